Context: an optimization exercise on an open-source flow, tuned for small area, a short achievable clock period and few clock cycles. The choices shown serve that exercise and are no tape-out recipe. RTL that was checked went through simulation tests only; none was proved equivalent to the original. Order is by start time. A run may have started before the one above it ended, and the first run may already hold edits. The series may have gaps, and a smaller design here may also do less where the tests do not look. For runs 10 and 12, only the layout was checked, not whether the RTL still works. Power is estimated from default activity; no workload was simulated.

$ cat design.v
package mp_types;
  typedef enum logic [1:0] {
    PREC_INT8  = 2'b00,
    PREC_FP16  = 2'b01,
    PREC_FP32  = 2'b10
  } prec_e;
  localparam int W_INT8 = 8;
  localparam int W_FP16 = 16;  
  localparam int W_FP32 = 32;  
  localparam int W_ACC_INT8 = 32;  
endpackage
module int8_mac (
  input  logic         clk,
  input  logic         rstn,
  input  logic         valid,
  input  logic  [7:0]  a,
  input  logic  [7:0]  b,
  input  logic  [31:0] acc_in,
  output logic  [31:0] acc_out
);
  logic signed [15:0] prod;
  assign prod = $signed(a) * $signed(b);
  assign acc_out = acc_in + {{16{prod[15]}}, prod};
endmodule
module fp16_mul(
  input  logic        clk,
  input  logic        rstn,
  input  logic        valid,
  input  logic [15:0] a,
  input  logic [15:0] b,
  output logic [15:0] y,
  output logic        ready
);
  logic        sa, sb, s;
  logic [4:0]  ea, eb;
  logic [9:0]  fa, fb;
  logic        a_nan, b_nan, a_inf, b_inf, a_zero, b_zero;
  logic [21:0] p;
  logic [10:0] mant;
  logic        g, st, inc;
  logic [11:0] mant_r;
  logic signed [7:0] e;
  assign ready = valid;
  always_comb begin
    sa = a[15]; ea = a[14:10]; fa = a[9:0];
    sb = b[15]; eb = b[14:10]; fb = b[9:0];
    s  = sa ^ sb;
    a_nan  = (ea == 5'h1f) && (fa != 10'h0);
    b_nan  = (eb == 5'h1f) && (fb != 10'h0);
    a_inf  = (ea == 5'h1f) && (fa == 10'h0);
    b_inf  = (eb == 5'h1f) && (fb == 10'h0);
    a_zero = (ea == 5'h00);
    b_zero = (eb == 5'h00);
    p = {1'b1, fa} * {1'b1, fb};
    e = $signed({3'b000, ea}) + $signed({3'b000, eb}) - 8'sd15;
    if (p[21]) begin
      mant = p[21:11]; g = p[10]; st = |p[9:0]; e = e + 8'sd1;
    end else begin
      mant = p[20:10]; g = p[9];  st = |p[8:0];
    end
    inc    = g & (st | mant[0]);
    mant_r = {1'b0, mant} + {11'b0, inc};
    if (a_nan || b_nan || (a_inf && b_zero) || (a_zero && b_inf))
      y = 16'h7e00;
    else if (a_inf || b_inf)
      y = {s, 5'h1f, 10'h0};
    else if (a_zero || b_zero)
      y = {s, 15'h0};
    else if (e < 8'sd1)
      y = {s, 15'h0};
    else begin
      if (mant_r[11]) begin
        mant_r = 12'h400;
        e = e + 8'sd1;
      end
      if (e >= 8'sd31) y = {s, 5'h1f, 10'h0};
      else             y = {s, e[4:0], mant_r[9:0]};
    end
  end
endmodule
module fp16_add(
  input  logic        clk,
  input  logic        rstn,
  input  logic        valid,
  input  logic [15:0] a,
  input  logic [15:0] b,
  output logic [15:0] y,
  output logic        ready
);
  logic        sa, sb, sx, sy;
  logic [4:0]  ea, eb, ex, ey;
  logic [9:0]  fa, fb;
  logic        a_nan, b_nan, a_inf, b_inf, a_zero, b_zero;
  logic [4:0]  d;
  logic [13:0] mx, my, my_sh;
  logic        sticky;
  logic [14:0] sum;
  logic [13:0] n;
  logic [3:0]  lz;
  logic [10:0] mant;
  logic        g, st, inc;
  logic [11:0] mant_r;
  logic signed [7:0] e;
  assign ready = valid;
  always_comb begin
    sa = a[15]; ea = a[14:10]; fa = a[9:0];
    sb = b[15]; eb = b[14:10]; fb = b[9:0];
    a_nan  = (ea == 5'h1f) && (fa != 10'h0);
    b_nan  = (eb == 5'h1f) && (fb != 10'h0);
    a_inf  = (ea == 5'h1f) && (fa == 10'h0);
    b_inf  = (eb == 5'h1f) && (fb == 10'h0);
    a_zero = (ea == 5'h00);
    b_zero = (eb == 5'h00);
    if (a[14:0] >= b[14:0]) begin
      sx = sa; ex = ea; mx = {1'b1, fa, 3'b000};
      sy = sb; ey = eb; my = {1'b1, fb, 3'b000};
    end else begin
      sx = sb; ex = eb; mx = {1'b1, fb, 3'b000};
      sy = sa; ey = ea; my = {1'b1, fa, 3'b000};
    end
    d = ex - ey;
    if (d >= 5'd14) begin
      my_sh  = 14'h0;
      sticky = 1'b1;
    end else begin
      my_sh  = my >> d;
      sticky = ((my_sh << d) != my);
    end
    my_sh[0] = my_sh[0] | sticky;
    if (sx == sy) sum = {1'b0, mx} + {1'b0, my_sh};
    else          sum = {1'b0, mx} - {1'b0, my_sh};
    e  = $signed({3'b000, ex});
    lz = 4'd0;
    if (sum[14]) begin
      n = sum[14:1];
      n[0] = sum[1] | sum[0];
      e = e + 8'sd1;
    end else begin
      n = sum[13:0];
      for (int q = 13; q >= 0; q--)
        if (n[13] == 1'b0 && lz < 4'd14) begin
          n  = n << 1;
          lz = lz + 4'd1;
        end
      e = e - $signed({4'b0000, lz});
    end
    mant = n[13:3];
    g    = n[2];
    st   = n[1] | n[0];
    inc  = g & (st | mant[0]);
    mant_r = {1'b0, mant} + {11'b0, inc};
    if (a_nan || b_nan || (a_inf && b_inf && (sa != sb)))
      y = 16'h7e00;
    else if (a_inf)
      y = a;
    else if (b_inf)
      y = b;
    else if (a_zero && b_zero)
      y = {sa & sb, 15'h0};
    else if (a_zero)
      y = b;
    else if (b_zero)
      y = a;
    else if (sum == 15'h0)
      y = 16'h0000;
    else if (e < 8'sd1)
      y = {sx, 15'h0};
    else begin
      if (mant_r[11]) begin
        mant_r = 12'h400;
        e = e + 8'sd1;
      end
      if (e >= 8'sd31) y = {sx, 5'h1f, 10'h0};
      else             y = {sx, e[4:0], mant_r[9:0]};
    end
  end
endmodule
module pe_cell #(
  parameter mp_types::prec_e PREC = mp_types::PREC_INT8
)(
  input  logic clk,
  input  logic rstn,
  input  logic valid,
  input  logic [31:0] acc_in,
  input  logic [31:0] a_in,
  input  logic [31:0] b_in,
  output logic [31:0] acc_out
);
  generate
    if (PREC == mp_types::PREC_INT8) begin : g_int8
      int8_mac u_mac (
        .clk(clk), .rstn(rstn), .valid(valid),
        .a(a_in[7:0]), .b(b_in[7:0]),
        .acc_in(acc_in), .acc_out(acc_out)
      );
    end else if (PREC == mp_types::PREC_FP16) begin : g_fp16
      logic [15:0] prod;
      logic        mready, aready;
      fp16_mul u_mul (.clk(clk), .rstn(rstn), .valid(valid), .a(a_in[15:0]), .b(b_in[15:0]), .y(prod), .ready(mready));
      logic [15:0] sum;
      fp16_add u_add (.clk(clk), .rstn(rstn), .valid(mready), .a(acc_in[15:0]), .b(prod), .y(sum), .ready(aready));
      assign acc_out = {16'b0, sum};
    end
  endgenerate
endmodule
module gemm_controller #(
  parameter int MAX_ELEMS = 16384,
  parameter mp_types::prec_e PREC = mp_types::PREC_FP16
)(
  input  logic        clk,
  input  logic        rstn,
  input  logic        start,
  input  logic [15:0] M, K, Ncols,    
  output logic        done,
  output logic [$clog2(MAX_ELEMS)-1:0] addr_A,
  input  logic [31:0]                  data_A,
  output logic [$clog2(MAX_ELEMS)-1:0] addr_B,
  input  logic [31:0]                  data_B,
  output logic [$clog2(MAX_ELEMS)-1:0] addr_C,
  output logic [31:0]                  data_C,
  output logic                         we_C
);
  typedef enum logic [2:0] {S_IDLE, S_LOAD, S_READ, S_MAC, S_STORE, S_NEXT, S_DONE} state_e;
  state_e s;
  logic [31:0] acc;
  logic [15:0] i,j,k;
  logic [31:0] acc_next;
  function automatic [$clog2(MAX_ELEMS)-1:0] idx_A(input integer r, input integer c);
    idx_A = r*K + c;
  endfunction
  function automatic [$clog2(MAX_ELEMS)-1:0] idx_B(input integer r, input integer c);
    idx_B = r*Ncols + c;
  endfunction
  function automatic [$clog2(MAX_ELEMS)-1:0] idx_C(input integer r, input integer c);
    idx_C = r*Ncols + c;
  endfunction
  pe_cell #(.PREC(PREC)) u_pe (
    .clk(clk), .rstn(rstn), .valid(s==S_MAC),
    .acc_in(acc), .a_in(data_A), .b_in(data_B), .acc_out(acc_next)
  );
  always_ff @(posedge clk) begin
    if (!rstn) begin
      s    <= S_IDLE; done <= 1'b0; we_C <= 1'b0;
      i<='0; j<='0; k<='0; acc<='0; addr_A<='0; addr_B<='0;
    end else begin
      we_C <= 1'b0; done <= 1'b0;
      unique case (s)
        S_IDLE: if (start) begin i<=0; j<=0; k<=0; acc<='0; s<=S_LOAD; end
        S_LOAD: begin
          addr_A <= idx_A(i,k);
          addr_B <= idx_B(k,j);
          s <= S_READ;
        end
        S_READ: begin
          s <= S_MAC;
        end
        S_MAC: begin
          acc <= acc_next;
          if (k+1 < K) begin
            k <= k+1;
            s <= S_LOAD;
          end else begin
            s <= S_STORE;
          end
        end
        S_STORE: begin
          addr_C <= idx_C(i,j);
          data_C <= acc;
          we_C   <= 1'b1;
          s <= S_NEXT;
        end
        S_NEXT: begin
          acc <= '0; k <= 0;
          if (j+1 < Ncols) begin j <= j+1; s <= S_LOAD; end
          else if (i+1 < M) begin j <= 0; i <= i+1; s <= S_LOAD; end
          else begin s <= S_DONE; end
        end
        S_DONE: begin done <= 1'b1; s <= S_IDLE; end
      endcase
    end
  end
endmodule
$ cat run.sh
#!/bin/bash
# synth_recipe.tcl (not shown) runs the flow's synth.tcl, then flattens the netlist and writes it again
# the make line also repeats each setting of config.mk as NAME=value (left out here)
make -C /OpenROAD-flow-scripts/flow DESIGN_CONFIG=/design/flow/config.mk WORK_HOME=/design/flow/orfs CLKGATE_MAP_FILE= SYNTH_SCRIPT=/design/flow/synth_recipe.tcl finish
$ cat constraint.sdc
create_clock -name core_clock -period 30.0 [get_ports {clk}]
set_input_delay 6.0000 -clock core_clock [delete_from_list [all_inputs] [get_ports {clk}]]
set_output_delay 6.0000 -clock core_clock [all_outputs]
set_load 0.01 [all_outputs]
$ cat config.mk
export PLATFORM = sky130hd
export DESIGN_NAME = gemm_controller
export DESIGN_NICKNAME = gemm_controller
export VERILOG_FILES = /design/flow/design.v
export SDC_FILE = /design/flow/constraint.sdc
export NUM_CORES = 4
export LEC_CHECK = 0
export CAP_MARGIN = 20
export CORE_MARGIN = 2
export CORE_UTILIZATION = 40
export PLACE_DENSITY = 0.6
export SLEW_MARGIN = 20
==> results.txt, run 1 <==
- The number of buffers created by CTS is 17.
- The post-route clock period utilization is 96.6%.
- The clock passes through at most 2 buffers.
- The cell count after synthesis is 3,818.
- The cell area after synthesis is 0.0294 mm^2.
- The number of different library cells used by synthesis comes to 116.
- The count of final max-slew check failures is 0.
- The flow ran to the end and the layout has no timing, DRC or antenna violations.
- TritonCTS built the clock tree.
- The type of the worst min-delay path is flip-flop to flip-flop.
- The critical path start-end classification is input port to flip-flop.
- The total area inside the core boundary comes to 0.0730 mm^2.
- The total iterations of the first detailed-routing run is 6.
- The final worst clock skew is 0.0164 ns.
- For this block, the routed nets add up to 94,200 um of wire.
- The worst path needs 28.99 ns of the cycle, external delays included.
- The instance area at placement is 0.0344 mm^2.
- The arrival time reported for the critical path endpoint is 29.40 ns.
- The total overflow reported by the global router is 0.
- The Yosys step of the flow raised 3 warnings.
- The worst hold path begins at addr_A[0]$_SDFFE_PN0P_.
- The worst pin sits at a relative slew slack of 27.6%.
- In this run, the number of DRC markers left after iteration 0 of detailed routing was 2,014.
- The largest net degree at the start of global routing is 87.
- The initial core utilization is 40.4%.
- The cell type with the highest occurrence count on the critical path is sky130_fd_sc_hd__ha_1.
- The synthesized design contains 30 enable-type register cells.
- The post-synthesis to final-layout area growth is 20.7%.
- The clock insertion delay at the later pin of the skew report is 0.48 ns.
- The final weighted congestion in routability-driven placement is 0.942.
- After routing the design area is 0.0355 mm^2.
- The largest fanout on the critical path is 7.
- The terminating pin of the worst hold path is addr_A[0]$_SDFFE_PN0P_.
- The number of setup violations in the final report is 0.
- The tool flagged a number of max-cap violations equal to 0.
- The cell depth of the worst flop-to-flop path is 96.
- Synthesis inferred 127 register bits.
- In the routed design, unresolved DRC markers number 0.
- After detailed routing, no signal wire sits above met5.
- STA puts the critical path data required time at 30.41 ns.
- Measured on the finished design, the core utilization comes to 48.7%.
- The height of the die is 275 um.
- The overall track demand over capacity in global routing is 25.1%.
- In this run the horizontal extent of the chip is 275 um.
- Summed over all nets, the half-perimeter wirelength after detailed placement is 75,900 um.
- The total count of hold-check failures in the final report is 0.
- The maximum clock rate is 34.5 MHz.
- The family of cells with the greatest summed delay on the critical path is adder cells.
- The clock tree root buffer cell is sky130_fd_sc_hd__clkbuf_16.
- The critical path's slowest cell is sky130_fd_sc_hd__fa_1.
- The via-per-instance ratio is 5.46.
- The clock drives 127 sinks.
- The delay contributed by the slowest stage of the critical path is 0.55 ns.
- The total die area is 0.0758 mm^2.
- The mean instance size in the synthesized netlist is 7.71 um^2.
- The routed metal-1 wirelength is 41,700 um.
- The actual slew at the worst max-slew pin is 1.08 ns.
- The critical path endpoint category is a flip-flop.
- Summing the sequential cell areas from Yosys gives 9.65% of the chip area.
- The share of layout cells above drive strength 1 is 14.9%.
- After floorplanning, the core was divided into 99 placement rows.
- Counting instances, the worst hold path has a depth of 2.
- The start of the worst register-to-register path is acc[11]$_SDFFE_PN0P_.
- Counting both buffers and inverters, the worst setup path holds a total of 17.
- The first global-routing pass estimated 151,000 um of wire.
- The number of input and output port buffers inserted is 142.
- The final route contains 28,300 vias.
- In this run the number of H-tree levels came out at 4.
- The clock transition at the registers of the reported paths is 0.06 ns.
- The flop-to-flop setup slack is 12.39 ns.
- The wire length on met2 is 44,600 um.
- Buffers inserted to repair hold after CTS numbered 0.
- The most common flop cell mapped by yosys is sky130_fd_sc_hd__dfxtp_1.
- The via count of the first global-routing pass was 27,900.
- The filler cells instantiated in the layout total 7,240.
- The number of antenna violations at the first check in global routing came to 2.
- The endpoint identified for the worst register-to-register timing path is acc[12]$_SDFFE_PN0P_.
- After detailed routing, the average wire length per cell comes to 18.2 um.
- The type of origin of the critical path is an input port.
- The detailed route wirelength on metal3 is 5740 um.
- Once detail routing completed, the nets flagged for antenna violations numbered 0.
- The count of boundary I/O pins is 191.
- In the final design database the tool counted 4,909 nets.
- The share of synthesized flip-flops with an asynchronous set or reset is 0%.
[area by class of cell]
cell class                 instances  area [um^2]  area share, %
multi-input combinational       3002        24300           68.5
antenna                            1         2.50        0.00704
inverter                         493         1850           5.21
timing repair buffer             573         4750           13.4
sequential                       127         2840           8.00
clock buffer                      17          425           1.20
tap                              959         1200           3.38
clock inverter                    15          128          0.359
[cells by family (layout without fill, tap and decap cells)]
logic type      after synthesis  after routing  share of synthesized area, %
buf+inv                     704           1098                          9.47
simple gates               1354           1354                          22.1
xor+xnor                    234            234                          6.96
fa+ha+maj                   580            580                          32.0
compound gates              778            778                          18.3
mux                          40             40                          1.57
other cells                   1             17                        0.0127
flops                       127            127                          9.65
[through the flow]
stage	setup TNS, ns	worst slack (ns)	hold WS [ns]	instances
6_report	0	1.01	0.454	5187
5_1_grt	-2.42	-0.256	0.477	5187
4_1_cts	0	0.0806	0.455	5172
3_5_place_dp	-1.78	-0.289	0.446	5140
3_3_place_gp	-1.69	-0.246	0.443	5140
2_1_floorplan	0	0.00497	0.452	3833
[flip-flops by register name (all words and copies together), names as in the netlist]
register and cells:
addr_C 14, addr_B 14, k 16, j 16, data_C 16, acc 16
i 16, we_C 1, addr_A 14, done 1, s 3
[cells in the final DEF, fill, tap and decap left out, types with 22 or more instances in the layout]
master / count
sky130_fd_sc_hd__and2_1: 176
sky130_fd_sc_hd__o21ai_0: 113
sky130_fd_sc_hd__edfxtp_1: 30
sky130_fd_sc_hd__buf_4: 423
sky130_fd_sc_hd__a31oi_1: 22
sky130_fd_sc_hd__nand4_1: 41
sky130_fd_sc_hd__xnor2_1: 168
sky130_fd_sc_hd__o211ai_1: 34
sky130_fd_sc_hd__nor2_1: 251
sky130_fd_sc_hd__clkdlybuf4s50_1: 125
sky130_fd_sc_hd__nand2_1: 517
sky130_fd_sc_hd__nor3_1: 47
sky130_fd_sc_hd__fa_1: 284
sky130_fd_sc_hd__xor2_1: 63
sky130_fd_sc_hd__and3_1: 46
sky130_fd_sc_hd__ha_1: 287
sky130_fd_sc_hd__a21o_1: 42
sky130_fd_sc_hd__a21oi_1: 212
sky130_fd_sc_hd__a211oi_1: 32
sky130_fd_sc_hd__nand3_1: 97
sky130_fd_sc_hd__dfxtp_1: 97
sky130_fd_sc_hd__inv_1: 487
sky130_fd_sc_hd__o21bai_1: 28
[per-layer routing]
metal	up-vias	track usage [%]
li1	13600	-
met1	13700	33.8
met2	847	42.4
met3	137	3.06
met4	2	6.56
met5	-	0
[what timing repair did]
item | CTS | global route
endpoints found under the setup margin | 0 | 15
gates resized for setup | 0 | 117
setup buffers | 0 | 14
[cell usage after synthesis, drive strengths merged (17+ instances only)]
cell,instances,area (um^2)
nand2b,21,131
o21bai,28,210
ha,293,3670
xor2,63,552
clkbuf,158,594
nor3,53,275
and2,180,1130
a211oi,41,348
o211ai,37,293
xnor2,171,1500
o31ai,22,213
nor2b,22,140
a21o,42,315
o21ai,140,708
and3,48,300
a31oi,24,150
a21oi,235,1220
nand2,521,1960
nor2,260,976
mux2i,21,214
fa,287,5750
nand4,42,269
buf,53,343
nor3b,17,139
nand3,99,500
dfxtp,97,1940
edfxtp,30,901
o22ai,18,113
nor4,25,184
inv,492,1850
[worst min-delay path: cells and delay by family (launching register included)]
kind | cells | cell delay [ns]
DFF | 1 | 0.31
AOI/OAI and AO/OA | 1 | 0.05
and+or+nand+nor | 1 | 0.05
[worst max-delay path by stage]
stage	startpoint	endpoint	slack [ns]	cells after the start
after global routing	data_A[1]	acc[8]$_SDFFE_PN0P_	-0.26	124
after floorplan	data_A[1]	acc[12]$_SDFFE_PN0P_	0.005	126
after global placement	data_A[5]	acc[12]$_SDFFE_PN0P_	-0.25	122
after CTS	data_A[5]	acc[12]$_SDFFE_PN0P_	0.08	121
after detailed placement	data_A[5]	acc[12]$_SDFFE_PN0P_	-0.29	121
final	data_A[1]	acc[12]$_SDFFE_PN0P_	1.01	125
Testbench counts, summed over its fixed seeds: cycles 219,963.
Power of run 1 is left out: the tool's default activity adds up to more than one toggle a clock period on the data nets, which glitch-free logic cannot reach.
==> inputs of run 2 (changes only) <==
==> design.v (replaced) <==
package mp_types;
  typedef enum logic [1:0] {
    PREC_INT8  = 2'b00,
    PREC_FP16  = 2'b01,
    PREC_FP32  = 2'b10
  } prec_e;
  localparam int W_INT8 = 8;
  localparam int W_FP16 = 16;  
  localparam int W_FP32 = 32;  
  localparam int W_ACC_INT8 = 32;  
endpackage
module fp16_mul (
  input  logic [15:0] a,
  input  logic [15:0] b,
  output logic [15:0] y
);
  logic        s;
  logic [4:0]  ea, eb;
  logic        a_max, b_max, a_zero, b_zero, a_nan, b_nan;
  logic [21:0] p;
  logic [10:0] mant;
  logic        g, st, inc, hi;
  logic [11:0] mant_r;
  logic [6:0]  esum;      
  logic [6:0]  efin;
  always_comb begin
    s  = a[15] ^ b[15];
    ea = a[14:10];
    eb = b[14:10];
    a_max  = &ea;
    b_max  = &eb;
    a_zero = ~|ea;
    b_zero = ~|eb;
    a_nan  = a_max & (|a[9:0]);
    b_nan  = b_max & (|b[9:0]);
    p  = {1'b1, a[9:0]} * {1'b1, b[9:0]};
    hi = p[21];
    if (hi) begin
      mant = p[21:11]; g = p[10]; st = |p[9:0];
    end else begin
      mant = p[20:10]; g = p[9];  st = |p[8:0];
    end
    inc    = g & (st | mant[0]);
    mant_r = {1'b0, mant} + {11'b0, inc};
    esum = {2'b00, ea} + {2'b00, eb} + {6'b0, hi};
    efin = esum + {6'b0, mant_r[11]};
    if (a_nan || b_nan || (a_max && b_zero) || (a_zero && b_max))
      y = 16'h7e00;
    else if (a_max || b_max)
      y = {s, 5'h1f, 10'h0};
    else if (a_zero || b_zero || esum < 7'd16)
      y = {s, 15'h0};
    else if (efin >= 7'd46)
      y = {s, 5'h1f, 10'h0};
    else
      y = {s, 5'(efin - 7'd15), mant_r[9:0]};
  end
endmodule
module fp16_add_align (
  input  logic [15:0] a,
  input  logic [15:0] b,
  output logic [23:0] r
);
  logic        swap, sx, sy;
  logic [14:0] mx_w, my_w;
  logic [4:0]  ex, ey, d;
  logic        ax_max, ay_max, a_zero, b_zero, y_zero, x_zero;
  logic        a_nan, b_nan, a_inf, b_inf, nan, inf, zs;
  logic [13:0] mx, my, my_sh;
  logic        sticky;
  logic [14:0] sum;
  always_comb begin
    a_zero = ~|a[14:10];
    b_zero = ~|b[14:10];
    a_nan  = (&a[14:10]) & (|a[9:0]);
    b_nan  = (&b[14:10]) & (|b[9:0]);
    a_inf  = (&a[14:10]) & ~(|a[9:0]);
    b_inf  = (&b[14:10]) & ~(|b[9:0]);
    nan    = a_nan | b_nan | (a_inf & b_inf & (a[15] ^ b[15]));
    inf    = a_inf | b_inf;
    zs     = a_zero & b_zero & a[15] & b[15];
    swap = b[14:0] > a[14:0];
    if (swap) begin
      sx = b[15]; ex = b[14:10]; mx = {~b_zero, b[9:0], 3'b000};
      sy = a[15]; ey = a[14:10]; my = {~a_zero, a[9:0], 3'b000};
    end else begin
      sx = a[15]; ex = a[14:10]; mx = {~a_zero, a[9:0], 3'b000};
      sy = b[15]; ey = b[14:10]; my = {~b_zero, b[9:0], 3'b000};
    end
    y_zero = ~|ey;
    if (y_zero) my = 14'h0;
    d = ex - ey;
    if (d >= 5'd14) begin
      my_sh  = 14'h0;
      sticky = |my;
    end else begin
      my_sh  = my >> d;
      sticky = ((my_sh << d) != my);
    end
    my_sh[0] = my_sh[0] | sticky;
    if (sx == sy) sum = {1'b0, mx} + {1'b0, my_sh};
    else          sum = {1'b0, mx} - {1'b0, my_sh};
    r = {nan, inf, zs, sx, ex, sum};
  end
endmodule
module fp16_add_norm (
  input  logic [23:0] r,
  output logic [15:0] y
);
  logic        nan, inf, zs, sx;
  logic [4:0]  ex;
  logic [14:0] sum;
  logic [13:0] n;
  logic [3:0]  lz;
  logic [10:0] mant;
  logic        g, st, inc, uf;
  logic [11:0] mant_r;
  logic [5:0]  e;
  always_comb begin
    {nan, inf, zs, sx, ex, sum} = r;
    lz = 4'd0;
    for (int q = 0; q <= 13; q++)
      if (sum[q]) lz = 4'(13 - q);
    if (sum[14]) begin
      n  = {sum[14:2], sum[1] | sum[0]};
      e  = {1'b0, ex} + 6'd1;
      uf = 1'b0;
    end else begin
      n  = sum[13:0] << lz;
      e  = {1'b0, ex} - {2'b00, lz};
      uf = {1'b0, lz} >= ex;
    end
    mant   = n[13:3];
    g      = n[2];
    st     = n[1] | n[0];
    inc    = g & (st | mant[0]);
    mant_r = {1'b0, mant} + {11'b0, inc};
    e      = e + {5'b0, mant_r[11]};
    if (nan)
      y = 16'h7e00;
    else if (inf)
      y = {sx, 5'h1f, 10'h0};
    else if (sum == 15'h0)
      y = {zs, 15'h0};
    else if (uf)
      y = {sx, 15'h0};
    else if (e >= 6'd31)
      y = {sx, 5'h1f, 10'h0};
    else
      y = {sx, e[4:0], mant_r[9:0]};
  end
endmodule
module gemm_controller (
  input  logic        clk,
  input  logic        rstn,
  input  logic        start,
  input  logic [15:0] M, K, Ncols,
  output logic        done,
  output logic [13:0] addr_A,
  input  logic [31:0] data_A,
  output logic [13:0] addr_B,
  input  logic [31:0] data_B,
  output logic [13:0] addr_C,
  output logic [31:0] data_C,
  output logic        we_C
);
  logic [14:0] n_q;
  logic [13:0] k_q;
  logic        busy, pre, ph, gnew;
  logic [14:0] kl;                  
  logic [13:0] alt_A, alt_B;        
  logic [13:0] col, row_base;       
  logic [14:0] rows_left;
  logic        more;                
  logic        e0_last, e1_last, s1_valid;
  logic        f0_v, f0_k0, f0_kl, f0_fin;
  logic        f1_k0, f1_wr, f1_fin;
  logic        f2_k0, f2_wr, f2_fin;
  logic        f3_k0, f3_wr, f3_fin;
  logic        f4_wr, f4_fin;
  logic [15:0] op_a, op_b, prod, acc, prod_c, acc_c, acc_in;
  logic [23:0] mid, mid_c;
  logic        col_end, it_last, k_is1;
  assign col_end = ({1'b0, col} + 15'd1) == n_q;
  assign it_last = col_end && (rows_left == 15'd1);
  assign k_is1   = (K == 16'd1);
  always_ff @(posedge clk) begin
    n_q <= Ncols[14:0];
    k_q <= K[13:0];
    alt_A <= addr_A + 14'd1;
    alt_B <= addr_B + n_q[13:0];
  end
  always_ff @(posedge clk) begin
    if (!rstn) begin
      busy <= 1'b0; pre <= 1'b0;
      f0_v <= 1'b0; f0_k0 <= 1'b0; f0_kl <= 1'b0; f0_fin <= 1'b0;
      addr_A <= '0; addr_B <= '0;
    end else if (!busy) begin
      f0_v <= 1'b0; f0_fin <= 1'b0;
      rows_left <= M[14:0];
      if (start) begin
        busy <= 1'b1; pre <= 1'b1;
        ph <= 1'b0; gnew <= 1'b1; more <= 1'b1;
        col <= '0; row_base <= '0;
      end
    end else if (pre) begin
      pre <= 1'b0;
    end else if (!ph) begin
      ph <= 1'b1;
      if (gnew) begin
        if (!more) begin
          busy <= 1'b0;
          f0_v <= 1'b0; f0_fin <= 1'b0;
        end else begin
          gnew <= 1'b0;
          addr_A <= row_base; addr_B <= col;
          kl <= K[14:0];
          f0_v <= 1'b1; f0_k0 <= 1'b1; f0_kl <= k_is1; f0_fin <= k_is1 & it_last;
          e0_last <= it_last;
          if (col_end) begin
            col <= '0; row_base <= row_base + k_q;
            rows_left <= rows_left - 15'd1;
            if (rows_left == 15'd1) more <= 1'b0;
          end else
            col <= col + 14'd1;
        end
      end else begin
        addr_A <= alt_A; addr_B <= alt_B;
        kl <= kl - 15'd1;
        f0_v <= 1'b1; f0_k0 <= 1'b0; f0_kl <= (kl == 15'd2); f0_fin <= (kl == 15'd2) & e0_last;
      end
    end else begin
      ph <= 1'b0;
      if (f0_kl) gnew <= 1'b1;
      if (f0_k0) begin
        addr_A <= row_base; addr_B <= col;
        s1_valid <= more;
        e1_last  <= more & it_last;
        f0_v     <= more;
        f0_fin   <= f0_kl & more & it_last;
        if (more) begin
          if (col_end) begin
            col <= '0; row_base <= row_base + k_q;
            rows_left <= rows_left - 15'd1;
            if (rows_left == 15'd1) more <= 1'b0;
          end else
            col <= col + 14'd1;
        end
      end else begin
        addr_A <= alt_A; addr_B <= alt_B;
        f0_v   <= s1_valid;
        f0_fin <= f0_kl & e1_last;
      end
    end
  end
  always_ff @(posedge clk) begin
    if (!rstn) begin
      f1_wr <= 1'b0; f1_fin <= 1'b0; f2_wr <= 1'b0; f2_fin <= 1'b0;
      f3_wr <= 1'b0; f3_fin <= 1'b0; f4_wr <= 1'b0; f4_fin <= 1'b0;
      we_C <= 1'b0; done <= 1'b0;
    end else begin
      f1_wr <= f0_v & f0_kl; f1_fin <= f0_fin;
      f2_wr <= f1_wr;        f2_fin <= f1_fin;
      f3_wr <= f2_wr;        f3_fin <= f2_fin;
      f4_wr <= f3_wr;        f4_fin <= f3_fin;
      we_C  <= f4_wr;        done   <= f4_fin;
    end
  end
  always_ff @(posedge clk) begin
    f1_k0 <= f0_k0; f2_k0 <= f1_k0; f3_k0 <= f2_k0;
  end
  always_ff @(posedge clk) begin
    if (!rstn || done) addr_C <= '0;
    else if (we_C)     addr_C <= addr_C + 14'd1;
  end
  fp16_mul u_mul (.a(op_a), .b(op_b), .y(prod_c));
  assign acc_in = f3_k0 ? 16'h0000 : acc;
  fp16_add_align u_al (.a(acc_in), .b(prod), .r(mid_c));
  fp16_add_norm  u_nr (.r(mid), .y(acc_c));
  always_ff @(posedge clk) begin
    op_a <= data_A[15:0];
    op_b <= data_B[15:0];
    prod <= prod_c;
    mid  <= mid_c;
    acc  <= acc_c;
  end
  assign data_C = {16'h0000, acc};
endmodule
==> results.txt, run 2 <==
- The finished layout cell area was 0.0229 mm^2 (was 0.0355 mm^2).
- The instance area at placement is 0.0218 mm^2 (was 0.0344 mm^2).
- The critical path's slowest cell was sky130_fd_sc_hd__ha_1 (was sky130_fd_sc_hd__fa_1).
- The synthesized-area fraction occupied by adder cells was 17.4% (was 32.0%).
- The total count of hold-check failures in the final report came to 0 (unchanged).
- The cell count after synthesis came to 2,256 (was 3,818).
- The clock insertion delay at the later pin of the skew report was 0.55 ns (was 0.48 ns).
- The type of origin of the critical path is a flip-flop (was input port).
- The share of Yosys cell area claimed by the top area cell type was 20.8% (was 19.5%).
- The die width came to 227 um (was 275 um).
- The total routed wirelength is 49,700 um (was 94,200 um).
- The cell area after synthesis is 0.0198 mm^2 (was 0.0294 mm^2).
- The start of the worst register-to-register path is f3_k0$_DFF_P_ (was acc[11]$_SDFFE_PN0P_).
- The number of buffers on the longest clock path is 3 (was 2).
- The minimum clock period after layout is 9.73 ns (was 28.99 ns).
- The via count of the first global-routing pass is 15,900 (was 27,900).
- The overall track demand over capacity in global routing is 19.4% (was 25.1%).
- The leading cell type by number of instances after synthesis is sky130_fd_sc_hd__nor2_1 (was sky130_fd_sc_hd__nand2_1).
- The total number of yosys warnings is 4 (was 3).
- The core box area is 0.0490 mm^2 (was 0.0730 mm^2).
- Setup repair after global routing left no endpoint under its margin.
- The number of setup buffers added after CTS is 0 (unchanged).
- The height of the die is 227 um (was 275 um).
- The multiplexer area fraction after synthesis is 5.33% (was 1.57%).
- The combinational family with the most area after synthesis is simple AND/OR/NAND/NOR gates (was adder cells).
- The startpoint of the lowest-slack hold path is f2_k0$_DFF_P_ (was addr_A[0]$_SDFFE_PN0P_).
- The cell depth of the worst flop-to-flop path is 35 (was 96).
- The number of synthesized flops with an enable pin was 64 (was 30).
- The initial core utilization came to 40.5% (was 40.4%).
- The aggregate negative setup slack is 0 ns (unchanged).
- The register bit count reported by yosys came to 270 (was 127).
- The depth of the CTS H-tree is 2 (was 4).
- Leading post-synthesis cells by cell area: sky130_fd_sc_hd__dfxtp_1, sky130_fd_sc_hd__edfxtp_1, sky130_fd_sc_hd__ha_1, sky130_fd_sc_hd__fa_1, sky130_fd_sc_hd__xnor2_1 (was sky130_fd_sc_hd__fa_1, sky130_fd_sc_hd__ha_1, sky130_fd_sc_hd__nand2_1, sky130_fd_sc_hd__dfxtp_1, sky130_fd_sc_hd__inv_1).
- The number of input and output port buffers inserted came to 140 (was 142).
- The flop-to-flop setup slack came to 20.27 ns (was 12.39 ns).
- The total clock sinks was 270 (was 127).
- The number of DRC markers after the initial detailed-route iteration is 930 (was 2,014).
- The detail-routed net length per standard cell is 16.3 um (was 18.2 um).
- The critical path start-end classification is flip-flop to flip-flop (was input port to flip-flop).
- The total overflow reported by the global router is 0 (unchanged).
- The number of cells upsized or downsized after cts was 0 (unchanged).
- The largest net degree at the start of global routing was 57 (was 87).
- The maximum clock rate is 103 MHz (was 34.5 MHz).
- The CTS tree is done (unchanged).
- The estimated wirelength of the detail-placed design is 37,400 um (was 75,900 um).
- The delay contributed by the slowest stage of the critical path is 0.73 ns (was 0.55 ns).
- The post-synthesis share of cell area spent on and, or, nand and nor gates is 19.2% (was 22.1%).
- The final worst clock skew was 0.0226 ns (was 0.0164 ns).
- The cell type with the highest occurrence count on the critical path is sky130_fd_sc_hd__a21oi_1 (was sky130_fd_sc_hd__ha_1).
- The post-synthesis to final-layout area growth is 15.6% (was 20.7%).
- The number of buffers created by CTS is 34 (was 17).
- The share of layout cells above drive strength 1 is 5.62% (was 14.9%).
- The number of flip-flops under the largest register name is 24.
- The mean instance size in the synthesized netlist is 8.79 um^2 (was 7.71 um^2).
- The number of setup violations in the final report is 0 (unchanged).
- The first-pass GRT wire length is 81,200 um (was 151,000 um).
- The largest fanout on the critical path came to 23 (was 7).
- The capture instance of the worst register-to-register path was mid[14]$_DFF_P_ (was acc[12]$_SDFFE_PN0P_).
- The number of remaining DRC errors is 0 (unchanged).
- The type of the worst min-delay path was flip-flop to flip-flop (unchanged).
- The leading area contributor after synthesis is sky130_fd_sc_hd__dfxtp_1 (was sky130_fd_sc_hd__fa_1).
- The final weighted congestion in routability-driven placement came to 0.911 (was 0.942).
- Run status: complete, no violations (unchanged).
- The endpoint required time on the critical path came to 30.48 ns (was 30.41 ns).
- The share of synthesized flip-flops with an asynchronous set or reset is 0% (unchanged).
- The count of final max-slew check failures is 0 (unchanged).
- The area share of xor/xnor cells in the synthesized design is 7.60% (was 6.96%).
- The headroom to the max-slew limit is 29.6% (was 27.6%).
- The terminating pin of the worst hold path was f3_k0$_DFF_P_ (was addr_A[0]$_SDFFE_PN0P_).
- The post-route clock period utilization is 32.4% (was 96.6%).
- The vias after detailed routing is 16,100 (was 28,300).
- The total die area is 0.0514 mm^2 (was 0.0758 mm^2).
- The number of placement rows is 81 (was 99).
- The arrival time reported for the critical path endpoint is 10.21 ns (was 29.40 ns).
- Highest-count cells in the layout ignoring fill and taps: sky130_fd_sc_hd__nor2_1, sky130_fd_sc_hd__dfxtp_1, sky130_fd_sc_hd__nand2_1, sky130_fd_sc_hd__inv_1 (was sky130_fd_sc_hd__nand2_1, sky130_fd_sc_hd__inv_1, sky130_fd_sc_hd__buf_4, sky130_fd_sc_hd__ha_1, sky130_fd_sc_hd__fa_1).
- The critical path endpoint category is a flip-flop (unchanged).
- The via-per-instance ratio was 5.28 (was 5.46).
- The clock tree root buffer cell is sky130_fd_sc_hd__clkbuf_16 (unchanged).
- Ranking of synthesized cells by instance count: sky130_fd_sc_hd__nor2_1, sky130_fd_sc_hd__dfxtp_1, sky130_fd_sc_hd__nand2_1, sky130_fd_sc_hd__inv_1, sky130_fd_sc_hd__ha_1 (was sky130_fd_sc_hd__nand2_1, sky130_fd_sc_hd__inv_1, sky130_fd_sc_hd__ha_1, sky130_fd_sc_hd__fa_1, sky130_fd_sc_hd__nor2_1).
- The number of library cell types mapped by synthesis is 95 (was 116).
- The number of antenna-violating nets in the routed design came to 0 (unchanged).
- The cell depth of the worst min-delay path is 0 (was 2).
- The layout net count is 2,697 (was 4,909).
- The leading cell type in the layout, fill and taps excluded is sky130_fd_sc_hd__nor2_1 (was sky130_fd_sc_hd__nand2_1).
- The clock transition at the registers of the reported paths is 0.06 ns (about the same).
- The most common flop cell mapped by yosys is sky130_fd_sc_hd__dfxtp_1 (unchanged).
- The number of antenna violations at the first check in global routing was 1 (was 2).
- The actual slew at the worst max-slew pin was 1.05 ns (was 1.08 ns).
- The register name with the most flops is mid.
- The fraction of the yosys area taken by sequential cells is 30.5% (was 9.65%).
- The count of boundary I/O pins is 191 (unchanged).
- The count of max-cap constraint violations is 0 (unchanged).
- The complex-gate fraction of the synthesized area came to 14.2% (was 18.3%).
- The total iterations of the first detailed-routing run is 5 (was 6).
- The number of hold buffers added after CTS is 0 (unchanged).
## run 2: changes by cell type in the layout (fill, tap and decap cells not counted), sizes merged, moves of 51 or more
| cell | before | now |
|---|---|---|
| a21oi | 235 | 133 |
| buf | 431 | 17 |
| fa | 287 | 85 |
| xnor2 | 171 | 120 |
| inv | 501 | 174 |
| and2 | 180 | 70 |
| ha | 293 | 140 |
| dfxtp | 97 | 206 |
| nand2 | 521 | 195 |
## run 2: area by class of cell
class / count / area (um^2)
inverter: 175 / 657
fill: 4686 / 26000
clock inverter: 21 / 188
clock buffer: 41 / 938
multi-input combinational: 1719 / 12700
sequential: 270 / 6050
antenna: 3 / 7.51
timing repair buffer: 157 / 1530
tap: 664 / 831
## run 2: cell families after synthesis
| family | after synthesis |
|---|---|
| simple gates | 780 |
| xor+xnor | 172 |
| flops | 270 |
| compound gates | 436 |
| mux | 90 |
| buf+inv | 282 |
| other cells | 1 |
| fa+ha+maj | 225 |
## run 2: how the worst max path moves through the flow
stage | end | slack [ns] | start
floorplan | col[0]$_SDFFCE_PN0P_ | 21.75 | rstn
global placement | mid[14]$_DFF_P_ | 20.51 | f3_k0$_DFF_P_
detailed placement | mid[14]$_DFF_P_ | 20.40 | f3_k0$_DFF_P_
CTS | mid[14]$_DFF_P_ | 20.38 | f3_k0$_DFF_P_
global route | mid[14]$_DFF_P_ | 19.56 | f3_k0$_DFF_P_
finish | mid[14]$_DFF_P_ | 20.27 | f3_k0$_DFF_P_
## run 2: metrics by stage
stage	hold slack [ns]	instances	setup slack [ns]	utilization (%)
6_report	0.328	3050	20.27	46.8
5_1_grt	0.341	3048	19.56	46.8
3_3_place_gp	0.319	2985	20.51	44.5
2_1_floorplan	0.310	2271	21.75	-
4_1_cts	0.332	3047	20.38	46.8
3_5_place_dp	0.319	2985	20.40	44.5
## run 2: critical path: cells and delay by family, from the launching register on
family,cells,cell delay (ns)
AO/OA/AOI/OAI,19,4.36
flip-flops,1,0.48
buffers and inverters,3,0.59
XOR/XNOR,2,0.39
adder cells (fa/ha/maj),4,1.61
AND/OR/NAND/NOR,5,1.12
multiplexers,2,1.07
## run 2: per-layer routing
layer	up-vias	GRT usage, %	part of all wire (%)
li1	8000	-	-
met1	7670	26.3	47
met2	365	32.2	47
met3	66	2.28	4.0
met4	0	6.41	2.1
met5	-	0	0
Testbench counts for the RTL of run 2, summed over its fixed seeds: cycles 68,853.
Power of run 2 is not shown: the default activity estimate is doubtful for this run.
==> inputs of run 3 (changes only) <==
==> design.v (replaced) <==
package mp_types;
  typedef enum logic [1:0] {
    PREC_INT8  = 2'b00,
    PREC_FP16  = 2'b01,
    PREC_FP32  = 2'b10
  } prec_e;
  localparam int W_INT8 = 8;
  localparam int W_FP16 = 16;  
  localparam int W_FP32 = 32;  
  localparam int W_ACC_INT8 = 32;  
endpackage
module mul11_csa (
  input  logic [10:0] a,
  input  logic [10:0] b,
  output logic [21:0] s,
  output logic [21:0] c
);
  logic pp_0_0;
  logic pp_0_1;
  logic pp_0_2;
  logic pp_0_3;
  logic pp_0_4;
  logic pp_0_5;
  logic pp_0_6;
  logic pp_0_7;
  logic pp_0_8;
  logic pp_0_9;
  logic pp_0_10;
  logic pp_1_0;
  logic pp_1_1;
  logic pp_1_2;
  logic pp_1_3;
  logic pp_1_4;
  logic pp_1_5;
  logic pp_1_6;
  logic pp_1_7;
  logic pp_1_8;
  logic pp_1_9;
  logic pp_1_10;
  logic pp_2_0;
  logic pp_2_1;
  logic pp_2_2;
  logic pp_2_3;
  logic pp_2_4;
  logic pp_2_5;
  logic pp_2_6;
  logic pp_2_7;
  logic pp_2_8;
  logic pp_2_9;
  logic pp_2_10;
  logic pp_3_0;
  logic pp_3_1;
  logic pp_3_2;
  logic pp_3_3;
  logic pp_3_4;
  logic pp_3_5;
  logic pp_3_6;
  logic pp_3_7;
  logic pp_3_8;
  logic pp_3_9;
  logic pp_3_10;
  logic pp_4_0;
  logic pp_4_1;
  logic pp_4_2;
  logic pp_4_3;
  logic pp_4_4;
  logic pp_4_5;
  logic pp_4_6;
  logic pp_4_7;
  logic pp_4_8;
  logic pp_4_9;
  logic pp_4_10;
  logic pp_5_0;
  logic pp_5_1;
  logic pp_5_2;
  logic pp_5_3;
  logic pp_5_4;
  logic pp_5_5;
  logic pp_5_6;
  logic pp_5_7;
  logic pp_5_8;
  logic pp_5_9;
  logic pp_5_10;
  logic pp_6_0;
  logic pp_6_1;
  logic pp_6_2;
  logic pp_6_3;
  logic pp_6_4;
  logic pp_6_5;
  logic pp_6_6;
  logic pp_6_7;
  logic pp_6_8;
  logic pp_6_9;
  logic pp_6_10;
  logic pp_7_0;
  logic pp_7_1;
  logic pp_7_2;
  logic pp_7_3;
  logic pp_7_4;
  logic pp_7_5;
  logic pp_7_6;
  logic pp_7_7;
  logic pp_7_8;
  logic pp_7_9;
  logic pp_7_10;
  logic pp_8_0;
  logic pp_8_1;
  logic pp_8_2;
  logic pp_8_3;
  logic pp_8_4;
  logic pp_8_5;
  logic pp_8_6;
  logic pp_8_7;
  logic pp_8_8;
  logic pp_8_9;
  logic pp_8_10;
  logic pp_9_0;
  logic pp_9_1;
  logic pp_9_2;
  logic pp_9_3;
  logic pp_9_4;
  logic pp_9_5;
  logic pp_9_6;
  logic pp_9_7;
  logic pp_9_8;
  logic pp_9_9;
  logic pp_9_10;
  logic pp_10_0;
  logic pp_10_1;
  logic pp_10_2;
  logic pp_10_3;
  logic pp_10_4;
  logic pp_10_5;
  logic pp_10_6;
  logic pp_10_7;
  logic pp_10_8;
  logic pp_10_9;
  logic pp_10_10;
  logic hs0;
  logic hc0;
  logic fs1;
  logic fc1;
  logic hs2;
  logic hc2;
  logic fs3;
  logic fc3;
  logic hs4;
  logic hc4;
  logic fs5;
  logic fc5;
  logic hs6;
  logic hc6;
  logic fs7;
  logic fc7;
  logic hs8;
  logic hc8;
  logic fs9;
  logic fc9;
  logic fs10;
  logic fc10;
  logic hs11;
  logic hc11;
  logic fs12;
  logic fc12;
  logic fs13;
  logic fc13;
  logic fs14;
  logic fc14;
  logic fs15;
  logic fc15;
  logic fs16;
  logic fc16;
  logic fs17;
  logic fc17;
  logic fs18;
  logic fc18;
  logic fs19;
  logic fc19;
  logic fs20;
  logic fc20;
  logic fs21;
  logic fc21;
  logic fs22;
  logic fc22;
  logic fs23;
  logic fc23;
  logic fs24;
  logic fc24;
  logic fs25;
  logic fc25;
  logic fs26;
  logic fc26;
  logic fs27;
  logic fc27;
  logic fs28;
  logic fc28;
  logic fs29;
  logic fc29;
  logic hs30;
  logic hc30;
  logic fs31;
  logic fc31;
  logic hs32;
  logic hc32;
  logic fs33;
  logic fc33;
  logic fs34;
  logic fc34;
  logic fs35;
  logic fc35;
  logic fs36;
  logic fc36;
  logic fs37;
  logic fc37;
  logic fs38;
  logic fc38;
  logic fs39;
  logic fc39;
  logic fs40;
  logic fc40;
  logic fs41;
  logic fc41;
  logic fs42;
  logic fc42;
  logic fs43;
  logic fc43;
  logic fs44;
  logic fc44;
  logic fs45;
  logic fc45;
  logic fs46;
  logic fc46;
  logic fs47;
  logic fc47;
  logic fs48;
  logic fc48;
  logic fs49;
  logic fc49;
  logic fs50;
  logic fc50;
  logic fs51;
  logic fc51;
  logic fs52;
  logic fc52;
  logic fs53;
  logic fc53;
  logic fs54;
  logic fc54;
  logic fs55;
  logic fc55;
  logic hs56;
  logic hc56;
  logic fs57;
  logic fc57;
  logic fs58;
  logic fc58;
  logic fs59;
  logic fc59;
  logic fs60;
  logic fc60;
  logic fs61;
  logic fc61;
  logic fs62;
  logic fc62;
  logic fs63;
  logic fc63;
  logic fs64;
  logic fc64;
  logic fs65;
  logic fc65;
  logic fs66;
  logic fc66;
  logic fs67;
  logic fc67;
  logic fs68;
  logic fc68;
  logic fs69;
  logic fc69;
  logic fs70;
  logic fc70;
  logic fs71;
  logic fc71;
  logic hs72;
  logic hc72;
  logic fs73;
  logic fc73;
  logic fs74;
  logic fc74;
  logic fs75;
  logic fc75;
  logic fs76;
  logic fc76;
  logic fs77;
  logic fc77;
  logic fs78;
  logic fc78;
  logic fs79;
  logic fc79;
  logic fs80;
  logic fc80;
  logic fs81;
  logic fc81;
  logic fs82;
  logic fc82;
  logic fs83;
  logic fc83;
  logic fs84;
  logic fc84;
  logic fs85;
  logic fc85;
  logic fs86;
  logic fc86;
  logic fs87;
  logic fc87;
  logic fs88;
  logic fc88;
  logic fs89;
  logic fc89;
  assign pp_0_0 = a[0] & b[0];
  assign pp_0_1 = a[0] & b[1];
  assign pp_0_2 = a[0] & b[2];
  assign pp_0_3 = a[0] & b[3];
  assign pp_0_4 = a[0] & b[4];
  assign pp_0_5 = a[0] & b[5];
  assign pp_0_6 = a[0] & b[6];
  assign pp_0_7 = a[0] & b[7];
  assign pp_0_8 = a[0] & b[8];
  assign pp_0_9 = a[0] & b[9];
  assign pp_0_10 = a[0] & b[10];
  assign pp_1_0 = a[1] & b[0];
  assign pp_1_1 = a[1] & b[1];
  assign pp_1_2 = a[1] & b[2];
  assign pp_1_3 = a[1] & b[3];
  assign pp_1_4 = a[1] & b[4];
  assign pp_1_5 = a[1] & b[5];
  assign pp_1_6 = a[1] & b[6];
  assign pp_1_7 = a[1] & b[7];
  assign pp_1_8 = a[1] & b[8];
  assign pp_1_9 = a[1] & b[9];
  assign pp_1_10 = a[1] & b[10];
  assign pp_2_0 = a[2] & b[0];
  assign pp_2_1 = a[2] & b[1];
  assign pp_2_2 = a[2] & b[2];
  assign pp_2_3 = a[2] & b[3];
  assign pp_2_4 = a[2] & b[4];
  assign pp_2_5 = a[2] & b[5];
  assign pp_2_6 = a[2] & b[6];
  assign pp_2_7 = a[2] & b[7];
  assign pp_2_8 = a[2] & b[8];
  assign pp_2_9 = a[2] & b[9];
  assign pp_2_10 = a[2] & b[10];
  assign pp_3_0 = a[3] & b[0];
  assign pp_3_1 = a[3] & b[1];
  assign pp_3_2 = a[3] & b[2];
  assign pp_3_3 = a[3] & b[3];
  assign pp_3_4 = a[3] & b[4];
  assign pp_3_5 = a[3] & b[5];
  assign pp_3_6 = a[3] & b[6];
  assign pp_3_7 = a[3] & b[7];
  assign pp_3_8 = a[3] & b[8];
  assign pp_3_9 = a[3] & b[9];
  assign pp_3_10 = a[3] & b[10];
  assign pp_4_0 = a[4] & b[0];
  assign pp_4_1 = a[4] & b[1];
  assign pp_4_2 = a[4] & b[2];
  assign pp_4_3 = a[4] & b[3];
  assign pp_4_4 = a[4] & b[4];
  assign pp_4_5 = a[4] & b[5];
  assign pp_4_6 = a[4] & b[6];
  assign pp_4_7 = a[4] & b[7];
  assign pp_4_8 = a[4] & b[8];
  assign pp_4_9 = a[4] & b[9];
  assign pp_4_10 = a[4] & b[10];
  assign pp_5_0 = a[5] & b[0];
  assign pp_5_1 = a[5] & b[1];
  assign pp_5_2 = a[5] & b[2];
  assign pp_5_3 = a[5] & b[3];
  assign pp_5_4 = a[5] & b[4];
  assign pp_5_5 = a[5] & b[5];
  assign pp_5_6 = a[5] & b[6];
  assign pp_5_7 = a[5] & b[7];
  assign pp_5_8 = a[5] & b[8];
  assign pp_5_9 = a[5] & b[9];
  assign pp_5_10 = a[5] & b[10];
  assign pp_6_0 = a[6] & b[0];
  assign pp_6_1 = a[6] & b[1];
  assign pp_6_2 = a[6] & b[2];
  assign pp_6_3 = a[6] & b[3];
  assign pp_6_4 = a[6] & b[4];
  assign pp_6_5 = a[6] & b[5];
  assign pp_6_6 = a[6] & b[6];
  assign pp_6_7 = a[6] & b[7];
  assign pp_6_8 = a[6] & b[8];
  assign pp_6_9 = a[6] & b[9];
  assign pp_6_10 = a[6] & b[10];
  assign pp_7_0 = a[7] & b[0];
  assign pp_7_1 = a[7] & b[1];
  assign pp_7_2 = a[7] & b[2];
  assign pp_7_3 = a[7] & b[3];
  assign pp_7_4 = a[7] & b[4];
  assign pp_7_5 = a[7] & b[5];
  assign pp_7_6 = a[7] & b[6];
  assign pp_7_7 = a[7] & b[7];
  assign pp_7_8 = a[7] & b[8];
  assign pp_7_9 = a[7] & b[9];
  assign pp_7_10 = a[7] & b[10];
  assign pp_8_0 = a[8] & b[0];
  assign pp_8_1 = a[8] & b[1];
  assign pp_8_2 = a[8] & b[2];
  assign pp_8_3 = a[8] & b[3];
  assign pp_8_4 = a[8] & b[4];
  assign pp_8_5 = a[8] & b[5];
  assign pp_8_6 = a[8] & b[6];
  assign pp_8_7 = a[8] & b[7];
  assign pp_8_8 = a[8] & b[8];
  assign pp_8_9 = a[8] & b[9];
  assign pp_8_10 = a[8] & b[10];
  assign pp_9_0 = a[9] & b[0];
  assign pp_9_1 = a[9] & b[1];
  assign pp_9_2 = a[9] & b[2];
  assign pp_9_3 = a[9] & b[3];
  assign pp_9_4 = a[9] & b[4];
  assign pp_9_5 = a[9] & b[5];
  assign pp_9_6 = a[9] & b[6];
  assign pp_9_7 = a[9] & b[7];
  assign pp_9_8 = a[9] & b[8];
  assign pp_9_9 = a[9] & b[9];
  assign pp_9_10 = a[9] & b[10];
  assign pp_10_0 = a[10] & b[0];
  assign pp_10_1 = a[10] & b[1];
  assign pp_10_2 = a[10] & b[2];
  assign pp_10_3 = a[10] & b[3];
  assign pp_10_4 = a[10] & b[4];
  assign pp_10_5 = a[10] & b[5];
  assign pp_10_6 = a[10] & b[6];
  assign pp_10_7 = a[10] & b[7];
  assign pp_10_8 = a[10] & b[8];
  assign pp_10_9 = a[10] & b[9];
  assign pp_10_10 = a[10] & b[10];
  assign hs0 = pp_0_9 ^ pp_1_8;
  assign hc0 = pp_0_9 & pp_1_8;
  assign fs1 = pp_0_10 ^ pp_1_9 ^ pp_2_8;
  assign fc1 = (pp_0_10 & pp_1_9) | (pp_0_10 & pp_2_8) | (pp_1_9 & pp_2_8);
  assign hs2 = pp_3_7 ^ pp_4_6;
  assign hc2 = pp_3_7 & pp_4_6;
  assign fs3 = pp_1_10 ^ pp_2_9 ^ pp_3_8;
  assign fc3 = (pp_1_10 & pp_2_9) | (pp_1_10 & pp_3_8) | (pp_2_9 & pp_3_8);
  assign hs4 = pp_4_7 ^ pp_5_6;
  assign hc4 = pp_4_7 & pp_5_6;
  assign fs5 = pp_2_10 ^ pp_3_9 ^ pp_4_8;
  assign fc5 = (pp_2_10 & pp_3_9) | (pp_2_10 & pp_4_8) | (pp_3_9 & pp_4_8);
  assign hs6 = pp_0_6 ^ pp_1_5;
  assign hc6 = pp_0_6 & pp_1_5;
  assign fs7 = pp_0_7 ^ pp_1_6 ^ pp_2_5;
  assign fc7 = (pp_0_7 & pp_1_6) | (pp_0_7 & pp_2_5) | (pp_1_6 & pp_2_5);
  assign hs8 = pp_3_4 ^ pp_4_3;
  assign hc8 = pp_3_4 & pp_4_3;
  assign fs9 = pp_0_8 ^ pp_1_7 ^ pp_2_6;
  assign fc9 = (pp_0_8 & pp_1_7) | (pp_0_8 & pp_2_6) | (pp_1_7 & pp_2_6);
  assign fs10 = pp_3_5 ^ pp_4_4 ^ pp_5_3;
  assign fc10 = (pp_3_5 & pp_4_4) | (pp_3_5 & pp_5_3) | (pp_4_4 & pp_5_3);
  assign hs11 = pp_6_2 ^ pp_7_1;
  assign hc11 = pp_6_2 & pp_7_1;
  assign fs12 = pp_2_7 ^ pp_3_6 ^ pp_4_5;
  assign fc12 = (pp_2_7 & pp_3_6) | (pp_2_7 & pp_4_5) | (pp_3_6 & pp_4_5);
  assign fs13 = pp_5_4 ^ pp_6_3 ^ pp_7_2;
  assign fc13 = (pp_5_4 & pp_6_3) | (pp_5_4 & pp_7_2) | (pp_6_3 & pp_7_2);
  assign fs14 = pp_8_1 ^ pp_9_0 ^ hs0;
  assign fc14 = (pp_8_1 & pp_9_0) | (pp_8_1 & hs0) | (pp_9_0 & hs0);
  assign fs15 = pp_5_5 ^ pp_6_4 ^ pp_7_3;
  assign fc15 = (pp_5_5 & pp_6_4) | (pp_5_5 & pp_7_3) | (pp_6_4 & pp_7_3);
  assign fs16 = pp_8_2 ^ pp_9_1 ^ pp_10_0;
  assign fc16 = (pp_8_2 & pp_9_1) | (pp_8_2 & pp_10_0) | (pp_9_1 & pp_10_0);
  assign fs17 = hc0 ^ fs1 ^ hs2;
  assign fc17 = (hc0 & fs1) | (hc0 & hs2) | (fs1 & hs2);
  assign fs18 = pp_6_5 ^ pp_7_4 ^ pp_8_3;
  assign fc18 = (pp_6_5 & pp_7_4) | (pp_6_5 & pp_8_3) | (pp_7_4 & pp_8_3);
  assign fs19 = pp_9_2 ^ pp_10_1 ^ fc1;
  assign fc19 = (pp_9_2 & pp_10_1) | (pp_9_2 & fc1) | (pp_10_1 & fc1);
  assign fs20 = hc2 ^ fs3 ^ hs4;
  assign fc20 = (hc2 & fs3) | (hc2 & hs4) | (fs3 & hs4);
  assign fs21 = pp_5_7 ^ pp_6_6 ^ pp_7_5;
  assign fc21 = (pp_5_7 & pp_6_6) | (pp_5_7 & pp_7_5) | (pp_6_6 & pp_7_5);
  assign fs22 = pp_8_4 ^ pp_9_3 ^ pp_10_2;
  assign fc22 = (pp_8_4 & pp_9_3) | (pp_8_4 & pp_10_2) | (pp_9_3 & pp_10_2);
  assign fs23 = fc3 ^ hc4 ^ fs5;
  assign fc23 = (fc3 & hc4) | (fc3 & fs5) | (hc4 & fs5);
  assign fs24 = pp_3_10 ^ pp_4_9 ^ pp_5_8;
  assign fc24 = (pp_3_10 & pp_4_9) | (pp_3_10 & pp_5_8) | (pp_4_9 & pp_5_8);
  assign fs25 = pp_6_7 ^ pp_7_6 ^ pp_8_5;
  assign fc25 = (pp_6_7 & pp_7_6) | (pp_6_7 & pp_8_5) | (pp_7_6 & pp_8_5);
  assign fs26 = pp_9_4 ^ pp_10_3 ^ fc5;
  assign fc26 = (pp_9_4 & pp_10_3) | (pp_9_4 & fc5) | (pp_10_3 & fc5);
  assign fs27 = pp_4_10 ^ pp_5_9 ^ pp_6_8;
  assign fc27 = (pp_4_10 & pp_5_9) | (pp_4_10 & pp_6_8) | (pp_5_9 & pp_6_8);
  assign fs28 = pp_7_7 ^ pp_8_6 ^ pp_9_5;
  assign fc28 = (pp_7_7 & pp_8_6) | (pp_7_7 & pp_9_5) | (pp_8_6 & pp_9_5);
  assign fs29 = pp_5_10 ^ pp_6_9 ^ pp_7_8;
  assign fc29 = (pp_5_10 & pp_6_9) | (pp_5_10 & pp_7_8) | (pp_6_9 & pp_7_8);
  assign hs30 = pp_0_4 ^ pp_1_3;
  assign hc30 = pp_0_4 & pp_1_3;
  assign fs31 = pp_0_5 ^ pp_1_4 ^ pp_2_3;
  assign fc31 = (pp_0_5 & pp_1_4) | (pp_0_5 & pp_2_3) | (pp_1_4 & pp_2_3);
  assign hs32 = pp_3_2 ^ pp_4_1;
  assign hc32 = pp_3_2 & pp_4_1;
  assign fs33 = pp_2_4 ^ pp_3_3 ^ pp_4_2;
  assign fc33 = (pp_2_4 & pp_3_3) | (pp_2_4 & pp_4_2) | (pp_3_3 & pp_4_2);
  assign fs34 = pp_5_1 ^ pp_6_0 ^ hs6;
  assign fc34 = (pp_5_1 & pp_6_0) | (pp_5_1 & hs6) | (pp_6_0 & hs6);
  assign fs35 = pp_5_2 ^ pp_6_1 ^ pp_7_0;
  assign fc35 = (pp_5_2 & pp_6_1) | (pp_5_2 & pp_7_0) | (pp_6_1 & pp_7_0);
  assign fs36 = hc6 ^ fs7 ^ hs8;
  assign fc36 = (hc6 & fs7) | (hc6 & hs8) | (fs7 & hs8);
  assign fs37 = pp_8_0 ^ fc7 ^ hc8;
  assign fc37 = (pp_8_0 & fc7) | (pp_8_0 & hc8) | (fc7 & hc8);
  assign fs38 = fs9 ^ fs10 ^ hs11;
  assign fc38 = (fs9 & fs10) | (fs9 & hs11) | (fs10 & hs11);
  assign fs39 = fc9 ^ fc10 ^ hc11;
  assign fc39 = (fc9 & fc10) | (fc9 & hc11) | (fc10 & hc11);
  assign fs40 = fs12 ^ fs13 ^ fs14;
  assign fc40 = (fs12 & fs13) | (fs12 & fs14) | (fs13 & fs14);
  assign fs41 = fc12 ^ fc13 ^ fs15;
  assign fc41 = (fc12 & fc13) | (fc12 & fs15) | (fc13 & fs15);
  assign fs42 = fs16 ^ fc14 ^ fs17;
  assign fc42 = (fs16 & fc14) | (fs16 & fs17) | (fc14 & fs17);
  assign fs43 = fc15 ^ fc16 ^ fs18;
  assign fc43 = (fc15 & fc16) | (fc15 & fs18) | (fc16 & fs18);
  assign fs44 = fc17 ^ fs19 ^ fs20;
  assign fc44 = (fc17 & fs19) | (fc17 & fs20) | (fs19 & fs20);
  assign fs45 = fc18 ^ fs21 ^ fs22;
  assign fc45 = (fc18 & fs21) | (fc18 & fs22) | (fs21 & fs22);
  assign fs46 = fc19 ^ fc20 ^ fs23;
  assign fc46 = (fc19 & fc20) | (fc19 & fs23) | (fc20 & fs23);
  assign fs47 = fc21 ^ fc22 ^ fs24;
  assign fc47 = (fc21 & fc22) | (fc21 & fs24) | (fc22 & fs24);
  assign fs48 = fs25 ^ fc23 ^ fs26;
  assign fc48 = (fs25 & fc23) | (fs25 & fs26) | (fc23 & fs26);
  assign fs49 = pp_10_4 ^ fc24 ^ fc25;
  assign fc49 = (pp_10_4 & fc24) | (pp_10_4 & fc25) | (fc24 & fc25);
  assign fs50 = fs27 ^ fs28 ^ fc26;
  assign fc50 = (fs27 & fs28) | (fs27 & fc26) | (fs28 & fc26);
  assign fs51 = pp_8_7 ^ pp_9_6 ^ pp_10_5;
  assign fc51 = (pp_8_7 & pp_9_6) | (pp_8_7 & pp_10_5) | (pp_9_6 & pp_10_5);
  assign fs52 = fc27 ^ fc28 ^ fs29;
  assign fc52 = (fc27 & fc28) | (fc27 & fs29) | (fc28 & fs29);
  assign fs53 = pp_6_10 ^ pp_7_9 ^ pp_8_8;
  assign fc53 = (pp_6_10 & pp_7_9) | (pp_6_10 & pp_8_8) | (pp_7_9 & pp_8_8);
  assign fs54 = pp_9_7 ^ pp_10_6 ^ fc29;
  assign fc54 = (pp_9_7 & pp_10_6) | (pp_9_7 & fc29) | (pp_10_6 & fc29);
  assign fs55 = pp_7_10 ^ pp_8_9 ^ pp_9_8;
  assign fc55 = (pp_7_10 & pp_8_9) | (pp_7_10 & pp_9_8) | (pp_8_9 & pp_9_8);
  assign hs56 = pp_0_3 ^ pp_1_2;
  assign hc56 = pp_0_3 & pp_1_2;
  assign fs57 = pp_2_2 ^ pp_3_1 ^ pp_4_0;
  assign fc57 = (pp_2_2 & pp_3_1) | (pp_2_2 & pp_4_0) | (pp_3_1 & pp_4_0);
  assign fs58 = pp_5_0 ^ hc30 ^ fs31;
  assign fc58 = (pp_5_0 & hc30) | (pp_5_0 & fs31) | (hc30 & fs31);
  assign fs59 = fc31 ^ hc32 ^ fs33;
  assign fc59 = (fc31 & hc32) | (fc31 & fs33) | (hc32 & fs33);
  assign fs60 = fc33 ^ fs35 ^ fc34;
  assign fc60 = (fc33 & fs35) | (fc33 & fc34) | (fs35 & fc34);
  assign fs61 = fc35 ^ fc36 ^ fs37;
  assign fc61 = (fc35 & fc36) | (fc35 & fs37) | (fc36 & fs37);
  assign fs62 = fc37 ^ fc38 ^ fs39;
  assign fc62 = (fc37 & fc38) | (fc37 & fs39) | (fc38 & fs39);
  assign fs63 = fc39 ^ fs41 ^ fc40;
  assign fc63 = (fc39 & fs41) | (fc39 & fc40) | (fs41 & fc40);
  assign fs64 = fc41 ^ fs43 ^ fc42;
  assign fc64 = (fc41 & fs43) | (fc41 & fc42) | (fs43 & fc42);
  assign fs65 = fc43 ^ fs45 ^ fc44;
  assign fc65 = (fc43 & fs45) | (fc43 & fc44) | (fs45 & fc44);
  assign fs66 = fc45 ^ fs47 ^ fc46;
  assign fc66 = (fc45 & fs47) | (fc45 & fc46) | (fs47 & fc46);
  assign fs67 = fc47 ^ fs49 ^ fc48;
  assign fc67 = (fc47 & fs49) | (fc47 & fc48) | (fs49 & fc48);
  assign fs68 = fs51 ^ fc49 ^ fs52;
  assign fc68 = (fs51 & fc49) | (fs51 & fs52) | (fc49 & fs52);
  assign fs69 = fc51 ^ fs53 ^ fc52;
  assign fc69 = (fc51 & fs53) | (fc51 & fc52) | (fs53 & fc52);
  assign fs70 = pp_10_7 ^ fc53 ^ fs55;
  assign fc70 = (pp_10_7 & fc53) | (pp_10_7 & fs55) | (fc53 & fs55);
  assign fs71 = pp_8_10 ^ pp_9_9 ^ pp_10_8;
  assign fc71 = (pp_8_10 & pp_9_9) | (pp_8_10 & pp_10_8) | (pp_9_9 & pp_10_8);
  assign hs72 = pp_0_2 ^ pp_1_1;
  assign hc72 = pp_0_2 & pp_1_1;
  assign fs73 = pp_2_1 ^ pp_3_0 ^ hs56;
  assign fc73 = (pp_2_1 & pp_3_0) | (pp_2_1 & hs56) | (pp_3_0 & hs56);
  assign fs74 = hc56 ^ fs57 ^ hs30;
  assign fc74 = (hc56 & fs57) | (hc56 & hs30) | (fs57 & hs30);
  assign fs75 = fc57 ^ hs32 ^ fs58;
  assign fc75 = (fc57 & hs32) | (fc57 & fs58) | (hs32 & fs58);
  assign fs76 = fc58 ^ fs59 ^ fs34;
  assign fc76 = (fc58 & fs59) | (fc58 & fs34) | (fs59 & fs34);
  assign fs77 = fc59 ^ fs36 ^ fs60;
  assign fc77 = (fc59 & fs36) | (fc59 & fs60) | (fs36 & fs60);
  assign fs78 = fs38 ^ fc60 ^ fs61;
  assign fc78 = (fs38 & fc60) | (fs38 & fs61) | (fc60 & fs61);
  assign fs79 = fc61 ^ fs62 ^ fs40;
  assign fc79 = (fc61 & fs62) | (fc61 & fs40) | (fs62 & fs40);
  assign fs80 = fc62 ^ fs42 ^ fs63;
  assign fc80 = (fc62 & fs42) | (fc62 & fs63) | (fs42 & fs63);
  assign fs81 = fs44 ^ fc63 ^ fs64;
  assign fc81 = (fs44 & fc63) | (fs44 & fs64) | (fc63 & fs64);
  assign fs82 = fs46 ^ fc64 ^ fs65;
  assign fc82 = (fs46 & fc64) | (fs46 & fs65) | (fc64 & fs65);
  assign fs83 = fs48 ^ fc65 ^ fs66;
  assign fc83 = (fs48 & fc65) | (fs48 & fs66) | (fc65 & fs66);
  assign fs84 = fs50 ^ fc66 ^ fs67;
  assign fc84 = (fs50 & fc66) | (fs50 & fs67) | (fc66 & fs67);
  assign fs85 = fs68 ^ fc50 ^ fc67;
  assign fc85 = (fs68 & fc50) | (fs68 & fc67) | (fc50 & fc67);
  assign fs86 = fs54 ^ fc68 ^ fs69;
  assign fc86 = (fs54 & fc68) | (fs54 & fs69) | (fc68 & fs69);
  assign fs87 = fs70 ^ fc54 ^ fc69;
  assign fc87 = (fs70 & fc54) | (fs70 & fc69) | (fc54 & fc69);
  assign fs88 = fs71 ^ fc55 ^ fc70;
  assign fc88 = (fs71 & fc55) | (fs71 & fc70) | (fc55 & fc70);
  assign fs89 = pp_9_10 ^ pp_10_9 ^ fc71;
  assign fc89 = (pp_9_10 & pp_10_9) | (pp_9_10 & fc71) | (pp_10_9 & fc71);
  assign s[0] = pp_0_0;
  assign c[0] = 1'b0;
  assign s[1] = pp_0_1;
  assign c[1] = pp_1_0;
  assign s[2] = hs72;
  assign c[2] = pp_2_0;
  assign s[3] = hc72;
  assign c[3] = fs73;
  assign s[4] = fc73;
  assign c[4] = fs74;
  assign s[5] = fc74;
  assign c[5] = fs75;
  assign s[6] = fc75;
  assign c[6] = fs76;
  assign s[7] = fc76;
  assign c[7] = fs77;
  assign s[8] = fc77;
  assign c[8] = fs78;
  assign s[9] = fc78;
  assign c[9] = fs79;
  assign s[10] = fc79;
  assign c[10] = fs80;
  assign s[11] = fc80;
  assign c[11] = fs81;
  assign s[12] = fc81;
  assign c[12] = fs82;
  assign s[13] = fc82;
  assign c[13] = fs83;
  assign s[14] = fc83;
  assign c[14] = fs84;
  assign s[15] = fc84;
  assign c[15] = fs85;
  assign s[16] = fc85;
  assign c[16] = fs86;
  assign s[17] = fc86;
  assign c[17] = fs87;
  assign s[18] = fc87;
  assign c[18] = fs88;
  assign s[19] = fc88;
  assign c[19] = fs89;
  assign s[20] = fc89;
  assign c[20] = pp_10_10;
  assign s[21] = 1'b0;
  assign c[21] = 1'b0;
endmodule
module pfx_add #(parameter int W = 8) (
  input  logic [W-1:0] a,
  input  logic [W-1:0] b,
  input  logic         cin,
  output logic [W-1:0] s,
  output logic         cout
);
  localparam int L = $clog2(W);
  logic [(L+1)*W-1:0] g, p;
  logic [W-1:0] p0;
  assign p0 = a ^ b;
  assign g[W-1:0] = (a & b) | {{(W-1){1'b0}}, p0[0] & cin};
  assign p[W-1:0] = p0;
  genvar l, i;
  generate
    for (l = 0; l < L; l++) begin : lv
      for (i = 0; i < W; i++) begin : bt
        if ((i >> l) & 1) begin : cmb
          assign g[(l+1)*W+i] = g[l*W+i] | (p[l*W+i] & g[l*W+((i>>l)<<l)-1]);
          assign p[(l+1)*W+i] = p[l*W+i] & p[l*W+((i>>l)<<l)-1];
        end else begin : pass
          assign g[(l+1)*W+i] = g[l*W+i];
          assign p[(l+1)*W+i] = p[l*W+i];
        end
      end
    end
  endgenerate
  assign s    = p0 ^ {g[L*W +: W-1], cin};
  assign cout = g[L*W+W-1];
endmodule
module pfx_inc #(parameter int W = 8) (
  input  logic [W-1:0] x,
  output logic [W:0]   s
);
  logic [W:0] c;    
  assign c[0] = 1'b1;
  genvar i;
  generate
    for (i = 1; i <= W; i++) begin : cy
      assign c[i] = &x[i-1:0];
    end
  endgenerate
  assign s = {1'b0, x} ^ c;
endmodule
module fp16_mul (
  input  logic [15:0] a,
  input  logic [15:0] b,
  output logic [15:0] y
);
  logic        s;
  logic [4:0]  ea, eb;
  logic        a_max, b_max, a_zero, b_zero, a_nan, b_nan;
  logic [21:0] ts, tc, p;
  logic        hi, st_lo, st_hi, inc_lo, inc_hi, ovf;
  logic [11:0] lo_p1, hi_p1, mant_r;
  logic [5:0]  e0;
  logic [6:0]  em15, em14, em13, ef;
  mul11_csa u_tree (.a({1'b1, a[9:0]}), .b({1'b1, b[9:0]}), .s(ts), .c(tc));
  pfx_add #(.W(22)) u_cpa (.a(ts), .b(tc), .cin(1'b0), .s(p), .cout());
  pfx_inc #(.W(11)) u_ilo (.x(p[20:10]), .s(lo_p1));
  pfx_inc #(.W(11)) u_ihi (.x(p[21:11]), .s(hi_p1));
  always_comb begin
    s  = a[15] ^ b[15];
    ea = a[14:10];
    eb = b[14:10];
    a_max  = &ea;
    b_max  = &eb;
    a_zero = ~|ea;
    b_zero = ~|eb;
    a_nan  = a_max & (|a[9:0]);
    b_nan  = b_max & (|b[9:0]);
    hi     = p[21];
    st_lo  = |p[8:0];
    st_hi  = st_lo | p[9];
    inc_lo = p[9]  & (st_lo | p[10]);
    inc_hi = p[10] & (st_hi | p[11]);
    if (hi) mant_r = inc_hi ? hi_p1 : {1'b0, p[21:11]};
    else    mant_r = inc_lo ? lo_p1 : {1'b0, p[20:10]};
    ovf = mant_r[11];
    e0   = {1'b0, ea} + {1'b0, eb};
    em15 = {1'b0, e0} - 7'd15;
    em14 = {1'b0, e0} - 7'd14;
    em13 = {1'b0, e0} - 7'd13;
    case ({hi, ovf})
      2'b00:   ef = em15;
      2'b11:   ef = em13;
      default: ef = em14;
    endcase
    if (a_nan || b_nan || (a_max && b_zero) || (a_zero && b_max))
      y = 16'h7e00;
    else if (a_max || b_max)
      y = {s, 5'h1f, 10'h0};
    else if (a_zero || b_zero || (hi ? e0 < 6'd15 : e0 < 6'd16))
      y = {s, 15'h0};
    else if (!ef[6] && ef >= 7'd31)
      y = {s, 5'h1f, 10'h0};
    else
      y = {s, ef[4:0], mant_r[9:0]};
  end
endmodule
module fp16_add_align (
  input  logic [15:0] a,
  input  logic [15:0] b,
  output logic [23:0] r
);
  logic        ge, swap, sx, sy, sub;
  logic [4:0]  ex, ey, d, d_ab, d_ba;
  logic        a_zero, b_zero;
  logic        a_nan, b_nan, a_inf, b_inf, nan, inf, zs;
  logic [13:0] ma, mb, mx, my, my_sh, lost;
  logic        sticky;
  logic [14:0] sum;
  pfx_add #(.W(15)) u_cmp (.a(a[14:0]), .b(~b[14:0]), .cin(1'b1), .s(), .cout(ge));
  pfx_add #(.W(15)) u_add (.a({1'b0, mx}), .b({1'b0, my_sh} ^ {15{sub}}), .cin(sub), .s(sum), .cout());
  always_comb begin
    a_zero = ~|a[14:10];
    b_zero = ~|b[14:10];
    a_nan  = (&a[14:10]) & (|a[9:0]);
    b_nan  = (&b[14:10]) & (|b[9:0]);
    a_inf  = (&a[14:10]) & ~(|a[9:0]);
    b_inf  = (&b[14:10]) & ~(|b[9:0]);
    nan    = a_nan | b_nan | (a_inf & b_inf & (a[15] ^ b[15]));
    inf    = a_inf | b_inf;
    zs     = a_zero & b_zero & a[15] & b[15];
    ma   = a_zero ? 14'h0 : {1'b1, a[9:0], 3'b000};
    mb   = b_zero ? 14'h0 : {1'b1, b[9:0], 3'b000};
    d_ab = a[14:10] - b[14:10];
    d_ba = b[14:10] - a[14:10];
    swap = ~ge;
    sub  = a[15] ^ b[15];
    if (swap) begin
      sx = b[15]; ex = b[14:10]; mx = mb; my = ma; d = d_ba;
    end else begin
      sx = a[15]; ex = a[14:10]; mx = ma; my = mb; d = d_ab;
    end
    lost = my & ~(14'h3fff << d);
    if (d >= 5'd14) begin
      my_sh  = 14'h0;
      sticky = |my;
    end else begin
      my_sh  = my >> d;
      sticky = |lost;
    end
    my_sh[0] = my_sh[0] | sticky;
    r = {nan, inf, zs, sx, ex, sum};
  end
endmodule
module fp16_add_norm (
  input  logic [23:0] r,
  output logic [15:0] y
);
  logic        nan, inf, zs, sx;
  logic [4:0]  ex;
  logic [14:0] sum;
  logic [13:0] n;
  logic [3:0]  lz;
  logic [10:0] mant;
  logic        g, st, inc, uf;
  logic [11:0] mant_p1, mant_r;
  logic [5:0]  e;
  pfx_inc #(.W(11)) u_inc (.x(mant), .s(mant_p1));
  always_comb begin
    {nan, inf, zs, sx, ex, sum} = r;
    lz = 4'd0;
    for (int q = 0; q <= 13; q++)
      if (sum[q]) lz = 4'(13 - q);
    if (sum[14]) begin
      n  = {sum[14:2], sum[1] | sum[0]};
      e  = {1'b0, ex} + 6'd1;
      uf = 1'b0;
    end else begin
      n  = sum[13:0] << lz;
      e  = {1'b0, ex} - {2'b00, lz};
      uf = {1'b0, lz} >= ex;
    end
    mant   = n[13:3];
    g      = n[2];
    st     = n[1] | n[0];
    inc    = g & (st | mant[0]);
    mant_r = inc ? mant_p1 : {1'b0, mant};
    e      = e + {5'b0, mant_r[11]};
    if (nan)
      y = 16'h7e00;
    else if (inf)
      y = {sx, 5'h1f, 10'h0};
    else if (sum == 15'h0)
      y = {zs, 15'h0};
    else if (uf)
      y = {sx, 15'h0};
    else if (e >= 6'd31)
      y = {sx, 5'h1f, 10'h0};
    else
      y = {sx, e[4:0], mant_r[9:0]};
  end
endmodule
module gemm_controller (
  input  logic        clk,
  input  logic        rstn,
  input  logic        start,
  input  logic [15:0] M, K, Ncols,
  output logic        done,
  output logic [13:0] addr_A,
  input  logic [31:0] data_A,
  output logic [13:0] addr_B,
  input  logic [31:0] data_B,
  output logic [13:0] addr_C,
  output logic [31:0] data_C,
  output logic        we_C
);
  logic [14:0] n_q;
  logic [13:0] k_q;
  logic        busy, pre, ph, gnew;
  logic [13:0] kl;                  
  logic [13:0] alt_A, alt_B;        
  logic [13:0] col, row_base;       
  logic [14:0] rows_left;
  logic        more;                
  logic        e0_last, e1_last, s1_valid;
  logic        f0_v, f0_k0, f0_kl, f0_fin;
  logic        f1_k0, f1_wr, f1_fin;
  logic        f2_k0, f2_wr, f2_fin;
  logic        f3_k0, f3_wr, f3_fin;
  logic        f4_wr, f4_fin;
  logic [15:0] op_a, op_b, prod, acc, prod_c, acc_c, acc_in;
  logic [23:0] mid, mid_c;
  logic        col_end, it_last, k_is1, kl_is2;
  logic        go, issue, s0, s1, s0_new, stop, load0, load1, adv;
  assign col_end = ({1'b0, col} + 15'd1) == n_q;
  assign it_last = col_end && (rows_left == 15'd1);
  assign k_is1   = (k_q == 14'd1);
  assign kl_is2  = (kl == 14'd2);
  assign go     = !busy && start;
  assign issue  = busy && !pre;
  assign s0     = issue && !ph;
  assign s1     = issue && ph;
  assign s0_new = s0 && gnew;
  assign stop   = s0_new && !more;
  assign load0  = s0_new && more;
  assign load1  = s1 && f0_k0 && more;
  assign adv    = load0 || load1;
  always_ff @(posedge clk) begin
    if (!rstn) begin
      busy <= 1'b0; f0_v <= 1'b0; f0_fin <= 1'b0;
    end else begin
      if (go) busy <= 1'b1;
      else if (stop) busy <= 1'b0;
      if (s0) begin
        f0_v   <= more || !gnew;
        f0_fin <= gnew ? (more && k_is1 && it_last) : (kl_is2 && e0_last);
      end else if (s1) begin
        f0_v   <= f0_k0 ? more : s1_valid;
        f0_fin <= f0_kl && (f0_k0 ? (more && it_last) : e1_last);
      end else begin
        f0_v <= 1'b0; f0_fin <= 1'b0;
      end
    end
  end
  always_ff @(posedge clk) begin
    n_q <= Ncols[14:0];
    k_q <= K[13:0];
    pre <= go;
    if (!busy) begin
      rows_left <= M[14:0];
      ph <= 1'b0; gnew <= 1'b1; more <= 1'b1;
      col <= '0; row_base <= '0;
    end else begin
      if (issue) ph <= ~ph;
      if (s0) begin
        f0_k0 <= gnew;
        f0_kl <= gnew ? k_is1 : kl_is2;
        kl    <= gnew ? k_q : kl - 14'd1;
      end
      if (load0) begin
        gnew <= 1'b0; e0_last <= it_last;
      end else if (s1 && f0_kl)
        gnew <= 1'b1;
      if (s1 && f0_k0) begin
        s1_valid <= more; e1_last <= more && it_last;
      end
      if (adv) begin
        if (col_end) begin
          col <= '0;
          row_base <= row_base + k_q;
          rows_left <= rows_left - 15'd1;
          if (rows_left == 15'd1) more <= 1'b0;
        end else
          col <= col + 14'd1;
      end
    end
    if (adv) begin
      addr_A <= row_base; addr_B <= col;
    end else if (issue) begin
      addr_A <= alt_A; addr_B <= alt_B;
    end
    alt_A <= addr_A + 14'd1;
    alt_B <= addr_B + n_q[13:0];
  end
  always_ff @(posedge clk) begin
    if (!rstn) begin
      f1_wr <= 1'b0; f1_fin <= 1'b0; f2_wr <= 1'b0; f2_fin <= 1'b0;
      f3_wr <= 1'b0; f3_fin <= 1'b0; f4_wr <= 1'b0; f4_fin <= 1'b0;
      we_C <= 1'b0; done <= 1'b0;
    end else begin
      f1_wr <= f0_v & f0_kl; f1_fin <= f0_fin;
      f2_wr <= f1_wr;        f2_fin <= f1_fin;
      f3_wr <= f2_wr;        f3_fin <= f2_fin;
      f4_wr <= f3_wr;        f4_fin <= f3_fin;
      we_C  <= f4_wr;        done   <= f4_fin;
    end
  end
  always_ff @(posedge clk) begin
    f1_k0 <= f0_k0; f2_k0 <= f1_k0; f3_k0 <= f2_k0;
  end
  always_ff @(posedge clk) begin
    if (!rstn || done) addr_C <= '0;
    else if (we_C)     addr_C <= addr_C + 14'd1;
  end
  fp16_mul u_mul (.a(op_a), .b(op_b), .y(prod_c));
  assign acc_in = {acc[15] & ~f3_k0, acc[14:10] & {5{~f3_k0}}, acc[9:0]};
  fp16_add_align u_al (.a(acc_in), .b(prod), .r(mid_c));
  fp16_add_norm  u_nr (.r(mid), .y(acc_c));
  always_ff @(posedge clk) begin
    op_a <= data_A[15:0];
    op_b <= data_B[15:0];
    prod <= prod_c;
    mid  <= mid_c;
    acc  <= acc_c;
  end
  assign data_C = {16'h0000, acc};
endmodule
==> results.txt, run 3 <==
- Run status: complete, no violations (unchanged).
- The number of synthesized flops with an enable pin is 62 (was 64).
- The overall track demand over capacity in global routing is 18.1% (was 19.4%).
- The core box area is 0.0466 mm^2 (was 0.0490 mm^2).
- The register bit count reported by yosys came to 269 (was 270).
- The vias after detailed routing came to 15,000 (was 16,100).
- Leading post-synthesis cells by cell area: sky130_fd_sc_hd__dfxtp_1, sky130_fd_sc_hd__edfxtp_1, sky130_fd_sc_hd__fa_1, sky130_fd_sc_hd__ha_1, sky130_fd_sc_hd__xnor2_1 (was sky130_fd_sc_hd__dfxtp_1, sky130_fd_sc_hd__edfxtp_1, sky130_fd_sc_hd__ha_1, sky130_fd_sc_hd__fa_1, sky130_fd_sc_hd__xnor2_1).
- The worst setup path startpoint is op_a[3]$_DFF_P_ (was f3_k0$_DFF_P_).
- The actual slew at the worst max-slew pin came to 1.04 ns (was 1.05 ns).
- The height of the die is 221 um (was 227 um).
- The clock tree root buffer cell is sky130_fd_sc_hd__clkbuf_16 (unchanged).
- The delay contributed by the slowest stage of the critical path was 0.63 ns (was 0.73 ns).
- The number of setup buffers added after CTS is 0 (unchanged).
- Highest-count cells in the layout ignoring fill and taps: sky130_fd_sc_hd__dfxtp_1, sky130_fd_sc_hd__inv_1, sky130_fd_sc_hd__nand2_1, sky130_fd_sc_hd__nor2_1, sky130_fd_sc_hd__clkdlybuf4s50_1 (was sky130_fd_sc_hd__nor2_1, sky130_fd_sc_hd__dfxtp_1, sky130_fd_sc_hd__nand2_1, sky130_fd_sc_hd__inv_1).
- Ranking of synthesized cells by instance count: sky130_fd_sc_hd__dfxtp_1, sky130_fd_sc_hd__inv_1, sky130_fd_sc_hd__nand2_1, sky130_fd_sc_hd__nor2_1, sky130_fd_sc_hd__o21ai_0 (was sky130_fd_sc_hd__nor2_1, sky130_fd_sc_hd__dfxtp_1, sky130_fd_sc_hd__nand2_1, sky130_fd_sc_hd__inv_1, sky130_fd_sc_hd__ha_1).
- The die width came to 221 um (was 227 um).
- The initial core utilization is 40.5% (about the same).
- The total inserted antenna cells came to 0 (was 3).
- The ratio of total power to cell area is 107 mW/mm^2.
- The number of buffers created by CTS came to 31 (was 34).
- Per report_power, the clock group accounts for 16.8% of the total.
- The arrival time reported for the critical path endpoint was 8.99 ns (was 10.21 ns).
- The aggregate negative setup slack is 0 ns (unchanged).
- The critical path endpoint category is a flip-flop (unchanged).
- The total iterations of the first detailed-routing run was 5 (unchanged).
- The share of layout cells above drive strength 1 is 5.73% (was 5.62%).
- The end of the critical path is prod[0]$_SDFF_PP0_ (was mid[14]$_DFF_P_).
- The total count of hold-check failures in the final report is 0 (unchanged).
- The number of DRC markers after the initial detailed-route iteration is 835 (was 930).
- The number of setup violations in the final report was 0 (unchanged).
- The via-per-instance ratio is 5.28 (about the same).
- The critical path's slowest cell was sky130_fd_sc_hd__dfxtp_1 (was sky130_fd_sc_hd__ha_1).
- The headroom to the max-slew limit is 28.7% (was 29.6%).
- The cell depth of the worst min-delay path came to 0 (unchanged).
- The cell count after synthesis was 2,110 (was 2,256).
- Setup repair after global routing missed its margin: no (unchanged).
- The number of placement rows was 79 (was 81).
- The switching power total is 1060 uW.
- The total number of yosys warnings is 4 (unchanged).
- Net switching is 45.5% of the power.
- The number of flip-flops under the largest register name came to 24 (unchanged).
- The estimated wirelength of the detail-placed design is 34,100 um (was 37,400 um).
- The post-route clock period utilization is 28.4% (was 32.4%).
- The most common flop cell mapped by yosys is sky130_fd_sc_hd__dfxtp_1 (unchanged).
- The largest net degree at the start of global routing came to 63 (was 57).
- The number of hold buffers added after CTS was 0 (unchanged).
- The largest fanout on the critical path is 23 (unchanged).
- The register name with the most flops is mid (unchanged).
- The leading area contributor after synthesis is sky130_fd_sc_hd__dfxtp_1 (unchanged).
- The endpoint required time on the critical path is 30.48 ns (about the same).
- The CTS tree was done (unchanged).
- The total die area is 0.0489 mm^2 (was 0.0514 mm^2).
- The total overflow reported by the global router came to 0 (unchanged).
- The leading cell type by number of instances after synthesis is sky130_fd_sc_hd__dfxtp_1 (was sky130_fd_sc_hd__nor2_1).
- The number of antenna-violating nets in the routed design is 0 (unchanged).
- The via count of the first global-routing pass is 14,800 (was 15,900).
- Of the total power, registers draw 22.1%.
- The count of max-cap constraint violations is 0 (unchanged).
- The area occupied by registers is 0.00601 mm^2 (was 0.00605 mm^2).
- Internal power comes to 1270 uW.
- The final worst clock skew is 0.0293 ns (was 0.0226 ns).
- The number of input and output port buffers inserted is 138 (was 140).
- The detail-routed net length per standard cell is 15.9 um (was 16.3 um).
- The share of Yosys cell area claimed by the top area cell type is 22.0% (was 20.8%).
- The area taken by multi-input logic gates was 0.0118 mm^2 (was 0.0127 mm^2).
- The critical path start-end classification was flip-flop to flip-flop (unchanged).
- The number of filler instances in the final layout is 4,427 (was 4,686).
- The flop-to-flop setup slack is 21.49 ns (was 20.27 ns).
- The number of cells upsized or downsized after cts is 0 (unchanged).
- The clock insertion delay at the later pin of the skew report was 0.60 ns (was 0.55 ns).
- The post-synthesis to final-layout area growth is 15.6% (about the same).
- The total clock sinks is 269 (was 270).
- The maximum clock rate came to 117 MHz (was 103 MHz).
- The cell area after synthesis was 0.0189 mm^2 (was 0.0198 mm^2).
- The number of remaining DRC errors is 0 (unchanged).
- The mean instance size in the synthesized netlist came to 8.94 um^2 (was 8.79 um^2).
- The count of final max-slew check failures is 0 (unchanged).
- The type of the worst min-delay path was flip-flop to flip-flop (unchanged).
- The fraction of the yosys area taken by sequential cells is 31.8% (was 30.5%).
- Summed over all cells, the static leakage comes to 0.00917 uW.
- The worst supply voltage drop on vdd is 60.8 uV.
- The cell count after placement was 2,784 (was 2,985).
- In this run, the combinational gates consume 61.1% of the power.
- The layout net count is 2,542 (was 2,697).
- The cell depth of the worst flop-to-flop path was 31 (was 35).
- The minimum clock period after layout is 8.51 ns (was 9.73 ns).
- The share of synthesized flip-flops with an asynchronous set or reset was 0% (unchanged).
- The non-filler instance count after layout is 2,842 (was 3,050).
- The number of antenna violations at the first check in global routing is 0 (was 1).
- The first-pass GRT wire length is 74,800 um (was 81,200 um).
- The type of origin of the critical path is a flip-flop (unchanged).
- The number of buffers on the longest clock path was 3 (unchanged).
- The total routed wirelength is 45,200 um (was 49,700 um).
- The clock transition at the registers of the reported paths is 0.06 ns (about the same).
- The depth of the CTS H-tree is 1 (was 2).
- The count of boundary I/O pins is 191 (unchanged).
- The start of the worst register-to-register path is op_a[3]$_DFF_P_ (was f3_k0$_DFF_P_).
- The capture instance of the worst register-to-register path was prod[0]$_SDFF_PP0_ (was mid[14]$_DFF_P_).
- The number of library cell types mapped by synthesis is 83 (was 95).
- The final weighted congestion in routability-driven placement is 0.867 (was 0.911).
- The leading cell type in the layout, fill and taps excluded is sky130_fd_sc_hd__dfxtp_1 (was sky130_fd_sc_hd__nor2_1).
==> run 3: how the worst min path moves through the flow <==
stage,start,end,slack (ns)
floorplan,f1_k0$_DFF_P_,f2_k0$_DFF_P_,0.31
global placement,f1_k0$_DFF_P_,f2_k0$_DFF_P_,0.32
detailed placement,f1_k0$_DFF_P_,f2_k0$_DFF_P_,0.34
CTS,f1_k0$_DFF_P_,f2_k0$_DFF_P_,0.37
global route,f1_k0$_DFF_P_,f2_k0$_DFF_P_,0.38
finish,f1_k0$_DFF_P_,f2_k0$_DFF_P_,0.37
==> run 3: metrics by stage <==
stage	setup slack [ns]	power, uW	hold WS [ns]	instance area (um^2)	utilization [%]
finish	21.49	2330	0.365	21800	46.8
global route	20.76	2550	0.382	21800	46.8
CTS	21.48	2340	0.372	21800	46.8
global placement	21.58	1900	0.324	20700	44.5
floorplan	22.95	1600	0.310	18900	-
detailed placement	21.51	1940	0.336	20700	44.5
==> run 3: per-layer routing <==
layer  track usage, %  routed length (um)  share of wire [%]
met2             30.4               21200                 47
met1             24.2               20900                 46
met4             5.76                1250                2.8
met5                0                   0                  0
met3             2.62                1850                4.1
==> run 3: layout make-up <==
| type | instances | area share (%) |
|---|---|---|
| flip-flops and latches | 269 | 27.6 |
| clock inverters | 11 | 0.717 |
| multi-input cells | 1563 | 54.0 |
| inverters | 194 | 3.34 |
| well taps | 607 | 3.48 |
| repair buffers | 151 | 6.78 |
| clock buffers | 47 | 4.16 |
==> run 3: kinds of logic (layout without fill, tap and decap cells) <==
family | count (synthesis) | after routing | share of synthesized area (%)
compound gates | 412 | 412 | 13.8
xor+xnor | 151 | 151 | 7.15
fa+ha+maj | 217 | 217 | 18.1
buf+inv | 293 | 403 | 6.21
flops | 269 | 269 | 31.8
mux | 89 | 89 | 5.41
other cells | 1 | 16 | 0.0199
simple gates | 678 | 678 | 17.5
==> run 3: worst max-delay path, delay by kind of cell (launching register included) <==
family	cells	cell delay [ns]
DFF	1	0.63
AOI/OAI and AO/OA	13	2.92
and+or+nand+nor	7	1.66
buffers and inverters	4	0.24
adders and majority gates	7	2.93
==> run 3: power groups by stage <==
stage	combinational [uW]	clock [uW]	sequential, uW
finish	1420	391	515
global route	1610	417	522
CTS	1420	404	513
detailed placement	1410	0	521
global placement	1380	0	520
floorplan	1110	0	491
Testbench counts for the RTL of run 3, summed over its fixed seeds: cycles 68,853.
==> inputs of run 4 (changes only) <==
--- a/design.v
+++ b/design.v
@@ -708,31 +708,41 @@
 endmodule
-module fp16_mul (
+module fp16_mul_a (
   input  logic [15:0] a,
   input  logic [15:0] b,
-  output logic [15:0] y
+  output logic [23:0] r
 );
-  logic        s;
-  logic [4:0]  ea, eb;
-  logic        a_max, b_max, a_zero, b_zero, a_nan, b_nan;
+  logic        a_max, b_max, a_zero, b_zero, a_nan, b_nan, nan, inf, zero;
   logic [21:0] ts, tc, p;
-  logic        hi, st_lo, st_hi, inc_lo, inc_hi, ovf;
-  logic [11:0] lo_p1, hi_p1, mant_r;
   logic [5:0]  e0;
-  logic [6:0]  em15, em14, em13, ef;
   mul11_csa u_tree (.a({1'b1, a[9:0]}), .b({1'b1, b[9:0]}), .s(ts), .c(tc));
   pfx_add #(.W(22)) u_cpa (.a(ts), .b(tc), .cin(1'b0), .s(p), .cout());
-  pfx_inc #(.W(11)) u_ilo (.x(p[20:10]), .s(lo_p1));
-  pfx_inc #(.W(11)) u_ihi (.x(p[21:11]), .s(hi_p1));
   always_comb begin
-    s  = a[15] ^ b[15];
-    ea = a[14:10];
-    eb = b[14:10];
-    a_max  = &ea;
-    b_max  = &eb;
-    a_zero = ~|ea;
-    b_zero = ~|eb;
+    a_max  = &a[14:10];
+    b_max  = &b[14:10];
+    a_zero = ~|a[14:10];
+    b_zero = ~|b[14:10];
     a_nan  = a_max & (|a[9:0]);
     b_nan  = b_max & (|b[9:0]);
+    nan    = a_nan | b_nan | (a_max & b_zero) | (a_zero & b_max);
+    inf    = ~nan & (a_max | b_max);
+    zero   = ~nan & ~inf & (a_zero | b_zero);
+    e0     = {1'b0, a[14:10]} + {1'b0, b[14:10]};
+    r      = {nan, inf, zero, a[15] ^ b[15], e0, |p[8:0], p[21:9]};
+  end
+endmodule
+module fp16_mul_b (
+  input  logic [23:0] r,
+  output logic [15:0] y
+);
+  logic        nan, inf, zero, s, st_lo;
+  logic [5:0]  e0;
+  logic [21:9] p;
+  logic        hi, st_hi, inc_lo, inc_hi, ovf;
+  logic [11:0] lo_p1, hi_p1, mant_r;
+  logic [6:0]  em15, em14, em13, ef;
+  assign {nan, inf, zero, s, e0, st_lo, p} = r;
+  pfx_inc #(.W(11)) u_ilo (.x(p[20:10]), .s(lo_p1));
+  pfx_inc #(.W(11)) u_ihi (.x(p[21:11]), .s(hi_p1));
+  always_comb begin
     hi     = p[21];
-    st_lo  = |p[8:0];
     st_hi  = st_lo | p[9];
@@ -743,3 +753,2 @@
     ovf = mant_r[11];
-    e0   = {1'b0, ea} + {1'b0, eb};
     em15 = {1'b0, e0} - 7'd15;
@@ -752,7 +761,7 @@
     endcase
-    if (a_nan || b_nan || (a_max && b_zero) || (a_zero && b_max))
+    if (nan)
       y = 16'h7e00;
-    else if (a_max || b_max)
+    else if (inf)
       y = {s, 5'h1f, 10'h0};
-    else if (a_zero || b_zero || (hi ? e0 < 6'd15 : e0 < 6'd16))
+    else if (zero || (hi ? e0 < 6'd15 : e0 < 6'd16))
       y = {s, 15'h0};
@@ -764,2 +773,11 @@
 endmodule
+module fp16_mul (
+  input  logic [15:0] a,
+  input  logic [15:0] b,
+  output logic [15:0] y
+);
+  logic [23:0] r;
+  fp16_mul_a u_a (.a(a), .b(b), .r(r));
+  fp16_mul_b u_b (.r(r), .y(y));
+endmodule
 module fp16_add_align (
@@ -886,5 +904,6 @@
   logic        f3_k0, f3_wr, f3_fin;
-  logic        f4_wr, f4_fin;
+  logic        f4_k0, f4_wr, f4_fin;
+  logic        f5_wr, f5_fin;
   logic [15:0] op_a, op_b, prod, acc, prod_c, acc_c, acc_in;
-  logic [23:0] mid, mid_c;
+  logic [23:0] mid, mid_c, pm, pm_c;
   logic        col_end, it_last, k_is1, kl_is2;
@@ -965,2 +984,3 @@
       f3_wr <= 1'b0; f3_fin <= 1'b0; f4_wr <= 1'b0; f4_fin <= 1'b0;
+      f5_wr <= 1'b0; f5_fin <= 1'b0;
       we_C <= 1'b0; done <= 1'b0;
@@ -971,3 +991,4 @@
       f4_wr <= f3_wr;        f4_fin <= f3_fin;
-      we_C  <= f4_wr;        done   <= f4_fin;
+      f5_wr <= f4_wr;        f5_fin <= f4_fin;
+      we_C  <= f5_wr;        done   <= f5_fin;
     end
@@ -975,3 +996,3 @@
   always_ff @(posedge clk) begin
-    f1_k0 <= f0_k0; f2_k0 <= f1_k0; f3_k0 <= f2_k0;
+    f1_k0 <= f0_k0; f2_k0 <= f1_k0; f3_k0 <= f2_k0; f4_k0 <= f3_k0;
   end
@@ -981,4 +1002,5 @@
   end
-  fp16_mul u_mul (.a(op_a), .b(op_b), .y(prod_c));
-  assign acc_in = {acc[15] & ~f3_k0, acc[14:10] & {5{~f3_k0}}, acc[9:0]};
+  fp16_mul_a u_mula (.a(op_a), .b(op_b), .r(pm_c));
+  fp16_mul_b u_mulb (.r(pm), .y(prod_c));
+  assign acc_in = {acc[15] & ~f4_k0, acc[14:10] & {5{~f4_k0}}, acc[9:0]};
   fp16_add_align u_al (.a(acc_in), .b(prod), .r(mid_c));
@@ -988,2 +1010,3 @@
     op_b <= data_B[15:0];
+    pm   <= pm_c;
     prod <= prod_c;
==> results.txt, run 4 <==
- The die width is 225 um (was 221 um).
- The layout net count was 2,574 (was 2,542).
- The number of setup violations in the final report is 0 (unchanged).
- The CTS tree is done (unchanged).
- The core box area came to 0.0479 mm^2 (was 0.0466 mm^2).
- The number of buffers created by CTS was 36 (was 31).
- The estimated wirelength of the detail-placed design is 34,100 um (about the same).
- The static leakage power is 0.00948 uW (was 0.00917 uW).
- The number of placement rows came to 80 (was 79).
- The number of antenna-violating nets in the routed design is 0 (unchanged).
- The initial core utilization was 40.6% (was 40.5%).
- In the final layout, the registers with the most flip-flops are mid x24, pm x24.
- The total die area was 0.0505 mm^2 (was 0.0489 mm^2).
- The type of the worst min-delay path is flip-flop to flip-flop (unchanged).
- The via count of the first global-routing pass is 15,300 (was 14,800).
- The endpoint required time on the critical path is 24.00 ns (was 30.48 ns).
- The via-per-instance ratio came to 5.30 (was 5.28).
- The count of boundary I/O pins is 191 (unchanged).
- The aggregate negative setup slack was 0 ns (unchanged).
- The height of the die was 225 um (was 221 um).
- The final cell utilization of the core was 47.0% (was 46.8%).
- The final worst clock skew came to 0.0224 ns (was 0.0293 ns).
- The number of remaining DRC errors is 0 (unchanged).
- Traced cell by cell, the critical path runs through clkdlybuf4s50_1.
- The critical path endpoint category is an output port (was flip-flop).
- The first-pass GRT wire length is 76,700 um (was 74,800 um).
- The detail-routed net length per standard cell is 16.0 um (was 15.9 um).
- The arrival time reported for the critical path endpoint is 1.69 ns (was 8.99 ns).
- The number of cells upsized or downsized after cts came to 0 (unchanged).
- The largest fanout on the critical path is 6 (was 23).
- The total overflow reported by the global router came to 0 (unchanged).
- The depth of the CTS H-tree is 2 (was 1).
- The post-synthesis to final-layout area growth came to 15.8% (was 15.6%).
- The ratio of total power to cell area is 93.7 mW/mm^2 (was 107 mW/mm^2).
- The mean instance size in the synthesized netlist is 9.08 um^2 (was 8.94 um^2).
- The cell count after synthesis is 2,146 (was 2,110).
- The number of hold buffers added after CTS was 0 (unchanged).
- The clock insertion delay at the later pin of the skew report came to 0.55 ns (was 0.60 ns).
- The cell depth of the worst min-delay path came to 0 (unchanged).
- The type of origin of the critical path was a flip-flop (unchanged).
- The share of Yosys cell area claimed by the top area cell type is 24.0% (was 22.0%).
- Leading post-synthesis cells by cell area: sky130_fd_sc_hd__dfxtp_1, sky130_fd_sc_hd__edfxtp_1, sky130_fd_sc_hd__fa_1, sky130_fd_sc_hd__ha_1, sky130_fd_sc_hd__xnor2_1 (unchanged).
- The overall track demand over capacity in global routing is 18.5% (was 18.1%).
- The vias after detailed routing is 15,300 (was 15,000).
- Ranking of synthesized cells by instance count: sky130_fd_sc_hd__dfxtp_1, sky130_fd_sc_hd__nand2_1, sky130_fd_sc_hd__inv_1, sky130_fd_sc_hd__nor2_1, sky130_fd_sc_hd__ha_1 (was sky130_fd_sc_hd__dfxtp_1, sky130_fd_sc_hd__inv_1, sky130_fd_sc_hd__nand2_1, sky130_fd_sc_hd__nor2_1, sky130_fd_sc_hd__o21ai_0).
- The total number of yosys warnings was 5 (was 4).
- The number of DRC markers after the initial detailed-route iteration is 952 (was 835).
- The number of input and output port buffers inserted came to 138 (unchanged).
- The minimum clock period after layout is 7.69 ns (was 8.51 ns).
- The leading cell type by number of instances after synthesis is sky130_fd_sc_hd__dfxtp_1 (unchanged).
- The number of logic stages on the critical path including buffering is 1 (was 31).
- The largest net degree at the start of global routing is 64 (was 63).
- Highest-count cells in the layout ignoring fill and taps: sky130_fd_sc_hd__dfxtp_1, sky130_fd_sc_hd__nand2_1, sky130_fd_sc_hd__inv_1, sky130_fd_sc_hd__nor2_1, sky130_fd_sc_hd__clkdlybuf4s50_1 (was sky130_fd_sc_hd__dfxtp_1, sky130_fd_sc_hd__inv_1, sky130_fd_sc_hd__nand2_1, sky130_fd_sc_hd__nor2_1, sky130_fd_sc_hd__clkdlybuf4s50_1).
- The number of antenna violations at the first check in global routing is 0 (unchanged).
- The count of max-cap constraint violations is 0 (unchanged).
- The most common flop cell mapped by yosys is sky130_fd_sc_hd__dfxtp_1 (unchanged).
- The clock tree root buffer cell is sky130_fd_sc_hd__clkbuf_16 (unchanged).
- The post-route clock period utilization is 25.6% (was 28.4%).
- The number of library cell types mapped by synthesis is 81 (was 83).
- The leading cell type in the layout, fill and taps excluded is sky130_fd_sc_hd__dfxtp_1 (unchanged).
- The register bit count reported by yosys is 296 (was 269).
- The final weighted congestion in routability-driven placement came to 0.908 (was 0.867).
- The leading area contributor after synthesis is sky130_fd_sc_hd__dfxtp_1 (unchanged).
- The cell area after synthesis is 0.0195 mm^2 (was 0.0189 mm^2).
- The actual slew at the worst max-slew pin is 1.04 ns (about the same).
- The maximum clock rate is 130 MHz (was 117 MHz).
- The count of final max-slew check failures is 0 (unchanged).
- The share of synthesized flip-flops with an asynchronous set or reset is 0% (unchanged).
- The fraction of the yosys area taken by sequential cells was 33.6% (was 31.8%).
- The total count of hold-check failures in the final report was 0 (unchanged).
- The worst supply voltage drop on vdd came to 58.4 uV (was 60.8 uV).
- The headroom to the max-slew limit is 29.7% (was 28.7%).
- The total iterations of the first detailed-routing run came to 7 (was 5).
- The cell depth of the worst flop-to-flop path is 24 (was 31).
- Run status: complete, no violations (unchanged).
- The delay contributed by the slowest stage of the critical path is 0.61 ns (was 0.63 ns).
- The number of synthesized flops with an enable pin is 62 (unchanged).
- The number of setup buffers added after CTS is 0 (unchanged).
- The share of layout cells above drive strength 1 came to 6.26% (was 5.73%).
- The total routed wirelength was 46,300 um (was 45,200 um).
- The number of buffers on the longest clock path was 3 (unchanged).
- The critical path's slowest cell is sky130_fd_sc_hd__clkdlybuf4s50_1 (was sky130_fd_sc_hd__dfxtp_1).
- The family of cells with the greatest summed delay on the critical path is buffers and inverters (was adder cells).
- The clock transition at the registers of the reported paths is 0.06 ns (about the same).
- The count of buffering cells on the critical path with inverters included was 1 (was 4).
- Setup repair after global routing missed its margin: no (unchanged).
- The total clock sinks was 296 (was 269).
- The critical path start-end classification is flip-flop to output port (was flip-flop to flip-flop).
==> run 4: cell types whose count changed in the layout (fill, tap and decap cells not counted), moves of 13 or more <==
cell / change
sky130_fd_sc_hd__dfxtp_1: +27
sky130_fd_sc_hd__o21ai_0: -13
sky130_fd_sc_hd__inv_1: -18
sky130_fd_sc_hd__and2_1: +20
==> run 4: worst paths after layout <==
kind / endpoint / startpoint / slack [ns]
worst min-delay path: f2_k0$_DFF_P_ / f1_k0$_DFF_P_ / 0.31
worst min register to register: f2_k0$_DFF_P_ / f1_k0$_DFF_P_ / 0.31
worst max-delay path: data_C[3] / acc[3]$_SDFF_PP0_ / 22.31
worst max register to register: mid[9]$_DFF_P_ / f4_k0$_DFF_P_ / 23.59
==> run 4: layout make-up <==
class                      instances  area, um^2
fill                            4544       25400
multi-input combinational       1584       11900
sequential                       296        6550
timing repair buffer             148        1460
clock buffer                      49        1060
tap                              615         769
inverter                         176         661
clock inverter                    16         179
antenna                            1        2.50
==> run 4: power by group <==
group          switching [uW]  total, uW  internal [uW]
logic                     600       1070            472
clock network             173        448            275
registers                 105        593            488
==> run 4: per-layer routing <==
| layer | GRT usage, % | share of wire (%) | vias to the layer above | wire (um) |
|---|---|---|---|---|
| met5 | 0 | 0 | - | 0 |
| met3 | 3.21 | 5.0 | 67 | 2310 |
| met1 | 24.7 | 46 | 7320 | 21400 |
| li1 | - | - | 7551 | - |
| met4 | 5.28 | 2.0 | 0 | 904 |
| met2 | 30.8 | 47 | 361 | 21700 |
==> run 4: per-stage QoR <==
| stage | power, uW | instance area, um^2 | worst slack [ns] | cells | hold WS, ns |
|---|---|---|---|---|---|
| CTS | 2120 | 22500 | 22.29 | 2884 | 0.306 |
| detailed placement | 1660 | 21300 | 22.48 | 2819 | 0.314 |
| floorplan | 1400 | 19500 | 23.41 | 2161 | 0.310 |
| global placement | 1640 | 21300 | 22.52 | 2819 | 0.313 |
| global route | 2290 | 22600 | 22.25 | 2884 | 0.314 |
| finish | 2110 | 22600 | 22.31 | 2885 | 0.307 |
==> run 4: worst register-to-register path: stages, from the launching register on <==
cell,delay (ns)
sky130_fd_sc_hd__dfxtp_1,0.43
sky130_fd_sc_hd__nand2b_1,0.19
sky130_fd_sc_hd__inv_1,0.06
sky130_fd_sc_hd__ha_1,0.72
sky130_fd_sc_hd__nand2_1,0.23
sky130_fd_sc_hd__nor4_1,0.59
sky130_fd_sc_hd__nor2_1,0.21
sky130_fd_sc_hd__nand3_1,0.19
sky130_fd_sc_hd__buf_4,0.33
sky130_fd_sc_hd__mux2_2,0.52
sky130_fd_sc_hd__a211oi_1,0.37
sky130_fd_sc_hd__inv_1,0.08
sky130_fd_sc_hd__o32ai_1,0.13
sky130_fd_sc_hd__nand2_1,0.10
sky130_fd_sc_hd__xnor2_1,0.34
sky130_fd_sc_hd__ha_1,0.33
sky130_fd_sc_hd__a21oi_1,0.14
sky130_fd_sc_hd__nor2_1,0.05
sky130_fd_sc_hd__o21ai_0,0.16
sky130_fd_sc_hd__nand2b_1,0.07
sky130_fd_sc_hd__a41o_1,0.27
sky130_fd_sc_hd__a21oi_1,0.19
sky130_fd_sc_hd__inv_1,0.07
sky130_fd_sc_hd__fa_1,0.37
sky130_fd_sc_hd__xor2_1,0.17
==> run 4: cells by family (layout without fill, tap and decap cells) <==
kind of cell / Yosys count / after routing / share of synthesized area (%)
buf+inv: 281 / 389 / 5.80
mux: 84 / 84 / 4.77
fa+ha+maj: 217 / 217 / 17.5
flops: 296 / 296 / 33.6
xor+xnor: 154 / 154 / 6.96
other cells: 1 / 17 / 0.0192
compound gates: 404 / 404 / 13.3
simple gates: 709 / 709 / 18.0
Testbench counts for the RTL of run 4, summed over its fixed seeds: cycles 68,949.
==> inputs of run 5 (changes only) <==
==> flow/run.sh (new file) <==
#!/bin/bash
# The standard layout, with the port buffers made of sky130_fd_sc_hd__buf_2
# (ORFS's buffer_ports otherwise picks clkdlybuf4s50_1, a slow delay cell).
set -euo pipefail
export BUFFER_PORTS_ARGS="-buffer_cell sky130_fd_sc_hd__buf_2"
bash standard.sh > standard.log 2>&1
==> standard.sh (new file) <==
#!/bin/bash
# synth_recipe.tcl (not shown) runs the flow's synth.tcl, then flattens the netlist and writes it again
# the make line also repeats each setting of config.mk as NAME=value (left out here)
make -C /OpenROAD-flow-scripts/flow DESIGN_CONFIG=/design/flow/config.mk WORK_HOME=/design/flow/orfs CLKGATE_MAP_FILE= SYNTH_SCRIPT=/design/flow/synth_recipe.tcl "${@:-finish}"
removed: run.sh
==> results.txt, run 5 <==
- The delay contributed by the slowest stage of the critical path is 0.53 ns (was 0.61 ns).
- The arrival time reported for the critical path endpoint came to 1.28 ns (was 1.69 ns).
- The clock tree root buffer cell is sky130_fd_sc_hd__clkbuf_16 (unchanged).
- The via-per-instance ratio is 5.27 (was 5.30).
- The total die area is 0.0505 mm^2 (unchanged).
- The number of setup violations in the final report is 0 (unchanged).
- The terminating pin of the worst hold path is f3_k0$_DFF_P_ (was f2_k0$_DFF_P_).
- The number of synthesized flops with an enable pin is 62 (unchanged).
- The number of hold buffers added after CTS is 0 (unchanged).
- The headroom to the max-slew limit is 27.7% (was 29.7%).
- The core box area is 0.0479 mm^2 (unchanged).
- The number of setup buffers added after CTS is 0 (unchanged).
- The worst supply voltage drop on vdd is 52.2 uV (was 58.4 uV).
- The critical path endpoint category is an output port (unchanged).
- The vias after detailed routing is 15,200 (was 15,300).
- The number of library cell types mapped by synthesis is 81 (unchanged).
- The cell area after synthesis is 0.0195 mm^2 (unchanged).
- The mean instance size in the synthesized netlist is 9.08 um^2 (unchanged).
- The number of cells upsized or downsized after cts is 0 (unchanged).
- The first-pass GRT wire length is 75,200 um (was 76,700 um).
- The largest fanout on the critical path is 5 (was 6).
- The total number of yosys warnings is 5 (unchanged).
- The number of filler instances in the final layout is 4,654 (was 4,544).
- The number of DRC markers after the initial detailed-route iteration is 1,084 (was 952).
- The share of layout cells above drive strength 1 is 12.3% (was 6.26%).
- The cell depth of the worst min-delay path is 0 (unchanged).
- The count of boundary I/O pins is 191 (unchanged).
- The fraction of the yosys area taken by sequential cells came to 33.6% (unchanged).
- Ordered list of cells on the worst path: buf_2 (was clkdlybuf4s50_1).
- The number of antenna-violating nets in the routed design came to 0 (unchanged).
- Setup repair after global routing missed its margin: no (unchanged).
- The register bit count reported by yosys came to 296 (unchanged).
- The total iterations of the first detailed-routing run is 5 (was 7).
- The total routed wirelength is 46,100 um (was 46,300 um).
- Ranking of synthesized cells by instance count: sky130_fd_sc_hd__dfxtp_1, sky130_fd_sc_hd__nand2_1, sky130_fd_sc_hd__inv_1, sky130_fd_sc_hd__nor2_1, sky130_fd_sc_hd__ha_1 (unchanged).
- The overall track demand over capacity in global routing is 18.2% (was 18.5%).
- The instance area at placement is 0.0206 mm^2 (was 0.0213 mm^2).
- The share of synthesized flip-flops with an asynchronous set or reset is 0% (unchanged).
- The post-layout total power is 2090 uW (was 2110 uW).
- The largest net degree at the start of global routing is 65 (was 64).
- The cell count after placement is 2,818 (was 2,819).
- The aggregate negative setup slack is 0 ns (unchanged).
- The number of logic stages on the critical path including buffering is 1 (unchanged).
- The maximum clock rate is 137 MHz (was 130 MHz).
- The post-synthesis to final-layout area growth came to 12.1% (was 15.8%).
- The height of the die was 225 um (unchanged).
- The die width is 225 um (unchanged).
- Highest-count cells in the layout ignoring fill and taps: sky130_fd_sc_hd__dfxtp_1, sky130_fd_sc_hd__nand2_1, sky130_fd_sc_hd__inv_1, sky130_fd_sc_hd__nor2_1, sky130_fd_sc_hd__buf_2 (was sky130_fd_sc_hd__dfxtp_1, sky130_fd_sc_hd__nand2_1, sky130_fd_sc_hd__inv_1, sky130_fd_sc_hd__nor2_1, sky130_fd_sc_hd__clkdlybuf4s50_1).
- The post-route clock period utilization is 24.3% (was 25.6%).
- The type of the worst min-delay path is flip-flop to flip-flop (unchanged).
- The total inserted antenna cells is 0 (was 1).
- The family of cells with the greatest summed delay on the critical path is flip-flops (was buffers and inverters).
- The number of remaining DRC errors came to 0 (unchanged).
- The leading cell type in the layout, fill and taps excluded is sky130_fd_sc_hd__dfxtp_1 (unchanged).
- The total overflow reported by the global router is 0 (unchanged).
- The initial core utilization is 40.6% (unchanged).
- The count of max-cap constraint violations was 0 (unchanged).
- The minimum clock period after layout was 7.28 ns (was 7.69 ns).
- The ratio of total power to cell area was 95.7 mW/mm^2 (was 93.7 mW/mm^2).
- The number of input and output port buffers inserted is 138 (unchanged).
- The non-filler instance count after layout is 2,887 (was 2,885).
- The final weighted congestion in routability-driven placement is 0.879 (was 0.908).
- The most common flop cell mapped by yosys is sky130_fd_sc_hd__dfxtp_1 (unchanged).
- The actual slew at the worst max-slew pin is 1.08 ns (was 1.04 ns).
- The startpoint of the lowest-slack hold path was f2_k0$_DFF_P_ (was f1_k0$_DFF_P_).
- Registers with the most flip-flops: mid x24, pm x24 (unchanged).
- The number of buffers created by CTS is 37 (was 36).
- The depth of the CTS H-tree was 2 (unchanged).
- The critical path's slowest cell is sky130_fd_sc_hd__dfxtp_1 (was sky130_fd_sc_hd__clkdlybuf4s50_1).
- The leading cell type by number of instances after synthesis is sky130_fd_sc_hd__dfxtp_1 (unchanged).
- The via count of the first global-routing pass is 15,100 (was 15,300).
- The start of the worst register-to-register path is f4_k0$_DFF_P_ (unchanged).
- The worst setup path startpoint is acc[1]$_SDFF_PP0_ (was acc[3]$_SDFF_PP0_).
- The estimated wirelength of the detail-placed design is 34,100 um (about the same).
- The number of antenna violations at the first check in global routing is 0 (unchanged).
- The static leakage power was 0.00951 uW (was 0.00948 uW).
- The cell count after synthesis was 2,146 (unchanged).
- The detail-routed net length per standard cell came to 16.0 um (about the same).
- The total clock sinks is 296 (unchanged).
- The number of buffers on the longest clock path came to 3 (unchanged).
- The clock transition at the registers of the reported paths is 0.06 ns (about the same).
- The critical path start-end classification was flip-flop to output port (unchanged).
- The total count of hold-check failures in the final report came to 0 (unchanged).
- The finished layout cell area was 0.0218 mm^2 (was 0.0226 mm^2).
- The count of buffering cells on the critical path with inverters included is 1 (unchanged).
- The capture instance of the worst register-to-register path is mid[9]$_DFF_P_ (unchanged).
- The cell depth of the worst flop-to-flop path is 24 (unchanged).
- The leading area contributor after synthesis is sky130_fd_sc_hd__dfxtp_1 (unchanged).
- Run status: complete, no violations (unchanged).
- The flop-to-flop setup slack was 23.33 ns (was 23.59 ns).
- The final worst clock skew is 0.0204 ns (was 0.0224 ns).
- The CTS tree is done (unchanged).
- The layout net count is 2,575 (was 2,574).
- The clock insertion delay at the later pin of the skew report is 0.56 ns (was 0.55 ns).
- Leading post-synthesis cells by cell area: sky130_fd_sc_hd__dfxtp_1, sky130_fd_sc_hd__edfxtp_1, sky130_fd_sc_hd__fa_1, sky130_fd_sc_hd__ha_1, sky130_fd_sc_hd__xnor2_1 (unchanged).
- The type of origin of the critical path is a flip-flop (unchanged).
- The endpoint required time on the critical path is 24.00 ns (about the same).
- The share of Yosys cell area claimed by the top area cell type is 24.0% (unchanged).
- The count of final max-slew check failures was 0 (unchanged).
- The number of placement rows came to 80 (unchanged).
## run 5: worst max-delay path by stage
stage	endpoint	slack, ns
2_1_floorplan	addr_C[10]$_SDFFE_PP0P_	23.41
3_5_place_dp	addr_C[5]$_SDFFE_PP0P_	23.13
4_1_cts	data_C[3]	22.70
6_report	data_C[1]	22.72
5_1_grt	data_C[1]	22.66
3_3_place_gp	addr_C[7]$_SDFFE_PP0P_	23.15
## run 5: kinds of logic after synthesis
| logic type | synth area share, % |
|---|---|
| AO/OA/AOI/OAI | 13.3 |
| XOR/XNOR | 6.96 |
| adder cells (fa/ha/maj) | 17.5 |
| buffers and inverters | 5.80 |
| flip-flops | 33.6 |
| multiplexers | 4.77 |
| other | 0.0192 |
| AND/OR/NAND/NOR | 18.0 |
## run 5: cell type report
type                       count  area, um^2  share of cell area [%]
clock inverter                20         198                   0.906
tap                          615         769                    3.52
inverter                     176         661                    3.03
clock buffer                  48        1020                    4.67
sequential                   296        6550                    30.0
timing repair buffer         148         763                    3.50
multi-input combinational   1584       11900                    54.4
## run 5: layer usage
metal / GRT usage, % / wire length [um] / vias to the layer above
met2: 30.3 / 21700 / 326
met4: 6.71 / 1230 / 0
met1: 23.7 / 21300 / 7260
li1: - / - / 7563
met3: 2.83 / 1910 / 71
met5: 0 / 0 / -
## run 5: power breakdown
group / switching (uW) / total (uW) / leakage (uW) / internal [uW]
Combinational: 600 / 1050 / 0.00637 / 454
Clock: 181 / 443 / 0.000605 / 262
Sequential: 104 / 592 / 0.00254 / 488
Total: 886 / 2090 / 0.00951 / 1200
## run 5: stage by stage
stage	util (%)	hold slack (ns)	worst slack [ns]
5_1_grt	45.5	0.325	22.66
2_1_floorplan	-	0.310	23.41
4_1_cts	45.5	0.319	22.70
6_report	45.5	0.319	22.72
3_3_place_gp	43.0	0.314	23.15
3_5_place_dp	43.0	0.314	23.13
==> inputs of run 6 (changes only) <==
--- a/design.v
+++ b/design.v
@@ -894,24 +894,36 @@
   logic        busy, pre, ph, gnew;
+  logic [1:0]  bub;                 
   logic [13:0] kl;                  
   logic [13:0] alt_A, alt_B;        
-  logic [13:0] col, row_base;       
-  logic [14:0] rows_left;
+  logic [13:0] col, rb0;            
+  logic [14:0] rows_left;           
   logic        more;                
-  logic        e0_last, e1_last, s1_valid;
-  logic        f0_v, f0_k0, f0_kl, f0_fin;
-  logic        f1_k0, f1_wr, f1_fin;
-  logic        f2_k0, f2_wr, f2_fin;
-  logic        f3_k0, f3_wr, f3_fin;
-  logic        f4_k0, f4_wr, f4_fin;
-  logic        f5_wr, f5_fin;
-  logic [15:0] op_a, op_b, prod, acc, prod_c, acc_c, acc_in;
-  logic [23:0] mid, mid_c, pm, pm_c;
-  logic        col_end, it_last, k_is1, kl_is2;
-  logic        go, issue, s0, s1, s0_new, stop, load0, load1, adv;
-  assign col_end = ({1'b0, col} + 15'd1) == n_q;
-  assign it_last = col_end && (rows_left == 15'd1);
-  assign k_is1   = (k_q == 14'd1);
-  assign kl_is2  = (kl == 14'd2);
+  logic        b_c1v, b_r1v, b_re, b_fin;    
+  logic        col_end1, col_end2, c1v, lastcol, r1v, lastrow;
+  logic        k_is1, kl_is2, go, issue, s0, s1, s0_new, stop, load0, load1, klast;
+  logic [13:0] col_p1, rb1;
+  logic        f0_k0, f0_kl;
+  logic [6:1]  k0_p;                
+  logic        adr_ph, d_ph;        
+  logic [4:0]  info [0:5];          
+  logic        q1, q2, q3;          
+  logic        w_c1v, w_r1v, w_re, w_fin;
+  logic [13:0] wbase, wrow;         
+  logic [13:0] wadd_b;
+  logic        wadd_c;
+  logic [15:0] a0_r, a1_r, b_r, b1_r;
+  logic [23:0] pm0, pm0_c, pm1, pm1_c, mid0, mid0_c, mid1, mid1_c;
+  logic [15:0] prod0, prod0_c, prod1, prod1_c, prod1d, acc0, acc1, y0, y1, acc0_in, acc1_in, dc;
+  assign col_p1   = col + 14'd1;
+  assign col_end1 = {1'b0, col_p1} == n_q;             
+  assign col_end2 = ({1'b0, col_p1} + 15'd1) == n_q;   
+  assign c1v      = !col_end1;
+  assign lastcol  = col_end1 || col_end2;
+  assign r1v      = rows_left != 15'd1;
+  assign lastrow  = (rows_left == 15'd1) || (rows_left == 15'd2);
+  assign rb1      = rb0 + k_q;
+  assign k_is1    = (k_q == 14'd1);
+  assign kl_is2   = (kl == 14'd2);
   assign go     = !busy && start;
-  assign issue  = busy && !pre;
+  assign issue  = busy && !pre && (bub == 2'd0);
   assign s0     = issue && !ph;
@@ -921,20 +933,8 @@
   assign load0  = s0_new && more;
-  assign load1  = s1 && f0_k0 && more;
-  assign adv    = load0 || load1;
+  assign load1  = s1 && f0_k0;
+  assign klast  = gnew ? k_is1 : kl_is2;      
   always_ff @(posedge clk) begin
-    if (!rstn) begin
-      busy <= 1'b0; f0_v <= 1'b0; f0_fin <= 1'b0;
-    end else begin
-      if (go) busy <= 1'b1;
-      else if (stop) busy <= 1'b0;
-      if (s0) begin
-        f0_v   <= more || !gnew;
-        f0_fin <= gnew ? (more && k_is1 && it_last) : (kl_is2 && e0_last);
-      end else if (s1) begin
-        f0_v   <= f0_k0 ? more : s1_valid;
-        f0_fin <= f0_kl && (f0_k0 ? (more && it_last) : e1_last);
-      end else begin
-        f0_v <= 1'b0; f0_fin <= 1'b0;
-      end
-    end
+    if (!rstn) busy <= 1'b0;
+    else if (go) busy <= 1'b1;
+    else if (stop) busy <= 1'b0;
   end
@@ -946,5 +946,6 @@
       rows_left <= M[14:0];
-      ph <= 1'b0; gnew <= 1'b1; more <= 1'b1;
-      col <= '0; row_base <= '0;
+      ph <= 1'b0; gnew <= 1'b1; more <= 1'b1; bub <= 2'd0;
+      col <= '0; rb0 <= '0;
     end else begin
+      if (bub != 2'd0) bub <= bub - 2'd1;
       if (issue) ph <= ~ph;
@@ -952,3 +953,3 @@
         f0_k0 <= gnew;
-        f0_kl <= gnew ? k_is1 : kl_is2;
+        f0_kl <= klast;
         kl    <= gnew ? k_q : kl - 14'd1;
@@ -956,20 +957,22 @@
       if (load0) begin
-        gnew <= 1'b0; e0_last <= it_last;
-      end else if (s1 && f0_kl)
+        gnew <= 1'b0;
+        b_c1v <= c1v; b_r1v <= r1v; b_re <= lastcol; b_fin <= lastcol && lastrow;
+      end else if (s1 && f0_kl) begin
         gnew <= 1'b1;
-      if (s1 && f0_k0) begin
-        s1_valid <= more; e1_last <= more && it_last;
+        if (k_is1) bub <= 2'd2;
       end
-      if (adv) begin
-        if (col_end) begin
+      if (load1) begin
+        if (lastcol) begin
           col <= '0;
-          row_base <= row_base + k_q;
-          rows_left <= rows_left - 15'd1;
-          if (rows_left == 15'd1) more <= 1'b0;
+          rb0 <= rb0 + {k_q[12:0], 1'b0};
+          rows_left <= rows_left - 15'd2;
+          if (lastrow) more <= 1'b0;
         end else
-          col <= col + 14'd1;
+          col <= col + 14'd2;
       end
     end
-    if (adv) begin
-      addr_A <= row_base; addr_B <= col;
+    if (load0) begin
+      addr_A <= rb0; addr_B <= col;
+    end else if (load1) begin
+      addr_A <= rb1; addr_B <= col_p1;
     end else if (issue) begin
@@ -981,14 +984,21 @@
   always_ff @(posedge clk) begin
+    adr_ph <= issue && ph;
+    d_ph   <= adr_ph;
+    k0_p <= {k0_p[5:1], f0_k0};
+  end
+  always_ff @(posedge clk) begin
     if (!rstn) begin
-      f1_wr <= 1'b0; f1_fin <= 1'b0; f2_wr <= 1'b0; f2_fin <= 1'b0;
-      f3_wr <= 1'b0; f3_fin <= 1'b0; f4_wr <= 1'b0; f4_fin <= 1'b0;
-      f5_wr <= 1'b0; f5_fin <= 1'b0;
+      for (int i = 0; i <= 5; i++) info[i] <= '0;
+      q1 <= 1'b0; q2 <= 1'b0; q3 <= 1'b0;
       we_C <= 1'b0; done <= 1'b0;
     end else begin
-      f1_wr <= f0_v & f0_kl; f1_fin <= f0_fin;
-      f2_wr <= f1_wr;        f2_fin <= f1_fin;
-      f3_wr <= f2_wr;        f3_fin <= f2_fin;
-      f4_wr <= f3_wr;        f4_fin <= f3_fin;
-      f5_wr <= f4_wr;        f5_fin <= f4_fin;
-      we_C  <= f5_wr;        done   <= f5_fin;
+      if (s0 && !stop && klast)
+        info[0] <= gnew ? {1'b1, c1v, r1v, lastcol, lastcol && lastrow}
+                        : {1'b1, b_c1v, b_r1v, b_re, b_fin};
+      else
+        info[0] <= '0;
+      for (int i = 1; i <= 5; i++) info[i] <= info[i-1];
+      q1 <= info[5][4]; q2 <= q1; q3 <= q2;
+      we_C <= info[5][4] | (q1 & w_c1v) | (q2 & w_r1v) | (q3 & w_r1v & w_c1v);
+      done <= q3 & w_fin;
     end
@@ -996,22 +1006,52 @@
   always_ff @(posedge clk) begin
-    f1_k0 <= f0_k0; f2_k0 <= f1_k0; f3_k0 <= f2_k0; f4_k0 <= f3_k0;
+    if (info[5][4]) begin
+      {w_c1v, w_r1v, w_re, w_fin} <= info[5][3:0];
+    end
+    if (!rstn || (q3 && w_fin)) begin
+      wbase <= '0; wrow <= '0;
+    end else if (q3) begin
+      if (w_re) begin
+        wbase <= wrow + {n_q[12:0], 1'b0};
+        wrow  <= wrow + {n_q[12:0], 1'b0};
+      end else
+        wbase <= wbase + 14'd2;
+    end
   end
+  assign wadd_b = (q1 || q2) ? n_q[13:0] : 14'd0;
+  assign wadd_c = info[5][4] ? 1'b0 : (q1 || q3);
   always_ff @(posedge clk) begin
-    if (!rstn || done) addr_C <= '0;
-    else if (we_C)     addr_C <= addr_C + 14'd1;
-  end
-  fp16_mul_a u_mula (.a(op_a), .b(op_b), .r(pm_c));
-  fp16_mul_b u_mulb (.r(pm), .y(prod_c));
-  assign acc_in = {acc[15] & ~f4_k0, acc[14:10] & {5{~f4_k0}}, acc[9:0]};
-  fp16_add_align u_al (.a(acc_in), .b(prod), .r(mid_c));
-  fp16_add_norm  u_nr (.r(mid), .y(acc_c));
-  always_ff @(posedge clk) begin
-    op_a <= data_A[15:0];
-    op_b <= data_B[15:0];
-    pm   <= pm_c;
-    prod <= prod_c;
-    mid  <= mid_c;
-    acc  <= acc_c;
+    if (info[5][4])   addr_C <= wbase;
+    else if (q1)      addr_C <= wbase + 14'd1;
+    else if (q2)      addr_C <= wbase + n_q[13:0];
+    else if (q3)      addr_C <= wbase + n_q[13:0] + 14'd1;
+  end
+  always_ff @(posedge clk) begin
+    if (!d_ph) a0_r <= data_A[15:0];
+    else       a1_r <= data_A[15:0];
+    b_r  <= data_B[15:0];
+    b1_r <= b_r;
+  end
+  fp16_mul_a u_m0a (.a(a0_r), .b(b_r),  .r(pm0_c));
+  fp16_mul_b u_m0b (.r(pm0), .y(prod0_c));
+  fp16_mul_a u_m1a (.a(a1_r), .b(b1_r), .r(pm1_c));
+  fp16_mul_b u_m1b (.r(pm1), .y(prod1_c));
+  assign acc0_in = {acc0[15] & ~k0_p[4], acc0[14:10] & {5{~k0_p[4]}}, acc0[9:0]};
+  assign acc1_in = {acc1[15] & ~k0_p[6], acc1[14:10] & {5{~k0_p[6]}}, acc1[9:0]};
+  fp16_add_align u_al0 (.a(acc0_in), .b(prod0),  .r(mid0_c));
+  fp16_add_norm  u_nr0 (.r(mid0), .y(y0));
+  fp16_add_align u_al1 (.a(acc1_in), .b(prod1d), .r(mid1_c));
+  fp16_add_norm  u_nr1 (.r(mid1), .y(y1));
+  always_ff @(posedge clk) begin
+    pm0    <= pm0_c;
+    pm1    <= pm1_c;
+    prod0  <= prod0_c;
+    prod1  <= prod1_c;
+    prod1d <= prod1;
+    mid0   <= mid0_c;
+    mid1   <= mid1_c;
+    acc0   <= y0;
+    acc1   <= y1;
+    dc     <= (q2 || q3) ? y1 : y0;
   end
-  assign data_C = {16'h0000, acc};
+  assign data_C = {16'h0000, dc};
 endmodule
==> results.txt, run 6 <==
- The clock tree root buffer cell is sky130_fd_sc_hd__clkbuf_16 (unchanged).
- The leading cell type by number of instances after synthesis is sky130_fd_sc_hd__nand2_1 (was sky130_fd_sc_hd__dfxtp_1).
- The count of max-cap constraint violations came to 0 (unchanged).
- The layout net count came to 4,466 (was 2,575).
- The endpoint required time on the critical path is 24.00 ns (about the same).
- Leading post-synthesis cells by cell area: sky130_fd_sc_hd__dfxtp_1, sky130_fd_sc_hd__fa_1, sky130_fd_sc_hd__edfxtp_1, sky130_fd_sc_hd__ha_1, sky130_fd_sc_hd__xnor2_1 (was sky130_fd_sc_hd__dfxtp_1, sky130_fd_sc_hd__edfxtp_1, sky130_fd_sc_hd__fa_1, sky130_fd_sc_hd__ha_1, sky130_fd_sc_hd__xnor2_1).
- The cell area after synthesis was 0.0347 mm^2 (was 0.0195 mm^2).
- The switching power total was 1660 uW (was 886 uW).
- The total routed wirelength is 82,900 um (was 46,100 um).
- The part of the total power dissipated in sequential elements is 27.2% (was 28.3%).
- The most common flop cell mapped by yosys is sky130_fd_sc_hd__dfxtp_1 (unchanged).
- The headroom to the max-slew limit is 33.6% (was 27.7%).
- The total count of hold-check failures in the final report is 0 (unchanged).
- The net switching share of the total power came to 44.0% (was 42.4%).
- The count of final max-slew check failures was 0 (unchanged).
- The critical path start-end classification is flip-flop to output port (unchanged).
- The arrival time reported for the critical path endpoint is 1.31 ns (was 1.28 ns).
- Setup repair after global routing missed its margin: no (unchanged).
- The total overflow reported by the global router is 0 (unchanged).
- The post-synthesis to final-layout area growth was 10.2% (was 12.1%).
- The clock insertion delay at the later pin of the skew report was 0.61 ns (was 0.56 ns).
- The overall track demand over capacity in global routing is 18.5% (was 18.2%).
- The total inserted antenna cells is 0 (unchanged).
- The ratio of total power to cell area came to 98.6 mW/mm^2 (was 95.7 mW/mm^2).
- The static leakage power was 0.0166 uW (was 0.00951 uW).
- The count of boundary I/O pins was 191 (unchanged).
- The via count of the first global-routing pass is 25,600 (was 15,100).
- The leading cell type in the layout, fill and taps excluded was sky130_fd_sc_hd__nand2_1 (was sky130_fd_sc_hd__dfxtp_1).
- The number of remaining DRC errors came to 0 (unchanged).
- The type of the worst min-delay path is flip-flop to flip-flop (unchanged).
- The post-route clock period utilization was 24.4% (was 24.3%).
- The number of synthesized flops with an enable pin is 113 (was 62).
- The share of synthesized flip-flops with an asynchronous set or reset is 0% (unchanged).
- The first-pass GRT wire length is 136,000 um (was 75,200 um).
- The vias after detailed routing is 26,500 (was 15,200).
- The number of input and output port buffers inserted was 138 (unchanged).
- The number of antenna-violating nets in the routed design is 0 (unchanged).
- The number of buffers on the longest clock path is 3 (unchanged).
- Run status: complete, no violations (unchanged).
- The number of hold buffers added after CTS is 0 (unchanged).
- The total clock sinks is 496 (was 296).
- The number of placement rows is 108 (was 80).
- The register with the most flip-flops in the layout has 30 of them.
- The die width is 299 um (was 225 um).
- The flop-to-flop setup slack is 23.14 ns (was 23.33 ns).
- The largest fanout on the critical path was 5 (unchanged).
- The aggregate negative setup slack is 0 ns (unchanged).
- The number of DRC markers after the initial detailed-route iteration is 1,652 (was 1,084).
- The estimated wirelength of the detail-placed design is 62,200 um (was 34,100 um).
- The total iterations of the first detailed-routing run came to 5 (unchanged).
- The delay contributed by the slowest stage of the critical path is 0.50 ns (was 0.53 ns).
- Ranking of synthesized cells by instance count: sky130_fd_sc_hd__nand2_1, sky130_fd_sc_hd__dfxtp_1, sky130_fd_sc_hd__inv_1, sky130_fd_sc_hd__nor2_1, sky130_fd_sc_hd__ha_1 (was sky130_fd_sc_hd__dfxtp_1, sky130_fd_sc_hd__nand2_1, sky130_fd_sc_hd__inv_1, sky130_fd_sc_hd__nor2_1, sky130_fd_sc_hd__ha_1).
- The height of the die is 299 um (was 225 um).
- The critical path's slowest cell is sky130_fd_sc_hd__edfxtp_1 (was sky130_fd_sc_hd__dfxtp_1).
- The count of buffering cells on the critical path with inverters included is 1 (unchanged).
- The type of origin of the critical path is a flip-flop (unchanged).
- Ordered list of cells on the worst path: buf_2 (unchanged).
- Highest-count cells in the layout ignoring fill and taps: sky130_fd_sc_hd__nand2_1, sky130_fd_sc_hd__dfxtp_1, sky130_fd_sc_hd__inv_1, sky130_fd_sc_hd__nor2_1, sky130_fd_sc_hd__ha_1 (was sky130_fd_sc_hd__dfxtp_1, sky130_fd_sc_hd__nand2_1, sky130_fd_sc_hd__inv_1, sky130_fd_sc_hd__nor2_1, sky130_fd_sc_hd__buf_2).
- The depth of the CTS H-tree came to 2 (unchanged).
- The number of library cell types mapped by synthesis was 99 (was 81).
- The number of setup buffers added after CTS is 0 (unchanged).
- The register name with the most flops is info.
- The share of Yosys cell area claimed by the top area cell type came to 22.1% (was 24.0%).
- The number of buffers created by CTS was 55 (was 37).
- The minimum clock period after layout is 7.31 ns (was 7.28 ns).
- The setup slack after layout is 22.69 ns (was 22.72 ns).
- The maximum clock rate came to 137 MHz (about the same).
- The leading area contributor after synthesis is sky130_fd_sc_hd__dfxtp_1 (unchanged).
- The clock transition at the registers of the reported paths is 0.06 ns (about the same).
- The internal power consumption came to 2120 uW (was 1200 uW).
- The actual slew at the worst max-slew pin is 0.995 ns (was 1.08 ns).
- The register bit count reported by yosys was 496 (was 296).
- The part of the total power dissipated in combinational logic is 54.4% (was 50.5%).
- The family of cells with the greatest summed delay on the critical path is flip-flops (unchanged).
- The area occupied by registers was 0.0111 mm^2 (was 0.00655 mm^2).
- The number of filler instances in the final layout is 8,420 (was 4,654).
- The area taken by multi-input logic gates was 0.0218 mm^2 (was 0.0119 mm^2).
- The proportion of power drawn by the clock network is 18.4% (was 21.2%).
- The critical path endpoint category is an output port (unchanged).
- The initial core utilization is 40.2% (was 40.6%).
- The total number of yosys warnings was 6 (was 5).
- The worst slack at placement is 22.51 ns (was 23.13 ns).
- The mean instance size in the synthesized netlist was 9.02 um^2 (was 9.08 um^2).
- The total die area is 0.0892 mm^2 (was 0.0505 mm^2).
- The core box area came to 0.0863 mm^2 (was 0.0479 mm^2).
- The cell count after synthesis was 3,851 (was 2,146).
- The CTS tree was done (unchanged).
- The share of layout cells above drive strength 1 was 8.76% (was 12.3%).
- The via-per-instance ratio is 5.19 (was 5.27).
- The largest net degree at the start of global routing came to 52 (was 65).
- The worst supply voltage drop on vdd came to 56.4 uV (was 52.2 uV).
- The number of antenna violations at the first check in global routing is 0 (unchanged).
- The detail-routed net length per standard cell is 16.2 um (was 16.0 um).
- The number of cells upsized or downsized after cts is 0 (unchanged).
- The fraction of the yosys area taken by sequential cells was 31.8% (was 33.6%).
- The final weighted congestion in routability-driven placement is 0.876 (was 0.879).
- The final worst clock skew is 0.0209 ns (was 0.0204 ns).
- The number of setup violations in the final report is 0 (unchanged).
==> run 6: cell count changes in the layout (fill, tap and decap cells not counted), sizes merged, moves of 98 or more <==
cell and change:
nor2 +108, ha +128, o21ai +98, inv +160, nand2 +200, dfxtp +149
==> run 6: final cells by class <==
type                    instances  area share (%)
inverters                     342            3.35
clock buffers                  72            4.09
well taps                    1155            3.77
clock inverters                30           0.860
flip-flops and latches        496            28.9
multi-input cells            2861            56.8
repair buffers                158            2.20
==> run 6: worst paths after layout <==
path                                              start         endpoint  cells past startpoint
worst max register to register          k0_p[4]$_DFF_P_  mid0[9]$_DFF_P_                     26
worst min register to register          k0_p[1]$_DFF_P_  k0_p[2]$_DFF_P_                      0
worst min-delay path                    k0_p[1]$_DFF_P_  k0_p[2]$_DFF_P_                      0
worst max-delay path            addr_A[0]$_SDFFCE_PP0P_        addr_A[0]                      1
==> run 6: cells by family after synthesis <==
group           synth area share (%)
compound gates                  13.9
xor+xnor                        6.83
fa+ha+maj                       19.8
buf+inv                         5.73
flops                           31.8
mux                             4.31
other cells                   0.0108
simple gates                    17.6
==> run 6: routing by layer <==
| layer | global-route usage (%) | vias up | routed length (um) |
|---|---|---|---|
| li1 | - | 13300 | - |
| met1 | 25.9 | 12600 | 39800 |
| met2 | 29.9 | 534 | 37800 |
| met3 | 2.38 | 130 | 3390 |
| met4 | 4.94 | 0 | 2010 |
| met5 | 0 | - | 0 |
==> run 6: through the flow <==
stage	cell area, um^2	std cells	hold slack (ns)	total power, uW	util (%)
2_1_floorplan	34800	3866	0.310	2560	-
3_3_place_gp	36400	5012	0.312	3050	42.1
3_5_place_dp	36400	5012	0.312	3060	42.1
4_1_cts	38300	5114	0.319	3780	44.3
5_1_grt	38300	5114	0.329	4110	44.3
6_report	38300	5114	0.324	3780	44.3
==> run 6: power by group through the flow <==
| stage | Sequential [uW] | Clock (uW) | Combinational [uW] |
|---|---|---|---|
| 2_1_floorplan | 952 | 0 | 1610 |
| 3_3_place_gp | 1040 | 0 | 2010 |
| 3_5_place_dp | 1040 | 0 | 2020 |
| 4_1_cts | 1020 | 718 | 2040 |
| 5_1_grt | 1050 | 741 | 2320 |
| 6_report | 1030 | 696 | 2050 |
Testbench counts for the RTL of run 6, summed over its fixed seeds: cycles 38,586.
==> inputs of run 7 (changes only) <==
--- a/config.mk
+++ b/config.mk
@@ -10,2 +10,3 @@
 export CORE_UTILIZATION = 40
+export CTS_BUF_LIST = sky130_fd_sc_hd__clkbuf_4 sky130_fd_sc_hd__clkbuf_8
 export PLACE_DENSITY = 0.6
==> results.txt, run 7 <==
- The largest fanout on the critical path is 5 (unchanged).
- Leading post-synthesis cells by cell area: sky130_fd_sc_hd__dfxtp_1, sky130_fd_sc_hd__fa_1, sky130_fd_sc_hd__edfxtp_1, sky130_fd_sc_hd__ha_1, sky130_fd_sc_hd__xnor2_1 (unchanged).
- The worst hold slack is 0.321 ns (was 0.324 ns).
- The detail-routed net length per standard cell is 16.1 um (was 16.2 um).
- Setup repair after global routing missed its margin: no (unchanged).
- The ratio of total power to cell area is 98.4 mW/mm^2 (was 98.6 mW/mm^2).
- The most common flop cell mapped by yosys is sky130_fd_sc_hd__dfxtp_1 (unchanged).
- The first-pass GRT wire length is 137,000 um (was 136,000 um).
- The maximum clock rate is 136 MHz (was 137 MHz).
- The final weighted congestion in routability-driven placement was 0.876 (unchanged).
- The area occupied by registers is 0.0111 mm^2 (unchanged).
- The register bit count reported by yosys is 496 (unchanged).
- The clock insertion delay at the later pin of the skew report was 0.69 ns (was 0.61 ns).
- The via-per-instance ratio is 5.16 (was 5.19).
- The overall track demand over capacity in global routing is 18.7% (was 18.5%).
- The delay contributed by the slowest stage of the critical path is 0.50 ns (about the same).
- The share of layout cells above drive strength 1 is 10.4% (was 8.76%).
- The final worst clock skew was 0.0313 ns (was 0.0209 ns).
- The height of the die is 299 um (unchanged).
- The share of synthesized flip-flops with an asynchronous set or reset is 0% (unchanged).
- The via count of the first global-routing pass is 26,000 (was 25,600).
- The number of remaining DRC errors is 0 (unchanged).
- Ranking of synthesized cells by instance count: sky130_fd_sc_hd__nand2_1, sky130_fd_sc_hd__dfxtp_1, sky130_fd_sc_hd__inv_1, sky130_fd_sc_hd__nor2_1, sky130_fd_sc_hd__ha_1 (unchanged).
- The clock transition at the registers of the reported paths is 0.06 ns (about the same).
- The number of buffers created by CTS is 88 (was 55).
- The depth of the CTS H-tree is 3 (was 2).
- The number of antenna violations at the first check in global routing is 1 (was 0).
- The type of the worst min-delay path was flip-flop to flip-flop (unchanged).
- The type of origin of the critical path is a flip-flop (unchanged).
- The actual slew at the worst max-slew pin is 0.985 ns (was 0.995 ns).
- The number of cells upsized or downsized after cts is 0 (unchanged).
- The layout net count is 4,499 (was 4,466).
- The CTS tree is done (unchanged).
- The number of filler instances in the final layout is 8,468 (was 8,420).
- The largest net degree at the start of global routing was 52 (unchanged).
- The minimum clock period after layout came to 7.37 ns (was 7.31 ns).
- The highest-utilization routing layer at the global route stage is met2 (unchanged).
- The count of boundary I/O pins is 191 (unchanged).
- The number of hold buffers added after CTS is 0 (unchanged).
- The critical path start-end classification is flip-flop to output port (unchanged).
- The mean instance size in the synthesized netlist is 9.02 um^2 (unchanged).
- The number of antenna-violating nets in the routed design is 0 (unchanged).
- The arrival time reported for the critical path endpoint is 1.37 ns (was 1.31 ns).
- The static leakage power came to 0.0168 uW (was 0.0166 uW).
- The number of synthesized flops with an enable pin is 113 (unchanged).
- The count of buffering cells on the critical path with inverters included is 1 (unchanged).
- The total iterations of the first detailed-routing run was 5 (unchanged).
- The met3 global-route usage was 2.97% (was 2.38%).
- Run status: complete, no violations (unchanged).
- The number of placement rows came to 108 (unchanged).
- The endpoint required time on the critical path is 24.00 ns (about the same).
- The count of final max-slew check failures is 0 (unchanged).
- The number of flip-flops under the largest register name is 30 (unchanged).
- The estimated wirelength of the detail-placed design is 62,200 um (unchanged).
- The post-route clock period utilization is 24.6% (was 24.4%).
- The vias after detailed routing is 26,700 (was 26,500).
- The total clock sinks is 496 (unchanged).
- The count of max-cap constraint violations is 0 (unchanged).
- The routing usage on met1 is 25.8% (was 25.9%).
- The total overflow reported by the global router came to 0 (unchanged).
- The total die area is 0.0892 mm^2 (unchanged).
- The number of input and output port buffers inserted came to 138 (unchanged).
- The worst supply voltage drop on vdd was 56.0 uV (was 56.4 uV).
- The post-synthesis to final-layout area growth was 10.6% (was 10.2%).
- The initial core utilization was 40.2% (unchanged).
- The cell count after synthesis was 3,851 (unchanged).
- The leading area contributor after synthesis is sky130_fd_sc_hd__dfxtp_1 (unchanged).
- The leading cell type in the layout, fill and taps excluded is sky130_fd_sc_hd__nand2_1 (unchanged).
- Highest-count cells in the layout ignoring fill and taps: sky130_fd_sc_hd__nand2_1, sky130_fd_sc_hd__dfxtp_1, sky130_fd_sc_hd__inv_1, sky130_fd_sc_hd__nor2_1, sky130_fd_sc_hd__ha_1 (unchanged).
- The die width is 299 um (unchanged).
- The total number of yosys warnings is 6 (unchanged).
- The fraction of the yosys area taken by sequential cells is 31.8% (unchanged).
- The critical path endpoint category is an output port (unchanged).
- The clock tree root buffer cell is sky130_fd_sc_hd__clkbuf_8 (was sky130_fd_sc_hd__clkbuf_16).
- The core box area is 0.0863 mm^2 (unchanged).
- The headroom to the max-slew limit is 34.2% (was 33.6%).
- The number of buffers on the longest clock path was 3 (unchanged).
- The critical path's slowest cell is sky130_fd_sc_hd__edfxtp_1 (unchanged).
- The total routed wirelength is 83,100 um (was 82,900 um).
- The number of library cell types mapped by synthesis was 99 (unchanged).
- The area taken by multi-input logic gates was 0.0218 mm^2 (unchanged).
- The number of setup buffers added after CTS is 0 (unchanged).
- The family of cells with the greatest summed delay on the critical path is flip-flops (unchanged).
- The share of Yosys cell area claimed by the top area cell type is 22.1% (unchanged).
- The register name with the most flops is info (unchanged).
- The number of setup violations in the final report is 0 (unchanged).
- The aggregate negative setup slack is 0 ns (unchanged).
- The met2 track utilization from global routing is 29.9% (about the same).
- The total count of hold-check failures in the final report is 0 (unchanged).
- The cell area after synthesis is 0.0347 mm^2 (unchanged).
- The leading cell type by number of instances after synthesis is sky130_fd_sc_hd__nand2_1 (unchanged).
- The number of DRC markers after the initial detailed-route iteration is 1,712 (was 1,652).
- Ordered list of cells on the worst path: buf_2 (unchanged).
==> run 7: cell counts after synthesis <==
No cell type changed its count.
==> run 7: area by class of cell <==
type / count / share of cell area, %
clock buffer: 130 / 4.31
timing repair buffer: 158 / 2.19
inverter: 342 / 3.34
sequential: 496 / 28.8
tap: 1155 / 3.76
antenna: 1 / 0.00651
multi-input combinational: 2861 / 56.6
clock inverter: 35 / 0.974
==> run 7: power by group <==
part           switching [uW]  total (uW)  internal (uW)
Combinational            1190        2050            857
Clock                     293         704            411
Sequential                184        1030            844
==> run 7: final timing paths <==
path,start,endpoint,slack (ns),cells past startpoint
worst min register to register,prod1[0]$_SDFF_PP0_,prod1d[0]$_DFF_P_,0.32,0
worst max register to register,k0_p[4]$_DFF_P_,mid0[9]$_DFF_P_,23.13,26
worst min-delay path,prod1[0]$_SDFF_PP0_,prod1d[0]$_DFF_P_,0.32,0
worst max-delay path,addr_A[0]$_SDFFCE_PP0P_,addr_A[0],22.63,1
==> run 7: layer usage <==
layer | vias to the layer above | wire length [um]
li1 | 13400 | -
met1 | 12600 | 39700
met4 | 0 | 1960
met5 | - | 0
met3 | 135 | 3820
met2 | 603 | 37700
==> run 7: stage by stage <==
step                      area [um^2]  worst slack, ns  util, %  power (uW)  cells
after CTS                       38400            22.54     44.5        3790   5177
after global routing            38400            22.55     44.5        4120   5178
final                           38400            22.63     44.5        3780   5178
after floorplan                 34800            23.40        -        2560   3866
after detailed placement        36400            22.51     42.1        3060   5012
after global placement          36400            22.56     42.1        3050   5012
==> run 7: cell families after synthesis <==
group                      count (synthesis)  share of synthesized area [%]
xor gates and xnor gates                 270                           6.83
and+or+nand+nor                         1257                           17.6
AOI/OAI and AO/OA                        746                           13.9
DFF                                      496                           31.8
other                                      1                         0.0108
buffers and inverters                    509                           5.73
muxes                                    133                           4.31
adders and majority gates                439                           19.8
==> inputs of run 8 (changes only) <==
--- a/config.mk
+++ b/config.mk
@@ -10,3 +10,4 @@
 export CORE_UTILIZATION = 40
-export CTS_BUF_LIST = sky130_fd_sc_hd__clkbuf_4 sky130_fd_sc_hd__clkbuf_8
+export CTS_BUF_LIST = sky130_fd_sc_hd__clkbuf_8
+export CTS_CLUSTER_SIZE = 24
 export PLACE_DENSITY = 0.6
==> results.txt, run 8 <==
- Run status: complete, no violations (unchanged).
- The cell area after synthesis is 0.0347 mm^2 (unchanged).
- The estimated wirelength of the detail-placed design came to 62,200 um (unchanged).
- The critical path endpoint category was an output port (unchanged).
- The aggregate negative setup slack is 0 ns (unchanged).
- The CTS tree is done (unchanged).
- The initial core utilization is 40.2% (unchanged).
- The vias after detailed routing is 26,700 (about the same).
- The count of buffering cells on the critical path with inverters included is 1 (unchanged).
- The worst supply voltage drop on vdd is 56.0 uV (about the same).
- The number of flip-flops under the largest register name is 30 (unchanged).
- The delay contributed by the slowest stage of the critical path is 0.50 ns (about the same).
- The cell count after synthesis came to 3,851 (unchanged).
- The depth of the CTS H-tree is 3 (unchanged).
- The static leakage power is 0.0168 uW (about the same).
- The total count of hold-check failures in the final report is 0 (unchanged).
- The layout net count is 4,499 (unchanged).
- The first-pass GRT wire length is 137,000 um (about the same).
- The total clock sinks is 496 (unchanged).
- The number of synthesized flops with an enable pin is 113 (unchanged).
- The core box area came to 0.0863 mm^2 (unchanged).
- The number of placement rows came to 108 (unchanged).
- The number of buffers on the longest clock path was 3 (unchanged).
- The height of the die was 299 um (unchanged).
- The clock tree root buffer cell is sky130_fd_sc_hd__clkbuf_8 (unchanged).
- The final worst clock skew is 0.0304 ns (was 0.0313 ns).
- The overall track demand over capacity in global routing came to 18.6% (was 18.7%).
- The total iterations of the first detailed-routing run was 5 (unchanged).
- The number of remaining DRC errors is 0 (unchanged).
- The leading area contributor after synthesis is sky130_fd_sc_hd__dfxtp_1 (unchanged).
- Highest-count cells in the layout ignoring fill and taps: sky130_fd_sc_hd__nand2_1, sky130_fd_sc_hd__dfxtp_1, sky130_fd_sc_hd__inv_1, sky130_fd_sc_hd__nor2_1, sky130_fd_sc_hd__ha_1 (unchanged).
- The clock transition at the registers of the reported paths was 0.06 ns (about the same).
- The number of setup violations in the final report is 0 (unchanged).
- The number of DRC markers after the initial detailed-route iteration came to 1,703 (was 1,712).
- The via-per-instance ratio is 5.16 (about the same).
- The type of the worst min-delay path is flip-flop to flip-flop (unchanged).
- The total routed wirelength came to 83,200 um (was 83,100 um).
- The final cell utilization of the core is 44.4% (was 44.5%).
- The arrival time reported for the critical path endpoint is 1.37 ns (about the same).
- The total overflow reported by the global router was 0 (unchanged).
- The share of layout cells above drive strength 1 is 9.92% (was 10.4%).
- Setup repair after global routing missed its margin: no (unchanged).
- The share of synthesized flip-flops with an asynchronous set or reset came to 0% (unchanged).
- The number of buffers created by CTS came to 88 (unchanged).
- The largest fanout on the critical path is 5 (unchanged).
- The clock insertion delay at the later pin of the skew report is 0.69 ns (about the same).
- The leading cell type in the layout, fill and taps excluded is sky130_fd_sc_hd__nand2_1 (unchanged).
- The mean instance size in the synthesized netlist is 9.02 um^2 (unchanged).
- The number of antenna-violating nets in the routed design was 0 (unchanged).
- The register bit count reported by yosys was 496 (unchanged).
- The minimum clock period after layout is 7.37 ns (about the same).
- The most common flop cell mapped by yosys is sky130_fd_sc_hd__dfxtp_1 (unchanged).
- The number of antenna violations at the first check in global routing is 1 (unchanged).
- The fraction of the yosys area taken by sequential cells came to 31.8% (unchanged).
- The die width was 299 um (unchanged).
- The ratio of total power to cell area is 97.9 mW/mm^2 (was 98.4 mW/mm^2).
- The count of max-cap constraint violations is 0 (unchanged).
- Ordered list of cells on the worst path: buf_2 (unchanged).
- The leading cell type by number of instances after synthesis is sky130_fd_sc_hd__nand2_1 (unchanged).
- Leading post-synthesis cells by cell area: sky130_fd_sc_hd__dfxtp_1, sky130_fd_sc_hd__fa_1, sky130_fd_sc_hd__edfxtp_1, sky130_fd_sc_hd__ha_1, sky130_fd_sc_hd__xnor2_1 (unchanged).
- The count of final max-slew check failures came to 0 (unchanged).
- The number of cells upsized or downsized after cts was 0 (unchanged).
- The critical path start-end classification is flip-flop to output port (unchanged).
- The number of library cell types mapped by synthesis was 99 (unchanged).
- The endpoint required time on the critical path is 24.00 ns (about the same).
- The number of setup buffers added after CTS is 0 (unchanged).
- The total number of yosys warnings is 6 (unchanged).
- The number of input and output port buffers inserted is 138 (unchanged).
- The critical path's slowest cell is sky130_fd_sc_hd__edfxtp_1 (unchanged).
- The register name with the most flops is info (unchanged).
- The total die area was 0.0892 mm^2 (unchanged).
- The final weighted congestion in routability-driven placement is 0.876 (unchanged).
- The headroom to the max-slew limit is 33.6% (was 34.2%).
- The post-synthesis to final-layout area growth was 10.4% (was 10.6%).
- The maximum clock rate was 136 MHz (about the same).
- The type of origin of the critical path is a flip-flop (unchanged).
- The post-route clock period utilization was 24.6% (about the same).
- The detail-routed net length per standard cell was 16.1 um (about the same).
- The count of boundary I/O pins is 191 (unchanged).
- The number of hold buffers added after CTS came to 0 (unchanged).
- The via count of the first global-routing pass came to 26,000 (about the same).
- Ranking of synthesized cells by instance count: sky130_fd_sc_hd__nand2_1, sky130_fd_sc_hd__dfxtp_1, sky130_fd_sc_hd__inv_1, sky130_fd_sc_hd__nor2_1, sky130_fd_sc_hd__ha_1 (unchanged).
- The share of Yosys cell area claimed by the top area cell type is 22.1% (unchanged).
- The largest net degree at the start of global routing is 52 (unchanged).
- The actual slew at the worst max-slew pin is 0.994 ns (was 0.985 ns).
- The family of cells with the greatest summed delay on the critical path is flip-flops (unchanged).
-- run 8: final cells by class --
cell class | count | area [um^2]
Tap cell | 1155 | 1450
Timing Repair Buffer | 158 | 841
Inverter | 342 | 1280
Multi-Input combinational cell | 2861 | 21800
Clock buffer | 109 | 1500
Sequential cell | 496 | 11100
Clock inverter | 56 | 453
Fill cell | 8481 | 48000
Antenna cell | 1 | 2.50
-- run 8: through the flow --
stage / power [uW] / hold WS (ns) / setup slack [ns] / std cells / instance area (um^2)
after floorplan: 2560 / 0.310 / 23.40 / 3866 / 34800
after global placement: 3050 / 0.312 / 22.56 / 5012 / 36400
after detailed placement: 3060 / 0.312 / 22.51 / 5012 / 36400
after CTS: 3760 / 0.321 / 22.54 / 5177 / 38300
after global routing: 4090 / 0.332 / 22.55 / 5178 / 38300
final: 3760 / 0.320 / 22.63 / 5178 / 38300
-- run 8: metal layers --
| layer | GRT usage (%) | share of wire, % | vias to the layer above |
|---|---|---|---|
| met1 | 25.8 | 48 | 12600 |
| met3 | 2.97 | 4.5 | 138 |
| met4 | 5.75 | 2.4 | 0 |
| met2 | 29.8 | 45 | 601 |
| met5 | 0 | 0 | - |
| li1 | - | - | 13400 |
-- run 8: worst paths after layout --
path | from | to | slack (ns) | depth (start not counted)
worst max-delay path | addr_A[0]$_SDFFCE_PP0P_ | addr_A[0] | 22.63 | 1
worst max register to register | k0_p[4]$_DFF_P_ | mid0[9]$_DFF_P_ | 23.11 | 26
worst min-delay path | prod1[0]$_SDFF_PP0_ | prod1d[0]$_DFF_P_ | 0.32 | 0
worst min register to register | prod1[0]$_SDFF_PP0_ | prod1d[0]$_DFF_P_ | 0.32 | 0
-- run 8: kinds of logic after synthesis --
family | Yosys count | synth area share [%]
fa+ha+maj | 439 | 19.8
other cells | 1 | 0.0108
flops | 496 | 31.8
buf+inv | 509 | 5.73
mux | 133 | 4.31
xor+xnor | 270 | 6.83
compound gates | 746 | 13.9
simple gates | 1257 | 17.6
-- run 8: where the power goes --
part	total, uW	internal (uW)	switching, uW
Clock	677	385	293
Combinational	2050	858	1190
Sequential	1030	844	184
Total	3760	2090	1670
==> inputs of run 9 (changes only) <==
--- a/design.v
+++ b/design.v
@@ -740,7 +740,8 @@
   logic        hi, st_hi, inc_lo, inc_hi, ovf;
-  logic [11:0] lo_p1, hi_p1, mant_r;
+  logic [10:0] mant;
+  logic [11:0] mant_p1, mant_r;
   logic [6:0]  em15, em14, em13, ef;
   assign {nan, inf, zero, s, e0, st_lo, p} = r;
-  pfx_inc #(.W(11)) u_ilo (.x(p[20:10]), .s(lo_p1));
-  pfx_inc #(.W(11)) u_ihi (.x(p[21:11]), .s(hi_p1));
+  assign mant = p[21] ? p[21:11] : p[20:10];
+  pfx_inc #(.W(11)) u_inc (.x(mant), .s(mant_p1));
   always_comb begin
@@ -750,4 +751,3 @@
     inc_hi = p[10] & (st_hi | p[11]);
-    if (hi) mant_r = inc_hi ? hi_p1 : {1'b0, p[21:11]};
-    else    mant_r = inc_lo ? lo_p1 : {1'b0, p[20:10]};
+    mant_r = (hi ? inc_hi : inc_lo) ? mant_p1 : {1'b0, mant};
     ovf = mant_r[11];
@@ -905,3 +905,3 @@
   logic        f0_k0, f0_kl;
-  logic [6:1]  k0_p;                
+  logic [5:1]  k0_p;                
   logic        adr_ph, d_ph;        
@@ -911,7 +911,5 @@
   logic [13:0] wbase, wrow;         
-  logic [13:0] wadd_b;
-  logic        wadd_c;
   logic [15:0] a0_r, a1_r, b_r, b1_r;
   logic [23:0] pm0, pm0_c, pm1, pm1_c, mid0, mid0_c, mid1, mid1_c;
-  logic [15:0] prod0, prod0_c, prod1, prod1_c, prod1d, acc0, acc1, y0, y1, acc0_in, acc1_in, dc;
+  logic [15:0] prod0, prod0_c, prod1, prod1_c, acc0, acc1, y0, y1, acc0_in, acc1_in, dc;
   assign col_p1   = col + 14'd1;
@@ -986,3 +984,3 @@
     d_ph   <= adr_ph;
-    k0_p <= {k0_p[5:1], f0_k0};
+    k0_p <= {k0_p[4:1], f0_k0};
   end
@@ -1001,3 +999,3 @@
       q1 <= info[5][4]; q2 <= q1; q3 <= q2;
-      we_C <= info[5][4] | (q1 & w_c1v) | (q2 & w_r1v) | (q3 & w_r1v & w_c1v);
+      we_C <= info[5][4] | (q1 & w_r1v) | (q2 & w_c1v) | (q3 & w_r1v & w_c1v);
       done <= q3 & w_fin;
@@ -1019,8 +1017,6 @@
   end
-  assign wadd_b = (q1 || q2) ? n_q[13:0] : 14'd0;
-  assign wadd_c = info[5][4] ? 1'b0 : (q1 || q3);
   always_ff @(posedge clk) begin
     if (info[5][4])   addr_C <= wbase;
-    else if (q1)      addr_C <= wbase + 14'd1;
-    else if (q2)      addr_C <= wbase + n_q[13:0];
+    else if (q1)      addr_C <= wbase + n_q[13:0];
+    else if (q2)      addr_C <= wbase + 14'd1;
     else if (q3)      addr_C <= wbase + n_q[13:0] + 14'd1;
@@ -1038,6 +1034,6 @@
   assign acc0_in = {acc0[15] & ~k0_p[4], acc0[14:10] & {5{~k0_p[4]}}, acc0[9:0]};
-  assign acc1_in = {acc1[15] & ~k0_p[6], acc1[14:10] & {5{~k0_p[6]}}, acc1[9:0]};
+  assign acc1_in = {acc1[15] & ~k0_p[5], acc1[14:10] & {5{~k0_p[5]}}, acc1[9:0]};
   fp16_add_align u_al0 (.a(acc0_in), .b(prod0),  .r(mid0_c));
   fp16_add_norm  u_nr0 (.r(mid0), .y(y0));
-  fp16_add_align u_al1 (.a(acc1_in), .b(prod1d), .r(mid1_c));
+  fp16_add_align u_al1 (.a(acc1_in), .b(prod1), .r(mid1_c));
   fp16_add_norm  u_nr1 (.r(mid1), .y(y1));
@@ -1048,3 +1044,2 @@
     prod1  <= prod1_c;
-    prod1d <= prod1;
     mid0   <= mid0_c;
@@ -1053,3 +1048,6 @@
     acc1   <= y1;
-    dc     <= (q2 || q3) ? y1 : y0;
+    if (q1)      dc <= y1;
+    else if (q2) dc <= acc0;
+    else if (q3) dc <= acc1;
+    else         dc <= y0;
   end
--- a/config.mk
+++ b/config.mk
@@ -10,4 +10,2 @@
 export CORE_UTILIZATION = 40
-export CTS_BUF_LIST = sky130_fd_sc_hd__clkbuf_8
-export CTS_CLUSTER_SIZE = 24
 export PLACE_DENSITY = 0.6
==> results.txt, run 9 <==
- Run status: complete, no violations (unchanged).
- The via count of the first global-routing pass is 26,800 (was 26,000).
- The number of antenna violations at the first check in global routing is 1 (unchanged).
- The capture instance of the worst register-to-register path is mid0[9]$_DFF_P_ (unchanged).
- The type of origin of the critical path is a flip-flop (unchanged).
- The depth of the CTS H-tree is 2 (was 3).
- The start of the worst register-to-register path is k0_p[4]$_DFF_P_ (unchanged).
- The worst supply voltage drop on vdd is 67.4 uV (was 56.0 uV).
- The leading cell type in the layout, fill and taps excluded was sky130_fd_sc_hd__nand2_1 (unchanged).
- The number of hold buffers added after CTS came to 0 (unchanged).
- The mean instance size in the synthesized netlist was 8.77 um^2 (was 9.02 um^2).
- The cell area after synthesis was 0.0349 mm^2 (was 0.0347 mm^2).
- The height of the die came to 300 um (was 299 um).
- The ratio of total power to cell area came to 98.1 mW/mm^2 (was 97.9 mW/mm^2).
- The largest fanout on the critical path is 33 (was 5).
- The number of setup violations in the final report is 0 (unchanged).
- The type of the worst min-delay path is flip-flop to flip-flop (unchanged).
- The number of library cell types mapped by synthesis is 100 (was 99).
- The arrival time reported for the critical path endpoint was 7.99 ns (was 1.37 ns).
- The initial core utilization is 40.3% (was 40.2%).
- The static leakage power is 0.0166 uW (was 0.0168 uW).
- The estimated wirelength of the detail-placed design was 65,500 um (was 62,200 um).
- Ranking of synthesized cells by instance count: sky130_fd_sc_hd__nand2_1, sky130_fd_sc_hd__dfxtp_1, sky130_fd_sc_hd__inv_1, sky130_fd_sc_hd__nor2_1, sky130_fd_sc_hd__ha_1 (unchanged).
- The critical path start-end classification is flip-flop to flip-flop (was flip-flop to output port).
- The endpoint required time on the critical path came to 30.51 ns (was 24.00 ns).
- Setup repair after global routing missed its margin: no (unchanged).
- The vias after detailed routing is 27,800 (was 26,700).
- The share of layout cells above drive strength 1 is 8.94% (was 9.92%).
- The cell depth of the worst min-delay path is 0 (unchanged).
- The die width came to 300 um (was 299 um).
- The actual slew at the worst max-slew pin is 1.06 ns (was 0.994 ns).
- The multiplexer area fraction after synthesis came to 4.16% (was 4.31%).
- The total clock sinks is 479 (was 496).
- The aggregate negative setup slack is 0 ns (unchanged).
- The number of buffers on the longest clock path is 3 (unchanged).
- Highest-count cells in the layout ignoring fill and taps: sky130_fd_sc_hd__nand2_1, sky130_fd_sc_hd__dfxtp_1, sky130_fd_sc_hd__inv_1, sky130_fd_sc_hd__nor2_1, sky130_fd_sc_hd__ha_1 (unchanged).
- The count of final max-slew check failures was 0 (unchanged).
- Leading post-synthesis cells by cell area: sky130_fd_sc_hd__dfxtp_1, sky130_fd_sc_hd__fa_1, sky130_fd_sc_hd__edfxtp_1, sky130_fd_sc_hd__ha_1, sky130_fd_sc_hd__nand2_1 (was sky130_fd_sc_hd__dfxtp_1, sky130_fd_sc_hd__fa_1, sky130_fd_sc_hd__edfxtp_1, sky130_fd_sc_hd__ha_1, sky130_fd_sc_hd__xnor2_1).
- The detail-routed net length per standard cell is 16.8 um (was 16.1 um).
- The number of DRC markers after the initial detailed-route iteration is 1,787 (was 1,703).
- The layout net count is 4,568 (was 4,499).
- The cell depth of the worst flop-to-flop path was 25 (was 26).
- The total overflow reported by the global router was 0 (unchanged).
- The register name with the most flops is info (unchanged).
- The total number of yosys warnings is 6 (unchanged).
- The clock transition at the registers of the reported paths is 0.06 ns (about the same).
- The count of max-cap constraint violations is 0 (unchanged).
- The final weighted congestion in routability-driven placement was 0.903 (was 0.876).
- The post-synthesis share of cell area spent on and, or, nand and nor gates is 18.4% (was 17.6%).
- The flop-to-flop setup slack is 22.52 ns (was 23.11 ns).
- The maximum clock rate was 134 MHz (was 136 MHz).
- The final cell utilization of the core was 44.4% (about the same).
- The CTS tree was done (unchanged).
- The number of antenna-violating nets in the routed design was 0 (unchanged).
- The number of synthesized flops with an enable pin was 113 (unchanged).
- The number of buffers created by CTS was 54 (was 88).
- The complex-gate fraction of the synthesized area came to 15.2% (was 13.9%).
- The number of cells upsized or downsized after cts is 0 (unchanged).
- The cell count after synthesis is 3,983 (was 3,851).
- The total inserted antenna cells came to 0 (was 1).
- The total count of hold-check failures in the final report is 0 (unchanged).
- The total die area came to 0.0897 mm^2 (was 0.0892 mm^2).
- The clock tree root buffer cell was sky130_fd_sc_hd__clkbuf_16 (was sky130_fd_sc_hd__clkbuf_8).
- The startpoint of the lowest-slack hold path is k0_p[1]$_DFF_P_ (was prod1[0]$_SDFF_PP0_).
- The register bit count reported by yosys is 479 (was 496).
- The clock insertion delay at the later pin of the skew report is 0.64 ns (was 0.69 ns).
- The combinational family with the most area after synthesis was adder cells (unchanged).
- The critical path endpoint category is a flip-flop (was output port).
- The post-synthesis to final-layout area growth came to 10.1% (was 10.4%).
- The core box area is 0.0866 mm^2 (was 0.0863 mm^2).
- The leading area contributor after synthesis was sky130_fd_sc_hd__dfxtp_1 (unchanged).
- The number of input and output port buffers inserted is 138 (unchanged).
- The number of placement rows came to 108 (unchanged).
- The leading cell type by number of instances after synthesis is sky130_fd_sc_hd__nand2_1 (unchanged).
- The headroom to the max-slew limit is 28.7% (was 33.6%).
- The share of Yosys cell area claimed by the top area cell type is 21.0% (was 22.1%).
- The overall track demand over capacity in global routing is 19.5% (was 18.6%).
- The total routed wirelength is 87,700 um (was 83,200 um).
- The number of setup buffers added after CTS was 0 (unchanged).
- The first-pass GRT wire length is 143,000 um (was 137,000 um).
- The minimum clock period after layout came to 7.48 ns (was 7.37 ns).
- The via-per-instance ratio came to 5.31 (was 5.16).
- The post-route clock period utilization is 24.9% (was 24.6%).
- The area share of xor/xnor cells in the synthesized design is 6.26% (was 6.83%).
- The number of remaining DRC errors is 0 (unchanged).
- The number of flip-flops under the largest register name is 30 (unchanged).
- The synthesized-area fraction occupied by adder cells was 19.3% (was 19.8%).
- The fraction of the yosys area taken by sequential cells is 30.7% (was 31.8%).
- The share of synthesized flip-flops with an asynchronous set or reset is 0% (unchanged).
- The terminating pin of the worst hold path was k0_p[2]$_DFF_P_ (was prod1d[0]$_DFF_P_).
- The largest net degree at the start of global routing was 49 (was 52).
- The most common flop cell mapped by yosys is sky130_fd_sc_hd__dfxtp_1 (unchanged).
- The final worst clock skew is 0.0545 ns (was 0.0304 ns).
- The total iterations of the first detailed-routing run is 7 (was 5).
- The count of boundary I/O pins came to 191 (unchanged).
## run 9: cell count changes after synthesis, sizes merged, moves of 10 or more
cell / before / now
a31oi: 22 / 37
dfxtp: 383 / 366
nand2b: 32 / 43
nor3: 67 / 90
xor2: 100 / 86
a211oi: 32 / 43
a21o: 55 / 65
a21oi: 194 / 234
clkbuf: 133 / 152
and2: 183 / 170
nand2: 384 / 402
nor2: 266 / 299
## run 9: logic make-up (layout without fill, tap and decap cells)
logic type	count (synthesis)	after routing
buf+inv	538	610
xor+xnor	249	249
flops	479	479
compound gates	831	831
simple gates	1331	1331
other cells	1	16
mux	125	125
fa+ha+maj	429	429
## run 9: report_power, final
group	internal (uW)	total (uW)	switching [uW]	leakage, uW
registers	812	990	178	0.00411
logic	860	2070	1210	0.0116
clock network	426	713	287	0.000948
## run 9: per-stage QoR
step           cell area, um^2  setup slack [ns]  std cells  hold WS (ns)  total power [uW]
6_report                 38500             22.52       5225         0.328              3780
5_1_grt                  38500             21.84       5225         0.335              4110
4_1_cts                  38500             22.57       5225         0.327              3780
3_5_place_dp             36500             22.33       5123         0.312              3050
3_3_place_gp             36500             22.34       5123         0.313              3040
2_1_floorplan            35000             23.33       3998         0.310              2550
## run 9: cell type report
type,instances,area [um^2]
clock buffers,65,1440
multi-input cells,2981,22200
inverters,348,1310
flip-flops and latches,479,10700
well taps,1155,1450
fillers,8421,48100
repair buffers,160,856
clock inverters,37,507
## run 9: layer usage
metal  track usage, %  vias to the layer above  share of wire [%]
li1                 -                    13800                  -
met2             31.5                      685                 45
met5                0                        -                  0
met4             4.44                        0                1.8
met1             27.9                    13200                 48
met3             2.33                       95                5.1
## run 9: how the worst max path moves through the flow
stage / start / to / slack (ns) / depth (start not counted)
CTS: k0_p[4]$_DFF_P_ / mid0[9]$_DFF_P_ / 22.57 / 25
global placement: rstn / wbase[9]$_SDFFE_PP0P_ / 22.34 / 4
global route: k0_p[4]$_DFF_P_ / mid0[9]$_DFF_P_ / 21.84 / 24
floorplan: rstn / wbase[1]$_SDFFE_PP0P_ / 23.33 / 3
finish: k0_p[4]$_DFF_P_ / mid0[9]$_DFF_P_ / 22.52 / 25
detailed placement: rstn / wbase[9]$_SDFFE_PP0P_ / 22.33 / 4
## run 9: critical path, stage by stage, from the launching register on
cell,delay (ns)
sky130_fd_sc_hd__dfxtp_1,0.46
sky130_fd_sc_hd__nand2b_1,0.21
sky130_fd_sc_hd__inv_1,0.06
sky130_fd_sc_hd__ha_1,0.83
sky130_fd_sc_hd__nand2_1,0.15
sky130_fd_sc_hd__o211ai_1,0.26
sky130_fd_sc_hd__a41oi_1,0.20
sky130_fd_sc_hd__a21oi_4,0.59
sky130_fd_sc_hd__buf_4,0.46
sky130_fd_sc_hd__mux2i_1,0.83
sky130_fd_sc_hd__nor2_1,0.09
sky130_fd_sc_hd__or3_1,0.37
sky130_fd_sc_hd__o21ai_0,0.14
sky130_fd_sc_hd__a21oi_1,0.12
sky130_fd_sc_hd__o22ai_1,0.20
sky130_fd_sc_hd__nand2_1,0.09
sky130_fd_sc_hd__xnor2_1,0.32
sky130_fd_sc_hd__ha_1,0.30
sky130_fd_sc_hd__and4_1,0.22
sky130_fd_sc_hd__o211ai_1,0.09
sky130_fd_sc_hd__mux2i_1,0.11
sky130_fd_sc_hd__or2_2,0.32
sky130_fd_sc_hd__a21oi_1,0.22
sky130_fd_sc_hd__o21bai_1,0.12
sky130_fd_sc_hd__fa_1,0.43
sky130_fd_sc_hd__xor2_1,0.17
Testbench counts for the RTL of run 9, summed over its fixed seeds: cycles 38,586.
==> inputs of run 10 (changes only) <==
--- a/design.v
+++ b/design.v
@@ -907,3 +907,5 @@
   logic        adr_ph, d_ph;        
-  logic [4:0]  info [0:5];          
+  logic [5:0]  la;                  
+  logic [3:0]  slot0, slot1;        
+  logic        wp, rp;              
   logic        q1, q2, q3;          
@@ -988,3 +990,3 @@
     if (!rstn) begin
-      for (int i = 0; i <= 5; i++) info[i] <= '0;
+      la <= '0; wp <= 1'b0; rp <= 1'b0;
       q1 <= 1'b0; q2 <= 1'b0; q3 <= 1'b0;
@@ -992,10 +994,7 @@
     end else begin
-      if (s0 && !stop && klast)
-        info[0] <= gnew ? {1'b1, c1v, r1v, lastcol, lastcol && lastrow}
-                        : {1'b1, b_c1v, b_r1v, b_re, b_fin};
-      else
-        info[0] <= '0;
-      for (int i = 1; i <= 5; i++) info[i] <= info[i-1];
-      q1 <= info[5][4]; q2 <= q1; q3 <= q2;
-      we_C <= info[5][4] | (q1 & w_r1v) | (q2 & w_c1v) | (q3 & w_r1v & w_c1v);
+      la <= {la[4:0], s0 && !stop && klast};
+      if (s0 && !stop && klast) wp <= ~wp;
+      if (la[5]) rp <= ~rp;
+      q1 <= la[5]; q2 <= q1; q3 <= q2;
+      we_C <= la[5] | (q1 & w_r1v) | (q2 & w_c1v) | (q3 & w_r1v & w_c1v);
       done <= q3 & w_fin;
@@ -1004,4 +1003,10 @@
   always_ff @(posedge clk) begin
-    if (info[5][4]) begin
-      {w_c1v, w_r1v, w_re, w_fin} <= info[5][3:0];
+    if (s0 && !stop && klast) begin
+      if (wp) slot1 <= gnew ? {c1v, r1v, lastcol, lastcol && lastrow} : {b_c1v, b_r1v, b_re, b_fin};
+      else    slot0 <= gnew ? {c1v, r1v, lastcol, lastcol && lastrow} : {b_c1v, b_r1v, b_re, b_fin};
+    end
+  end
+  always_ff @(posedge clk) begin
+    if (la[5]) begin
+      {w_c1v, w_r1v, w_re, w_fin} <= rp ? slot1 : slot0;
     end
@@ -1018,3 +1023,3 @@
   always_ff @(posedge clk) begin
-    if (info[5][4])   addr_C <= wbase;
+    if (la[5])        addr_C <= wbase;
     else if (q1)      addr_C <= wbase + n_q[13:0];
--- a/config.mk
+++ b/config.mk
@@ -9,4 +9,4 @@
 export CORE_MARGIN = 2
-export CORE_UTILIZATION = 40
-export PLACE_DENSITY = 0.6
+export CORE_UTILIZATION = 60
+export PLACE_DENSITY = 0.8
 export SLEW_MARGIN = 20
==> results.txt, run 10 <==
- The final worst clock skew is 0.0178 ns (was 0.0545 ns).
- The share of layout cells above drive strength 1 is 8.46% (was 8.94%).
- The post-synthesis to final-layout area growth was 8.04% (was 10.1%).
- The count of final max-slew check failures is 0 (unchanged).
- The endpoint required time on the critical path was 24.00 ns (was 30.51 ns).
- The worst supply voltage drop on vdd is 65.4 uV (was 67.4 uV).
- The ratio of total power to cell area came to 99.7 mW/mm^2 (was 98.1 mW/mm^2).
- The count of boundary I/O pins was 191 (unchanged).
- The cell count after synthesis was 3,928 (was 3,983).
- The number of placement rows came to 87 (was 108).
- Setup repair after global routing missed its margin: no (unchanged).
- The post-route clock period utilization is 24.6% (was 24.9%).
- The aggregate negative setup slack came to 0 ns (unchanged).
- The mean instance size in the synthesized netlist is 8.80 um^2 (was 8.77 um^2).
- The clock insertion delay at the later pin of the skew report is 0.61 ns (was 0.64 ns).
- The critical path goes through buf_2.
- The family of cells with the greatest summed delay on the critical path is flip-flops (was compound AO/OA/AOI/OAI gates).
- The count of buffering cells on the critical path with inverters included is 1 (was 2).
- The number of buffers created by CTS is 51 (was 54).
- The via-per-instance ratio was 5.96 (was 5.31).
- The total clock sinks was 465 (was 479).
- The non-filler instance count after layout is 4,764 (was 5,225).
- The number of antenna-violating nets in the routed design is 0 (unchanged).
- The vias after detailed routing is 28,400 (was 27,800).
- The height of the die is 244 um (was 300 um).
- Leading post-synthesis cells by cell area: sky130_fd_sc_hd__dfxtp_1, sky130_fd_sc_hd__fa_1, sky130_fd_sc_hd__edfxtp_1, sky130_fd_sc_hd__ha_1, sky130_fd_sc_hd__xnor2_1 (was sky130_fd_sc_hd__dfxtp_1, sky130_fd_sc_hd__fa_1, sky130_fd_sc_hd__edfxtp_1, sky130_fd_sc_hd__ha_1, sky130_fd_sc_hd__nand2_1).
- The final cell utilization of the core was 65.9% (was 44.4%).
- The delay contributed by the slowest stage of the critical path is 0.54 ns (was 0.83 ns).
- The cell area after synthesis is 0.0346 mm^2 (was 0.0349 mm^2).
- The total die area came to 0.0596 mm^2 (was 0.0897 mm^2).
- The maximum clock rate is 136 MHz (was 134 MHz).
- The number of buffers on the longest clock path is 3 (unchanged).
- The total overflow reported by the global router is 0 (unchanged).
- The minimum clock period after layout is 7.37 ns (was 7.48 ns).
- The total iterations of the first detailed-routing run is 8 (was 7).
- The critical path's slowest cell is sky130_fd_sc_hd__edfxtp_1 (was sky130_fd_sc_hd__ha_1).
- The type of origin of the critical path is a flip-flop (unchanged).
- The first-pass GRT wire length is 137,000 um (was 143,000 um).
- The leading cell type by number of instances after synthesis is sky130_fd_sc_hd__nand2_1 (unchanged).
- The number of synthesized flops with an enable pin is 121 (was 113).
- The cell depth of the worst min-delay path is 0 (unchanged).
- The CTS tree is done (unchanged).
- The clock tree root buffer cell is sky130_fd_sc_hd__clkbuf_16 (unchanged).
- The critical path start-end classification is flip-flop to output port (was flip-flop to flip-flop).
- The number of cells upsized or downsized after cts is 0 (unchanged).
- Ranking of synthesized cells by instance count: sky130_fd_sc_hd__nand2_1, sky130_fd_sc_hd__dfxtp_1, sky130_fd_sc_hd__inv_1, sky130_fd_sc_hd__nor2_1, sky130_fd_sc_hd__ha_1 (unchanged).
- Highest-count cells in the layout ignoring fill and taps: sky130_fd_sc_hd__nand2_1, sky130_fd_sc_hd__inv_1, sky130_fd_sc_hd__dfxtp_1, sky130_fd_sc_hd__nor2_1, sky130_fd_sc_hd__ha_1 (was sky130_fd_sc_hd__nand2_1, sky130_fd_sc_hd__dfxtp_1, sky130_fd_sc_hd__inv_1, sky130_fd_sc_hd__nor2_1, sky130_fd_sc_hd__ha_1).
- The number of antenna violations at the first check in global routing is 0 (was 1).
- The via count of the first global-routing pass is 27,200 (was 26,800).
- The number of filler instances in the final layout came to 4,564 (was 8,421).
- The total inserted antenna cells is 0 (unchanged).
- The number of remaining DRC errors is 0 (unchanged).
- The total count of hold-check failures in the final report came to 0 (unchanged).
- The leading cell type in the layout, fill and taps excluded was sky130_fd_sc_hd__nand2_1 (unchanged).
- The share of synthesized flip-flops with an asynchronous set or reset came to 0% (unchanged).
- The die width was 244 um (was 300 um).
- The post-layout total power came to 3720 uW (was 3780 uW).
- The cell depth of the worst flop-to-flop path is 28 (was 25).
- The initial core utilization is 61.0% (was 40.3%).
- The final weighted congestion in routability-driven placement was 0.928 (was 0.903).
- The depth of the CTS H-tree came to 2 (unchanged).
- The headroom to the max-slew limit is 29.9% (was 28.7%).
- The type of the worst min-delay path is flip-flop to flip-flop (unchanged).
- The cell count after placement came to 4,668 (was 5,123).
- The number of logic stages on the critical path including buffering was 1 (was 25).
- The share of Yosys cell area claimed by the top area cell type is 19.9% (was 21.0%).
- The actual slew at the worst max-slew pin was 1.05 ns (was 1.06 ns).
- The detail-routed net length per standard cell was 17.6 um (was 16.8 um).
- The total number of yosys warnings is 5 (was 6).
- The overall track demand over capacity in global routing is 27.9% (was 19.5%).
- The largest fanout on the critical path is 6 (was 33).
- The number of input and output port buffers inserted came to 138 (unchanged).
- The clock transition at the registers of the reported paths came to 0.06 ns (about the same).
- The most common flop cell mapped by yosys is sky130_fd_sc_hd__dfxtp_1 (unchanged).
- The leading area contributor after synthesis is sky130_fd_sc_hd__dfxtp_1 (unchanged).
- The core box area is 0.0567 mm^2 (was 0.0866 mm^2).
- The count of max-cap constraint violations is 0 (unchanged).
- The static leakage power is 0.0162 uW (was 0.0166 uW).
- Run status: complete, no violations (unchanged).
- The number of setup buffers added after CTS is 0 (unchanged).
- The critical path endpoint category was an output port (was flip-flop).
- The number of DRC markers after the initial detailed-route iteration came to 2,594 (was 1,787).
- The register bit count reported by yosys was 465 (was 479).
- The number of library cell types mapped by synthesis is 89 (was 100).
- The number of setup violations in the final report is 0 (unchanged).
- The estimated wirelength of the detail-placed design is 61,300 um (was 65,500 um).
- The largest net degree at the start of global routing was 59 (was 49).
- The number of hold buffers added after CTS is 0 (unchanged).
- The fraction of the yosys area taken by sequential cells is 30.4% (was 30.7%).
- The total routed wirelength is 83,700 um (was 87,700 um).
- The worst hold slack is 0.326 ns (was 0.328 ns).
- The arrival time reported for the critical path endpoint is 1.37 ns (was 7.99 ns).
- The layout net count is 4,509 (was 4,568).
==> run 10: cell count changes after synthesis, sizes merged, moves of 8 or more <==
| cell | previous run | this run |
|---|---|---|
| mux2i | 72 | 89 |
| nor2b | 34 | 44 |
| nand2 | 402 | 374 |
| edfxtp | 113 | 121 |
| and2 | 170 | 151 |
| clkbuf | 152 | 161 |
| a211oi | 43 | 24 |
| nand3 | 108 | 130 |
| dfxtp | 366 | 344 |
| xnor2 | 163 | 175 |
| o21ai | 214 | 228 |
| a31oi | 37 | 24 |
| nand2b | 43 | 31 |
| a21o | 65 | 47 |
==> run 10: kinds of logic after synthesis <==
kind of cell               after synthesis  share of synthesized area [%]
muxes                                  142                           4.82
buffers and inverters                  540                           6.05
adders and majority gates              429                           19.5
other                                    1                         0.0108
AOI/OAI and AO/OA                      801                           14.7
DFF                                    465                           30.4
and+or+nand+nor                       1291                           17.9
xor gates and xnor gates               259                           6.58
==> run 10: final cells by class <==
cell class	count	area, um^2	area share (%)
clock buffers	64	1410	3.76
repair buffers	161	863	2.31
clock inverters	32	280	0.750
flip-flops and latches	465	10500	28.2
inverters	348	1310	3.50
multi-input cells	2938	22000	59.0
well taps	756	946	2.53
==> run 10: power by group <==
group / internal (uW) / switching [uW] / total, uW
logic: 886 / 1230 / 2120
clock network: 354 / 269 / 623
registers: 795 / 188 / 982
total: 2030 / 1690 / 3720
==> run 10: path summary, 6_finish.rpt <==
check,from,end,slack [ns]
worst max register to register,k0_p[5]$_DFF_P_,mid1[9]$_DFF_P_,23.10
worst min-delay path,k0_p[1]$_DFF_P_,k0_p[2]$_DFF_P_,0.33
worst max-delay path,addr_A[0]$_SDFFCE_PP0P_,addr_A[0],22.63
worst min register to register,k0_p[1]$_DFF_P_,k0_p[2]$_DFF_P_,0.33
==> run 10: per-stage QoR <==
step	worst slack [ns]	area [um^2]
4_1_cts	22.62	37400
5_1_grt	22.43	37400
6_report	22.63	37400
2_1_floorplan	23.41	34600
3_3_place_gp	22.55	35700
3_5_place_dp	22.56	35700
==> run 10: routing by layer <==
metal / GRT usage (%) / share of wire [%] / up-vias
li1: - / - / 13600
met1: 38.3 / 43 / 13500
met2: 45.1 / 45 / 1100
met3: 4.49 / 8.0 / 180
met4: 9.36 / 3.1 / 0
met5: 0 / 0 / -
==> inputs of run 11 (changes only) <==
--- a/design.v
+++ b/design.v
@@ -915,3 +915,3 @@
   logic [23:0] pm0, pm0_c, pm1, pm1_c, mid0, mid0_c, mid1, mid1_c;
-  logic [15:0] prod0, prod0_c, prod1, prod1_c, acc0, acc1, y0, y1, acc0_in, acc1_in, dc;
+  logic [15:0] prod0, prod0_c, prod1, prod1_c, prod1d, acc0, acc1, y0, y1, acc0_in, acc1_in, dc;
   assign col_p1   = col + 14'd1;
@@ -998,3 +998,3 @@
       q1 <= la[5]; q2 <= q1; q3 <= q2;
-      we_C <= la[5] | (q1 & w_r1v) | (q2 & w_c1v) | (q3 & w_r1v & w_c1v);
+      we_C <= la[5] | (q1 & w_c1v) | (q2 & w_r1v) | (q3 & w_r1v & w_c1v);
       done <= q3 & w_fin;
@@ -1024,4 +1024,4 @@
     if (la[5])        addr_C <= wbase;
-    else if (q1)      addr_C <= wbase + n_q[13:0];
-    else if (q2)      addr_C <= wbase + 14'd1;
+    else if (q1)      addr_C <= wbase + 14'd1;
+    else if (q2)      addr_C <= wbase + n_q[13:0];
     else if (q3)      addr_C <= wbase + n_q[13:0] + 14'd1;
@@ -1038,7 +1038,7 @@
   fp16_mul_b u_m1b (.r(pm1), .y(prod1_c));
-  assign acc0_in = {acc0[15] & ~k0_p[4], acc0[14:10] & {5{~k0_p[4]}}, acc0[9:0]};
-  assign acc1_in = {acc1[15] & ~k0_p[5], acc1[14:10] & {5{~k0_p[5]}}, acc1[9:0]};
-  fp16_add_align u_al0 (.a(acc0_in), .b(prod0),  .r(mid0_c));
+  assign acc0_in = {y0[15] & ~k0_p[3], y0[14:10] & {5{~k0_p[3]}}, y0[9:0]};
+  assign acc1_in = {y1[15] & ~k0_p[5], y1[14:10] & {5{~k0_p[5]}}, y1[9:0]};
+  fp16_add_align u_al0 (.a(acc0), .b(prod0),  .r(mid0_c));
   fp16_add_norm  u_nr0 (.r(mid0), .y(y0));
-  fp16_add_align u_al1 (.a(acc1_in), .b(prod1), .r(mid1_c));
+  fp16_add_align u_al1 (.a(acc1), .b(prod1d), .r(mid1_c));
   fp16_add_norm  u_nr1 (.r(mid1), .y(y1));
@@ -1049,10 +1049,8 @@
     prod1  <= prod1_c;
+    prod1d <= prod1;
     mid0   <= mid0_c;
     mid1   <= mid1_c;
-    acc0   <= y0;
-    acc1   <= y1;
-    if (q1)      dc <= y1;
-    else if (q2) dc <= acc0;
-    else if (q3) dc <= acc1;
-    else         dc <= y0;
+    acc0   <= acc0_in;
+    acc1   <= acc1_in;
+    dc     <= (q2 || q3) ? y1 : y0;
   end
--- a/config.mk
+++ b/config.mk
@@ -9,4 +9,4 @@
 export CORE_MARGIN = 2
-export CORE_UTILIZATION = 60
-export PLACE_DENSITY = 0.8
+export CORE_UTILIZATION = 40
+export PLACE_DENSITY = 0.6
 export SLEW_MARGIN = 20
==> results.txt, run 11 <==
- The total number of yosys warnings is 5 (unchanged).
- Highest-count cells in the layout ignoring fill and taps: sky130_fd_sc_hd__dfxtp_1, sky130_fd_sc_hd__nand2_1, sky130_fd_sc_hd__inv_1, sky130_fd_sc_hd__nor2_1, sky130_fd_sc_hd__ha_1 (was sky130_fd_sc_hd__nand2_1, sky130_fd_sc_hd__inv_1, sky130_fd_sc_hd__dfxtp_1, sky130_fd_sc_hd__nor2_1, sky130_fd_sc_hd__ha_1).
- The critical path start-end classification was flip-flop to output port (unchanged).
- The total clock sinks is 481 (was 465).
- The cell depth of the worst flop-to-flop path is 22 (was 28).
- The multiplexer area fraction after synthesis is 4.93% (was 4.82%).
- Run status: complete, no violations (unchanged).
- The number of antenna violations at the first check in global routing was 1 (was 0).
- The total iterations of the first detailed-routing run is 5 (was 8).
- The number of placement rows is 107 (was 87).
- The largest net degree at the start of global routing is 45 (was 59).
- The type of origin of the critical path is a flip-flop (unchanged).
- The height of the die is 297 um (was 244 um).
- The clock transition at the registers of the reported paths is 0.06 ns (about the same).
- The start of the worst register-to-register path was prod0[10]$_SDFF_PP1_ (was k0_p[5]$_DFF_P_).
- The capture instance of the worst register-to-register path is mid0[9]$_DFF_P_ (was mid1[9]$_DFF_P_).
- The core box area came to 0.0851 mm^2 (was 0.0567 mm^2).
- The critical path's slowest cell is sky130_fd_sc_hd__edfxtp_1 (unchanged).
- The number of buffers created by CTS is 55 (was 51).
- The static leakage power is 0.0165 uW (was 0.0162 uW).
- The clock insertion delay at the later pin of the skew report is 0.63 ns (was 0.61 ns).
- The post-route clock period utilization is 24.2% (was 24.6%).
- The share of Yosys cell area claimed by the top area cell type is 21.0% (was 19.9%).
- The ratio of total power to cell area came to 103 mW/mm^2 (was 99.7 mW/mm^2).
- The largest fanout on the critical path came to 4 (was 6).
- The synthesized-area fraction occupied by adder cells came to 19.7% (was 19.5%).
- The aggregate negative setup slack is 0 ns (unchanged).
- The type of the worst min-delay path is flip-flop to flip-flop (unchanged).
- The number of library cell types mapped by synthesis is 106 (was 89).
- The count of final max-slew check failures is 0 (unchanged).
- The post-synthesis to final-layout area growth is 10.5% (was 8.04%).
- The number of setup violations in the final report came to 0 (unchanged).
- The arrival time reported for the critical path endpoint is 1.26 ns (was 1.37 ns).
- The number of DRC markers after the initial detailed-route iteration was 1,469 (was 2,594).
- The flop-to-flop setup slack was 23.72 ns (was 23.10 ns).
- The final weighted congestion in routability-driven placement is 0.878 (was 0.928).
- The number of input and output port buffers inserted is 138 (unchanged).
- The leading cell type in the layout, fill and taps excluded was sky130_fd_sc_hd__dfxtp_1 (was sky130_fd_sc_hd__nand2_1).
- The fraction of the yosys area taken by sequential cells was 31.6% (was 30.4%).
- The mean instance size in the synthesized netlist is 9.08 um^2 (was 8.80 um^2).
- The number of hold buffers added after CTS is 0 (unchanged).
- The number of synthesized flops with an enable pin came to 121 (unchanged).
- The terminating pin of the worst hold path is prod1d[3]$_DFF_P_ (was k0_p[2]$_DFF_P_).
- The post-synthesis share of cell area spent on and, or, nand and nor gates came to 17.9% (about the same).
- The endpoint required time on the critical path is 24.00 ns (about the same).
- The family of cells with the greatest summed delay on the critical path is flip-flops (unchanged).
- The detail-routed net length per standard cell is 16.6 um (was 17.6 um).
- The worst supply voltage drop on vdd is 56.3 uV (was 65.4 uV).
- The via-per-instance ratio came to 5.18 (was 5.96).
- The leading cell type by number of instances after synthesis is sky130_fd_sc_hd__dfxtp_1 (was sky130_fd_sc_hd__nand2_1).
- The number of logic stages on the critical path including buffering came to 1 (unchanged).
- The minimum clock period after layout is 7.26 ns (was 7.37 ns).
- The headroom to the max-slew limit is 31.3% (was 29.9%).
- The vias after detailed routing is 26,000 (was 28,400).
- The share of layout cells above drive strength 1 was 9.76% (was 8.46%).
- The initial core utilization is 40.3% (was 61.0%).
- The count of boundary I/O pins is 191 (unchanged).
- Ranking of synthesized cells by instance count: sky130_fd_sc_hd__dfxtp_1, sky130_fd_sc_hd__nand2_1, sky130_fd_sc_hd__inv_1, sky130_fd_sc_hd__nor2_1, sky130_fd_sc_hd__ha_1 (was sky130_fd_sc_hd__nand2_1, sky130_fd_sc_hd__dfxtp_1, sky130_fd_sc_hd__inv_1, sky130_fd_sc_hd__nor2_1, sky130_fd_sc_hd__ha_1).
- The share of synthesized flip-flops with an asynchronous set or reset was 0% (unchanged).
- The maximum clock rate came to 138 MHz (was 136 MHz).
- The number of cells upsized or downsized after cts is 0 (unchanged).
- The most common flop cell mapped by yosys is sky130_fd_sc_hd__dfxtp_1 (unchanged).
- The total routed wirelength came to 83,600 um (was 83,700 um).
- The depth of the CTS H-tree was 2 (unchanged).
- The combinational family with the most area after synthesis is adder cells (unchanged).
- Leading post-synthesis cells by cell area: sky130_fd_sc_hd__dfxtp_1, sky130_fd_sc_hd__fa_1, sky130_fd_sc_hd__edfxtp_1, sky130_fd_sc_hd__ha_1, sky130_fd_sc_hd__xnor2_1 (unchanged).
- The via count of the first global-routing pass is 25,700 (was 27,200).
- Setup repair after global routing missed its margin: no (unchanged).
- The layout net count was 4,383 (was 4,509).
- The clock tree root buffer cell was sky130_fd_sc_hd__clkbuf_16 (unchanged).
- The count of max-cap constraint violations is 0 (unchanged).
- The number of setup buffers added after CTS came to 0 (unchanged).
- The cell area after synthesis is 0.0343 mm^2 (was 0.0346 mm^2).
- The die width is 297 um (was 244 um).
- The number of remaining DRC errors is 0 (unchanged).
- The total overflow reported by the global router came to 0 (unchanged).
- The number of buffers on the longest clock path is 3 (unchanged).
- The area share of xor/xnor cells in the synthesized design is 6.58% (about the same).
- The actual slew at the worst max-slew pin is 1.03 ns (was 1.05 ns).
- The startpoint of the lowest-slack hold path is prod1[3]$_SDFF_PP0_ (was k0_p[1]$_DFF_P_).
- The total die area is 0.0882 mm^2 (was 0.0596 mm^2).
- The leading area contributor after synthesis is sky130_fd_sc_hd__dfxtp_1 (unchanged).
- The number of antenna-violating nets in the routed design is 0 (unchanged).
- Ordered list of cells on the worst path: buf_2 (unchanged).
- The register bit count reported by yosys is 481 (was 465).
- The critical path endpoint category was an output port (unchanged).
- The total count of hold-check failures in the final report is 0 (unchanged).
- The worst hold slack is 0.321 ns (was 0.326 ns).
- The count of buffering cells on the critical path with inverters included is 1 (unchanged).
- The cell depth of the worst min-delay path was 0 (unchanged).
- The final worst clock skew is 0.0300 ns (was 0.0178 ns).
- The first-pass GRT wire length is 138,000 um (was 137,000 um).
- The number of filler instances in the final layout came to 8,364 (was 4,564).
- The delay contributed by the slowest stage of the critical path is 0.45 ns (was 0.54 ns).
- The complex-gate fraction of the synthesized area is 13.4% (was 14.7%).
- The estimated wirelength of the detail-placed design is 63,000 um (was 61,300 um).
- The cell count after synthesis is 3,779 (was 3,928).
- The CTS tree is done (unchanged).
- The overall track demand over capacity in global routing is 18.8% (was 27.9%).
[run 11: cell types whose count changed after synthesis, moves of 10 or more]
cell | before | now
sky130_fd_sc_hd__clkbuf_1 | 160 | 125
sky130_fd_sc_hd__nor3_1 | 94 | 81
sky130_fd_sc_hd__o31ai_1 | 15 | 26
sky130_fd_sc_hd__xnor2_1 | 174 | 154
sky130_fd_sc_hd__nor2_1 | 294 | 276
sky130_fd_sc_hd__nand3_1 | 130 | 110
sky130_fd_sc_hd__xor2_1 | 84 | 104
sky130_fd_sc_hd__mux2i_1 | 89 | 79
sky130_fd_sc_hd__nand2_1 | 374 | 354
sky130_fd_sc_hd__dfxtp_1 | 344 | 360
sky130_fd_sc_hd__a21oi_1 | 231 | 207
sky130_fd_sc_hd__o21ai_0 | 222 | 180
sky130_fd_sc_hd__and3_1 | 45 | 31
[run 11: worst max-delay path by stage]
stage                         start                     end  slack, ns
2_1_floorplan                  rstn  wbase[11]$_SDFFE_PP0P_      23.36
3_3_place_gp                   rstn   wbase[7]$_SDFFE_PP0P_      22.74
3_5_place_dp                   rstn   wbase[7]$_SDFFE_PP0P_      22.72
4_1_cts        addr_A[11]$_DFFE_PP_              addr_A[11]      22.67
5_1_grt        addr_A[11]$_DFFE_PP_              addr_A[11]      22.67
6_report       addr_A[11]$_DFFE_PP_              addr_A[11]      22.74
[run 11: power breakdown]
| part | internal [uW] | switching, uW |
|---|---|---|
| Clock | 434 | 291 |
| Combinational | 920 | 1290 |
| Sequential | 820 | 167 |
| Total | 2170 | 1750 |
[run 11: area by class of cell]
type,instances,area (um^2),share of cell area (%)
Clock inverter,25,342,0.901
Multi-Input combinational cell,2806,21600,56.9
Sequential cell,481,10800,28.6
Clock buffer,79,1660,4.38
Timing Repair Buffer,154,811,2.14
Antenna cell,1,2.50,0.00660
Tap cell,1144,1430,3.77
Inverter,339,1270,3.36
[run 11: per-stage QoR]
stage | utilization (%) | power (uW) | worst slack [ns] | cell area (um^2) | instances
after detailed placement | 42.2 | 3180 | 22.72 | 35900 | 4924
after global routing | 44.5 | 4260 | 22.67 | 37900 | 5029
after CTS | 44.5 | 3930 | 22.67 | 37900 | 5028
after floorplan | - | 2670 | 23.36 | 34400 | 3794
final | 44.5 | 3920 | 22.74 | 37900 | 5029
after global placement | 42.2 | 3170 | 22.74 | 35900 | 4924
[run 11: cell families after synthesis]
kind of cell               count (synthesis)
muxes                                    142
adders and majority gates                431
and+or+nand+nor                         1248
other                                      1
DFF                                      481
buffers and inverters                    507
AOI/OAI and AO/OA                        711
xor gates and xnor gates                 258
[run 11: worst register-to-register path, cell delays in order (launching register included)]
cell	delay (ns)
sky130_fd_sc_hd__dfxtp_1	0.39
sky130_fd_sc_hd__inv_1	0.08
sky130_fd_sc_hd__ha_1	0.52
sky130_fd_sc_hd__and4_1	0.32
sky130_fd_sc_hd__nand2_4	0.07
sky130_fd_sc_hd__or4_4	0.62
sky130_fd_sc_hd__nand3_4	0.25
sky130_fd_sc_hd__mux2i_1	0.26
sky130_fd_sc_hd__xor2_1	0.74
sky130_fd_sc_hd__nand2b_1	0.37
sky130_fd_sc_hd__nor2_1	0.14
sky130_fd_sc_hd__a21oi_1	0.18
sky130_fd_sc_hd__o31ai_1	0.11
sky130_fd_sc_hd__ha_1	0.21
sky130_fd_sc_hd__ha_1	0.25
sky130_fd_sc_hd__nand2_1	0.11
sky130_fd_sc_hd__nor3_1	0.04
sky130_fd_sc_hd__mux2_1	0.32
sky130_fd_sc_hd__nor2_2	0.18
sky130_fd_sc_hd__o21ai_2	0.12
sky130_fd_sc_hd__or2_2	0.31
sky130_fd_sc_hd__fa_1	0.44
sky130_fd_sc_hd__xor2_1	0.15
[run 11: routing by layer]
layer  vias up  part of all wire (%)  global-route usage, %  wire length [um]
met4         0                   2.1                   4.44              1760
met5         -                     0                      0                 0
met2       446                    45                   30.7             38000
met3        96                   3.6                   1.93              3010
met1     12400                    49                   26.7             40800
li1      13100                     -                      -                 -
Testbench counts for the RTL of run 11, summed over its fixed seeds: cycles 38,586.
==> inputs of run 12 (changes only) <==
--- a/design.v
+++ b/design.v
@@ -915,3 +915,3 @@
   logic [23:0] pm0, pm0_c, pm1, pm1_c, mid0, mid0_c, mid1, mid1_c;
-  logic [15:0] prod0, prod0_c, prod1, prod1_c, prod1d, acc0, acc1, y0, y1, acc0_in, acc1_in, dc;
+  logic [15:0] prod0, prod0_c, prod1, prod1_c, acc0, acc1, y0, y1, acc0_in, acc1_in, dc;
   assign col_p1   = col + 14'd1;
@@ -998,3 +998,3 @@
       q1 <= la[5]; q2 <= q1; q3 <= q2;
-      we_C <= la[5] | (q1 & w_c1v) | (q2 & w_r1v) | (q3 & w_r1v & w_c1v);
+      we_C <= la[5] | (q1 & w_r1v) | (q2 & w_c1v) | (q3 & w_r1v & w_c1v);
       done <= q3 & w_fin;
@@ -1024,4 +1024,4 @@
     if (la[5])        addr_C <= wbase;
-    else if (q1)      addr_C <= wbase + 14'd1;
-    else if (q2)      addr_C <= wbase + n_q[13:0];
+    else if (q1)      addr_C <= wbase + n_q[13:0];
+    else if (q2)      addr_C <= wbase + 14'd1;
     else if (q3)      addr_C <= wbase + n_q[13:0] + 14'd1;
@@ -1038,7 +1038,7 @@
   fp16_mul_b u_m1b (.r(pm1), .y(prod1_c));
-  assign acc0_in = {y0[15] & ~k0_p[3], y0[14:10] & {5{~k0_p[3]}}, y0[9:0]};
-  assign acc1_in = {y1[15] & ~k0_p[5], y1[14:10] & {5{~k0_p[5]}}, y1[9:0]};
-  fp16_add_align u_al0 (.a(acc0), .b(prod0),  .r(mid0_c));
+  assign acc0_in = {acc0[15] & ~k0_p[4], acc0[14:10] & {5{~k0_p[4]}}, acc0[9:0]};
+  assign acc1_in = {acc1[15] & ~k0_p[5], acc1[14:10] & {5{~k0_p[5]}}, acc1[9:0]};
+  fp16_add_align u_al0 (.a(acc0_in), .b(prod0),  .r(mid0_c));
   fp16_add_norm  u_nr0 (.r(mid0), .y(y0));
-  fp16_add_align u_al1 (.a(acc1), .b(prod1d), .r(mid1_c));
+  fp16_add_align u_al1 (.a(acc1_in), .b(prod1), .r(mid1_c));
   fp16_add_norm  u_nr1 (.r(mid1), .y(y1));
@@ -1049,8 +1049,10 @@
     prod1  <= prod1_c;
-    prod1d <= prod1;
     mid0   <= mid0_c;
     mid1   <= mid1_c;
-    acc0   <= acc0_in;
-    acc1   <= acc1_in;
-    dc     <= (q2 || q3) ? y1 : y0;
+    acc0   <= y0;
+    acc1   <= y1;
+    if (q1)      dc <= y1;
+    else if (q2) dc <= acc0;
+    else if (q3) dc <= acc1;
+    else         dc <= y0;
   end
==> results.txt, run 12 <==
- The number of antenna-violating nets in the routed design is 0 (unchanged).
- The number of antenna violations at the first check in global routing is 2 (was 1).
- The die width is 298 um (was 297 um).
- The static leakage power came to 0.0163 uW (was 0.0165 uW).
- The endpoint required time on the critical path is 24.00 ns (about the same).
- The cell count after placement came to 5,056 (was 4,924).
- The number of cells upsized or downsized after cts was 0 (unchanged).
- The terminating pin of the worst hold path is k0_p[2]$_DFF_P_ (was prod1d[3]$_DFF_P_).
- Leading post-synthesis cells by cell area: sky130_fd_sc_hd__dfxtp_1, sky130_fd_sc_hd__fa_1, sky130_fd_sc_hd__edfxtp_1, sky130_fd_sc_hd__ha_1, sky130_fd_sc_hd__xnor2_1 (unchanged).
- The number of setup buffers added after CTS is 0 (unchanged).
- The actual slew at the worst max-slew pin is 1.05 ns (was 1.03 ns).
- The initial core utilization is 40.5% (was 40.3%).
- The first-pass GRT wire length is 142,000 um (was 138,000 um).
- The maximum clock rate came to 137 MHz (was 138 MHz).
- Highest-count cells in the layout ignoring fill and taps: sky130_fd_sc_hd__nand2_1, sky130_fd_sc_hd__inv_1, sky130_fd_sc_hd__dfxtp_1, sky130_fd_sc_hd__nor2_1, sky130_fd_sc_hd__ha_1 (was sky130_fd_sc_hd__dfxtp_1, sky130_fd_sc_hd__nand2_1, sky130_fd_sc_hd__inv_1, sky130_fd_sc_hd__nor2_1, sky130_fd_sc_hd__ha_1).
- The total count of hold-check failures in the final report is 0 (unchanged).
- The post-route clock period utilization is 24.4% (was 24.2%).
- The via count of the first global-routing pass is 26,300 (was 25,700).
- The total number of yosys warnings is 5 (unchanged).
- The share of synthesized flip-flops with an asynchronous set or reset is 0% (unchanged).
- The via-per-instance ratio is 5.30 (was 5.18).
- The headroom to the max-slew limit is 29.9% (was 31.3%).
- The type of the worst min-delay path is flip-flop to flip-flop (unchanged).
- The leading cell type by number of instances after synthesis is sky130_fd_sc_hd__nand2_1 (was sky130_fd_sc_hd__dfxtp_1).
- The worst supply voltage drop on vdd was 56.5 uV (was 56.3 uV).
- The start of the worst register-to-register path is k0_p[5]$_DFF_P_ (was prod0[10]$_SDFF_PP1_).
- The number of synthesized flops with an enable pin is 121 (unchanged).
- The cell count after synthesis was 3,928 (was 3,779).
- The count of final max-slew check failures is 0 (unchanged).
- The critical path endpoint category is an output port (unchanged).
- The mean instance size in the synthesized netlist came to 8.80 um^2 (was 9.08 um^2).
- The count of max-cap constraint violations is 0 (unchanged).
- The cell area after synthesis is 0.0346 mm^2 (was 0.0343 mm^2).
- Ranking of synthesized cells by instance count: sky130_fd_sc_hd__nand2_1, sky130_fd_sc_hd__dfxtp_1, sky130_fd_sc_hd__inv_1, sky130_fd_sc_hd__nor2_1, sky130_fd_sc_hd__ha_1 (was sky130_fd_sc_hd__dfxtp_1, sky130_fd_sc_hd__nand2_1, sky130_fd_sc_hd__inv_1, sky130_fd_sc_hd__nor2_1, sky130_fd_sc_hd__ha_1).
- The post-layout total power was 3750 uW (was 3920 uW).
- The depth of the CTS H-tree is 2 (unchanged).
- The count of buffering cells on the critical path with inverters included is 1 (unchanged).
- The leading cell type in the layout, fill and taps excluded is sky130_fd_sc_hd__nand2_1 (was sky130_fd_sc_hd__dfxtp_1).
- The arrival time reported for the critical path endpoint is 1.31 ns (was 1.26 ns).
- The startpoint of the lowest-slack hold path is k0_p[1]$_DFF_P_ (was prod1[3]$_SDFF_PP0_).
- The type of origin of the critical path is a flip-flop (unchanged).
- Run status: complete, no violations (unchanged).
- The aggregate negative setup slack is 0 ns (unchanged).
- The number of input and output port buffers inserted is 138 (unchanged).
- The most common flop cell mapped by yosys is sky130_fd_sc_hd__dfxtp_1 (unchanged).
- The leading area contributor after synthesis is sky130_fd_sc_hd__dfxtp_1 (unchanged).
- The flop-to-flop setup slack is 22.92 ns (was 23.72 ns).
- The worst hold slack came to 0.304 ns (was 0.321 ns).
- The final weighted congestion in routability-driven placement is 0.903 (was 0.878).
- The number of remaining DRC errors is 0 (unchanged).
- The total routed wirelength is 87,800 um (was 83,600 um).
- The number of placement rows is 107 (unchanged).
- The largest fanout on the critical path came to 6 (was 4).
- The number of buffers on the longest clock path is 3 (unchanged).
- The final worst clock skew was 0.0569 ns (was 0.0300 ns).
- The cell depth of the worst min-delay path is 0 (unchanged).
- Ordered list of cells on the worst path: buf_2 (unchanged).
- The vias after detailed routing is 27,300 (was 26,000).
- The total die area came to 0.0888 mm^2 (was 0.0882 mm^2).
- The largest net degree at the start of global routing is 58 (was 45).
- The register bit count reported by yosys is 465 (was 481).
- The family of cells with the greatest summed delay on the critical path is flip-flops (unchanged).
- The number of buffers created by CTS is 53 (was 55).
- The height of the die is 298 um (was 297 um).
- The clock transition at the registers of the reported paths is 0.06 ns (about the same).
- The clock insertion delay at the later pin of the skew report is 0.64 ns (was 0.63 ns).
- The core box area is 0.0854 mm^2 (was 0.0851 mm^2).
- The critical path's slowest cell is sky130_fd_sc_hd__edfxtp_1 (unchanged).
- The post-synthesis to final-layout area growth is 9.78% (was 10.5%).
- The capture instance of the worst register-to-register path is mid1[9]$_DFF_P_ (was mid0[9]$_DFF_P_).
- Setup repair after global routing missed its margin: no (unchanged).
- The overall track demand over capacity in global routing is 19.5% (was 18.8%).
- The detail-routed net length per standard cell is 17.0 um (was 16.6 um).
- The total clock sinks is 465 (was 481).
- The ratio of total power to cell area is 98.8 mW/mm^2 (was 103 mW/mm^2).
- The clock tree root buffer cell was sky130_fd_sc_hd__clkbuf_16 (unchanged).
- The estimated wirelength of the detail-placed design is 65,500 um (was 63,000 um).
- The final cell utilization of the core is 44.4% (was 44.5%).
- The delay contributed by the slowest stage of the critical path came to 0.50 ns (was 0.45 ns).
- The count of boundary I/O pins is 191 (unchanged).
- The minimum clock period after layout came to 7.31 ns (was 7.26 ns).
- The CTS tree is done (unchanged).
- The number of DRC markers after the initial detailed-route iteration is 2,067 (was 1,469).
- The cell depth of the worst flop-to-flop path is 28 (was 22).
- The share of Yosys cell area claimed by the top area cell type is 19.9% (was 21.0%).
- The number of setup violations in the final report is 0 (unchanged).
- The layout net count is 4,511 (was 4,383).
- The critical path start-end classification is flip-flop to output port (unchanged).
- The non-filler instance count after layout came to 5,157 (was 5,029).
- The share of layout cells above drive strength 1 is 8.47% (was 9.76%).
- The number of hold buffers added after CTS is 0 (unchanged).
- The number of library cell types mapped by synthesis came to 89 (was 106).
- The fraction of the yosys area taken by sequential cells is 30.4% (was 31.6%).
- The total iterations of the first detailed-routing run is 5 (unchanged).
- The total overflow reported by the global router is 0 (unchanged).
==> run 12: stage by stage <==
stage               cell area (um^2)  setup WS [ns]
floorplan                      34600          23.41
global route                   38000          22.24
CTS                            38000          22.63
detailed placement             36200          22.45
finish                         38000          22.69
global placement               36200          22.48
==> run 12: worst max path at each step <==
| stage | slack (ns) | start | to | cells past startpoint |
|---|---|---|---|---|
| floorplan | 23.41 | rstn | wrow[13]$_SDFFE_PP0P_ | 3 |
| global placement | 22.48 | rstn | wbase[10]$_SDFFE_PP0P_ | 4 |
| detailed placement | 22.45 | rstn | wbase[9]$_SDFFE_PP0P_ | 4 |
| CTS | 22.63 | addr_A[0]$_SDFFCE_PP0P_ | addr_A[0] | 1 |
| global route | 22.24 | k0_p[5]$_DFF_P_ | mid1[8]$_DFF_P_ | 26 |
| finish | 22.69 | addr_A[0]$_SDFFCE_PP0P_ | addr_A[0] | 1 |
==> run 12: worst register-to-register path, delay by kind of cell, from the launching register on <==
family	cells	cell delay, ns
simple gates	9	1.39
mux	2	0.88
flops	1	0.41
xor+xnor	1	0.16
fa+ha+maj	4	1.62
buf+inv	2	0.41
compound gates	10	2.09
==> run 12: cells by family (layout without fill, tap and decap cells) <==
| group | after synthesis | in the layout | share of synthesized area, % |
|---|---|---|---|
| simple gates | 1291 | 1291 | 17.9 |
| compound gates | 801 | 801 | 14.7 |
| buf+inv | 540 | 609 | 6.05 |
| flops | 465 | 465 | 30.4 |
| fa+ha+maj | 429 | 429 | 19.5 |
| xor+xnor | 259 | 259 | 6.58 |
| mux | 142 | 142 | 4.82 |
| other cells | 1 | 17 | 0.0108 |
==> run 12: cell type report <==
class	instances	area [um^2]
fill	8392	47500
multi-input combinational	2938	22000
sequential	465	10500
tap	1144	1430
clock buffer	61	1410
inverter	348	1310
timing repair buffer	161	863
clock inverter	39	383
antenna	1	2.50
==> run 12: power by group <==
| group | internal, uW | total, uW | switching (uW) |
|---|---|---|---|
| sequential | 795 | 985 | 190 |
| combinational | 879 | 2110 | 1230 |
| clock | 370 | 659 | 290 |
| total | 2040 | 3750 | 1710 |
==> run 12: layer usage <==
metal,vias up,global-route usage (%),routed length (um)
li1,13600,-,-
met4,0,5.00,1890
met1,13000,27.7,42100
met2,605,31.4,39700
met5,-,0,0
met3,112,2.49,4160
==> inputs of run 13 (changes only) <==
--- a/design.v
+++ b/design.v
@@ -913,5 +913,6 @@
   logic [13:0] wbase, wrow;         
+  logic        rst_q;               
   logic [15:0] a0_r, a1_r, b_r, b1_r;
   logic [23:0] pm0, pm0_c, pm1, pm1_c, mid0, mid0_c, mid1, mid1_c;
-  logic [15:0] prod0, prod0_c, prod1, prod1_c, acc0, acc1, y0, y1, acc0_in, acc1_in, dc;
+  logic [15:0] prod0, prod0_c, prod1, prod1_c, prod1d, acc0, acc1, y0, y1, acc0_in, acc1_in, dc;
   assign col_p1   = col + 14'd1;
@@ -977,3 +978,3 @@
       addr_A <= rb1; addr_B <= col_p1;
-    end else if (issue) begin
+    end else begin
       addr_A <= alt_A; addr_B <= alt_B;
@@ -998,3 +999,3 @@
       q1 <= la[5]; q2 <= q1; q3 <= q2;
-      we_C <= la[5] | (q1 & w_r1v) | (q2 & w_c1v) | (q3 & w_r1v & w_c1v);
+      we_C <= la[5] | (q1 & w_c1v) | (q2 & w_r1v) | (q3 & w_r1v & w_c1v);
       done <= q3 & w_fin;
@@ -1012,3 +1013,4 @@
     end
-    if (!rstn || (q3 && w_fin)) begin
+    rst_q <= !rstn;
+    if (rst_q || (q3 && w_fin)) begin
       wbase <= '0; wrow <= '0;
@@ -1023,6 +1025,6 @@
   always_ff @(posedge clk) begin
-    if (la[5])        addr_C <= wbase;
-    else if (q1)      addr_C <= wbase + n_q[13:0];
-    else if (q2)      addr_C <= wbase + 14'd1;
-    else if (q3)      addr_C <= wbase + n_q[13:0] + 14'd1;
+    if (q1)      addr_C <= wbase + 14'd1;
+    else if (q2) addr_C <= wbase + n_q[13:0];
+    else if (q3) addr_C <= wbase + n_q[13:0] + 14'd1;
+    else         addr_C <= wbase;
   end
@@ -1038,7 +1040,7 @@
   fp16_mul_b u_m1b (.r(pm1), .y(prod1_c));
-  assign acc0_in = {acc0[15] & ~k0_p[4], acc0[14:10] & {5{~k0_p[4]}}, acc0[9:0]};
-  assign acc1_in = {acc1[15] & ~k0_p[5], acc1[14:10] & {5{~k0_p[5]}}, acc1[9:0]};
-  fp16_add_align u_al0 (.a(acc0_in), .b(prod0),  .r(mid0_c));
+  assign acc0_in = {y0[15] & ~k0_p[3], y0[14:10] & {5{~k0_p[3]}}, y0[9:0]};
+  assign acc1_in = {y1[15] & ~k0_p[5], y1[14:10] & {5{~k0_p[5]}}, y1[9:0]};
+  fp16_add_align u_al0 (.a(acc0), .b(prod0),  .r(mid0_c));
   fp16_add_norm  u_nr0 (.r(mid0), .y(y0));
-  fp16_add_align u_al1 (.a(acc1_in), .b(prod1), .r(mid1_c));
+  fp16_add_align u_al1 (.a(acc1), .b(prod1d), .r(mid1_c));
   fp16_add_norm  u_nr1 (.r(mid1), .y(y1));
@@ -1049,10 +1051,8 @@
     prod1  <= prod1_c;
+    prod1d <= prod1;
     mid0   <= mid0_c;
     mid1   <= mid1_c;
-    acc0   <= y0;
-    acc1   <= y1;
-    if (q1)      dc <= y1;
-    else if (q2) dc <= acc0;
-    else if (q3) dc <= acc1;
-    else         dc <= y0;
+    acc0   <= acc0_in;
+    acc1   <= acc1_in;
+    dc     <= (q2 || q3) ? y1 : y0;
   end
==> results.txt, run 13 <==
- Setup repair after global routing missed its margin: no (unchanged).
- The count of buffering cells on the critical path with inverters included was 1 (unchanged).
- The post-synthesis to final-layout area growth is 10.1% (was 9.78%).
- The headroom to the max-slew limit came to 30.3% (was 29.9%).
- The arrival time reported for the critical path endpoint came to 1.29 ns (was 1.31 ns).
- The via-per-instance ratio is 5.22 (was 5.30).
- The worst supply voltage drop on vdd is 59.3 uV (was 56.5 uV).
- The register bit count reported by yosys is 482 (was 465).
- The cell area after synthesis is 0.0339 mm^2 (was 0.0346 mm^2).
- The switching power total is 1870 uW (was 1710 uW).
- The delay contributed by the slowest stage of the critical path is 0.47 ns (was 0.50 ns).
- The share of synthesized flip-flops with an asynchronous set or reset came to 0% (unchanged).
- The estimated wirelength of the detail-placed design came to 62,700 um (was 65,500 um).
- The total clock sinks is 482 (was 465).
- The type of origin of the critical path is a flip-flop (unchanged).
- The number of antenna violations at the first check in global routing was 0 (was 2).
- The leading cell type by number of instances after synthesis was sky130_fd_sc_hd__nand2_1 (unchanged).
- The total overflow reported by the global router is 0 (unchanged).
- The static leakage power came to 0.0164 uW (was 0.0163 uW).
- The clock insertion delay at the later pin of the skew report was 0.61 ns (was 0.64 ns).
- The number of cells upsized or downsized after cts came to 0 (unchanged).
- Ranking of synthesized cells by instance count: sky130_fd_sc_hd__nand2_1, sky130_fd_sc_hd__dfxtp_1, sky130_fd_sc_hd__inv_1, sky130_fd_sc_hd__nor2_1, sky130_fd_sc_hd__ha_1 (unchanged).
- The total routed wirelength is 84,400 um (was 87,800 um).
- The part of the total power dissipated in combinational logic is 58.3% (was 56.2%).
- The number of hold buffers added after CTS was 0 (unchanged).
- The count of final max-slew check failures is 0 (unchanged).
- The aggregate negative setup slack was 0 ns (unchanged).
- The mean instance size in the synthesized netlist is 8.81 um^2 (was 8.80 um^2).
- The total count of hold-check failures in the final report is 0 (unchanged).
- The part of the total power dissipated in sequential elements is 24.8% (was 26.3%).
- The clock transition at the registers of the reported paths is 0.06 ns (about the same).
- The final cell utilization of the core is 44.6% (was 44.4%).
- The minimum clock period after layout is 7.29 ns (was 7.31 ns).
- Run status: complete, no violations (unchanged).
- The number of DRC markers after the initial detailed-route iteration came to 1,579 (was 2,067).
- The total inserted antenna cells is 0 (was 1).
- The number of library cell types mapped by synthesis came to 99 (was 89).
- The proportion of power drawn by the clock network came to 16.9% (was 17.6%).
- The detail-routed net length per standard cell came to 16.6 um (was 17.0 um).
- The clock tree root buffer cell is sky130_fd_sc_hd__clkbuf_16 (unchanged).
- The largest net degree at the start of global routing is 71 (was 58).
- The total number of yosys warnings was 5 (unchanged).
- The number of synthesized flops with an enable pin is 79 (was 121).
- The number of setup violations in the final report is 0 (unchanged).
- The critical path start-end classification is flip-flop to output port (unchanged).
- The share of layout cells above drive strength 1 was 8.87% (was 8.47%).
- The height of the die is 295 um (was 298 um).
- The total die area is 0.0872 mm^2 (was 0.0888 mm^2).
- Highest-count cells in the layout ignoring fill and taps: sky130_fd_sc_hd__nand2_1, sky130_fd_sc_hd__dfxtp_1, sky130_fd_sc_hd__inv_1, sky130_fd_sc_hd__nor2_1, sky130_fd_sc_hd__ha_1 (was sky130_fd_sc_hd__nand2_1, sky130_fd_sc_hd__inv_1, sky130_fd_sc_hd__dfxtp_1, sky130_fd_sc_hd__nor2_1, sky130_fd_sc_hd__ha_1).
- The fraction of the yosys area taken by sequential cells came to 30.8% (was 30.4%).
- The total iterations of the first detailed-routing run came to 5 (unchanged).
- The number of antenna-violating nets in the routed design is 0 (unchanged).
- The final worst clock skew is 0.0224 ns (was 0.0569 ns).
- The layout net count was 4,447 (was 4,511).
- The final weighted congestion in routability-driven placement came to 0.895 (was 0.903).
- The vias after detailed routing came to 26,500 (was 27,300).
- The largest fanout on the critical path is 6 (unchanged).
- The count of max-cap constraint violations came to 0 (unchanged).
- The leading cell type in the layout, fill and taps excluded is sky130_fd_sc_hd__nand2_1 (unchanged).
- The cell count after synthesis was 3,853 (was 3,928).
- The number of remaining DRC errors is 0 (unchanged).
- The type of the worst min-delay path is flip-flop to flip-flop (unchanged).
- The actual slew at the worst max-slew pin is 1.02 ns (was 1.05 ns).
- The via count of the first global-routing pass was 25,600 (was 26,300).
- The count of boundary I/O pins is 191 (unchanged).
- The CTS tree is done (unchanged).
- The overall track demand over capacity in global routing is 19.2% (was 19.5%).
- The leading area contributor after synthesis is sky130_fd_sc_hd__dfxtp_1 (unchanged).
- The number of setup buffers added after CTS is 0 (unchanged).
- The core box area is 0.0838 mm^2 (was 0.0854 mm^2).
- The ratio of total power to cell area is 110 mW/mm^2 (was 98.8 mW/mm^2).
- The initial core utilization is 40.5% (about the same).
- The family of cells with the greatest summed delay on the critical path is flip-flops (unchanged).
- The critical path endpoint category is an output port (unchanged).
- The share of Yosys cell area claimed by the top area cell type is 23.8% (was 19.9%).
- The net switching share of the total power is 45.7% (was 45.5%).
- The maximum clock rate was 137 MHz (about the same).
- The most common flop cell mapped by yosys was sky130_fd_sc_hd__dfxtp_1 (unchanged).
- The internal power consumption is 2220 uW (was 2040 uW).
- The depth of the CTS H-tree came to 2 (unchanged).
- The first-pass GRT wire length is 136,000 um (was 142,000 um).
- The number of placement rows is 106 (was 107).
- The post-route clock period utilization is 24.3% (was 24.4%).
- Leading post-synthesis cells by cell area: sky130_fd_sc_hd__dfxtp_1, sky130_fd_sc_hd__fa_1, sky130_fd_sc_hd__ha_1, sky130_fd_sc_hd__edfxtp_1, sky130_fd_sc_hd__nand2_1 (was sky130_fd_sc_hd__dfxtp_1, sky130_fd_sc_hd__fa_1, sky130_fd_sc_hd__edfxtp_1, sky130_fd_sc_hd__ha_1, sky130_fd_sc_hd__xnor2_1).
- The number of buffers created by CTS was 55 (was 53).
- The die width is 295 um (was 298 um).
- Ordered list of cells on the worst path: buf_2 (unchanged).
- The number of filler instances in the final layout came to 8,282 (was 8,392).
- The number of input and output port buffers inserted was 138 (unchanged).
- The number of buffers on the longest clock path is 3 (unchanged).
- The endpoint required time on the critical path is 24.00 ns (about the same).
- The critical path's slowest cell is sky130_fd_sc_hd__dfxtp_1 (was sky130_fd_sc_hd__edfxtp_1).
==> run 13: through the flow <==
stage | power [uW] | hold slack, ns | cell area, um^2 | setup slack, ns | std cells
after floorplan | 2810 | 0.310 | 34000 | 23.50 | 3868
after global placement | 3370 | 0.310 | 35500 | 23.34 | 4977
after detailed placement | 3380 | 0.312 | 35500 | 23.31 | 4977
after CTS | 4110 | 0.322 | 37400 | 22.65 | 5080
after global routing | 4460 | 0.328 | 37400 | 22.62 | 5081
final | 4100 | 0.315 | 37400 | 22.71 | 5081
==> run 13: logic make-up (layout without fill, tap and decap cells) <==
family          Yosys count  count (layout)  share of synthesized area (%)
buf+inv                 525             604                           6.09
other cells               1              16                         0.0111
mux                     143             143                           4.80
compound gates          752             752                           14.2
xor+xnor                251             251                           6.52
simple gates           1268            1268                           17.7
flops                   482             482                           30.8
fa+ha+maj               431             431                           20.0
==> run 13: final timing paths <==
path / from / to / slack, ns / depth (start not counted)
max reg2reg: prod0[10]$_SDFF_PP1_ / mid0[11]$_DFF_P_ / 23.27 / 23
max: addr_A[2]$_DFF_P_ / addr_A[2] / 22.71 / 1
min: prod1[3]$_SDFF_PP0_ / prod1d[3]$_DFF_P_ / 0.32 / 0
min reg2reg: prod1[3]$_SDFF_PP0_ / prod1d[3]$_DFF_P_ / 0.32 / 0
==> run 13: final cells by class <==
cell class | count | area (um^2) | share of cell area (%)
timing repair buffer | 153 | 801 | 2.14
clock buffer | 76 | 1570 | 4.19
clock inverter | 27 | 319 | 0.854
multi-input combinational | 2861 | 21500 | 57.6
tap | 1134 | 1420 | 3.80
inverter | 348 | 1310 | 3.50
sequential | 482 | 10400 | 27.9
==> run 13: power by group through the flow <==
| stage | sequential [uW] | combinational (uW) | clock (uW) |
|---|---|---|---|
| 6_report | 1020 | 2390 | 692 |
| 5_1_grt | 1030 | 2690 | 738 |
| 4_1_cts | 1010 | 2380 | 713 |
| 3_5_place_dp | 1020 | 2360 | 0 |
| 3_3_place_gp | 1030 | 2350 | 0 |
| 2_1_floorplan | 947 | 1870 | 0 |
==> run 13: layer usage <==
layer / vias to the layer above / track usage, % / share of wire, %
li1: 13200 / - / -
met1: 12500 / 26.6 / 47
met2: 619 / 30.9 / 45
met3: 135 / 2.86 / 4.8
met4: 0 / 5.53 / 2.5
met5: - / 0 / 0
Testbench counts for the RTL of run 13, summed over its fixed seeds: cycles 38,586.
==> inputs of run 14 (changes only) <==
--- a/design.v
+++ b/design.v
@@ -912,3 +912,4 @@
   logic        w_c1v, w_r1v, w_re, w_fin;
-  logic [13:0] wbase, wrow;         
+  logic [13:0] wbase;               
+  logic [3:0]  w_rd;                
   logic        rst_q;               
@@ -1000,5 +1001,9 @@
       we_C <= la[5] | (q1 & w_c1v) | (q2 & w_r1v) | (q3 & w_r1v & w_c1v);
-      done <= q3 & w_fin;
+      done <= (la[5] & w_rd[0] & ~w_rd[3] & ~w_rd[2]) |
+              (q1 & w_fin & w_c1v & ~w_r1v) |
+              (q2 & w_fin & w_r1v & ~w_c1v) |
+              (q3 & w_fin & w_r1v & w_c1v);
     end
   end
+  assign w_rd = rp ? slot1 : slot0;
   always_ff @(posedge clk) begin
@@ -1011,14 +1016,9 @@
     if (la[5]) begin
-      {w_c1v, w_r1v, w_re, w_fin} <= rp ? slot1 : slot0;
+      {w_c1v, w_r1v, w_re, w_fin} <= w_rd;
     end
     rst_q <= !rstn;
-    if (rst_q || (q3 && w_fin)) begin
-      wbase <= '0; wrow <= '0;
-    end else if (q3) begin
-      if (w_re) begin
-        wbase <= wrow + {n_q[12:0], 1'b0};
-        wrow  <= wrow + {n_q[12:0], 1'b0};
-      end else
-        wbase <= wbase + 14'd2;
-    end
+    if (rst_q || (q3 && w_fin))
+      wbase <= '0;
+    else if (q3)
+      wbase <= w_re ? wbase + n_q[13:0] + {12'd0, ~n_q[0], n_q[0]} : wbase + 14'd2;
   end
==> results.txt, run 14 <==
- The number of buffers on the longest clock path came to 3 (unchanged).
- The overall track demand over capacity in global routing was 18.9% (was 19.2%).
- The number of antenna violations at the first check in global routing came to 3 (was 0).
- The number of antenna-violating nets in the routed design was 0 (unchanged).
- The number of synthesized flops with an enable pin is 79 (unchanged).
- The height of the die is 293 um (was 295 um).
- The number of setup buffers added after CTS is 0 (unchanged).
- The ratio of total power to cell area is 109 mW/mm^2 (was 110 mW/mm^2).
- The cell area after synthesis is 0.0333 mm^2 (was 0.0339 mm^2).
- The actual slew at the worst max-slew pin is 1.04 ns (was 1.02 ns).
- The leading area contributor after synthesis is sky130_fd_sc_hd__dfxtp_1 (unchanged).
- The largest net degree at the start of global routing is 62 (was 71).
- The via count of the first global-routing pass is 24,800 (was 25,600).
- The number of filler instances in the final layout came to 8,072 (was 8,282).
- The final worst clock skew is 0.0277 ns (was 0.0224 ns).
- The final cell utilization of the core is 44.5% (was 44.6%).
- The type of the worst min-delay path is flip-flop to flip-flop (unchanged).
- The critical path's slowest cell is sky130_fd_sc_hd__dfxtp_1 (unchanged).
- The number of setup violations in the final report came to 0 (unchanged).
- The headroom to the max-slew limit is 30.5% (was 30.3%).
- The mean instance size in the synthesized netlist was 8.86 um^2 (was 8.81 um^2).
- The start of the worst register-to-register path is prod1d[10]$_DFF_P_ (was prod0[10]$_SDFF_PP1_).
- The clock tree root buffer cell is sky130_fd_sc_hd__clkbuf_16 (unchanged).
- The count of max-cap constraint violations is 0 (unchanged).
- Ranking of synthesized cells by instance count: sky130_fd_sc_hd__dfxtp_1, sky130_fd_sc_hd__nand2_1, sky130_fd_sc_hd__inv_1, sky130_fd_sc_hd__nor2_1, sky130_fd_sc_hd__ha_1 (was sky130_fd_sc_hd__nand2_1, sky130_fd_sc_hd__dfxtp_1, sky130_fd_sc_hd__inv_1, sky130_fd_sc_hd__nor2_1, sky130_fd_sc_hd__ha_1).
- The die width came to 293 um (was 295 um).
- The worst setup path startpoint is addr_A[6]$_DFF_P_ (was addr_A[2]$_DFF_P_).
- The depth of the CTS H-tree came to 2 (unchanged).
- The via-per-instance ratio is 5.26 (was 5.22).
- The CTS tree is done (unchanged).
- The post-synthesis to final-layout area growth was 9.89% (was 10.1%).
- The terminating pin of the worst hold path is prod1d[4]$_DFF_P_ (was prod1d[3]$_DFF_P_).
- The worst supply voltage drop on vdd is 56.4 uV (was 59.3 uV).
- The number of library cell types mapped by synthesis is 95 (was 99).
- The count of buffering cells on the critical path with inverters included is 1 (unchanged).
- The total number of yosys warnings is 5 (unchanged).
- The worst slack at placement is 23.34 ns (was 23.31 ns).
- The fraction of the yosys area taken by sequential cells came to 30.6% (was 30.8%).
- The total clock sinks is 470 (was 482).
- The detail-routed net length per standard cell is 16.5 um (was 16.6 um).
- The startpoint of the lowest-slack hold path is prod1[4]$_SDFF_PP0_ (was prod1[3]$_SDFF_PP0_).
- The instance area at placement is 0.0348 mm^2 (was 0.0355 mm^2).
- The count of boundary I/O pins is 191 (unchanged).
- The setup slack after layout came to 22.78 ns (was 22.71 ns).
- The vias after detailed routing was 25,900 (was 26,500).
- The arrival time reported for the critical path endpoint is 1.22 ns (was 1.29 ns).
- The most common flop cell mapped by yosys is sky130_fd_sc_hd__dfxtp_1 (unchanged).
- The number of remaining DRC errors was 0 (unchanged).
- The total count of hold-check failures in the final report came to 0 (unchanged).
- The flop-to-flop setup slack is 23.59 ns (was 23.27 ns).
- The endpoint required time on the critical path is 24.00 ns (about the same).
- The core box area is 0.0822 mm^2 (was 0.0838 mm^2).
- Ordered list of cells on the worst path: buf_2 (unchanged).
- The number of DRC markers after the initial detailed-route iteration came to 1,623 (was 1,579).
- The share of layout cells above drive strength 1 is 9.09% (was 8.87%).
- The cell depth of the worst flop-to-flop path is 22 (was 23).
- The leading cell type by number of instances after synthesis is sky130_fd_sc_hd__dfxtp_1 (was sky130_fd_sc_hd__nand2_1).
- The finished layout cell area is 0.0366 mm^2 (was 0.0374 mm^2).
- The cell depth of the worst min-delay path is 0 (unchanged).
- The type of origin of the critical path is a flip-flop (unchanged).
- Setup repair after global routing missed its margin: no (unchanged).
- Leading post-synthesis cells by cell area: sky130_fd_sc_hd__dfxtp_1, sky130_fd_sc_hd__fa_1, sky130_fd_sc_hd__ha_1, sky130_fd_sc_hd__edfxtp_1, sky130_fd_sc_hd__xnor2_1 (was sky130_fd_sc_hd__dfxtp_1, sky130_fd_sc_hd__fa_1, sky130_fd_sc_hd__ha_1, sky130_fd_sc_hd__edfxtp_1, sky130_fd_sc_hd__nand2_1).
- The total iterations of the first detailed-routing run is 5 (unchanged).
- The final weighted congestion in routability-driven placement came to 0.895 (about the same).
- The post-route clock period utilization is 24.1% (was 24.3%).
- The share of synthesized flip-flops with an asynchronous set or reset came to 0% (unchanged).
- Highest-count cells in the layout ignoring fill and taps: sky130_fd_sc_hd__dfxtp_1, sky130_fd_sc_hd__nand2_1, sky130_fd_sc_hd__inv_1, sky130_fd_sc_hd__nor2_1, sky130_fd_sc_hd__ha_1 (was sky130_fd_sc_hd__nand2_1, sky130_fd_sc_hd__dfxtp_1, sky130_fd_sc_hd__inv_1, sky130_fd_sc_hd__nor2_1, sky130_fd_sc_hd__ha_1).
- The number of buffers created by CTS is 54 (was 55).
- The delay contributed by the slowest stage of the critical path is 0.44 ns (was 0.47 ns).
- The total routed wirelength was 81,400 um (was 84,400 um).
- The number of hold buffers added after CTS is 0 (unchanged).
- The static leakage power was 0.0159 uW (was 0.0164 uW).
- The minimum clock period after layout came to 7.22 ns (was 7.29 ns).
- The aggregate negative setup slack is 0 ns (unchanged).
- The clock transition at the registers of the reported paths was 0.06 ns (about the same).
- The total overflow reported by the global router is 0 (unchanged).
- The total die area is 0.0856 mm^2 (was 0.0872 mm^2).
- The leading cell type in the layout, fill and taps excluded is sky130_fd_sc_hd__dfxtp_1 (was sky130_fd_sc_hd__nand2_1).
- The family of cells with the greatest summed delay on the critical path is flip-flops (unchanged).
- The number of placement rows is 105 (was 106).
- The first-pass GRT wire length is 133,000 um (was 136,000 um).
- The layout net count came to 4,346 (was 4,447).
- The maximum clock rate is 138 MHz (was 137 MHz).
- The worst hold slack is 0.325 ns (was 0.315 ns).
- The share of Yosys cell area claimed by the top area cell type came to 23.5% (was 23.8%).
- The number of cells upsized or downsized after cts was 0 (unchanged).
- The count of final max-slew check failures came to 0 (unchanged).
- The largest fanout on the critical path is 6 (unchanged).
- The clock insertion delay at the later pin of the skew report was 0.62 ns (was 0.61 ns).
- The capture instance of the worst register-to-register path is mid1[8]$_DFF_P_ (was mid0[11]$_DFF_P_).
- The critical path start-end classification is flip-flop to output port (unchanged).
- The critical path endpoint category is an output port (unchanged).
- The estimated wirelength of the detail-placed design is 61,900 um (was 62,700 um).
- The register bit count reported by yosys was 470 (was 482).
- The initial core utilization was 40.5% (about the same).
- The cell count after synthesis was 3,758 (was 3,853).
- Run status: complete, no violations (unchanged).
- The number of input and output port buffers inserted is 138 (unchanged).
-- run 14: cell families (layout without fill, tap and decap cells) --
kind of cell / after synthesis / count (layout) / share of synthesized area [%]
buf+inv: 516 / 595 / 6.11
simple gates: 1227 / 1227 / 17.7
mux: 135 / 135 / 4.78
flops: 470 / 470 / 30.6
xor+xnor: 278 / 278 / 7.34
compound gates: 710 / 710 / 13.5
other cells: 1 / 17 / 0.0113
fa+ha+maj: 421 / 421 / 20.0
-- run 14: how the worst max path moves through the flow --
stage,to,cells after the start
6_report,addr_A[6],1
5_1_grt,addr_A[0],1
4_1_cts,addr_A[6],1
3_5_place_dp,done$_SDFF_PN0_,4
3_3_place_gp,done$_SDFF_PN0_,4
2_1_floorplan,rows_left[1]$_DFFE_PP_,1
-- run 14: layout make-up --
type                       instances  area, um^2  share of cell area [%]
multi-input combinational       2787       21200                    57.8
sequential                       470       10200                    27.9
clock buffer                      71        1500                    4.09
tap                             1070        1340                    3.66
inverter                         340        1280                    3.49
timing repair buffer             157         845                    2.31
clock inverter                    27         268                   0.732
antenna                            1        2.50                 0.00684
-- run 14: report_power, final --
part | internal [uW] | total (uW) | switching, uW
combinational | 971 | 2330 | 1360
sequential | 818 | 992 | 175
clock | 379 | 654 | 276
total | 2170 | 3980 | 1810
-- run 14: metrics by stage --
step / power (uW) / cells
2_1_floorplan: 2760 / 3773
3_5_place_dp: 3310 / 4823
3_3_place_gp: 3300 / 4822
4_1_cts: 3990 / 4921
5_1_grt: 4340 / 4923
6_report: 3980 / 4923
-- run 14: routing by layer --
| metal | share of wire, % | GRT usage (%) | vias up |
|---|---|---|---|
| met5 | 0 | 0 | - |
| met4 | 2.0 | 4.48 | 0 |
| met3 | 4.6 | 2.20 | 99 |
| met2 | 45 | 30.1 | 565 |
| met1 | 48 | 27.4 | 12300 |
| li1 | - | - | 12900 |
Testbench counts for the RTL of run 14, summed over its fixed seeds: cycles 38,461.
==> inputs of run 15 (changes only) <==
--- a/design.v
+++ b/design.v
@@ -980,6 +980,6 @@
     end else begin
-      addr_A <= alt_A; addr_B <= alt_B;
+      addr_A <= alt_A + 14'd1; addr_B <= alt_B + n_q[13:0];
     end
-    alt_A <= addr_A + 14'd1;
-    alt_B <= addr_B + n_q[13:0];
+    alt_A <= addr_A;
+    alt_B <= addr_B;
   end
==> results.txt, run 15 <==
- Run status: complete, no violations (unchanged).
- The number of filler instances in the final layout was 8,168 (was 8,072).
- The type of origin of the critical path is a flip-flop (unchanged).
- The post-synthesis to final-layout area growth was 10.4% (was 9.89%).
- The clock tree root buffer cell is sky130_fd_sc_hd__clkbuf_16 (unchanged).
- The share of Yosys cell area claimed by the top area cell type is 23.3% (was 23.5%).
- The final weighted congestion in routability-driven placement came to 0.893 (was 0.895).
- The post-route clock period utilization came to 23.7% (was 24.1%).
- The static leakage power came to 0.0162 uW (was 0.0159 uW).
- The critical path start-end classification was flip-flop to output port (unchanged).
- The family of cells with the greatest summed delay on the critical path was flip-flops (unchanged).
- The via-per-instance ratio came to 5.32 (was 5.26).
- The total overflow reported by the global router was 0 (unchanged).
- The clock transition at the registers of the reported paths came to 0.06 ns (about the same).
- The fraction of the yosys area taken by sequential cells is 30.4% (was 30.6%).
- The count of buffering cells on the critical path with inverters included was 1 (unchanged).
- The overall track demand over capacity in global routing is 19.0% (was 18.9%).
- The clock insertion delay at the later pin of the skew report is 0.62 ns (about the same).
- The number of setup violations in the final report is 0 (unchanged).
- The number of antenna-violating nets in the routed design is 0 (unchanged).
- The number of buffers created by CTS is 56 (was 54).
- The largest fanout on the critical path is 2 (was 6).
- The total routed wirelength came to 82,300 um (was 81,400 um).
- The minimum clock period after layout is 7.11 ns (was 7.22 ns).
- The delay contributed by the slowest stage of the critical path is 0.32 ns (was 0.44 ns).
- The ratio of total power to cell area came to 111 mW/mm^2 (was 109 mW/mm^2).
- The leading area contributor after synthesis is sky130_fd_sc_hd__dfxtp_1 (unchanged).
- The vias after detailed routing is 26,500 (was 25,900).
- The endpoint required time on the critical path came to 24.00 ns (about the same).
- The total clock sinks is 470 (unchanged).
- The initial core utilization is 40.3% (was 40.5%).
- Leading post-synthesis cells by cell area: sky130_fd_sc_hd__dfxtp_1, sky130_fd_sc_hd__fa_1, sky130_fd_sc_hd__ha_1, sky130_fd_sc_hd__edfxtp_1, sky130_fd_sc_hd__nand2_1 (was sky130_fd_sc_hd__dfxtp_1, sky130_fd_sc_hd__fa_1, sky130_fd_sc_hd__ha_1, sky130_fd_sc_hd__edfxtp_1, sky130_fd_sc_hd__xnor2_1).
- The mean instance size in the synthesized netlist is 8.82 um^2 (was 8.86 um^2).
- The core box area came to 0.0833 mm^2 (was 0.0822 mm^2).
- The number of library cell types mapped by synthesis is 94 (was 95).
- Ranking of synthesized cells by instance count: sky130_fd_sc_hd__dfxtp_1, sky130_fd_sc_hd__nand2_1, sky130_fd_sc_hd__inv_1, sky130_fd_sc_hd__nor2_1, sky130_fd_sc_hd__ha_1 (unchanged).
- The number of antenna violations at the first check in global routing is 2 (was 3).
- The number of setup buffers added after CTS is 0 (unchanged).
- The largest net degree at the start of global routing was 51 (was 62).
- The count of max-cap constraint violations was 0 (unchanged).
- The count of final max-slew check failures is 0 (unchanged).
- The number of DRC markers after the initial detailed-route iteration is 1,894 (was 1,623).
- The number of buffers on the longest clock path is 3 (unchanged).
- The flop-to-flop setup slack was 23.13 ns (was 23.59 ns).
- The total die area came to 0.0862 mm^2 (was 0.0856 mm^2).
- The non-filler instance count after layout is 4,982 (was 4,923).
- The maximum clock rate came to 141 MHz (was 138 MHz).
- The layout net count is 4,392 (was 4,346).
- The CTS tree is done (unchanged).
- The number of remaining DRC errors was 0 (unchanged).
- The actual slew at the worst max-slew pin is 1.10 ns (was 1.04 ns).
- The worst hold slack came to 0.318 ns (was 0.325 ns).
- The total count of hold-check failures in the final report is 0 (unchanged).
- The die width is 294 um (was 293 um).
- The cell count after synthesis is 3,803 (was 3,758).
- The share of layout cells above drive strength 1 was 8.92% (was 9.09%).
- The cell area after synthesis is 0.0336 mm^2 (was 0.0333 mm^2).
- The detail-routed net length per standard cell is 16.5 um (about the same).
- The via count of the first global-routing pass was 25,300 (was 24,800).
- The final worst clock skew is 0.0272 ns (was 0.0277 ns).
- The depth of the CTS H-tree is 2 (unchanged).
- The estimated wirelength of the detail-placed design came to 62,000 um (was 61,900 um).
- The number of synthesized flops with an enable pin came to 79 (unchanged).
- The critical path endpoint category is an output port (unchanged).
- The number of input and output port buffers inserted is 138 (unchanged).
- The cell count after placement is 4,878 (was 4,823).
- The leading cell type in the layout, fill and taps excluded is sky130_fd_sc_hd__dfxtp_1 (unchanged).
- The first-pass GRT wire length is 135,000 um (was 133,000 um).
- The height of the die is 294 um (was 293 um).
- The critical path's slowest cell is sky130_fd_sc_hd__dfxtp_1 (unchanged).
- The total iterations of the first detailed-routing run is 7 (was 5).
- The worst supply voltage drop on vdd is 59.2 uV (was 56.4 uV).
- The total number of yosys warnings is 5 (unchanged).
- The number of hold buffers added after CTS came to 0 (unchanged).
- The most common flop cell mapped by yosys is sky130_fd_sc_hd__dfxtp_1 (unchanged).
- The leading cell type by number of instances after synthesis is sky130_fd_sc_hd__dfxtp_1 (unchanged).
- Highest-count cells in the layout ignoring fill and taps: sky130_fd_sc_hd__dfxtp_1, sky130_fd_sc_hd__nand2_1, sky130_fd_sc_hd__inv_1, sky130_fd_sc_hd__nor2_1, sky130_fd_sc_hd__ha_1 (unchanged).
- Setup repair after global routing missed its margin: no (unchanged).
- The aggregate negative setup slack is 0 ns (unchanged).
- The type of the worst min-delay path is flip-flop to flip-flop (unchanged).
- Ordered list of cells on the worst path: buf_2 (unchanged).
- The count of boundary I/O pins is 191 (unchanged).
- The headroom to the max-slew limit is 26.4% (was 30.5%).
- The arrival time reported for the critical path endpoint came to 1.11 ns (was 1.22 ns).
- The share of synthesized flip-flops with an asynchronous set or reset is 0% (unchanged).
- The number of cells upsized or downsized after cts is 0 (unchanged).
- The register bit count reported by yosys is 470 (unchanged).
- The number of placement rows came to 106 (was 105).
==> run 15: cell count changes after synthesis, sizes merged, moves of 10 or more <==
cell    delta
mux2      -19
a21oi     -10
nand3     +13
nor3      -23
o211ai    +13
nand2     +16
xnor2     -32
xor2      +14
==> run 15: through the flow <==
stage	area [um^2]	worst slack, ns	utilization, %	total power, uW
6_report	37100	22.89	44.5	4090
5_1_grt	37100	22.54	44.5	4460
4_1_cts	37100	22.82	44.5	4110
3_5_place_dp	35100	23.20	42.1	3370
3_3_place_gp	35100	23.18	42.1	3350
2_1_floorplan	33600	23.50	-	2800
==> run 15: path summary, 6_finish.rpt <==
check                           cells past startpoint                 from                 to
worst min-delay path                                0  prod1[7]$_SDFF_PP0_  prod1d[7]$_DFF_P_
worst max-delay path                                1    addr_A[8]$_DFF_P_          addr_A[8]
worst min register to register                      0  prod1[7]$_SDFF_PP0_  prod1d[7]$_DFF_P_
worst max register to register                     22      mid1[3]$_DFF_P_      dc[4]$_DFF_P_
==> run 15: final cells by class <==
cell class              instances  area (um^2)  share of cell area [%]
diodes                          1         2.50                 0.00675
clock buffers                  73         1570                    4.23
clock inverters                30          402                    1.08
flip-flops and latches        470        10200                    27.5
repair buffers                161          863                    2.33
inverters                     344         1290                    3.48
well taps                    1080         1350                    3.65
multi-input cells            2823        21400                    57.7
==> run 15: per-layer routing <==
metal | vias to the layer above | share of wire (%) | global-route usage (%) | routed length [um]
met5 | - | 0 | 0 | 0
met4 | 0 | 2.0 | 4.34 | 1630
met3 | 106 | 4.7 | 2.40 | 3830
met2 | 634 | 45 | 30.6 | 37000
met1 | 12600 | 48 | 27.2 | 39900
li1 | 13200 | - | - | -
==> run 15: cell families after synthesis <==
family	share of synthesized area, %
other	0.0112
muxes	4.51
AOI/OAI and AO/OA	14.2
and+or+nand+nor	18.2
buffers and inverters	6.12
xor gates and xnor gates	6.79
adders and majority gates	19.8
DFF	30.4
==> run 15: report_power, final <==
group | leakage (uW) | internal (uW) | switching, uW
registers | 0.00401 | 821 | 173
clock network | 0.000967 | 432 | 277
logic | 0.0112 | 998 | 1390
total | 0.0162 | 2250 | 1840
==> run 15: worst register-to-register path, delay by kind of cell, from the launching register on <==
family          cells  cell delay (ns)
simple gates       10             2.16
compound gates      5             2.00
buf+inv             1             0.66
fa+ha+maj           3             0.64
mux                 2             0.62
flops               1             0.50
xor+xnor            1             0.17
Testbench counts for the RTL of run 15, summed over its fixed seeds: cycles 38,461.
==> inputs of run 16 (changes only) <==
--- a/design.v
+++ b/design.v
@@ -898,2 +898,3 @@
   logic [13:0] col, rb0;            
+  logic        rstep;               
   logic [14:0] rows_left;           
@@ -914,2 +915,3 @@
   logic [3:0]  w_rd;                
+  logic [13:0] wsum, wnext;
   logic        rst_q;               
@@ -949,4 +951,6 @@
       ph <= 1'b0; gnew <= 1'b1; more <= 1'b1; bub <= 2'd0;
-      col <= '0; rb0 <= '0;
+      col <= '0; rb0 <= '0; rstep <= 1'b0;
     end else begin
+      rstep <= 1'b0;
+      if (rstep) rb0 <= rb1;
       if (bub != 2'd0) bub <= bub - 2'd1;
@@ -968,3 +972,3 @@
           col <= '0;
-          rb0 <= rb0 + {k_q[12:0], 1'b0};
+          rb0 <= rb1; rstep <= 1'b1;
           rows_left <= rows_left - 15'd2;
@@ -1014,2 +1018,4 @@
   end
+  assign wsum  = wbase + ((q2 || q3) ? n_q[13:0] : 14'd0) + {13'd0, q1 || q3};
+  assign wnext = wbase + (w_re ? {n_q[13:1], 1'b0} : 14'd0) + 14'd2;
   always_ff @(posedge clk) begin
@@ -1022,9 +1028,4 @@
     else if (q3)
-      wbase <= w_re ? wbase + n_q[13:0] + {12'd0, ~n_q[0], n_q[0]} : wbase + 14'd2;
-  end
-  always_ff @(posedge clk) begin
-    if (q1)      addr_C <= wbase + 14'd1;
-    else if (q2) addr_C <= wbase + n_q[13:0];
-    else if (q3) addr_C <= wbase + n_q[13:0] + 14'd1;
-    else         addr_C <= wbase;
+      wbase <= wnext;
+    addr_C <= wsum;
   end
==> results.txt, run 16 <==
- Run status: complete, no violations (unchanged).
- The share of Yosys cell area claimed by the top area cell type came to 24.1% (was 23.3%).
- The leading cell type in the layout, fill and taps excluded is sky130_fd_sc_hd__dfxtp_1 (unchanged).
- Ranking of synthesized cells by instance count: sky130_fd_sc_hd__dfxtp_1, sky130_fd_sc_hd__nand2_1, sky130_fd_sc_hd__inv_1, sky130_fd_sc_hd__nor2_1, sky130_fd_sc_hd__ha_1 (unchanged).
- Ordered list of cells on the worst path: buf_2 (unchanged).
- The worst slack at placement was 23.32 ns (was 23.20 ns).
- The capture instance of the worst register-to-register path is mid1[14]$_DFF_P_ (was dc[4]$_DFF_P_).
- The number of synthesized flops with an enable pin came to 79 (unchanged).
- The total iterations of the first detailed-routing run is 5 (was 7).
- Setup repair after global routing missed its margin: no (unchanged).
- The number of antenna violations at the first check in global routing came to 2 (unchanged).
- The largest net degree at the start of global routing was 65 (was 51).
- The actual slew at the worst max-slew pin is 1.02 ns (was 1.10 ns).
- The ratio of total power to cell area is 112 mW/mm^2 (was 111 mW/mm^2).
- The total overflow reported by the global router is 0 (unchanged).
- Leading post-synthesis cells by cell area: sky130_fd_sc_hd__dfxtp_1, sky130_fd_sc_hd__fa_1, sky130_fd_sc_hd__ha_1, sky130_fd_sc_hd__edfxtp_1, sky130_fd_sc_hd__nand2_1 (unchanged).
- The share of synthesized flip-flops with an asynchronous set or reset came to 0% (unchanged).
- The via-per-instance ratio is 5.17 (was 5.32).
- The CTS tree is done (unchanged).
- The aggregate negative setup slack is 0 ns (unchanged).
- The height of the die is 289 um (was 294 um).
- The clock tree root buffer cell is sky130_fd_sc_hd__clkbuf_16 (unchanged).
- The critical path's slowest cell is sky130_fd_sc_hd__dfxtp_1 (unchanged).
- The mean instance size in the synthesized netlist is 8.98 um^2 (was 8.82 um^2).
- The number of placement rows is 104 (was 106).
- The total routed wirelength is 78,900 um (was 82,300 um).
- The type of the worst min-delay path is flip-flop to flip-flop (unchanged).
- The total count of hold-check failures in the final report is 0 (unchanged).
- The count of buffering cells on the critical path with inverters included is 1 (unchanged).
- The headroom to the max-slew limit is 32.0% (was 26.4%).
- The terminating pin of the worst hold path is k0_p[5]$_DFF_P_ (was prod1d[7]$_DFF_P_).
- The start of the worst register-to-register path is prod1d[12]$_DFF_P_ (was mid1[3]$_DFF_P_).
- The cell depth of the worst flop-to-flop path is 25 (was 22).
- The cell depth of the worst min-delay path came to 0 (unchanged).
- The cell area after synthesis is 0.0325 mm^2 (was 0.0336 mm^2).
- Highest-count cells in the layout ignoring fill and taps: sky130_fd_sc_hd__dfxtp_1, sky130_fd_sc_hd__nand2_1, sky130_fd_sc_hd__inv_1, sky130_fd_sc_hd__nor2_1, sky130_fd_sc_hd__ha_1 (unchanged).
- The delay contributed by the slowest stage of the critical path is 0.39 ns (was 0.32 ns).
- The number of cells upsized or downsized after cts was 0 (unchanged).
- The worst hold slack is 0.319 ns (was 0.318 ns).
- The layout net count is 4,241 (was 4,392).
- The total die area is 0.0836 mm^2 (was 0.0862 mm^2).
- The number of remaining DRC errors came to 0 (unchanged).
- The count of boundary I/O pins is 191 (unchanged).
- The post-synthesis to final-layout area growth is 10.9% (was 10.4%).
- The number of antenna-violating nets in the routed design is 0 (unchanged).
- The setup slack after layout was 22.82 ns (was 22.89 ns).
- The type of origin of the critical path is a flip-flop (unchanged).
- The count of final max-slew check failures is 0 (unchanged).
- The depth of the CTS H-tree is 2 (unchanged).
- The vias after detailed routing is 24,900 (was 26,500).
- The number of setup violations in the final report is 0 (unchanged).
- The flop-to-flop setup slack is 23.58 ns (was 23.13 ns).
- The static leakage power is 0.0160 uW (was 0.0162 uW).
- The critical path start-end classification is flip-flop to output port (unchanged).
- The core box area is 0.0805 mm^2 (was 0.0833 mm^2).
- The fraction of the yosys area taken by sequential cells is 31.4% (was 30.4%).
- The leading area contributor after synthesis was sky130_fd_sc_hd__dfxtp_1 (unchanged).
- The share of layout cells above drive strength 1 is 9.24% (was 8.92%).
- The number of setup buffers added after CTS was 0 (unchanged).
- The overall track demand over capacity in global routing is 18.8% (was 19.0%).
- The final worst clock skew is 0.0300 ns (was 0.0272 ns).
- The register bit count reported by yosys is 471 (was 470).
- The largest fanout on the critical path came to 2 (unchanged).
- The count of max-cap constraint violations is 0 (unchanged).
- The startpoint of the lowest-slack hold path is k0_p[4]$_DFF_P_ (was prod1[7]$_SDFF_PP0_).
- The endpoint required time on the critical path came to 24.00 ns (about the same).
- The detail-routed net length per standard cell is 16.4 um (was 16.5 um).
- The number of DRC markers after the initial detailed-route iteration was 1,751 (was 1,894).
- The estimated wirelength of the detail-placed design came to 59,500 um (was 62,000 um).
- The leading cell type by number of instances after synthesis is sky130_fd_sc_hd__dfxtp_1 (unchanged).
- The first-pass GRT wire length came to 128,000 um (was 135,000 um).
- The minimum clock period after layout is 7.18 ns (was 7.11 ns).
- The family of cells with the greatest summed delay on the critical path is flip-flops (unchanged).
- The cell count after synthesis is 3,621 (was 3,803).
- The total inserted antenna cells came to 0 (was 1).
- The number of library cell types mapped by synthesis is 95 (was 94).
- The die width is 289 um (was 294 um).
- The initial core utilization is 40.4% (was 40.3%).
- The number of buffers on the longest clock path came to 3 (unchanged).
- The number of buffers created by CTS is 55 (was 56).
- The cell count after placement is 4,699 (was 4,878).
- The clock transition at the registers of the reported paths is 0.06 ns (about the same).
- The total number of yosys warnings came to 5 (unchanged).
- The via count of the first global-routing pass is 24,000 (was 25,300).
- The number of hold buffers added after CTS came to 0 (unchanged).
- The number of input and output port buffers inserted is 138 (unchanged).
- The post-route clock period utilization was 23.9% (was 23.7%).
- The critical path endpoint category is an output port (unchanged).
- The clock insertion delay at the later pin of the skew report is 0.63 ns (was 0.62 ns).
- The total clock sinks is 471 (was 470).
- The non-filler instance count after layout is 4,803 (was 4,982).
- The most common flop cell mapped by yosys was sky130_fd_sc_hd__dfxtp_1 (unchanged).
- The final weighted congestion in routability-driven placement is 0.880 (was 0.893).
- The arrival time reported for the critical path endpoint was 1.18 ns (was 1.11 ns).
- The number of filler instances in the final layout is 7,850 (was 8,168).
- The maximum clock rate came to 139 MHz (was 141 MHz).
- The worst supply voltage drop on vdd was 51.5 uV (was 59.2 uV).
## run 16: layer usage
metal / wire length (um) / share of wire [%] / GRT usage (%)
met1: 38500 / 49 / 27.0
met4: 1800 / 2.3 / 4.83
met3: 3650 / 4.6 / 2.63
met5: 0 / 0 / 0
met2: 35000 / 44 / 29.6
## run 16: cell families after synthesis
group                    synth area share, %
AND/OR/NAND/NOR                         18.0
AO/OA/AOI/OAI                           12.4
buffers and inverters                   5.79
flip-flops                              31.4
adder cells (fa/ha/maj)                 20.8
XOR/XNOR                                6.54
multiplexers                            5.07
other                                 0.0115
## run 16: layout make-up
class	instances	area, um^2	share of cell area (%)
Clock buffer	66	1530	4.25
Clock inverter	38	424	1.18
Inverter	328	1230	3.41
Multi-Input combinational cell	2683	20500	56.8
Sequential cell	471	10200	28.3
Tap cell	1060	1330	3.68
Timing Repair Buffer	157	833	2.31
## run 16: worst max path at each step
| stage | end | startpoint | cells after the start | slack, ns |
|---|---|---|---|---|
| CTS | addr_A[13] | addr_A[13]$_DFF_P_ | 1 | 22.78 |
| floorplan | rows_left[1]$_DFFE_PP_ | M[1] | 1 | 23.50 |
| finish | addr_A[7] | addr_A[7]$_DFF_P_ | 1 | 22.82 |
| global route | addr_A[13] | addr_A[13]$_DFF_P_ | 1 | 22.77 |
| global placement | done$_SDFF_PN0_ | rstn | 4 | 23.32 |
| detailed placement | done$_SDFF_PN0_ | rstn | 4 | 23.32 |
## run 16: metrics by stage
step / total power (uW) / util [%] / area [um^2]
6_report: 4040 / 44.8 / 36100
5_1_grt: 4400 / 44.8 / 36100
4_1_cts: 4040 / 44.8 / 36100
3_5_place_dp: 3310 / 42.4 / 34100
3_3_place_gp: 3290 / 42.4 / 34100
2_1_floorplan: 2740 / - / 32600
## run 16: power by group
part,switching [uW],internal [uW],leakage [uW],total (uW)
registers,185,822,0.00402,1010
logic,1350,974,0.0110,2320
clock network,291,416,0.000965,707
total,1830,2210,0.0160,4040
Testbench counts for the RTL of run 16, summed over its fixed seeds: cycles 38,461.
==> inputs of run 17 (changes only) <==
--- a/design.v
+++ b/design.v
@@ -893,3 +893,6 @@
   logic [13:0] k_q;
-  logic        busy, pre, ph, gnew;
+  logic        busy, ph, gnew;
+  logic        adv1;                
+  logic        k_in1;               
+  logic [3:0]  info_in;             
   logic [1:0]  bub;                 
@@ -931,3 +934,5 @@
   assign go     = !busy && start;
-  assign issue  = busy && !pre && (bub == 2'd0);
+  assign issue  = busy && (bub == 2'd0);
+  assign k_in1  = (K == 16'd1);
+  assign info_in = {Ncols != 16'd1, M != 16'd1, Ncols <= 16'd2, (Ncols <= 16'd2) && (M <= 16'd2)};
   assign s0     = issue && !ph;
@@ -947,3 +952,3 @@
     k_q <= K[13:0];
-    pre <= go;
+    adv1 <= go;
     if (!busy) begin
@@ -952,2 +957,9 @@
       col <= '0; rb0 <= '0; rstep <= 1'b0;
+      if (go) begin
+        gnew  <= k_in1;
+        if (k_in1) bub <= 2'd2;
+        f0_k0 <= 1'b1;
+        f0_kl <= k_in1;
+        kl    <= K[13:0];
+      end
     end else begin
@@ -964,3 +976,2 @@
         gnew <= 1'b0;
-        b_c1v <= c1v; b_r1v <= r1v; b_re <= lastcol; b_fin <= lastcol && lastrow;
       end else if (s1 && f0_kl) begin
@@ -969,3 +980,6 @@
       end
-      if (load1) begin
+      if (load0 || adv1) begin
+        b_c1v <= c1v; b_r1v <= r1v; b_re <= lastcol; b_fin <= lastcol && lastrow;
+      end
+      if (load1 || adv1) begin
         if (lastcol) begin
@@ -979,3 +993,7 @@
     end
-    if (load0) begin
+    if (!rstn || (!busy && !go)) begin
+      addr_A <= '0; addr_B <= '0;
+    end else if (go) begin
+      addr_A <= K[13:0]; addr_B <= 14'd1;
+    end else if (load0) begin
       addr_A <= rb0; addr_B <= col;
@@ -990,5 +1008,5 @@
   always_ff @(posedge clk) begin
-    adr_ph <= issue && ph;
-    d_ph   <= adr_ph;
-    k0_p <= {k0_p[4:1], f0_k0};
+    adr_ph <= (issue && ph) || go;
+    d_ph   <= adr_ph && !go;
+    k0_p <= {k0_p[4:1], f0_k0 || go};
   end
@@ -1000,4 +1018,4 @@
     end else begin
-      la <= {la[4:0], s0 && !stop && klast};
-      if (s0 && !stop && klast) wp <= ~wp;
+      la <= {la[4:1], la[0] || (go && k_in1), s0 && !stop && klast};
+      if ((s0 && !stop && klast) || (go && k_in1)) wp <= ~wp;
       if (la[5]) rp <= ~rp;
@@ -1013,5 +1031,8 @@
   always_ff @(posedge clk) begin
-    if (s0 && !stop && klast) begin
-      if (wp) slot1 <= gnew ? {c1v, r1v, lastcol, lastcol && lastrow} : {b_c1v, b_r1v, b_re, b_fin};
-      else    slot0 <= gnew ? {c1v, r1v, lastcol, lastcol && lastrow} : {b_c1v, b_r1v, b_re, b_fin};
+    if (go && k_in1) begin
+      if (wp) slot1 <= info_in;
+      else    slot0 <= info_in;
+    end else if (s0 && !stop && klast) begin
+      if (wp) slot1 <= (gnew || adv1) ? {c1v, r1v, lastcol, lastcol && lastrow} : {b_c1v, b_r1v, b_re, b_fin};
+      else    slot0 <= (gnew || adv1) ? {c1v, r1v, lastcol, lastcol && lastrow} : {b_c1v, b_r1v, b_re, b_fin};
     end
==> results.txt, run 17 <==
- The number of remaining DRC errors is 0 (unchanged).
- The first-pass GRT wire length is 137,000 um (was 128,000 um).
- The switching power total came to 1870 uW (was 1830 uW).
- The share of synthesized flip-flops with an asynchronous set or reset is 0% (unchanged).
- The proportion of power drawn by the clock network was 17.2% (was 17.5%).
- The start of the worst register-to-register path was prod1d[10]$_DFF_P_ (was prod1d[12]$_DFF_P_).
- The total number of yosys warnings is 5 (unchanged).
- The mean instance size in the synthesized netlist came to 8.88 um^2 (was 8.98 um^2).
- The number of hold buffers added after CTS is 0 (unchanged).
- The non-filler instance count after layout is 4,936 (was 4,803).
- The internal power consumption is 2190 uW (was 2210 uW).
- The number of library cell types mapped by synthesis came to 91 (was 95).
- Leading post-synthesis cells by cell area: sky130_fd_sc_hd__dfxtp_1, sky130_fd_sc_hd__fa_1, sky130_fd_sc_hd__ha_1, sky130_fd_sc_hd__edfxtp_1, sky130_fd_sc_hd__nand2_1 (unchanged).
- The total overflow reported by the global router is 0 (unchanged).
- The type of origin of the critical path is an input port (was flip-flop).
- The number of setup buffers added after CTS came to 0 (unchanged).
- The cell depth of the worst min-delay path was 0 (unchanged).
- The number of DRC markers after the initial detailed-route iteration is 1,561 (was 1,751).
- The post-synthesis to final-layout area growth was 10.4% (was 10.9%).
- The total count of hold-check failures in the final report came to 0 (unchanged).
- The worst supply voltage drop on vdd is 60.2 uV (was 51.5 uV).
- The clock insertion delay at the later pin of the skew report is 0.64 ns (was 0.63 ns).
- The height of the die is 292 um (was 289 um).
- The startpoint of the lowest-slack hold path is k0_p[4]$_DFF_P_ (unchanged).
- The depth of the CTS H-tree came to 2 (unchanged).
- The aggregate negative setup slack is 0 ns (unchanged).
- The largest fanout on the critical path was 8 (was 2).
- The CTS tree is done (unchanged).
- The estimated wirelength of the detail-placed design is 63,900 um (was 59,500 um).
- The finished layout cell area is 0.0368 mm^2 (was 0.0361 mm^2).
- The via count of the first global-routing pass is 25,500 (was 24,000).
- The share of Yosys cell area claimed by the top area cell type is 23.5% (was 24.1%).
- The total die area is 0.0855 mm^2 (was 0.0836 mm^2).
- The number of setup violations in the final report is 0 (unchanged).
- The cell area after synthesis is 0.0333 mm^2 (was 0.0325 mm^2).
- Run status: complete, no violations (unchanged).
- The delay contributed by the slowest stage of the critical path is 0.44 ns (was 0.39 ns).
- The number of antenna-violating nets in the routed design is 0 (unchanged).
- The share of layout cells above drive strength 1 is 9.06% (was 9.24%).
- The cell count after synthesis is 3,750 (was 3,621).
- The number of antenna violations at the first check in global routing was 4 (was 2).
- The layout net count is 4,364 (was 4,241).
- The part of the total power dissipated in sequential elements is 24.1% (was 24.9%).
- The total clock sinks is 471 (unchanged).
- The post-route clock period utilization came to 24.6% (was 23.9%).
- The part of the total power dissipated in combinational logic is 58.7% (was 57.6%).
- The number of filler instances in the final layout is 8,050 (was 7,850).
- The number of buffers on the longest clock path is 3 (unchanged).
- The worst hold slack is 0.313 ns (was 0.319 ns).
- The terminating pin of the worst hold path is k0_p[5]$_DFF_P_ (unchanged).
- The leading cell type in the layout, fill and taps excluded was sky130_fd_sc_hd__dfxtp_1 (unchanged).
- The arrival time reported for the critical path endpoint is 7.88 ns (was 1.18 ns).
- The maximum clock rate is 135 MHz (was 139 MHz).
- The number of synthesized flops with an enable pin came to 80 (was 79).
- The overall track demand over capacity in global routing was 19.7% (was 18.8%).
- Setup repair after global routing missed its margin: no (unchanged).
- The fraction of the yosys area taken by sequential cells is 30.7% (was 31.4%).
- The leading area contributor after synthesis is sky130_fd_sc_hd__dfxtp_1 (unchanged).
- The capture instance of the worst register-to-register path is mid1[14]$_DFF_P_ (unchanged).
- The flop-to-flop setup slack came to 22.97 ns (was 23.58 ns).
- Ranking of synthesized cells by instance count: sky130_fd_sc_hd__dfxtp_1, sky130_fd_sc_hd__nand2_1, sky130_fd_sc_hd__inv_1, sky130_fd_sc_hd__nor2_1, sky130_fd_sc_hd__ha_1 (unchanged).
- The total routed wirelength is 84,400 um (was 78,900 um).
- The cell count after placement is 4,831 (was 4,699).
- The leading cell type by number of instances after synthesis was sky130_fd_sc_hd__dfxtp_1 (unchanged).
- The count of max-cap constraint violations came to 0 (unchanged).
- The detail-routed net length per standard cell is 17.1 um (was 16.4 um).
- The largest net degree at the start of global routing was 69 (was 65).
- Highest-count cells in the layout ignoring fill and taps: sky130_fd_sc_hd__dfxtp_1, sky130_fd_sc_hd__nand2_1, sky130_fd_sc_hd__inv_1, sky130_fd_sc_hd__nor2_1, sky130_fd_sc_hd__ha_1 (unchanged).
- The core box area is 0.0822 mm^2 (was 0.0805 mm^2).
- The actual slew at the worst max-slew pin is 1.01 ns (was 1.02 ns).
- The headroom to the max-slew limit is 32.8% (was 32.0%).
- Ordered list of cells on the worst path: buf_2, nor4_1, nand2_1, nor3_1, nand2_1, nor2_1, nand2_1, a211oi_1, a21o_1 (was buf_2).
- The ratio of total power to cell area is 111 mW/mm^2 (was 112 mW/mm^2).
- The total iterations of the first detailed-routing run is 6 (was 5).
- The cell depth of the worst flop-to-flop path is 28 (was 25).
- The number of cells upsized or downsized after cts is 0 (unchanged).
- The instance area at placement is 0.0349 mm^2 (was 0.0341 mm^2).
- The via-per-instance ratio is 5.27 (was 5.17).
- The vias after detailed routing is 26,000 (was 24,900).
- The critical path endpoint category is a flip-flop (was output port).
- The clock tree root buffer cell is sky130_fd_sc_hd__clkbuf_16 (unchanged).
- The number of buffers created by CTS is 56 (was 55).
- The critical path start-end classification is input port to flip-flop (was flip-flop to output port).
- The cell type with the highest occurrence count on the critical path is sky130_fd_sc_hd__nand2_1.
- The net switching share of the total power is 46.1% (was 45.2%).
- The register bit count reported by yosys was 471 (unchanged).
- The number of placement rows is 105 (was 104).
- The initial core utilization is 40.5% (was 40.4%).
- The critical path's slowest cell was sky130_fd_sc_hd__nor4_1 (was sky130_fd_sc_hd__dfxtp_1).
- The die width came to 292 um (was 289 um).
- The count of boundary I/O pins came to 191 (unchanged).
- The number of input and output port buffers inserted is 142 (was 138).
- The clock transition at the registers of the reported paths is 0.06 ns (about the same).
- The endpoint required time on the critical path is 30.50 ns (was 24.00 ns).
- The count of final max-slew check failures is 0 (unchanged).
- The minimum clock period after layout is 7.38 ns (was 7.18 ns).
- The most common flop cell mapped by yosys is sky130_fd_sc_hd__dfxtp_1 (unchanged).
- The final weighted congestion in routability-driven placement was 0.882 (was 0.880).
- The type of the worst min-delay path was flip-flop to flip-flop (unchanged).
- The final worst clock skew is 0.0218 ns (was 0.0300 ns).
- The static leakage power is 0.0163 uW (was 0.0160 uW).
run 17: changes by cell type in the layout (fill, tap and decap cells not counted), sizes merged, moves of 10 or more:
cell    before  now
nor4        46   56
a21oi      184  201
mux2i       92  102
nand2      367  385
nor2       260  291
mux2        38   49
o21ai      164  184
a211oi      16   31
run 17: metal layers:
layer / global-route usage, % / share of wire, %
met2: 32.2 / 46
met4: 4.62 / 2.0
met1: 27.0 / 47
met3: 3.53 / 5.4
met5: 0 / 0.013
run 17: metrics by stage:
stage	total power (uW)	util [%]	worst slack [ns]
floorplan	2780	-	22.65
global placement	3340	42.4	21.95
detailed placement	3350	42.4	21.98
CTS	4080	44.7	22.65
global route	4450	44.7	22.45
finish	4070	44.7	22.62
run 17: logic make-up (layout without fill, tap and decap cells):
family	count (synthesis)	in the layout	synth area share (%)
AOI/OAI and AO/OA	697	697	13.3
xor gates and xnor gates	240	240	6.34
muxes	159	159	5.27
buffers and inverters	490	590	5.77
other	1	17	0.0113
adders and majority gates	430	430	20.3
DFF	471	471	30.7
and+or+nand+nor	1262	1262	18.3
run 17: layout make-up:
type / count / area, um^2 / area share (%)
Antenna cell: 1 / 2.50 / 0.00681
Clock buffer: 72 / 1540 / 4.20
Clock inverter: 32 / 352 / 0.957
Inverter: 326 / 1220 / 3.33
Multi-Input combinational cell: 2804 / 21200 / 57.7
Sequential cell: 471 / 10200 / 27.8
Tap cell: 1070 / 1340 / 3.64
Timing Repair Buffer: 160 / 846 / 2.30
run 17: how the worst max path moves through the flow:
stage | startpoint | to | slack (ns) | cells past startpoint
final | K[4] | slot1[0]$_DFFE_PP_ | 22.62 | 9
after global routing | prod1d[10]$_DFF_P_ | mid1[14]$_DFF_P_ | 22.45 | 28
after CTS | K[4] | slot1[0]$_DFFE_PP_ | 22.65 | 9
after detailed placement | K[4] | slot0[0]$_DFFE_PP_ | 21.98 | 9
after global placement | K[4] | slot0[0]$_DFFE_PP_ | 21.95 | 9
after floorplan | K[11] | slot1[0]$_DFFE_PP_ | 22.65 | 5
run 17: power groups by stage:
stage | combinational, uW | clock [uW] | sequential [uW]
2_1_floorplan | 1870 | 0 | 906
3_3_place_gp | 2350 | 0 | 991
3_5_place_dp | 2360 | 0 | 990
4_1_cts | 2380 | 718 | 978
5_1_grt | 2700 | 744 | 1000
6_report | 2390 | 698 | 981
run 17: worst max-delay path, delay by kind of cell:
family	cells	cell delay [ns]
compound gates	2	0.40
buf+inv	1	0.14
simple gates	6	1.33
Testbench counts for the RTL of run 17, summed over its fixed seeds: cycles 38,173.
==> inputs of run 18 (changes only) <==
==> design.v: back to that of run 16 <==
--- a/config.mk
+++ b/config.mk
@@ -7,2 +7,3 @@
 export LEC_CHECK = 0
+export ABC_AREA = 1
 export CAP_MARGIN = 20
==> results.txt, run 18 <==
- The total number of yosys warnings is 5 (unchanged).
- The cell depth of the worst flop-to-flop path is 20 (was 28).
- The number of antenna violations at the first check in global routing is 3 (was 4).
- The largest net degree at the start of global routing is 52 (was 69).
- The mean instance size in the synthesized netlist was 7.61 um^2 (was 8.88 um^2).
- The share of Yosys cell area claimed by the top area cell type is 23.4% (was 23.5%).
- The critical path endpoint category is an output port (was flip-flop).
- The worst slack at placement came to 23.16 ns (was 21.98 ns).
- The final weighted congestion in routability-driven placement is 0.918 (was 0.882).
- The number of logic stages on the critical path including buffering is 1 (was 9).
- Setup repair after global routing missed its margin: no (unchanged).
- The finished layout cell area is 0.0368 mm^2 (about the same).
- Ranking of synthesized cells by instance count: sky130_fd_sc_hd__nand2_1, sky130_fd_sc_hd__inv_1, sky130_fd_sc_hd__dfxtp_1, sky130_fd_sc_hd__nor2_1, sky130_fd_sc_hd__nand3_1 (was sky130_fd_sc_hd__dfxtp_1, sky130_fd_sc_hd__nand2_1, sky130_fd_sc_hd__inv_1, sky130_fd_sc_hd__nor2_1, sky130_fd_sc_hd__ha_1).
- The final worst clock skew is 0.0210 ns (was 0.0218 ns).
- The via-per-instance ratio is 4.97 (was 5.27).
- The cell count after placement was 5,493 (was 4,831).
- The height of the die is 293 um (was 292 um).
- The final cell utilization of the core is 44.2% (was 44.7%).
- The startpoint of the lowest-slack hold path is prod1[15]$_SDFF_PP0_ (was k0_p[4]$_DFF_P_).
- The number of placement rows is 106 (was 105).
- The number of buffers created by CTS was 53 (was 56).
- The aggregate negative setup slack is 0 ns (unchanged).
- The clock insertion delay at the later pin of the skew report is 0.62 ns (was 0.64 ns).
- The count of final max-slew check failures is 0 (unchanged).
- The depth of the CTS H-tree is 2 (unchanged).
- The headroom to the max-slew limit is 36.7% (was 32.8%).
- The flop-to-flop setup slack is 23.51 ns (was 22.97 ns).
- The number of remaining DRC errors came to 0 (unchanged).
- The total count of hold-check failures in the final report was 0 (unchanged).
- The number of setup violations in the final report is 0 (unchanged).
- The critical path's slowest cell is sky130_fd_sc_hd__dfxtp_1 (was sky130_fd_sc_hd__nor4_1).
- The detail-routed net length per standard cell came to 15.2 um (was 17.1 um).
- The worst setup path startpoint is done$_SDFF_PN0_ (was K[4]).
- The type of the worst min-delay path was flip-flop to flip-flop (unchanged).
- The most common flop cell mapped by yosys was sky130_fd_sc_hd__dfxtp_1 (unchanged).
- The overall track demand over capacity in global routing is 19.6% (was 19.7%).
- The leading area contributor after synthesis was sky130_fd_sc_hd__dfxtp_1 (unchanged).
- The number of library cell types mapped by synthesis is 75 (was 91).
- The via count of the first global-routing pass is 26,700 (was 25,500).
- The critical path start-end classification is flip-flop to output port (was input port to flip-flop).
- The core box area is 0.0833 mm^2 (was 0.0822 mm^2).
- The total clock sinks was 471 (unchanged).
- The cell depth of the worst min-delay path is 0 (unchanged).
- The number of hold buffers added after CTS was 0 (unchanged).
- The cell area after synthesis is 0.0335 mm^2 (was 0.0333 mm^2).
- The count of boundary I/O pins came to 191 (unchanged).
- The clock transition at the registers of the reported paths is 0.06 ns (about the same).
- The arrival time reported for the critical path endpoint is 1.17 ns (was 7.88 ns).
- The count of max-cap constraint violations is 0 (unchanged).
- The leading cell type in the layout, fill and taps excluded is sky130_fd_sc_hd__nand2_1 (was sky130_fd_sc_hd__dfxtp_1).
- The layout net count is 5,013 (was 4,364).
- The non-filler instance count after layout came to 5,593 (was 4,936).
- The minimum clock period after layout was 7.17 ns (was 7.38 ns).
- Run status: complete, no violations (unchanged).
- The area taken by multi-input logic gates is 0.0199 mm^2 (was 0.0212 mm^2).
- The actual slew at the worst max-slew pin is 0.948 ns (was 1.01 ns).
- The total iterations of the first detailed-routing run came to 6 (unchanged).
- The register bit count reported by yosys is 471 (unchanged).
- The share of synthesized flip-flops with an asynchronous set or reset is 0% (unchanged).
- The number of DRC markers after the initial detailed-route iteration was 1,812 (was 1,561).
- The maximum clock rate was 139 MHz (was 135 MHz).
- The delay contributed by the slowest stage of the critical path is 0.38 ns (was 0.44 ns).
- Leading post-synthesis cells by cell area: sky130_fd_sc_hd__dfxtp_1, sky130_fd_sc_hd__nand2_1, sky130_fd_sc_hd__fa_1, sky130_fd_sc_hd__ha_1, sky130_fd_sc_hd__inv_1 (was sky130_fd_sc_hd__dfxtp_1, sky130_fd_sc_hd__fa_1, sky130_fd_sc_hd__ha_1, sky130_fd_sc_hd__edfxtp_1, sky130_fd_sc_hd__nand2_1).
- The ratio of total power to cell area is 111 mW/mm^2 (about the same).
- The total overflow reported by the global router was 0 (unchanged).
- The largest fanout on the critical path came to 1 (was 8).
- The endpoint required time on the critical path is 24.00 ns (was 30.50 ns).
- The share of layout cells above drive strength 1 is 7.74% (was 9.06%).
- The first-pass GRT wire length is 138,000 um (was 137,000 um).
- The instance area at placement is 0.0349 mm^2 (about the same).
- Highest-count cells in the layout ignoring fill and taps: sky130_fd_sc_hd__nand2_1, sky130_fd_sc_hd__inv_1, sky130_fd_sc_hd__dfxtp_1, sky130_fd_sc_hd__nor2_1, sky130_fd_sc_hd__nand3_1 (was sky130_fd_sc_hd__dfxtp_1, sky130_fd_sc_hd__nand2_1, sky130_fd_sc_hd__inv_1, sky130_fd_sc_hd__nor2_1, sky130_fd_sc_hd__ha_1).
- The type of origin of the critical path is a flip-flop (was input port).
- The capture instance of the worst register-to-register path is mid0[9]$_DFF_P_ (was mid1[14]$_DFF_P_).
- The number of setup buffers added after CTS is 0 (unchanged).
- The setup slack after layout is 22.83 ns (was 22.62 ns).
- The cell count after synthesis is 4,401 (was 3,750).
- The family of cells with the greatest summed delay on the critical path is flip-flops (was simple AND/OR/NAND/NOR gates).
- The clock tree root buffer cell is sky130_fd_sc_hd__clkbuf_16 (unchanged).
- The estimated wirelength of the detail-placed design came to 64,900 um (was 63,900 um).
- The fraction of the yosys area taken by sequential cells is 30.5% (was 30.7%).
- The number of synthesized flops with an enable pin came to 79 (was 80).
- The worst supply voltage drop on vdd is 54.6 uV (was 60.2 uV).
- The total die area is 0.0861 mm^2 (was 0.0855 mm^2).
- The area occupied by registers came to 0.0102 mm^2 (about the same).
- The initial core utilization is 40.2% (was 40.5%).
- The static leakage power is 0.0187 uW (was 0.0163 uW).
- The vias after detailed routing is 27,800 (was 26,000).
- The end of the critical path was done (was slot1[0]$_DFFE_PP_).
- The number of antenna-violating nets in the routed design is 0 (unchanged).
- The number of cells upsized or downsized after cts is 0 (unchanged).
- The die width is 293 um (was 292 um).
- The count of buffering cells on the critical path with inverters included came to 1 (unchanged).
- The start of the worst register-to-register path is prod0[10]$_SDFF_PP1_ (was prod1d[10]$_DFF_P_).
- The post-route clock period utilization is 23.9% (was 24.6%).
- The CTS tree is done (unchanged).
- The leading cell type by number of instances after synthesis is sky130_fd_sc_hd__nand2_1 (was sky130_fd_sc_hd__dfxtp_1).
- The total routed wirelength came to 85,000 um (was 84,400 um).
- Ordered list of cells on the worst path: buf_2 (was buf_2, nor4_1, nand2_1, nor3_1, nand2_1, nor2_1, nand2_1, a211oi_1, a21o_1).
- The post-synthesis to final-layout area growth is 9.90% (was 10.4%).
- The number of input and output port buffers inserted is 138 (was 142).
- The number of buffers on the longest clock path is 3 (unchanged).
- The number of filler instances in the final layout is 8,393 (was 8,050).
-- run 18: kinds of logic (layout without fill, tap and decap cells) --
kind of cell | Yosys count | after routing | share of synthesized area [%]
other | 1 | 18 | 0.0112
DFF | 471 | 471 | 30.5
muxes | 14 | 14 | 0.430
AOI/OAI and AO/OA | 566 | 566 | 9.82
adders and majority gates | 430 | 430 | 20.2
and+or+nand+nor | 1853 | 1853 | 23.8
xor gates and xnor gates | 188 | 188 | 4.94
buffers and inverters | 878 | 973 | 10.3
-- run 18: per-stage QoR --
stage / hold WS [ns] / power [uW]
6_report: 0.324 / 4080
3_3_place_gp: 0.310 / 3370
4_1_cts: 0.326 / 4090
5_1_grt: 0.328 / 4500
3_5_place_dp: 0.312 / 3380
2_1_floorplan: 0.310 / 2820
-- run 18: how the worst min path moves through the flow --
stage / end
2_1_floorplan: d_ph$_DFF_P_
5_1_grt: prod1d[15]$_DFF_P_
3_5_place_dp: prod1d[11]$_DFF_P_
6_report: prod1d[15]$_DFF_P_
4_1_cts: prod1d[11]$_DFF_P_
3_3_place_gp: prod1d[10]$_DFF_P_
-- run 18: final cells by class --
class,count,share of cell area [%]
clock inverters,31,0.985
flip-flops and latches,471,27.8
inverters,728,7.42
repair buffers,147,2.06
diodes,2,0.0136
multi-input cells,3067,54.0
well taps,1080,3.67
clock buffers,67,4.05
-- run 18: where the power goes --
part | leakage [uW] | switching (uW) | internal, uW
logic | 0.0138 | 1570 | 861
registers | 0.00402 | 147 | 822
clock network | 0.000904 | 281 | 400
-- run 18: per-layer routing --
layer | share of wire, % | routed length (um) | global-route usage [%] | vias up
met5 | 0 | 0 | 0 | -
met4 | 1.9 | 1650 | 4.74 | 0
met3 | 4.8 | 4080 | 2.44 | 98
met2 | 46 | 39000 | 32.5 | 617
met1 | 47 | 40200 | 27.2 | 12900
li1 | - | - | - | 14200
Testbench counts for the RTL of run 18, summed over its fixed seeds: cycles 38,461.
==> inputs of run 19 (changes only) <==
--- a/design.v
+++ b/design.v
@@ -739,24 +739,14 @@
   logic [21:9] p;
-  logic        hi, st_hi, inc_lo, inc_hi, ovf;
-  logic [10:0] mant;
-  logic [11:0] mant_p1, mant_r;
-  logic [6:0]  em15, em14, em13, ef;
+  logic        hi, st_hi, inc;
+  logic [9:0]  frac;
+  logic [6:0]  ef0;
+  logic [15:0] pk_r;
   assign {nan, inf, zero, s, e0, st_lo, p} = r;
-  assign mant = p[21] ? p[21:11] : p[20:10];
-  pfx_inc #(.W(11)) u_inc (.x(mant), .s(mant_p1));
+  assign hi   = p[21];
+  assign frac = hi ? p[20:11] : p[19:10];
+  assign ef0  = {1'b0, e0} - 7'd15 + {6'd0, hi};
+  pfx_inc #(.W(15)) u_inc (.x({ef0[4:0], frac}), .s(pk_r));
   always_comb begin
-    hi     = p[21];
-    st_hi  = st_lo | p[9];
-    inc_lo = p[9]  & (st_lo | p[10]);
-    inc_hi = p[10] & (st_hi | p[11]);
-    mant_r = (hi ? inc_hi : inc_lo) ? mant_p1 : {1'b0, mant};
-    ovf = mant_r[11];
-    em15 = {1'b0, e0} - 7'd15;
-    em14 = {1'b0, e0} - 7'd14;
-    em13 = {1'b0, e0} - 7'd13;
-    case ({hi, ovf})
-      2'b00:   ef = em15;
-      2'b11:   ef = em13;
-      default: ef = em14;
-    endcase
+    st_hi = st_lo | p[9];
+    inc   = hi ? p[10] & (st_hi | p[11]) : p[9] & (st_lo | p[10]);
     if (nan)
@@ -765,8 +755,8 @@
       y = {s, 5'h1f, 10'h0};
-    else if (zero || (hi ? e0 < 6'd15 : e0 < 6'd16))
+    else if (zero || ef0[6] || ef0 == 7'd0)
       y = {s, 15'h0};
-    else if (!ef[6] && ef >= 7'd31)
+    else if (ef0 >= 7'd31)
       y = {s, 5'h1f, 10'h0};
     else
-      y = {s, ef[4:0], mant_r[9:0]};
+      y = {s, inc ? pk_r[14:0] : {ef0[4:0], frac}};
   end
@@ -838,7 +828,6 @@
   logic [3:0]  lz;
-  logic [10:0] mant;
   logic        g, st, inc, uf;
-  logic [11:0] mant_p1, mant_r;
   logic [5:0]  e;
-  pfx_inc #(.W(11)) u_inc (.x(mant), .s(mant_p1));
+  logic [15:0] pk_r;
+  pfx_inc #(.W(15)) u_inc (.x({e[4:0], n[12:3]}), .s(pk_r));
   always_comb begin
@@ -857,8 +846,5 @@
     end
-    mant   = n[13:3];
-    g      = n[2];
-    st     = n[1] | n[0];
-    inc    = g & (st | mant[0]);
-    mant_r = inc ? mant_p1 : {1'b0, mant};
-    e      = e + {5'b0, mant_r[11]};
+    g   = n[2];
+    st  = n[1] | n[0];
+    inc = g & (st | n[3]);
     if (nan)
@@ -874,3 +860,3 @@
     else
-      y = {sx, e[4:0], mant_r[9:0]};
+      y = {sx, inc ? pk_r[14:0] : {e[4:0], n[12:3]}};
   end
@@ -891,5 +877,6 @@
 );
-  logic [14:0] n_q;
+  logic [13:0] n_q;                 
   logic [13:0] k_q;
-  logic        busy, pre, ph, gnew;
+  logic        busy, ph, gnew;
+  logic        adv1;                
   logic [1:0]  bub;                 
@@ -899,3 +886,3 @@
   logic        rstep;               
-  logic [14:0] rows_left;           
+  logic [13:0] rows_left;           
   logic        more;                
@@ -903,3 +890,3 @@
   logic        col_end1, col_end2, c1v, lastcol, r1v, lastrow;
-  logic        k_is1, kl_is2, go, issue, s0, s1, s0_new, stop, load0, load1, klast;
+  logic        k_is1, kl_is2, go, issue, s0, s1, s0_new, stop, load0, load1, klast, f0_kl1;
   logic [13:0] col_p1, rb1;
@@ -921,8 +908,8 @@
   assign col_p1   = col + 14'd1;
-  assign col_end1 = {1'b0, col_p1} == n_q;             
-  assign col_end2 = ({1'b0, col_p1} + 15'd1) == n_q;   
+  assign col_end1 = col_p1 == n_q;                     
+  assign col_end2 = (col_p1 + 14'd1) == n_q;           
   assign c1v      = !col_end1;
   assign lastcol  = col_end1 || col_end2;
-  assign r1v      = rows_left != 15'd1;
-  assign lastrow  = (rows_left == 15'd1) || (rows_left == 15'd2);
+  assign r1v      = rows_left != 14'd1;
+  assign lastrow  = (rows_left == 14'd1) || (rows_left == 14'd2);
   assign rb1      = rb0 + k_q;
@@ -931,3 +918,3 @@
   assign go     = !busy && start;
-  assign issue  = busy && !pre && (bub == 2'd0);
+  assign issue  = busy && (bub == 2'd0);
   assign s0     = issue && !ph;
@@ -939,2 +926,3 @@
   assign klast  = gnew ? k_is1 : kl_is2;      
+  assign f0_kl1 = adv1 ? k_is1 : f0_kl;       
   always_ff @(posedge clk) begin
@@ -945,9 +933,13 @@
   always_ff @(posedge clk) begin
-    n_q <= Ncols[14:0];
+    n_q <= Ncols[13:0];
     k_q <= K[13:0];
-    pre <= go;
+    adv1 <= go;
     if (!busy) begin
-      rows_left <= M[14:0];
+      rows_left <= M[13:0];
       ph <= 1'b0; gnew <= 1'b1; more <= 1'b1; bub <= 2'd0;
       col <= '0; rb0 <= '0; rstep <= 1'b0;
+      if (go) begin
+        ph <= 1'b1; gnew <= 1'b0;
+        f0_k0 <= 1'b1;
+      end
     end else begin
@@ -962,6 +954,7 @@
       end
+      if (adv1)
+        kl <= k_q;
       if (load0) begin
         gnew <= 1'b0;
-        b_c1v <= c1v; b_r1v <= r1v; b_re <= lastcol; b_fin <= lastcol && lastrow;
-      end else if (s1 && f0_kl) begin
+      end else if (s1 && f0_kl1) begin
         gnew <= 1'b1;
@@ -969,2 +962,5 @@
       end
+      if (load0 || adv1) begin
+        b_c1v <= c1v; b_r1v <= r1v; b_re <= lastcol; b_fin <= lastcol && lastrow;
+      end
       if (load1) begin
@@ -973,3 +969,3 @@
           rb0 <= rb1; rstep <= 1'b1;
-          rows_left <= rows_left - 15'd2;
+          rows_left <= rows_left - 14'd2;
           if (lastrow) more <= 1'b0;
@@ -979,3 +975,5 @@
     end
-    if (load0) begin
+    if (!busy) begin
+      addr_A <= '0; addr_B <= '0;
+    end else if (load0) begin
       addr_A <= rb0; addr_B <= col;
@@ -984,3 +982,3 @@
     end else begin
-      addr_A <= alt_A + 14'd1; addr_B <= alt_B + n_q[13:0];
+      addr_A <= alt_A + 14'd1; addr_B <= alt_B + n_q;
     end
@@ -1000,4 +998,4 @@
     end else begin
-      la <= {la[4:0], s0 && !stop && klast};
-      if (s0 && !stop && klast) wp <= ~wp;
+      la <= {la[4:1], la[0] || (adv1 && k_is1), s0 && !stop && klast};
+      if ((s0 && !stop && klast) || (adv1 && k_is1)) wp <= ~wp;
       if (la[5]) rp <= ~rp;
@@ -1013,8 +1011,8 @@
   always_ff @(posedge clk) begin
-    if (s0 && !stop && klast) begin
-      if (wp) slot1 <= gnew ? {c1v, r1v, lastcol, lastcol && lastrow} : {b_c1v, b_r1v, b_re, b_fin};
-      else    slot0 <= gnew ? {c1v, r1v, lastcol, lastcol && lastrow} : {b_c1v, b_r1v, b_re, b_fin};
+    if ((s0 && !stop && klast) || (adv1 && k_is1)) begin
+      if (wp) slot1 <= (gnew || adv1) ? {c1v, r1v, lastcol, lastcol && lastrow} : {b_c1v, b_r1v, b_re, b_fin};
+      else    slot0 <= (gnew || adv1) ? {c1v, r1v, lastcol, lastcol && lastrow} : {b_c1v, b_r1v, b_re, b_fin};
     end
   end
-  assign wsum  = wbase + ((q2 || q3) ? n_q[13:0] : 14'd0) + {13'd0, q1 || q3};
+  assign wsum  = wbase + ((q2 || q3) ? n_q : 14'd0) + {13'd0, q1 || q3};
   assign wnext = wbase + (w_re ? {n_q[13:1], 1'b0} : 14'd0) + 14'd2;
--- a/config.mk
+++ b/config.mk
@@ -7,3 +7,2 @@
 export LEC_CHECK = 0
-export ABC_AREA = 1
 export CAP_MARGIN = 20
==> results.txt, run 19 <==
- The number of setup violations in the final report is 0 (unchanged).
- The synthesized-area fraction occupied by adder cells is 20.3% (was 20.2%).
- The mean instance size in the synthesized netlist is 8.93 um^2 (was 7.61 um^2).
- The estimated wirelength of the detail-placed design is 60,000 um (was 64,900 um).
- The clock insertion delay at the later pin of the skew report is 0.63 ns (was 0.62 ns).
- The total clock sinks is 469 (was 471).
- The via count of the first global-routing pass is 24,500 (was 26,700).
- The number of input and output port buffers inserted is 136 (was 138).
- The total number of yosys warnings is 5 (unchanged).
- The total routed wirelength is 79,300 um (was 85,000 um).
- The endpoint required time on the critical path was 24.00 ns (about the same).
- The post-synthesis to final-layout area growth is 10.7% (was 9.90%).
- Leading post-synthesis cells by cell area: sky130_fd_sc_hd__dfxtp_1, sky130_fd_sc_hd__fa_1, sky130_fd_sc_hd__ha_1, sky130_fd_sc_hd__edfxtp_1, sky130_fd_sc_hd__xnor2_1 (was sky130_fd_sc_hd__dfxtp_1, sky130_fd_sc_hd__nand2_1, sky130_fd_sc_hd__fa_1, sky130_fd_sc_hd__ha_1, sky130_fd_sc_hd__inv_1).
- The count of max-cap constraint violations is 0 (unchanged).
- Highest-count cells in the layout ignoring fill and taps: sky130_fd_sc_hd__dfxtp_1, sky130_fd_sc_hd__nand2_1, sky130_fd_sc_hd__inv_1, sky130_fd_sc_hd__nor2_1, sky130_fd_sc_hd__ha_1 (was sky130_fd_sc_hd__nand2_1, sky130_fd_sc_hd__inv_1, sky130_fd_sc_hd__dfxtp_1, sky130_fd_sc_hd__nor2_1, sky130_fd_sc_hd__nand3_1).
- The number of cells upsized or downsized after cts is 0 (unchanged).
- The leading cell type in the layout, fill and taps excluded is sky130_fd_sc_hd__dfxtp_1 (was sky130_fd_sc_hd__nand2_1).
- The number of antenna violations at the first check in global routing is 3 (unchanged).
- The number of buffers created by CTS came to 54 (was 53).
- The clock tree root buffer cell is sky130_fd_sc_hd__clkbuf_16 (unchanged).
- The actual slew at the worst max-slew pin is 1.11 ns (was 0.948 ns).
- The multiplexer area fraction after synthesis is 4.72% (was 0.430%).
- The fraction of the yosys area taken by sequential cells was 31.4% (was 30.5%).
- The ratio of total power to cell area is 110 mW/mm^2 (was 111 mW/mm^2).
- The critical path's slowest cell is sky130_fd_sc_hd__dfxtp_1 (unchanged).
- The total inserted antenna cells is 0 (was 2).
- The overall track demand over capacity in global routing was 19.0% (was 19.6%).
- The maximum clock rate is 139 MHz (about the same).
- The register bit count reported by yosys is 469 (was 471).
- The number of library cell types mapped by synthesis is 92 (was 75).
- The leading cell type by number of instances after synthesis is sky130_fd_sc_hd__dfxtp_1 (was sky130_fd_sc_hd__nand2_1).
- The core box area is 0.0805 mm^2 (was 0.0833 mm^2).
- The share of synthesized flip-flops with an asynchronous set or reset came to 0% (unchanged).
- Ranking of synthesized cells by instance count: sky130_fd_sc_hd__dfxtp_1, sky130_fd_sc_hd__nand2_1, sky130_fd_sc_hd__inv_1, sky130_fd_sc_hd__nor2_1, sky130_fd_sc_hd__ha_1 (was sky130_fd_sc_hd__nand2_1, sky130_fd_sc_hd__inv_1, sky130_fd_sc_hd__dfxtp_1, sky130_fd_sc_hd__nor2_1, sky130_fd_sc_hd__nand3_1).
- The cell area after synthesis is 0.0325 mm^2 (was 0.0335 mm^2).
- The number of hold buffers added after CTS was 0 (unchanged).
- The largest fanout on the critical path is 2 (was 1).
- The setup slack after layout was 22.82 ns (was 22.83 ns).
- The critical path start-end classification was flip-flop to output port (unchanged).
- The cell count after synthesis came to 3,639 (was 4,401).
- The combinational family with the most area after synthesis is adder cells (was simple AND/OR/NAND/NOR gates).
- The total overflow reported by the global router was 0 (unchanged).
- The area share of xor/xnor cells in the synthesized design is 6.52% (was 4.94%).
- The complex-gate fraction of the synthesized area is 12.8% (was 9.82%).
- The static leakage power is 0.0157 uW (was 0.0187 uW).
- The CTS tree is done (unchanged).
- The number of synthesized flops with an enable pin is 80 (was 79).
- The type of the worst min-delay path is flip-flop to flip-flop (unchanged).
- The minimum clock period after layout is 7.18 ns (was 7.17 ns).
- The number of antenna-violating nets in the routed design is 0 (unchanged).
- The count of final max-slew check failures is 0 (unchanged).
- The via-per-instance ratio is 5.20 (was 4.97).
- The number of setup buffers added after CTS was 0 (unchanged).
- The post-route clock period utilization is 23.9% (about the same).
- The delay contributed by the slowest stage of the critical path is 0.40 ns (was 0.38 ns).
- The worst slack at placement is 22.84 ns (was 23.16 ns).
- The post-synthesis share of cell area spent on and, or, nand and nor gates is 18.5% (was 23.8%).
- The number of DRC markers after the initial detailed-route iteration is 1,606 (was 1,812).
- The largest net degree at the start of global routing is 63 (was 52).
- The initial core utilization is 40.3% (was 40.2%).
- The aggregate negative setup slack is 0 ns (unchanged).
- The depth of the CTS H-tree is 2 (unchanged).
- The worst supply voltage drop on vdd is 74.9 uV (was 54.6 uV).
- The total die area is 0.0835 mm^2 (was 0.0861 mm^2).
- The headroom to the max-slew limit is 26.0% (was 36.7%).
- The count of buffering cells on the critical path with inverters included is 1 (unchanged).
- The first-pass GRT wire length is 129,000 um (was 138,000 um).
- The family of cells with the greatest summed delay on the critical path was flip-flops (unchanged).
- The clock transition at the registers of the reported paths is 0.06 ns (about the same).
- The critical path endpoint category is an output port (unchanged).
- The number of remaining DRC errors was 0 (unchanged).
- Run status: complete, no violations (unchanged).
- The number of filler instances in the final layout was 7,821 (was 8,393).
- The most common flop cell mapped by yosys is sky130_fd_sc_hd__dfxtp_1 (unchanged).
- The total count of hold-check failures in the final report is 0 (unchanged).
- The final worst clock skew was 0.0306 ns (was 0.0210 ns).
- The type of origin of the critical path is a flip-flop (unchanged).
- The arrival time reported for the critical path endpoint is 1.18 ns (was 1.17 ns).
- Ordered list of cells on the worst path: buf_2 (unchanged).
- The total iterations of the first detailed-routing run was 5 (was 6).
- The number of buffers on the longest clock path is 3 (unchanged).
- The share of Yosys cell area claimed by the top area cell type is 24.0% (was 23.4%).
- The layout net count is 4,233 (was 5,013).
- Setup repair after global routing missed its margin: no (unchanged).
- The die width is 289 um (was 293 um).
- The count of boundary I/O pins is 191 (unchanged).
- The share of layout cells above drive strength 1 was 9.31% (was 7.74%).
- The height of the die is 289 um (was 293 um).
- The number of placement rows is 104 (was 106).
- The vias after detailed routing came to 25,000 (was 27,800).
- The final weighted congestion in routability-driven placement is 0.884 (was 0.918).
- The leading area contributor after synthesis was sky130_fd_sc_hd__dfxtp_1 (unchanged).
- The detail-routed net length per standard cell came to 16.5 um (was 15.2 um).
==> run 19: cell count changes in the layout (fill, tap and decap cells not counted), moves of 66 or more <==
cell                      previous run  this run
sky130_fd_sc_hd__inv_1             708       324
sky130_fd_sc_hd__nand2_1           988       358
sky130_fd_sc_hd__nand3_1           280        96
sky130_fd_sc_hd__and2_1              6       160
sky130_fd_sc_hd__xnor2_1            48       163
sky130_fd_sc_hd__mux2i_1            11        77
==> run 19: logic make-up (layout without fill, tap and decap cells) <==
| logic type | after synthesis | after routing |
|---|---|---|
| AOI/OAI and AO/OA | 644 | 644 |
| xor gates and xnor gates | 241 | 241 |
| adders and majority gates | 416 | 416 |
| buffers and inverters | 490 | 584 |
| DFF | 469 | 469 |
| muxes | 133 | 133 |
| other | 1 | 16 |
| and+or+nand+nor | 1245 | 1245 |
==> run 19: through the flow <==
stage                     cells  utilization, %  instance area, um^2  hold slack [ns]  power (uW)
after global placement     4706            42.3                34000            0.310        3230
after detailed placement   4706            42.3                34000            0.312        3250
after CTS                  4808            44.7                36000            0.326        3970
after floorplan            3654               -                32600            0.310        2700
final                      4808            44.7                36000            0.325        3960
after global routing       4808            44.7                36000            0.329        4320
==> run 19: path summary, 6_finish.rpt <==
| kind | from | end | cells past startpoint | slack, ns |
|---|---|---|---|---|
| min reg2reg | prod1[5]$_SDFF_PP0_ | prod1d[5]$_DFF_P_ | 0 | 0.32 |
| max reg2reg | prod1d[10]$_DFF_P_ | mid1[13]$_DFF_P_ | 24 | 22.83 |
| max | addr_A[11]$_SDFF_PN0_ | addr_A[11] | 1 | 22.82 |
| min | prod1[5]$_SDFF_PP0_ | prod1d[5]$_DFF_P_ | 0 | 0.32 |
==> run 19: layout make-up <==
class	instances	area, um^2	share of cell area [%]
clock buffer	68	1530	4.25
clock inverter	34	407	1.13
inverter	330	1240	3.44
multi-input combinational	2695	20500	56.9
sequential	469	10200	28.3
tap	1060	1330	3.69
timing repair buffer	152	801	2.23
==> run 19: metal layers <==
layer,up-vias,track usage [%],part of all wire [%]
li1,12500,-,-
met1,11900,26.7,48
met2,510,31.3,46
met3,90,2.38,4.4
met4,2,4.09,1.7
met5,-,0,0.014
==> run 19: report_power, final <==
group	internal [uW]	switching (uW)	leakage [uW]
sequential	796	175	0.00399
combinational	945	1350	0.0108
clock	411	286	0.000945
Testbench counts for the RTL of run 19, summed over its fixed seeds: cycles 38,269.
==> inputs of run 20 (changes only) <==
--- a/design.v
+++ b/design.v
@@ -834,5 +834,7 @@
     {nan, inf, zs, sx, ex, sum} = r;
-    lz = 4'd0;
-    for (int q = 0; q <= 13; q++)
-      if (sum[q]) lz = 4'(13 - q);
+    n = sum[13:0];
+    lz[3] = ~|n[13:6]; if (lz[3]) n = {n[5:0], 8'h00};
+    lz[2] = ~|n[13:10]; if (lz[2]) n = {n[9:0], 4'h0};
+    lz[1] = ~|n[13:12]; if (lz[1]) n = {n[11:0], 2'b00};
+    lz[0] = ~n[13];     if (lz[0]) n = {n[12:0], 1'b0};
     if (sum[14]) begin
@@ -842,3 +844,2 @@
     end else begin
-      n  = sum[13:0] << lz;
       e  = {1'b0, ex} - {2'b00, lz};
==> results.txt, run 20 <==
- The family of cells with the greatest summed delay on the critical path is flip-flops (unchanged).
- The clock insertion delay at the later pin of the skew report is 0.61 ns (was 0.63 ns).
- The largest net degree at the start of global routing is 50 (was 63).
- The via count of the first global-routing pass is 24,500 (about the same).
- The critical path start-end classification is flip-flop to output port (unchanged).
- The estimated wirelength of the detail-placed design is 59,400 um (was 60,000 um).
- The count of final max-slew check failures is 0 (unchanged).
- The total overflow reported by the global router came to 0 (unchanged).
- The total iterations of the first detailed-routing run is 5 (unchanged).
- The minimum clock period after layout came to 7.14 ns (was 7.18 ns).
- The delay contributed by the slowest stage of the critical path is 0.39 ns (was 0.40 ns).
- The number of antenna violations at the first check in global routing came to 1 (was 3).
- Run status: complete, no violations (unchanged).
- The final weighted congestion in routability-driven placement is 0.871 (was 0.884).
- The start of the worst register-to-register path is prod0[10]$_SDFF_PP1_ (was prod1d[10]$_DFF_P_).
- Setup repair after global routing missed its margin: no (unchanged).
- The number of library cell types mapped by synthesis is 89 (was 92).
- The total number of yosys warnings is 5 (unchanged).
- The worst supply voltage drop on vdd is 55.4 uV (was 74.9 uV).
- The leading area contributor after synthesis is sky130_fd_sc_hd__dfxtp_1 (unchanged).
- The register bit count reported by yosys was 469 (unchanged).
- The endpoint required time on the critical path came to 24.00 ns (about the same).
- The number of logic stages on the critical path including buffering is 1 (unchanged).
- The maximum clock rate is 140 MHz (was 139 MHz).
- Ranking of synthesized cells by instance count: sky130_fd_sc_hd__dfxtp_1, sky130_fd_sc_hd__nand2_1, sky130_fd_sc_hd__inv_1, sky130_fd_sc_hd__nor2_1, sky130_fd_sc_hd__ha_1 (unchanged).
- The total clock sinks is 469 (unchanged).
- The vias after detailed routing came to 25,200 (was 25,000).
- The clock transition at the registers of the reported paths is 0.06 ns (about the same).
- The height of the die came to 290 um (was 289 um).
- The total inserted antenna cells came to 0 (unchanged).
- The number of setup violations in the final report came to 0 (unchanged).
- The mean instance size in the synthesized netlist came to 8.90 um^2 (was 8.93 um^2).
- The share of synthesized flip-flops with an asynchronous set or reset is 0% (unchanged).
- The largest fanout on the critical path is 2 (unchanged).
- The overall track demand over capacity in global routing was 18.7% (was 19.0%).
- The startpoint of the lowest-slack hold path is prod1[10]$_SDFF_PP1_ (was prod1[5]$_SDFF_PP0_).
- The post-route clock period utilization was 23.8% (was 23.9%).
- The number of antenna-violating nets in the routed design is 0 (unchanged).
- The total routed wirelength is 78,700 um (was 79,300 um).
- The ratio of total power to cell area was 111 mW/mm^2 (was 110 mW/mm^2).
- The CTS tree is done (unchanged).
- The cell depth of the worst min-delay path was 0 (unchanged).
- Leading post-synthesis cells by cell area: sky130_fd_sc_hd__dfxtp_1, sky130_fd_sc_hd__fa_1, sky130_fd_sc_hd__ha_1, sky130_fd_sc_hd__edfxtp_1, sky130_fd_sc_hd__xnor2_1 (unchanged).
- The fraction of the yosys area taken by sequential cells is 31.2% (was 31.4%).
- The number of synthesized flops with an enable pin is 80 (unchanged).
- The critical path's slowest cell is sky130_fd_sc_hd__dfxtp_1 (unchanged).
- The number of placement rows is 104 (unchanged).
- The type of the worst min-delay path is flip-flop to flip-flop (unchanged).
- The critical path endpoint category is an output port (unchanged).
- The number of filler instances in the final layout is 8,022 (was 7,821).
- The core box area came to 0.0807 mm^2 (was 0.0805 mm^2).
- The cell count after synthesis was 3,664 (was 3,639).
- The worst setup path startpoint is addr_A[13]$_SDFF_PN0_ (was addr_A[11]$_SDFF_PN0_).
- The type of origin of the critical path is a flip-flop (unchanged).
- The first-pass GRT wire length is 128,000 um (was 129,000 um).
- The share of Yosys cell area claimed by the top area cell type is 23.9% (was 24.0%).
- The number of input and output port buffers inserted came to 136 (unchanged).
- The leading cell type by number of instances after synthesis is sky130_fd_sc_hd__dfxtp_1 (unchanged).
- The post-synthesis to final-layout area growth is 10.1% (was 10.7%).
- The most common flop cell mapped by yosys is sky130_fd_sc_hd__dfxtp_1 (unchanged).
- The detail-routed net length per standard cell is 16.3 um (was 16.5 um).
- The number of DRC markers after the initial detailed-route iteration is 1,541 (was 1,606).
- The share of layout cells above drive strength 1 was 8.82% (was 9.31%).
- The die width is 290 um (was 289 um).
- The post-layout total power is 4000 uW (was 3960 uW).
- Ordered list of cells on the worst path: buf_2 (unchanged).
- The number of cells upsized or downsized after cts is 0 (unchanged).
- The instance area at placement was 0.0341 mm^2 (was 0.0340 mm^2).
- The final worst clock skew is 0.0247 ns (was 0.0306 ns).
- The area occupied by registers was 0.0102 mm^2 (about the same).
- The arrival time reported for the critical path endpoint is 1.14 ns (was 1.18 ns).
- The actual slew at the worst max-slew pin is 1.07 ns (was 1.11 ns).
- Highest-count cells in the layout ignoring fill and taps: sky130_fd_sc_hd__dfxtp_1, sky130_fd_sc_hd__nand2_1, sky130_fd_sc_hd__inv_1, sky130_fd_sc_hd__nor2_1, sky130_fd_sc_hd__ha_1 (unchanged).
- The number of hold buffers added after CTS came to 0 (unchanged).
- The count of max-cap constraint violations came to 0 (unchanged).
- The cell depth of the worst flop-to-flop path is 22 (was 24).
- The leading cell type in the layout, fill and taps excluded is sky130_fd_sc_hd__dfxtp_1 (unchanged).
- The depth of the CTS H-tree is 2 (unchanged).
- The aggregate negative setup slack is 0 ns (unchanged).
- The layout net count is 4,252 (was 4,233).
- The finished layout cell area is 0.0359 mm^2 (was 0.0360 mm^2).
- The count of buffering cells on the critical path with inverters included was 1 (unchanged).
- The static leakage power is 0.0157 uW (about the same).
- The total count of hold-check failures in the final report is 0 (unchanged).
- The initial core utilization is 40.4% (was 40.3%).
- The headroom to the max-slew limit is 28.1% (was 26.0%).
- The clock tree root buffer cell is sky130_fd_sc_hd__clkbuf_16 (unchanged).
- The cell area after synthesis was 0.0326 mm^2 (was 0.0325 mm^2).
- The number of remaining DRC errors was 0 (unchanged).
- The number of buffers created by CTS came to 53 (was 54).
- The area taken by multi-input logic gates is 0.0205 mm^2 (about the same).
- The number of buffers on the longest clock path is 3 (unchanged).
- The total die area is 0.0839 mm^2 (was 0.0835 mm^2).
- The via-per-instance ratio is 5.23 (was 5.20).
- The count of boundary I/O pins is 191 (unchanged).
- The number of setup buffers added after CTS is 0 (unchanged).
-- run 20: cell types whose count changed after synthesis, moves of 9 or more --
cell	change
sky130_fd_sc_hd__o211ai_1	+22
sky130_fd_sc_hd__nand2b_1	-16
sky130_fd_sc_hd__nand2_1	-12
sky130_fd_sc_hd__nor3_1	-10
sky130_fd_sc_hd__mux4_2	-10
sky130_fd_sc_hd__nor2_1	-9
sky130_fd_sc_hd__a211oi_1	+10
-- run 20: final cells by class --
class,count,area share (%)
Multi-Input combinational cell,2705,57.2
Sequential cell,469,28.4
Clock buffer,77,4.31
Tap cell,1060,3.69
Inverter,340,3.56
Timing Repair Buffer,152,2.23
Clock inverter,22,0.679
-- run 20: final timing paths --
path,endpoint,slack (ns)
worst min-delay path,prod1d[10]$_DFF_P_,0.33
worst min register to register,prod1d[10]$_DFF_P_,0.33
worst max register to register,mid0[9]$_DFF_P_,23.36
worst max-delay path,addr_A[13],22.86
-- run 20: where the power goes --
part / leakage (uW) / internal [uW] / switching, uW / total, uW
combinational: 0.0108 / 966 / 1400 / 2370
clock: 0.000876 / 388 / 267 / 656
sequential: 0.00399 / 798 / 179 / 976
total: 0.0157 / 2150 / 1850 / 4000
-- run 20: routing by layer --
metal / global-route usage (%) / part of all wire (%) / vias to the layer above
met2: 30.4 / 45 / 507
met5: 0 / 0 / -
met3: 2.32 / 4.2 / 118
li1: - / - / 12600
met1: 26.3 / 48 / 12000
met4: 4.81 / 2.1 / 0
-- run 20: cells by family after synthesis --
kind of cell,share of synthesized area [%]
fa+ha+maj,20.2
mux,4.01
buf+inv,6.09
other cells,0.0115
flops,31.2
compound gates,13.9
simple gates,18.0
xor+xnor,6.55
-- run 20: per-stage QoR --
stage          utilization (%)  instances  setup WS [ns]  hold WS, ns
6_report                  44.5       4825          22.86        0.326
5_1_grt                   44.5       4825          22.75        0.329
4_1_cts                   44.5       4825          22.78        0.326
3_5_place_dp              42.3       4726          23.16        0.312
3_3_place_gp              42.3       4726          23.16        0.311
2_1_floorplan                -       3679          23.32        0.310
Testbench counts for the RTL of run 20, summed over its fixed seeds: cycles 38,269.
==> inputs of run 21 (changes only) <==
--- a/design.v
+++ b/design.v
@@ -918,3 +918,3 @@
   assign kl_is2   = (kl == 14'd2);
-  assign go     = !busy && start;
+  assign go     = !busy && start && rstn;    
   assign issue  = busy && (bub == 2'd0);
==> results.txt, run 21 <==
- The minimum clock period after layout came to 7.12 ns (was 7.14 ns).
- The delay contributed by the slowest stage of the critical path was 0.37 ns (was 0.39 ns).
- The layout net count is 4,255 (was 4,252).
- The setup slack after layout is 22.88 ns (was 22.86 ns).
- Highest-count cells in the layout ignoring fill and taps: sky130_fd_sc_hd__dfxtp_1, sky130_fd_sc_hd__nand2_1, sky130_fd_sc_hd__inv_1, sky130_fd_sc_hd__nor2_1, sky130_fd_sc_hd__ha_1 (unchanged).
- The cell count after synthesis is 3,676 (was 3,664).
- Run status: complete, no violations (unchanged).
- The flop-to-flop setup slack is 23.57 ns (was 23.36 ns).
- The aggregate negative setup slack is 0 ns (unchanged).
- Ordered list of cells on the worst path: buf_2 (unchanged).
- The type of origin of the critical path is a flip-flop (unchanged).
- The via count of the first global-routing pass is 24,600 (was 24,500).
- The share of layout cells above drive strength 1 is 9.13% (was 8.82%).
- The mean instance size in the synthesized netlist came to 8.92 um^2 (was 8.90 um^2).
- The height of the die is 290 um (about the same).
- The leading cell type in the layout, fill and taps excluded is sky130_fd_sc_hd__dfxtp_1 (unchanged).
- The count of max-cap constraint violations is 0 (unchanged).
- The cell depth of the worst min-delay path is 0 (unchanged).
- The count of boundary I/O pins was 191 (unchanged).
- The core box area is 0.0816 mm^2 (was 0.0807 mm^2).
- The leading cell type by number of instances after synthesis is sky130_fd_sc_hd__dfxtp_1 (unchanged).
- The number of placement rows came to 105 (was 104).
- The number of library cell types mapped by synthesis is 102 (was 89).
- The clock tree root buffer cell was sky130_fd_sc_hd__clkbuf_16 (unchanged).
- The total die area is 0.0843 mm^2 (was 0.0839 mm^2).
- The number of hold buffers added after CTS is 0 (unchanged).
- The cell area after synthesis was 0.0328 mm^2 (was 0.0326 mm^2).
- The headroom to the max-slew limit is 31.3% (was 28.1%).
- Leading post-synthesis cells by cell area: sky130_fd_sc_hd__dfxtp_1, sky130_fd_sc_hd__fa_1, sky130_fd_sc_hd__ha_1, sky130_fd_sc_hd__edfxtp_1, sky130_fd_sc_hd__xnor2_1 (unchanged).
- The number of antenna-violating nets in the routed design is 0 (unchanged).
- The worst setup path startpoint is addr_B[6]$_SDFF_PN0_ (was addr_A[13]$_SDFF_PN0_).
- The capture instance of the worst register-to-register path is mid0[9]$_DFF_P_ (unchanged).
- The number of synthesized flops with an enable pin is 80 (unchanged).
- Ranking of synthesized cells by instance count: sky130_fd_sc_hd__dfxtp_1, sky130_fd_sc_hd__nand2_1, sky130_fd_sc_hd__inv_1, sky130_fd_sc_hd__nor2_1, sky130_fd_sc_hd__ha_1 (unchanged).
- The post-route clock period utilization came to 23.7% (was 23.8%).
- The number of buffers on the longest clock path came to 3 (unchanged).
- The total number of yosys warnings is 5 (unchanged).
- The startpoint of the lowest-slack hold path is prod1[4]$_SDFF_PP0_ (was prod1[10]$_SDFF_PP1_).
- The share of Yosys cell area claimed by the top area cell type was 23.7% (was 23.9%).
- The depth of the CTS H-tree is 2 (unchanged).
- The vias after detailed routing is 25,400 (was 25,200).
- The actual slew at the worst max-slew pin came to 1.03 ns (was 1.07 ns).
- The initial core utilization is 40.2% (was 40.4%).
- The cell depth of the worst flop-to-flop path is 23 (was 22).
- The clock transition at the registers of the reported paths is 0.06 ns (about the same).
- Setup repair after global routing missed its margin: no (unchanged).
- The terminating pin of the worst hold path was prod1d[4]$_DFF_P_ (was prod1d[10]$_DFF_P_).
- The via-per-instance ratio is 5.26 (was 5.23).
- The endpoint required time on the critical path is 24.00 ns (about the same).
- The total inserted antenna cells is 0 (unchanged).
- The final weighted congestion in routability-driven placement is 0.911 (was 0.871).
- The largest net degree at the start of global routing is 44 (was 50).
- The CTS tree is done (unchanged).
- The number of cells upsized or downsized after cts is 0 (unchanged).
- The total overflow reported by the global router is 0 (unchanged).
- The number of setup buffers added after CTS is 0 (unchanged).
- The total count of hold-check failures in the final report is 0 (unchanged).
- The worst supply voltage drop on vdd is 58.0 uV (was 55.4 uV).
- The ratio of total power to cell area is 108 mW/mm^2 (was 111 mW/mm^2).
- The critical path's slowest cell was sky130_fd_sc_hd__dfxtp_1 (unchanged).
- The static leakage power was 0.0157 uW (about the same).
- The number of logic stages on the critical path including buffering is 1 (unchanged).
- The worst slack at placement came to 23.03 ns (was 23.16 ns).
- The total routed wirelength was 78,400 um (was 78,700 um).
- The number of buffers created by CTS is 52 (was 53).
- The count of buffering cells on the critical path with inverters included came to 1 (unchanged).
- The count of final max-slew check failures is 0 (unchanged).
- The clock insertion delay at the later pin of the skew report was 0.60 ns (was 0.61 ns).
- The critical path start-end classification is flip-flop to output port (unchanged).
- The share of synthesized flip-flops with an asynchronous set or reset is 0% (unchanged).
- The overall track demand over capacity in global routing is 18.5% (was 18.7%).
- The family of cells with the greatest summed delay on the critical path is flip-flops (unchanged).
- The arrival time reported for the critical path endpoint is 1.12 ns (was 1.14 ns).
- The number of remaining DRC errors is 0 (unchanged).
- The leading area contributor after synthesis is sky130_fd_sc_hd__dfxtp_1 (unchanged).
- The register bit count reported by yosys came to 469 (unchanged).
- The total clock sinks is 469 (unchanged).
- The number of antenna violations at the first check in global routing is 2 (was 1).
- The estimated wirelength of the detail-placed design is 60,200 um (was 59,400 um).
- The number of DRC markers after the initial detailed-route iteration is 1,722 (was 1,541).
- The number of setup violations in the final report is 0 (unchanged).
- The post-synthesis to final-layout area growth is 9.95% (was 10.1%).
- The first-pass GRT wire length is 129,000 um (was 128,000 um).
- The number of input and output port buffers inserted is 136 (unchanged).
- The start of the worst register-to-register path is prod0[10]$_SDFF_PP1_ (unchanged).
- The type of the worst min-delay path is flip-flop to flip-flop (unchanged).
- The die width is 290 um (about the same).
- The detail-routed net length per standard cell came to 16.2 um (was 16.3 um).
- The largest fanout on the critical path came to 2 (unchanged).
- The total iterations of the first detailed-routing run is 5 (unchanged).
- The fraction of the yosys area taken by sequential cells came to 31.1% (was 31.2%).
- The final cell utilization of the core is 44.2% (was 44.5%).
- The most common flop cell mapped by yosys is sky130_fd_sc_hd__dfxtp_1 (unchanged).
- The final worst clock skew was 0.0307 ns (was 0.0247 ns).
- The maximum clock rate is 141 MHz (was 140 MHz).
- The critical path endpoint category is an output port (unchanged).
==> run 21: cell types whose count changed after synthesis, sizes merged, moves of 7 or more <==
cell    before  now
mux2i       80   72
nor2       299  312
inv        338  324
nor2b       34   41
nor3        68   61
o21ai      161  151
or2         12   19
o21bai      27   20
and2       162  173
==> run 21: stage by stage <==
step                area, um^2  cells  power [uW]  hold WS, ns
global route             36100   4837        4260        0.328
global placement         34300   4740        3230        0.310
detailed placement       34300   4740        3240        0.312
finish                   36100   4837        3910        0.323
floorplan                32900   3691        2700        0.310
CTS                      36100   4837        3910        0.325
==> run 21: power by group <==
part | switching, uW | internal, uW | leakage, uW
sequential | 179 | 801 | 0.00399
combinational | 1350 | 929 | 0.0109
clock | 265 | 386 | 0.000872
total | 1790 | 2120 | 0.0157
==> run 21: area by class of cell <==
| cell class | instances | area [um^2] |
|---|---|---|
| Fill cell | 7919 | 45500 |
| Multi-Input combinational cell | 2722 | 20700 |
| Sequential cell | 469 | 10200 |
| Clock buffer | 72 | 1530 |
| Tap cell | 1070 | 1340 |
| Inverter | 326 | 1220 |
| Timing Repair Buffer | 153 | 808 |
| Clock inverter | 25 | 250 |
==> run 21: kinds of logic after synthesis <==
kind of cell	Yosys count	share of synthesized area (%)
adders and majority gates	416	20.1
AOI/OAI and AO/OA	694	13.9
xor gates and xnor gates	235	6.30
muxes	115	3.91
other	1	0.0114
buffers and inverters	500	6.02
and+or+nand+nor	1246	18.7
DFF	469	31.1
==> run 21: how the worst max path moves through the flow <==
stage / end / slack, ns
floorplan: f0_k0$_SDFFCE_PN1P_ / 23.43
global placement: f0_k0$_SDFFCE_PN1P_ / 23.04
detailed placement: f0_k0$_SDFFCE_PN1P_ / 23.03
CTS: addr_B[7] / 22.85
global route: addr_B[7] / 22.83
finish: addr_B[6] / 22.88
==> run 21: metal layers <==
metal  vias up  track usage (%)  part of all wire [%]  wire [um]
met2       653             29.4                    44      34800
met3       125             2.39                   5.1       4040
li1      12600                -                     -          -
met5         -                0                     0          0
met4         0             5.41                   2.7       2150
met1     12000             26.2                    48      37400
Testbench counts for the RTL of run 21, summed over its fixed seeds: cycles 38,269.
==> inputs of run 22 (changes only) <==
--- a/config.mk
+++ b/config.mk
@@ -10,2 +10,4 @@
 export CORE_UTILIZATION = 40
+export CTS_CLUSTER_DIAMETER = 100
+export CTS_CLUSTER_SIZE = 30
 export PLACE_DENSITY = 0.6
==> results.txt, run 22 <==
- The aggregate negative setup slack is 0 ns (unchanged).
- The static leakage power came to 0.0153 uW (was 0.0157 uW).
- Highest-count cells in the layout ignoring fill and taps: sky130_fd_sc_hd__dfxtp_1, sky130_fd_sc_hd__nand2_1, sky130_fd_sc_hd__inv_1, sky130_fd_sc_hd__nor2_1, sky130_fd_sc_hd__ha_1 (unchanged).
- The number of setup buffers added after CTS is 0 (unchanged).
- The most common flop cell mapped by yosys is sky130_fd_sc_hd__dfxtp_1 (unchanged).
- The total iterations of the first detailed-routing run came to 5 (unchanged).
- The number of cells upsized or downsized after cts is 0 (unchanged).
- Ordered list of cells on the worst path: buf_2 (unchanged).
- The largest fanout on the critical path was 2 (unchanged).
- The final weighted congestion in routability-driven placement is 0.911 (unchanged).
- The share of layout cells above drive strength 1 is 8.10% (was 9.13%).
- The total count of hold-check failures in the final report came to 0 (unchanged).
- Ranking of synthesized cells by instance count: sky130_fd_sc_hd__dfxtp_1, sky130_fd_sc_hd__nand2_1, sky130_fd_sc_hd__inv_1, sky130_fd_sc_hd__nor2_1, sky130_fd_sc_hd__ha_1 (unchanged).
- Setup repair after global routing missed its margin: no (unchanged).
- The critical path start-end classification is flip-flop to output port (unchanged).
- The total clock sinks is 469 (unchanged).
- The arrival time reported for the critical path endpoint is 1.13 ns (was 1.12 ns).
- The leading area contributor after synthesis was sky130_fd_sc_hd__dfxtp_1 (unchanged).
- The layout net count is 4,228 (was 4,255).
- The type of origin of the critical path is a flip-flop (unchanged).
- Leading post-synthesis cells by cell area: sky130_fd_sc_hd__dfxtp_1, sky130_fd_sc_hd__fa_1, sky130_fd_sc_hd__ha_1, sky130_fd_sc_hd__edfxtp_1, sky130_fd_sc_hd__xnor2_1 (unchanged).
- The via count of the first global-routing pass is 24,400 (was 24,600).
- The count of buffering cells on the critical path with inverters included came to 1 (unchanged).
- The count of final max-slew check failures came to 0 (unchanged).
- The capture instance of the worst register-to-register path was mid0[9]$_DFF_P_ (unchanged).
- The share of synthesized flip-flops with an asynchronous set or reset is 0% (unchanged).
- The initial core utilization is 40.2% (unchanged).
- The leading cell type in the layout, fill and taps excluded was sky130_fd_sc_hd__dfxtp_1 (unchanged).
- The cell depth of the worst flop-to-flop path came to 23 (unchanged).
- The register bit count reported by yosys is 469 (unchanged).
- The cell area after synthesis is 0.0328 mm^2 (unchanged).
- The clock transition at the registers of the reported paths is 0.11 ns (was 0.06 ns).
- The number of input and output port buffers inserted is 136 (unchanged).
- The share of Yosys cell area claimed by the top area cell type is 23.7% (unchanged).
- The detail-routed net length per standard cell was 16.2 um (about the same).
- The number of library cell types mapped by synthesis is 102 (unchanged).
- The number of buffers on the longest clock path is 3 (unchanged).
- The estimated wirelength of the detail-placed design was 60,200 um (unchanged).
- The number of filler instances in the final layout is 7,997 (was 7,919).
- The number of hold buffers added after CTS was 0 (unchanged).
- The type of the worst min-delay path was flip-flop to flip-flop (unchanged).
- The final worst clock skew is 0.0208 ns (was 0.0307 ns).
- The mean instance size in the synthesized netlist was 8.92 um^2 (unchanged).
- The critical path's slowest cell is sky130_fd_sc_hd__dfxtp_1 (unchanged).
- The total routed wirelength is 77,600 um (was 78,400 um).
- The area occupied by registers is 0.0102 mm^2 (unchanged).
- The vias after detailed routing came to 25,200 (was 25,400).
- The number of placement rows is 105 (unchanged).
- The post-layout total power is 3670 uW (was 3910 uW).
- The number of synthesized flops with an enable pin is 80 (unchanged).
- The largest net degree at the start of global routing is 44 (unchanged).
- The clock tree root buffer cell is sky130_fd_sc_hd__clkbuf_16 (unchanged).
- The first-pass GRT wire length is 128,000 um (was 129,000 um).
- The flop-to-flop setup slack is 23.61 ns (was 23.57 ns).
- The count of max-cap constraint violations is 0 (unchanged).
- The final cell utilization of the core is 43.1% (was 44.2%).
- The number of buffers created by CTS came to 25 (was 52).
- The actual slew at the worst max-slew pin is 1.04 ns (was 1.03 ns).
- The number of antenna violations at the first check in global routing was 2 (unchanged).
- The depth of the CTS H-tree came to 1 (was 2).
- The die width is 290 um (unchanged).
- The area taken by multi-input logic gates is 0.0207 mm^2 (unchanged).
- The total die area is 0.0843 mm^2 (unchanged).
- The critical path endpoint category is an output port (unchanged).
- The post-route clock period utilization was 23.8% (was 23.7%).
- The cell count after synthesis is 3,676 (unchanged).
- The number of remaining DRC errors came to 0 (unchanged).
- The endpoint required time on the critical path is 24.00 ns (about the same).
- The start of the worst register-to-register path is prod0[10]$_SDFF_PP1_ (unchanged).
- The terminating pin of the worst hold path is prod1d[10]$_DFF_P_ (was prod1d[4]$_DFF_P_).
- The worst supply voltage drop on vdd is 58.1 uV (was 58.0 uV).
- The delay contributed by the slowest stage of the critical path is 0.39 ns (was 0.37 ns).
- The clock insertion delay at the later pin of the skew report is 0.58 ns (was 0.60 ns).
- The family of cells with the greatest summed delay on the critical path is flip-flops (unchanged).
- The core box area came to 0.0816 mm^2 (unchanged).
- The post-synthesis to final-layout area growth came to 7.31% (was 9.95%).
- The number of antenna-violating nets in the routed design was 0 (unchanged).
- The headroom to the max-slew limit came to 30.8% (was 31.3%).
- The ratio of total power to cell area is 104 mW/mm^2 (was 108 mW/mm^2).
- The via-per-instance ratio is 5.27 (was 5.26).
- Run status: complete, no violations (unchanged).
- The fraction of the yosys area taken by sequential cells is 31.1% (unchanged).
- The height of the die is 290 um (unchanged).
- The total inserted antenna cells was 0 (unchanged).
- The total overflow reported by the global router is 0 (unchanged).
- The count of boundary I/O pins was 191 (unchanged).
- The minimum clock period after layout is 7.13 ns (was 7.12 ns).
- The maximum clock rate is 140 MHz (was 141 MHz).
- The leading cell type by number of instances after synthesis is sky130_fd_sc_hd__dfxtp_1 (unchanged).
- The startpoint of the lowest-slack hold path is prod1[10]$_SDFF_PP1_ (was prod1[4]$_SDFF_PP0_).
- The CTS tree is done (unchanged).
- The overall track demand over capacity in global routing is 18.2% (was 18.5%).
- The total number of yosys warnings came to 5 (unchanged).
- The number of DRC markers after the initial detailed-route iteration is 1,836 (was 1,722).
- The cell depth of the worst min-delay path is 0 (unchanged).
- The number of setup violations in the final report is 0 (unchanged).
## run 22: cell counts after synthesis
No cell type changed its count.
## run 22: final cells by class
class	instances	area share [%]
Inverter	326	3.48
Timing Repair Buffer	153	2.30
Tap cell	1070	3.80
Sequential cell	469	29.0
Clock inverter	14	0.633
Multi-Input combinational cell	2722	58.9
Clock buffer	31	1.97
## run 22: worst max-delay path by stage
stage                                     end  cells after the start                  from
after CTS                           addr_B[7]                      1  addr_B[7]$_SDFF_PN0_
after detailed placement  f0_k0$_SDFFCE_PN1P_                      4                  rstn
after global routing                addr_B[7]                      1  addr_B[7]$_SDFF_PN0_
after floorplan           f0_k0$_SDFFCE_PN1P_                      3                  rstn
after global placement    f0_k0$_SDFFCE_PN1P_                      4                  rstn
final                               addr_B[9]                      1  addr_B[9]$_SDFF_PN0_
## run 22: cells by family after synthesis
group / synth area share, %
buffers and inverters: 6.02
AOI/OAI and AO/OA: 13.9
other: 0.0114
and+or+nand+nor: 18.7
DFF: 31.1
muxes: 3.91
adders and majority gates: 20.1
xor gates and xnor gates: 6.30
## run 22: metal layers
| metal | part of all wire, % | GRT usage, % | vias up |
|---|---|---|---|
| met5 | 0 | 0 | - |
| met4 | 2.8 | 5.37 | 0 |
| met3 | 4.4 | 1.57 | 108 |
| met2 | 44 | 29.2 | 586 |
| met1 | 48 | 26.2 | 12000 |
| li1 | - | - | 12500 |
## run 22: where the power goes
group | switching, uW | internal, uW | leakage (uW) | total (uW)
logic | 1350 | 928 | 0.0109 | 2270
clock network | 235 | 180 | 0.000435 | 415
registers | 180 | 799 | 0.00399 | 979
## run 22: worst reg2reg max path, cell delays in order, from the launching register on
cell,delay (ns)
sky130_fd_sc_hd__dfxtp_1,0.40
sky130_fd_sc_hd__inv_1,0.08
sky130_fd_sc_hd__ha_1,0.69
sky130_fd_sc_hd__nand2_1,0.19
sky130_fd_sc_hd__nor2_1,0.19
sky130_fd_sc_hd__nand2_1,0.12
sky130_fd_sc_hd__o31ai_4,0.41
sky130_fd_sc_hd__a2111oi_0,0.16
sky130_fd_sc_hd__o21ai_0,0.43
sky130_fd_sc_hd__nand2b_1,0.25
sky130_fd_sc_hd__a21oi_1,0.59
sky130_fd_sc_hd__a21boi_0,0.24
sky130_fd_sc_hd__o22ai_1,0.09
sky130_fd_sc_hd__or4_1,0.48
sky130_fd_sc_hd__o22ai_1,0.28
sky130_fd_sc_hd__ha_1,0.21
sky130_fd_sc_hd__ha_1,0.20
sky130_fd_sc_hd__nand4_1,0.13
sky130_fd_sc_hd__nor2b_1,0.12
sky130_fd_sc_hd__mux2i_1,0.16
sky130_fd_sc_hd__a21oi_1,0.21
sky130_fd_sc_hd__nor2_1,0.08
sky130_fd_sc_hd__fa_1,0.44
sky130_fd_sc_hd__xnor2_1,0.14
## run 22: through the flow
stage | hold slack, ns | setup slack [ns] | instance area (um^2) | std cells
after CTS | 0.334 | 22.84 | 35200 | 4785
final | 0.329 | 22.87 | 35200 | 4785
after global routing | 0.341 | 22.82 | 35200 | 4785
after detailed placement | 0.312 | 23.03 | 34300 | 4740
after floorplan | 0.310 | 23.43 | 32900 | 3691
after global placement | 0.310 | 23.04 | 34300 | 4740
==> inputs of run 23 (changes only) <==
--- a/config.mk
+++ b/config.mk
@@ -10,4 +10,4 @@
 export CORE_UTILIZATION = 40
-export CTS_CLUSTER_DIAMETER = 100
-export CTS_CLUSTER_SIZE = 30
+export CTS_CLUSTER_DIAMETER = 150
+export CTS_CLUSTER_SIZE = 24
 export PLACE_DENSITY = 0.6
==> results.txt, run 23 <==
- The largest fanout on the critical path is 2 (unchanged).
- The leading cell type in the layout, fill and taps excluded is sky130_fd_sc_hd__dfxtp_1 (unchanged).
- The total overflow reported by the global router is 0 (unchanged).
- The number of input and output port buffers inserted came to 136 (unchanged).
- The depth of the CTS H-tree was 1 (unchanged).
- The maximum clock rate is 141 MHz (was 140 MHz).
- The layout net count is 4,227 (was 4,228).
- Highest-count cells in the layout ignoring fill and taps: sky130_fd_sc_hd__dfxtp_1, sky130_fd_sc_hd__nand2_1, sky130_fd_sc_hd__inv_1, sky130_fd_sc_hd__nor2_1, sky130_fd_sc_hd__ha_1 (unchanged).
- Ordered list of cells on the worst path: buf_2 (unchanged).
- The critical path endpoint category is an output port (unchanged).
- The share of layout cells above drive strength 1 is 7.76% (was 8.10%).
- The count of boundary I/O pins was 191 (unchanged).
- The CTS tree is done (unchanged).
- The mean instance size in the synthesized netlist came to 8.92 um^2 (unchanged).
- The non-filler instance count after layout is 4,779 (was 4,785).
- The minimum clock period after layout is 7.11 ns (was 7.13 ns).
- The worst hold slack is 0.333 ns (was 0.329 ns).
- The number of buffers created by CTS was 24 (was 25).
- The via-per-instance ratio was 5.26 (was 5.27).
- The number of hold buffers added after CTS is 0 (unchanged).
- The clock transition at the registers of the reported paths is 0.09 ns (was 0.11 ns).
- The final cell utilization of the core is 42.9% (was 43.1%).
- The number of library cell types mapped by synthesis came to 102 (unchanged).
- The clock tree root buffer cell is sky130_fd_sc_hd__clkbuf_16 (unchanged).
- The first-pass GRT wire length was 127,000 um (was 128,000 um).
- The delay contributed by the slowest stage of the critical path is 0.38 ns (was 0.39 ns).
- The cell depth of the worst min-delay path came to 0 (unchanged).
- The cell count after synthesis was 3,676 (unchanged).
- The via count of the first global-routing pass came to 24,300 (was 24,400).
- The share of Yosys cell area claimed by the top area cell type was 23.7% (unchanged).
- The post-route clock period utilization is 23.7% (was 23.8%).
- The total inserted antenna cells is 0 (unchanged).
- The clock insertion delay at the later pin of the skew report is 0.58 ns (about the same).
- The number of buffers on the longest clock path is 3 (unchanged).
- Leading post-synthesis cells by cell area: sky130_fd_sc_hd__dfxtp_1, sky130_fd_sc_hd__fa_1, sky130_fd_sc_hd__ha_1, sky130_fd_sc_hd__edfxtp_1, sky130_fd_sc_hd__xnor2_1 (unchanged).
- The largest net degree at the start of global routing came to 44 (unchanged).
- The family of cells with the greatest summed delay on the critical path is flip-flops (unchanged).
- The post-synthesis to final-layout area growth came to 6.71% (was 7.31%).
- The startpoint of the lowest-slack hold path is prod1[3]$_SDFF_PP0_ (was prod1[10]$_SDFF_PP1_).
- The worst supply voltage drop on vdd came to 57.9 uV (was 58.1 uV).
- The total routed wirelength is 77,500 um (was 77,600 um).
- The cell area after synthesis was 0.0328 mm^2 (unchanged).
- The final worst clock skew is 0.0232 ns (was 0.0208 ns).
- Run status: complete, no violations (unchanged).
- The number of setup violations in the final report is 0 (unchanged).
- The cell depth of the worst flop-to-flop path is 23 (unchanged).
- The height of the die is 290 um (unchanged).
- The die width is 290 um (unchanged).
- The critical path start-end classification is flip-flop to output port (unchanged).
- The vias after detailed routing is 25,100 (was 25,200).
- The arrival time reported for the critical path endpoint was 1.11 ns (was 1.13 ns).
- The final weighted congestion in routability-driven placement was 0.911 (unchanged).
- The count of final max-slew check failures was 0 (unchanged).
- The overall track demand over capacity in global routing was 18.2% (about the same).
- Setup repair after global routing missed its margin: no (unchanged).
- The cell count after placement is 4,740 (unchanged).
- The total number of yosys warnings is 5 (unchanged).
- The start of the worst register-to-register path is prod0[10]$_SDFF_PP1_ (unchanged).
- The share of synthesized flip-flops with an asynchronous set or reset was 0% (unchanged).
- The worst slack at placement is 23.03 ns (unchanged).
- The capture instance of the worst register-to-register path is mid0[9]$_DFF_P_ (unchanged).
- The number of antenna violations at the first check in global routing was 1 (was 2).
- The actual slew at the worst max-slew pin is 1.03 ns (was 1.04 ns).
- The total die area is 0.0843 mm^2 (unchanged).
- The endpoint required time on the critical path is 24.00 ns (about the same).
- The type of origin of the critical path is a flip-flop (unchanged).
- The number of synthesized flops with an enable pin is 80 (unchanged).
- The total count of hold-check failures in the final report came to 0 (unchanged).
- The number of cells upsized or downsized after cts came to 0 (unchanged).
- The flop-to-flop setup slack is 23.60 ns (was 23.61 ns).
- The aggregate negative setup slack is 0 ns (unchanged).
- The total clock sinks was 469 (unchanged).
- The number of antenna-violating nets in the routed design came to 0 (unchanged).
- The number of remaining DRC errors is 0 (unchanged).
- The static leakage power is 0.0152 uW (was 0.0153 uW).
- The estimated wirelength of the detail-placed design was 60,200 um (unchanged).
- The most common flop cell mapped by yosys is sky130_fd_sc_hd__dfxtp_1 (unchanged).
- The initial core utilization was 40.2% (unchanged).
- Ranking of synthesized cells by instance count: sky130_fd_sc_hd__dfxtp_1, sky130_fd_sc_hd__nand2_1, sky130_fd_sc_hd__inv_1, sky130_fd_sc_hd__nor2_1, sky130_fd_sc_hd__ha_1 (unchanged).
- The number of setup buffers added after CTS is 0 (unchanged).
- The setup slack after layout is 22.89 ns (was 22.87 ns).
- The total iterations of the first detailed-routing run is 5 (unchanged).
- The detail-routed net length per standard cell was 16.2 um (about the same).
- The number of placement rows is 105 (unchanged).
- The leading area contributor after synthesis is sky130_fd_sc_hd__dfxtp_1 (unchanged).
- The leading cell type by number of instances after synthesis is sky130_fd_sc_hd__dfxtp_1 (unchanged).
- The count of buffering cells on the critical path with inverters included is 1 (unchanged).
- The type of the worst min-delay path is flip-flop to flip-flop (unchanged).
- The ratio of total power to cell area was 103 mW/mm^2 (was 104 mW/mm^2).
- The critical path's slowest cell is sky130_fd_sc_hd__dfxtp_1 (unchanged).
- The number of DRC markers after the initial detailed-route iteration is 1,821 (was 1,836).
- The terminating pin of the worst hold path is prod1d[3]$_DFF_P_ (was prod1d[10]$_DFF_P_).
- The count of max-cap constraint violations was 0 (unchanged).
- The headroom to the max-slew limit is 31.1% (was 30.8%).
- The fraction of the yosys area taken by sequential cells was 31.1% (unchanged).
- The core box area is 0.0816 mm^2 (unchanged).
- The register bit count reported by yosys was 469 (unchanged).
[run 23: worst max-delay path by stage]
stage / startpoint / end / slack (ns) / cells past startpoint
after floorplan: rstn / f0_k0$_SDFFCE_PN1P_ / 23.43 / 3
after global placement: rstn / f0_k0$_SDFFCE_PN1P_ / 23.04 / 4
after detailed placement: rstn / f0_k0$_SDFFCE_PN1P_ / 23.03 / 4
after CTS: addr_B[7]$_SDFF_PN0_ / addr_B[7] / 22.85 / 1
after global routing: addr_B[7]$_SDFF_PN0_ / addr_B[7] / 22.83 / 1
final: addr_B[9]$_SDFF_PN0_ / addr_B[9] / 22.89 / 1
[run 23: area by class of cell]
cell class,instances,area (um^2)
well taps,1070,1340
flip-flops and latches,469,10200
clock buffers,36,677
inverters,326,1220
fillers,8023,46600
repair buffers,153,808
multi-input cells,2722,20700
clock inverters,3,41.3
[run 23: stage by stage]
step	power, uW	instance area, um^2
floorplan	2700	32900
global placement	3230	34300
detailed placement	3240	34300
CTS	3620	35000
global route	3970	35000
finish	3620	35000
[run 23: report_power, final]
part	total (uW)	internal, uW	switching (uW)
sequential	977	799	178
combinational	2270	928	1350
clock	365	159	206
total	3620	1890	1730
[run 23: metal layers]
metal	vias to the layer above	global-route usage, %	wire length, um
li1	12500	-	-
met1	11900	26.1	37500
met2	562	29.0	34300
met3	106	1.69	3520
met4	0	5.30	2140
met5	-	0	0
[run 23: logic make-up (layout without fill, tap and decap cells)]
| kind of cell | count (synthesis) | count (layout) | share of synthesized area, % |
|---|---|---|---|
| compound gates | 694 | 694 | 13.9 |
| xor+xnor | 235 | 235 | 6.30 |
| flops | 469 | 469 | 31.1 |
| fa+ha+maj | 416 | 416 | 20.1 |
| buf+inv | 500 | 518 | 6.02 |
| simple gates | 1246 | 1246 | 18.7 |
| mux | 115 | 115 | 3.91 |
| other cells | 1 | 16 | 0.0114 |

re-timing with driven ports:
How much do the figures lean on ideal ports? The routed layouts below were timed once more, with nothing changed but the port constraints. Step 1 assumes that a clkbuf_16 drives the clock port and a buf_2 every other input. Step 2 times the ports against the registers' clock, not the clock port: input delays grow and output delays shrink by t, the midpoint of the rising clock arrivals with the driver on. Three values: no drivers, after step 1, after step 2; two values: the first two.
run	shift t [ns]	slack for setup (ns)	worst hold slack (ns)	worst register clock-pin slew, ns
run 1	0.529	1.015 / 1.049 / 0.520	0.454 / 0.454 / 0.454	0.07 / 0.07
run 2	0.601	20.272 / 20.272 / 20.272	0.328 / 0.328 / 0.328	0.06 / 0.06
run 3	0.639	21.487 / 21.487 / 21.487	0.365 / 0.365 / 0.365	0.07 / 0.07
run 4	0.588	22.305 / 22.254 / 22.510	0.307 / 0.307 / 0.307	0.06 / 0.06
run 5	0.600	22.724 / 22.673 / 23.148	0.319 / 0.319 / 0.319	0.06 / 0.06
run 6	0.667	22.693 / 22.631 / 22.582	0.324 / 0.324 / 0.324	0.07 / 0.07
run 7	0.734	22.626 / 22.568 / 22.524	0.321 / 0.321 / 0.321	0.07 / 0.07
run 8	0.730	22.628 / 22.571 / 22.535	0.320 / 0.320 / 0.320	0.07 / 0.07
run 9	0.688	22.517 / 22.517 / 22.361	0.328 / 0.328 / 0.328	0.07 / 0.07
run 10	0.669	22.630 / 22.564 / 22.498	0.326 / 0.326 / 0.326	0.07 / 0.07
run 11	0.676	22.741 / 22.675 / 22.677	0.321 / 0.321 / 0.321	0.07 / 0.07
run 12	0.678	22.689 / 22.625 / 22.390	0.304 / 0.304 / 0.304	0.07 / 0.07
run 13	0.665	22.705 / 22.647 / 23.268	0.315 / 0.315 / 0.315	0.07 / 0.07
run 14	0.666	22.776 / 22.713 / 23.287	0.325 / 0.325 / 0.325	0.07 / 0.07
run 15	0.671	22.893 / 22.826 / 23.132	0.318 / 0.318 / 0.318	0.07 / 0.07
run 16	0.674	22.819 / 22.754 / 23.271	0.319 / 0.319 / 0.319	0.08 / 0.08
run 17	0.689	22.619 / 22.652 / 21.964	0.313 / 0.313 / 0.313	0.07 / 0.07
run 18	0.680	22.831 / 22.763 / 23.128	0.324 / 0.324 / 0.324	0.07 / 0.07
run 19	0.677	22.819 / 22.754 / 22.834	0.325 / 0.325 / 0.325	0.07 / 0.07
run 20	0.655	22.855 / 22.792 / 23.133	0.326 / 0.326 / 0.326	0.07 / 0.07
run 21	0.649	22.883 / 22.816 / 23.004	0.323 / 0.323 / 0.323	0.07 / 0.07
run 22	0.645	22.870 / 22.802 / 23.022	0.329 / 0.329 / 0.329	0.11 / 0.11
run 23	0.639	22.886 / 22.818 / 23.014	0.333 / 0.333 / 0.333	0.10 / 0.10
After both steps setup and hold are still met in every run listed. For run 17, which loses most, drivers alone change the setup slack by +0.033 ns; drivers and shift together by -0.655 ns.
